What follows belongs to an exercise in optimizing a design on an open flow for small area, a short achievable clock period and few clock cycles; a production flow would make more cautious choices.
Where RTL was checked, it was by simulation tests only, not by an equivalence proof against the original.
The runs stand in the order in which they began. Some may have run side by side, so a run need not build on the results above it, and the first need not be the original design.
Some runs may be left out. An edit can pass the tests and still lose a function that they never use.
Only the layout flow was run in runs 2 to 9, 12 to 14, 16, 17, 19 to 22, 28 and 29; the RTL was not checked for function there.

## design/flow/design.v

```verilog
module multipler_16x16 #(
    parameter integer BLOCK_LENGTH = 16
) (
    input  logic                        clk_i,           
    input  logic [BLOCK_LENGTH-1:0]     indata_a_i,      
    input  logic [BLOCK_LENGTH-1:0]     indata_b_i,      
    output logic [BLOCK_LENGTH*2-1:0]   outdata_r_o      
);
logic [BLOCK_LENGTH*2-1:0] result_buffer;
always_ff @(posedge clk_i) begin
    result_buffer <= indata_a_i * indata_b_i;
end
assign outdata_r_o = result_buffer;
endmodule
module multipler_top #(
    parameter integer DATA_LENGTH       = 64,
    parameter integer BLOCK_LENGTH      = 16,
    parameter integer LENGTH            = 16
) (
    input  logic                        clk_i,            
    input  logic                        rst_ni,           
    input  logic                        start_i,          
    output logic                        busy_o,           
    output logic                        finish_o,         
    input  logic [DATA_LENGTH-1:0]      indata_a_i,       
    input  logic [DATA_LENGTH-1:0]      indata_b_i,       
    output logic [DATA_LENGTH*2-1:0]    outdata_r_o       
);
localparam integer NUM_BLOCKS        = DATA_LENGTH / BLOCK_LENGTH;
localparam integer NUM_MULS          = NUM_BLOCKS * NUM_BLOCKS;
localparam logic [2:0] idle        = 3'd0;
localparam logic [2:0] init        = 3'd1;
localparam logic [2:0] compute_mul = 3'd2;
localparam logic [2:0] compute_acc = 3'd3;
localparam logic [2:0] compute_chk = 3'd4;
localparam logic [2:0] finish      = 3'd5;
logic [2:0] curr_state;
logic [2:0] next_state;
logic [LENGTH-1:0] a_counter;
logic [LENGTH-1:0] b_counter;
logic [LENGTH-1:0] r_counter;
logic [DATA_LENGTH-1:0] operand_a;
logic [DATA_LENGTH-1:0] operand_b;
logic [DATA_LENGTH*2-1:0] result;
logic [BLOCK_LENGTH-1:0] operand_a_block [NUM_BLOCKS-1:0];
logic [BLOCK_LENGTH-1:0] operand_b_block [NUM_BLOCKS-1:0];
generate
    for (genvar i=0; i<NUM_BLOCKS; i++) begin
        assign operand_a_block[i] = operand_a[BLOCK_LENGTH*i+:BLOCK_LENGTH];
        assign operand_b_block[i] = operand_b[BLOCK_LENGTH*i+:BLOCK_LENGTH];
    end
endgenerate
logic ctrl_update_operands;
logic ctrl_update_a_counter;
logic ctrl_update_b_counter;
logic ctrl_update_r_counter;
logic ctrl_update_result;
logic [BLOCK_LENGTH-1:0]    mul16_indata_a_i;   
logic [BLOCK_LENGTH-1:0]    mul16_indata_b_i;   
logic [BLOCK_LENGTH*2-1:0]  mul16_outdata_r_o;  
multipler_16x16 #(
    .BLOCK_LENGTH   (BLOCK_LENGTH)
) multipler_16x16_i (
    .clk_i          (clk_i),
    .indata_a_i     (mul16_indata_a_i),
    .indata_b_i     (mul16_indata_b_i),
    .outdata_r_o    (mul16_outdata_r_o)
);
always_comb begin
    mul16_indata_a_i = operand_a_block[a_counter];
    mul16_indata_b_i = operand_b_block[b_counter];
end
always_comb begin
    ctrl_update_operands = (curr_state == init);
    ctrl_update_a_counter = (curr_state == compute_chk);
    ctrl_update_b_counter = (curr_state == compute_chk);
    ctrl_update_r_counter = (curr_state == compute_chk);
    ctrl_update_result = (curr_state == compute_acc);
end
always_ff @(posedge clk_i) begin
    if (rst_ni == 0) begin
        curr_state <= idle;
    end 
    else begin
        curr_state <= next_state;
    end
end
always_comb begin
    next_state = curr_state;  
    case (curr_state)
        idle : begin
            if (start_i == 1) begin
                next_state = init;
            end
        end
        init : begin
            next_state = compute_mul;
        end
        compute_mul : begin
            next_state = compute_acc;
        end
        compute_acc : begin
            next_state = compute_chk;
        end
        compute_chk : begin
            if (r_counter == NUM_MULS-1) 
                next_state = finish;
            else 
                next_state = compute_mul;
        end
        finish : begin
            next_state = idle;
        end
        default : begin
            next_state = idle;
        end
    endcase
end
always_ff @(posedge clk_i) begin
    if (rst_ni == 0) begin
        operand_a <= 0;
    end 
    else if (ctrl_update_operands) begin
        operand_a <= indata_a_i;
    end
end
always_ff @(posedge clk_i) begin
    if (rst_ni == 0) begin
        operand_b <= 0;
    end 
    else if (ctrl_update_operands) begin
        operand_b <= indata_b_i;
    end
end
always_ff @(posedge clk_i) begin
    if (rst_ni == 0) begin
        a_counter <= 0;
    end 
    else if (ctrl_update_operands) begin
        a_counter <= 0;  
    end
    else if (ctrl_update_a_counter) begin
        a_counter <= (a_counter == NUM_BLOCKS-1) ? 0 : a_counter + 1;
    end
end
always_ff @(posedge clk_i) begin
    if (rst_ni == 0) begin
        b_counter <= 0;
    end 
    else if (ctrl_update_operands) begin
        b_counter <= 0;  
    end
    else if (ctrl_update_b_counter) begin
        b_counter <= (a_counter == NUM_BLOCKS-1) ? b_counter + 1 : b_counter;
    end
end
always_ff @(posedge clk_i) begin
    if (rst_ni == 0) begin
        r_counter <= 0;
    end 
    else if (ctrl_update_operands) begin
        r_counter <= 0;  
    end
    else if (ctrl_update_r_counter) begin
        r_counter <= r_counter + 1;
    end
end
always_ff @(posedge clk_i) begin
    if (rst_ni == 0) begin
        result <= 0;
    end 
    else if (ctrl_update_operands) begin
        result <= 0;  
    end
    else if (ctrl_update_result) begin
        result <= result + (mul16_outdata_r_o << (b_counter + a_counter)*BLOCK_LENGTH);
    end
end
assign busy_o = (curr_state != idle && curr_state != finish);
assign finish_o = (curr_state == finish);
assign outdata_r_o = result;
endmodule
```

## design/flow/constraint.sdc

```tcl
create_clock -name core_clock -period 10.0 [get_ports {clk_i}]
set_input_delay 2.0000 -clock core_clock [delete_from_list [all_inputs] [get_ports {clk_i}]]
set_output_delay 2.0000 -clock core_clock [all_outputs]
set_load 0.01 [all_outputs]
```

## design/flow/config.mk

```make
export PLATFORM = sky130hd
export DESIGN_NAME = multipler_top
export DESIGN_NICKNAME = multipler_top
export VERILOG_FILES = /design/flow/design.v
export SDC_FILE = /design/flow/constraint.sdc
export NUM_CORES = 4
export LEC_CHECK = 0
export CAP_MARGIN = 20
export CORE_MARGIN = 2
export CORE_UTILIZATION = 45
export SLEW_MARGIN = 20
```

## design/flow/run.sh

```bash
#!/bin/bash
# synth_recipe.tcl (not shown) runs the flow's synth.tcl, then flattens the netlist and writes it again
# the make line also repeats each setting of config.mk as NAME=value (left out here)
make -C /OpenROAD-flow-scripts/flow DESIGN_CONFIG=/design/flow/config.mk WORK_HOME=/design/flow/orfs CLKGATE_MAP_FILE= SYNTH_SCRIPT=/design/flow/synth_recipe.tcl finish
```

==> results of run 1 <==
## cell usage after synthesis (88+ instances only)
library cell and count:
nand2_1 656, nor2_1 379, dfxtp_1 339, inv_1 303, ha_1 256, a21oi_1 247
fa_1 196, clkbuf_1 186, o21ai_0 163, a21boi_0 143, a22oi_1 115, xnor2_1 109
nor2b_1 95, xor2_1 88
## cell type report
class,instances,area (um2),share of cell area [%]
clock buffer,60,1200,3.35
clock inverter,14,251,0.703
inverter,304,1140,3.19
multi-input combinational,3137,22400,62.6
sequential,339,6790,19.0
tap,882,1100,3.09
timing repair buffer,300,2900,8.11
## flip-flops by register name, indices dropped and copies added (netlist names)
register / count
r_counter: 16
result: 128
operand_b: 64
a_counter: 16
operand_a: 64
b_counter: 16
multipler_16x16_i.result_buffer: 32
curr_state: 3
## logic make-up after synthesis
| group | after synthesis | synth area share (%) |
|---|---|---|
| buffers and inverters | 514 | 6.40 |
| adders and majority gates | 452 | 22.9 |
| DFF | 339 | 21.8 |
| AOI/OAI and AO/OA | 971 | 20.5 |
| and+or+nand+nor | 1459 | 20.8 |
| xor gates and xnor gates | 197 | 5.55 |
| muxes | 58 | 1.94 |
## layout by cell type (no fill, tap or decap), types with 95 or more instances in the layout
cell and count:
xnor2_1 109, inv_1 303, clkdlybuf4s50_1 259, a21oi_1 247
a21boi_0 143, ha_1 256, nand2_1 654, a22oi_1 115
nor2_1 378, fa_1 196, dfxtp_1 339, nor2b_1 95
o21ai_0 161
## how the worst max path moves through the flow
| stage | start | endpoint | slack [ns] |
|---|---|---|---|
| global route | a_counter[0] | multipler_16x16_i.result_buffer[31] | 1.29 |
| CTS | a_counter[0] | multipler_16x16_i.result_buffer[31] | 1.81 |
| detailed placement | a_counter[0] | multipler_16x16_i.result_buffer[31] | 1.89 |
| global placement | a_counter[1] | multipler_16x16_i.result_buffer[31] | 2.03 |
| finish | a_counter[0] | multipler_16x16_i.result_buffer[31] | 1.78 |
| floorplan | a_counter[0] | multipler_16x16_i.result_buffer[31] | 2.32 |
## layer usage
layer | vias to the layer above | global-route usage, % | share of wire, %
met2 | 888 | 49.8 | 47
met5 | - | 0 | 0
met1 | 13631 | 38.6 | 43
li1 | 13875 | - | -
met3 | 174 | 4.60 | 6.2
met4 | 0 | 9.93 | 3.6
## worst max-delay path, delay by kind of cell, from the launching register on
kind                     cells  cell delay [ns]
AO/OA/AOI/OAI               10             2.14
multiplexers                 1             0.70
flip-flops                   1             0.45
adder cells (fa/ha/maj)      8             3.85
XOR/XNOR                     1             0.12
buffers and inverters        5             0.29
AND/OR/NAND/NOR              4             0.55
## metrics by stage
stage / hold slack (ns) / instances
2_1_floorplan: 0.440 / 3990
3_3_place_gp: 0.455 / 4962
3_5_place_dp: 0.461 / 4962
4_1_cts: 0.469 / 5036
5_1_grt: 0.485 / 5036
6_report: 0.467 / 5036
==> reports/summary.txt, run 1 <==
run status = complete, no violations
hold path startpoint = operand_b[3]
CTS tree = yes
CTS Sinks = 339
GPL Wtd Cong = 1.00
WP data required = 10.51 ns
FF-to-FF path depth = 29
gr ovfl total = 0
Reg2Reg Launch Point = a_counter[0]
Final Routed Wirelength = 106000 um
area delta synth->final = 15.0%
share of the yosys chip area belonging to registers = 21.8%
reg-to-reg critical path endpoint = multipler_16x16_i.result_buffer[31]
Post-DP HPWL = 84000 um
core area = 0.0685 mm2
Final Hold Vio Count = 0
H-tree levels = 2
final setup vio count = 0
PortBufs = 260
min-delay worst type = reg2reg
gr usage total = 29.6%
CP Class = reg2reg
NumNets Final = 4707
syn_nets = 4573
vias in the first global route = 27584
Synth Warn # = 4
Post-synth ARST share = 0%
DRT iter0 DRCs = 2362
biggest area consumer among synthesized cells = dfxtp_1
Ports = 261
Synth cell types = 79
utilization after layout = 52.2%
CP max stage delay = 0.70 ns
final period utilization = 82.2%
vias = 28568
Worst Hold Depth = 2
row count = 96
slowest CP cell = mux2i_1
CTS Hold Buffers Added = 0
die extent in y = 267 um
DP Area = 0.0343 mm2
Setup Buffers After CTS = 0
width of the die = 267 um
root buffer cell = clkbuf_16
Hold Path End = operand_b[3]
post-CTS sizing = 0
residual DRC count = 0
unrepaired setup endpoints after global routing = false
fmax = 0.122 GHz
Reg2Reg Setup Slack = 1.78 ns
Synth Flop Type = dfxtp_1
most used cell, CP = fa_1
max cap viols = 0
Slew @ Worst Pin = 1.22 ns
Inserted Clock Buffers = 42
fin area = 0.0358 mm2
Detailed Routing Iterations Pass 1 = 10
share of the synthesized area in the top cell type = 21.8%
antenna fix cells = 0
Slew headroom = 16.6%
critical path fanouts, max = 16
pin count of the biggest net entering global routing = 120
Worst-Skew Late Latency = 0.61 ns
routed length per instance = 21.0 um
Final Skew = 0.0355 ns
layout cells sized above 1 = 4.26%
Tmin final = 8.22 ns
Post-synth EDFFs = 0
first-pass GRT wire length = 163000 um
final worst slack = 1.78 ns
fill cell count = 6788
clock tree buffer depth = 3
register clock-pin slew on the reported worst setup and hold paths = 0.06 ns
Synth area leaders = dfxtp_1 (22%), fa_1 (13%), ha_1 (10%), nand2_1 (7.9%), nor2_1 (4.6%)
max-slew violations = 0
Post-Syn Area = 0.0311 mm2
Die ar. = 0.0712 mm2
dpl ws = 1.89 ns
initial antenna violation count = 0
Initial Util = 45.4%
Syn Area/Cell = 7.79 um2
number of synthesized register bits = 339
WP data arrival = 8.72 ns
DR vias/cell = 5.67
CP Launch Type = flip-flop
Cells after Synth = 3990
setup TNS = 0 ns
CP Capture Type = flip-flop
Antenna Nets Post-Route = 0
Testbench counts, summed over its fixed seeds: cycles 122,400.
Power of run 1 is not shown: the default activity estimate is doubtful for this run.
==> inputs of run 2 (changes only) <==
==> design/flow/design.v (replaced) <==
module multipler_16x16 #(
    parameter integer BLOCK_LENGTH = 16
) (
    input  logic                        clk_i,           
    input  logic [BLOCK_LENGTH-1:0]     indata_a_i,      
    input  logic [BLOCK_LENGTH-1:0]     indata_b_i,      
    output logic [BLOCK_LENGTH*2-1:0]   outdata_r_o      
);
logic [BLOCK_LENGTH*2-1:0] result_buffer;
always_ff @(posedge clk_i) begin
    result_buffer <= indata_a_i * indata_b_i;
end
assign outdata_r_o = result_buffer;
endmodule
module multipler_top #(
    parameter integer DATA_LENGTH       = 64,
    parameter integer BLOCK_LENGTH      = 16,
    parameter integer LENGTH            = 16
) (
    input  logic                        clk_i,
    input  logic                        rst_ni,
    input  logic                        start_i,
    output logic                        busy_o,
    output logic                        finish_o,
    input  logic [DATA_LENGTH-1:0]      indata_a_i,
    input  logic [DATA_LENGTH-1:0]      indata_b_i,
    output logic [DATA_LENGTH*2-1:0]    outdata_r_o
);
localparam integer K = 8;
localparam integer N = 8;
localparam integer W = 72;
logic st_run, st_cpa, st_fin;
logic [2:0] cnt_q;
wire  st_idle = ~(st_run | st_cpa | st_fin);
logic [63:0]  a_q;       
logic [63:0]  b_q;       
logic [63:0]  s_q;       
logic [63:0]  c_q;       
logic [K-1:0] ls_q;      
logic [K-1:0] lc_q;      
logic         cy_q;      
always_ff @(posedge clk_i) begin
    if (!rst_ni) begin
        st_run <= 1'b0;
        st_cpa <= 1'b0;
        st_fin <= 1'b0;
        cnt_q  <= '0;
    end else begin
        st_run <= (st_idle & start_i) | (st_run & ~(cnt_q == N-1));
        st_cpa <= st_run & (cnt_q == N-1);
        st_fin <= st_cpa;
        cnt_q  <= st_run ? cnt_q + 1'b1 : '0;
    end
end
wire [K-1:0] dig = b_q[K-1:0];
wire [63:0] pp [K-1:0];
generate
    for (genvar j = 0; j < K; j++) begin : g_pp
        assign pp[j] = a_q & {64{dig[j]}};
    end
endgenerate
wire [W-1:0] csa_s;
wire [W-1:0] csa_c;
wire hs1, hc2, fs3, fc4, fs5, fc6, fs7, fc8, fs9, fc10, fs11, fc12, fs13, fc14, fs15, fc16, fs17, fc18, fs19, fc20, fs21, fc22, fs23, fc24, fs25, fc26, fs27, fc28, fs29, fc30, fs31, fc32, fs33, fc34, fs35, fc36, fs37, fc38, fs39, fc40, fs41, fc42, fs43, fc44, fs45, fc46, fs47, fc48, fs49, fc50, fs51, fc52, fs53, fc54, fs55, fc56, fs57, fc58, fs59, fc60, fs61, fc62, fs63, fc64, fs65, fc66, fs67, fc68, fs69, fc70, fs71, fc72, fs73, fc74, fs75, fc76, fs77, fc78, fs79, fc80, fs81, fc82, fs83, fc84, fs85, fc86, fs87, fc88, fs89, fc90, fs91, fc92, fs93, fc94, fs95, fc96, fs97, fc98, fs99, fc100, fs101, fc102, fs103, fc104, fs105, fc106, fs107, fc108, fs109, fc110, fs111, fc112, fs113, fc114, hs115, hc116, fs117, fc118, hs119, hc120, fs121, fc122, fs123, fc124, hs125, hc126, fs127, fc128, fs129, fc130, fs131, fc132, fs133, fc134, fs135, fc136, fs137, fc138, fs139, fc140, fs141, fc142, fs143, fc144, fs145, fc146, fs147, fc148, fs149, fc150, fs151, fc152, fs153, fc154, fs155, fc156, fs157, fc158, fs159, fc160, fs161, fc162, fs163, fc164, fs165, fc166, fs167, fc168, fs169, fc170, fs171, fc172, fs173, fc174, fs175, fc176, fs177, fc178, fs179, fc180, fs181, fc182, fs183, fc184, fs185, fc186, fs187, fc188, fs189, fc190, fs191, fc192, fs193, fc194, fs195, fc196, fs197, fc198, fs199, fc200, fs201, fc202, fs203, fc204, fs205, fc206, fs207, fc208, fs209, fc210, fs211, fc212, fs213, fc214, fs215, fc216, fs217, fc218, fs219, fc220, fs221, fc222, fs223, fc224, fs225, fc226, fs227, fc228, fs229, fc230, fs231, fc232, fs233, fc234, fs235, fc236, fs237, fc238, fs239, fc240, fs241, fc242, fs243, fc244, fs245, fc246, fs247, fc248, fs249, fc250, fs251, fc252, fs253, fc254, fs255, fc256, fs257, fc258, fs259, fc260, fs261, fc262, fs263, fc264, fs265, fc266, fs267, fc268, fs269, fc270, fs271, fc272, fs273, fc274, fs275, fc276, fs277, fc278, fs279, fc280, fs281, fc282, fs283, fc284, fs285, fc286, fs287, fc288, fs289, fc290, fs291, fc292, fs293, fc294, fs295, fc296, fs297, fc298, fs299, fc300, fs301, fc302, fs303, fc304, fs305, fc306, fs307, fc308, fs309, fc310, fs311, fc312, fs313, fc314, fs315, fc316, fs317, fc318, fs319, fc320, fs321, fc322, fs323, fc324, fs325, fc326, fs327, fc328, fs329, fc330, fs331, fc332, fs333, fc334, fs335, fc336, fs337, fc338, fs339, fc340, fs341, fc342, fs343, fc344, fs345, fc346, fs347, fc348, fs349, fc350, fs351, fc352, fs353, fc354, fs355, fc356, fs357, fc358, fs359, fc360, fs361, fc362, fs363, fc364, fs365, fc366, fs367, fc368, fs369, fc370, fs371, fc372, fs373, fc374, fs375, fc376, fs377, fc378, fs379, fc380, fs381, fc382, fs383, fc384, fs385, fc386, fs387, fc388, fs389, fc390, fs391, fc392, fs393, fc394, fs395, fc396, fs397, fc398, fs399, fc400, fs401, fc402, fs403, fc404, fs405, fc406, fs407, fc408, fs409, fc410, fs411, fc412, fs413, fc414, fs415, fc416, fs417, fc418, fs419, fc420, fs421, fc422, fs423, fc424, fs425, fc426, fs427, fc428, fs429, fc430, fs431, fc432, fs433, fc434, fs435, fc436, fs437, fc438, fs439, fc440, fs441, fc442, fs443, fc444, fs445, fc446, fs447, fc448, fs449, fc450, fs451, fc452, fs453, fc454, fs455, fc456, fs457, fc458, fs459, fc460, fs461, fc462, fs463, fc464, fs465, fc466, fs467, fc468, fs469, fc470, fs471, fc472, hs473, hc474, fs475, fc476, hs477, hc478, hs479, hc480, hs481, hc482, fs483, fc484, hs485, hc486, fs487, fc488, fs489, fc490, fs491, fc492, fs493, fc494, fs495, fc496, fs497, fc498, fs499, fc500, fs501, fc502, fs503, fc504, fs505, fc506, fs507, fc508, fs509, fc510, fs511, fc512, fs513, fc514, fs515, fc516, fs517, fc518, fs519, fc520, fs521, fc522, fs523, fc524, fs525, fc526, fs527, fc528, fs529, fc530, fs531, fc532, fs533, fc534, fs535, fc536, fs537, fc538, fs539, fc540, fs541, fc542, fs543, fc544, fs545, fc546, fs547, fc548, fs549, fc550, fs551, fc552, fs553, fc554, fs555, fc556, fs557, fc558, fs559, fc560, fs561, fc562, fs563, fc564, fs565, fc566, fs567, fc568, fs569, fc570, fs571, fc572, fs573, fc574, fs575, fc576, fs577, fc578, fs579, fc580, fs581, fc582, fs583, fc584, fs585, fc586, fs587, fc588, fs589, fc590, fs591, fc592, fs593, fc594, fs595, fc596, fs597, fc598, fs599, fc600, fs601, fc602, fs603, fc604, fs605, fc606, fs607, fc608, fs609, fc610, fs611, fc612, fs613, fc614, fs615, fc616, fs617, fc618, fs619, fc620, fs621, fc622, fs623, fc624, fs625, fc626, fs627, fc628, fs629, fc630, fs631, fc632, fs633, fc634, fs635, fc636, fs637, fc638, fs639, fc640, fs641, fc642, fs643, fc644, fs645, fc646, fs647, fc648, fs649, fc650, fs651, fc652, fs653, fc654, fs655, fc656, fs657, fc658, fs659, fc660, fs661, fc662, fs663, fc664, fs665, fc666, fs667, fc668, fs669, fc670, fs671, fc672, fs673, fc674, fs675, fc676, fs677, fc678, fs679, fc680, fs681, fc682, fs683, fc684, fs685, fc686, fs687, fc688, fs689, fc690, fs691, fc692, fs693, fc694, fs695, fc696, fs697, fc698, fs699, fc700, fs701, fc702, fs703, fc704, fs705, fc706, fs707, fc708, fs709, fc710, fs711, fc712, fs713, fc714, fs715, fc716, fs717, fc718, fs719, fc720, fs721, fc722, fs723, fc724, fs725, fc726, fs727, fc728, fs729, fc730, fs731, fc732, fs733, fc734, fs735, fc736, fs737, fc738, fs739, fc740, hs741, hc742, hs743, hc744, hs745, hc746, fs747, fc748, fs749, fc750, fs751, fc752, fs753, fc754, fs755, fc756, fs757, fc758, fs759, fc760, fs761, fc762, fs763, fc764, fs765, fc766, fs767, fc768, fs769, fc770, fs771, fc772, fs773, fc774, fs775, fc776, fs777, fc778, fs779, fc780, fs781, fc782, fs783, fc784, fs785, fc786, fs787, fc788, fs789, fc790, fs791, fc792, fs793, fc794, fs795, fc796, fs797, fc798, fs799, fc800, fs801, fc802, fs803, fc804, fs805, fc806, fs807, fc808, fs809, fc810, fs811, fc812, fs813, fc814, fs815, fc816, fs817, fc818, fs819, fc820, fs821, fc822, fs823, fc824, fs825, fc826, fs827, fc828, fs829, fc830, fs831, fc832, fs833, fc834, fs835, fc836, fs837, fc838, fs839, fc840, fs841, fc842, fs843, fc844, fs845, fc846, fs847, fc848, fs849, fc850, fs851, fc852, fs853, fc854, fs855, fc856, fs857, fc858, fs859, fc860, fs861, fc862, fs863, fc864, fs865, fc866, fs867, fc868, fs869, fc870, fs871, fc872, fs873, fc874, fs875, fc876, fs877, fc878, fs879, fc880, hs881, hc882, hs883, hc884, fs885, fc886, fs887, fc888, fs889, fc890, fs891, fc892, fs893, fc894, fs895, fc896, fs897, fc898, fs899, fc900, fs901, fc902, fs903, fc904, fs905, fc906, fs907, fc908, fs909, fc910, fs911, fc912, fs913, fc914, fs915, fc916, fs917, fc918, fs919, fc920, fs921, fc922, fs923, fc924, fs925, fc926, fs927, fc928, fs929, fc930, fs931, fc932, fs933, fc934, fs935, fc936, fs937, fc938, fs939, fc940, fs941, fc942, fs943, fc944, fs945, fc946, fs947, fc948, fs949, fc950, fs951, fc952, fs953, fc954, fs955, fc956, fs957, fc958, fs959, fc960, fs961, fc962, fs963, fc964, fs965, fc966, fs967, fc968, fs969, fc970, fs971, fc972, fs973, fc974, fs975, fc976, fs977, fc978, fs979, fc980, fs981, fc982, fs983, fc984, fs985, fc986, fs987, fc988, fs989, fc990, fs991, fc992, fs993, fc994, fs995, fc996, fs997, fc998, fs999, fc1000, fs1001, fc1002, fs1003, fc1004, fs1005, fc1006, fs1007, fc1008, fs1009, fc1010, fs1011, fc1012, fs1013, fc1014, fs1015, fc1016, fs1017, fc1018, fs1019, fc1020, fs1021, fc1022, hs1023, hc1024;
assign hs1 = pp[0][7] ^ pp[1][6];
assign hc2 = pp[0][7] & pp[1][6];
assign fs3 = pp[0][8] ^ pp[1][7] ^ pp[2][6];
assign fc4 = (pp[0][8] & pp[1][7]) | (pp[0][8] & pp[2][6]) | (pp[1][7] & pp[2][6]);
assign fs5 = pp[0][9] ^ pp[1][8] ^ pp[2][7];
assign fc6 = (pp[0][9] & pp[1][8]) | (pp[0][9] & pp[2][7]) | (pp[1][8] & pp[2][7]);
assign fs7 = pp[0][10] ^ pp[1][9] ^ pp[2][8];
assign fc8 = (pp[0][10] & pp[1][9]) | (pp[0][10] & pp[2][8]) | (pp[1][9] & pp[2][8]);
assign fs9 = pp[0][11] ^ pp[1][10] ^ pp[2][9];
assign fc10 = (pp[0][11] & pp[1][10]) | (pp[0][11] & pp[2][9]) | (pp[1][10] & pp[2][9]);
assign fs11 = pp[0][12] ^ pp[1][11] ^ pp[2][10];
assign fc12 = (pp[0][12] & pp[1][11]) | (pp[0][12] & pp[2][10]) | (pp[1][11] & pp[2][10]);
assign fs13 = pp[0][13] ^ pp[1][12] ^ pp[2][11];
assign fc14 = (pp[0][13] & pp[1][12]) | (pp[0][13] & pp[2][11]) | (pp[1][12] & pp[2][11]);
assign fs15 = pp[0][14] ^ pp[1][13] ^ pp[2][12];
assign fc16 = (pp[0][14] & pp[1][13]) | (pp[0][14] & pp[2][12]) | (pp[1][13] & pp[2][12]);
assign fs17 = pp[0][15] ^ pp[1][14] ^ pp[2][13];
assign fc18 = (pp[0][15] & pp[1][14]) | (pp[0][15] & pp[2][13]) | (pp[1][14] & pp[2][13]);
assign fs19 = pp[0][16] ^ pp[1][15] ^ pp[2][14];
assign fc20 = (pp[0][16] & pp[1][15]) | (pp[0][16] & pp[2][14]) | (pp[1][15] & pp[2][14]);
assign fs21 = pp[0][17] ^ pp[1][16] ^ pp[2][15];
assign fc22 = (pp[0][17] & pp[1][16]) | (pp[0][17] & pp[2][15]) | (pp[1][16] & pp[2][15]);
assign fs23 = pp[0][18] ^ pp[1][17] ^ pp[2][16];
assign fc24 = (pp[0][18] & pp[1][17]) | (pp[0][18] & pp[2][16]) | (pp[1][17] & pp[2][16]);
assign fs25 = pp[0][19] ^ pp[1][18] ^ pp[2][17];
assign fc26 = (pp[0][19] & pp[1][18]) | (pp[0][19] & pp[2][17]) | (pp[1][18] & pp[2][17]);
assign fs27 = pp[0][20] ^ pp[1][19] ^ pp[2][18];
assign fc28 = (pp[0][20] & pp[1][19]) | (pp[0][20] & pp[2][18]) | (pp[1][19] & pp[2][18]);
assign fs29 = pp[0][21] ^ pp[1][20] ^ pp[2][19];
assign fc30 = (pp[0][21] & pp[1][20]) | (pp[0][21] & pp[2][19]) | (pp[1][20] & pp[2][19]);
assign fs31 = pp[0][22] ^ pp[1][21] ^ pp[2][20];
assign fc32 = (pp[0][22] & pp[1][21]) | (pp[0][22] & pp[2][20]) | (pp[1][21] & pp[2][20]);
assign fs33 = pp[0][23] ^ pp[1][22] ^ pp[2][21];
assign fc34 = (pp[0][23] & pp[1][22]) | (pp[0][23] & pp[2][21]) | (pp[1][22] & pp[2][21]);
assign fs35 = pp[0][24] ^ pp[1][23] ^ pp[2][22];
assign fc36 = (pp[0][24] & pp[1][23]) | (pp[0][24] & pp[2][22]) | (pp[1][23] & pp[2][22]);
assign fs37 = pp[0][25] ^ pp[1][24] ^ pp[2][23];
assign fc38 = (pp[0][25] & pp[1][24]) | (pp[0][25] & pp[2][23]) | (pp[1][24] & pp[2][23]);
assign fs39 = pp[0][26] ^ pp[1][25] ^ pp[2][24];
assign fc40 = (pp[0][26] & pp[1][25]) | (pp[0][26] & pp[2][24]) | (pp[1][25] & pp[2][24]);
assign fs41 = pp[0][27] ^ pp[1][26] ^ pp[2][25];
assign fc42 = (pp[0][27] & pp[1][26]) | (pp[0][27] & pp[2][25]) | (pp[1][26] & pp[2][25]);
assign fs43 = pp[0][28] ^ pp[1][27] ^ pp[2][26];
assign fc44 = (pp[0][28] & pp[1][27]) | (pp[0][28] & pp[2][26]) | (pp[1][27] & pp[2][26]);
assign fs45 = pp[0][29] ^ pp[1][28] ^ pp[2][27];
assign fc46 = (pp[0][29] & pp[1][28]) | (pp[0][29] & pp[2][27]) | (pp[1][28] & pp[2][27]);
assign fs47 = pp[0][30] ^ pp[1][29] ^ pp[2][28];
assign fc48 = (pp[0][30] & pp[1][29]) | (pp[0][30] & pp[2][28]) | (pp[1][29] & pp[2][28]);
assign fs49 = pp[0][31] ^ pp[1][30] ^ pp[2][29];
assign fc50 = (pp[0][31] & pp[1][30]) | (pp[0][31] & pp[2][29]) | (pp[1][30] & pp[2][29]);
assign fs51 = pp[0][32] ^ pp[1][31] ^ pp[2][30];
assign fc52 = (pp[0][32] & pp[1][31]) | (pp[0][32] & pp[2][30]) | (pp[1][31] & pp[2][30]);
assign fs53 = pp[0][33] ^ pp[1][32] ^ pp[2][31];
assign fc54 = (pp[0][33] & pp[1][32]) | (pp[0][33] & pp[2][31]) | (pp[1][32] & pp[2][31]);
assign fs55 = pp[0][34] ^ pp[1][33] ^ pp[2][32];
assign fc56 = (pp[0][34] & pp[1][33]) | (pp[0][34] & pp[2][32]) | (pp[1][33] & pp[2][32]);
assign fs57 = pp[0][35] ^ pp[1][34] ^ pp[2][33];
assign fc58 = (pp[0][35] & pp[1][34]) | (pp[0][35] & pp[2][33]) | (pp[1][34] & pp[2][33]);
assign fs59 = pp[0][36] ^ pp[1][35] ^ pp[2][34];
assign fc60 = (pp[0][36] & pp[1][35]) | (pp[0][36] & pp[2][34]) | (pp[1][35] & pp[2][34]);
assign fs61 = pp[0][37] ^ pp[1][36] ^ pp[2][35];
assign fc62 = (pp[0][37] & pp[1][36]) | (pp[0][37] & pp[2][35]) | (pp[1][36] & pp[2][35]);
assign fs63 = pp[0][38] ^ pp[1][37] ^ pp[2][36];
assign fc64 = (pp[0][38] & pp[1][37]) | (pp[0][38] & pp[2][36]) | (pp[1][37] & pp[2][36]);
assign fs65 = pp[0][39] ^ pp[1][38] ^ pp[2][37];
assign fc66 = (pp[0][39] & pp[1][38]) | (pp[0][39] & pp[2][37]) | (pp[1][38] & pp[2][37]);
assign fs67 = pp[0][40] ^ pp[1][39] ^ pp[2][38];
assign fc68 = (pp[0][40] & pp[1][39]) | (pp[0][40] & pp[2][38]) | (pp[1][39] & pp[2][38]);
assign fs69 = pp[0][41] ^ pp[1][40] ^ pp[2][39];
assign fc70 = (pp[0][41] & pp[1][40]) | (pp[0][41] & pp[2][39]) | (pp[1][40] & pp[2][39]);
assign fs71 = pp[0][42] ^ pp[1][41] ^ pp[2][40];
assign fc72 = (pp[0][42] & pp[1][41]) | (pp[0][42] & pp[2][40]) | (pp[1][41] & pp[2][40]);
assign fs73 = pp[0][43] ^ pp[1][42] ^ pp[2][41];
assign fc74 = (pp[0][43] & pp[1][42]) | (pp[0][43] & pp[2][41]) | (pp[1][42] & pp[2][41]);
assign fs75 = pp[0][44] ^ pp[1][43] ^ pp[2][42];
assign fc76 = (pp[0][44] & pp[1][43]) | (pp[0][44] & pp[2][42]) | (pp[1][43] & pp[2][42]);
assign fs77 = pp[0][45] ^ pp[1][44] ^ pp[2][43];
assign fc78 = (pp[0][45] & pp[1][44]) | (pp[0][45] & pp[2][43]) | (pp[1][44] & pp[2][43]);
assign fs79 = pp[0][46] ^ pp[1][45] ^ pp[2][44];
assign fc80 = (pp[0][46] & pp[1][45]) | (pp[0][46] & pp[2][44]) | (pp[1][45] & pp[2][44]);
assign fs81 = pp[0][47] ^ pp[1][46] ^ pp[2][45];
assign fc82 = (pp[0][47] & pp[1][46]) | (pp[0][47] & pp[2][45]) | (pp[1][46] & pp[2][45]);
assign fs83 = pp[0][48] ^ pp[1][47] ^ pp[2][46];
assign fc84 = (pp[0][48] & pp[1][47]) | (pp[0][48] & pp[2][46]) | (pp[1][47] & pp[2][46]);
assign fs85 = pp[0][49] ^ pp[1][48] ^ pp[2][47];
assign fc86 = (pp[0][49] & pp[1][48]) | (pp[0][49] & pp[2][47]) | (pp[1][48] & pp[2][47]);
assign fs87 = pp[0][50] ^ pp[1][49] ^ pp[2][48];
assign fc88 = (pp[0][50] & pp[1][49]) | (pp[0][50] & pp[2][48]) | (pp[1][49] & pp[2][48]);
assign fs89 = pp[0][51] ^ pp[1][50] ^ pp[2][49];
assign fc90 = (pp[0][51] & pp[1][50]) | (pp[0][51] & pp[2][49]) | (pp[1][50] & pp[2][49]);
assign fs91 = pp[0][52] ^ pp[1][51] ^ pp[2][50];
assign fc92 = (pp[0][52] & pp[1][51]) | (pp[0][52] & pp[2][50]) | (pp[1][51] & pp[2][50]);
assign fs93 = pp[0][53] ^ pp[1][52] ^ pp[2][51];
assign fc94 = (pp[0][53] & pp[1][52]) | (pp[0][53] & pp[2][51]) | (pp[1][52] & pp[2][51]);
assign fs95 = pp[0][54] ^ pp[1][53] ^ pp[2][52];
assign fc96 = (pp[0][54] & pp[1][53]) | (pp[0][54] & pp[2][52]) | (pp[1][53] & pp[2][52]);
assign fs97 = pp[0][55] ^ pp[1][54] ^ pp[2][53];
assign fc98 = (pp[0][55] & pp[1][54]) | (pp[0][55] & pp[2][53]) | (pp[1][54] & pp[2][53]);
assign fs99 = pp[0][56] ^ pp[1][55] ^ pp[2][54];
assign fc100 = (pp[0][56] & pp[1][55]) | (pp[0][56] & pp[2][54]) | (pp[1][55] & pp[2][54]);
assign fs101 = pp[0][57] ^ pp[1][56] ^ pp[2][55];
assign fc102 = (pp[0][57] & pp[1][56]) | (pp[0][57] & pp[2][55]) | (pp[1][56] & pp[2][55]);
assign fs103 = pp[0][58] ^ pp[1][57] ^ pp[2][56];
assign fc104 = (pp[0][58] & pp[1][57]) | (pp[0][58] & pp[2][56]) | (pp[1][57] & pp[2][56]);
assign fs105 = pp[0][59] ^ pp[1][58] ^ pp[2][57];
assign fc106 = (pp[0][59] & pp[1][58]) | (pp[0][59] & pp[2][57]) | (pp[1][58] & pp[2][57]);
assign fs107 = pp[0][60] ^ pp[1][59] ^ pp[2][58];
assign fc108 = (pp[0][60] & pp[1][59]) | (pp[0][60] & pp[2][58]) | (pp[1][59] & pp[2][58]);
assign fs109 = pp[0][61] ^ pp[1][60] ^ pp[2][59];
assign fc110 = (pp[0][61] & pp[1][60]) | (pp[0][61] & pp[2][59]) | (pp[1][60] & pp[2][59]);
assign fs111 = pp[0][62] ^ pp[1][61] ^ pp[2][60];
assign fc112 = (pp[0][62] & pp[1][61]) | (pp[0][62] & pp[2][60]) | (pp[1][61] & pp[2][60]);
assign fs113 = pp[0][63] ^ pp[1][62] ^ pp[2][61];
assign fc114 = (pp[0][63] & pp[1][62]) | (pp[0][63] & pp[2][61]) | (pp[1][62] & pp[2][61]);
assign hs115 = pp[0][4] ^ pp[1][3];
assign hc116 = pp[0][4] & pp[1][3];
assign fs117 = pp[0][5] ^ pp[1][4] ^ pp[2][3];
assign fc118 = (pp[0][5] & pp[1][4]) | (pp[0][5] & pp[2][3]) | (pp[1][4] & pp[2][3]);
assign hs119 = pp[3][2] ^ pp[4][1];
assign hc120 = pp[3][2] & pp[4][1];
assign fs121 = pp[0][6] ^ pp[1][5] ^ pp[2][4];
assign fc122 = (pp[0][6] & pp[1][5]) | (pp[0][6] & pp[2][4]) | (pp[1][5] & pp[2][4]);
assign fs123 = pp[3][3] ^ pp[4][2] ^ pp[5][1];
assign fc124 = (pp[3][3] & pp[4][2]) | (pp[3][3] & pp[5][1]) | (pp[4][2] & pp[5][1]);
assign hs125 = pp[6][0] ^ s_q[6];
assign hc126 = pp[6][0] & s_q[6];
assign fs127 = pp[2][5] ^ pp[3][4] ^ pp[4][3];
assign fc128 = (pp[2][5] & pp[3][4]) | (pp[2][5] & pp[4][3]) | (pp[3][4] & pp[4][3]);
assign fs129 = pp[5][2] ^ pp[6][1] ^ pp[7][0];
assign fc130 = (pp[5][2] & pp[6][1]) | (pp[5][2] & pp[7][0]) | (pp[6][1] & pp[7][0]);
assign fs131 = s_q[7] ^ c_q[7] ^ hs1;
assign fc132 = (s_q[7] & c_q[7]) | (s_q[7] & hs1) | (c_q[7] & hs1);
assign fs133 = pp[3][5] ^ pp[4][4] ^ pp[5][3];
assign fc134 = (pp[3][5] & pp[4][4]) | (pp[3][5] & pp[5][3]) | (pp[4][4] & pp[5][3]);
assign fs135 = pp[6][2] ^ pp[7][1] ^ s_q[8];
assign fc136 = (pp[6][2] & pp[7][1]) | (pp[6][2] & s_q[8]) | (pp[7][1] & s_q[8]);
assign fs137 = c_q[8] ^ fs3 ^ hc2;
assign fc138 = (c_q[8] & fs3) | (c_q[8] & hc2) | (fs3 & hc2);
assign fs139 = pp[3][6] ^ pp[4][5] ^ pp[5][4];
assign fc140 = (pp[3][6] & pp[4][5]) | (pp[3][6] & pp[5][4]) | (pp[4][5] & pp[5][4]);
assign fs141 = pp[6][3] ^ pp[7][2] ^ s_q[9];
assign fc142 = (pp[6][3] & pp[7][2]) | (pp[6][3] & s_q[9]) | (pp[7][2] & s_q[9]);
assign fs143 = c_q[9] ^ fs5 ^ fc4;
assign fc144 = (c_q[9] & fs5) | (c_q[9] & fc4) | (fs5 & fc4);
assign fs145 = pp[3][7] ^ pp[4][6] ^ pp[5][5];
assign fc146 = (pp[3][7] & pp[4][6]) | (pp[3][7] & pp[5][5]) | (pp[4][6] & pp[5][5]);
assign fs147 = pp[6][4] ^ pp[7][3] ^ s_q[10];
assign fc148 = (pp[6][4] & pp[7][3]) | (pp[6][4] & s_q[10]) | (pp[7][3] & s_q[10]);
assign fs149 = c_q[10] ^ fs7 ^ fc6;
assign fc150 = (c_q[10] & fs7) | (c_q[10] & fc6) | (fs7 & fc6);
assign fs151 = pp[3][8] ^ pp[4][7] ^ pp[5][6];
assign fc152 = (pp[3][8] & pp[4][7]) | (pp[3][8] & pp[5][6]) | (pp[4][7] & pp[5][6]);
assign fs153 = pp[6][5] ^ pp[7][4] ^ s_q[11];
assign fc154 = (pp[6][5] & pp[7][4]) | (pp[6][5] & s_q[11]) | (pp[7][4] & s_q[11]);
assign fs155 = c_q[11] ^ fs9 ^ fc8;
assign fc156 = (c_q[11] & fs9) | (c_q[11] & fc8) | (fs9 & fc8);
assign fs157 = pp[3][9] ^ pp[4][8] ^ pp[5][7];
assign fc158 = (pp[3][9] & pp[4][8]) | (pp[3][9] & pp[5][7]) | (pp[4][8] & pp[5][7]);
assign fs159 = pp[6][6] ^ pp[7][5] ^ s_q[12];
assign fc160 = (pp[6][6] & pp[7][5]) | (pp[6][6] & s_q[12]) | (pp[7][5] & s_q[12]);
assign fs161 = c_q[12] ^ fs11 ^ fc10;
assign fc162 = (c_q[12] & fs11) | (c_q[12] & fc10) | (fs11 & fc10);
assign fs163 = pp[3][10] ^ pp[4][9] ^ pp[5][8];
assign fc164 = (pp[3][10] & pp[4][9]) | (pp[3][10] & pp[5][8]) | (pp[4][9] & pp[5][8]);
assign fs165 = pp[6][7] ^ pp[7][6] ^ s_q[13];
assign fc166 = (pp[6][7] & pp[7][6]) | (pp[6][7] & s_q[13]) | (pp[7][6] & s_q[13]);
assign fs167 = c_q[13] ^ fs13 ^ fc12;
assign fc168 = (c_q[13] & fs13) | (c_q[13] & fc12) | (fs13 & fc12);
assign fs169 = pp[3][11] ^ pp[4][10] ^ pp[5][9];
assign fc170 = (pp[3][11] & pp[4][10]) | (pp[3][11] & pp[5][9]) | (pp[4][10] & pp[5][9]);
assign fs171 = pp[6][8] ^ pp[7][7] ^ s_q[14];
assign fc172 = (pp[6][8] & pp[7][7]) | (pp[6][8] & s_q[14]) | (pp[7][7] & s_q[14]);
assign fs173 = c_q[14] ^ fs15 ^ fc14;
assign fc174 = (c_q[14] & fs15) | (c_q[14] & fc14) | (fs15 & fc14);
assign fs175 = pp[3][12] ^ pp[4][11] ^ pp[5][10];
assign fc176 = (pp[3][12] & pp[4][11]) | (pp[3][12] & pp[5][10]) | (pp[4][11] & pp[5][10]);
assign fs177 = pp[6][9] ^ pp[7][8] ^ s_q[15];
assign fc178 = (pp[6][9] & pp[7][8]) | (pp[6][9] & s_q[15]) | (pp[7][8] & s_q[15]);
assign fs179 = c_q[15] ^ fs17 ^ fc16;
assign fc180 = (c_q[15] & fs17) | (c_q[15] & fc16) | (fs17 & fc16);
assign fs181 = pp[3][13] ^ pp[4][12] ^ pp[5][11];
assign fc182 = (pp[3][13] & pp[4][12]) | (pp[3][13] & pp[5][11]) | (pp[4][12] & pp[5][11]);
assign fs183 = pp[6][10] ^ pp[7][9] ^ s_q[16];
assign fc184 = (pp[6][10] & pp[7][9]) | (pp[6][10] & s_q[16]) | (pp[7][9] & s_q[16]);
assign fs185 = c_q[16] ^ fs19 ^ fc18;
assign fc186 = (c_q[16] & fs19) | (c_q[16] & fc18) | (fs19 & fc18);
assign fs187 = pp[3][14] ^ pp[4][13] ^ pp[5][12];
assign fc188 = (pp[3][14] & pp[4][13]) | (pp[3][14] & pp[5][12]) | (pp[4][13] & pp[5][12]);
assign fs189 = pp[6][11] ^ pp[7][10] ^ s_q[17];
assign fc190 = (pp[6][11] & pp[7][10]) | (pp[6][11] & s_q[17]) | (pp[7][10] & s_q[17]);
assign fs191 = c_q[17] ^ fs21 ^ fc20;
assign fc192 = (c_q[17] & fs21) | (c_q[17] & fc20) | (fs21 & fc20);
assign fs193 = pp[3][15] ^ pp[4][14] ^ pp[5][13];
assign fc194 = (pp[3][15] & pp[4][14]) | (pp[3][15] & pp[5][13]) | (pp[4][14] & pp[5][13]);
assign fs195 = pp[6][12] ^ pp[7][11] ^ s_q[18];
assign fc196 = (pp[6][12] & pp[7][11]) | (pp[6][12] & s_q[18]) | (pp[7][11] & s_q[18]);
assign fs197 = c_q[18] ^ fs23 ^ fc22;
assign fc198 = (c_q[18] & fs23) | (c_q[18] & fc22) | (fs23 & fc22);
assign fs199 = pp[3][16] ^ pp[4][15] ^ pp[5][14];
assign fc200 = (pp[3][16] & pp[4][15]) | (pp[3][16] & pp[5][14]) | (pp[4][15] & pp[5][14]);
assign fs201 = pp[6][13] ^ pp[7][12] ^ s_q[19];
assign fc202 = (pp[6][13] & pp[7][12]) | (pp[6][13] & s_q[19]) | (pp[7][12] & s_q[19]);
assign fs203 = c_q[19] ^ fs25 ^ fc24;
assign fc204 = (c_q[19] & fs25) | (c_q[19] & fc24) | (fs25 & fc24);
assign fs205 = pp[3][17] ^ pp[4][16] ^ pp[5][15];
assign fc206 = (pp[3][17] & pp[4][16]) | (pp[3][17] & pp[5][15]) | (pp[4][16] & pp[5][15]);
assign fs207 = pp[6][14] ^ pp[7][13] ^ s_q[20];
assign fc208 = (pp[6][14] & pp[7][13]) | (pp[6][14] & s_q[20]) | (pp[7][13] & s_q[20]);
assign fs209 = c_q[20] ^ fs27 ^ fc26;
assign fc210 = (c_q[20] & fs27) | (c_q[20] & fc26) | (fs27 & fc26);
assign fs211 = pp[3][18] ^ pp[4][17] ^ pp[5][16];
assign fc212 = (pp[3][18] & pp[4][17]) | (pp[3][18] & pp[5][16]) | (pp[4][17] & pp[5][16]);
assign fs213 = pp[6][15] ^ pp[7][14] ^ s_q[21];
assign fc214 = (pp[6][15] & pp[7][14]) | (pp[6][15] & s_q[21]) | (pp[7][14] & s_q[21]);
assign fs215 = c_q[21] ^ fs29 ^ fc28;
assign fc216 = (c_q[21] & fs29) | (c_q[21] & fc28) | (fs29 & fc28);
assign fs217 = pp[3][19] ^ pp[4][18] ^ pp[5][17];
assign fc218 = (pp[3][19] & pp[4][18]) | (pp[3][19] & pp[5][17]) | (pp[4][18] & pp[5][17]);
assign fs219 = pp[6][16] ^ pp[7][15] ^ s_q[22];
assign fc220 = (pp[6][16] & pp[7][15]) | (pp[6][16] & s_q[22]) | (pp[7][15] & s_q[22]);
assign fs221 = c_q[22] ^ fs31 ^ fc30;
assign fc222 = (c_q[22] & fs31) | (c_q[22] & fc30) | (fs31 & fc30);
assign fs223 = pp[3][20] ^ pp[4][19] ^ pp[5][18];
assign fc224 = (pp[3][20] & pp[4][19]) | (pp[3][20] & pp[5][18]) | (pp[4][19] & pp[5][18]);
assign fs225 = pp[6][17] ^ pp[7][16] ^ s_q[23];
assign fc226 = (pp[6][17] & pp[7][16]) | (pp[6][17] & s_q[23]) | (pp[7][16] & s_q[23]);
assign fs227 = c_q[23] ^ fs33 ^ fc32;
assign fc228 = (c_q[23] & fs33) | (c_q[23] & fc32) | (fs33 & fc32);
assign fs229 = pp[3][21] ^ pp[4][20] ^ pp[5][19];
assign fc230 = (pp[3][21] & pp[4][20]) | (pp[3][21] & pp[5][19]) | (pp[4][20] & pp[5][19]);
assign fs231 = pp[6][18] ^ pp[7][17] ^ s_q[24];
assign fc232 = (pp[6][18] & pp[7][17]) | (pp[6][18] & s_q[24]) | (pp[7][17] & s_q[24]);
assign fs233 = c_q[24] ^ fs35 ^ fc34;
assign fc234 = (c_q[24] & fs35) | (c_q[24] & fc34) | (fs35 & fc34);
assign fs235 = pp[3][22] ^ pp[4][21] ^ pp[5][20];
assign fc236 = (pp[3][22] & pp[4][21]) | (pp[3][22] & pp[5][20]) | (pp[4][21] & pp[5][20]);
assign fs237 = pp[6][19] ^ pp[7][18] ^ s_q[25];
assign fc238 = (pp[6][19] & pp[7][18]) | (pp[6][19] & s_q[25]) | (pp[7][18] & s_q[25]);
assign fs239 = c_q[25] ^ fs37 ^ fc36;
assign fc240 = (c_q[25] & fs37) | (c_q[25] & fc36) | (fs37 & fc36);
assign fs241 = pp[3][23] ^ pp[4][22] ^ pp[5][21];
assign fc242 = (pp[3][23] & pp[4][22]) | (pp[3][23] & pp[5][21]) | (pp[4][22] & pp[5][21]);
assign fs243 = pp[6][20] ^ pp[7][19] ^ s_q[26];
assign fc244 = (pp[6][20] & pp[7][19]) | (pp[6][20] & s_q[26]) | (pp[7][19] & s_q[26]);
assign fs245 = c_q[26] ^ fs39 ^ fc38;
assign fc246 = (c_q[26] & fs39) | (c_q[26] & fc38) | (fs39 & fc38);
assign fs247 = pp[3][24] ^ pp[4][23] ^ pp[5][22];
assign fc248 = (pp[3][24] & pp[4][23]) | (pp[3][24] & pp[5][22]) | (pp[4][23] & pp[5][22]);
assign fs249 = pp[6][21] ^ pp[7][20] ^ s_q[27];
assign fc250 = (pp[6][21] & pp[7][20]) | (pp[6][21] & s_q[27]) | (pp[7][20] & s_q[27]);
assign fs251 = c_q[27] ^ fs41 ^ fc40;
assign fc252 = (c_q[27] & fs41) | (c_q[27] & fc40) | (fs41 & fc40);
assign fs253 = pp[3][25] ^ pp[4][24] ^ pp[5][23];
assign fc254 = (pp[3][25] & pp[4][24]) | (pp[3][25] & pp[5][23]) | (pp[4][24] & pp[5][23]);
assign fs255 = pp[6][22] ^ pp[7][21] ^ s_q[28];
assign fc256 = (pp[6][22] & pp[7][21]) | (pp[6][22] & s_q[28]) | (pp[7][21] & s_q[28]);
assign fs257 = c_q[28] ^ fs43 ^ fc42;
assign fc258 = (c_q[28] & fs43) | (c_q[28] & fc42) | (fs43 & fc42);
assign fs259 = pp[3][26] ^ pp[4][25] ^ pp[5][24];
assign fc260 = (pp[3][26] & pp[4][25]) | (pp[3][26] & pp[5][24]) | (pp[4][25] & pp[5][24]);
assign fs261 = pp[6][23] ^ pp[7][22] ^ s_q[29];
assign fc262 = (pp[6][23] & pp[7][22]) | (pp[6][23] & s_q[29]) | (pp[7][22] & s_q[29]);
assign fs263 = c_q[29] ^ fs45 ^ fc44;
assign fc264 = (c_q[29] & fs45) | (c_q[29] & fc44) | (fs45 & fc44);
assign fs265 = pp[3][27] ^ pp[4][26] ^ pp[5][25];
assign fc266 = (pp[3][27] & pp[4][26]) | (pp[3][27] & pp[5][25]) | (pp[4][26] & pp[5][25]);
assign fs267 = pp[6][24] ^ pp[7][23] ^ s_q[30];
assign fc268 = (pp[6][24] & pp[7][23]) | (pp[6][24] & s_q[30]) | (pp[7][23] & s_q[30]);
assign fs269 = c_q[30] ^ fs47 ^ fc46;
assign fc270 = (c_q[30] & fs47) | (c_q[30] & fc46) | (fs47 & fc46);
assign fs271 = pp[3][28] ^ pp[4][27] ^ pp[5][26];
assign fc272 = (pp[3][28] & pp[4][27]) | (pp[3][28] & pp[5][26]) | (pp[4][27] & pp[5][26]);
assign fs273 = pp[6][25] ^ pp[7][24] ^ s_q[31];
assign fc274 = (pp[6][25] & pp[7][24]) | (pp[6][25] & s_q[31]) | (pp[7][24] & s_q[31]);
assign fs275 = c_q[31] ^ fs49 ^ fc48;
assign fc276 = (c_q[31] & fs49) | (c_q[31] & fc48) | (fs49 & fc48);
assign fs277 = pp[3][29] ^ pp[4][28] ^ pp[5][27];
assign fc278 = (pp[3][29] & pp[4][28]) | (pp[3][29] & pp[5][27]) | (pp[4][28] & pp[5][27]);
assign fs279 = pp[6][26] ^ pp[7][25] ^ s_q[32];
assign fc280 = (pp[6][26] & pp[7][25]) | (pp[6][26] & s_q[32]) | (pp[7][25] & s_q[32]);
assign fs281 = c_q[32] ^ fs51 ^ fc50;
assign fc282 = (c_q[32] & fs51) | (c_q[32] & fc50) | (fs51 & fc50);
assign fs283 = pp[3][30] ^ pp[4][29] ^ pp[5][28];
assign fc284 = (pp[3][30] & pp[4][29]) | (pp[3][30] & pp[5][28]) | (pp[4][29] & pp[5][28]);
assign fs285 = pp[6][27] ^ pp[7][26] ^ s_q[33];
assign fc286 = (pp[6][27] & pp[7][26]) | (pp[6][27] & s_q[33]) | (pp[7][26] & s_q[33]);
assign fs287 = c_q[33] ^ fs53 ^ fc52;
assign fc288 = (c_q[33] & fs53) | (c_q[33] & fc52) | (fs53 & fc52);
assign fs289 = pp[3][31] ^ pp[4][30] ^ pp[5][29];
assign fc290 = (pp[3][31] & pp[4][30]) | (pp[3][31] & pp[5][29]) | (pp[4][30] & pp[5][29]);
assign fs291 = pp[6][28] ^ pp[7][27] ^ s_q[34];
assign fc292 = (pp[6][28] & pp[7][27]) | (pp[6][28] & s_q[34]) | (pp[7][27] & s_q[34]);
assign fs293 = c_q[34] ^ fs55 ^ fc54;
assign fc294 = (c_q[34] & fs55) | (c_q[34] & fc54) | (fs55 & fc54);
assign fs295 = pp[3][32] ^ pp[4][31] ^ pp[5][30];
assign fc296 = (pp[3][32] & pp[4][31]) | (pp[3][32] & pp[5][30]) | (pp[4][31] & pp[5][30]);
assign fs297 = pp[6][29] ^ pp[7][28] ^ s_q[35];
assign fc298 = (pp[6][29] & pp[7][28]) | (pp[6][29] & s_q[35]) | (pp[7][28] & s_q[35]);
assign fs299 = c_q[35] ^ fs57 ^ fc56;
assign fc300 = (c_q[35] & fs57) | (c_q[35] & fc56) | (fs57 & fc56);
assign fs301 = pp[3][33] ^ pp[4][32] ^ pp[5][31];
assign fc302 = (pp[3][33] & pp[4][32]) | (pp[3][33] & pp[5][31]) | (pp[4][32] & pp[5][31]);
assign fs303 = pp[6][30] ^ pp[7][29] ^ s_q[36];
assign fc304 = (pp[6][30] & pp[7][29]) | (pp[6][30] & s_q[36]) | (pp[7][29] & s_q[36]);
assign fs305 = c_q[36] ^ fs59 ^ fc58;
assign fc306 = (c_q[36] & fs59) | (c_q[36] & fc58) | (fs59 & fc58);
assign fs307 = pp[3][34] ^ pp[4][33] ^ pp[5][32];
assign fc308 = (pp[3][34] & pp[4][33]) | (pp[3][34] & pp[5][32]) | (pp[4][33] & pp[5][32]);
assign fs309 = pp[6][31] ^ pp[7][30] ^ s_q[37];
assign fc310 = (pp[6][31] & pp[7][30]) | (pp[6][31] & s_q[37]) | (pp[7][30] & s_q[37]);
assign fs311 = c_q[37] ^ fs61 ^ fc60;
assign fc312 = (c_q[37] & fs61) | (c_q[37] & fc60) | (fs61 & fc60);
assign fs313 = pp[3][35] ^ pp[4][34] ^ pp[5][33];
assign fc314 = (pp[3][35] & pp[4][34]) | (pp[3][35] & pp[5][33]) | (pp[4][34] & pp[5][33]);
assign fs315 = pp[6][32] ^ pp[7][31] ^ s_q[38];
assign fc316 = (pp[6][32] & pp[7][31]) | (pp[6][32] & s_q[38]) | (pp[7][31] & s_q[38]);
assign fs317 = c_q[38] ^ fs63 ^ fc62;
assign fc318 = (c_q[38] & fs63) | (c_q[38] & fc62) | (fs63 & fc62);
assign fs319 = pp[3][36] ^ pp[4][35] ^ pp[5][34];
assign fc320 = (pp[3][36] & pp[4][35]) | (pp[3][36] & pp[5][34]) | (pp[4][35] & pp[5][34]);
assign fs321 = pp[6][33] ^ pp[7][32] ^ s_q[39];
assign fc322 = (pp[6][33] & pp[7][32]) | (pp[6][33] & s_q[39]) | (pp[7][32] & s_q[39]);
assign fs323 = c_q[39] ^ fs65 ^ fc64;
assign fc324 = (c_q[39] & fs65) | (c_q[39] & fc64) | (fs65 & fc64);
assign fs325 = pp[3][37] ^ pp[4][36] ^ pp[5][35];
assign fc326 = (pp[3][37] & pp[4][36]) | (pp[3][37] & pp[5][35]) | (pp[4][36] & pp[5][35]);
assign fs327 = pp[6][34] ^ pp[7][33] ^ s_q[40];
assign fc328 = (pp[6][34] & pp[7][33]) | (pp[6][34] & s_q[40]) | (pp[7][33] & s_q[40]);
assign fs329 = c_q[40] ^ fs67 ^ fc66;
assign fc330 = (c_q[40] & fs67) | (c_q[40] & fc66) | (fs67 & fc66);
assign fs331 = pp[3][38] ^ pp[4][37] ^ pp[5][36];
assign fc332 = (pp[3][38] & pp[4][37]) | (pp[3][38] & pp[5][36]) | (pp[4][37] & pp[5][36]);
assign fs333 = pp[6][35] ^ pp[7][34] ^ s_q[41];
assign fc334 = (pp[6][35] & pp[7][34]) | (pp[6][35] & s_q[41]) | (pp[7][34] & s_q[41]);
assign fs335 = c_q[41] ^ fs69 ^ fc68;
assign fc336 = (c_q[41] & fs69) | (c_q[41] & fc68) | (fs69 & fc68);
assign fs337 = pp[3][39] ^ pp[4][38] ^ pp[5][37];
assign fc338 = (pp[3][39] & pp[4][38]) | (pp[3][39] & pp[5][37]) | (pp[4][38] & pp[5][37]);
assign fs339 = pp[6][36] ^ pp[7][35] ^ s_q[42];
assign fc340 = (pp[6][36] & pp[7][35]) | (pp[6][36] & s_q[42]) | (pp[7][35] & s_q[42]);
assign fs341 = c_q[42] ^ fs71 ^ fc70;
assign fc342 = (c_q[42] & fs71) | (c_q[42] & fc70) | (fs71 & fc70);
assign fs343 = pp[3][40] ^ pp[4][39] ^ pp[5][38];
assign fc344 = (pp[3][40] & pp[4][39]) | (pp[3][40] & pp[5][38]) | (pp[4][39] & pp[5][38]);
assign fs345 = pp[6][37] ^ pp[7][36] ^ s_q[43];
assign fc346 = (pp[6][37] & pp[7][36]) | (pp[6][37] & s_q[43]) | (pp[7][36] & s_q[43]);
assign fs347 = c_q[43] ^ fs73 ^ fc72;
assign fc348 = (c_q[43] & fs73) | (c_q[43] & fc72) | (fs73 & fc72);
assign fs349 = pp[3][41] ^ pp[4][40] ^ pp[5][39];
assign fc350 = (pp[3][41] & pp[4][40]) | (pp[3][41] & pp[5][39]) | (pp[4][40] & pp[5][39]);
assign fs351 = pp[6][38] ^ pp[7][37] ^ s_q[44];
assign fc352 = (pp[6][38] & pp[7][37]) | (pp[6][38] & s_q[44]) | (pp[7][37] & s_q[44]);
assign fs353 = c_q[44] ^ fs75 ^ fc74;
assign fc354 = (c_q[44] & fs75) | (c_q[44] & fc74) | (fs75 & fc74);
assign fs355 = pp[3][42] ^ pp[4][41] ^ pp[5][40];
assign fc356 = (pp[3][42] & pp[4][41]) | (pp[3][42] & pp[5][40]) | (pp[4][41] & pp[5][40]);
assign fs357 = pp[6][39] ^ pp[7][38] ^ s_q[45];
assign fc358 = (pp[6][39] & pp[7][38]) | (pp[6][39] & s_q[45]) | (pp[7][38] & s_q[45]);
assign fs359 = c_q[45] ^ fs77 ^ fc76;
assign fc360 = (c_q[45] & fs77) | (c_q[45] & fc76) | (fs77 & fc76);
assign fs361 = pp[3][43] ^ pp[4][42] ^ pp[5][41];
assign fc362 = (pp[3][43] & pp[4][42]) | (pp[3][43] & pp[5][41]) | (pp[4][42] & pp[5][41]);
assign fs363 = pp[6][40] ^ pp[7][39] ^ s_q[46];
assign fc364 = (pp[6][40] & pp[7][39]) | (pp[6][40] & s_q[46]) | (pp[7][39] & s_q[46]);
assign fs365 = c_q[46] ^ fs79 ^ fc78;
assign fc366 = (c_q[46] & fs79) | (c_q[46] & fc78) | (fs79 & fc78);
assign fs367 = pp[3][44] ^ pp[4][43] ^ pp[5][42];
assign fc368 = (pp[3][44] & pp[4][43]) | (pp[3][44] & pp[5][42]) | (pp[4][43] & pp[5][42]);
assign fs369 = pp[6][41] ^ pp[7][40] ^ s_q[47];
assign fc370 = (pp[6][41] & pp[7][40]) | (pp[6][41] & s_q[47]) | (pp[7][40] & s_q[47]);
assign fs371 = c_q[47] ^ fs81 ^ fc80;
assign fc372 = (c_q[47] & fs81) | (c_q[47] & fc80) | (fs81 & fc80);
assign fs373 = pp[3][45] ^ pp[4][44] ^ pp[5][43];
assign fc374 = (pp[3][45] & pp[4][44]) | (pp[3][45] & pp[5][43]) | (pp[4][44] & pp[5][43]);
assign fs375 = pp[6][42] ^ pp[7][41] ^ s_q[48];
assign fc376 = (pp[6][42] & pp[7][41]) | (pp[6][42] & s_q[48]) | (pp[7][41] & s_q[48]);
assign fs377 = c_q[48] ^ fs83 ^ fc82;
assign fc378 = (c_q[48] & fs83) | (c_q[48] & fc82) | (fs83 & fc82);
assign fs379 = pp[3][46] ^ pp[4][45] ^ pp[5][44];
assign fc380 = (pp[3][46] & pp[4][45]) | (pp[3][46] & pp[5][44]) | (pp[4][45] & pp[5][44]);
assign fs381 = pp[6][43] ^ pp[7][42] ^ s_q[49];
assign fc382 = (pp[6][43] & pp[7][42]) | (pp[6][43] & s_q[49]) | (pp[7][42] & s_q[49]);
assign fs383 = c_q[49] ^ fs85 ^ fc84;
assign fc384 = (c_q[49] & fs85) | (c_q[49] & fc84) | (fs85 & fc84);
assign fs385 = pp[3][47] ^ pp[4][46] ^ pp[5][45];
assign fc386 = (pp[3][47] & pp[4][46]) | (pp[3][47] & pp[5][45]) | (pp[4][46] & pp[5][45]);
assign fs387 = pp[6][44] ^ pp[7][43] ^ s_q[50];
assign fc388 = (pp[6][44] & pp[7][43]) | (pp[6][44] & s_q[50]) | (pp[7][43] & s_q[50]);
assign fs389 = c_q[50] ^ fs87 ^ fc86;
assign fc390 = (c_q[50] & fs87) | (c_q[50] & fc86) | (fs87 & fc86);
assign fs391 = pp[3][48] ^ pp[4][47] ^ pp[5][46];
assign fc392 = (pp[3][48] & pp[4][47]) | (pp[3][48] & pp[5][46]) | (pp[4][47] & pp[5][46]);
assign fs393 = pp[6][45] ^ pp[7][44] ^ s_q[51];
assign fc394 = (pp[6][45] & pp[7][44]) | (pp[6][45] & s_q[51]) | (pp[7][44] & s_q[51]);
assign fs395 = c_q[51] ^ fs89 ^ fc88;
assign fc396 = (c_q[51] & fs89) | (c_q[51] & fc88) | (fs89 & fc88);
assign fs397 = pp[3][49] ^ pp[4][48] ^ pp[5][47];
assign fc398 = (pp[3][49] & pp[4][48]) | (pp[3][49] & pp[5][47]) | (pp[4][48] & pp[5][47]);
assign fs399 = pp[6][46] ^ pp[7][45] ^ s_q[52];
assign fc400 = (pp[6][46] & pp[7][45]) | (pp[6][46] & s_q[52]) | (pp[7][45] & s_q[52]);
assign fs401 = c_q[52] ^ fs91 ^ fc90;
assign fc402 = (c_q[52] & fs91) | (c_q[52] & fc90) | (fs91 & fc90);
assign fs403 = pp[3][50] ^ pp[4][49] ^ pp[5][48];
assign fc404 = (pp[3][50] & pp[4][49]) | (pp[3][50] & pp[5][48]) | (pp[4][49] & pp[5][48]);
assign fs405 = pp[6][47] ^ pp[7][46] ^ s_q[53];
assign fc406 = (pp[6][47] & pp[7][46]) | (pp[6][47] & s_q[53]) | (pp[7][46] & s_q[53]);
assign fs407 = c_q[53] ^ fs93 ^ fc92;
assign fc408 = (c_q[53] & fs93) | (c_q[53] & fc92) | (fs93 & fc92);
assign fs409 = pp[3][51] ^ pp[4][50] ^ pp[5][49];
assign fc410 = (pp[3][51] & pp[4][50]) | (pp[3][51] & pp[5][49]) | (pp[4][50] & pp[5][49]);
assign fs411 = pp[6][48] ^ pp[7][47] ^ s_q[54];
assign fc412 = (pp[6][48] & pp[7][47]) | (pp[6][48] & s_q[54]) | (pp[7][47] & s_q[54]);
assign fs413 = c_q[54] ^ fs95 ^ fc94;
assign fc414 = (c_q[54] & fs95) | (c_q[54] & fc94) | (fs95 & fc94);
assign fs415 = pp[3][52] ^ pp[4][51] ^ pp[5][50];
assign fc416 = (pp[3][52] & pp[4][51]) | (pp[3][52] & pp[5][50]) | (pp[4][51] & pp[5][50]);
assign fs417 = pp[6][49] ^ pp[7][48] ^ s_q[55];
assign fc418 = (pp[6][49] & pp[7][48]) | (pp[6][49] & s_q[55]) | (pp[7][48] & s_q[55]);
assign fs419 = c_q[55] ^ fs97 ^ fc96;
assign fc420 = (c_q[55] & fs97) | (c_q[55] & fc96) | (fs97 & fc96);
assign fs421 = pp[3][53] ^ pp[4][52] ^ pp[5][51];
assign fc422 = (pp[3][53] & pp[4][52]) | (pp[3][53] & pp[5][51]) | (pp[4][52] & pp[5][51]);
assign fs423 = pp[6][50] ^ pp[7][49] ^ s_q[56];
assign fc424 = (pp[6][50] & pp[7][49]) | (pp[6][50] & s_q[56]) | (pp[7][49] & s_q[56]);
assign fs425 = c_q[56] ^ fs99 ^ fc98;
assign fc426 = (c_q[56] & fs99) | (c_q[56] & fc98) | (fs99 & fc98);
assign fs427 = pp[3][54] ^ pp[4][53] ^ pp[5][52];
assign fc428 = (pp[3][54] & pp[4][53]) | (pp[3][54] & pp[5][52]) | (pp[4][53] & pp[5][52]);
assign fs429 = pp[6][51] ^ pp[7][50] ^ s_q[57];
assign fc430 = (pp[6][51] & pp[7][50]) | (pp[6][51] & s_q[57]) | (pp[7][50] & s_q[57]);
assign fs431 = c_q[57] ^ fs101 ^ fc100;
assign fc432 = (c_q[57] & fs101) | (c_q[57] & fc100) | (fs101 & fc100);
assign fs433 = pp[3][55] ^ pp[4][54] ^ pp[5][53];
assign fc434 = (pp[3][55] & pp[4][54]) | (pp[3][55] & pp[5][53]) | (pp[4][54] & pp[5][53]);
assign fs435 = pp[6][52] ^ pp[7][51] ^ s_q[58];
assign fc436 = (pp[6][52] & pp[7][51]) | (pp[6][52] & s_q[58]) | (pp[7][51] & s_q[58]);
assign fs437 = c_q[58] ^ fs103 ^ fc102;
assign fc438 = (c_q[58] & fs103) | (c_q[58] & fc102) | (fs103 & fc102);
assign fs439 = pp[3][56] ^ pp[4][55] ^ pp[5][54];
assign fc440 = (pp[3][56] & pp[4][55]) | (pp[3][56] & pp[5][54]) | (pp[4][55] & pp[5][54]);
assign fs441 = pp[6][53] ^ pp[7][52] ^ s_q[59];
assign fc442 = (pp[6][53] & pp[7][52]) | (pp[6][53] & s_q[59]) | (pp[7][52] & s_q[59]);
assign fs443 = c_q[59] ^ fs105 ^ fc104;
assign fc444 = (c_q[59] & fs105) | (c_q[59] & fc104) | (fs105 & fc104);
assign fs445 = pp[3][57] ^ pp[4][56] ^ pp[5][55];
assign fc446 = (pp[3][57] & pp[4][56]) | (pp[3][57] & pp[5][55]) | (pp[4][56] & pp[5][55]);
assign fs447 = pp[6][54] ^ pp[7][53] ^ s_q[60];
assign fc448 = (pp[6][54] & pp[7][53]) | (pp[6][54] & s_q[60]) | (pp[7][53] & s_q[60]);
assign fs449 = c_q[60] ^ fs107 ^ fc106;
assign fc450 = (c_q[60] & fs107) | (c_q[60] & fc106) | (fs107 & fc106);
assign fs451 = pp[3][58] ^ pp[4][57] ^ pp[5][56];
assign fc452 = (pp[3][58] & pp[4][57]) | (pp[3][58] & pp[5][56]) | (pp[4][57] & pp[5][56]);
assign fs453 = pp[6][55] ^ pp[7][54] ^ s_q[61];
assign fc454 = (pp[6][55] & pp[7][54]) | (pp[6][55] & s_q[61]) | (pp[7][54] & s_q[61]);
assign fs455 = c_q[61] ^ fs109 ^ fc108;
assign fc456 = (c_q[61] & fs109) | (c_q[61] & fc108) | (fs109 & fc108);
assign fs457 = pp[3][59] ^ pp[4][58] ^ pp[5][57];
assign fc458 = (pp[3][59] & pp[4][58]) | (pp[3][59] & pp[5][57]) | (pp[4][58] & pp[5][57]);
assign fs459 = pp[6][56] ^ pp[7][55] ^ s_q[62];
assign fc460 = (pp[6][56] & pp[7][55]) | (pp[6][56] & s_q[62]) | (pp[7][55] & s_q[62]);
assign fs461 = c_q[62] ^ fs111 ^ fc110;
assign fc462 = (c_q[62] & fs111) | (c_q[62] & fc110) | (fs111 & fc110);
assign fs463 = pp[3][60] ^ pp[4][59] ^ pp[5][58];
assign fc464 = (pp[3][60] & pp[4][59]) | (pp[3][60] & pp[5][58]) | (pp[4][59] & pp[5][58]);
assign fs465 = pp[6][57] ^ pp[7][56] ^ s_q[63];
assign fc466 = (pp[6][57] & pp[7][56]) | (pp[6][57] & s_q[63]) | (pp[7][56] & s_q[63]);
assign fs467 = c_q[63] ^ fs113 ^ fc112;
assign fc468 = (c_q[63] & fs113) | (c_q[63] & fc112) | (fs113 & fc112);
assign fs469 = pp[1][63] ^ pp[2][62] ^ pp[3][61];
assign fc470 = (pp[1][63] & pp[2][62]) | (pp[1][63] & pp[3][61]) | (pp[2][62] & pp[3][61]);
assign fs471 = pp[4][60] ^ pp[5][59] ^ pp[6][58];
assign fc472 = (pp[4][60] & pp[5][59]) | (pp[4][60] & pp[6][58]) | (pp[5][59] & pp[6][58]);
assign hs473 = pp[7][57] ^ fc114;
assign hc474 = pp[7][57] & fc114;
assign fs475 = pp[2][63] ^ pp[3][62] ^ pp[4][61];
assign fc476 = (pp[2][63] & pp[3][62]) | (pp[2][63] & pp[4][61]) | (pp[3][62] & pp[4][61]);
assign hs477 = pp[5][60] ^ pp[6][59];
assign hc478 = pp[5][60] & pp[6][59];
assign hs479 = pp[3][63] ^ pp[4][62];
assign hc480 = pp[3][63] & pp[4][62];
assign hs481 = pp[0][2] ^ pp[1][1];
assign hc482 = pp[0][2] & pp[1][1];
assign fs483 = pp[0][3] ^ pp[1][2] ^ pp[2][1];
assign fc484 = (pp[0][3] & pp[1][2]) | (pp[0][3] & pp[2][1]) | (pp[1][2] & pp[2][1]);
assign hs485 = pp[3][0] ^ s_q[3];
assign hc486 = pp[3][0] & s_q[3];
assign fs487 = pp[2][2] ^ pp[3][1] ^ pp[4][0];
assign fc488 = (pp[2][2] & pp[3][1]) | (pp[2][2] & pp[4][0]) | (pp[3][1] & pp[4][0]);
assign fs489 = s_q[4] ^ c_q[4] ^ hs115;
assign fc490 = (s_q[4] & c_q[4]) | (s_q[4] & hs115) | (c_q[4] & hs115);
assign fs491 = pp[5][0] ^ s_q[5] ^ c_q[5];
assign fc492 = (pp[5][0] & s_q[5]) | (pp[5][0] & c_q[5]) | (s_q[5] & c_q[5]);
assign fs493 = fs117 ^ hs119 ^ hc116;
assign fc494 = (fs117 & hs119) | (fs117 & hc116) | (hs119 & hc116);
assign fs495 = c_q[6] ^ fs121 ^ fs123;
assign fc496 = (c_q[6] & fs121) | (c_q[6] & fs123) | (fs121 & fs123);
assign fs497 = hs125 ^ fc118 ^ hc120;
assign fc498 = (hs125 & fc118) | (hs125 & hc120) | (fc118 & hc120);
assign fs499 = fs127 ^ fs129 ^ fs131;
assign fc500 = (fs127 & fs129) | (fs127 & fs131) | (fs129 & fs131);
assign fs501 = fc122 ^ fc124 ^ hc126;
assign fc502 = (fc122 & fc124) | (fc122 & hc126) | (fc124 & hc126);
assign fs503 = fs133 ^ fs135 ^ fs137;
assign fc504 = (fs133 & fs135) | (fs133 & fs137) | (fs135 & fs137);
assign fs505 = fc128 ^ fc130 ^ fc132;
assign fc506 = (fc128 & fc130) | (fc128 & fc132) | (fc130 & fc132);
assign fs507 = fs139 ^ fs141 ^ fs143;
assign fc508 = (fs139 & fs141) | (fs139 & fs143) | (fs141 & fs143);
assign fs509 = fc134 ^ fc136 ^ fc138;
assign fc510 = (fc134 & fc136) | (fc134 & fc138) | (fc136 & fc138);
assign fs511 = fs145 ^ fs147 ^ fs149;
assign fc512 = (fs145 & fs147) | (fs145 & fs149) | (fs147 & fs149);
assign fs513 = fc140 ^ fc142 ^ fc144;
assign fc514 = (fc140 & fc142) | (fc140 & fc144) | (fc142 & fc144);
assign fs515 = fs151 ^ fs153 ^ fs155;
assign fc516 = (fs151 & fs153) | (fs151 & fs155) | (fs153 & fs155);
assign fs517 = fc146 ^ fc148 ^ fc150;
assign fc518 = (fc146 & fc148) | (fc146 & fc150) | (fc148 & fc150);
assign fs519 = fs157 ^ fs159 ^ fs161;
assign fc520 = (fs157 & fs159) | (fs157 & fs161) | (fs159 & fs161);
assign fs521 = fc152 ^ fc154 ^ fc156;
assign fc522 = (fc152 & fc154) | (fc152 & fc156) | (fc154 & fc156);
assign fs523 = fs163 ^ fs165 ^ fs167;
assign fc524 = (fs163 & fs165) | (fs163 & fs167) | (fs165 & fs167);
assign fs525 = fc158 ^ fc160 ^ fc162;
assign fc526 = (fc158 & fc160) | (fc158 & fc162) | (fc160 & fc162);
assign fs527 = fs169 ^ fs171 ^ fs173;
assign fc528 = (fs169 & fs171) | (fs169 & fs173) | (fs171 & fs173);
assign fs529 = fc164 ^ fc166 ^ fc168;
assign fc530 = (fc164 & fc166) | (fc164 & fc168) | (fc166 & fc168);
assign fs531 = fs175 ^ fs177 ^ fs179;
assign fc532 = (fs175 & fs177) | (fs175 & fs179) | (fs177 & fs179);
assign fs533 = fc170 ^ fc172 ^ fc174;
assign fc534 = (fc170 & fc172) | (fc170 & fc174) | (fc172 & fc174);
assign fs535 = fs181 ^ fs183 ^ fs185;
assign fc536 = (fs181 & fs183) | (fs181 & fs185) | (fs183 & fs185);
assign fs537 = fc176 ^ fc178 ^ fc180;
assign fc538 = (fc176 & fc178) | (fc176 & fc180) | (fc178 & fc180);
assign fs539 = fs187 ^ fs189 ^ fs191;
assign fc540 = (fs187 & fs189) | (fs187 & fs191) | (fs189 & fs191);
assign fs541 = fc182 ^ fc184 ^ fc186;
assign fc542 = (fc182 & fc184) | (fc182 & fc186) | (fc184 & fc186);
assign fs543 = fs193 ^ fs195 ^ fs197;
assign fc544 = (fs193 & fs195) | (fs193 & fs197) | (fs195 & fs197);
assign fs545 = fc188 ^ fc190 ^ fc192;
assign fc546 = (fc188 & fc190) | (fc188 & fc192) | (fc190 & fc192);
assign fs547 = fs199 ^ fs201 ^ fs203;
assign fc548 = (fs199 & fs201) | (fs199 & fs203) | (fs201 & fs203);
assign fs549 = fc194 ^ fc196 ^ fc198;
assign fc550 = (fc194 & fc196) | (fc194 & fc198) | (fc196 & fc198);
assign fs551 = fs205 ^ fs207 ^ fs209;
assign fc552 = (fs205 & fs207) | (fs205 & fs209) | (fs207 & fs209);
assign fs553 = fc200 ^ fc202 ^ fc204;
assign fc554 = (fc200 & fc202) | (fc200 & fc204) | (fc202 & fc204);
assign fs555 = fs211 ^ fs213 ^ fs215;
assign fc556 = (fs211 & fs213) | (fs211 & fs215) | (fs213 & fs215);
assign fs557 = fc206 ^ fc208 ^ fc210;
assign fc558 = (fc206 & fc208) | (fc206 & fc210) | (fc208 & fc210);
assign fs559 = fs217 ^ fs219 ^ fs221;
assign fc560 = (fs217 & fs219) | (fs217 & fs221) | (fs219 & fs221);
assign fs561 = fc212 ^ fc214 ^ fc216;
assign fc562 = (fc212 & fc214) | (fc212 & fc216) | (fc214 & fc216);
assign fs563 = fs223 ^ fs225 ^ fs227;
assign fc564 = (fs223 & fs225) | (fs223 & fs227) | (fs225 & fs227);
assign fs565 = fc218 ^ fc220 ^ fc222;
assign fc566 = (fc218 & fc220) | (fc218 & fc222) | (fc220 & fc222);
assign fs567 = fs229 ^ fs231 ^ fs233;
assign fc568 = (fs229 & fs231) | (fs229 & fs233) | (fs231 & fs233);
assign fs569 = fc224 ^ fc226 ^ fc228;
assign fc570 = (fc224 & fc226) | (fc224 & fc228) | (fc226 & fc228);
assign fs571 = fs235 ^ fs237 ^ fs239;
assign fc572 = (fs235 & fs237) | (fs235 & fs239) | (fs237 & fs239);
assign fs573 = fc230 ^ fc232 ^ fc234;
assign fc574 = (fc230 & fc232) | (fc230 & fc234) | (fc232 & fc234);
assign fs575 = fs241 ^ fs243 ^ fs245;
assign fc576 = (fs241 & fs243) | (fs241 & fs245) | (fs243 & fs245);
assign fs577 = fc236 ^ fc238 ^ fc240;
assign fc578 = (fc236 & fc238) | (fc236 & fc240) | (fc238 & fc240);
assign fs579 = fs247 ^ fs249 ^ fs251;
assign fc580 = (fs247 & fs249) | (fs247 & fs251) | (fs249 & fs251);
assign fs581 = fc242 ^ fc244 ^ fc246;
assign fc582 = (fc242 & fc244) | (fc242 & fc246) | (fc244 & fc246);
assign fs583 = fs253 ^ fs255 ^ fs257;
assign fc584 = (fs253 & fs255) | (fs253 & fs257) | (fs255 & fs257);
assign fs585 = fc248 ^ fc250 ^ fc252;
assign fc586 = (fc248 & fc250) | (fc248 & fc252) | (fc250 & fc252);
assign fs587 = fs259 ^ fs261 ^ fs263;
assign fc588 = (fs259 & fs261) | (fs259 & fs263) | (fs261 & fs263);
assign fs589 = fc254 ^ fc256 ^ fc258;
assign fc590 = (fc254 & fc256) | (fc254 & fc258) | (fc256 & fc258);
assign fs591 = fs265 ^ fs267 ^ fs269;
assign fc592 = (fs265 & fs267) | (fs265 & fs269) | (fs267 & fs269);
assign fs593 = fc260 ^ fc262 ^ fc264;
assign fc594 = (fc260 & fc262) | (fc260 & fc264) | (fc262 & fc264);
assign fs595 = fs271 ^ fs273 ^ fs275;
assign fc596 = (fs271 & fs273) | (fs271 & fs275) | (fs273 & fs275);
assign fs597 = fc266 ^ fc268 ^ fc270;
assign fc598 = (fc266 & fc268) | (fc266 & fc270) | (fc268 & fc270);
assign fs599 = fs277 ^ fs279 ^ fs281;
assign fc600 = (fs277 & fs279) | (fs277 & fs281) | (fs279 & fs281);
assign fs601 = fc272 ^ fc274 ^ fc276;
assign fc602 = (fc272 & fc274) | (fc272 & fc276) | (fc274 & fc276);
assign fs603 = fs283 ^ fs285 ^ fs287;
assign fc604 = (fs283 & fs285) | (fs283 & fs287) | (fs285 & fs287);
assign fs605 = fc278 ^ fc280 ^ fc282;
assign fc606 = (fc278 & fc280) | (fc278 & fc282) | (fc280 & fc282);
assign fs607 = fs289 ^ fs291 ^ fs293;
assign fc608 = (fs289 & fs291) | (fs289 & fs293) | (fs291 & fs293);
assign fs609 = fc284 ^ fc286 ^ fc288;
assign fc610 = (fc284 & fc286) | (fc284 & fc288) | (fc286 & fc288);
assign fs611 = fs295 ^ fs297 ^ fs299;
assign fc612 = (fs295 & fs297) | (fs295 & fs299) | (fs297 & fs299);
assign fs613 = fc290 ^ fc292 ^ fc294;
assign fc614 = (fc290 & fc292) | (fc290 & fc294) | (fc292 & fc294);
assign fs615 = fs301 ^ fs303 ^ fs305;
assign fc616 = (fs301 & fs303) | (fs301 & fs305) | (fs303 & fs305);
assign fs617 = fc296 ^ fc298 ^ fc300;
assign fc618 = (fc296 & fc298) | (fc296 & fc300) | (fc298 & fc300);
assign fs619 = fs307 ^ fs309 ^ fs311;
assign fc620 = (fs307 & fs309) | (fs307 & fs311) | (fs309 & fs311);
assign fs621 = fc302 ^ fc304 ^ fc306;
assign fc622 = (fc302 & fc304) | (fc302 & fc306) | (fc304 & fc306);
assign fs623 = fs313 ^ fs315 ^ fs317;
assign fc624 = (fs313 & fs315) | (fs313 & fs317) | (fs315 & fs317);
assign fs625 = fc308 ^ fc310 ^ fc312;
assign fc626 = (fc308 & fc310) | (fc308 & fc312) | (fc310 & fc312);
assign fs627 = fs319 ^ fs321 ^ fs323;
assign fc628 = (fs319 & fs321) | (fs319 & fs323) | (fs321 & fs323);
assign fs629 = fc314 ^ fc316 ^ fc318;
assign fc630 = (fc314 & fc316) | (fc314 & fc318) | (fc316 & fc318);
assign fs631 = fs325 ^ fs327 ^ fs329;
assign fc632 = (fs325 & fs327) | (fs325 & fs329) | (fs327 & fs329);
assign fs633 = fc320 ^ fc322 ^ fc324;
assign fc634 = (fc320 & fc322) | (fc320 & fc324) | (fc322 & fc324);
assign fs635 = fs331 ^ fs333 ^ fs335;
assign fc636 = (fs331 & fs333) | (fs331 & fs335) | (fs333 & fs335);
assign fs637 = fc326 ^ fc328 ^ fc330;
assign fc638 = (fc326 & fc328) | (fc326 & fc330) | (fc328 & fc330);
assign fs639 = fs337 ^ fs339 ^ fs341;
assign fc640 = (fs337 & fs339) | (fs337 & fs341) | (fs339 & fs341);
assign fs641 = fc332 ^ fc334 ^ fc336;
assign fc642 = (fc332 & fc334) | (fc332 & fc336) | (fc334 & fc336);
assign fs643 = fs343 ^ fs345 ^ fs347;
assign fc644 = (fs343 & fs345) | (fs343 & fs347) | (fs345 & fs347);
assign fs645 = fc338 ^ fc340 ^ fc342;
assign fc646 = (fc338 & fc340) | (fc338 & fc342) | (fc340 & fc342);
assign fs647 = fs349 ^ fs351 ^ fs353;
assign fc648 = (fs349 & fs351) | (fs349 & fs353) | (fs351 & fs353);
assign fs649 = fc344 ^ fc346 ^ fc348;
assign fc650 = (fc344 & fc346) | (fc344 & fc348) | (fc346 & fc348);
assign fs651 = fs355 ^ fs357 ^ fs359;
assign fc652 = (fs355 & fs357) | (fs355 & fs359) | (fs357 & fs359);
assign fs653 = fc350 ^ fc352 ^ fc354;
assign fc654 = (fc350 & fc352) | (fc350 & fc354) | (fc352 & fc354);
assign fs655 = fs361 ^ fs363 ^ fs365;
assign fc656 = (fs361 & fs363) | (fs361 & fs365) | (fs363 & fs365);
assign fs657 = fc356 ^ fc358 ^ fc360;
assign fc658 = (fc356 & fc358) | (fc356 & fc360) | (fc358 & fc360);
assign fs659 = fs367 ^ fs369 ^ fs371;
assign fc660 = (fs367 & fs369) | (fs367 & fs371) | (fs369 & fs371);
assign fs661 = fc362 ^ fc364 ^ fc366;
assign fc662 = (fc362 & fc364) | (fc362 & fc366) | (fc364 & fc366);
assign fs663 = fs373 ^ fs375 ^ fs377;
assign fc664 = (fs373 & fs375) | (fs373 & fs377) | (fs375 & fs377);
assign fs665 = fc368 ^ fc370 ^ fc372;
assign fc666 = (fc368 & fc370) | (fc368 & fc372) | (fc370 & fc372);
assign fs667 = fs379 ^ fs381 ^ fs383;
assign fc668 = (fs379 & fs381) | (fs379 & fs383) | (fs381 & fs383);
assign fs669 = fc374 ^ fc376 ^ fc378;
assign fc670 = (fc374 & fc376) | (fc374 & fc378) | (fc376 & fc378);
assign fs671 = fs385 ^ fs387 ^ fs389;
assign fc672 = (fs385 & fs387) | (fs385 & fs389) | (fs387 & fs389);
assign fs673 = fc380 ^ fc382 ^ fc384;
assign fc674 = (fc380 & fc382) | (fc380 & fc384) | (fc382 & fc384);
assign fs675 = fs391 ^ fs393 ^ fs395;
assign fc676 = (fs391 & fs393) | (fs391 & fs395) | (fs393 & fs395);
assign fs677 = fc386 ^ fc388 ^ fc390;
assign fc678 = (fc386 & fc388) | (fc386 & fc390) | (fc388 & fc390);
assign fs679 = fs397 ^ fs399 ^ fs401;
assign fc680 = (fs397 & fs399) | (fs397 & fs401) | (fs399 & fs401);
assign fs681 = fc392 ^ fc394 ^ fc396;
assign fc682 = (fc392 & fc394) | (fc392 & fc396) | (fc394 & fc396);
assign fs683 = fs403 ^ fs405 ^ fs407;
assign fc684 = (fs403 & fs405) | (fs403 & fs407) | (fs405 & fs407);
assign fs685 = fc398 ^ fc400 ^ fc402;
assign fc686 = (fc398 & fc400) | (fc398 & fc402) | (fc400 & fc402);
assign fs687 = fs409 ^ fs411 ^ fs413;
assign fc688 = (fs409 & fs411) | (fs409 & fs413) | (fs411 & fs413);
assign fs689 = fc404 ^ fc406 ^ fc408;
assign fc690 = (fc404 & fc406) | (fc404 & fc408) | (fc406 & fc408);
assign fs691 = fs415 ^ fs417 ^ fs419;
assign fc692 = (fs415 & fs417) | (fs415 & fs419) | (fs417 & fs419);
assign fs693 = fc410 ^ fc412 ^ fc414;
assign fc694 = (fc410 & fc412) | (fc410 & fc414) | (fc412 & fc414);
assign fs695 = fs421 ^ fs423 ^ fs425;
assign fc696 = (fs421 & fs423) | (fs421 & fs425) | (fs423 & fs425);
assign fs697 = fc416 ^ fc418 ^ fc420;
assign fc698 = (fc416 & fc418) | (fc416 & fc420) | (fc418 & fc420);
assign fs699 = fs427 ^ fs429 ^ fs431;
assign fc700 = (fs427 & fs429) | (fs427 & fs431) | (fs429 & fs431);
assign fs701 = fc422 ^ fc424 ^ fc426;
assign fc702 = (fc422 & fc424) | (fc422 & fc426) | (fc424 & fc426);
assign fs703 = fs433 ^ fs435 ^ fs437;
assign fc704 = (fs433 & fs435) | (fs433 & fs437) | (fs435 & fs437);
assign fs705 = fc428 ^ fc430 ^ fc432;
assign fc706 = (fc428 & fc430) | (fc428 & fc432) | (fc430 & fc432);
assign fs707 = fs439 ^ fs441 ^ fs443;
assign fc708 = (fs439 & fs441) | (fs439 & fs443) | (fs441 & fs443);
assign fs709 = fc434 ^ fc436 ^ fc438;
assign fc710 = (fc434 & fc436) | (fc434 & fc438) | (fc436 & fc438);
assign fs711 = fs445 ^ fs447 ^ fs449;
assign fc712 = (fs445 & fs447) | (fs445 & fs449) | (fs447 & fs449);
assign fs713 = fc440 ^ fc442 ^ fc444;
assign fc714 = (fc440 & fc442) | (fc440 & fc444) | (fc442 & fc444);
assign fs715 = fs451 ^ fs453 ^ fs455;
assign fc716 = (fs451 & fs453) | (fs451 & fs455) | (fs453 & fs455);
assign fs717 = fc446 ^ fc448 ^ fc450;
assign fc718 = (fc446 & fc448) | (fc446 & fc450) | (fc448 & fc450);
assign fs719 = fs457 ^ fs459 ^ fs461;
assign fc720 = (fs457 & fs459) | (fs457 & fs461) | (fs459 & fs461);
assign fs721 = fc452 ^ fc454 ^ fc456;
assign fc722 = (fc452 & fc454) | (fc452 & fc456) | (fc454 & fc456);
assign fs723 = fs463 ^ fs465 ^ fs467;
assign fc724 = (fs463 & fs465) | (fs463 & fs467) | (fs465 & fs467);
assign fs725 = fc458 ^ fc460 ^ fc462;
assign fc726 = (fc458 & fc460) | (fc458 & fc462) | (fc460 & fc462);
assign fs727 = fs469 ^ fs471 ^ hs473;
assign fc728 = (fs469 & fs471) | (fs469 & hs473) | (fs471 & hs473);
assign fs729 = fc464 ^ fc466 ^ fc468;
assign fc730 = (fc464 & fc466) | (fc464 & fc468) | (fc466 & fc468);
assign fs731 = pp[7][58] ^ fs475 ^ hs477;
assign fc732 = (pp[7][58] & fs475) | (pp[7][58] & hs477) | (fs475 & hs477);
assign fs733 = fc470 ^ fc472 ^ hc474;
assign fc734 = (fc470 & fc472) | (fc470 & hc474) | (fc472 & hc474);
assign fs735 = pp[5][61] ^ pp[6][60] ^ pp[7][59];
assign fc736 = (pp[5][61] & pp[6][60]) | (pp[5][61] & pp[7][59]) | (pp[6][60] & pp[7][59]);
assign fs737 = hs479 ^ fc476 ^ hc478;
assign fc738 = (hs479 & fc476) | (hs479 & hc478) | (fc476 & hc478);
assign fs739 = pp[4][63] ^ pp[5][62] ^ pp[6][61];
assign fc740 = (pp[4][63] & pp[5][62]) | (pp[4][63] & pp[6][61]) | (pp[5][62] & pp[6][61]);
assign hs741 = pp[7][60] ^ hc480;
assign hc742 = pp[7][60] & hc480;
assign hs743 = pp[5][63] ^ pp[6][62];
assign hc744 = pp[5][63] & pp[6][62];
assign hs745 = pp[0][1] ^ pp[1][0];
assign hc746 = pp[0][1] & pp[1][0];
assign fs747 = pp[2][0] ^ s_q[2] ^ c_q[2];
assign fc748 = (pp[2][0] & s_q[2]) | (pp[2][0] & c_q[2]) | (s_q[2] & c_q[2]);
assign fs749 = c_q[3] ^ fs483 ^ hs485;
assign fc750 = (c_q[3] & fs483) | (c_q[3] & hs485) | (fs483 & hs485);
assign fs751 = fs487 ^ fs489 ^ fc484;
assign fc752 = (fs487 & fs489) | (fs487 & fc484) | (fs489 & fc484);
assign fs753 = fs491 ^ fs493 ^ fc488;
assign fc754 = (fs491 & fs493) | (fs491 & fc488) | (fs493 & fc488);
assign fs755 = fs495 ^ fs497 ^ fc492;
assign fc756 = (fs495 & fs497) | (fs495 & fc492) | (fs497 & fc492);
assign fs757 = fs499 ^ fs501 ^ fc496;
assign fc758 = (fs499 & fs501) | (fs499 & fc496) | (fs501 & fc496);
assign fs759 = fs503 ^ fs505 ^ fc500;
assign fc760 = (fs503 & fs505) | (fs503 & fc500) | (fs505 & fc500);
assign fs761 = fs507 ^ fs509 ^ fc504;
assign fc762 = (fs507 & fs509) | (fs507 & fc504) | (fs509 & fc504);
assign fs763 = fs511 ^ fs513 ^ fc508;
assign fc764 = (fs511 & fs513) | (fs511 & fc508) | (fs513 & fc508);
assign fs765 = fs515 ^ fs517 ^ fc512;
assign fc766 = (fs515 & fs517) | (fs515 & fc512) | (fs517 & fc512);
assign fs767 = fs519 ^ fs521 ^ fc516;
assign fc768 = (fs519 & fs521) | (fs519 & fc516) | (fs521 & fc516);
assign fs769 = fs523 ^ fs525 ^ fc520;
assign fc770 = (fs523 & fs525) | (fs523 & fc520) | (fs525 & fc520);
assign fs771 = fs527 ^ fs529 ^ fc524;
assign fc772 = (fs527 & fs529) | (fs527 & fc524) | (fs529 & fc524);
assign fs773 = fs531 ^ fs533 ^ fc528;
assign fc774 = (fs531 & fs533) | (fs531 & fc528) | (fs533 & fc528);
assign fs775 = fs535 ^ fs537 ^ fc532;
assign fc776 = (fs535 & fs537) | (fs535 & fc532) | (fs537 & fc532);
assign fs777 = fs539 ^ fs541 ^ fc536;
assign fc778 = (fs539 & fs541) | (fs539 & fc536) | (fs541 & fc536);
assign fs779 = fs543 ^ fs545 ^ fc540;
assign fc780 = (fs543 & fs545) | (fs543 & fc540) | (fs545 & fc540);
assign fs781 = fs547 ^ fs549 ^ fc544;
assign fc782 = (fs547 & fs549) | (fs547 & fc544) | (fs549 & fc544);
assign fs783 = fs551 ^ fs553 ^ fc548;
assign fc784 = (fs551 & fs553) | (fs551 & fc548) | (fs553 & fc548);
assign fs785 = fs555 ^ fs557 ^ fc552;
assign fc786 = (fs555 & fs557) | (fs555 & fc552) | (fs557 & fc552);
assign fs787 = fs559 ^ fs561 ^ fc556;
assign fc788 = (fs559 & fs561) | (fs559 & fc556) | (fs561 & fc556);
assign fs789 = fs563 ^ fs565 ^ fc560;
assign fc790 = (fs563 & fs565) | (fs563 & fc560) | (fs565 & fc560);
assign fs791 = fs567 ^ fs569 ^ fc564;
assign fc792 = (fs567 & fs569) | (fs567 & fc564) | (fs569 & fc564);
assign fs793 = fs571 ^ fs573 ^ fc568;
assign fc794 = (fs571 & fs573) | (fs571 & fc568) | (fs573 & fc568);
assign fs795 = fs575 ^ fs577 ^ fc572;
assign fc796 = (fs575 & fs577) | (fs575 & fc572) | (fs577 & fc572);
assign fs797 = fs579 ^ fs581 ^ fc576;
assign fc798 = (fs579 & fs581) | (fs579 & fc576) | (fs581 & fc576);
assign fs799 = fs583 ^ fs585 ^ fc580;
assign fc800 = (fs583 & fs585) | (fs583 & fc580) | (fs585 & fc580);
assign fs801 = fs587 ^ fs589 ^ fc584;
assign fc802 = (fs587 & fs589) | (fs587 & fc584) | (fs589 & fc584);
assign fs803 = fs591 ^ fs593 ^ fc588;
assign fc804 = (fs591 & fs593) | (fs591 & fc588) | (fs593 & fc588);
assign fs805 = fs595 ^ fs597 ^ fc592;
assign fc806 = (fs595 & fs597) | (fs595 & fc592) | (fs597 & fc592);
assign fs807 = fs599 ^ fs601 ^ fc596;
assign fc808 = (fs599 & fs601) | (fs599 & fc596) | (fs601 & fc596);
assign fs809 = fs603 ^ fs605 ^ fc600;
assign fc810 = (fs603 & fs605) | (fs603 & fc600) | (fs605 & fc600);
assign fs811 = fs607 ^ fs609 ^ fc604;
assign fc812 = (fs607 & fs609) | (fs607 & fc604) | (fs609 & fc604);
assign fs813 = fs611 ^ fs613 ^ fc608;
assign fc814 = (fs611 & fs613) | (fs611 & fc608) | (fs613 & fc608);
assign fs815 = fs615 ^ fs617 ^ fc612;
assign fc816 = (fs615 & fs617) | (fs615 & fc612) | (fs617 & fc612);
assign fs817 = fs619 ^ fs621 ^ fc616;
assign fc818 = (fs619 & fs621) | (fs619 & fc616) | (fs621 & fc616);
assign fs819 = fs623 ^ fs625 ^ fc620;
assign fc820 = (fs623 & fs625) | (fs623 & fc620) | (fs625 & fc620);
assign fs821 = fs627 ^ fs629 ^ fc624;
assign fc822 = (fs627 & fs629) | (fs627 & fc624) | (fs629 & fc624);
assign fs823 = fs631 ^ fs633 ^ fc628;
assign fc824 = (fs631 & fs633) | (fs631 & fc628) | (fs633 & fc628);
assign fs825 = fs635 ^ fs637 ^ fc632;
assign fc826 = (fs635 & fs637) | (fs635 & fc632) | (fs637 & fc632);
assign fs827 = fs639 ^ fs641 ^ fc636;
assign fc828 = (fs639 & fs641) | (fs639 & fc636) | (fs641 & fc636);
assign fs829 = fs643 ^ fs645 ^ fc640;
assign fc830 = (fs643 & fs645) | (fs643 & fc640) | (fs645 & fc640);
assign fs831 = fs647 ^ fs649 ^ fc644;
assign fc832 = (fs647 & fs649) | (fs647 & fc644) | (fs649 & fc644);
assign fs833 = fs651 ^ fs653 ^ fc648;
assign fc834 = (fs651 & fs653) | (fs651 & fc648) | (fs653 & fc648);
assign fs835 = fs655 ^ fs657 ^ fc652;
assign fc836 = (fs655 & fs657) | (fs655 & fc652) | (fs657 & fc652);
assign fs837 = fs659 ^ fs661 ^ fc656;
assign fc838 = (fs659 & fs661) | (fs659 & fc656) | (fs661 & fc656);
assign fs839 = fs663 ^ fs665 ^ fc660;
assign fc840 = (fs663 & fs665) | (fs663 & fc660) | (fs665 & fc660);
assign fs841 = fs667 ^ fs669 ^ fc664;
assign fc842 = (fs667 & fs669) | (fs667 & fc664) | (fs669 & fc664);
assign fs843 = fs671 ^ fs673 ^ fc668;
assign fc844 = (fs671 & fs673) | (fs671 & fc668) | (fs673 & fc668);
assign fs845 = fs675 ^ fs677 ^ fc672;
assign fc846 = (fs675 & fs677) | (fs675 & fc672) | (fs677 & fc672);
assign fs847 = fs679 ^ fs681 ^ fc676;
assign fc848 = (fs679 & fs681) | (fs679 & fc676) | (fs681 & fc676);
assign fs849 = fs683 ^ fs685 ^ fc680;
assign fc850 = (fs683 & fs685) | (fs683 & fc680) | (fs685 & fc680);
assign fs851 = fs687 ^ fs689 ^ fc684;
assign fc852 = (fs687 & fs689) | (fs687 & fc684) | (fs689 & fc684);
assign fs853 = fs691 ^ fs693 ^ fc688;
assign fc854 = (fs691 & fs693) | (fs691 & fc688) | (fs693 & fc688);
assign fs855 = fs695 ^ fs697 ^ fc692;
assign fc856 = (fs695 & fs697) | (fs695 & fc692) | (fs697 & fc692);
assign fs857 = fs699 ^ fs701 ^ fc696;
assign fc858 = (fs699 & fs701) | (fs699 & fc696) | (fs701 & fc696);
assign fs859 = fs703 ^ fs705 ^ fc700;
assign fc860 = (fs703 & fs705) | (fs703 & fc700) | (fs705 & fc700);
assign fs861 = fs707 ^ fs709 ^ fc704;
assign fc862 = (fs707 & fs709) | (fs707 & fc704) | (fs709 & fc704);
assign fs863 = fs711 ^ fs713 ^ fc708;
assign fc864 = (fs711 & fs713) | (fs711 & fc708) | (fs713 & fc708);
assign fs865 = fs715 ^ fs717 ^ fc712;
assign fc866 = (fs715 & fs717) | (fs715 & fc712) | (fs717 & fc712);
assign fs867 = fs719 ^ fs721 ^ fc716;
assign fc868 = (fs719 & fs721) | (fs719 & fc716) | (fs721 & fc716);
assign fs869 = fs723 ^ fs725 ^ fc720;
assign fc870 = (fs723 & fs725) | (fs723 & fc720) | (fs725 & fc720);
assign fs871 = fs727 ^ fs729 ^ fc724;
assign fc872 = (fs727 & fs729) | (fs727 & fc724) | (fs729 & fc724);
assign fs873 = fs731 ^ fs733 ^ fc728;
assign fc874 = (fs731 & fs733) | (fs731 & fc728) | (fs733 & fc728);
assign fs875 = fs735 ^ fs737 ^ fc732;
assign fc876 = (fs735 & fs737) | (fs735 & fc732) | (fs737 & fc732);
assign fs877 = fs739 ^ hs741 ^ fc736;
assign fc878 = (fs739 & hs741) | (fs739 & fc736) | (hs741 & fc736);
assign fs879 = pp[7][61] ^ hs743 ^ fc740;
assign fc880 = (pp[7][61] & hs743) | (pp[7][61] & fc740) | (hs743 & fc740);
assign hs881 = pp[6][63] ^ pp[7][62];
assign hc882 = pp[6][63] & pp[7][62];
assign hs883 = pp[0][0] ^ s_q[0];
assign hc884 = pp[0][0] & s_q[0];
assign fs885 = s_q[1] ^ c_q[1] ^ hs745;
assign fc886 = (s_q[1] & c_q[1]) | (s_q[1] & hs745) | (c_q[1] & hs745);
assign fs887 = hs481 ^ fs747 ^ hc746;
assign fc888 = (hs481 & fs747) | (hs481 & hc746) | (fs747 & hc746);
assign fs889 = hc482 ^ fs749 ^ fc748;
assign fc890 = (hc482 & fs749) | (hc482 & fc748) | (fs749 & fc748);
assign fs891 = hc486 ^ fs751 ^ fc750;
assign fc892 = (hc486 & fs751) | (hc486 & fc750) | (fs751 & fc750);
assign fs893 = fc490 ^ fs753 ^ fc752;
assign fc894 = (fc490 & fs753) | (fc490 & fc752) | (fs753 & fc752);
assign fs895 = fc494 ^ fs755 ^ fc754;
assign fc896 = (fc494 & fs755) | (fc494 & fc754) | (fs755 & fc754);
assign fs897 = fc498 ^ fs757 ^ fc756;
assign fc898 = (fc498 & fs757) | (fc498 & fc756) | (fs757 & fc756);
assign fs899 = fc502 ^ fs759 ^ fc758;
assign fc900 = (fc502 & fs759) | (fc502 & fc758) | (fs759 & fc758);
assign fs901 = fc506 ^ fs761 ^ fc760;
assign fc902 = (fc506 & fs761) | (fc506 & fc760) | (fs761 & fc760);
assign fs903 = fc510 ^ fs763 ^ fc762;
assign fc904 = (fc510 & fs763) | (fc510 & fc762) | (fs763 & fc762);
assign fs905 = fc514 ^ fs765 ^ fc764;
assign fc906 = (fc514 & fs765) | (fc514 & fc764) | (fs765 & fc764);
assign fs907 = fc518 ^ fs767 ^ fc766;
assign fc908 = (fc518 & fs767) | (fc518 & fc766) | (fs767 & fc766);
assign fs909 = fc522 ^ fs769 ^ fc768;
assign fc910 = (fc522 & fs769) | (fc522 & fc768) | (fs769 & fc768);
assign fs911 = fc526 ^ fs771 ^ fc770;
assign fc912 = (fc526 & fs771) | (fc526 & fc770) | (fs771 & fc770);
assign fs913 = fc530 ^ fs773 ^ fc772;
assign fc914 = (fc530 & fs773) | (fc530 & fc772) | (fs773 & fc772);
assign fs915 = fc534 ^ fs775 ^ fc774;
assign fc916 = (fc534 & fs775) | (fc534 & fc774) | (fs775 & fc774);
assign fs917 = fc538 ^ fs777 ^ fc776;
assign fc918 = (fc538 & fs777) | (fc538 & fc776) | (fs777 & fc776);
assign fs919 = fc542 ^ fs779 ^ fc778;
assign fc920 = (fc542 & fs779) | (fc542 & fc778) | (fs779 & fc778);
assign fs921 = fc546 ^ fs781 ^ fc780;
assign fc922 = (fc546 & fs781) | (fc546 & fc780) | (fs781 & fc780);
assign fs923 = fc550 ^ fs783 ^ fc782;
assign fc924 = (fc550 & fs783) | (fc550 & fc782) | (fs783 & fc782);
assign fs925 = fc554 ^ fs785 ^ fc784;
assign fc926 = (fc554 & fs785) | (fc554 & fc784) | (fs785 & fc784);
assign fs927 = fc558 ^ fs787 ^ fc786;
assign fc928 = (fc558 & fs787) | (fc558 & fc786) | (fs787 & fc786);
assign fs929 = fc562 ^ fs789 ^ fc788;
assign fc930 = (fc562 & fs789) | (fc562 & fc788) | (fs789 & fc788);
assign fs931 = fc566 ^ fs791 ^ fc790;
assign fc932 = (fc566 & fs791) | (fc566 & fc790) | (fs791 & fc790);
assign fs933 = fc570 ^ fs793 ^ fc792;
assign fc934 = (fc570 & fs793) | (fc570 & fc792) | (fs793 & fc792);
assign fs935 = fc574 ^ fs795 ^ fc794;
assign fc936 = (fc574 & fs795) | (fc574 & fc794) | (fs795 & fc794);
assign fs937 = fc578 ^ fs797 ^ fc796;
assign fc938 = (fc578 & fs797) | (fc578 & fc796) | (fs797 & fc796);
assign fs939 = fc582 ^ fs799 ^ fc798;
assign fc940 = (fc582 & fs799) | (fc582 & fc798) | (fs799 & fc798);
assign fs941 = fc586 ^ fs801 ^ fc800;
assign fc942 = (fc586 & fs801) | (fc586 & fc800) | (fs801 & fc800);
assign fs943 = fc590 ^ fs803 ^ fc802;
assign fc944 = (fc590 & fs803) | (fc590 & fc802) | (fs803 & fc802);
assign fs945 = fc594 ^ fs805 ^ fc804;
assign fc946 = (fc594 & fs805) | (fc594 & fc804) | (fs805 & fc804);
assign fs947 = fc598 ^ fs807 ^ fc806;
assign fc948 = (fc598 & fs807) | (fc598 & fc806) | (fs807 & fc806);
assign fs949 = fc602 ^ fs809 ^ fc808;
assign fc950 = (fc602 & fs809) | (fc602 & fc808) | (fs809 & fc808);
assign fs951 = fc606 ^ fs811 ^ fc810;
assign fc952 = (fc606 & fs811) | (fc606 & fc810) | (fs811 & fc810);
assign fs953 = fc610 ^ fs813 ^ fc812;
assign fc954 = (fc610 & fs813) | (fc610 & fc812) | (fs813 & fc812);
assign fs955 = fc614 ^ fs815 ^ fc814;
assign fc956 = (fc614 & fs815) | (fc614 & fc814) | (fs815 & fc814);
assign fs957 = fc618 ^ fs817 ^ fc816;
assign fc958 = (fc618 & fs817) | (fc618 & fc816) | (fs817 & fc816);
assign fs959 = fc622 ^ fs819 ^ fc818;
assign fc960 = (fc622 & fs819) | (fc622 & fc818) | (fs819 & fc818);
assign fs961 = fc626 ^ fs821 ^ fc820;
assign fc962 = (fc626 & fs821) | (fc626 & fc820) | (fs821 & fc820);
assign fs963 = fc630 ^ fs823 ^ fc822;
assign fc964 = (fc630 & fs823) | (fc630 & fc822) | (fs823 & fc822);
assign fs965 = fc634 ^ fs825 ^ fc824;
assign fc966 = (fc634 & fs825) | (fc634 & fc824) | (fs825 & fc824);
assign fs967 = fc638 ^ fs827 ^ fc826;
assign fc968 = (fc638 & fs827) | (fc638 & fc826) | (fs827 & fc826);
assign fs969 = fc642 ^ fs829 ^ fc828;
assign fc970 = (fc642 & fs829) | (fc642 & fc828) | (fs829 & fc828);
assign fs971 = fc646 ^ fs831 ^ fc830;
assign fc972 = (fc646 & fs831) | (fc646 & fc830) | (fs831 & fc830);
assign fs973 = fc650 ^ fs833 ^ fc832;
assign fc974 = (fc650 & fs833) | (fc650 & fc832) | (fs833 & fc832);
assign fs975 = fc654 ^ fs835 ^ fc834;
assign fc976 = (fc654 & fs835) | (fc654 & fc834) | (fs835 & fc834);
assign fs977 = fc658 ^ fs837 ^ fc836;
assign fc978 = (fc658 & fs837) | (fc658 & fc836) | (fs837 & fc836);
assign fs979 = fc662 ^ fs839 ^ fc838;
assign fc980 = (fc662 & fs839) | (fc662 & fc838) | (fs839 & fc838);
assign fs981 = fc666 ^ fs841 ^ fc840;
assign fc982 = (fc666 & fs841) | (fc666 & fc840) | (fs841 & fc840);
assign fs983 = fc670 ^ fs843 ^ fc842;
assign fc984 = (fc670 & fs843) | (fc670 & fc842) | (fs843 & fc842);
assign fs985 = fc674 ^ fs845 ^ fc844;
assign fc986 = (fc674 & fs845) | (fc674 & fc844) | (fs845 & fc844);
assign fs987 = fc678 ^ fs847 ^ fc846;
assign fc988 = (fc678 & fs847) | (fc678 & fc846) | (fs847 & fc846);
assign fs989 = fc682 ^ fs849 ^ fc848;
assign fc990 = (fc682 & fs849) | (fc682 & fc848) | (fs849 & fc848);
assign fs991 = fc686 ^ fs851 ^ fc850;
assign fc992 = (fc686 & fs851) | (fc686 & fc850) | (fs851 & fc850);
assign fs993 = fc690 ^ fs853 ^ fc852;
assign fc994 = (fc690 & fs853) | (fc690 & fc852) | (fs853 & fc852);
assign fs995 = fc694 ^ fs855 ^ fc854;
assign fc996 = (fc694 & fs855) | (fc694 & fc854) | (fs855 & fc854);
assign fs997 = fc698 ^ fs857 ^ fc856;
assign fc998 = (fc698 & fs857) | (fc698 & fc856) | (fs857 & fc856);
assign fs999 = fc702 ^ fs859 ^ fc858;
assign fc1000 = (fc702 & fs859) | (fc702 & fc858) | (fs859 & fc858);
assign fs1001 = fc706 ^ fs861 ^ fc860;
assign fc1002 = (fc706 & fs861) | (fc706 & fc860) | (fs861 & fc860);
assign fs1003 = fc710 ^ fs863 ^ fc862;
assign fc1004 = (fc710 & fs863) | (fc710 & fc862) | (fs863 & fc862);
assign fs1005 = fc714 ^ fs865 ^ fc864;
assign fc1006 = (fc714 & fs865) | (fc714 & fc864) | (fs865 & fc864);
assign fs1007 = fc718 ^ fs867 ^ fc866;
assign fc1008 = (fc718 & fs867) | (fc718 & fc866) | (fs867 & fc866);
assign fs1009 = fc722 ^ fs869 ^ fc868;
assign fc1010 = (fc722 & fs869) | (fc722 & fc868) | (fs869 & fc868);
assign fs1011 = fc726 ^ fs871 ^ fc870;
assign fc1012 = (fc726 & fs871) | (fc726 & fc870) | (fs871 & fc870);
assign fs1013 = fc730 ^ fs873 ^ fc872;
assign fc1014 = (fc730 & fs873) | (fc730 & fc872) | (fs873 & fc872);
assign fs1015 = fc734 ^ fs875 ^ fc874;
assign fc1016 = (fc734 & fs875) | (fc734 & fc874) | (fs875 & fc874);
assign fs1017 = fc738 ^ fs877 ^ fc876;
assign fc1018 = (fc738 & fs877) | (fc738 & fc876) | (fs877 & fc876);
assign fs1019 = hc742 ^ fs879 ^ fc878;
assign fc1020 = (hc742 & fs879) | (hc742 & fc878) | (fs879 & fc878);
assign fs1021 = hc744 ^ hs881 ^ fc880;
assign fc1022 = (hc744 & hs881) | (hc744 & fc880) | (hs881 & fc880);
assign hs1023 = pp[7][63] ^ hc882;
assign hc1024 = pp[7][63] & hc882;
assign csa_s[0] = c_q[0];
assign csa_s[1] = fs885;
assign csa_s[2] = fs887;
assign csa_s[3] = fs889;
assign csa_s[4] = fs891;
assign csa_s[5] = fs893;
assign csa_s[6] = fs895;
assign csa_s[7] = fs897;
assign csa_s[8] = fs899;
assign csa_s[9] = fs901;
assign csa_s[10] = fs903;
assign csa_s[11] = fs905;
assign csa_s[12] = fs907;
assign csa_s[13] = fs909;
assign csa_s[14] = fs911;
assign csa_s[15] = fs913;
assign csa_s[16] = fs915;
assign csa_s[17] = fs917;
assign csa_s[18] = fs919;
assign csa_s[19] = fs921;
assign csa_s[20] = fs923;
assign csa_s[21] = fs925;
assign csa_s[22] = fs927;
assign csa_s[23] = fs929;
assign csa_s[24] = fs931;
assign csa_s[25] = fs933;
assign csa_s[26] = fs935;
assign csa_s[27] = fs937;
assign csa_s[28] = fs939;
assign csa_s[29] = fs941;
assign csa_s[30] = fs943;
assign csa_s[31] = fs945;
assign csa_s[32] = fs947;
assign csa_s[33] = fs949;
assign csa_s[34] = fs951;
assign csa_s[35] = fs953;
assign csa_s[36] = fs955;
assign csa_s[37] = fs957;
assign csa_s[38] = fs959;
assign csa_s[39] = fs961;
assign csa_s[40] = fs963;
assign csa_s[41] = fs965;
assign csa_s[42] = fs967;
assign csa_s[43] = fs969;
assign csa_s[44] = fs971;
assign csa_s[45] = fs973;
assign csa_s[46] = fs975;
assign csa_s[47] = fs977;
assign csa_s[48] = fs979;
assign csa_s[49] = fs981;
assign csa_s[50] = fs983;
assign csa_s[51] = fs985;
assign csa_s[52] = fs987;
assign csa_s[53] = fs989;
assign csa_s[54] = fs991;
assign csa_s[55] = fs993;
assign csa_s[56] = fs995;
assign csa_s[57] = fs997;
assign csa_s[58] = fs999;
assign csa_s[59] = fs1001;
assign csa_s[60] = fs1003;
assign csa_s[61] = fs1005;
assign csa_s[62] = fs1007;
assign csa_s[63] = fs1009;
assign csa_s[64] = fs1011;
assign csa_s[65] = fs1013;
assign csa_s[66] = fs1015;
assign csa_s[67] = fs1017;
assign csa_s[68] = fs1019;
assign csa_s[69] = fs1021;
assign csa_s[70] = hs1023;
assign csa_s[71] = hc1024;
assign csa_c[0] = hs883;
assign csa_c[1] = hc884;
assign csa_c[2] = fc886;
assign csa_c[3] = fc888;
assign csa_c[4] = fc890;
assign csa_c[5] = fc892;
assign csa_c[6] = fc894;
assign csa_c[7] = fc896;
assign csa_c[8] = fc898;
assign csa_c[9] = fc900;
assign csa_c[10] = fc902;
assign csa_c[11] = fc904;
assign csa_c[12] = fc906;
assign csa_c[13] = fc908;
assign csa_c[14] = fc910;
assign csa_c[15] = fc912;
assign csa_c[16] = fc914;
assign csa_c[17] = fc916;
assign csa_c[18] = fc918;
assign csa_c[19] = fc920;
assign csa_c[20] = fc922;
assign csa_c[21] = fc924;
assign csa_c[22] = fc926;
assign csa_c[23] = fc928;
assign csa_c[24] = fc930;
assign csa_c[25] = fc932;
assign csa_c[26] = fc934;
assign csa_c[27] = fc936;
assign csa_c[28] = fc938;
assign csa_c[29] = fc940;
assign csa_c[30] = fc942;
assign csa_c[31] = fc944;
assign csa_c[32] = fc946;
assign csa_c[33] = fc948;
assign csa_c[34] = fc950;
assign csa_c[35] = fc952;
assign csa_c[36] = fc954;
assign csa_c[37] = fc956;
assign csa_c[38] = fc958;
assign csa_c[39] = fc960;
assign csa_c[40] = fc962;
assign csa_c[41] = fc964;
assign csa_c[42] = fc966;
assign csa_c[43] = fc968;
assign csa_c[44] = fc970;
assign csa_c[45] = fc972;
assign csa_c[46] = fc974;
assign csa_c[47] = fc976;
assign csa_c[48] = fc978;
assign csa_c[49] = fc980;
assign csa_c[50] = fc982;
assign csa_c[51] = fc984;
assign csa_c[52] = fc986;
assign csa_c[53] = fc988;
assign csa_c[54] = fc990;
assign csa_c[55] = fc992;
assign csa_c[56] = fc994;
assign csa_c[57] = fc996;
assign csa_c[58] = fc998;
assign csa_c[59] = fc1000;
assign csa_c[60] = fc1002;
assign csa_c[61] = fc1004;
assign csa_c[62] = fc1006;
assign csa_c[63] = fc1008;
assign csa_c[64] = fc1010;
assign csa_c[65] = fc1012;
assign csa_c[66] = fc1014;
assign csa_c[67] = fc1016;
assign csa_c[68] = fc1018;
assign csa_c[69] = fc1020;
assign csa_c[70] = fc1022;
assign csa_c[71] = 1'b0;
wire [K:0]  low_sum = {1'b0, ls_q} + {1'b0, lc_q} + {{K{1'b0}}, cy_q};
wire [63:0] hi_sum  = s_q + c_q + {63'd0, low_sum[K]};
always_ff @(posedge clk_i) begin
    a_q  <= st_idle ? indata_a_i : a_q;
    b_q  <= st_idle ? indata_b_i : {low_sum[K-1:0], b_q[63:K]};
    s_q  <= st_cpa ? hi_sum : (st_run ? csa_s[W-1:K] : 64'd0);
    c_q  <= st_run ? csa_c[W-1:K] : 64'd0;
    ls_q <= st_run ? csa_s[K-1:0] : {K{1'b0}};
    lc_q <= st_run ? csa_c[K-1:0] : {K{1'b0}};
    cy_q <= st_run & low_sum[K];
end
assign busy_o      = st_run | st_cpa;
assign finish_o    = st_fin;
assign outdata_r_o = {s_q, b_q};
endmodule
==> run 2 against run 1 <==
Compared with the run above:
- still clean
- clock skew is 0.0056 ns lower
- final area is 12% lower
- cell count is 26% lower
- first-iteration DRC count is 65% lower
- via count is 31% lower
- clock-buffer cell count is 9 lower
- flip-flop and latch count is 61 lower
- critical path type unchanged
==> reports/summary.txt, run 2 <==
CP delay by family, top = compound AO/OA/AOI/OAI gates
PortBufs = 260
Post-synth EDFFs = 64
Ports = 261
Setup Buffers After CTS = 0
Reg2Reg Setup Slack = 5.10 ns
commonest non-fill, non-tap cell in the layout = fa_1
vias = 19794
Post-Syn Area = 0.0270 mm2
Final Skew = 0.0299 ns
Synth Flop Type = dfxtp_1
WP data arrival = 5.38 ns
Reg2Reg Launch Point = ls_q[0]
pin count of the biggest net entering global routing = 88
Slew headroom = 28.4%
Synth Warn # = 1
share of the synthesized area in the top cell type = 37.1%
syn_nets = 3462
Detailed Routing Iterations Pass 1 = 5
CP Class = reg2reg
CTS Sinks = 278
biggest area consumer among synthesized cells = fa_1
Tmin final = 4.90 ns
WP data required = 10.47 ns
Hold Path End = cnt_q[0]
core area = 0.0591 mm2
DR vias/cell = 5.28
min-delay worst type = reg2reg
Die ar. = 0.0619 mm2
root buffer cell = clkbuf_16
CTS Hold Buffers Added = 0
area delta synth->final = 17.0%
gr usage total = 25.9%
Worst Hold Depth = 1
post-CTS sizing = 0
Syn Area/Cell = 9.83 um2
final setup vio count = 0
CP max stage delay = 0.52 ns
Cells after Synth = 2744
Antenna Nets Post-Route = 0
setup TNS = 0 ns
number of synthesized register bits = 278
register clock-pin slew on the reported worst setup and hold paths = 0.06 ns
unrepaired setup endpoints after global routing = false
CTS tree = yes
Post-DP HPWL = 58700 um
Synth cell types = 69
die extent in y = 249 um
run status = complete, no violations
Synth area leaders = fa_1 (37%), dfxtp_1 (16%), edfxtp_1 (7.1%), and2_1 (7.0%), inv_1 (6.7%)
GPL Wtd Cong = 0.902
commonest cells in the netlist = fa_1 (500), inv_1 (482), nand2_1 (408)
most frequent cells in the layout = fa_1 (500), inv_1 (481), nand2_1 (408), and2_1 (304), clkdlybuf4s50_1 (260)
final period utilization = 49.0%
first-pass GRT wire length = 125000 um
initial antenna violation count = 0
gr ovfl total = 0
vias in the first global route = 22146
worst path bufs/invs = 2
Initial Util = 45.6%
cell with the most instances after synthesis = fa_1
CP Launch Type = flip-flop
fmax = 0.204 GHz
routed length per instance = 20.8 um
share of the yosys chip area belonging to registers = 23.0%
Final Hold Vio Count = 0
antenna fix cells = 0
Inserted Clock Buffers = 38
row count = 89
clock tree buffer depth = 3
max-slew violations = 0
Final Routed Wirelength = 77900 um
residual DRC count = 0
CP Capture Type = flip-flop
layout cells sized above 1 = 5.65%
max cap viols = 0
hold path startpoint = cnt_q[0]
worst-path cell chain = inv_1, fa_1, inv_1, fa_1, nand2_1, nand2_1, a21oi_1, o21bai_1, a21oi_1, o21bai_1, a21oi_1, fa_1, fa_1, nand2b_2, a21oi_1, o41ai_4, a211oi_1, o21ai_1, a21o_1, a211oi_1, or3_1, a32o_1
H-tree levels = 2
biggest registers after layout = a_q (64), b_q (64), s_q (64)
Slew @ Worst Pin = 1.07 ns
slowest CP cell = o21ai_1
width of the die = 249 um
critical path fanouts, max = 4
FF-to-FF path depth = 22
DRT iter0 DRCs = 819
reg-to-reg critical path endpoint = s_q[58]
Post-synth ARST share = 0%
NumNets Final = 3664
Worst-Skew Late Latency = 0.59 ns
## run 2: changes by cell type in the layout (fill, tap and decap cells not counted), moves of 80 or more
cell	before	now
a21oi_1	247	92
a21boi_0	143	5
nand2_1	654	408
inv_1	303	481
nor2_1	378	43
dfxtp_1	339	205
fa_1	196	500
nor2b_1	95	11
xnor2_1	109	29
and2_1	35	304
ha_1	256	87
a22oi_1	115	0
## run 2: area by class of cell
class	instances	area, um2
Tap cell	773	967
Inverter	482	1810
Timing Repair Buffer	274	2720
Fill cell	5322	27600
Clock inverter	19	228
Multi-Input combinational cell	1872	18500
Sequential cell	278	6220
Clock buffer	51	1130
## run 2: cell families after synthesis
group | synth area share (%)
buf+inv | 8.56
fa+ha+maj | 41.1
flops | 23.0
simple gates | 15.7
xor+xnor | 1.72
mux | 2.45
compound gates | 7.45
## run 2: per-layer routing
| metal | track usage (%) | part of all wire [%] |
|---|---|---|
| met3 | 3.56 | 5.1 |
| met2 | 46.2 | 51 |
| met4 | 6.67 | 2.4 |
| met5 | 0 | 0 |
| met1 | 33.1 | 42 |
## run 2: through the flow
step	setup WS [ns]	hold WS [ns]	std cells	area, um2	utilization [%]
2_1_floorplan	5.62	0.396	2744	27000	-
3_3_place_gp	5.19	0.404	3678	30200	51.0
3_5_place_dp	5.13	0.411	3678	30200	51.0
4_1_cts	5.10	0.425	3748	31500	53.3
5_1_grt	4.77	0.452	3749	31600	53.4
6_report	5.10	0.427	3749	31600	53.4
## run 2: worst max-delay path by stage
stage | start | end | cells after the start | slack [ns]
2_1_floorplan | ls_q[0] | s_q[60] | 22 | 5.62
3_3_place_gp | ls_q[0] | s_q[60] | 22 | 5.19
3_5_place_dp | ls_q[0] | s_q[58] | 22 | 5.13
4_1_cts | ls_q[0] | s_q[58] | 22 | 5.10
5_1_grt | ls_q[0] | s_q[58] | 22 | 4.77
6_report | ls_q[0] | s_q[58] | 22 | 5.10
Power of run 2 is not shown: the default activity estimate is doubtful for this run.
==> inputs of run 3 (changes only) <==
--- a/design/flow/design.v
+++ b/design/flow/design.v
@@ -54,3 +54,3 @@
 end
-wire [K-1:0] dig = b_q[K-1:0];
+logic [K-1:0] dig;     
 wire [63:0] pp [K-1:0];
@@ -1233,3 +1233,1025 @@
 wire [K:0]  low_sum = {1'b0, ls_q} + {1'b0, lc_q} + {{K{1'b0}}, cy_q};
-wire [63:0] hi_sum  = s_q + c_q + {63'd0, low_sum[K]};
+wire [W-1:0] full_sum;
+wire [71:0] pa_p0, pa_g0;
+assign pa_p0 = {s_q, ls_q} ^ {c_q, lc_q};
+assign pa_g0 = {s_q, ls_q} & {c_q, lc_q};
+wire [71:0] pa_G_0, pa_P_0;
+assign pa_G_0 = {pa_g0[71:1], pa_g0[0] | (pa_p0[0] & cy_q)};
+assign pa_P_0 = pa_p0;
+wire [71:0] pa_G_1, pa_P_1;
+assign pa_G_1[0] = pa_G_0[0];
+assign pa_P_1[0] = pa_P_0[0];
+assign pa_G_1[1] = pa_G_0[1] | (pa_P_0[1] & pa_G_0[0]);
+assign pa_P_1[1] = pa_P_0[1] & pa_P_0[0];
+assign pa_G_1[2] = pa_G_0[2];
+assign pa_P_1[2] = pa_P_0[2];
+assign pa_G_1[3] = pa_G_0[3] | (pa_P_0[3] & pa_G_0[2]);
+assign pa_P_1[3] = pa_P_0[3] & pa_P_0[2];
+assign pa_G_1[4] = pa_G_0[4];
+assign pa_P_1[4] = pa_P_0[4];
+assign pa_G_1[5] = pa_G_0[5] | (pa_P_0[5] & pa_G_0[4]);
+assign pa_P_1[5] = pa_P_0[5] & pa_P_0[4];
+assign pa_G_1[6] = pa_G_0[6];
+assign pa_P_1[6] = pa_P_0[6];
+assign pa_G_1[7] = pa_G_0[7] | (pa_P_0[7] & pa_G_0[6]);
+assign pa_P_1[7] = pa_P_0[7] & pa_P_0[6];
+assign pa_G_1[8] = pa_G_0[8];
+assign pa_P_1[8] = pa_P_0[8];
+assign pa_G_1[9] = pa_G_0[9] | (pa_P_0[9] & pa_G_0[8]);
+assign pa_P_1[9] = pa_P_0[9] & pa_P_0[8];
+assign pa_G_1[10] = pa_G_0[10];
+assign pa_P_1[10] = pa_P_0[10];
+assign pa_G_1[11] = pa_G_0[11] | (pa_P_0[11] & pa_G_0[10]);
+assign pa_P_1[11] = pa_P_0[11] & pa_P_0[10];
+assign pa_G_1[12] = pa_G_0[12];
+assign pa_P_1[12] = pa_P_0[12];
+assign pa_G_1[13] = pa_G_0[13] | (pa_P_0[13] & pa_G_0[12]);
+assign pa_P_1[13] = pa_P_0[13] & pa_P_0[12];
+assign pa_G_1[14] = pa_G_0[14];
+assign pa_P_1[14] = pa_P_0[14];
+assign pa_G_1[15] = pa_G_0[15] | (pa_P_0[15] & pa_G_0[14]);
+assign pa_P_1[15] = pa_P_0[15] & pa_P_0[14];
+assign pa_G_1[16] = pa_G_0[16];
+assign pa_P_1[16] = pa_P_0[16];
+assign pa_G_1[17] = pa_G_0[17] | (pa_P_0[17] & pa_G_0[16]);
+assign pa_P_1[17] = pa_P_0[17] & pa_P_0[16];
+assign pa_G_1[18] = pa_G_0[18];
+assign pa_P_1[18] = pa_P_0[18];
+assign pa_G_1[19] = pa_G_0[19] | (pa_P_0[19] & pa_G_0[18]);
+assign pa_P_1[19] = pa_P_0[19] & pa_P_0[18];
+assign pa_G_1[20] = pa_G_0[20];
+assign pa_P_1[20] = pa_P_0[20];
+assign pa_G_1[21] = pa_G_0[21] | (pa_P_0[21] & pa_G_0[20]);
+assign pa_P_1[21] = pa_P_0[21] & pa_P_0[20];
+assign pa_G_1[22] = pa_G_0[22];
+assign pa_P_1[22] = pa_P_0[22];
+assign pa_G_1[23] = pa_G_0[23] | (pa_P_0[23] & pa_G_0[22]);
+assign pa_P_1[23] = pa_P_0[23] & pa_P_0[22];
+assign pa_G_1[24] = pa_G_0[24];
+assign pa_P_1[24] = pa_P_0[24];
+assign pa_G_1[25] = pa_G_0[25] | (pa_P_0[25] & pa_G_0[24]);
+assign pa_P_1[25] = pa_P_0[25] & pa_P_0[24];
+assign pa_G_1[26] = pa_G_0[26];
+assign pa_P_1[26] = pa_P_0[26];
+assign pa_G_1[27] = pa_G_0[27] | (pa_P_0[27] & pa_G_0[26]);
+assign pa_P_1[27] = pa_P_0[27] & pa_P_0[26];
+assign pa_G_1[28] = pa_G_0[28];
+assign pa_P_1[28] = pa_P_0[28];
+assign pa_G_1[29] = pa_G_0[29] | (pa_P_0[29] & pa_G_0[28]);
+assign pa_P_1[29] = pa_P_0[29] & pa_P_0[28];
+assign pa_G_1[30] = pa_G_0[30];
+assign pa_P_1[30] = pa_P_0[30];
+assign pa_G_1[31] = pa_G_0[31] | (pa_P_0[31] & pa_G_0[30]);
+assign pa_P_1[31] = pa_P_0[31] & pa_P_0[30];
+assign pa_G_1[32] = pa_G_0[32];
+assign pa_P_1[32] = pa_P_0[32];
+assign pa_G_1[33] = pa_G_0[33] | (pa_P_0[33] & pa_G_0[32]);
+assign pa_P_1[33] = pa_P_0[33] & pa_P_0[32];
+assign pa_G_1[34] = pa_G_0[34];
+assign pa_P_1[34] = pa_P_0[34];
+assign pa_G_1[35] = pa_G_0[35] | (pa_P_0[35] & pa_G_0[34]);
+assign pa_P_1[35] = pa_P_0[35] & pa_P_0[34];
+assign pa_G_1[36] = pa_G_0[36];
+assign pa_P_1[36] = pa_P_0[36];
+assign pa_G_1[37] = pa_G_0[37] | (pa_P_0[37] & pa_G_0[36]);
+assign pa_P_1[37] = pa_P_0[37] & pa_P_0[36];
+assign pa_G_1[38] = pa_G_0[38];
+assign pa_P_1[38] = pa_P_0[38];
+assign pa_G_1[39] = pa_G_0[39] | (pa_P_0[39] & pa_G_0[38]);
+assign pa_P_1[39] = pa_P_0[39] & pa_P_0[38];
+assign pa_G_1[40] = pa_G_0[40];
+assign pa_P_1[40] = pa_P_0[40];
+assign pa_G_1[41] = pa_G_0[41] | (pa_P_0[41] & pa_G_0[40]);
+assign pa_P_1[41] = pa_P_0[41] & pa_P_0[40];
+assign pa_G_1[42] = pa_G_0[42];
+assign pa_P_1[42] = pa_P_0[42];
+assign pa_G_1[43] = pa_G_0[43] | (pa_P_0[43] & pa_G_0[42]);
+assign pa_P_1[43] = pa_P_0[43] & pa_P_0[42];
+assign pa_G_1[44] = pa_G_0[44];
+assign pa_P_1[44] = pa_P_0[44];
+assign pa_G_1[45] = pa_G_0[45] | (pa_P_0[45] & pa_G_0[44]);
+assign pa_P_1[45] = pa_P_0[45] & pa_P_0[44];
+assign pa_G_1[46] = pa_G_0[46];
+assign pa_P_1[46] = pa_P_0[46];
+assign pa_G_1[47] = pa_G_0[47] | (pa_P_0[47] & pa_G_0[46]);
+assign pa_P_1[47] = pa_P_0[47] & pa_P_0[46];
+assign pa_G_1[48] = pa_G_0[48];
+assign pa_P_1[48] = pa_P_0[48];
+assign pa_G_1[49] = pa_G_0[49] | (pa_P_0[49] & pa_G_0[48]);
+assign pa_P_1[49] = pa_P_0[49] & pa_P_0[48];
+assign pa_G_1[50] = pa_G_0[50];
+assign pa_P_1[50] = pa_P_0[50];
+assign pa_G_1[51] = pa_G_0[51] | (pa_P_0[51] & pa_G_0[50]);
+assign pa_P_1[51] = pa_P_0[51] & pa_P_0[50];
+assign pa_G_1[52] = pa_G_0[52];
+assign pa_P_1[52] = pa_P_0[52];
+assign pa_G_1[53] = pa_G_0[53] | (pa_P_0[53] & pa_G_0[52]);
+assign pa_P_1[53] = pa_P_0[53] & pa_P_0[52];
+assign pa_G_1[54] = pa_G_0[54];
+assign pa_P_1[54] = pa_P_0[54];
+assign pa_G_1[55] = pa_G_0[55] | (pa_P_0[55] & pa_G_0[54]);
+assign pa_P_1[55] = pa_P_0[55] & pa_P_0[54];
+assign pa_G_1[56] = pa_G_0[56];
+assign pa_P_1[56] = pa_P_0[56];
+assign pa_G_1[57] = pa_G_0[57] | (pa_P_0[57] & pa_G_0[56]);
+assign pa_P_1[57] = pa_P_0[57] & pa_P_0[56];
+assign pa_G_1[58] = pa_G_0[58];
+assign pa_P_1[58] = pa_P_0[58];
+assign pa_G_1[59] = pa_G_0[59] | (pa_P_0[59] & pa_G_0[58]);
+assign pa_P_1[59] = pa_P_0[59] & pa_P_0[58];
+assign pa_G_1[60] = pa_G_0[60];
+assign pa_P_1[60] = pa_P_0[60];
+assign pa_G_1[61] = pa_G_0[61] | (pa_P_0[61] & pa_G_0[60]);
+assign pa_P_1[61] = pa_P_0[61] & pa_P_0[60];
+assign pa_G_1[62] = pa_G_0[62];
+assign pa_P_1[62] = pa_P_0[62];
+assign pa_G_1[63] = pa_G_0[63] | (pa_P_0[63] & pa_G_0[62]);
+assign pa_P_1[63] = pa_P_0[63] & pa_P_0[62];
+assign pa_G_1[64] = pa_G_0[64];
+assign pa_P_1[64] = pa_P_0[64];
+assign pa_G_1[65] = pa_G_0[65] | (pa_P_0[65] & pa_G_0[64]);
+assign pa_P_1[65] = pa_P_0[65] & pa_P_0[64];
+assign pa_G_1[66] = pa_G_0[66];
+assign pa_P_1[66] = pa_P_0[66];
+assign pa_G_1[67] = pa_G_0[67] | (pa_P_0[67] & pa_G_0[66]);
+assign pa_P_1[67] = pa_P_0[67] & pa_P_0[66];
+assign pa_G_1[68] = pa_G_0[68];
+assign pa_P_1[68] = pa_P_0[68];
+assign pa_G_1[69] = pa_G_0[69] | (pa_P_0[69] & pa_G_0[68]);
+assign pa_P_1[69] = pa_P_0[69] & pa_P_0[68];
+assign pa_G_1[70] = pa_G_0[70];
+assign pa_P_1[70] = pa_P_0[70];
+assign pa_G_1[71] = pa_G_0[71] | (pa_P_0[71] & pa_G_0[70]);
+assign pa_P_1[71] = pa_P_0[71] & pa_P_0[70];
+wire [71:0] pa_G_2, pa_P_2;
+assign pa_G_2[0] = pa_G_1[0];
+assign pa_P_2[0] = pa_P_1[0];
+assign pa_G_2[1] = pa_G_1[1];
+assign pa_P_2[1] = pa_P_1[1];
+assign pa_G_2[2] = pa_G_1[2] | (pa_P_1[2] & pa_G_1[1]);
+assign pa_P_2[2] = pa_P_1[2] & pa_P_1[1];
+assign pa_G_2[3] = pa_G_1[3] | (pa_P_1[3] & pa_G_1[1]);
+assign pa_P_2[3] = pa_P_1[3] & pa_P_1[1];
+assign pa_G_2[4] = pa_G_1[4];
+assign pa_P_2[4] = pa_P_1[4];
+assign pa_G_2[5] = pa_G_1[5];
+assign pa_P_2[5] = pa_P_1[5];
+assign pa_G_2[6] = pa_G_1[6] | (pa_P_1[6] & pa_G_1[5]);
+assign pa_P_2[6] = pa_P_1[6] & pa_P_1[5];
+assign pa_G_2[7] = pa_G_1[7] | (pa_P_1[7] & pa_G_1[5]);
+assign pa_P_2[7] = pa_P_1[7] & pa_P_1[5];
+assign pa_G_2[8] = pa_G_1[8];
+assign pa_P_2[8] = pa_P_1[8];
+assign pa_G_2[9] = pa_G_1[9];
+assign pa_P_2[9] = pa_P_1[9];
+assign pa_G_2[10] = pa_G_1[10] | (pa_P_1[10] & pa_G_1[9]);
+assign pa_P_2[10] = pa_P_1[10] & pa_P_1[9];
+assign pa_G_2[11] = pa_G_1[11] | (pa_P_1[11] & pa_G_1[9]);
+assign pa_P_2[11] = pa_P_1[11] & pa_P_1[9];
+assign pa_G_2[12] = pa_G_1[12];
+assign pa_P_2[12] = pa_P_1[12];
+assign pa_G_2[13] = pa_G_1[13];
+assign pa_P_2[13] = pa_P_1[13];
+assign pa_G_2[14] = pa_G_1[14] | (pa_P_1[14] & pa_G_1[13]);
+assign pa_P_2[14] = pa_P_1[14] & pa_P_1[13];
+assign pa_G_2[15] = pa_G_1[15] | (pa_P_1[15] & pa_G_1[13]);
+assign pa_P_2[15] = pa_P_1[15] & pa_P_1[13];
+assign pa_G_2[16] = pa_G_1[16];
+assign pa_P_2[16] = pa_P_1[16];
+assign pa_G_2[17] = pa_G_1[17];
+assign pa_P_2[17] = pa_P_1[17];
+assign pa_G_2[18] = pa_G_1[18] | (pa_P_1[18] & pa_G_1[17]);
+assign pa_P_2[18] = pa_P_1[18] & pa_P_1[17];
+assign pa_G_2[19] = pa_G_1[19] | (pa_P_1[19] & pa_G_1[17]);
+assign pa_P_2[19] = pa_P_1[19] & pa_P_1[17];
+assign pa_G_2[20] = pa_G_1[20];
+assign pa_P_2[20] = pa_P_1[20];
+assign pa_G_2[21] = pa_G_1[21];
+assign pa_P_2[21] = pa_P_1[21];
+assign pa_G_2[22] = pa_G_1[22] | (pa_P_1[22] & pa_G_1[21]);
+assign pa_P_2[22] = pa_P_1[22] & pa_P_1[21];
+assign pa_G_2[23] = pa_G_1[23] | (pa_P_1[23] & pa_G_1[21]);
+assign pa_P_2[23] = pa_P_1[23] & pa_P_1[21];
+assign pa_G_2[24] = pa_G_1[24];
+assign pa_P_2[24] = pa_P_1[24];
+assign pa_G_2[25] = pa_G_1[25];
+assign pa_P_2[25] = pa_P_1[25];
+assign pa_G_2[26] = pa_G_1[26] | (pa_P_1[26] & pa_G_1[25]);
+assign pa_P_2[26] = pa_P_1[26] & pa_P_1[25];
+assign pa_G_2[27] = pa_G_1[27] | (pa_P_1[27] & pa_G_1[25]);
+assign pa_P_2[27] = pa_P_1[27] & pa_P_1[25];
+assign pa_G_2[28] = pa_G_1[28];
+assign pa_P_2[28] = pa_P_1[28];
+assign pa_G_2[29] = pa_G_1[29];
+assign pa_P_2[29] = pa_P_1[29];
+assign pa_G_2[30] = pa_G_1[30] | (pa_P_1[30] & pa_G_1[29]);
+assign pa_P_2[30] = pa_P_1[30] & pa_P_1[29];
+assign pa_G_2[31] = pa_G_1[31] | (pa_P_1[31] & pa_G_1[29]);
+assign pa_P_2[31] = pa_P_1[31] & pa_P_1[29];
+assign pa_G_2[32] = pa_G_1[32];
+assign pa_P_2[32] = pa_P_1[32];
+assign pa_G_2[33] = pa_G_1[33];
+assign pa_P_2[33] = pa_P_1[33];
+assign pa_G_2[34] = pa_G_1[34] | (pa_P_1[34] & pa_G_1[33]);
+assign pa_P_2[34] = pa_P_1[34] & pa_P_1[33];
+assign pa_G_2[35] = pa_G_1[35] | (pa_P_1[35] & pa_G_1[33]);
+assign pa_P_2[35] = pa_P_1[35] & pa_P_1[33];
+assign pa_G_2[36] = pa_G_1[36];
+assign pa_P_2[36] = pa_P_1[36];
+assign pa_G_2[37] = pa_G_1[37];
+assign pa_P_2[37] = pa_P_1[37];
+assign pa_G_2[38] = pa_G_1[38] | (pa_P_1[38] & pa_G_1[37]);
+assign pa_P_2[38] = pa_P_1[38] & pa_P_1[37];
+assign pa_G_2[39] = pa_G_1[39] | (pa_P_1[39] & pa_G_1[37]);
+assign pa_P_2[39] = pa_P_1[39] & pa_P_1[37];
+assign pa_G_2[40] = pa_G_1[40];
+assign pa_P_2[40] = pa_P_1[40];
+assign pa_G_2[41] = pa_G_1[41];
+assign pa_P_2[41] = pa_P_1[41];
+assign pa_G_2[42] = pa_G_1[42] | (pa_P_1[42] & pa_G_1[41]);
+assign pa_P_2[42] = pa_P_1[42] & pa_P_1[41];
+assign pa_G_2[43] = pa_G_1[43] | (pa_P_1[43] & pa_G_1[41]);
+assign pa_P_2[43] = pa_P_1[43] & pa_P_1[41];
+assign pa_G_2[44] = pa_G_1[44];
+assign pa_P_2[44] = pa_P_1[44];
+assign pa_G_2[45] = pa_G_1[45];
+assign pa_P_2[45] = pa_P_1[45];
+assign pa_G_2[46] = pa_G_1[46] | (pa_P_1[46] & pa_G_1[45]);
+assign pa_P_2[46] = pa_P_1[46] & pa_P_1[45];
+assign pa_G_2[47] = pa_G_1[47] | (pa_P_1[47] & pa_G_1[45]);
+assign pa_P_2[47] = pa_P_1[47] & pa_P_1[45];
+assign pa_G_2[48] = pa_G_1[48];
+assign pa_P_2[48] = pa_P_1[48];
+assign pa_G_2[49] = pa_G_1[49];
+assign pa_P_2[49] = pa_P_1[49];
+assign pa_G_2[50] = pa_G_1[50] | (pa_P_1[50] & pa_G_1[49]);
+assign pa_P_2[50] = pa_P_1[50] & pa_P_1[49];
+assign pa_G_2[51] = pa_G_1[51] | (pa_P_1[51] & pa_G_1[49]);
+assign pa_P_2[51] = pa_P_1[51] & pa_P_1[49];
+assign pa_G_2[52] = pa_G_1[52];
+assign pa_P_2[52] = pa_P_1[52];
+assign pa_G_2[53] = pa_G_1[53];
+assign pa_P_2[53] = pa_P_1[53];
+assign pa_G_2[54] = pa_G_1[54] | (pa_P_1[54] & pa_G_1[53]);
+assign pa_P_2[54] = pa_P_1[54] & pa_P_1[53];
+assign pa_G_2[55] = pa_G_1[55] | (pa_P_1[55] & pa_G_1[53]);
+assign pa_P_2[55] = pa_P_1[55] & pa_P_1[53];
+assign pa_G_2[56] = pa_G_1[56];
+assign pa_P_2[56] = pa_P_1[56];
+assign pa_G_2[57] = pa_G_1[57];
+assign pa_P_2[57] = pa_P_1[57];
+assign pa_G_2[58] = pa_G_1[58] | (pa_P_1[58] & pa_G_1[57]);
+assign pa_P_2[58] = pa_P_1[58] & pa_P_1[57];
+assign pa_G_2[59] = pa_G_1[59] | (pa_P_1[59] & pa_G_1[57]);
+assign pa_P_2[59] = pa_P_1[59] & pa_P_1[57];
+assign pa_G_2[60] = pa_G_1[60];
+assign pa_P_2[60] = pa_P_1[60];
+assign pa_G_2[61] = pa_G_1[61];
+assign pa_P_2[61] = pa_P_1[61];
+assign pa_G_2[62] = pa_G_1[62] | (pa_P_1[62] & pa_G_1[61]);
+assign pa_P_2[62] = pa_P_1[62] & pa_P_1[61];
+assign pa_G_2[63] = pa_G_1[63] | (pa_P_1[63] & pa_G_1[61]);
+assign pa_P_2[63] = pa_P_1[63] & pa_P_1[61];
+assign pa_G_2[64] = pa_G_1[64];
+assign pa_P_2[64] = pa_P_1[64];
+assign pa_G_2[65] = pa_G_1[65];
+assign pa_P_2[65] = pa_P_1[65];
+assign pa_G_2[66] = pa_G_1[66] | (pa_P_1[66] & pa_G_1[65]);
+assign pa_P_2[66] = pa_P_1[66] & pa_P_1[65];
+assign pa_G_2[67] = pa_G_1[67] | (pa_P_1[67] & pa_G_1[65]);
+assign pa_P_2[67] = pa_P_1[67] & pa_P_1[65];
+assign pa_G_2[68] = pa_G_1[68];
+assign pa_P_2[68] = pa_P_1[68];
+assign pa_G_2[69] = pa_G_1[69];
+assign pa_P_2[69] = pa_P_1[69];
+assign pa_G_2[70] = pa_G_1[70] | (pa_P_1[70] & pa_G_1[69]);
+assign pa_P_2[70] = pa_P_1[70] & pa_P_1[69];
+assign pa_G_2[71] = pa_G_1[71] | (pa_P_1[71] & pa_G_1[69]);
+assign pa_P_2[71] = pa_P_1[71] & pa_P_1[69];
+wire [71:0] pa_G_3, pa_P_3;
+assign pa_G_3[0] = pa_G_2[0];
+assign pa_P_3[0] = pa_P_2[0];
+assign pa_G_3[1] = pa_G_2[1];
+assign pa_P_3[1] = pa_P_2[1];
+assign pa_G_3[2] = pa_G_2[2];
+assign pa_P_3[2] = pa_P_2[2];
+assign pa_G_3[3] = pa_G_2[3];
+assign pa_P_3[3] = pa_P_2[3];
+assign pa_G_3[4] = pa_G_2[4] | (pa_P_2[4] & pa_G_2[3]);
+assign pa_P_3[4] = pa_P_2[4] & pa_P_2[3];
+assign pa_G_3[5] = pa_G_2[5] | (pa_P_2[5] & pa_G_2[3]);
+assign pa_P_3[5] = pa_P_2[5] & pa_P_2[3];
+assign pa_G_3[6] = pa_G_2[6] | (pa_P_2[6] & pa_G_2[3]);
+assign pa_P_3[6] = pa_P_2[6] & pa_P_2[3];
+assign pa_G_3[7] = pa_G_2[7] | (pa_P_2[7] & pa_G_2[3]);
+assign pa_P_3[7] = pa_P_2[7] & pa_P_2[3];
+assign pa_G_3[8] = pa_G_2[8];
+assign pa_P_3[8] = pa_P_2[8];
+assign pa_G_3[9] = pa_G_2[9];
+assign pa_P_3[9] = pa_P_2[9];
+assign pa_G_3[10] = pa_G_2[10];
+assign pa_P_3[10] = pa_P_2[10];
+assign pa_G_3[11] = pa_G_2[11];
+assign pa_P_3[11] = pa_P_2[11];
+assign pa_G_3[12] = pa_G_2[12] | (pa_P_2[12] & pa_G_2[11]);
+assign pa_P_3[12] = pa_P_2[12] & pa_P_2[11];
+assign pa_G_3[13] = pa_G_2[13] | (pa_P_2[13] & pa_G_2[11]);
+assign pa_P_3[13] = pa_P_2[13] & pa_P_2[11];
+assign pa_G_3[14] = pa_G_2[14] | (pa_P_2[14] & pa_G_2[11]);
+assign pa_P_3[14] = pa_P_2[14] & pa_P_2[11];
+assign pa_G_3[15] = pa_G_2[15] | (pa_P_2[15] & pa_G_2[11]);
+assign pa_P_3[15] = pa_P_2[15] & pa_P_2[11];
+assign pa_G_3[16] = pa_G_2[16];
+assign pa_P_3[16] = pa_P_2[16];
+assign pa_G_3[17] = pa_G_2[17];
+assign pa_P_3[17] = pa_P_2[17];
+assign pa_G_3[18] = pa_G_2[18];
+assign pa_P_3[18] = pa_P_2[18];
+assign pa_G_3[19] = pa_G_2[19];
+assign pa_P_3[19] = pa_P_2[19];
+assign pa_G_3[20] = pa_G_2[20] | (pa_P_2[20] & pa_G_2[19]);
+assign pa_P_3[20] = pa_P_2[20] & pa_P_2[19];
+assign pa_G_3[21] = pa_G_2[21] | (pa_P_2[21] & pa_G_2[19]);
+assign pa_P_3[21] = pa_P_2[21] & pa_P_2[19];
+assign pa_G_3[22] = pa_G_2[22] | (pa_P_2[22] & pa_G_2[19]);
+assign pa_P_3[22] = pa_P_2[22] & pa_P_2[19];
+assign pa_G_3[23] = pa_G_2[23] | (pa_P_2[23] & pa_G_2[19]);
+assign pa_P_3[23] = pa_P_2[23] & pa_P_2[19];
+assign pa_G_3[24] = pa_G_2[24];
+assign pa_P_3[24] = pa_P_2[24];
+assign pa_G_3[25] = pa_G_2[25];
+assign pa_P_3[25] = pa_P_2[25];
+assign pa_G_3[26] = pa_G_2[26];
+assign pa_P_3[26] = pa_P_2[26];
+assign pa_G_3[27] = pa_G_2[27];
+assign pa_P_3[27] = pa_P_2[27];
+assign pa_G_3[28] = pa_G_2[28] | (pa_P_2[28] & pa_G_2[27]);
+assign pa_P_3[28] = pa_P_2[28] & pa_P_2[27];
+assign pa_G_3[29] = pa_G_2[29] | (pa_P_2[29] & pa_G_2[27]);
+assign pa_P_3[29] = pa_P_2[29] & pa_P_2[27];
+assign pa_G_3[30] = pa_G_2[30] | (pa_P_2[30] & pa_G_2[27]);
+assign pa_P_3[30] = pa_P_2[30] & pa_P_2[27];
+assign pa_G_3[31] = pa_G_2[31] | (pa_P_2[31] & pa_G_2[27]);
+assign pa_P_3[31] = pa_P_2[31] & pa_P_2[27];
+assign pa_G_3[32] = pa_G_2[32];
+assign pa_P_3[32] = pa_P_2[32];
+assign pa_G_3[33] = pa_G_2[33];
+assign pa_P_3[33] = pa_P_2[33];
+assign pa_G_3[34] = pa_G_2[34];
+assign pa_P_3[34] = pa_P_2[34];
+assign pa_G_3[35] = pa_G_2[35];
+assign pa_P_3[35] = pa_P_2[35];
+assign pa_G_3[36] = pa_G_2[36] | (pa_P_2[36] & pa_G_2[35]);
+assign pa_P_3[36] = pa_P_2[36] & pa_P_2[35];
+assign pa_G_3[37] = pa_G_2[37] | (pa_P_2[37] & pa_G_2[35]);
+assign pa_P_3[37] = pa_P_2[37] & pa_P_2[35];
+assign pa_G_3[38] = pa_G_2[38] | (pa_P_2[38] & pa_G_2[35]);
+assign pa_P_3[38] = pa_P_2[38] & pa_P_2[35];
+assign pa_G_3[39] = pa_G_2[39] | (pa_P_2[39] & pa_G_2[35]);
+assign pa_P_3[39] = pa_P_2[39] & pa_P_2[35];
+assign pa_G_3[40] = pa_G_2[40];
+assign pa_P_3[40] = pa_P_2[40];
+assign pa_G_3[41] = pa_G_2[41];
+assign pa_P_3[41] = pa_P_2[41];
+assign pa_G_3[42] = pa_G_2[42];
+assign pa_P_3[42] = pa_P_2[42];
+assign pa_G_3[43] = pa_G_2[43];
+assign pa_P_3[43] = pa_P_2[43];
+assign pa_G_3[44] = pa_G_2[44] | (pa_P_2[44] & pa_G_2[43]);
+assign pa_P_3[44] = pa_P_2[44] & pa_P_2[43];
+assign pa_G_3[45] = pa_G_2[45] | (pa_P_2[45] & pa_G_2[43]);
+assign pa_P_3[45] = pa_P_2[45] & pa_P_2[43];
+assign pa_G_3[46] = pa_G_2[46] | (pa_P_2[46] & pa_G_2[43]);
+assign pa_P_3[46] = pa_P_2[46] & pa_P_2[43];
+assign pa_G_3[47] = pa_G_2[47] | (pa_P_2[47] & pa_G_2[43]);
+assign pa_P_3[47] = pa_P_2[47] & pa_P_2[43];
+assign pa_G_3[48] = pa_G_2[48];
+assign pa_P_3[48] = pa_P_2[48];
+assign pa_G_3[49] = pa_G_2[49];
+assign pa_P_3[49] = pa_P_2[49];
+assign pa_G_3[50] = pa_G_2[50];
+assign pa_P_3[50] = pa_P_2[50];
+assign pa_G_3[51] = pa_G_2[51];
+assign pa_P_3[51] = pa_P_2[51];
+assign pa_G_3[52] = pa_G_2[52] | (pa_P_2[52] & pa_G_2[51]);
+assign pa_P_3[52] = pa_P_2[52] & pa_P_2[51];
+assign pa_G_3[53] = pa_G_2[53] | (pa_P_2[53] & pa_G_2[51]);
+assign pa_P_3[53] = pa_P_2[53] & pa_P_2[51];
+assign pa_G_3[54] = pa_G_2[54] | (pa_P_2[54] & pa_G_2[51]);
+assign pa_P_3[54] = pa_P_2[54] & pa_P_2[51];
+assign pa_G_3[55] = pa_G_2[55] | (pa_P_2[55] & pa_G_2[51]);
+assign pa_P_3[55] = pa_P_2[55] & pa_P_2[51];
+assign pa_G_3[56] = pa_G_2[56];
+assign pa_P_3[56] = pa_P_2[56];
+assign pa_G_3[57] = pa_G_2[57];
+assign pa_P_3[57] = pa_P_2[57];
+assign pa_G_3[58] = pa_G_2[58];
+assign pa_P_3[58] = pa_P_2[58];
+assign pa_G_3[59] = pa_G_2[59];
+assign pa_P_3[59] = pa_P_2[59];
+assign pa_G_3[60] = pa_G_2[60] | (pa_P_2[60] & pa_G_2[59]);
+assign pa_P_3[60] = pa_P_2[60] & pa_P_2[59];
+assign pa_G_3[61] = pa_G_2[61] | (pa_P_2[61] & pa_G_2[59]);
+assign pa_P_3[61] = pa_P_2[61] & pa_P_2[59];
+assign pa_G_3[62] = pa_G_2[62] | (pa_P_2[62] & pa_G_2[59]);
+assign pa_P_3[62] = pa_P_2[62] & pa_P_2[59];
+assign pa_G_3[63] = pa_G_2[63] | (pa_P_2[63] & pa_G_2[59]);
+assign pa_P_3[63] = pa_P_2[63] & pa_P_2[59];
+assign pa_G_3[64] = pa_G_2[64];
+assign pa_P_3[64] = pa_P_2[64];
+assign pa_G_3[65] = pa_G_2[65];
+assign pa_P_3[65] = pa_P_2[65];
+assign pa_G_3[66] = pa_G_2[66];
+assign pa_P_3[66] = pa_P_2[66];
+assign pa_G_3[67] = pa_G_2[67];
+assign pa_P_3[67] = pa_P_2[67];
+assign pa_G_3[68] = pa_G_2[68] | (pa_P_2[68] & pa_G_2[67]);
+assign pa_P_3[68] = pa_P_2[68] & pa_P_2[67];
+assign pa_G_3[69] = pa_G_2[69] | (pa_P_2[69] & pa_G_2[67]);
+assign pa_P_3[69] = pa_P_2[69] & pa_P_2[67];
+assign pa_G_3[70] = pa_G_2[70] | (pa_P_2[70] & pa_G_2[67]);
+assign pa_P_3[70] = pa_P_2[70] & pa_P_2[67];
+assign pa_G_3[71] = pa_G_2[71] | (pa_P_2[71] & pa_G_2[67]);
+assign pa_P_3[71] = pa_P_2[71] & pa_P_2[67];
+wire [71:0] pa_G_4, pa_P_4;
+assign pa_G_4[0] = pa_G_3[0];
+assign pa_P_4[0] = pa_P_3[0];
+assign pa_G_4[1] = pa_G_3[1];
+assign pa_P_4[1] = pa_P_3[1];
+assign pa_G_4[2] = pa_G_3[2];
+assign pa_P_4[2] = pa_P_3[2];
+assign pa_G_4[3] = pa_G_3[3];
+assign pa_P_4[3] = pa_P_3[3];
+assign pa_G_4[4] = pa_G_3[4];
+assign pa_P_4[4] = pa_P_3[4];
+assign pa_G_4[5] = pa_G_3[5];
+assign pa_P_4[5] = pa_P_3[5];
+assign pa_G_4[6] = pa_G_3[6];
+assign pa_P_4[6] = pa_P_3[6];
+assign pa_G_4[7] = pa_G_3[7];
+assign pa_P_4[7] = pa_P_3[7];
+assign pa_G_4[8] = pa_G_3[8] | (pa_P_3[8] & pa_G_3[7]);
+assign pa_P_4[8] = pa_P_3[8] & pa_P_3[7];
+assign pa_G_4[9] = pa_G_3[9] | (pa_P_3[9] & pa_G_3[7]);
+assign pa_P_4[9] = pa_P_3[9] & pa_P_3[7];
+assign pa_G_4[10] = pa_G_3[10] | (pa_P_3[10] & pa_G_3[7]);
+assign pa_P_4[10] = pa_P_3[10] & pa_P_3[7];
+assign pa_G_4[11] = pa_G_3[11] | (pa_P_3[11] & pa_G_3[7]);
+assign pa_P_4[11] = pa_P_3[11] & pa_P_3[7];
+assign pa_G_4[12] = pa_G_3[12] | (pa_P_3[12] & pa_G_3[7]);
+assign pa_P_4[12] = pa_P_3[12] & pa_P_3[7];
+assign pa_G_4[13] = pa_G_3[13] | (pa_P_3[13] & pa_G_3[7]);
+assign pa_P_4[13] = pa_P_3[13] & pa_P_3[7];
+assign pa_G_4[14] = pa_G_3[14] | (pa_P_3[14] & pa_G_3[7]);
+assign pa_P_4[14] = pa_P_3[14] & pa_P_3[7];
+assign pa_G_4[15] = pa_G_3[15] | (pa_P_3[15] & pa_G_3[7]);
+assign pa_P_4[15] = pa_P_3[15] & pa_P_3[7];
+assign pa_G_4[16] = pa_G_3[16];
+assign pa_P_4[16] = pa_P_3[16];
+assign pa_G_4[17] = pa_G_3[17];
+assign pa_P_4[17] = pa_P_3[17];
+assign pa_G_4[18] = pa_G_3[18];
+assign pa_P_4[18] = pa_P_3[18];
+assign pa_G_4[19] = pa_G_3[19];
+assign pa_P_4[19] = pa_P_3[19];
+assign pa_G_4[20] = pa_G_3[20];
+assign pa_P_4[20] = pa_P_3[20];
+assign pa_G_4[21] = pa_G_3[21];
+assign pa_P_4[21] = pa_P_3[21];
+assign pa_G_4[22] = pa_G_3[22];
+assign pa_P_4[22] = pa_P_3[22];
+assign pa_G_4[23] = pa_G_3[23];
+assign pa_P_4[23] = pa_P_3[23];
+assign pa_G_4[24] = pa_G_3[24] | (pa_P_3[24] & pa_G_3[23]);
+assign pa_P_4[24] = pa_P_3[24] & pa_P_3[23];
+assign pa_G_4[25] = pa_G_3[25] | (pa_P_3[25] & pa_G_3[23]);
+assign pa_P_4[25] = pa_P_3[25] & pa_P_3[23];
+assign pa_G_4[26] = pa_G_3[26] | (pa_P_3[26] & pa_G_3[23]);
+assign pa_P_4[26] = pa_P_3[26] & pa_P_3[23];
+assign pa_G_4[27] = pa_G_3[27] | (pa_P_3[27] & pa_G_3[23]);
+assign pa_P_4[27] = pa_P_3[27] & pa_P_3[23];
+assign pa_G_4[28] = pa_G_3[28] | (pa_P_3[28] & pa_G_3[23]);
+assign pa_P_4[28] = pa_P_3[28] & pa_P_3[23];
+assign pa_G_4[29] = pa_G_3[29] | (pa_P_3[29] & pa_G_3[23]);
+assign pa_P_4[29] = pa_P_3[29] & pa_P_3[23];
+assign pa_G_4[30] = pa_G_3[30] | (pa_P_3[30] & pa_G_3[23]);
+assign pa_P_4[30] = pa_P_3[30] & pa_P_3[23];
+assign pa_G_4[31] = pa_G_3[31] | (pa_P_3[31] & pa_G_3[23]);
+assign pa_P_4[31] = pa_P_3[31] & pa_P_3[23];
+assign pa_G_4[32] = pa_G_3[32];
+assign pa_P_4[32] = pa_P_3[32];
+assign pa_G_4[33] = pa_G_3[33];
+assign pa_P_4[33] = pa_P_3[33];
+assign pa_G_4[34] = pa_G_3[34];
+assign pa_P_4[34] = pa_P_3[34];
+assign pa_G_4[35] = pa_G_3[35];
+assign pa_P_4[35] = pa_P_3[35];
+assign pa_G_4[36] = pa_G_3[36];
+assign pa_P_4[36] = pa_P_3[36];
+assign pa_G_4[37] = pa_G_3[37];
+assign pa_P_4[37] = pa_P_3[37];
+assign pa_G_4[38] = pa_G_3[38];
+assign pa_P_4[38] = pa_P_3[38];
+assign pa_G_4[39] = pa_G_3[39];
+assign pa_P_4[39] = pa_P_3[39];
+assign pa_G_4[40] = pa_G_3[40] | (pa_P_3[40] & pa_G_3[39]);
+assign pa_P_4[40] = pa_P_3[40] & pa_P_3[39];
+assign pa_G_4[41] = pa_G_3[41] | (pa_P_3[41] & pa_G_3[39]);
+assign pa_P_4[41] = pa_P_3[41] & pa_P_3[39];
+assign pa_G_4[42] = pa_G_3[42] | (pa_P_3[42] & pa_G_3[39]);
+assign pa_P_4[42] = pa_P_3[42] & pa_P_3[39];
+assign pa_G_4[43] = pa_G_3[43] | (pa_P_3[43] & pa_G_3[39]);
+assign pa_P_4[43] = pa_P_3[43] & pa_P_3[39];
+assign pa_G_4[44] = pa_G_3[44] | (pa_P_3[44] & pa_G_3[39]);
+assign pa_P_4[44] = pa_P_3[44] & pa_P_3[39];
+assign pa_G_4[45] = pa_G_3[45] | (pa_P_3[45] & pa_G_3[39]);
+assign pa_P_4[45] = pa_P_3[45] & pa_P_3[39];
+assign pa_G_4[46] = pa_G_3[46] | (pa_P_3[46] & pa_G_3[39]);
+assign pa_P_4[46] = pa_P_3[46] & pa_P_3[39];
+assign pa_G_4[47] = pa_G_3[47] | (pa_P_3[47] & pa_G_3[39]);
+assign pa_P_4[47] = pa_P_3[47] & pa_P_3[39];
+assign pa_G_4[48] = pa_G_3[48];
+assign pa_P_4[48] = pa_P_3[48];
+assign pa_G_4[49] = pa_G_3[49];
+assign pa_P_4[49] = pa_P_3[49];
+assign pa_G_4[50] = pa_G_3[50];
+assign pa_P_4[50] = pa_P_3[50];
+assign pa_G_4[51] = pa_G_3[51];
+assign pa_P_4[51] = pa_P_3[51];
+assign pa_G_4[52] = pa_G_3[52];
+assign pa_P_4[52] = pa_P_3[52];
+assign pa_G_4[53] = pa_G_3[53];
+assign pa_P_4[53] = pa_P_3[53];
+assign pa_G_4[54] = pa_G_3[54];
+assign pa_P_4[54] = pa_P_3[54];
+assign pa_G_4[55] = pa_G_3[55];
+assign pa_P_4[55] = pa_P_3[55];
+assign pa_G_4[56] = pa_G_3[56] | (pa_P_3[56] & pa_G_3[55]);
+assign pa_P_4[56] = pa_P_3[56] & pa_P_3[55];
+assign pa_G_4[57] = pa_G_3[57] | (pa_P_3[57] & pa_G_3[55]);
+assign pa_P_4[57] = pa_P_3[57] & pa_P_3[55];
+assign pa_G_4[58] = pa_G_3[58] | (pa_P_3[58] & pa_G_3[55]);
+assign pa_P_4[58] = pa_P_3[58] & pa_P_3[55];
+assign pa_G_4[59] = pa_G_3[59] | (pa_P_3[59] & pa_G_3[55]);
+assign pa_P_4[59] = pa_P_3[59] & pa_P_3[55];
+assign pa_G_4[60] = pa_G_3[60] | (pa_P_3[60] & pa_G_3[55]);
+assign pa_P_4[60] = pa_P_3[60] & pa_P_3[55];
+assign pa_G_4[61] = pa_G_3[61] | (pa_P_3[61] & pa_G_3[55]);
+assign pa_P_4[61] = pa_P_3[61] & pa_P_3[55];
+assign pa_G_4[62] = pa_G_3[62] | (pa_P_3[62] & pa_G_3[55]);
+assign pa_P_4[62] = pa_P_3[62] & pa_P_3[55];
+assign pa_G_4[63] = pa_G_3[63] | (pa_P_3[63] & pa_G_3[55]);
+assign pa_P_4[63] = pa_P_3[63] & pa_P_3[55];
+assign pa_G_4[64] = pa_G_3[64];
+assign pa_P_4[64] = pa_P_3[64];
+assign pa_G_4[65] = pa_G_3[65];
+assign pa_P_4[65] = pa_P_3[65];
+assign pa_G_4[66] = pa_G_3[66];
+assign pa_P_4[66] = pa_P_3[66];
+assign pa_G_4[67] = pa_G_3[67];
+assign pa_P_4[67] = pa_P_3[67];
+assign pa_G_4[68] = pa_G_3[68];
+assign pa_P_4[68] = pa_P_3[68];
+assign pa_G_4[69] = pa_G_3[69];
+assign pa_P_4[69] = pa_P_3[69];
+assign pa_G_4[70] = pa_G_3[70];
+assign pa_P_4[70] = pa_P_3[70];
+assign pa_G_4[71] = pa_G_3[71];
+assign pa_P_4[71] = pa_P_3[71];
+wire [71:0] pa_G_5, pa_P_5;
+assign pa_G_5[0] = pa_G_4[0];
+assign pa_P_5[0] = pa_P_4[0];
+assign pa_G_5[1] = pa_G_4[1];
+assign pa_P_5[1] = pa_P_4[1];
+assign pa_G_5[2] = pa_G_4[2];
+assign pa_P_5[2] = pa_P_4[2];
+assign pa_G_5[3] = pa_G_4[3];
+assign pa_P_5[3] = pa_P_4[3];
+assign pa_G_5[4] = pa_G_4[4];
+assign pa_P_5[4] = pa_P_4[4];
+assign pa_G_5[5] = pa_G_4[5];
+assign pa_P_5[5] = pa_P_4[5];
+assign pa_G_5[6] = pa_G_4[6];
+assign pa_P_5[6] = pa_P_4[6];
+assign pa_G_5[7] = pa_G_4[7];
+assign pa_P_5[7] = pa_P_4[7];
+assign pa_G_5[8] = pa_G_4[8];
+assign pa_P_5[8] = pa_P_4[8];
+assign pa_G_5[9] = pa_G_4[9];
+assign pa_P_5[9] = pa_P_4[9];
+assign pa_G_5[10] = pa_G_4[10];
+assign pa_P_5[10] = pa_P_4[10];
+assign pa_G_5[11] = pa_G_4[11];
+assign pa_P_5[11] = pa_P_4[11];
+assign pa_G_5[12] = pa_G_4[12];
+assign pa_P_5[12] = pa_P_4[12];
+assign pa_G_5[13] = pa_G_4[13];
+assign pa_P_5[13] = pa_P_4[13];
+assign pa_G_5[14] = pa_G_4[14];
+assign pa_P_5[14] = pa_P_4[14];
+assign pa_G_5[15] = pa_G_4[15];
+assign pa_P_5[15] = pa_P_4[15];
+assign pa_G_5[16] = pa_G_4[16] | (pa_P_4[16] & pa_G_4[15]);
+assign pa_P_5[16] = pa_P_4[16] & pa_P_4[15];
+assign pa_G_5[17] = pa_G_4[17] | (pa_P_4[17] & pa_G_4[15]);
+assign pa_P_5[17] = pa_P_4[17] & pa_P_4[15];
+assign pa_G_5[18] = pa_G_4[18] | (pa_P_4[18] & pa_G_4[15]);
+assign pa_P_5[18] = pa_P_4[18] & pa_P_4[15];
+assign pa_G_5[19] = pa_G_4[19] | (pa_P_4[19] & pa_G_4[15]);
+assign pa_P_5[19] = pa_P_4[19] & pa_P_4[15];
+assign pa_G_5[20] = pa_G_4[20] | (pa_P_4[20] & pa_G_4[15]);
+assign pa_P_5[20] = pa_P_4[20] & pa_P_4[15];
+assign pa_G_5[21] = pa_G_4[21] | (pa_P_4[21] & pa_G_4[15]);
+assign pa_P_5[21] = pa_P_4[21] & pa_P_4[15];
+assign pa_G_5[22] = pa_G_4[22] | (pa_P_4[22] & pa_G_4[15]);
+assign pa_P_5[22] = pa_P_4[22] & pa_P_4[15];
+assign pa_G_5[23] = pa_G_4[23] | (pa_P_4[23] & pa_G_4[15]);
+assign pa_P_5[23] = pa_P_4[23] & pa_P_4[15];
+assign pa_G_5[24] = pa_G_4[24] | (pa_P_4[24] & pa_G_4[15]);
+assign pa_P_5[24] = pa_P_4[24] & pa_P_4[15];
+assign pa_G_5[25] = pa_G_4[25] | (pa_P_4[25] & pa_G_4[15]);
+assign pa_P_5[25] = pa_P_4[25] & pa_P_4[15];
+assign pa_G_5[26] = pa_G_4[26] | (pa_P_4[26] & pa_G_4[15]);
+assign pa_P_5[26] = pa_P_4[26] & pa_P_4[15];
+assign pa_G_5[27] = pa_G_4[27] | (pa_P_4[27] & pa_G_4[15]);
+assign pa_P_5[27] = pa_P_4[27] & pa_P_4[15];
+assign pa_G_5[28] = pa_G_4[28] | (pa_P_4[28] & pa_G_4[15]);
+assign pa_P_5[28] = pa_P_4[28] & pa_P_4[15];
+assign pa_G_5[29] = pa_G_4[29] | (pa_P_4[29] & pa_G_4[15]);
+assign pa_P_5[29] = pa_P_4[29] & pa_P_4[15];
+assign pa_G_5[30] = pa_G_4[30] | (pa_P_4[30] & pa_G_4[15]);
+assign pa_P_5[30] = pa_P_4[30] & pa_P_4[15];
+assign pa_G_5[31] = pa_G_4[31] | (pa_P_4[31] & pa_G_4[15]);
+assign pa_P_5[31] = pa_P_4[31] & pa_P_4[15];
+assign pa_G_5[32] = pa_G_4[32];
+assign pa_P_5[32] = pa_P_4[32];
+assign pa_G_5[33] = pa_G_4[33];
+assign pa_P_5[33] = pa_P_4[33];
+assign pa_G_5[34] = pa_G_4[34];
+assign pa_P_5[34] = pa_P_4[34];
+assign pa_G_5[35] = pa_G_4[35];
+assign pa_P_5[35] = pa_P_4[35];
+assign pa_G_5[36] = pa_G_4[36];
+assign pa_P_5[36] = pa_P_4[36];
+assign pa_G_5[37] = pa_G_4[37];
+assign pa_P_5[37] = pa_P_4[37];
+assign pa_G_5[38] = pa_G_4[38];
+assign pa_P_5[38] = pa_P_4[38];
+assign pa_G_5[39] = pa_G_4[39];
+assign pa_P_5[39] = pa_P_4[39];
+assign pa_G_5[40] = pa_G_4[40];
+assign pa_P_5[40] = pa_P_4[40];
+assign pa_G_5[41] = pa_G_4[41];
+assign pa_P_5[41] = pa_P_4[41];
+assign pa_G_5[42] = pa_G_4[42];
+assign pa_P_5[42] = pa_P_4[42];
+assign pa_G_5[43] = pa_G_4[43];
+assign pa_P_5[43] = pa_P_4[43];
+assign pa_G_5[44] = pa_G_4[44];
+assign pa_P_5[44] = pa_P_4[44];
+assign pa_G_5[45] = pa_G_4[45];
+assign pa_P_5[45] = pa_P_4[45];
+assign pa_G_5[46] = pa_G_4[46];
+assign pa_P_5[46] = pa_P_4[46];
+assign pa_G_5[47] = pa_G_4[47];
+assign pa_P_5[47] = pa_P_4[47];
+assign pa_G_5[48] = pa_G_4[48] | (pa_P_4[48] & pa_G_4[47]);
+assign pa_P_5[48] = pa_P_4[48] & pa_P_4[47];
+assign pa_G_5[49] = pa_G_4[49] | (pa_P_4[49] & pa_G_4[47]);
+assign pa_P_5[49] = pa_P_4[49] & pa_P_4[47];
+assign pa_G_5[50] = pa_G_4[50] | (pa_P_4[50] & pa_G_4[47]);
+assign pa_P_5[50] = pa_P_4[50] & pa_P_4[47];
+assign pa_G_5[51] = pa_G_4[51] | (pa_P_4[51] & pa_G_4[47]);
+assign pa_P_5[51] = pa_P_4[51] & pa_P_4[47];
+assign pa_G_5[52] = pa_G_4[52] | (pa_P_4[52] & pa_G_4[47]);
+assign pa_P_5[52] = pa_P_4[52] & pa_P_4[47];
+assign pa_G_5[53] = pa_G_4[53] | (pa_P_4[53] & pa_G_4[47]);
+assign pa_P_5[53] = pa_P_4[53] & pa_P_4[47];
+assign pa_G_5[54] = pa_G_4[54] | (pa_P_4[54] & pa_G_4[47]);
+assign pa_P_5[54] = pa_P_4[54] & pa_P_4[47];
+assign pa_G_5[55] = pa_G_4[55] | (pa_P_4[55] & pa_G_4[47]);
+assign pa_P_5[55] = pa_P_4[55] & pa_P_4[47];
+assign pa_G_5[56] = pa_G_4[56] | (pa_P_4[56] & pa_G_4[47]);
+assign pa_P_5[56] = pa_P_4[56] & pa_P_4[47];
+assign pa_G_5[57] = pa_G_4[57] | (pa_P_4[57] & pa_G_4[47]);
+assign pa_P_5[57] = pa_P_4[57] & pa_P_4[47];
+assign pa_G_5[58] = pa_G_4[58] | (pa_P_4[58] & pa_G_4[47]);
+assign pa_P_5[58] = pa_P_4[58] & pa_P_4[47];
+assign pa_G_5[59] = pa_G_4[59] | (pa_P_4[59] & pa_G_4[47]);
+assign pa_P_5[59] = pa_P_4[59] & pa_P_4[47];
+assign pa_G_5[60] = pa_G_4[60] | (pa_P_4[60] & pa_G_4[47]);
+assign pa_P_5[60] = pa_P_4[60] & pa_P_4[47];
+assign pa_G_5[61] = pa_G_4[61] | (pa_P_4[61] & pa_G_4[47]);
+assign pa_P_5[61] = pa_P_4[61] & pa_P_4[47];
+assign pa_G_5[62] = pa_G_4[62] | (pa_P_4[62] & pa_G_4[47]);
+assign pa_P_5[62] = pa_P_4[62] & pa_P_4[47];
+assign pa_G_5[63] = pa_G_4[63] | (pa_P_4[63] & pa_G_4[47]);
+assign pa_P_5[63] = pa_P_4[63] & pa_P_4[47];
+assign pa_G_5[64] = pa_G_4[64];
+assign pa_P_5[64] = pa_P_4[64];
+assign pa_G_5[65] = pa_G_4[65];
+assign pa_P_5[65] = pa_P_4[65];
+assign pa_G_5[66] = pa_G_4[66];
+assign pa_P_5[66] = pa_P_4[66];
+assign pa_G_5[67] = pa_G_4[67];
+assign pa_P_5[67] = pa_P_4[67];
+assign pa_G_5[68] = pa_G_4[68];
+assign pa_P_5[68] = pa_P_4[68];
+assign pa_G_5[69] = pa_G_4[69];
+assign pa_P_5[69] = pa_P_4[69];
+assign pa_G_5[70] = pa_G_4[70];
+assign pa_P_5[70] = pa_P_4[70];
+assign pa_G_5[71] = pa_G_4[71];
+assign pa_P_5[71] = pa_P_4[71];
+wire [71:0] pa_G_6, pa_P_6;
+assign pa_G_6[0] = pa_G_5[0];
+assign pa_P_6[0] = pa_P_5[0];
+assign pa_G_6[1] = pa_G_5[1];
+assign pa_P_6[1] = pa_P_5[1];
+assign pa_G_6[2] = pa_G_5[2];
+assign pa_P_6[2] = pa_P_5[2];
+assign pa_G_6[3] = pa_G_5[3];
+assign pa_P_6[3] = pa_P_5[3];
+assign pa_G_6[4] = pa_G_5[4];
+assign pa_P_6[4] = pa_P_5[4];
+assign pa_G_6[5] = pa_G_5[5];
+assign pa_P_6[5] = pa_P_5[5];
+assign pa_G_6[6] = pa_G_5[6];
+assign pa_P_6[6] = pa_P_5[6];
+assign pa_G_6[7] = pa_G_5[7];
+assign pa_P_6[7] = pa_P_5[7];
+assign pa_G_6[8] = pa_G_5[8];
+assign pa_P_6[8] = pa_P_5[8];
+assign pa_G_6[9] = pa_G_5[9];
+assign pa_P_6[9] = pa_P_5[9];
+assign pa_G_6[10] = pa_G_5[10];
+assign pa_P_6[10] = pa_P_5[10];
+assign pa_G_6[11] = pa_G_5[11];
+assign pa_P_6[11] = pa_P_5[11];
+assign pa_G_6[12] = pa_G_5[12];
+assign pa_P_6[12] = pa_P_5[12];
+assign pa_G_6[13] = pa_G_5[13];
+assign pa_P_6[13] = pa_P_5[13];
+assign pa_G_6[14] = pa_G_5[14];
+assign pa_P_6[14] = pa_P_5[14];
+assign pa_G_6[15] = pa_G_5[15];
+assign pa_P_6[15] = pa_P_5[15];
+assign pa_G_6[16] = pa_G_5[16];
+assign pa_P_6[16] = pa_P_5[16];
+assign pa_G_6[17] = pa_G_5[17];
+assign pa_P_6[17] = pa_P_5[17];
+assign pa_G_6[18] = pa_G_5[18];
+assign pa_P_6[18] = pa_P_5[18];
+assign pa_G_6[19] = pa_G_5[19];
+assign pa_P_6[19] = pa_P_5[19];
+assign pa_G_6[20] = pa_G_5[20];
+assign pa_P_6[20] = pa_P_5[20];
+assign pa_G_6[21] = pa_G_5[21];
+assign pa_P_6[21] = pa_P_5[21];
+assign pa_G_6[22] = pa_G_5[22];
+assign pa_P_6[22] = pa_P_5[22];
+assign pa_G_6[23] = pa_G_5[23];
+assign pa_P_6[23] = pa_P_5[23];
+assign pa_G_6[24] = pa_G_5[24];
+assign pa_P_6[24] = pa_P_5[24];
+assign pa_G_6[25] = pa_G_5[25];
+assign pa_P_6[25] = pa_P_5[25];
+assign pa_G_6[26] = pa_G_5[26];
+assign pa_P_6[26] = pa_P_5[26];
+assign pa_G_6[27] = pa_G_5[27];
+assign pa_P_6[27] = pa_P_5[27];
+assign pa_G_6[28] = pa_G_5[28];
+assign pa_P_6[28] = pa_P_5[28];
+assign pa_G_6[29] = pa_G_5[29];
+assign pa_P_6[29] = pa_P_5[29];
+assign pa_G_6[30] = pa_G_5[30];
+assign pa_P_6[30] = pa_P_5[30];
+assign pa_G_6[31] = pa_G_5[31];
+assign pa_P_6[31] = pa_P_5[31];
+assign pa_G_6[32] = pa_G_5[32] | (pa_P_5[32] & pa_G_5[31]);
+assign pa_P_6[32] = pa_P_5[32] & pa_P_5[31];
+assign pa_G_6[33] = pa_G_5[33] | (pa_P_5[33] & pa_G_5[31]);
+assign pa_P_6[33] = pa_P_5[33] & pa_P_5[31];
+assign pa_G_6[34] = pa_G_5[34] | (pa_P_5[34] & pa_G_5[31]);
+assign pa_P_6[34] = pa_P_5[34] & pa_P_5[31];
+assign pa_G_6[35] = pa_G_5[35] | (pa_P_5[35] & pa_G_5[31]);
+assign pa_P_6[35] = pa_P_5[35] & pa_P_5[31];
+assign pa_G_6[36] = pa_G_5[36] | (pa_P_5[36] & pa_G_5[31]);
+assign pa_P_6[36] = pa_P_5[36] & pa_P_5[31];
+assign pa_G_6[37] = pa_G_5[37] | (pa_P_5[37] & pa_G_5[31]);
+assign pa_P_6[37] = pa_P_5[37] & pa_P_5[31];
+assign pa_G_6[38] = pa_G_5[38] | (pa_P_5[38] & pa_G_5[31]);
+assign pa_P_6[38] = pa_P_5[38] & pa_P_5[31];
+assign pa_G_6[39] = pa_G_5[39] | (pa_P_5[39] & pa_G_5[31]);
+assign pa_P_6[39] = pa_P_5[39] & pa_P_5[31];
+assign pa_G_6[40] = pa_G_5[40] | (pa_P_5[40] & pa_G_5[31]);
+assign pa_P_6[40] = pa_P_5[40] & pa_P_5[31];
+assign pa_G_6[41] = pa_G_5[41] | (pa_P_5[41] & pa_G_5[31]);
+assign pa_P_6[41] = pa_P_5[41] & pa_P_5[31];
+assign pa_G_6[42] = pa_G_5[42] | (pa_P_5[42] & pa_G_5[31]);
+assign pa_P_6[42] = pa_P_5[42] & pa_P_5[31];
+assign pa_G_6[43] = pa_G_5[43] | (pa_P_5[43] & pa_G_5[31]);
+assign pa_P_6[43] = pa_P_5[43] & pa_P_5[31];
+assign pa_G_6[44] = pa_G_5[44] | (pa_P_5[44] & pa_G_5[31]);
+assign pa_P_6[44] = pa_P_5[44] & pa_P_5[31];
+assign pa_G_6[45] = pa_G_5[45] | (pa_P_5[45] & pa_G_5[31]);
+assign pa_P_6[45] = pa_P_5[45] & pa_P_5[31];
+assign pa_G_6[46] = pa_G_5[46] | (pa_P_5[46] & pa_G_5[31]);
+assign pa_P_6[46] = pa_P_5[46] & pa_P_5[31];
+assign pa_G_6[47] = pa_G_5[47] | (pa_P_5[47] & pa_G_5[31]);
+assign pa_P_6[47] = pa_P_5[47] & pa_P_5[31];
+assign pa_G_6[48] = pa_G_5[48] | (pa_P_5[48] & pa_G_5[31]);
+assign pa_P_6[48] = pa_P_5[48] & pa_P_5[31];
+assign pa_G_6[49] = pa_G_5[49] | (pa_P_5[49] & pa_G_5[31]);
+assign pa_P_6[49] = pa_P_5[49] & pa_P_5[31];
+assign pa_G_6[50] = pa_G_5[50] | (pa_P_5[50] & pa_G_5[31]);
+assign pa_P_6[50] = pa_P_5[50] & pa_P_5[31];
+assign pa_G_6[51] = pa_G_5[51] | (pa_P_5[51] & pa_G_5[31]);
+assign pa_P_6[51] = pa_P_5[51] & pa_P_5[31];
+assign pa_G_6[52] = pa_G_5[52] | (pa_P_5[52] & pa_G_5[31]);
+assign pa_P_6[52] = pa_P_5[52] & pa_P_5[31];
+assign pa_G_6[53] = pa_G_5[53] | (pa_P_5[53] & pa_G_5[31]);
+assign pa_P_6[53] = pa_P_5[53] & pa_P_5[31];
+assign pa_G_6[54] = pa_G_5[54] | (pa_P_5[54] & pa_G_5[31]);
+assign pa_P_6[54] = pa_P_5[54] & pa_P_5[31];
+assign pa_G_6[55] = pa_G_5[55] | (pa_P_5[55] & pa_G_5[31]);
+assign pa_P_6[55] = pa_P_5[55] & pa_P_5[31];
+assign pa_G_6[56] = pa_G_5[56] | (pa_P_5[56] & pa_G_5[31]);
+assign pa_P_6[56] = pa_P_5[56] & pa_P_5[31];
+assign pa_G_6[57] = pa_G_5[57] | (pa_P_5[57] & pa_G_5[31]);
+assign pa_P_6[57] = pa_P_5[57] & pa_P_5[31];
+assign pa_G_6[58] = pa_G_5[58] | (pa_P_5[58] & pa_G_5[31]);
+assign pa_P_6[58] = pa_P_5[58] & pa_P_5[31];
+assign pa_G_6[59] = pa_G_5[59] | (pa_P_5[59] & pa_G_5[31]);
+assign pa_P_6[59] = pa_P_5[59] & pa_P_5[31];
+assign pa_G_6[60] = pa_G_5[60] | (pa_P_5[60] & pa_G_5[31]);
+assign pa_P_6[60] = pa_P_5[60] & pa_P_5[31];
+assign pa_G_6[61] = pa_G_5[61] | (pa_P_5[61] & pa_G_5[31]);
+assign pa_P_6[61] = pa_P_5[61] & pa_P_5[31];
+assign pa_G_6[62] = pa_G_5[62] | (pa_P_5[62] & pa_G_5[31]);
+assign pa_P_6[62] = pa_P_5[62] & pa_P_5[31];
+assign pa_G_6[63] = pa_G_5[63] | (pa_P_5[63] & pa_G_5[31]);
+assign pa_P_6[63] = pa_P_5[63] & pa_P_5[31];
+assign pa_G_6[64] = pa_G_5[64];
+assign pa_P_6[64] = pa_P_5[64];
+assign pa_G_6[65] = pa_G_5[65];
+assign pa_P_6[65] = pa_P_5[65];
+assign pa_G_6[66] = pa_G_5[66];
+assign pa_P_6[66] = pa_P_5[66];
+assign pa_G_6[67] = pa_G_5[67];
+assign pa_P_6[67] = pa_P_5[67];
+assign pa_G_6[68] = pa_G_5[68];
+assign pa_P_6[68] = pa_P_5[68];
+assign pa_G_6[69] = pa_G_5[69];
+assign pa_P_6[69] = pa_P_5[69];
+assign pa_G_6[70] = pa_G_5[70];
+assign pa_P_6[70] = pa_P_5[70];
+assign pa_G_6[71] = pa_G_5[71];
+assign pa_P_6[71] = pa_P_5[71];
+wire [71:0] pa_G_7, pa_P_7;
+assign pa_G_7[0] = pa_G_6[0];
+assign pa_P_7[0] = pa_P_6[0];
+assign pa_G_7[1] = pa_G_6[1];
+assign pa_P_7[1] = pa_P_6[1];
+assign pa_G_7[2] = pa_G_6[2];
+assign pa_P_7[2] = pa_P_6[2];
+assign pa_G_7[3] = pa_G_6[3];
+assign pa_P_7[3] = pa_P_6[3];
+assign pa_G_7[4] = pa_G_6[4];
+assign pa_P_7[4] = pa_P_6[4];
+assign pa_G_7[5] = pa_G_6[5];
+assign pa_P_7[5] = pa_P_6[5];
+assign pa_G_7[6] = pa_G_6[6];
+assign pa_P_7[6] = pa_P_6[6];
+assign pa_G_7[7] = pa_G_6[7];
+assign pa_P_7[7] = pa_P_6[7];
+assign pa_G_7[8] = pa_G_6[8];
+assign pa_P_7[8] = pa_P_6[8];
+assign pa_G_7[9] = pa_G_6[9];
+assign pa_P_7[9] = pa_P_6[9];
+assign pa_G_7[10] = pa_G_6[10];
+assign pa_P_7[10] = pa_P_6[10];
+assign pa_G_7[11] = pa_G_6[11];
+assign pa_P_7[11] = pa_P_6[11];
+assign pa_G_7[12] = pa_G_6[12];
+assign pa_P_7[12] = pa_P_6[12];
+assign pa_G_7[13] = pa_G_6[13];
+assign pa_P_7[13] = pa_P_6[13];
+assign pa_G_7[14] = pa_G_6[14];
+assign pa_P_7[14] = pa_P_6[14];
+assign pa_G_7[15] = pa_G_6[15];
+assign pa_P_7[15] = pa_P_6[15];
+assign pa_G_7[16] = pa_G_6[16];
+assign pa_P_7[16] = pa_P_6[16];
+assign pa_G_7[17] = pa_G_6[17];
+assign pa_P_7[17] = pa_P_6[17];
+assign pa_G_7[18] = pa_G_6[18];
+assign pa_P_7[18] = pa_P_6[18];
+assign pa_G_7[19] = pa_G_6[19];
+assign pa_P_7[19] = pa_P_6[19];
+assign pa_G_7[20] = pa_G_6[20];
+assign pa_P_7[20] = pa_P_6[20];
+assign pa_G_7[21] = pa_G_6[21];
+assign pa_P_7[21] = pa_P_6[21];
+assign pa_G_7[22] = pa_G_6[22];
+assign pa_P_7[22] = pa_P_6[22];
+assign pa_G_7[23] = pa_G_6[23];
+assign pa_P_7[23] = pa_P_6[23];
+assign pa_G_7[24] = pa_G_6[24];
+assign pa_P_7[24] = pa_P_6[24];
+assign pa_G_7[25] = pa_G_6[25];
+assign pa_P_7[25] = pa_P_6[25];
+assign pa_G_7[26] = pa_G_6[26];
+assign pa_P_7[26] = pa_P_6[26];
+assign pa_G_7[27] = pa_G_6[27];
+assign pa_P_7[27] = pa_P_6[27];
+assign pa_G_7[28] = pa_G_6[28];
+assign pa_P_7[28] = pa_P_6[28];
+assign pa_G_7[29] = pa_G_6[29];
+assign pa_P_7[29] = pa_P_6[29];
+assign pa_G_7[30] = pa_G_6[30];
+assign pa_P_7[30] = pa_P_6[30];
+assign pa_G_7[31] = pa_G_6[31];
+assign pa_P_7[31] = pa_P_6[31];
+assign pa_G_7[32] = pa_G_6[32];
+assign pa_P_7[32] = pa_P_6[32];
+assign pa_G_7[33] = pa_G_6[33];
+assign pa_P_7[33] = pa_P_6[33];
+assign pa_G_7[34] = pa_G_6[34];
+assign pa_P_7[34] = pa_P_6[34];
+assign pa_G_7[35] = pa_G_6[35];
+assign pa_P_7[35] = pa_P_6[35];
+assign pa_G_7[36] = pa_G_6[36];
+assign pa_P_7[36] = pa_P_6[36];
+assign pa_G_7[37] = pa_G_6[37];
+assign pa_P_7[37] = pa_P_6[37];
+assign pa_G_7[38] = pa_G_6[38];
+assign pa_P_7[38] = pa_P_6[38];
+assign pa_G_7[39] = pa_G_6[39];
+assign pa_P_7[39] = pa_P_6[39];
+assign pa_G_7[40] = pa_G_6[40];
+assign pa_P_7[40] = pa_P_6[40];
+assign pa_G_7[41] = pa_G_6[41];
+assign pa_P_7[41] = pa_P_6[41];
+assign pa_G_7[42] = pa_G_6[42];
+assign pa_P_7[42] = pa_P_6[42];
+assign pa_G_7[43] = pa_G_6[43];
+assign pa_P_7[43] = pa_P_6[43];
+assign pa_G_7[44] = pa_G_6[44];
+assign pa_P_7[44] = pa_P_6[44];
+assign pa_G_7[45] = pa_G_6[45];
+assign pa_P_7[45] = pa_P_6[45];
+assign pa_G_7[46] = pa_G_6[46];
+assign pa_P_7[46] = pa_P_6[46];
+assign pa_G_7[47] = pa_G_6[47];
+assign pa_P_7[47] = pa_P_6[47];
+assign pa_G_7[48] = pa_G_6[48];
+assign pa_P_7[48] = pa_P_6[48];
+assign pa_G_7[49] = pa_G_6[49];
+assign pa_P_7[49] = pa_P_6[49];
+assign pa_G_7[50] = pa_G_6[50];
+assign pa_P_7[50] = pa_P_6[50];
+assign pa_G_7[51] = pa_G_6[51];
+assign pa_P_7[51] = pa_P_6[51];
+assign pa_G_7[52] = pa_G_6[52];
+assign pa_P_7[52] = pa_P_6[52];
+assign pa_G_7[53] = pa_G_6[53];
+assign pa_P_7[53] = pa_P_6[53];
+assign pa_G_7[54] = pa_G_6[54];
+assign pa_P_7[54] = pa_P_6[54];
+assign pa_G_7[55] = pa_G_6[55];
+assign pa_P_7[55] = pa_P_6[55];
+assign pa_G_7[56] = pa_G_6[56];
+assign pa_P_7[56] = pa_P_6[56];
+assign pa_G_7[57] = pa_G_6[57];
+assign pa_P_7[57] = pa_P_6[57];
+assign pa_G_7[58] = pa_G_6[58];
+assign pa_P_7[58] = pa_P_6[58];
+assign pa_G_7[59] = pa_G_6[59];
+assign pa_P_7[59] = pa_P_6[59];
+assign pa_G_7[60] = pa_G_6[60];
+assign pa_P_7[60] = pa_P_6[60];
+assign pa_G_7[61] = pa_G_6[61];
+assign pa_P_7[61] = pa_P_6[61];
+assign pa_G_7[62] = pa_G_6[62];
+assign pa_P_7[62] = pa_P_6[62];
+assign pa_G_7[63] = pa_G_6[63];
+assign pa_P_7[63] = pa_P_6[63];
+assign pa_G_7[64] = pa_G_6[64] | (pa_P_6[64] & pa_G_6[63]);
+assign pa_P_7[64] = pa_P_6[64] & pa_P_6[63];
+assign pa_G_7[65] = pa_G_6[65] | (pa_P_6[65] & pa_G_6[63]);
+assign pa_P_7[65] = pa_P_6[65] & pa_P_6[63];
+assign pa_G_7[66] = pa_G_6[66] | (pa_P_6[66] & pa_G_6[63]);
+assign pa_P_7[66] = pa_P_6[66] & pa_P_6[63];
+assign pa_G_7[67] = pa_G_6[67] | (pa_P_6[67] & pa_G_6[63]);
+assign pa_P_7[67] = pa_P_6[67] & pa_P_6[63];
+assign pa_G_7[68] = pa_G_6[68] | (pa_P_6[68] & pa_G_6[63]);
+assign pa_P_7[68] = pa_P_6[68] & pa_P_6[63];
+assign pa_G_7[69] = pa_G_6[69] | (pa_P_6[69] & pa_G_6[63]);
+assign pa_P_7[69] = pa_P_6[69] & pa_P_6[63];
+assign pa_G_7[70] = pa_G_6[70] | (pa_P_6[70] & pa_G_6[63]);
+assign pa_P_7[70] = pa_P_6[70] & pa_P_6[63];
+assign pa_G_7[71] = pa_G_6[71] | (pa_P_6[71] & pa_G_6[63]);
+assign pa_P_7[71] = pa_P_6[71] & pa_P_6[63];
+assign full_sum = pa_p0 ^ {pa_G_7[70:0], cy_q};
 always_ff @(posedge clk_i) begin
@@ -1237,3 +2259,4 @@
     b_q  <= st_idle ? indata_b_i : {low_sum[K-1:0], b_q[63:K]};
-    s_q  <= st_cpa ? hi_sum : (st_run ? csa_s[W-1:K] : 64'd0);
+    dig  <= st_idle ? indata_b_i[K-1:0] : b_q[2*K-1:K];
+    s_q  <= st_cpa ? full_sum[W-1:K] : (st_run ? csa_s[W-1:K] : 64'd0);
     c_q  <= st_run ? csa_c[W-1:K] : 64'd0;
--- a/design/flow/config.mk
+++ b/design/flow/config.mk
@@ -10,2 +10,3 @@
 export CORE_UTILIZATION = 45
+export SETUP_SLACK_MARGIN = 5
 export SLEW_MARGIN = 20
==> run 3 against run 2 <==
Compared with the run above:
- non-clock buffer count is 1 higher
- critical path type is now reg2out
- still clean on timing, DRC and antenna
- worst setup slack better by 0.48 ns
- via count is 9.2% lower
- die area is 5.0% lower
- utilization is 0.29 points higher
- final area is 4.1% lower
- first-iteration DRC count is 28% higher
- clock skew is 0.012 ns lower
- clock-buffer cell count is 4 lower
- synthesized area is 5.1% lower
- routed wire length is 7.5% lower
==> reports/summary.txt, run 3 <==
run status = complete, no violations
Synth Warn # = 1
largest family of logic cells by synthesized area = adder cells
syn_nets = 3212
layout cells sized above 1 = 5.71%
total placed cells including tap cells = 3435
worst-path cell chain = buf_4, clkdlybuf4s50_1
CTS Hold Buffers Added = 0
Post-DP HPWL = 53000 um
Tmin final = 4.42 ns
Synth cell types = 59
cell with the most instances after synthesis = fa_1
DR vias/cell = 5.13
CP Launch Type = flip-flop
Initial Util = 45.4%
biggest area consumer among synthesized cells = fa_1
Post-Synth XOR/XNOR Area = 1.91%
Post-Synth Adder-Cell Area = 43.5%
Post-synth EDFFs = 64
Synth area leaders = fa_1 (39%), dfxtp_1 (17%), edfxtp_1 (7.5%), and2_1 (7.5%), inv_1 (6.9%)
hold path startpoint = cnt_q[0]
clock tree buffer depth = 3
utilization after layout = 53.7%
max-slew violations = 0
share of the synthesized area in the top cell type = 39.2%
routed length per instance = 20.6 um
reg-to-reg critical path endpoint = s_q[46]
Final Hold Vio Count = 0
area delta synth->final = 18.1%
CP Capture Type = output port
die extent in y = 243 um
Post-Syn Area = 0.0256 mm2
Slew @ Worst Pin = 1.13 ns
min-delay worst type = reg2reg
WP data arrival = 2.42 ns
Post-synth ARST share = 0%
root buffer cell = clkbuf_16
number of synthesized register bits = 278
vias = 17974
Cells after Synth = 2491
Slew headroom = 24.8%
CP Class = reg2out
commonest cells in the netlist = fa_1 (502), inv_1 (473), nand2_1 (373)
WP data required = 8.00 ns
gr ovfl total = 0
Synth Flop Type = dfxtp_1
width of the die = 243 um
CTS tree = yes
PortBufs = 260
max cap viols = 0
post-CTS sizing = 0
row count = 87
Reg2Reg Setup Slack = 5.79 ns
pin count of the biggest net entering global routing = 66
setup TNS = 0 ns
Final Skew = 0.0180 ns
Final Routed Wirelength = 72100 um
post-synthesis compound-gate area fraction = 5.00%
Crit path depth = 2
fin area = 0.0303 mm2
initial antenna violation count = 2
share of the yosys chip area belonging to registers = 24.2%
Ports = 261
Setup Buffers After CTS = 0
DRT iter0 DRCs = 1046
DP Area = 0.0290 mm2
non-filler cells, final = 3507
critical path fanouts, max = 65
Inserted Clock Buffers = 38
Reg2Reg Launch Point = dig[1]
area occupied by multi-input gates = 0.0173 mm2
Worst-Skew Late Latency = 0.58 ns
Syn Area/Cell = 10.3 um2
most frequent cells in the layout = fa_1 (502), inv_1 (473), nand2_1 (373), and2_1 (307), clkdlybuf4s50_1 (260)
multiplexer share of the synthesized area = 2.54%
vias in the first global route = 20029
Detailed Routing Iterations Pass 1 = 5
fill cell count = 5155
fmax = 0.226 GHz
Antenna Nets Post-Route = 0
residual DRC count = 0
biggest registers after layout = a_q (64), s_q (64), c_q (63)
simple-gate portion of the synthesized area = 14.6%
core area = 0.0564 mm2
CP max stage delay = 0.82 ns
slowest CP cell = buf_4
register clock-pin slew on the reported worst setup and hold paths = 0.05 ns
unrepaired setup endpoints after global routing = false
gr usage total = 25.3%
first-pass GRT wire length = 115000 um
GPL Wtd Cong = 0.864
Hold Path End = cnt_q[0]
final period utilization = 44.2%
H-tree levels = 2
NumNets Final = 3440
register area = 0.00622 mm2
final setup vio count = 0
CTS Sinks = 278
Worst Hold Depth = 1
Die ar. = 0.0589 mm2
worst path bufs/invs = 2
commonest non-fill, non-tap cell in the layout = fa_1
CP delay by family, top = buffers and inverters
FF-to-FF path depth = 10
run 3: cell families after synthesis:
kind of cell / count (synthesis)
AO/OA/AOI/OAI: 200
XOR/XNOR: 56
adder cells (fa/ha/maj): 590
buffers and inverters: 560
flip-flops: 278
multiplexers: 58
AND/OR/NAND/NOR: 749
run 3: how the worst max path moves through the flow:
stage,start,end,slack (ns)
6_report,dig[3],outdata_r_o[3],5.58
2_1_floorplan,dig[1],s_q[30],6.28
4_1_cts,dig[3],outdata_r_o[3],5.57
5_1_grt,dig[4],outdata_r_o[4],5.50
3_5_place_dp,dig[1],s_q[46],5.82
3_3_place_gp,dig[1],s_q[25],5.88
run 3: cell type report:
type	count	share of cell area, %
multi-input cells	1653	57.3
clock buffers	47	3.35
clock inverters	23	0.860
flip-flops and latches	278	20.5
diodes	2	0.0165
well taps	756	3.13
repair buffers	275	8.97
inverters	473	5.87
run 3: per-stage QoR:
step | setup slack (ns) | hold WS, ns
floorplan | 6.28 | 0.396
global placement | 5.88 | 0.404
detailed placement | 5.82 | 0.424
CTS | 5.57 | 0.431
global route | 5.50 | 0.443
finish | 5.58 | 0.423
run 3: routing by layer:
| metal | wire (um) | GRT usage [%] | up-vias | share of wire, % |
|---|---|---|---|---|
| met1 | 30700 | 33.6 | 9301 | 43 |
| met2 | 35700 | 43.3 | 575 | 50 |
| li1 | - | - | 8000 | - |
| met5 | 0 | 0 | - | 0 |
| met4 | 1450 | 6.10 | 0 | 2.0 |
| met3 | 4220 | 4.20 | 98 | 5.9 |
Power of run 3 is not shown: the default activity estimate is doubtful for this run.
## Run 4: large edit since run 3, in outline
design/flow/design.v: 2270 -> 1694 lines; modules unchanged: 1
  multipler_top: edited, 2256 -> 1680 lines, shown in part
==> module multipler_top, changes in run 4, first 14 of 1936 lines <==
@@ -14,7 +14,7 @@
 );
-localparam integer K = 8;
-localparam integer N = 8;
-localparam integer W = 72;
+localparam integer K = 4;
+localparam integer N = 16;
+localparam integer W = 68;
 logic st_run, st_cpa, st_fin;
-logic [2:0] cnt_q;
+logic [3:0] cnt_q;
 wire  st_idle = ~(st_run | st_cpa | st_fin);
@@ -49,1180 +49,660 @@
 wire [W-1:0] csa_c;
==> run 4 against run 3 <==
Compared with the run above:
- flip-flop and latch count shrank 7
- via count fell by 30%
- clock-buffer cell count grew 5
- first-iteration DRC count shrank 49%
- register-to-register slack gained 0.39 ns
==> reports/summary.txt, run 4 <==
run status = complete, no violations
worst path bufs/invs = 2
final setup vio count = 0
biggest area consumer among synthesized cells = fa_1
dpl ws = 6.22 ns
launch point of the worst path = b_q[0]
Post-synth ARST share = 0%
Reg2Reg Setup Slack = 6.18 ns
non-filler cells, final = 2571
Slew headroom = 34.9%
Synth cell types = 50
CP max stage delay = 0.67 ns
DRT iter0 DRCs = 538
clock tree buffer depth = 3
register clock-pin slew on the reported worst setup and hold paths = 0.06 ns
CTS Sinks = 271
Worst-Skew Late Latency = 0.54 ns
Post-Syn Area = 0.0187 mm2
hold path startpoint = cnt_q[0]
max cap viols = 0
Synth area leaders = fa_1 (27%), dfxtp_1 (22%), and2_1 (11%), edfxtp_1 (10%), inv_1 (6.6%)
fmax = 0.244 GHz
slowest CP cell = clkdlybuf4s50_1
Slew @ Worst Pin = 0.977 ns
layout cells sized above 1 = 6.72%
pin count of the biggest net entering global routing = 78
H-tree levels = 2
reg-to-reg critical path endpoint = s_q[60]
critical path fanouts, max = 65
Tmin final = 4.10 ns
gr usage total = 21.9%
Worst Hold Depth = 1
CTS Hold Buffers Added = 0
Post-DP HPWL = 34000 um
routed length per instance = 17.7 um
min-delay worst type = reg2reg
Initial Util = 45.7%
number of synthesized register bits = 271
antenna fix cells = 0
Final Routed Wirelength = 45500 um
syn_nets = 2227
vias = 12543
CP Capture Type = output port
area delta synth->final = 23.0%
unrepaired setup endpoints after global routing = false
worst-path cell chain = buf_4, clkdlybuf4s50_1
DR vias/cell = 4.88
WP data required = 8.00 ns
final period utilization = 41.0%
root buffer cell = clkbuf_16
Hold Path End = cnt_q[0]
share of the synthesized area in the top cell type = 27.4%
row count = 74
cell with the most instances after synthesis = and2_1
CP delay by family, top = buffers and inverters
die extent in y = 208 um
setup TNS = 0 ns
Cells after Synth = 1766
fill cell count = 3637
residual DRC count = 0
WP data arrival = 2.10 ns
width of the die = 208 um
commonest non-fill, non-tap cell in the layout = and2_1
Antenna Nets Post-Route = 0
Reg2Reg Launch Point = ls_q[0]
Detailed Routing Iterations Pass 1 = 4
CP Class = reg2out
Post-synth EDFFs = 64
commonest cells in the netlist = and2_1 (327), inv_1 (326), fa_1 (255)
most frequent cells in the layout = and2_1 (327), inv_1 (326), clkdlybuf4s50_1 (260), fa_1 (255), dfxtp_1 (202)
vias in the first global route = 13577
Synth Warn # = 1
Syn Area/Cell = 10.6 um2
initial antenna violation count = 0
total placed cells including tap cells = 2511
utilization after layout = 56.2%
Final Skew = 0.0177 ns
Inserted Clock Buffers = 35
FF-to-FF path depth = 15
final worst slack = 5.90 ns
share of the yosys chip area belonging to registers = 32.5%
NumNets Final = 2477
first-pass GRT wire length = 74800 um
Setup Buffers After CTS = 0
CP Launch Type = flip-flop
gr ovfl total = 0
Synth Flop Type = dfxtp_1
biggest registers after layout = a_q (64), b_q (64), s_q (64)
CTS tree = yes
Final Hold Vio Count = 0
core area = 0.0408 mm2
PortBufs = 260
post-CTS sizing = 0
Die ar. = 0.0431 mm2
Ports = 261
GPL Wtd Cong = 0.844
max-slew violations = 0
==> run 4: layer usage <==
layer | vias up | part of all wire (%) | global-route usage, %
met4 | 0 | 2.8 | 6.26
met3 | 67 | 5.2 | 4.49
met2 | 269 | 47 | 35.7
met5 | - | 0 | 0
met1 | 6230 | 45 | 29.6
li1 | 5977 | - | -
==> run 4: cells by family after synthesis <==
family	Yosys count	synth area share [%]
flops	271	32.5
simple gates	476	14.6
fa+ha+maj	330	32.4
compound gates	190	6.49
mux	62	3.74
buf+inv	384	7.73
xor+xnor	53	2.49
==> run 4: how the worst max path moves through the flow <==
stage / to / slack [ns] / cells past startpoint
floorplan: b_q[0] / 6.08 / 6
global placement: s_q[60] / 6.37 / 15
global route: outdata_r_o[1] / 5.80 / 2
detailed placement: s_q[60] / 6.22 / 15
CTS: outdata_r_o[1] / 5.85 / 2
finish: outdata_r_o[0] / 5.90 / 2
==> run 4: area by class of cell <==
cell class	instances	area [um2]	area share (%)
inverter	327	1230	5.35
multi-input combinational	1111	11200	48.6
sequential	271	6070	26.5
clock inverter	8	87.6	0.382
clock buffer	52	1050	4.59
tap	532	666	2.90
timing repair buffer	270	2680	11.7
==> run 4: per-stage QoR <==
step | instance area, um2 | hold WS [ns]
after floorplan | 18700 | 0.418
final | 22900 | 0.461
after global placement | 21800 | 0.431
after global routing | 22900 | 0.477
after CTS | 22900 | 0.461
after detailed placement | 21800 | 0.447
Power of run 4 is not shown: the default activity estimate is doubtful for this run.
--- run 5: outline of the changes from run 4 ---
design/flow/design.v: 1694 -> 2270 lines; modules unchanged: 1
  multipler_top: edited, 1680 -> 2256 lines, shown in part
==> module multipler_top, changes in run 5, first 14 of 1941 lines <==
@@ -14,7 +14,7 @@
 );
-localparam integer K = 4;
-localparam integer N = 16;
-localparam integer W = 68;
+localparam integer K = 8;
+localparam integer N = 8;
+localparam integer W = 72;
 logic st_run, st_cpa, st_fin;
-logic [3:0] cnt_q;
+logic [2:0] cnt_q;
 wire  st_idle = ~(st_run | st_cpa | st_fin);
@@ -49,660 +49,1180 @@
 wire [W-1:0] csa_c;
removed: design/flow/run.sh
==> design/flow/flow/run.sh (new file) <==
#!/bin/bash
set -euo pipefail
MARGIN=$(cat flow/margin.txt)
{
  echo "include $(pwd)/config.mk"
  echo "export SETUP_SLACK_MARGIN = $MARGIN"
} > margin_config.mk
sed "s#DESIGN_CONFIG=[^ ]*#DESIGN_CONFIG=$(pwd)/margin_config.mk#" standard.sh > standard_margin.sh
bash standard_margin.sh > standard.log 2>&1
==> design/flow/flow/margin.txt (new file) <==
6.5
==> design/flow/standard.sh (new file) <==
#!/bin/bash
# synth_recipe.tcl (not shown) runs the flow's synth.tcl, then flattens the netlist and writes it again
# the make line also repeats each setting of config.mk as NAME=value (left out here)
make -C /OpenROAD-flow-scripts/flow DESIGN_CONFIG=/design/flow/config.mk WORK_HOME=/design/flow/orfs CLKGATE_MAP_FILE= SYNTH_SCRIPT=/design/flow/synth_recipe.tcl "${@:-finish}"
--- a/design/flow/config.mk
+++ b/design/flow/config.mk
@@ -10,3 +10,2 @@
 export CORE_UTILIZATION = 45
-export SETUP_SLACK_MARGIN = 5
 export SLEW_MARGIN = 20
==> run 5 against run 4 <==
Compared with the run above:
- still clean on timing, DRC and antenna
- worst setup slack better by 0.21 ns
- clock-buffer cell count up 3
- utilization down 1.2 points
- register-to-register slack worse by 0.07 ns
- cell count up 38%
- clock skew down 0.0014 ns
- flip-flop and latch count up 15
- final area up 36%
==> reports/summary.txt, run 5 <==
max-slew violations = 0
total placed cells including tap cells = 3454
PortBufs = 260
pin count of the biggest net entering global routing = 133
initial antenna violation count = 1
DR vias/cell = 5.20
antenna fix cells = 0
Post-synth EDFFs = 72
final period utilization = 38.9%
Synth Warn # = 1
biggest registers after layout = a_q (64), b_q (64), s_q (64)
fmax = 0.257 GHz
register area = 0.00652 mm2
die extent in y = 244 um
width of the die = 244 um
Detailed Routing Iterations Pass 1 = 5
Slew @ Worst Pin = 1.07 ns
commonest cells in the netlist = fa_1 (502), inv_1 (474), nand2_1 (363)
vias = 18421
share of the synthesized area in the top cell type = 38.8%
first-pass GRT wire length = 117000 um
Post-synth ARST share = 0%
GPL Wtd Cong = 0.859
Final Skew = 0.0163 ns
Worst Hold Depth = 1
Ports = 261
share of the yosys chip area belonging to registers = 24.9%
run status = complete, no violations
number of synthesized register bits = 286
WP data required = 10.44 ns
CP Launch Type = flip-flop
biggest area consumer among synthesized cells = fa_1
most frequent cells in the layout = inv_1 (466), fa_1 (433), nand2_1 (362), and2_1 (289), dfxtp_1 (167)
CP Capture Type = flip-flop
gr usage total = 25.7%
critical path fanouts, max = 16
non-filler cells, final = 3540
Tmin final = 3.89 ns
Final Routed Wirelength = 73800 um
Post-DP HPWL = 52600 um
residual DRC count = 0
gr ovfl total = 0
FF-to-FF path depth = 12
Cells after Synth = 2513
Synth cell types = 47
clock tree buffer depth = 3
CTS Sinks = 286
Antenna Nets Post-Route = 0
routed length per instance = 20.8 um
min-delay worst type = reg2reg
fill cell count = 5114
Synth area leaders = fa_1 (39%), dfxtp_1 (17%), edfxtp_1 (8.4%), and2_1 (7.4%), inv_1 (6.9%)
commonest non-fill, non-tap cell in the layout = inv_1
Inserted Clock Buffers = 39
CTS Hold Buffers Added = 0
core area = 0.0566 mm2
unrepaired setup endpoints after global routing = true
NumNets Final = 3474
Worst-Skew Late Latency = 0.57 ns
Final Hold Vio Count = 0
cell with the most instances after synthesis = fa_1
vias in the first global route = 20789
root buffer cell = clkbuf_16
H-tree levels = 2
row count = 87
DRT iter0 DRCs = 1128
max cap viols = 0
dpl ws = 5.63 ns
final setup vio count = 0
Die ar. = 0.0594 mm2
WP data arrival = 4.33 ns
layout cells sized above 1 = 11.2%
Slew headroom = 28.4%
area occupied by multi-input gates = 0.0177 mm2
CTS tree = yes
Synth Flop Type = dfxtp_1
final worst slack = 6.11 ns
syn_nets = 3234
area delta synth->final = 20.3%
Post-Syn Area = 0.0259 mm2
CP Class = reg2reg
setup TNS = 0 ns
Initial Util = 45.7%
Syn Area/Cell = 10.3 um2
register clock-pin slew on the reported worst setup and hold paths = 0.06 ns
-- run 5: cell count changes in the layout (fill, tap and decap cells not counted), moves of 10 or more --
cell             delta
nand2_1           +284
fa_1              +178
inv_1             +140
clkdlybuf4s50_1   -104
dlygate4sd2_1      +91
fa_2               +69
and2_1             -38
dfxtp_1            -35
dfxtp_2            +35
and2_4             +16
dlymetal6s2s_1     +12
o21ai_0            +12
ha_1               +10
-- run 5: cells by family (layout without fill, tap and decap cells) --
family | count (synthesis) | count (layout) | synth area share, %
adders and majority gates | 590 | 590 | 43.1
buffers and inverters | 562 | 833 | 8.15
and+or+nand+nor | 750 | 750 | 14.3
AOI/OAI and AO/OA | 214 | 214 | 5.17
xor gates and xnor gates | 54 | 54 | 1.83
DFF | 286 | 286 | 24.9
muxes | 57 | 57 | 2.48
-- run 5: critical path, stage by stage (launching register included) --
cell,delay (ns)
edfxtp_1,0.41
buf_4,0.20
buf_16,0.18
and2_1,0.17
fa_1,0.51
fa_2,0.54
inv_1,0.06
fa_2,0.57
fa_1,0.41
inv_1,0.09
fa_1,0.44
nand2_1,0.07
o21ai_0,0.09
-- run 5: layer usage --
metal | vias to the layer above | global-route usage (%) | wire length, um
met2 | 717 | 43.1 | 35300
met3 | 132 | 4.51 | 5640
met1 | 9468 | 34.4 | 31000
met5 | - | 0 | 0
li1 | 8104 | - | -
met4 | 0 | 6.99 | 1880
-- run 5: metrics by stage --
stage,utilization (%),area [um2],hold WS [ns]
floorplan,-,26200,0.396
global placement,51.9,29400,0.406
detailed placement,51.9,29400,0.416
CTS,54.4,30800,0.424
global route,55.0,31100,0.439
finish,55.0,31100,0.417
-- run 5: path summary, 6_finish.rpt --
path | from | endpoint | slack, ns
worst min register to register | cnt_q[0] | cnt_q[0] | 0.42
worst max register to register | dig[2] | s_q[10] | 6.11
worst min-delay path | cnt_q[0] | cnt_q[0] | 0.42
worst max-delay path | dig[2] | s_q[10] | 6.11
-- run 5: cell type report --
cell class | count | area share [%]
Clock buffer | 55 | 3.73
Clock inverter | 17 | 0.539
Timing Repair Buffer | 287 | 9.20
Tap cell | 756 | 3.04
Sequential cell | 286 | 21.0
Inverter | 474 | 5.72
Multi-Input combinational cell | 1665 | 56.8
-- run 5: what timing repair did --
action,in CTS,in global routing
cloned,0,2
setup endpoints to repair,219,136
endpoints found under the hold margin,0,0
pin swaps,5,22
resized for setup,160,72
buffers inserted,3,9
Power of run 5 is not shown: the default activity estimate is doubtful for this run.
==> inputs of run 6 (changes only) <==
==> design/flow/run.sh (new file) <==
#!/bin/bash
# synth_recipe.tcl (not shown) runs the flow's synth.tcl, then flattens the netlist and writes it again
# the make line also repeats each setting of config.mk as NAME=value (left out here)
make -C /OpenROAD-flow-scripts/flow DESIGN_CONFIG=/design/flow/config.mk WORK_HOME=/design/flow/orfs CLKGATE_MAP_FILE= SYNTH_SCRIPT=/design/flow/synth_recipe.tcl finish
--- a/design/flow/config.mk
+++ b/design/flow/config.mk
@@ -10,2 +10,3 @@
 export CORE_UTILIZATION = 45
+export SETUP_SLACK_MARGIN = 5
 export SLEW_MARGIN = 20
removed: design/flow/flow/run.sh
removed: design/flow/flow/margin.txt
removed: design/flow/standard.sh
==> run 6 against run 5 <==
Compared with the run above:
- critical path depth is 1 higher
- synthesized area did not move
- routed wire length fell by 2.4%
- clock-buffer cell count fell by 1
- register-to-register slack lost 0.57 ns
- utilization decreased by 1.1 points
- flip-flop and latch count did not move
- cell count down 0.51%
- global-route usage shrank 0.59 points
- non-clock buffer count shrank 13
- worst setup slack got worse by 0.57 ns
- first-iteration DRC count fell by 12%
- critical path type unchanged
==> reports/summary.txt, run 6 <==
run status = complete, no violations
root buffer cell = clkbuf_16
vias in the first global route = 20303
final setup vio count = 0
gr usage total = 25.1%
WHS = 0.421 ns
DRT iter0 DRCs = 990
worst-path cell chain = inv_1, fa_1, inv_1, fa_1, a211oi_1, o21bai_1, o211ai_1, a31oi_1, a21oi_1, o41ai_2, a41oi_1, or4_1, nand3_1
row count = 87
CP Class = reg2reg
WP data required = 10.51 ns
vias = 18038
Inserted Clock Buffers = 37
FF-to-FF path depth = 13
number of synthesized register bits = 286
Slew headroom = 28.3%
core area = 0.0566 mm2
max-slew violations = 0
biggest registers after layout = a_q (64), b_q (64), s_q (64)
CTS Hold Buffers Added = 0
WP data arrival = 4.97 ns
GPL Wtd Cong = 0.866
Die ar. = 0.0594 mm2
unrepaired setup endpoints after global routing = false
residual DRC count = 0
Setup Buffers After CTS = 0
Synth cell types = 47
DR vias/cell = 5.12
die extent in y = 244 um
Antenna Nets Post-Route = 0
pin count of the biggest net entering global routing = 76
Reg2Reg Setup Slack = 5.54 ns
gr ovfl total = 0
CTS Sinks = 286
Synth Flop Type = dfxtp_1
Reg2Reg Launch Point = ls_q[0]
Cells after Synth = 2513
H-tree levels = 2
fmax = 0.224 GHz
commonest cells in the netlist = fa_1 (502), inv_1 (474), nand2_1 (363)
Tmin final = 4.46 ns
Synth Warn # = 1
Final Hold Vio Count = 0
syn_nets = 3234
setup TNS = 0 ns
initial antenna violation count = 1
Post-DP HPWL = 53000 um
PortBufs = 260
CP Capture Point = s_q[60]
Post-synth EDFFs = 72
critical path fanouts, max = 5
width of the die = 244 um
post-CTS sizing = 0
cell with the most instances after synthesis = fa_1
routed length per instance = 20.5 um
Post-synth ARST share = 0%
most frequent cells in the layout = fa_1 (502), inv_1 (474), nand2_1 (363), and2_1 (305), clkdlybuf4s50_1 (260)
Detailed Routing Iterations Pass 1 = 5
area delta synth->final = 17.9%
final period utilization = 44.6%
CP max stage delay = 0.86 ns
Final Skew = 0.0244 ns
register clock-pin slew on the reported worst setup and hold paths = 0.06 ns
NumNets Final = 3459
Synth area leaders = fa_1 (39%), dfxtp_1 (17%), edfxtp_1 (8.4%), and2_1 (7.4%), inv_1 (6.9%)
min-delay worst type = reg2reg
max cap viols = 0
Final Routed Wirelength = 72000 um
Syn Area/Cell = 10.3 um2
layout cells sized above 1 = 4.92%
biggest area consumer among synthesized cells = fa_1
clock tree buffer depth = 3
CTS tree = yes
share of the synthesized area in the top cell type = 38.8%
Ports = 261
slowest CP cell = o41ai_2
Worst-Skew Late Latency = 0.57 ns
launch point of the worst path = ls_q[0]
Post-Syn Area = 0.0259 mm2
commonest non-fill, non-tap cell in the layout = fa_1
first-pass GRT wire length = 115000 um
Slew @ Worst Pin = 1.08 ns
reg-to-reg critical path endpoint = s_q[60]
Initial Util = 45.7%
CP Capture Type = flip-flop
share of the yosys chip area belonging to registers = 24.9%
fill cell count = 5076
CP Launch Type = flip-flop
## run 6: cell counts after synthesis
No cell type changed its count.
## run 6: worst min-delay path by stage
stage | depth (start not counted) | startpoint | to
after floorplan | 1 | cnt_q[0] | cnt_q[0]
after global placement | 1 | cnt_q[0] | cnt_q[0]
after detailed placement | 1 | cnt_q[0] | cnt_q[0]
after CTS | 1 | cnt_q[0] | cnt_q[0]
after global routing | 1 | cnt_q[0] | cnt_q[0]
final | 1 | cnt_q[0] | cnt_q[0]
## run 6: cell families after synthesis
family | count (synthesis) | share of synthesized area [%]
fa+ha+maj | 590 | 43.1
xor+xnor | 54 | 1.83
buf+inv | 562 | 8.15
compound gates | 214 | 5.17
simple gates | 750 | 14.3
flops | 286 | 24.9
mux | 57 | 2.48
## run 6: critical path, delay by kind of cell (launching register included)
family	cells	cell delay (ns)
buf+inv	2	0.15
fa+ha+maj	2	0.66
simple gates	2	0.60
compound gates	7	2.66
flops	1	0.31
## run 6: area by class of cell
class / instances / area [um2] / share of cell area, %
Antenna cell: 1 / 2.50 / 0.00821
Clock buffer: 54 / 1090 / 3.59
Clock inverter: 12 / 188 / 0.616
Inverter: 474 / 1780 / 5.84
Multi-Input combinational cell: 1665 / 17300 / 56.8
Sequential cell: 286 / 6450 / 21.1
Tap cell: 756 / 946 / 3.10
Timing Repair Buffer: 274 / 2710 / 8.88
## run 6: metrics by stage
step	utilization (%)	cells	setup slack (ns)	cell area [um2]
after floorplan	-	2513	6.26	25900
after global placement	51.6	3455	5.67	29200
after detailed placement	51.6	3455	5.56	29200
after CTS	53.9	3521	5.53	30500
after global routing	53.9	3522	5.26	30500
final	53.9	3522	5.54	30500
## run 6: per-layer routing
metal  track usage, %  wire [um]  share of wire (%)
met5                0          0                  0
met4             6.60       1710                2.4
met3             4.35       4210                5.8
met2             42.5      35100                 49
met1             33.5      31000                 43
Power of run 6 is not shown: the default activity estimate is doubtful for this run.
==> run 7: too many edits to list; what changed since run 6 <==
design/flow/design.v: 2270 -> 2154 lines; modules unchanged: 1
  multipler_top: edited, 2256 -> 2140 lines, shown in part
==> module multipler_top, changes in run 7, first 46 of 2452 lines <==
@@ -14,5 +14,8 @@
 );
-localparam integer K = 8;
-localparam integer N = 8;
-localparam integer W = 72;
+localparam integer K  = 12;
+localparam integer R  = 6;
+localparam integer N  = 6;
+localparam integer NK = 72;
+localparam integer M  = 67;
+localparam integer W  = 79;
 logic st_run, st_cpa, st_fin;
@@ -20,9 +23,13 @@
 wire  st_idle = ~(st_run | st_cpa | st_fin);
-logic [63:0]  a_q;       
-logic [63:0]  b_q;       
-logic [63:0]  s_q;       
-logic [63:0]  c_q;       
-logic [K-1:0] ls_q;      
-logic [K-1:0] lc_q;      
-logic         cy_q;      
+wire  first   = (cnt_q == '0);
+logic [63:0]   a_q;       
+logic [NK-1:0] b_q;       
+logic [M-1:0]  s_q;       
+logic [M-1:0]  c_q;       
+logic [K-1:0]  ls_q;      
+logic [K-1:0]  lc_q;      
+logic          cy_q;      
+logic [R-1:0]  one_q;     
+logic [R-1:0]  two_q;     
+logic [R-1:0]  neg_q;     
 always_ff @(posedge clk_i) begin
@@ -40,1189 +47,1120 @@
 end
-logic [K-1:0] dig;     
-wire [63:0] pp [K-1:0];
-generate
-    for (genvar j = 0; j < K; j++) begin : g_pp
-        assign pp[j] = a_q & {64{dig[j]}};
-    end
-endgenerate
+wire [R-1:0] one_in, two_in, neg_in, one_nx, two_nx, neg_nx;
+assign one_in[0] = (indata_b_i[0] ^ 1'b0); assign two_in[0] = ((indata_b_i[1] & ~indata_b_i[0] & ~1'b0) | (~indata_b_i[1] & indata_b_i[0] & 1'b0)); assign neg_in[0] = indata_b_i[1];
+assign one_nx[0] = (b_q[12] ^ b_q[11]); assign two_nx[0] = ((b_q[13] & ~b_q[12] & ~b_q[11]) | (~b_q[13] & b_q[12] & b_q[11])); assign neg_nx[0] = b_q[13];
+assign one_in[1] = (indata_b_i[2] ^ indata_b_i[1]); assign two_in[1] = ((indata_b_i[3] & ~indata_b_i[2] & ~indata_b_i[1]) | (~indata_b_i[3] & indata_b_i[2] & indata_b_i[1])); assign neg_in[1] = indata_b_i[3];
==> run 7 against run 6 <==
Compared with the run above:
- synthesized area up 13%
- critical endpoint is now s_q[3]
- global-route usage up 2.9 points
- register-to-register slack worse by 0.42 ns
- still clean on timing, DRC and antenna
- flip-flop and latch count rose by 28
- highest routed layer is now met5
- worst setup slack worse by 0.42 ns
==> reports/summary.txt, run 7 <==
run status = complete, no violations
max reg flops = 72
final period utilization = 48.8%
setup TNS = 0 ns
Final Skew = 0.0306 ns
launch point of the worst path = neg_q[2]
fill cell count = 5782
number of synthesized register bits = 314
non-filler cells, final = 3946
core area = 0.0643 mm2
Final Routed Wirelength = 93600 um
CTS tree = yes
GPL Wtd Cong = 0.914
most frequent cells in the layout = inv_1 (395), fa_1 (388), a22oi_1 (381), clkdlybuf4s50_1 (260), nand2_1 (255)
die extent in y = 259 um
Post-synth EDFFs = 82
Ports = 261
Worst Hold Depth = 2
critical path fanouts, max = 40
row count = 93
CTS Hold Buffers Added = 0
Post-Syn Area = 0.0292 mm2
biggest area consumer among synthesized cells = fa_1
DRT iter0 DRCs = 2138
min-delay worst type = reg2reg
worst-path cell chain = inv_2, buf_4, xnor2_1, fa_1, fa_1, fa_1, fa_1, o32a_1, nand2_1, a211o_1
vias in the first global route = 23790
gr usage total = 28.0%
CP Capture Point = s_q[3]
CTS Sinks = 314
CP Class = reg2reg
FF-to-FF path depth = 10
slowest CP cell = edfxtp_1
commonest cells in the netlist = inv_1 (396), fa_1 (388), a22oi_1 (381)
Inserted Clock Buffers = 41
final setup vio count = 0
CP Capture Type = flip-flop
max-slew violations = 0
max cap viols = 0
Post-DP HPWL = 63900 um
Reg2Reg Launch Point = neg_q[2]
post-CTS sizing = 1
Worst-Skew Late Latency = 0.61 ns
Initial Util = 45.4%
Biggest register = b_q
syn_nets = 3631
fmax = 0.205 GHz
initial antenna violation count = 3
NumNets Final = 3672
commonest non-fill, non-tap cell in the layout = inv_1
Die ar. = 0.0670 mm2
pin count of the biggest net entering global routing = 82
reg-to-reg critical path endpoint = s_q[3]
Slew headroom = 19.2%
H-tree levels = 2
Reg2Reg Setup Slack = 5.12 ns
WHS = 0.442 ns
root buffer cell = clkbuf_16
register clock-pin slew on the reported worst setup and hold paths = 0.07 ns
area delta synth->final = 13.9%
width of the die = 259 um
Synth Warn # = 1
cell with the most instances after synthesis = inv_1
share of the synthesized area in the top cell type = 26.6%
Setup Buffers After CTS = 0
CP max stage delay = 0.74 ns
Tmin final = 4.88 ns
routed length per instance = 23.7 um
Syn Area/Cell = 9.70 um2
layout cells sized above 1 = 3.66%
share of the yosys chip area belonging to registers = 24.3%
clock tree buffer depth = 3
vias = 22258
first-pass GRT wire length = 144000 um
residual DRC count = 0
Antenna Nets Post-Route = 0
DR vias/cell = 5.64
WP data arrival = 5.39 ns
Final Hold Vio Count = 0
Detailed Routing Iterations Pass 1 = 8
Cells after Synth = 3016
Post-synth ARST share = 0%
Synth cell types = 63
biggest registers after layout = b_q (72), s_q (65)
CP Launch Type = flip-flop
Slew @ Worst Pin = 1.21 ns
unrepaired setup endpoints after global routing = false
most used cell, CP = fa_1
gr ovfl total = 0
WP data required = 10.51 ns
Synth Flop Type = dfxtp_1
Synth area leaders = fa_1 (27%), dfxtp_1 (16%), a22oi_1 (9.8%), edfxtp_1 (8.4%), xor2_1 (7.3%)
PortBufs = 260
total placed cells including tap cells = 3869
==> run 7: cell count changes after synthesis, moves of 18 or more <==
| cell | before | now |
|---|---|---|
| a22oi_1 | 1 | 381 |
| inv_1 | 474 | 396 |
| mux2_2 | 57 | 0 |
| xnor2_1 | 34 | 195 |
| xor2_1 | 20 | 245 |
| and2_1 | 305 | 75 |
| clkbuf_1 | 87 | 181 |
| nor2_1 | 22 | 63 |
| fa_1 | 502 | 388 |
| buf_1 | 1 | 52 |
| buf_4 | 0 | 56 |
| nand2_1 | 363 | 256 |
| o21ai_0 | 79 | 58 |
| dfxtp_1 | 214 | 232 |
==> run 7: worst min path at each step <==
stage	slack (ns)	endpoint	start
CTS	0.44	b_q[12]	b_q[24]
global route	0.47	b_q[13]	b_q[25]
floorplan	0.43	cnt_q[0]	cnt_q[0]
finish	0.44	b_q[12]	b_q[24]
detailed placement	0.43	b_q[12]	b_q[24]
global placement	0.43	b_q[13]	b_q[25]
==> run 7: cell type report <==
cell class,instances,area (um2),share of cell area (%)
Sequential cell,314,7110,21.3
Inverter,400,1510,4.52
Clock buffer,47,1080,3.24
Antenna cell,1,2.50,0.00751
Multi-Input combinational cell,2013,19400,58.1
Tap cell,855,1070,3.21
Timing Repair Buffer,287,2810,8.43
Clock inverter,29,388,1.16
==> run 7: cell families after synthesis <==
group	after synthesis	synth area share (%)
AO/OA/AOI/OAI	589	14.3
XOR/XNOR	440	13.2
adder cells (fa/ha/maj)	484	30.7
buffers and inverters	689	9.56
flip-flops	314	24.3
multiplexers	4	0.137
AND/OR/NAND/NOR	496	7.87
==> run 7: per-stage QoR <==
stage	instance area, um2	util, %	setup WS (ns)
floorplan	29200	-	6.07
global placement	31800	49.5	5.25
detailed placement	31800	49.5	5.19
CTS	33300	51.8	5.10
global route	33300	51.8	5.01
finish	33300	51.8	5.12
==> run 7: per-layer routing <==
| metal | share of wire [%] | track usage (%) |
|---|---|---|
| met1 | 41 | 37.4 |
| met2 | 46 | 44.6 |
| met3 | 9.4 | 6.34 |
| met4 | 3.5 | 10.5 |
| met5 | 0.044 | 0 |
==> run 7: critical path: cells and delay by family, from the launching register on <==
family,cells,cell delay [ns]
AO/OA/AOI/OAI,2,0.36
XOR/XNOR,1,0.22
adder cells (fa/ha/maj),4,2.08
buffers and inverters,2,1.22
flip-flops,1,0.74
AND/OR/NAND/NOR,1,0.05
Power of run 7 is not shown: the default activity estimate is doubtful for this run.
==> inputs of run 8 (changes only) <==
==> design/flow/flow/run.sh (new file) <==
#!/bin/bash
set -euo pipefail
MARGIN=$(cat flow/margin.txt)
{
  echo "include $(pwd)/config.mk"
  echo "export SETUP_SLACK_MARGIN = $MARGIN"
} > margin_config.mk
sed "s#DESIGN_CONFIG=[^ ]*#DESIGN_CONFIG=$(pwd)/margin_config.mk#" standard.sh > standard_margin.sh
bash standard_margin.sh > standard.log 2>&1
==> design/flow/flow/margin.txt (new file) <==
6.5
==> design/flow/standard.sh (new file) <==
#!/bin/bash
# synth_recipe.tcl (not shown) runs the flow's synth.tcl, then flattens the netlist and writes it again
# the make line also repeats each setting of config.mk as NAME=value (left out here)
make -C /OpenROAD-flow-scripts/flow DESIGN_CONFIG=/design/flow/config.mk WORK_HOME=/design/flow/orfs CLKGATE_MAP_FILE= SYNTH_SCRIPT=/design/flow/synth_recipe.tcl "${@:-finish}"
--- a/design/flow/config.mk
+++ b/design/flow/config.mk
@@ -10,3 +10,2 @@
 export CORE_UTILIZATION = 45
-export SETUP_SLACK_MARGIN = 5
 export SLEW_MARGIN = 20
removed: design/flow/run.sh
==> run 8 against run 7 <==
Compared with the run above:
- clock-buffer cell count grew 11
- synthesized cell count is the same
- final area grew 17%
- non-clock buffer count grew 263
- worst hold slack gained 0.0011 ns
- critical endpoint is now s_q[0]
- highest routed layer unchanged
==> reports/summary.txt, run 8 <==
Post-Syn Area = 0.0292 mm2
cell with the most instances after synthesis = inv_1
core area = 0.0643 mm2
Synth cell types = 63
critical path fanouts, max = 8
area occupied by multi-input gates = 0.0211 mm2
GPL Wtd Cong = 0.880
Post-DP HPWL = 64200 um
Biggest register = b_q
share of the yosys chip area belonging to registers = 24.3%
worst path bufs/invs = 4
run status = complete, no violations
root buffer cell = clkbuf_16
Slew @ Worst Pin = 0.947 ns
biggest area consumer among synthesized cells = fa_1
DRT iter0 DRCs = 2617
Final Routed Wirelength = 115000 um
Cells after Synth = 3016
Synth Flop Type = dfxtp_1
Worst-Skew Late Latency = 0.61 ns
area delta synth->final = 33.4%
max cap viols = 0
max reg flops = 72
first-pass GRT wire length = 169000 um
CP max stage delay = 0.61 ns
CP Capture Type = flip-flop
routed length per instance = 27.3 um
CP Launch Type = flip-flop
NumNets Final = 3936
Post-synth EDFFs = 82
Final Hold Vio Count = 0
residual DRC count = 0
width of the die = 259 um
CTS Sinks = 314
max-slew violations = 0
gr usage total = 34.1%
unrepaired setup endpoints after global routing = true
most used cell, CP = fa_2
most frequent cells in the layout = inv_1 (359), fa_1 (285), nand2_1 (254), xor2_1 (231), dfxtp_1 (205)
final setup vio count = 0
register clock-pin slew on the reported worst setup and hold paths = 0.07 ns
commonest cells in the netlist = inv_1 (396), fa_1 (388), a22oi_1 (381)
share of the synthesized area in the top cell type = 26.6%
gr ovfl total = 0
Detailed Routing Iterations Pass 1 = 9
CTS tree = yes
Tmin final = 3.87 ns
PortBufs = 260
WP data arrival = 4.32 ns
register area = 0.00714 mm2
min-delay worst type = reg2reg
worst-path cell chain = buf_4, buf_6, buf_12, buf_16, a22oi_2, xor2_1, fa_1, fa_2, fa_2, fa_2, o22ai_1
Syn Area/Cell = 9.70 um2
biggest registers after layout = b_q (72), s_q (65)
WP data required = 10.45 ns
commonest non-fill, non-tap cell in the layout = inv_1
DR vias/cell = 5.94
syn_nets = 3631
row count = 93
CP Class = reg2reg
fill cell count = 5191
Synth Warn # = 1
Antenna Nets Post-Route = 0
Die ar. = 0.0670 mm2
initial antenna violation count = 8
fmax = 0.259 GHz
Final Skew = 0.0264 ns
CP delay by family, top = adder cells
pin count of the biggest net entering global routing = 89
Synth area leaders = fa_1 (27%), dfxtp_1 (16%), a22oi_1 (9.8%), edfxtp_1 (8.4%), xor2_1 (7.3%)
Initial Util = 45.4%
clock tree buffer depth = 3
die extent in y = 259 um
Post-synth ARST share = 0%
Inserted Clock Buffers = 42
vias = 25031
final period utilization = 38.7%
number of synthesized register bits = 314
setup TNS = 0 ns
Slew headroom = 36.9%
Ports = 261
H-tree levels = 2
vias in the first global route = 26131
slowest CP cell = fa_2
layout cells sized above 1 = 24.3%
[run 8: cell counts after synthesis]
No cell type changed its count.
[run 8: cell type report]
type,count,area share [%]
diodes,6,0.0385
clock buffers,58,3.06
clock inverters,18,0.510
inverters,400,3.94
multi-input cells,2013,54.0
flip-flops and latches,314,18.3
well taps,855,2.74
repair buffers,550,17.4
[run 8: cells by family (layout without fill, tap and decap cells)]
group / Yosys count / in the layout / share of synthesized area (%)
buffers and inverters: 689 / 1026 / 9.56
AOI/OAI and AO/OA: 589 / 589 / 14.3
and+or+nand+nor: 496 / 496 / 7.87
adders and majority gates: 484 / 484 / 30.7
xor gates and xnor gates: 440 / 440 / 13.2
DFF: 314 / 314 / 24.3
muxes: 4 / 4 / 0.137
other: 0 / 6 / 0
[run 8: path summary, 6_finish.rpt]
kind | start | end | slack (ns) | cells past startpoint
min reg2reg | b_q[25] | b_q[13] | 0.44 | 2
max | one_q[3] | s_q[0] | 6.13 | 11
min | b_q[25] | b_q[13] | 0.44 | 2
max reg2reg | one_q[3] | s_q[0] | 6.13 | 11
[run 8: what timing repair did]
action | CTS | global route
resized for setup | 601 | 151
pin swaps | 334 | 178
hold buffers | 0 | 0
buffers inserted | 163 | 45
gates cloned | 50 | 2
endpoints found under the setup margin | 292 | 173
[run 8: stage by stage]
| step | hold WS, ns | worst slack (ns) | utilization [%] | instances | cell area [um2] |
|---|---|---|---|---|---|
| global route | 0.460 | 6.07 | 60.6 | 4209 | 39000 |
| floorplan | 0.433 | 6.39 | - | 3016 | 29300 |
| detailed placement | 0.436 | 5.34 | 49.5 | 3872 | 31900 |
| global placement | 0.435 | 5.40 | 49.5 | 3872 | 31900 |
| CTS | 0.445 | 6.16 | 59.1 | 4161 | 38100 |
| finish | 0.443 | 6.13 | 60.6 | 4214 | 39000 |
[run 8: per-layer routing]
layer	vias to the layer above	track usage, %	wire length (um)
li1	10373	-	-
met1	12372	43.3	42600
met2	1725	51.3	49400
met3	551	10.5	14600
met4	10	20.0	8410
met5	-	0	68
[run 8: tightest hold or removal path, cell delays in order, from the launching register on]
cell	delay, ns
dfxtp_1	0.30
nand2_1	0.06
nand2_1	0.04
Power of run 8 is not shown: the default activity estimate is doubtful for this run.
==> inputs of run 9 (changes only) <==
--- a/design/flow/design.v
+++ b/design/flow/design.v
@@ -89,2 +89,4 @@
 assign cb[5] = (cnt_q <= 3'd4);
+wire [M-1:0] s_g = s_q & {M{~first}};
+wire [M-1:0] c_g = c_q & {M{~first}};
 wire [W-1:0] csa_s;
@@ -108,4 +110,4 @@
 assign fc16 = (pp3[4] & pp4[2]) | (pp3[4] & pp5[0]) | (pp4[2] & pp5[0]);
-assign hs17 = neg_q[5] ^ s_q[10];
-assign hc18 = neg_q[5] & s_q[10];
+assign hs17 = neg_q[5] ^ s_g[10];
+assign hc18 = neg_q[5] & s_g[10];
 assign fs19 = pp0[11] ^ pp1[9] ^ pp2[7];
@@ -114,4 +116,4 @@
 assign fc22 = (pp3[5] & pp4[3]) | (pp3[5] & pp5[1]) | (pp4[3] & pp5[1]);
-assign hs23 = s_q[11] ^ c_q[11];
-assign hc24 = s_q[11] & c_q[11];
+assign hs23 = s_g[11] ^ c_g[11];
+assign hc24 = s_g[11] & c_g[11];
 assign fs25 = pp0[12] ^ pp1[10] ^ pp2[8];
@@ -120,4 +122,4 @@
 assign fc28 = (pp3[6] & pp4[4]) | (pp3[6] & pp5[2]) | (pp4[4] & pp5[2]);
-assign hs29 = s_q[12] ^ c_q[12];
-assign hc30 = s_q[12] & c_q[12];
+assign hs29 = s_g[12] ^ c_g[12];
+assign hc30 = s_g[12] & c_g[12];
 assign fs31 = pp0[13] ^ pp1[11] ^ pp2[9];
@@ -126,4 +128,4 @@
 assign fc34 = (pp3[7] & pp4[5]) | (pp3[7] & pp5[3]) | (pp4[5] & pp5[3]);
-assign hs35 = s_q[13] ^ c_q[13];
-assign hc36 = s_q[13] & c_q[13];
+assign hs35 = s_g[13] ^ c_g[13];
+assign hc36 = s_g[13] & c_g[13];
 assign fs37 = pp0[14] ^ pp1[12] ^ pp2[10];
@@ -132,4 +134,4 @@
 assign fc40 = (pp3[8] & pp4[6]) | (pp3[8] & pp5[4]) | (pp4[6] & pp5[4]);
-assign hs41 = s_q[14] ^ c_q[14];
-assign hc42 = s_q[14] & c_q[14];
+assign hs41 = s_g[14] ^ c_g[14];
+assign hc42 = s_g[14] & c_g[14];
 assign fs43 = pp0[15] ^ pp1[13] ^ pp2[11];
@@ -138,4 +140,4 @@
 assign fc46 = (pp3[9] & pp4[7]) | (pp3[9] & pp5[5]) | (pp4[7] & pp5[5]);
-assign hs47 = s_q[15] ^ c_q[15];
-assign hc48 = s_q[15] & c_q[15];
+assign hs47 = s_g[15] ^ c_g[15];
+assign hc48 = s_g[15] & c_g[15];
 assign fs49 = pp0[16] ^ pp1[14] ^ pp2[12];
@@ -144,4 +146,4 @@
 assign fc52 = (pp3[10] & pp4[8]) | (pp3[10] & pp5[6]) | (pp4[8] & pp5[6]);
-assign hs53 = s_q[16] ^ c_q[16];
-assign hc54 = s_q[16] & c_q[16];
+assign hs53 = s_g[16] ^ c_g[16];
+assign hc54 = s_g[16] & c_g[16];
 assign fs55 = pp0[17] ^ pp1[15] ^ pp2[13];
@@ -150,4 +152,4 @@
 assign fc58 = (pp3[11] & pp4[9]) | (pp3[11] & pp5[7]) | (pp4[9] & pp5[7]);
-assign hs59 = s_q[17] ^ c_q[17];
-assign hc60 = s_q[17] & c_q[17];
+assign hs59 = s_g[17] ^ c_g[17];
+assign hc60 = s_g[17] & c_g[17];
 assign fs61 = pp0[18] ^ pp1[16] ^ pp2[14];
@@ -156,4 +158,4 @@
 assign fc64 = (pp3[12] & pp4[10]) | (pp3[12] & pp5[8]) | (pp4[10] & pp5[8]);
-assign hs65 = s_q[18] ^ c_q[18];
-assign hc66 = s_q[18] & c_q[18];
+assign hs65 = s_g[18] ^ c_g[18];
+assign hc66 = s_g[18] & c_g[18];
 assign fs67 = pp0[19] ^ pp1[17] ^ pp2[15];
@@ -162,4 +164,4 @@
 assign fc70 = (pp3[13] & pp4[11]) | (pp3[13] & pp5[9]) | (pp4[11] & pp5[9]);
-assign hs71 = s_q[19] ^ c_q[19];
-assign hc72 = s_q[19] & c_q[19];
+assign hs71 = s_g[19] ^ c_g[19];
+assign hc72 = s_g[19] & c_g[19];
 assign fs73 = pp0[20] ^ pp1[18] ^ pp2[16];
@@ -168,4 +170,4 @@
 assign fc76 = (pp3[14] & pp4[12]) | (pp3[14] & pp5[10]) | (pp4[12] & pp5[10]);
-assign hs77 = s_q[20] ^ c_q[20];
-assign hc78 = s_q[20] & c_q[20];
+assign hs77 = s_g[20] ^ c_g[20];
+assign hc78 = s_g[20] & c_g[20];
 assign fs79 = pp0[21] ^ pp1[19] ^ pp2[17];
@@ -174,4 +176,4 @@
 assign fc82 = (pp3[15] & pp4[13]) | (pp3[15] & pp5[11]) | (pp4[13] & pp5[11]);
-assign hs83 = s_q[21] ^ c_q[21];
-assign hc84 = s_q[21] & c_q[21];
+assign hs83 = s_g[21] ^ c_g[21];
+assign hc84 = s_g[21] & c_g[21];
 assign fs85 = pp0[22] ^ pp1[20] ^ pp2[18];
@@ -180,4 +182,4 @@
 assign fc88 = (pp3[16] & pp4[14]) | (pp3[16] & pp5[12]) | (pp4[14] & pp5[12]);
-assign hs89 = s_q[22] ^ c_q[22];
-assign hc90 = s_q[22] & c_q[22];
+assign hs89 = s_g[22] ^ c_g[22];
+assign hc90 = s_g[22] & c_g[22];
 assign fs91 = pp0[23] ^ pp1[21] ^ pp2[19];
@@ -186,4 +188,4 @@
 assign fc94 = (pp3[17] & pp4[15]) | (pp3[17] & pp5[13]) | (pp4[15] & pp5[13]);
-assign hs95 = s_q[23] ^ c_q[23];
-assign hc96 = s_q[23] & c_q[23];
+assign hs95 = s_g[23] ^ c_g[23];
+assign hc96 = s_g[23] & c_g[23];
 assign fs97 = pp0[24] ^ pp1[22] ^ pp2[20];
@@ -192,4 +194,4 @@
 assign fc100 = (pp3[18] & pp4[16]) | (pp3[18] & pp5[14]) | (pp4[16] & pp5[14]);
-assign hs101 = s_q[24] ^ c_q[24];
-assign hc102 = s_q[24] & c_q[24];
+assign hs101 = s_g[24] ^ c_g[24];
+assign hc102 = s_g[24] & c_g[24];
 assign fs103 = pp0[25] ^ pp1[23] ^ pp2[21];
@@ -198,4 +200,4 @@
 assign fc106 = (pp3[19] & pp4[17]) | (pp3[19] & pp5[15]) | (pp4[17] & pp5[15]);
-assign hs107 = s_q[25] ^ c_q[25];
-assign hc108 = s_q[25] & c_q[25];
+assign hs107 = s_g[25] ^ c_g[25];
+assign hc108 = s_g[25] & c_g[25];
 assign fs109 = pp0[26] ^ pp1[24] ^ pp2[22];
@@ -204,4 +206,4 @@
 assign fc112 = (pp3[20] & pp4[18]) | (pp3[20] & pp5[16]) | (pp4[18] & pp5[16]);
-assign hs113 = s_q[26] ^ c_q[26];
-assign hc114 = s_q[26] & c_q[26];
+assign hs113 = s_g[26] ^ c_g[26];
+assign hc114 = s_g[26] & c_g[26];
 assign fs115 = pp0[27] ^ pp1[25] ^ pp2[23];
@@ -210,4 +212,4 @@
 assign fc118 = (pp3[21] & pp4[19]) | (pp3[21] & pp5[17]) | (pp4[19] & pp5[17]);
-assign hs119 = s_q[27] ^ c_q[27];
-assign hc120 = s_q[27] & c_q[27];
+assign hs119 = s_g[27] ^ c_g[27];
+assign hc120 = s_g[27] & c_g[27];
 assign fs121 = pp0[28] ^ pp1[26] ^ pp2[24];
@@ -216,4 +218,4 @@
 assign fc124 = (pp3[22] & pp4[20]) | (pp3[22] & pp5[18]) | (pp4[20] & pp5[18]);
-assign hs125 = s_q[28] ^ c_q[28];
-assign hc126 = s_q[28] & c_q[28];
+assign hs125 = s_g[28] ^ c_g[28];
+assign hc126 = s_g[28] & c_g[28];
 assign fs127 = pp0[29] ^ pp1[27] ^ pp2[25];
@@ -222,4 +224,4 @@
 assign fc130 = (pp3[23] & pp4[21]) | (pp3[23] & pp5[19]) | (pp4[21] & pp5[19]);
-assign hs131 = s_q[29] ^ c_q[29];
-assign hc132 = s_q[29] & c_q[29];
+assign hs131 = s_g[29] ^ c_g[29];
+assign hc132 = s_g[29] & c_g[29];
 assign fs133 = pp0[30] ^ pp1[28] ^ pp2[26];
@@ -228,4 +230,4 @@
 assign fc136 = (pp3[24] & pp4[22]) | (pp3[24] & pp5[20]) | (pp4[22] & pp5[20]);
-assign hs137 = s_q[30] ^ c_q[30];
-assign hc138 = s_q[30] & c_q[30];
+assign hs137 = s_g[30] ^ c_g[30];
+assign hc138 = s_g[30] & c_g[30];
 assign fs139 = pp0[31] ^ pp1[29] ^ pp2[27];
@@ -234,4 +236,4 @@
 assign fc142 = (pp3[25] & pp4[23]) | (pp3[25] & pp5[21]) | (pp4[23] & pp5[21]);
-assign hs143 = s_q[31] ^ c_q[31];
-assign hc144 = s_q[31] & c_q[31];
+assign hs143 = s_g[31] ^ c_g[31];
+assign hc144 = s_g[31] & c_g[31];
 assign fs145 = pp0[32] ^ pp1[30] ^ pp2[28];
@@ -240,4 +242,4 @@
 assign fc148 = (pp3[26] & pp4[24]) | (pp3[26] & pp5[22]) | (pp4[24] & pp5[22]);
-assign hs149 = s_q[32] ^ c_q[32];
-assign hc150 = s_q[32] & c_q[32];
+assign hs149 = s_g[32] ^ c_g[32];
+assign hc150 = s_g[32] & c_g[32];
 assign fs151 = pp0[33] ^ pp1[31] ^ pp2[29];
@@ -246,4 +248,4 @@
 assign fc154 = (pp3[27] & pp4[25]) | (pp3[27] & pp5[23]) | (pp4[25] & pp5[23]);
-assign hs155 = s_q[33] ^ c_q[33];
-assign hc156 = s_q[33] & c_q[33];
+assign hs155 = s_g[33] ^ c_g[33];
+assign hc156 = s_g[33] & c_g[33];
 assign fs157 = pp0[34] ^ pp1[32] ^ pp2[30];
@@ -252,4 +254,4 @@
 assign fc160 = (pp3[28] & pp4[26]) | (pp3[28] & pp5[24]) | (pp4[26] & pp5[24]);
-assign hs161 = s_q[34] ^ c_q[34];
-assign hc162 = s_q[34] & c_q[34];
+assign hs161 = s_g[34] ^ c_g[34];
+assign hc162 = s_g[34] & c_g[34];
 assign fs163 = pp0[35] ^ pp1[33] ^ pp2[31];
@@ -258,4 +260,4 @@
 assign fc166 = (pp3[29] & pp4[27]) | (pp3[29] & pp5[25]) | (pp4[27] & pp5[25]);
-assign hs167 = s_q[35] ^ c_q[35];
-assign hc168 = s_q[35] & c_q[35];
+assign hs167 = s_g[35] ^ c_g[35];
+assign hc168 = s_g[35] & c_g[35];
 assign fs169 = pp0[36] ^ pp1[34] ^ pp2[32];
@@ -264,4 +266,4 @@
 assign fc172 = (pp3[30] & pp4[28]) | (pp3[30] & pp5[26]) | (pp4[28] & pp5[26]);
-assign hs173 = s_q[36] ^ c_q[36];
-assign hc174 = s_q[36] & c_q[36];
+assign hs173 = s_g[36] ^ c_g[36];
+assign hc174 = s_g[36] & c_g[36];
 assign fs175 = pp0[37] ^ pp1[35] ^ pp2[33];
@@ -270,4 +272,4 @@
 assign fc178 = (pp3[31] & pp4[29]) | (pp3[31] & pp5[27]) | (pp4[29] & pp5[27]);
-assign hs179 = s_q[37] ^ c_q[37];
-assign hc180 = s_q[37] & c_q[37];
+assign hs179 = s_g[37] ^ c_g[37];
+assign hc180 = s_g[37] & c_g[37];
 assign fs181 = pp0[38] ^ pp1[36] ^ pp2[34];
@@ -276,4 +278,4 @@
 assign fc184 = (pp3[32] & pp4[30]) | (pp3[32] & pp5[28]) | (pp4[30] & pp5[28]);
-assign hs185 = s_q[38] ^ c_q[38];
-assign hc186 = s_q[38] & c_q[38];
+assign hs185 = s_g[38] ^ c_g[38];
+assign hc186 = s_g[38] & c_g[38];
 assign fs187 = pp0[39] ^ pp1[37] ^ pp2[35];
@@ -282,4 +284,4 @@
 assign fc190 = (pp3[33] & pp4[31]) | (pp3[33] & pp5[29]) | (pp4[31] & pp5[29]);
-assign hs191 = s_q[39] ^ c_q[39];
-assign hc192 = s_q[39] & c_q[39];
+assign hs191 = s_g[39] ^ c_g[39];
+assign hc192 = s_g[39] & c_g[39];
 assign fs193 = pp0[40] ^ pp1[38] ^ pp2[36];
@@ -288,4 +290,4 @@
 assign fc196 = (pp3[34] & pp4[32]) | (pp3[34] & pp5[30]) | (pp4[32] & pp5[30]);
-assign hs197 = s_q[40] ^ c_q[40];
-assign hc198 = s_q[40] & c_q[40];
+assign hs197 = s_g[40] ^ c_g[40];
+assign hc198 = s_g[40] & c_g[40];
 assign fs199 = pp0[41] ^ pp1[39] ^ pp2[37];
@@ -294,4 +296,4 @@
 assign fc202 = (pp3[35] & pp4[33]) | (pp3[35] & pp5[31]) | (pp4[33] & pp5[31]);
-assign hs203 = s_q[41] ^ c_q[41];
-assign hc204 = s_q[41] & c_q[41];
+assign hs203 = s_g[41] ^ c_g[41];
+assign hc204 = s_g[41] & c_g[41];
 assign fs205 = pp0[42] ^ pp1[40] ^ pp2[38];
@@ -300,4 +302,4 @@
 assign fc208 = (pp3[36] & pp4[34]) | (pp3[36] & pp5[32]) | (pp4[34] & pp5[32]);
-assign hs209 = s_q[42] ^ c_q[42];
-assign hc210 = s_q[42] & c_q[42];
+assign hs209 = s_g[42] ^ c_g[42];
+assign hc210 = s_g[42] & c_g[42];
 assign fs211 = pp0[43] ^ pp1[41] ^ pp2[39];
@@ -306,4 +308,4 @@
 assign fc214 = (pp3[37] & pp4[35]) | (pp3[37] & pp5[33]) | (pp4[35] & pp5[33]);
-assign hs215 = s_q[43] ^ c_q[43];
-assign hc216 = s_q[43] & c_q[43];
+assign hs215 = s_g[43] ^ c_g[43];
+assign hc216 = s_g[43] & c_g[43];
 assign fs217 = pp0[44] ^ pp1[42] ^ pp2[40];
@@ -312,4 +314,4 @@
 assign fc220 = (pp3[38] & pp4[36]) | (pp3[38] & pp5[34]) | (pp4[36] & pp5[34]);
-assign hs221 = s_q[44] ^ c_q[44];
-assign hc222 = s_q[44] & c_q[44];
+assign hs221 = s_g[44] ^ c_g[44];
+assign hc222 = s_g[44] & c_g[44];
 assign fs223 = pp0[45] ^ pp1[43] ^ pp2[41];
@@ -318,4 +320,4 @@
 assign fc226 = (pp3[39] & pp4[37]) | (pp3[39] & pp5[35]) | (pp4[37] & pp5[35]);
-assign hs227 = s_q[45] ^ c_q[45];
-assign hc228 = s_q[45] & c_q[45];
+assign hs227 = s_g[45] ^ c_g[45];
+assign hc228 = s_g[45] & c_g[45];
 assign fs229 = pp0[46] ^ pp1[44] ^ pp2[42];
@@ -324,4 +326,4 @@
 assign fc232 = (pp3[40] & pp4[38]) | (pp3[40] & pp5[36]) | (pp4[38] & pp5[36]);
-assign hs233 = s_q[46] ^ c_q[46];
-assign hc234 = s_q[46] & c_q[46];
+assign hs233 = s_g[46] ^ c_g[46];
+assign hc234 = s_g[46] & c_g[46];
 assign fs235 = pp0[47] ^ pp1[45] ^ pp2[43];
@@ -330,4 +332,4 @@
 assign fc238 = (pp3[41] & pp4[39]) | (pp3[41] & pp5[37]) | (pp4[39] & pp5[37]);
-assign hs239 = s_q[47] ^ c_q[47];
-assign hc240 = s_q[47] & c_q[47];
+assign hs239 = s_g[47] ^ c_g[47];
+assign hc240 = s_g[47] & c_g[47];
 assign fs241 = pp0[48] ^ pp1[46] ^ pp2[44];
@@ -336,4 +338,4 @@
 assign fc244 = (pp3[42] & pp4[40]) | (pp3[42] & pp5[38]) | (pp4[40] & pp5[38]);
-assign hs245 = s_q[48] ^ c_q[48];
-assign hc246 = s_q[48] & c_q[48];
+assign hs245 = s_g[48] ^ c_g[48];
+assign hc246 = s_g[48] & c_g[48];
 assign fs247 = pp0[49] ^ pp1[47] ^ pp2[45];
@@ -342,4 +344,4 @@
 assign fc250 = (pp3[43] & pp4[41]) | (pp3[43] & pp5[39]) | (pp4[41] & pp5[39]);
-assign hs251 = s_q[49] ^ c_q[49];
-assign hc252 = s_q[49] & c_q[49];
+assign hs251 = s_g[49] ^ c_g[49];
+assign hc252 = s_g[49] & c_g[49];
 assign fs253 = pp0[50] ^ pp1[48] ^ pp2[46];
@@ -348,4 +350,4 @@
 assign fc256 = (pp3[44] & pp4[42]) | (pp3[44] & pp5[40]) | (pp4[42] & pp5[40]);
-assign hs257 = s_q[50] ^ c_q[50];
-assign hc258 = s_q[50] & c_q[50];
+assign hs257 = s_g[50] ^ c_g[50];
+assign hc258 = s_g[50] & c_g[50];
 assign fs259 = pp0[51] ^ pp1[49] ^ pp2[47];
@@ -354,4 +356,4 @@
 assign fc262 = (pp3[45] & pp4[43]) | (pp3[45] & pp5[41]) | (pp4[43] & pp5[41]);
-assign hs263 = s_q[51] ^ c_q[51];
-assign hc264 = s_q[51] & c_q[51];
+assign hs263 = s_g[51] ^ c_g[51];
+assign hc264 = s_g[51] & c_g[51];
 assign fs265 = pp0[52] ^ pp1[50] ^ pp2[48];
@@ -360,4 +362,4 @@
 assign fc268 = (pp3[46] & pp4[44]) | (pp3[46] & pp5[42]) | (pp4[44] & pp5[42]);
-assign hs269 = s_q[52] ^ c_q[52];
-assign hc270 = s_q[52] & c_q[52];
+assign hs269 = s_g[52] ^ c_g[52];
+assign hc270 = s_g[52] & c_g[52];
 assign fs271 = pp0[53] ^ pp1[51] ^ pp2[49];
@@ -366,4 +368,4 @@
 assign fc274 = (pp3[47] & pp4[45]) | (pp3[47] & pp5[43]) | (pp4[45] & pp5[43]);
-assign hs275 = s_q[53] ^ c_q[53];
-assign hc276 = s_q[53] & c_q[53];
+assign hs275 = s_g[53] ^ c_g[53];
+assign hc276 = s_g[53] & c_g[53];
 assign fs277 = pp0[54] ^ pp1[52] ^ pp2[50];
@@ -372,4 +374,4 @@
 assign fc280 = (pp3[48] & pp4[46]) | (pp3[48] & pp5[44]) | (pp4[46] & pp5[44]);
-assign hs281 = s_q[54] ^ c_q[54];
-assign hc282 = s_q[54] & c_q[54];
+assign hs281 = s_g[54] ^ c_g[54];
+assign hc282 = s_g[54] & c_g[54];
 assign fs283 = pp0[55] ^ pp1[53] ^ pp2[51];
@@ -378,4 +380,4 @@
 assign fc286 = (pp3[49] & pp4[47]) | (pp3[49] & pp5[45]) | (pp4[47] & pp5[45]);
-assign hs287 = s_q[55] ^ c_q[55];
-assign hc288 = s_q[55] & c_q[55];
+assign hs287 = s_g[55] ^ c_g[55];
+assign hc288 = s_g[55] & c_g[55];
 assign fs289 = pp0[56] ^ pp1[54] ^ pp2[52];
@@ -384,4 +386,4 @@
 assign fc292 = (pp3[50] & pp4[48]) | (pp3[50] & pp5[46]) | (pp4[48] & pp5[46]);
-assign hs293 = s_q[56] ^ c_q[56];
-assign hc294 = s_q[56] & c_q[56];
+assign hs293 = s_g[56] ^ c_g[56];
+assign hc294 = s_g[56] & c_g[56];
 assign fs295 = pp0[57] ^ pp1[55] ^ pp2[53];
@@ -390,4 +392,4 @@
 assign fc298 = (pp3[51] & pp4[49]) | (pp3[51] & pp5[47]) | (pp4[49] & pp5[47]);
-assign hs299 = s_q[57] ^ c_q[57];
-assign hc300 = s_q[57] & c_q[57];
+assign hs299 = s_g[57] ^ c_g[57];
+assign hc300 = s_g[57] & c_g[57];
 assign fs301 = pp0[58] ^ pp1[56] ^ pp2[54];
@@ -396,4 +398,4 @@
 assign fc304 = (pp3[52] & pp4[50]) | (pp3[52] & pp5[48]) | (pp4[50] & pp5[48]);
-assign hs305 = s_q[58] ^ c_q[58];
-assign hc306 = s_q[58] & c_q[58];
+assign hs305 = s_g[58] ^ c_g[58];
+assign hc306 = s_g[58] & c_g[58];
 assign fs307 = pp0[59] ^ pp1[57] ^ pp2[55];
@@ -402,4 +404,4 @@
 assign fc310 = (pp3[53] & pp4[51]) | (pp3[53] & pp5[49]) | (pp4[51] & pp5[49]);
-assign hs311 = s_q[59] ^ c_q[59];
-assign hc312 = s_q[59] & c_q[59];
+assign hs311 = s_g[59] ^ c_g[59];
+assign hc312 = s_g[59] & c_g[59];
 assign fs313 = pp0[60] ^ pp1[58] ^ pp2[56];
@@ -408,4 +410,4 @@
 assign fc316 = (pp3[54] & pp4[52]) | (pp3[54] & pp5[50]) | (pp4[52] & pp5[50]);
-assign hs317 = s_q[60] ^ c_q[60];
-assign hc318 = s_q[60] & c_q[60];
+assign hs317 = s_g[60] ^ c_g[60];
+assign hc318 = s_g[60] & c_g[60];
 assign fs319 = pp0[61] ^ pp1[59] ^ pp2[57];
@@ -414,4 +416,4 @@
 assign fc322 = (pp3[55] & pp4[53]) | (pp3[55] & pp5[51]) | (pp4[53] & pp5[51]);
-assign hs323 = s_q[61] ^ c_q[61];
-assign hc324 = s_q[61] & c_q[61];
+assign hs323 = s_g[61] ^ c_g[61];
+assign hc324 = s_g[61] & c_g[61];
 assign fs325 = pp0[62] ^ pp1[60] ^ pp2[58];
@@ -420,4 +422,4 @@
 assign fc328 = (pp3[56] & pp4[54]) | (pp3[56] & pp5[52]) | (pp4[54] & pp5[52]);
-assign hs329 = s_q[62] ^ c_q[62];
-assign hc330 = s_q[62] & c_q[62];
+assign hs329 = s_g[62] ^ c_g[62];
+assign hc330 = s_g[62] & c_g[62];
 assign fs331 = pp0[63] ^ pp1[61] ^ pp2[59];
@@ -426,4 +428,4 @@
 assign fc334 = (pp3[57] & pp4[55]) | (pp3[57] & pp5[53]) | (pp4[55] & pp5[53]);
-assign hs335 = s_q[63] ^ c_q[63];
-assign hc336 = s_q[63] & c_q[63];
+assign hs335 = s_g[63] ^ c_g[63];
+assign hc336 = s_g[63] & c_g[63];
 assign fs337 = pp0[64] ^ pp1[62] ^ pp2[60];
@@ -432,4 +434,4 @@
 assign fc340 = (pp3[58] & pp4[56]) | (pp3[58] & pp5[54]) | (pp4[56] & pp5[54]);
-assign hs341 = s_q[64] ^ c_q[64];
-assign hc342 = s_q[64] & c_q[64];
+assign hs341 = s_g[64] ^ c_g[64];
+assign hc342 = s_g[64] & c_g[64];
 assign fs343 = pp0[65] ^ pp1[63] ^ pp2[61];
@@ -438,4 +440,4 @@
 assign fc346 = (pp3[59] & pp4[57]) | (pp3[59] & pp5[55]) | (pp4[57] & pp5[55]);
-assign fs347 = first ^ s_q[65] ^ c_q[65];
-assign fc348 = (first & s_q[65]) | (first & c_q[65]) | (s_q[65] & c_q[65]);
+assign fs347 = first ^ s_g[65] ^ c_g[65];
+assign fc348 = (first & s_g[65]) | (first & c_g[65]) | (s_g[65] & c_g[65]);
 assign fs349 = cb[0] ^ pp1[64] ^ pp2[62];
@@ -444,4 +446,4 @@
 assign fc352 = (pp3[60] & pp4[58]) | (pp3[60] & pp5[56]) | (pp4[58] & pp5[56]);
-assign hs353 = s_q[66] ^ c_q[66];
-assign hc354 = s_q[66] & c_q[66];
+assign hs353 = s_g[66] ^ c_g[66];
+assign hc354 = s_g[66] & c_g[66];
 assign fs355 = pp1[65] ^ pp2[63] ^ pp3[61];
@@ -454,26 +456,26 @@
 assign fc362 = (pp0[4] & pp1[2]) | (pp0[4] & pp2[0]) | (pp1[2] & pp2[0]);
-assign hs363 = neg_q[2] ^ s_q[4];
-assign hc364 = neg_q[2] & s_q[4];
+assign hs363 = neg_q[2] ^ s_g[4];
+assign hc364 = neg_q[2] & s_g[4];
 assign fs365 = pp0[5] ^ pp1[3] ^ pp2[1];
 assign fc366 = (pp0[5] & pp1[3]) | (pp0[5] & pp2[1]) | (pp1[3] & pp2[1]);
-assign hs367 = s_q[5] ^ c_q[5];
-assign hc368 = s_q[5] & c_q[5];
+assign hs367 = s_g[5] ^ c_g[5];
+assign hc368 = s_g[5] & c_g[5];
 assign fs369 = pp2[2] ^ pp3[0] ^ neg_q[3];
 assign fc370 = (pp2[2] & pp3[0]) | (pp2[2] & neg_q[3]) | (pp3[0] & neg_q[3]);
-assign fs371 = s_q[6] ^ c_q[6] ^ hs1;
-assign fc372 = (s_q[6] & c_q[6]) | (s_q[6] & hs1) | (c_q[6] & hs1);
-assign fs373 = pp2[3] ^ pp3[1] ^ s_q[7];
-assign fc374 = (pp2[3] & pp3[1]) | (pp2[3] & s_q[7]) | (pp3[1] & s_q[7]);
-assign fs375 = c_q[7] ^ hs3 ^ hc2;
-assign fc376 = (c_q[7] & hs3) | (c_q[7] & hc2) | (hs3 & hc2);
-assign fs377 = neg_q[4] ^ s_q[8] ^ c_q[8];
-assign fc378 = (neg_q[4] & s_q[8]) | (neg_q[4] & c_q[8]) | (s_q[8] & c_q[8]);
+assign fs371 = s_g[6] ^ c_g[6] ^ hs1;
+assign fc372 = (s_g[6] & c_g[6]) | (s_g[6] & hs1) | (c_g[6] & hs1);
+assign fs373 = pp2[3] ^ pp3[1] ^ s_g[7];
+assign fc374 = (pp2[3] & pp3[1]) | (pp2[3] & s_g[7]) | (pp3[1] & s_g[7]);
+assign fs375 = c_g[7] ^ hs3 ^ hc2;
+assign fc376 = (c_g[7] & hs3) | (c_g[7] & hc2) | (hs3 & hc2);
+assign fs377 = neg_q[4] ^ s_g[8] ^ c_g[8];
+assign fc378 = (neg_q[4] & s_g[8]) | (neg_q[4] & c_g[8]) | (s_g[8] & c_g[8]);
 assign fs379 = fs5 ^ hs7 ^ hc4;
 assign fc380 = (fs5 & hs7) | (fs5 & hc4) | (hs7 & hc4);
-assign fs381 = s_q[9] ^ c_q[9] ^ fs9;
-assign fc382 = (s_q[9] & c_q[9]) | (s_q[9] & fs9) | (c_q[9] & fs9);
+assign fs381 = s_g[9] ^ c_g[9] ^ fs9;
+assign fc382 = (s_g[9] & c_g[9]) | (s_g[9] & fs9) | (c_g[9] & fs9);
 assign fs383 = hs11 ^ fc6 ^ hc8;
 assign fc384 = (hs11 & fc6) | (hs11 & hc8) | (fc6 & hc8);
-assign fs385 = c_q[10] ^ fs13 ^ fs15;
-assign fc386 = (c_q[10] & fs13) | (c_q[10] & fs15) | (fs13 & fs15);
+assign fs385 = c_g[10] ^ fs13 ^ fs15;
+assign fc386 = (c_g[10] & fs13) | (c_g[10] & fs15) | (fs13 & fs15);
 assign fs387 = hs17 ^ fc10 ^ hc12;
@@ -718,10 +720,10 @@
 assign hc626 = pp0[0] & neg_q[0];
-assign hs627 = pp0[1] ^ s_q[1];
-assign hc628 = pp0[1] & s_q[1];
-assign fs629 = neg_q[1] ^ s_q[2] ^ c_q[2];
-assign fc630 = (neg_q[1] & s_q[2]) | (neg_q[1] & c_q[2]) | (s_q[2] & c_q[2]);
-assign fs631 = s_q[3] ^ c_q[3] ^ hs359;
-assign fc632 = (s_q[3] & c_q[3]) | (s_q[3] & hs359) | (c_q[3] & hs359);
-assign fs633 = c_q[4] ^ fs361 ^ hs363;
-assign fc634 = (c_q[4] & fs361) | (c_q[4] & hs363) | (fs361 & hs363);
+assign hs627 = pp0[1] ^ s_g[1];
+assign hc628 = pp0[1] & s_g[1];
+assign fs629 = neg_q[1] ^ s_g[2] ^ c_g[2];
+assign fc630 = (neg_q[1] & s_g[2]) | (neg_q[1] & c_g[2]) | (s_g[2] & c_g[2]);
+assign fs631 = s_g[3] ^ c_g[3] ^ hs359;
+assign fc632 = (s_g[3] & c_g[3]) | (s_g[3] & hs359) | (c_g[3] & hs359);
+assign fs633 = c_g[4] ^ fs361 ^ hs363;
+assign fc634 = (c_g[4] & fs361) | (c_g[4] & hs363) | (fs361 & hs363);
 assign fs635 = fs365 ^ hs367 ^ fc362;
@@ -862,6 +864,6 @@
 assign hc770 = cb[3] & pp4[64];
-assign hs771 = s_q[0] ^ c_q[0];
-assign hc772 = s_q[0] & c_q[0];
-assign fs773 = c_q[1] ^ hs627 ^ hc626;
-assign fc774 = (c_q[1] & hs627) | (c_q[1] & hc626) | (hs627 & hc626);
+assign hs771 = s_g[0] ^ c_g[0];
+assign hc772 = s_g[0] & c_g[0];
+assign fs773 = c_g[1] ^ hs627 ^ hc626;
+assign fc774 = (c_g[1] & hs627) | (c_g[1] & hc626) | (hs627 & hc626);
 assign fs775 = hs357 ^ fs629 ^ hc628;
@@ -2141,10 +2143,10 @@
     b_q   <= st_idle ? {{(NK-64){1'b0}}, indata_b_i} : {low_sum[K-1:0], b_q[NK-1:K]};
-    one_q <= st_idle ? one_in : (st_run ? one_nx : one_q);
-    two_q <= st_idle ? two_in : (st_run ? two_nx : two_q);
-    neg_q <= st_idle ? neg_in : (st_run ? neg_nx : neg_q);
-    s_q   <= st_cpa ? {{(M-56){1'b0}}, full_sum[67:K]} : (st_run ? csa_s[W-1:K] : {M{1'b0}});
-    c_q   <= st_run ? csa_c[W-1:K] : {M{1'b0}};
-    ls_q  <= st_run ? csa_s[K-1:0] : {K{1'b0}};
-    lc_q  <= st_run ? csa_c[K-1:0] : {K{1'b0}};
-    cy_q  <= st_run & low_sum[K];
+    one_q <= st_idle ? one_in : one_nx;
+    two_q <= st_idle ? two_in : two_nx;
+    neg_q <= st_idle ? neg_in : neg_nx;
+    s_q   <= st_cpa ? {{(M-56){1'b0}}, full_sum[67:K]} : csa_s[W-1:K];
+    c_q   <= csa_c[W-1:K];
+    ls_q  <= csa_s[K-1:0];
+    lc_q  <= csa_c[K-1:0];
+    cy_q  <= st_run & ~first & low_sum[K];
 end
==> run 9 against run 8 <==
Compared with the run above:
- register-to-register slack worse by 0.05 ns
- final area grew 0.98%
- worst setup slack got worse by 0.051 ns
- non-clock buffer count is 4 higher
- worst hold slack got worse by 0.0029 ns
- routed wire length up 3.9%
- cell count up 2.0%
- critical path type unchanged
- largest cell class unchanged
==> reports/summary.txt, run 9 <==
cell with the most instances after synthesis = inv_1
initial antenna violation count = 7
Final Hold Vio Count = 0
Tmin final = 3.92 ns
Hold Path End = b_q[19]
clock tree buffer depth = 3
CP Capture Type = flip-flop
Synth Warn # = 1
Worst-Skew Late Latency = 0.62 ns
hold path startpoint = b_q[31]
fmax = 0.255 GHz
CTS Hold Buffers Added = 0
number of synthesized register bits = 308
Synth Flop Type = dfxtp_1
width of the die = 262 um
max cap viols = 0
Slew headroom = 43.4%
share of the yosys chip area belonging to registers = 22.7%
Reg2Reg Launch Point = outdata_r_o[98]
Biggest register = b_q
H-tree levels = 2
gr usage total = 32.2%
syn_nets = 3745
Final Routed Wirelength = 120000 um
commonest cells in the netlist = inv_1 (415), fa_1 (388), a22oi_1 (382)
final setup vio count = 0
row count = 94
CTS Sinks = 308
reg-to-reg critical path endpoint = outdata_r_o[124]
vias in the first global route = 26294
biggest registers after layout = b_q (69), a_q (64), c_q (64)
DR vias/cell = 5.97
Syn Area/Cell = 9.73 um2
pin count of the biggest net entering global routing = 81
core area = 0.0659 mm2
final period utilization = 39.2%
register clock-pin slew on the reported worst setup and hold paths = 0.07 ns
Die ar. = 0.0687 mm2
Inserted Clock Buffers = 39
max-slew violations = 0
FF-to-FF path depth = 13
layout cells sized above 1 = 20.9%
most frequent cells in the layout = inv_1 (390), fa_1 (349), a22oi_1 (255), xor2_1 (255), nand2_1 (249)
area delta synth->final = 31.4%
critical path fanouts, max = 3
CTS tree = yes
Final Skew = 0.0553 ns
Initial Util = 45.5%
first-pass GRT wire length = 165000 um
Ports = 261
residual DRC count = 0
Slew @ Worst Pin = 0.850 ns
Antenna Nets Post-Route = 0
Post-synth EDFFs = 64
WP data required = 10.50 ns
Post-synth ARST share = 0%
biggest area consumer among synthesized cells = fa_1
max reg flops = 69
run status = complete, no violations
vias = 25644
die extent in y = 262 um
WP data arrival = 4.42 ns
GPL Wtd Cong = 0.900
PortBufs = 260
Detailed Routing Iterations Pass 1 = 13
min-delay worst type = reg2reg
commonest non-fill, non-tap cell in the layout = inv_1
Synth area leaders = fa_1 (26%), dfxtp_1 (16%), a22oi_1 (9.6%), xor2_1 (7.9%), edfxtp_1 (6.4%)
Post-Syn Area = 0.0300 mm2
setup TNS = 0 ns
DRT iter0 DRCs = 3388
NumNets Final = 4061
CP Launch Type = flip-flop
Post-DP HPWL = 66400 um
gr ovfl total = 0
Cells after Synth = 3084
unrepaired setup endpoints after global routing = true
Reg2Reg Setup Slack = 6.08 ns
Worst Hold Depth = 2
Synth cell types = 66
root buffer cell = clkbuf_16
share of the synthesized area in the top cell type = 25.9%
CP Class = reg2reg
routed length per instance = 27.8 um
## run 9: worst max path at each step
stage	slack, ns	startpoint	to	depth (start not counted)
finish	6.08	outdata_r_o[98]	outdata_r_o[124]	13
global route	5.96	ls_q[0]	outdata_r_o[124]	16
CTS	5.99	ls_q[0]	outdata_r_o[124]	16
detailed placement	5.34	neg_q[2]	outdata_r_o[127]	10
global placement	5.41	neg_q[2]	outdata_r_o[127]	10
floorplan	6.39	b_q[9]	outdata_r_o[105]	10
## run 9: timing repair
action / in CTS / in global routing
setup buffers: 133 / 84
setup endpoints to repair: 248 / 70
endpoints found under the hold margin: 0 / 0
pin swaps: 98 / 241
gates resized for setup: 341 / 252
gates cloned: 35 / 27
## run 9: final cells by class
class,count,area (um2)
well taps,864,1080
flip-flops and latches,308,6920
inverters,419,1600
clock buffers,49,1060
fillers,5447,26500
multi-input cells,2077,21600
clock inverters,22,190
diodes,3,7.51
repair buffers,554,6880
repair inverters,1,16.3
## run 9: critical path: stages (launching register included)
cell      delay (ns)
dfxtp_1         0.35
ha_1            0.35
and3_1          0.23
a221o_1         0.30
a31oi_1         0.32
o21a_1          0.18
o21ai_0         0.28
a21oi_1         0.42
a21o_1          0.22
a311oi_4        0.13
a21oi_2         0.20
o21bai_1        0.10
fa_2            0.46
mux2_4          0.27
## run 9: cell families after synthesis
family | count (synthesis) | synth area share, %
AOI/OAI and AO/OA | 533 | 12.9
buffers and inverters | 706 | 9.59
DFF | 308 | 22.7
xor gates and xnor gates | 451 | 13.2
adders and majority gates | 530 | 31.8
muxes | 44 | 1.64
and+or+nand+nor | 512 | 8.17
## run 9: through the flow
step | util [%] | std cells | hold slack, ns | instance area, um2 | setup WS (ns)
finish | 59.8 | 4297 | 0.440 | 39400 | 6.08
floorplan | - | 3084 | 0.433 | 30100 | 6.39
global placement | 49.5 | 3944 | 0.437 | 32600 | 5.41
detailed placement | 49.5 | 3944 | 0.435 | 32600 | 5.34
CTS | 56.2 | 4183 | 0.445 | 37000 | 5.99
global route | 59.8 | 4296 | 0.456 | 39400 | 5.96
## run 9: layer usage
metal,track usage [%],wire length [um],up-vias
met4,17.2,8160,5
met5,0,121,-
met1,41.0,43600,12686
li1,-,-,10569
met2,50.0,51900,1810
met3,8.70,15700,574
Power of run 9 is not shown: the default activity estimate is doubtful for this run.
## Run 10: large edit since run 9, in outline
design/flow/design.v: 2156 -> 1743 lines; modules unchanged: 1
  multipler_top: edited, 2142 -> 1729 lines, shown in part
==> module multipler_top, changes in run 10, first 25 of 1834 lines <==
@@ -14,10 +14,10 @@
 );
-localparam integer K  = 12;
-localparam integer R  = 6;
-localparam integer N  = 6;
-localparam integer NK = 72;
+localparam integer K  = 6;
+localparam integer R  = 3;
+localparam integer N  = 11;
+localparam integer NK = 66;
 localparam integer M  = 67;
-localparam integer W  = 79;
+localparam integer W  = 73;
 logic st_run, st_cpa, st_fin;
-logic [2:0] cnt_q;
+logic [3:0] cnt_q;
 wire  st_idle = ~(st_run | st_cpa | st_fin);
@@ -49,13 +49,7 @@
 assign one_in[0] = (indata_b_i[0] ^ 1'b0); assign two_in[0] = ((indata_b_i[1] & ~indata_b_i[0] & ~1'b0) | (~indata_b_i[1] & indata_b_i[0] & 1'b0)); assign neg_in[0] = indata_b_i[1];
-assign one_nx[0] = (b_q[12] ^ b_q[11]); assign two_nx[0] = ((b_q[13] & ~b_q[12] & ~b_q[11]) | (~b_q[13] & b_q[12] & b_q[11])); assign neg_nx[0] = b_q[13];
+assign one_nx[0] = (b_q[6] ^ b_q[5]); assign two_nx[0] = ((b_q[7] & ~b_q[6] & ~b_q[5]) | (~b_q[7] & b_q[6] & b_q[5])); assign neg_nx[0] = b_q[7];
 assign one_in[1] = (indata_b_i[2] ^ indata_b_i[1]); assign two_in[1] = ((indata_b_i[3] & ~indata_b_i[2] & ~indata_b_i[1]) | (~indata_b_i[3] & indata_b_i[2] & indata_b_i[1])); assign neg_in[1] = indata_b_i[3];
-assign one_nx[1] = (b_q[14] ^ b_q[13]); assign two_nx[1] = ((b_q[15] & ~b_q[14] & ~b_q[13]) | (~b_q[15] & b_q[14] & b_q[13])); assign neg_nx[1] = b_q[15];
+assign one_nx[1] = (b_q[8] ^ b_q[7]); assign two_nx[1] = ((b_q[9] & ~b_q[8] & ~b_q[7]) | (~b_q[9] & b_q[8] & b_q[7])); assign neg_nx[1] = b_q[9];
 assign one_in[2] = (indata_b_i[4] ^ indata_b_i[3]); assign two_in[2] = ((indata_b_i[5] & ~indata_b_i[4] & ~indata_b_i[3]) | (~indata_b_i[5] & indata_b_i[4] & indata_b_i[3])); assign neg_in[2] = indata_b_i[5];
==> run 10 against run 9 <==
Compared with the run above:
- first-iteration DRC count fell by 68%
- register-to-register slack improved by 0.49 ns
- clock-buffer cell count rose by 7
- die area fell by 29%
- worst setup slack improved by 0.45 ns
- sequential share of layout area rose by 7.5 points
- global-route usage fell by 8.5 points
==> reports/summary.txt, run 10 <==
Final Skew = 0.0130 ns
CP max stage delay = 0.56 ns
total placed cells including tap cells = 2867
Post-synth ARST share = 0%
slowest CP cell = clkdlybuf4s50_1
biggest area consumer among synthesized cells = dfxtp_1
Post-synth EDFFs = 64
final period utilization = 34.7%
Slew headroom = 35.6%
Final Routed Wirelength = 58500 um
most frequent cells in the layout = nand2_1 (246), inv_1 (218), fa_1 (200), a22oi_1 (192), dfxtp_1 (189)
unrepaired setup endpoints after global routing = false
Initial Util = 45.7%
commonest non-fill, non-tap cell in the layout = nand2_1
Detailed Routing Iterations Pass 1 = 16
DP Area = 0.0240 mm2
gr ovfl total = 0
residual DRC count = 0
WP data arrival = 1.47 ns
CTS tree = yes
Ports = 261
routed length per instance = 19.8 um
launch point of the worst path = b_q[32]
non-filler cells, final = 2948
core area = 0.0467 mm2
Reg2Reg Launch Point = outdata_r_o[79]
first-pass GRT wire length = 92400 um
H-tree levels = 2
CP delay by family, top = buffers and inverters
Final Hold Vio Count = 0
share of the synthesized area in the top cell type = 20.8%
Synth cell types = 71
Die ar. = 0.0491 mm2
Syn Area/Cell = 9.90 um2
number of synthesized register bits = 285
cell with the most instances after synthesis = nand2_1
initial antenna violation count = 3
register area = 0.00639 mm2
Post-Syn Area = 0.0213 mm2
CTS Hold Buffers Added = 0
Antenna Nets Post-Route = 0
register clock-pin slew on the reported worst setup and hold paths = 0.06 ns
Cells after Synth = 2152
setup TNS = 0 ns
Tmin final = 3.47 ns
WP data required = 8.00 ns
vias in the first global route = 16501
FF-to-FF path depth = 10
Worst-Skew Late Latency = 0.56 ns
NumNets Final = 2784
GPL Wtd Cong = 0.827
utilization after layout = 54.7%
Inserted Clock Buffers = 37
Synth Flop Type = dfxtp_1
fill cell count = 4202
M1 GR Usage = 31.7%
row count = 79
max cap viols = 0
width of the die = 222 um
CP Launch Type = flip-flop
reg-to-reg critical path endpoint = outdata_r_o[124]
met3 GRT Util = 5.51%
clock tree buffer depth = 3
fmax = 0.288 GHz
run status = complete, no violations
max-slew violations = 0
worst-path cell chain = clkdlybuf4s50_1
root buffer cell = clkbuf_16
Synth area leaders = dfxtp_1 (21%), fa_1 (19%), edfxtp_1 (9.0%), ha_1 (8.2%), a22oi_1 (6.8%)
gr usage total = 23.7%
layout cells sized above 1 = 7.90%
CTS Sinks = 285
Crit path depth = 1
Slew @ Worst Pin = 0.957 ns
CP Class = reg2out
CP Capture Point = outdata_r_o[32]
commonest cells in the netlist = nand2_1 (247), dfxtp_1 (221), inv_1 (219)
GR peak layer = met2
syn_nets = 2622
PortBufs = 260
fin area = 0.0255 mm2
biggest registers after layout = a_q (64), b_q (64), c_q (64)
worst path bufs/invs = 1
DRT iter0 DRCs = 1071
pin count of the biggest net entering global routing = 95
area delta synth->final = 19.7%
Reg2Reg Setup Slack = 6.57 ns
DR vias/cell = 5.37
share of the yosys chip area belonging to registers = 29.8%
grt met2 use = 38.5%
CP Capture Type = output port
area occupied by multi-input gates = 0.0134 mm2
antenna fix cells = 0
min-delay worst type = reg2reg
vias = 15831
critical path fanouts, max = 2
die extent in y = 222 um
Post-DP HPWL = 41800 um
final setup vio count = 0
Synth Warn # = 1
run 10: changes by cell type in the layout (fill, tap and decap cells not counted), moves of 24 or more:
cell             before  now
clkdlybuf4s50_1     140  165
dlygate4sd2_1       114   78
inv_1               390  218
fa_2                 39    0
buf_16               41    2
buf_4               127   16
fa_1                349  200
a22oi_1             255  192
inv_2                25    1
a22oi_2             127    0
xor2_1              255  142
buf_12               70    1
xnor2_1             166   98
run 10: repair_timing:
action | in CTS | in global routing
endpoints found under the setup margin | 249 | 87
gates cloned | 0 | 1
pin swaps | 3 | 7
buffers inserted | 8 | 6
hold endpoints to repair | 0 | 0
resized for setup | 120 | 34
run 10: stage by stage:
| stage | setup slack (ns) | hold slack (ns) |
|---|---|---|
| after floorplan | 6.54 | 0.445 |
| after global placement | 5.46 | 0.429 |
| after detailed placement | 5.67 | 0.433 |
| after CTS | 6.50 | 0.433 |
| after global routing | 6.48 | 0.445 |
| final | 6.53 | 0.434 |
run 10: metal layers:
metal / vias to the layer above / share of wire, %
li1: 7423 / -
met1: 7739 / 43
met2: 561 / 46
met3: 102 / 7.8
met4: 6 / 2.5
met5: - / 0.065
run 10: cells by family after synthesis:
family / Yosys count / share of synthesized area, %
and+or+nand+nor: 501 / 11.2
buffers and inverters: 387 / 7.91
AOI/OAI and AO/OA: 368 / 12.6
adders and majority gates: 339 / 26.9
DFF: 285 / 29.8
xor gates and xnor gates: 240 / 9.86
muxes: 32 / 1.70
run 10: layout make-up:
| class | instances | share of cell area [%] |
|---|---|---|
| Clock buffer | 56 | 4.31 |
| Clock inverter | 10 | 0.505 |
| Inverter | 221 | 3.32 |
| Multi-Input combinational cell | 1480 | 52.6 |
| Sequential cell | 285 | 25.1 |
| Tap cell | 607 | 2.98 |
| Timing Repair Buffer | 289 | 11.3 |
run 10: how the worst min path moves through the flow:
stage | slack (ns) | startpoint | depth (start not counted) | endpoint
after floorplan | 0.44 | cnt_q[0] | 1 | cnt_q[0]
after global placement | 0.43 | b_q[22] | 2 | b_q[16]
after detailed placement | 0.43 | b_q[15] | 2 | b_q[9]
after CTS | 0.43 | b_q[15] | 2 | b_q[9]
after global routing | 0.45 | b_q[15] | 2 | b_q[9]
final | 0.43 | b_q[15] | 2 | b_q[9]
Testbench counts for the RTL of run 10, summed over its fixed seeds: cycles 33,600.
Power of run 10 is not shown: the default activity estimate is doubtful for this run.
==> inputs of run 11 (changes only) <==
--- a/design/flow/design.v
+++ b/design/flow/design.v
@@ -758,4 +758,4 @@
 assign csa_c[72] = 1'b0;
+wire [K:0]  low_sum = {1'b0, ls_q} + {1'b0, lc_q} + {{K{1'b0}}, cy_q};
 wire [67:0] full_sum;
-wire low_cy;
 wire [67:0] pa_p0, pa_g0;
@@ -1726,6 +1726,5 @@
 assign full_sum = pa_p0 ^ {pa_G_7[66:0], cy_q};
-assign low_cy = pa_G_7[5];
 always_ff @(posedge clk_i) begin
     a_q   <= st_idle ? indata_a_i : a_q;
-    b_q   <= st_idle ? {{(NK-64){1'b0}}, indata_b_i} : {full_sum[K-1:0], b_q[NK-1:K]};
+    b_q   <= st_idle ? {{(NK-64){1'b0}}, indata_b_i} : {low_sum[K-1:0], b_q[NK-1:K]};
     one_q <= st_idle ? one_in : one_nx;
@@ -1737,3 +1736,3 @@
     lc_q  <= csa_c[K-1:0];
-    cy_q  <= st_run & ~first & low_cy;
+    cy_q  <= st_run & ~first & low_sum[K];
 end
==> run 11 against run 10 <==
Compared with the run above:
- worst setup slack worse by 0.15 ns
- critical endpoint is now outdata_r_o[124]
- clock skew up 0.011 ns
- clock-buffer cell count down 9
- maximum frequency down 4.1%
- utilization about the same
- cell count down 1.3%
- still clean on timing, DRC and antenna
- synthesized cell count down 2.3%
- synthesized area down 1.2%
- critical path depth up 16
- global-route usage up 0.37 points
==> reports/summary.txt, run 11 <==
unrepaired setup endpoints after global routing = true
first-pass GRT wire length = 90000 um
min-delay worst type = reg2reg
Syn Area/Cell = 10.0 um2
worst path bufs/invs = 3
initial antenna violation count = 6
launch point of the worst path = ls_q[0]
max-slew violations = 0
Slew headroom = 38.0%
biggest registers after layout = a_q (64), b_q (64), c_q (64)
number of synthesized register bits = 285
Inserted Clock Buffers = 35
Final Routed Wirelength = 57500 um
Synth cell types = 61
Reg2Reg Launch Point = ls_q[0]
Post-synth EDFFs = 64
CP Class = reg2reg
critical path fanouts, max = 3
root buffer cell = clkbuf_16
CP max stage delay = 0.43 ns
Final Hold Vio Count = 0
gr usage total = 24.1%
reg-to-reg critical path endpoint = outdata_r_o[124]
PortBufs = 260
FF-to-FF path depth = 17
fill cell count = 4098
Synth Warn # = 1
fmax = 0.276 GHz
Post-DP HPWL = 41200 um
clock tree buffer depth = 3
WP data arrival = 4.07 ns
hold path startpoint = b_q[20]
Worst-Skew Late Latency = 0.56 ns
Post-synth ARST share = 0%
Tmin final = 3.62 ns
DR vias/cell = 5.25
CP Capture Type = flip-flop
area delta synth->final = 20.4%
setup TNS = 0 ns
die extent in y = 220 um
CP Launch Type = flip-flop
Slew @ Worst Pin = 0.930 ns
CP delay by family, top = compound AO/OA/AOI/OAI gates
max cap viols = 0
slowest CP cell = fa_2
Initial Util = 45.4%
row count = 79
cell with the most instances after synthesis = inv_1
routed length per instance = 19.7 um
most frequent cells in the layout = inv_1 (219), nand2_1 (219), fa_1 (195), dfxtp_1 (193), a22oi_1 (190)
worst-path cell chain = inv_2, fa_2, inv_2, fa_2, a21oi_2, o22ai_2, a21oi_2, o21ai_4, a21oi_4, o31a_4, clkinv_4, a21oi_4, o21a_1, o21bai_1, a21o_1, fa_2, mux2_2
final period utilization = 36.2%
Ports = 261
gr ovfl total = 0
vias = 15293
Final Skew = 0.0235 ns
NumNets Final = 2743
register clock-pin slew on the reported worst setup and hold paths = 0.06 ns
width of the die = 220 um
Antenna Nets Post-Route = 0
syn_nets = 2571
core area = 0.0464 mm2
Post-Syn Area = 0.0211 mm2
CTS Sinks = 285
vias in the first global route = 15992
residual DRC count = 0
CTS tree = yes
Synth Flop Type = dfxtp_1
Hold Path End = b_q[14]
pin count of the biggest net entering global routing = 76
GPL Wtd Cong = 0.853
run status = complete, no violations
commonest cells in the netlist = inv_1 (223), dfxtp_1 (221), nand2_1 (220)
WP data required = 10.45 ns
Synth area leaders = dfxtp_1 (21%), fa_1 (19%), edfxtp_1 (9.1%), ha_1 (8.3%), a22oi_1 (6.8%)
share of the yosys chip area belonging to registers = 30.1%
Worst Hold Depth = 2
Reg2Reg Setup Slack = 6.38 ns
share of the synthesized area in the top cell type = 21.0%
H-tree levels = 2
layout cells sized above 1 = 9.04%
final setup vio count = 0
biggest area consumer among synthesized cells = dfxtp_1
DRT iter0 DRCs = 1006
most used cell, CP = fa_2
Detailed Routing Iterations Pass 1 = 5
Die ar. = 0.0485 mm2
Cells after Synth = 2102
==> run 11: cell types whose count changed after synthesis, moves of 4 or more <==
| cell | delta |
|---|---|
| and3_1 | -8 |
| inv_1 | +4 |
| mux2_2 | +15 |
| nand2_1 | -27 |
| nand4_1 | +4 |
| nor3_1 | -7 |
| o21ai_1 | -4 |
| xnor2_1 | +10 |
==> run 11: per-stage QoR <==
step           instances  hold WS [ns]  worst slack [ns]  utilization (%)  cell area [um2]
4_1_cts             2899         0.439              6.38             54.3            25200
3_3_place_gp        2819         0.430              6.04             51.1            23700
3_5_place_dp        2819         0.432              5.95             51.1            23700
5_1_grt             2911         0.464              6.28             54.7            25400
2_1_floorplan       2102         0.445              6.56                -            21100
6_report            2911         0.436              6.38             54.7            25400
==> run 11: layout make-up <==
class                   count  area, um2  share of cell area, %
clock inverters            16        267                   1.05
well taps                 607        759                   2.99
inverters                 227        861                   3.39
flip-flops and latches    285       6390                   25.2
clock buffers              47        981                   3.87
multi-input cells        1427      13200                   51.9
repair buffers            298       2920                   11.5
diodes                      4       10.0                 0.0395
==> run 11: cells by family after synthesis <==
family | share of synthesized area [%]
mux | 2.35
buf+inv | 8.08
simple gates | 10.1
flops | 30.1
fa+ha+maj | 27.1
compound gates | 11.6
xor+xnor | 10.5
==> run 11: what timing repair did <==
item,CTS,global route
pin swaps,14,11
endpoints found under the setup margin,140,67
setup buffers,17,7
endpoints found under the hold margin,0,0
gates cloned,0,1
hold buffers,0,0
resized for setup,121,45
==> run 11: tightest hold or removal path, stage by stage (launching register included) <==
cell     delay [ns]
dfxtp_1        0.30
nand2_1        0.05
nand2_1        0.04
==> run 11: worst max-delay path by stage <==
stage	end	slack, ns	cells after the start
after detailed placement	outdata_r_o[124]	5.95	17
after CTS	outdata_r_o[124]	6.38	17
after global routing	outdata_r_o[124]	6.28	17
after floorplan	outdata_r_o[124]	6.56	17
final	outdata_r_o[124]	6.38	17
after global placement	outdata_r_o[124]	6.04	17
==> run 11: routing by layer <==
layer / share of wire, % / global-route usage (%) / up-vias
met3: 5.7 / 4.07 / 88
met5: 0 / 0 / -
met2: 46 / 37.7 / 419
met4: 2.9 / 8.23 / 0
met1: 45 / 33.7 / 7583
li1: - / - / 7203
Testbench counts for the RTL of run 11, summed over its fixed seeds: cycles 33,600.
Power of run 11 is not shown: the default activity estimate is doubtful for this run.
## Run 12: large edit since run 11, in outline
design/flow/design.v: 1742 -> 1743 lines; modules unchanged: 1
  multipler_top: edited, 1728 -> 1729 lines, not shown
removed: design/flow/flow/margin.txt
==> design/flow/flow/run.sh (replaced) <==
#!/bin/bash
set -euo pipefail
{
  echo "include $(pwd)/config.mk"
  cat flow/extra.mk
} > extra_config.mk
sed "s#DESIGN_CONFIG=[^ ]*#DESIGN_CONFIG=$(pwd)/extra_config.mk#" standard.sh > standard_extra.sh
bash standard_extra.sh > standard.log 2>&1
==> design/flow/flow/extra.mk (new file) <==
export SETUP_SLACK_MARGIN = 6.5
export BUFFER_PORTS_ARGS = -buffer_cell sky130_fd_sc_hd__buf_1
==> run 12 against run 11 <==
Compared with the run above:
- non-clock buffer count fell by 19
- register-to-register slack gained 0.13 ns
- utilization shrank 3.7 points
- sequential share of layout area grew 0.26 points
- worst setup slack better by 0.13 ns
- first-iteration DRC count rose by 80%
- worst hold slack improved by 0.0053 ns
- cell count is 9.0% higher
- synthesized cell count rose by 12%
- global-route usage is 0.057 points lower
- critical path type unchanged
==> reports/summary.txt, run 12 <==
H-tree levels = 2
Final Hold Vio Count = 0
Post-DP HPWL = 46400 um
PortBufs = 260
run status = complete, no violations
Final Skew = 0.0349 ns
Final Routed Wirelength = 61800 um
area delta synth->final = 11.5%
min-delay worst type = reg2reg
max cap viols = 0
setup TNS = 0 ns
Tmin final = 3.49 ns
WP data required = 10.46 ns
CP Launch Type = flip-flop
gr ovfl total = 0
final period utilization = 34.9%
row count = 81
Detailed Routing Iterations Pass 1 = 6
most frequent cells in the layout = nand2_1 (269), buf_1 (260), inv_1 (212), dfxtp_1 (212), fa_1 (194)
fill cell count = 4619
Slew headroom = 30.2%
biggest area consumer among synthesized cells = dfxtp_1
Synth Flop Type = dfxtp_1
DR vias/cell = 5.50
Syn Area/Cell = 9.54 um2
share of the synthesized area in the top cell type = 19.7%
vias in the first global route = 17533
Die ar. = 0.0516 mm2
WP data arrival = 3.95 ns
layout cells sized above 1 = 7.22%
commonest non-fill, non-tap cell in the layout = nand2_1
Post-synth ARST share = 0%
cell with the most instances after synthesis = nand2_1
commonest cells in the netlist = nand2_1 (270), dfxtp_1 (221), inv_1 (212)
CTS tree = yes
syn_nets = 2817
WHS = 0.441 ns
core area = 0.0491 mm2
Post-Syn Area = 0.0224 mm2
max-slew violations = 0
Slew @ Worst Pin = 1.05 ns
Post-synth EDFFs = 64
Cells after Synth = 2352
unrepaired setup endpoints after global routing = true
Inserted Clock Buffers = 38
initial antenna violation count = 1
die extent in y = 227 um
final setup vio count = 0
fmax = 0.287 GHz
pin count of the biggest net entering global routing = 85
CP Capture Type = flip-flop
residual DRC count = 0
clock tree buffer depth = 3
number of synthesized register bits = 285
CP Class = reg2reg
routed length per instance = 19.5 um
critical path fanouts, max = 4
gr usage total = 24.0%
Worst-Skew Late Latency = 0.57 ns
Antenna Nets Post-Route = 0
DRT iter0 DRCs = 1806
share of the yosys chip area belonging to registers = 28.3%
Synth cell types = 69
first-pass GRT wire length = 97500 um
vias = 17431
Synth area leaders = dfxtp_1 (20%), fa_1 (17%), edfxtp_1 (8.6%), ha_1 (7.8%), a22oi_1 (6.4%)
GPL Wtd Cong = 0.908
Ports = 261
biggest registers after layout = a_q (64), b_q (64), c_q (64)
root buffer cell = clkbuf_16
Synth Warn # = 1
Initial Util = 45.7%
NumNets Final = 2942
utilization after layout = 51.0%
CTS Sinks = 285
register clock-pin slew on the reported worst setup and hold paths = 0.06 ns
width of the die = 227 um
==> run 12: changes by cell type in the layout (fill, tap and decap cells not counted), sizes merged, moves of 15 or more <==
cell,change
o21ai,+23
a21o,+21
dlymetal6s2s,-19
buf,+241
nand4,+15
dlygate4sd2,-76
clkdlybuf4s50,-164
a21oi,+47
nor2,+18
nand2,+50
==> run 12: cell type report <==
class	instances	area, um2	area share, %
diodes	1	2.50	0.0100
clock buffers	55	1140	4.55
clock inverters	15	221	0.886
inverters	215	811	3.24
multi-input cells	1658	14400	57.8
flip-flops and latches	285	6370	25.5
well taps	664	831	3.32
repair buffers	279	1190	4.76
==> run 12: path summary, 6_finish.rpt <==
path | start | endpoint | slack [ns] | cells past startpoint
setup / recovery | ls_q[3] | outdata_r_o[123] | 6.51 | 13
hold / removal | b_q[31] | b_q[25] | 0.44 | 2
hold reg to reg | b_q[31] | b_q[25] | 0.44 | 2
setup reg to reg | ls_q[3] | outdata_r_o[123] | 6.51 | 13
==> run 12: stage by stage <==
step,setup slack (ns),cell area [um2],std cells
after CTS,6.42,24800,3166
after global placement,6.32,23400,3095
after global routing,6.41,25000,3172
after floorplan,6.53,22400,2352
after detailed placement,6.27,23400,3095
final,6.51,25000,3172
==> run 12: logic make-up (layout without fill, tap and decap cells) <==
| kind of cell | Yosys count | after routing | share of synthesized area, % |
|---|---|---|---|
| buffers and inverters | 409 | 564 | 7.94 |
| and+or+nand+nor | 549 | 549 | 11.6 |
| xor gates and xnor gates | 266 | 266 | 10.4 |
| other | 0 | 1 | 0 |
| muxes | 52 | 52 | 2.61 |
| DFF | 285 | 285 | 28.3 |
| adders and majority gates | 334 | 334 | 25.1 |
| AOI/OAI and AO/OA | 457 | 457 | 14.1 |
==> run 12: worst max-delay path: stages (launching register included) <==
cell	delay (ns)
dfxtp_1	0.30
ha_1	0.35
o211ai_1	0.14
o211ai_1	0.40
a21o_1	0.24
o211ai_1	0.11
buf_4	0.18
a2111oi_4	0.45
o211ai_2	0.19
a2111oi_4	0.42
buf_4	0.18
o21ai_2	0.05
a21o_1	0.15
a31o_1	0.20
==> run 12: timing repair <==
| action | in CTS | in global routing |
|---|---|---|
| gates cloned | 0 | 1 |
| pin swaps | 1 | 8 |
| hold endpoints to repair | 0 | 0 |
| setup buffers | 1 | 4 |
| hold buffers | 0 | 0 |
| resized for setup | 15 | 24 |
| endpoints found under the setup margin | 61 | 53 |
==> run 12: per-layer routing <==
metal / part of all wire (%) / track usage (%) / wire length [um]
met3: 5.8 / 3.68 / 3560
met2: 46 / 38.2 / 28500
met1: 46 / 33.9 / 28300
met5: 0 / 0 / 0
met4: 2.3 / 6.96 / 1420
Power of run 12 is not shown: the default activity estimate is doubtful for this run.
==> run 13: too many edits to list; what changed since run 12 <==
design/flow/design.v: 1743 -> 1747 lines; modules unchanged: 1
  multipler_top: edited, 1729 -> 1733 lines, not shown
==> run 13 against run 12 <==
Compared with the run above:
- still clean on timing, DRC and antenna
- flip-flop and latch count grew 4
- clock-buffer cell count down 7
- register-to-register slack worse by 0.19 ns
- maximum frequency fell by 5.1%
- worst hold slack worse by 0.0069 ns
- clock skew decreased by 0.0051 ns
- utilization is 0.51 points higher
- synthesized area decreased by 3.5%
- die area is 3.5% lower
- first-iteration DRC count shrank 37%
- routed wire length decreased by 10%
==> reports/summary.txt, run 13 <==
run status = complete, no violations
Final Routed Wirelength = 55400 um
CTS Hold Buffers Added = 0
Synth Warn # = 1
die extent in y = 223 um
root buffer cell = clkbuf_16
WHS = 0.434 ns
core area = 0.0476 mm2
pin count of the biggest net entering global routing = 130
fmax = 0.272 GHz
Biggest register = b_q
biggest area consumer among synthesized cells = dfxtp_1
PortBufs = 260
Synth Flop Type = dfxtp_1
DR vias/cell = 5.18
Worst-Skew Late Latency = 0.57 ns
biggest registers after layout = b_q (66), a_q (64), c_q (64)
Syn Area/Cell = 9.76 um2
width of the die = 223 um
final setup vio count = 0
post-synthesis compound-gate area fraction = 11.4%
number of synthesized register bits = 289
Synth cell types = 61
vias = 15719
GPL Wtd Cong = 0.864
most frequent cells in the layout = inv_1 (329), buf_1 (260), nand2_1 (218), dfxtp_1 (214), fa_1 (198)
unrepaired setup endpoints after global routing = true
Die ar. = 0.0499 mm2
setup TNS = 0 ns
residual DRC count = 0
WP data arrival = 4.13 ns
clock tree buffer depth = 3
Final Skew = 0.0298 ns
critical path fanouts, max = 2
Detailed Routing Iterations Pass 1 = 5
Tmin final = 3.67 ns
Inserted Clock Buffers = 35
Slew @ Worst Pin = 1.02 ns
gr usage total = 22.4%
Cells after Synth = 2217
Reg2Reg Setup Slack = 6.33 ns
CP Class = reg2reg
layout cells sized above 1 = 8.63%
Antenna Nets Post-Route = 0
commonest non-fill, non-tap cell in the layout = inv_1
antenna fix cells = 0
area delta synth->final = 13.4%
multiplexer share of the synthesized area = 2.44%
cell with the most instances after synthesis = inv_1
Post-Synth XOR/XNOR Area = 10.2%
wire length on met2 = 25500 um
Post-Synth Adder-Cell Area = 26.5%
Synth area leaders = dfxtp_1 (21%), fa_1 (19%), edfxtp_1 (8.9%), ha_1 (8.0%), a22oi_1 (6.6%)
Post-synth ARST share = 0%
min-delay worst type = reg2reg
NumNets Final = 2864
Post-synth EDFFs = 64
CP Launch Type = flip-flop
Post-Syn Area = 0.0216 mm2
largest family of logic cells by synthesized area = adder cells
Detail Route met3 WL = 3340 um
row count = 80
vias in the first global route = 16237
met1 WL = 24500 um
CTS tree = yes
fin area = 0.0245 mm2
DRT iter0 DRCs = 1137
register clock-pin slew on the reported worst setup and hold paths = 0.06 ns
CTS Sinks = 289
max layer used = met4
Initial Util = 45.4%
first-pass GRT wire length = 88400 um
Final Hold Vio Count = 0
max-slew violations = 0
Slew headroom = 31.4%
max reg flops = 66
initial antenna violation count = 0
gr ovfl total = 0
syn_nets = 2687
share of the yosys chip area belonging to registers = 29.7%
final period utilization = 36.7%
max cap viols = 0
WP data required = 10.45 ns
DP Area = 0.0227 mm2
routed length per instance = 18.2 um
Post-DP HPWL = 40200 um
simple-gate portion of the synthesized area = 9.93%
H-tree levels = 2
share of the synthesized area in the top cell type = 20.8%
commonest cells in the netlist = inv_1 (335), dfxtp_1 (225), nand2_1 (220)
CP Capture Type = flip-flop
Ports = 261
## run 13: cell types whose count changed in the layout (fill, tap and decap cells not counted), sizes merged, moves of 8 or more
cell | before | now
o21ai | 51 | 22
nand4 | 24 | 7
a21oi | 97 | 46
xor2 | 154 | 92
nor2 | 63 | 48
nand2 | 271 | 220
a21o | 39 | 22
clkbuf | 56 | 48
buf | 278 | 304
inv | 217 | 335
xnor2 | 112 | 160
## run 13: area by class of cell
class	instances	area, um2
Clock inverter	16	228
Inverter	336	1290
Clock buffer	48	996
Sequential cell	289	6440
Timing Repair Buffer	304	1390
Fill cell	4405	23100
Multi-Input combinational cell	1428	13400
Tap cell	615	769
## run 13: critical path, cell delays in order (launching register included)
cell and delay [ns]:
dfxtp_2 0.32, inv_2 0.04, fa_2 0.38, inv_2 0.06
fa_2 0.21, a211oi_2 0.08, o211a_1 0.25, or3_4 0.41
a2111oi_4 0.44, o211ai_2 0.18, a21oi_4 0.20, a41oi_2 0.12
nor2_1 0.15, fa_1 0.44, mux2_4 0.28
## run 13: kinds of logic after synthesis
| kind of cell | after synthesis |
|---|---|
| AND/OR/NAND/NOR | 450 |
| adder cells (fa/ha/maj) | 339 |
| flip-flops | 289 |
| multiplexers | 47 |
| XOR/XNOR | 252 |
| buffers and inverters | 500 |
| AO/OA/AOI/OAI | 340 |
## run 13: worst paths after layout
path / startpoint / to / cells past startpoint
setup / recovery: cy_q / outdata_r_o[124] / 14
hold / removal: b_q[52] / b_q[46] / 2
setup reg to reg: cy_q / outdata_r_o[124] / 14
hold reg to reg: b_q[52] / b_q[46] / 2
## run 13: through the flow
step	setup slack [ns]	std cells	utilization (%)
final	6.33	3036	51.5
after CTS	6.18	3026	50.8
after global routing	6.23	3036	51.5
after global placement	5.97	2943	47.6
after floorplan	6.51	2217	-
after detailed placement	5.90	2943	47.6
## run 13: routing by layer
layer,vias to the layer above,global-route usage [%]
li1,7466,-
met1,7658,29.5
met2,479,35.6
met3,116,5.27
met4,0,9.20
met5,-,0
## run 13: what timing repair did
action	in CTS	in global routing
resized for setup	43	55
setup buffers	19	10
pin swaps	34	28
setup endpoints to repair	74	53
Power of run 13 is not shown: the default activity estimate is doubtful for this run.
==> inputs of run 14 (changes only) <==
==> design/flow/flow/extra.mk (replaced) <==
export SETUP_SLACK_MARGIN = 7
export BUFFER_PORTS_ARGS = -buffer_cell sky130_fd_sc_hd__buf_1
==> run 14 against run 13 <==
Compared with the run above:
- via count grew 5.9%
- die area did not move
- maximum frequency shrank 1.3%
- worst hold slack better by 0.014 ns
- flip-flop and latch count is the same
- highest routed layer unchanged
==> reports/summary.txt, run 14 <==
antenna fix cells = 0
Final Hold Vio Count = 0
Synth area leaders = dfxtp_1 (21%), fa_1 (19%), edfxtp_1 (8.9%), ha_1 (8.0%), a22oi_1 (6.6%)
WP data required = 10.45 ns
Ports = 261
Worst Hold Depth = 2
fin area = 0.0269 mm2
Worst-Skew Late Latency = 0.57 ns
fmax = 0.269 GHz
gr ovfl total = 0
GPL Wtd Cong = 0.867
unrepaired setup endpoints after global routing = true
max-slew violations = 0
max reg flops = 66
CP Class = reg2reg
Reg2Reg Launch Point = cy_q
Die ar. = 0.0499 mm2
row count = 80
core area = 0.0476 mm2
run status = complete, no violations
layout cells sized above 1 = 23.4%
die extent in y = 223 um
NumNets Final = 2942
width of the die = 223 um
Tmin final = 3.72 ns
Post-DP HPWL = 41300 um
wire length on met2 = 30800 um
share of the synthesized area in the top cell type = 20.8%
routed length per instance = 20.7 um
CTS Sinks = 289
Synth cell types = 61
Detailed Routing Iterations Pass 1 = 5
Final Routed Wirelength = 64600 um
Syn Area/Cell = 9.76 um2
max cap viols = 0
area delta synth->final = 24.3%
gr usage total = 24.2%
Slew @ Worst Pin = 1.07 ns
vias = 16646
number of synthesized register bits = 289
Synth Flop Type = dfxtp_1
biggest area consumer among synthesized cells = dfxtp_1
utilization after layout = 56.5%
DP Area = 0.0227 mm2
fill cell count = 4153
Post-Syn Area = 0.0216 mm2
Biggest register = b_q
Post-synth EDFFs = 64
biggest registers after layout = b_q (66), a_q (64), c_q (64)
Reg2Reg Setup Slack = 6.28 ns
critical path fanouts, max = 2
CTS tree = yes
PortBufs = 260
DRT iter0 DRCs = 1153
residual DRC count = 0
most frequent cells in the layout = inv_1 (327), nand2_1 (216), fa_1 (197), a22oi_1 (162), xnor2_1 (154)
cell with the most instances after synthesis = inv_1
final period utilization = 37.2%
pin count of the biggest net entering global routing = 77
CP Capture Type = flip-flop
Hold Path End = b_q[10]
syn_nets = 2687
reg-to-reg critical path endpoint = outdata_r_o[124]
final setup vio count = 0
Inserted Clock Buffers = 37
commonest cells in the netlist = inv_1 (335), dfxtp_1 (225), nand2_1 (220)
hold path startpoint = b_q[16]
H-tree levels = 2
DR vias/cell = 5.34
setup TNS = 0 ns
WP data arrival = 4.17 ns
commonest non-fill, non-tap cell in the layout = inv_1
WHS = 0.449 ns
register clock-pin slew on the reported worst setup and hold paths = 0.06 ns
Detail Route met3 WL = 4790 um
max layer used = met4
min-delay worst type = reg2reg
Final Skew = 0.0291 ns
CP Launch Type = flip-flop
clock tree buffer depth = 3
share of the yosys chip area belonging to registers = 29.7%
root buffer cell = clkbuf_16
first-pass GRT wire length = 94100 um
Post-synth ARST share = 0%
FF-to-FF path depth = 15
Synth Warn # = 1
Slew headroom = 28.0%
Cells after Synth = 2217
Antenna Nets Post-Route = 0
met1 WL = 27200 um
Initial Util = 45.4%
vias in the first global route = 16988
initial antenna violation count = 1
==> run 14: cells by family (layout without fill, tap and decap cells) <==
| group | after synthesis | after routing | synth area share [%] |
|---|---|---|---|
| fa+ha+maj | 339 | 339 | 26.5 |
| mux | 47 | 47 | 2.44 |
| simple gates | 450 | 453 | 9.93 |
| compound gates | 340 | 340 | 11.4 |
| xor+xnor | 252 | 252 | 10.2 |
| flops | 289 | 289 | 29.7 |
| buf+inv | 500 | 781 | 9.75 |
==> run 14: routing by layer <==
metal,vias to the layer above,global-route usage [%]
met4,0,6.49
met1,8253,31.7
met2,635,40.8
li1,7646,-
met5,-,0
met3,112,4.78
==> run 14: critical path: stages, from the launching register on <==
cell and delay (ns):
dfxtp_2 0.32, inv_2 0.04, fa_2 0.37, inv_2 0.06, fa_2 0.20, a211oi_2 0.07
o211a_1 0.26, or3_4 0.44, a2111oi_4 0.31, buf_4 0.20, o211ai_4 0.13, a21oi_4 0.19
a41oi_2 0.16, nor2_2 0.15, fa_1 0.43, mux2_4 0.27
==> run 14: cell type report <==
cell class / count / area, um2 / share of cell area (%)
multi-input combinational: 1431 / 13600 / 50.5
inverter: 336 / 1300 / 4.83
timing repair buffer: 374 / 3290 / 12.2
sequential: 289 / 6690 / 24.9
tap: 615 / 769 / 2.86
timing repair inverter: 3 / 28.8 / 0.107
clock inverter: 15 / 165 / 0.614
clock buffer: 53 / 1090 / 4.04
==> run 14: repair_timing <==
action                     in CTS  in global routing
resized for setup             462                106
pin swaps                      25                 40
hold buffers                    0                  0
setup endpoints to repair     321                194
buffers inserted               52                 26
gates cloned                    9                 18
==> run 14: how the worst max path moves through the flow <==
stage	startpoint	end
after floorplan	cy_q	outdata_r_o[124]
after global placement	pos_q[0]	outdata_r_o[103]
after detailed placement	pos_q[0]	outdata_r_o[103]
after CTS	cy_q	outdata_r_o[124]
after global routing	cy_q	outdata_r_o[124]
final	cy_q	outdata_r_o[124]
==> run 14: through the flow <==
step	instances	setup slack, ns
finish	3116	6.28
global route	3116	6.16
CTS	3072	6.25
detailed placement	2943	5.84
global placement	2943	5.85
floorplan	2217	6.56
Power of run 14 is not shown: the default activity estimate is doubtful for this run.
==> inputs of run 15 (changes only) <==
==> design/flow/design.v: back to that of run 10 <==
==> run 15 against run 14 <==
Compared with the run above:
- critical endpoint is now busy_o
- sequential share of layout area down 1.0 points
- final area rose by 3.5%
- clock skew is 0.0087 ns lower
- cell count is 1.6% lower
- via count grew 4.9%
- worst setup slack improved by 0.34 ns
- largest cell class unchanged
- critical path depth shrank 12
- clock-buffer cell count down 4
- still clean
- global-route usage increased by 0.71 points
==> reports/summary.txt, run 15 <==
run status = complete, no violations
CP Capture Point = busy_o
hold path startpoint = b_q[27]
final setup vio count = 0
max-slew violations = 0
initial antenna violation count = 2
WP data required = 8.00 ns
antenna fix cells = 0
Die ar. = 0.0491 mm2
cell with the most instances after synthesis = nand2_1
width of the die = 222 um
Post-Syn Area = 0.0213 mm2
Crit path depth = 3
CP Class = reg2out
critical path fanouts, max = 2
biggest registers after layout = a_q (64), b_q (64), c_q (64)
Final Hold Vio Count = 0
slowest CP cell = dfxtp_4
share of the synthesized area in the top cell type = 20.8%
CTS tree = yes
row count = 79
min-delay worst type = reg2reg
residual DRC count = 0
Tmin final = 3.38 ns
Final Skew = 0.0205 ns
first-pass GRT wire length = 95900 um
NumNets Final = 2904
fmax = 0.296 GHz
most frequent cells in the layout = nand2_1 (245), inv_1 (212), fa_1 (187), buf_6 (155), a22oi_1 (153)
biggest area consumer among synthesized cells = dfxtp_1
Synth cell types = 71
Post-DP HPWL = 40100 um
Reg2Reg Setup Slack = 6.70 ns
Cells after Synth = 2152
H-tree levels = 2
number of synthesized register bits = 285
Slew @ Worst Pin = 1.12 ns
CTS Sinks = 285
die extent in y = 222 um
Synth area leaders = dfxtp_1 (21%), fa_1 (19%), edfxtp_1 (9.0%), ha_1 (8.2%), a22oi_1 (6.8%)
Worst-Skew Late Latency = 0.57 ns
Slew headroom = 25.2%
gr ovfl total = 0
Syn Area/Cell = 9.90 um2
Detailed Routing Iterations Pass 1 = 19
Antenna Nets Post-Route = 0
setup TNS = 0 ns
FF-to-FF path depth = 10
reg-to-reg critical path endpoint = outdata_r_o[124]
Final Routed Wirelength = 76100 um
area delta synth->final = 30.7%
GPL Wtd Cong = 0.871
layout cells sized above 1 = 27.6%
vias in the first global route = 16991
routed length per instance = 24.8 um
Ports = 261
root buffer cell = clkbuf_16
CP Launch Type = flip-flop
CP Capture Type = output port
worst-path cell chain = buf_16, or2_4, buf_6
CTS Hold Buffers Added = 0
DRT iter0 DRCs = 1776
commonest cells in the netlist = nand2_1 (247), dfxtp_1 (221), inv_1 (219)
worst path bufs/invs = 2
unrepaired setup endpoints after global routing = true
Synth Warn # = 1
final period utilization = 33.8%
Post-synth ARST share = 0%
pin count of the biggest net entering global routing = 78
WP data arrival = 1.38 ns
core area = 0.0467 mm2
Reg2Reg Launch Point = outdata_r_o[109]
PortBufs = 260
register clock-pin slew on the reported worst setup and hold paths = 0.06 ns
Post-synth EDFFs = 64
Inserted Clock Buffers = 36
syn_nets = 2622
max cap viols = 0
Synth Flop Type = dfxtp_1
launch point of the worst path = st_cpa
clock tree buffer depth = 3
share of the yosys chip area belonging to registers = 29.8%
CP max stage delay = 0.36 ns
gr usage total = 24.9%
vias = 17456
DR vias/cell = 5.69
commonest non-fill, non-tap cell in the layout = nand2_1
Initial Util = 45.7%
CP delay by family, top = flip-flops
-- run 15: what timing repair did --
| item | CTS | global route |
|---|---|---|
| resized for setup | 535 | 184 |
| setup buffers | 57 | 34 |
| pin swaps | 44 | 109 |
| setup endpoints to repair | 331 | 230 |
| cloned | 7 | 39 |
-- run 15: layout make-up --
class,instances,area (um2)
clock inverter,15,203
tap,607,759
clock buffer,49,1000
fill,3820,18800
sequential,285,6640
inverter,221,840
multi-input combinational,1481,14300
timing repair buffer,409,4100
-- run 15: through the flow --
step | util [%] | std cells | hold WS (ns) | setup WS, ns | instance area [um2]
after floorplan | - | 2152 | 0.445 | 6.93 | 21400
after global placement | 48.0 | 2866 | 0.428 | 6.12 | 22400
after detailed placement | 48.0 | 2866 | 0.429 | 6.10 | 22400
after CTS | 55.7 | 2994 | 0.426 | 6.59 | 26000
after global routing | 59.7 | 3067 | 0.449 | 6.59 | 27800
final | 59.7 | 3067 | 0.444 | 6.62 | 27800
-- run 15: how the worst min path moves through the flow --
| stage | endpoint | slack, ns | cells after the start |
|---|---|---|---|
| 2_1_floorplan | cnt_q[0] | 0.44 | 1 |
| 3_3_place_gp | b_q[7] | 0.43 | 2 |
| 3_5_place_dp | b_q[7] | 0.43 | 2 |
| 4_1_cts | b_q[12] | 0.43 | 2 |
| 5_1_grt | b_q[21] | 0.45 | 2 |
| 6_report | b_q[21] | 0.44 | 2 |
-- run 15: logic make-up (layout without fill, tap and decap cells) --
group,after synthesis,in the layout,synth area share [%]
compound gates,368,368,12.6
xor+xnor,240,240,9.86
fa+ha+maj,339,339,26.9
buf+inv,387,694,7.91
flops,285,285,29.8
mux,32,32,1.70
simple gates,501,502,11.2
-- run 15: worst register-to-register path, stage by stage (launching register included) --
cell,delay [ns]
dfxtp_4,0.37
ha_1,0.37
a21oi_2,0.23
o21bai_1,0.11
a2111oi_2,0.48
o21bai_2,0.17
a221oi_4,0.35
nand2_2,0.13
a211o_2,0.33
fa_2,0.41
mux2_2,0.27
-- run 15: layer usage --
layer  track usage [%]  vias to the layer above  routed length [um]
met5                 0                        -                  16
met4              9.98                        2                4380
met3              5.38                      271                8180
met2              39.7                      976               34300
met1              32.9                     8530               29200
li1                  -                     7677                   -
Testbench counts for the RTL of run 15, summed over its fixed seeds: cycles 33,600.
Power of run 15 is not shown: the default activity estimate is doubtful for this run.
## Run 16: large edit since run 15, in outline
design/flow/design.v: 1743 -> 2023 lines; modules unchanged: 1
  multipler_top: edited, 1729 -> 2009 lines, shown in part
==> module multipler_top, changes in run 16, first 36 of 1716 lines <==
@@ -14,10 +14,11 @@
 );
-localparam integer K  = 6;
-localparam integer R  = 3;
-localparam integer N  = 11;
-localparam integer NK = 66;
+localparam integer K  = 10;
+localparam integer R  = 5;
+localparam integer N  = 7;
+localparam integer NK = 70;
 localparam integer M  = 67;
-localparam integer W  = 73;
+localparam integer W  = 77;
 logic st_run, st_cpa, st_fin;
-logic [3:0] cnt_q;
+logic busy_q;
+logic [2:0] cnt_q;
 wire  st_idle = ~(st_run | st_cpa | st_fin);
@@ -33,3 +34,3 @@
 logic [R-1:0]  two_q;     
-logic [R-1:0]  neg_q;     
+logic [R-1:0]  pos_q;     
 always_ff @(posedge clk_i) begin
@@ -39,4 +40,6 @@
         st_fin <= 1'b0;
+        busy_q <= 1'b0;
         cnt_q  <= '0;
     end else begin
+        busy_q <= (st_idle & start_i) | st_run;
         st_run <= (st_idle & start_i) | (st_run & ~(cnt_q == N-1));
@@ -49,16 +52,25 @@
 assign one_in[0] = (indata_b_i[0] ^ 1'b0); assign two_in[0] = ((indata_b_i[1] & ~indata_b_i[0] & ~1'b0) | (~indata_b_i[1] & indata_b_i[0] & 1'b0)); assign neg_in[0] = indata_b_i[1];
-assign one_nx[0] = (b_q[6] ^ b_q[5]); assign two_nx[0] = ((b_q[7] & ~b_q[6] & ~b_q[5]) | (~b_q[7] & b_q[6] & b_q[5])); assign neg_nx[0] = b_q[7];
+assign one_nx[0] = (b_q[10] ^ b_q[9]); assign two_nx[0] = ((b_q[11] & ~b_q[10] & ~b_q[9]) | (~b_q[11] & b_q[10] & b_q[9])); assign neg_nx[0] = b_q[11];
 assign one_in[1] = (indata_b_i[2] ^ indata_b_i[1]); assign two_in[1] = ((indata_b_i[3] & ~indata_b_i[2] & ~indata_b_i[1]) | (~indata_b_i[3] & indata_b_i[2] & indata_b_i[1])); assign neg_in[1] = indata_b_i[3];
-assign one_nx[1] = (b_q[8] ^ b_q[7]); assign two_nx[1] = ((b_q[9] & ~b_q[8] & ~b_q[7]) | (~b_q[9] & b_q[8] & b_q[7])); assign neg_nx[1] = b_q[9];
==> design/flow/flow/extra.mk (replaced) <==
export SETUP_SLACK_MARGIN = 6.5
export BUFFER_PORTS_ARGS = -buffer_cell sky130_fd_sc_hd__buf_1
==> run 16 against run 15 <==
Compared with the run above:
- first-iteration DRC count up 44%
- register-to-register slack worse by 0.46 ns
- synthesized area up 25%
- maximum frequency down 10%
- sequential share of layout area down 3.3 points
- utilization down 3.2 points
- clock skew up 0.016 ns
- worst setup slack worse by 0.38 ns
- die area up 25%
- clock-buffer cell count unchanged
==> reports/summary.txt, run 16 <==
run status = complete, no violations
H-tree levels = 2
share of the synthesized area in the top cell type = 24.6%
CP Launch Type = flip-flop
commonest non-fill, non-tap cell in the layout = nand2_1
Inserted Clock Buffers = 39
area occupied by multi-input gates = 0.0188 mm2
Post-synth EDFFs = 64
CP Capture Type = flip-flop
Post-synth ARST share = 0%
initial antenna violation count = 2
gr ovfl total = 0
setup TNS = 0 ns
Detailed Routing Iterations Pass 1 = 6
biggest registers after layout = b_q (70), a_q (64), c_q (64)
max-slew violations = 0
unrepaired setup endpoints after global routing = true
register clock-pin slew on the reported worst setup and hold paths = 0.06 ns
CP Class = reg2reg
GPL Wtd Cong = 1.01
Post-Synth XOR/XNOR Area = 12.6%
Slew @ Worst Pin = 0.955 ns
residual DRC count = 0
DRT iter0 DRCs = 2561
Synth area leaders = fa_1 (25%), dfxtp_1 (18%), a22oi_1 (8.9%), xnor2_1 (7.5%), edfxtp_1 (7.2%)
core area = 0.0588 mm2
non-filler cells, final = 3792
fill cell count = 4990
DR vias/cell = 5.89
Synth Flop Type = dfxtp_1
final worst slack = 6.24 ns
Post-Syn Area = 0.0266 mm2
Final Routed Wirelength = 101000 um
width of the die = 247 um
Initial Util = 45.3%
root buffer cell = clkbuf_16
gr usage total = 30.3%
final period utilization = 37.6%
Antenna Nets Post-Route = 0
clock tree buffer depth = 3
WP data arrival = 4.23 ns
min-delay worst type = reg2reg
largest family of logic cells by synthesized area = adder cells
Syn Area/Cell = 9.84 um2
Slew headroom = 36.3%
Tmin final = 3.76 ns
Synth Warn # = 1
Biggest register = b_q
Synth cell types = 64
critical path fanouts, max = 8
pin count of the biggest net entering global routing = 88
PortBufs = 260
layout cells sized above 1 = 21.4%
dpl ws = 5.48 ns
area delta synth->final = 24.6%
register area = 0.00683 mm2
biggest area consumer among synthesized cells = fa_1
max reg flops = 70
multiplexer share of the synthesized area = 1.73%
CTS tree = yes
simple-gate portion of the synthesized area = 7.40%
share of the yosys chip area belonging to registers = 25.4%
Final Skew = 0.0368 ns
Ports = 261
Worst-Skew Late Latency = 0.61 ns
CTS Sinks = 306
fmax = 0.266 GHz
number of synthesized register bits = 306
total placed cells including tap cells = 3492
vias = 22352
cell with the most instances after synthesis = nand2_1
Die ar. = 0.0612 mm2
Final Hold Vio Count = 0
row count = 89
syn_nets = 3307
most frequent cells in the layout = nand2_1 (349), fa_1 (274), buf_1 (260), inv_1 (251), dfxtp_1 (225)
Cells after Synth = 2707
Post-DP HPWL = 59900 um
routed length per instance = 26.7 um
commonest cells in the netlist = nand2_1 (350), fa_1 (327), a22oi_1 (317)
NumNets Final = 3586
max cap viols = 0
vias in the first global route = 21883
Post-Synth Adder-Cell Area = 31.2%
final setup vio count = 0
post-synthesis compound-gate area fraction = 12.9%
first-pass GRT wire length = 137000 um
WP data required = 10.48 ns
die extent in y = 247 um
[run 16: changes by cell type after synthesis, sizes merged, moves of 10 or more]
| cell | before | now |
|---|---|---|
| clkbuf | 61 | 154 |
| a22oi | 192 | 317 |
| dfxtp | 221 | 242 |
| fa | 200 | 327 |
| xor2 | 142 | 155 |
| xnor2 | 98 | 228 |
| inv | 221 | 289 |
| and2 | 131 | 17 |
| buf | 105 | 115 |
| nand2 | 248 | 350 |
| mux2 | 30 | 40 |
[run 16: through the flow]
| stage | utilization, % | hold slack (ns) | instance area (um2) |
|---|---|---|---|
| 6_report | 56.4 | 0.440 | 33200 |
| 5_1_grt | 56.4 | 0.465 | 33200 |
| 4_1_cts | 52.4 | 0.441 | 30800 |
| 3_5_place_dp | 46.9 | 0.432 | 27600 |
| 3_3_place_gp | 46.9 | 0.434 | 27600 |
| 2_1_floorplan | - | 0.444 | 26700 |
[run 16: final cells by class]
type / count / share of cell area (%)
timing repair buffer: 502 / 12.3
timing repair inverter: 3 / 0.0792
clock inverter: 23 / 0.845
inverter: 290 / 3.41
clock buffer: 49 / 3.24
antenna: 2 / 0.0151
sequential: 306 / 20.6
multi-input combinational: 1844 / 56.7
tap: 773 / 2.91
[run 16: worst max-delay path, cell delays in order, from the launching register on]
cell	delay, ns
dfxtp_4	0.36
buf_12	0.15
clkbuf_16	0.20
a22oi_2	0.22
xor2_2	0.24
fa_1	0.47
inv_1	0.10
fa_2	0.50
fa_1	0.52
inv_1	0.05
fa_1	0.51
mux2_2	0.29
[run 16: logic make-up after synthesis]
family,count (synthesis)
buf+inv,559
compound gates,478
simple gates,471
fa+ha+maj,469
xor+xnor,383
flops,306
mux,41
[run 16: per-layer routing]
metal / vias up / global-route usage (%) / wire [um]
met5: - / 0 / 0
met3: 446 / 6.28 / 11200
met2: 1524 / 48.1 / 44800
met1: 10987 / 39.9 / 38300
li1: 9395 / - / -
met4: 0 / 13.5 / 6950
[run 16: path summary, 6_finish.rpt]
check	start	endpoint	slack, ns	cells after the start
worst max-delay path	two_q[1]	outdata_r_o[120]	6.24	11
worst min-delay path	b_q[46]	b_q[36]	0.44	2
worst max register to register	two_q[1]	outdata_r_o[120]	6.24	11
worst min register to register	b_q[46]	b_q[36]	0.44	2
[run 16: what timing repair did]
action | CTS | global route
pin swaps | 24 | 224
resized for setup | 135 | 255
buffers inserted | 78 | 100
cloned | 25 | 23
hold buffers | 0 | 0
setup endpoints to repair | 128 | 58
Power of run 16 is not shown: the default activity estimate is doubtful for this run.
--- run 17: outline of the changes from run 16 ---
design/flow/design.v: 2023 -> 2161 lines; modules unchanged: 1
  multipler_top: edited, 2009 -> 2147 lines, shown in part
==> module multipler_top, changes in run 17, first 23 of 2071 lines <==
@@ -14,8 +14,8 @@
 );
-localparam integer K  = 10;
-localparam integer R  = 5;
-localparam integer N  = 7;
-localparam integer NK = 70;
+localparam integer K  = 12;
+localparam integer R  = 6;
+localparam integer N  = 6;
+localparam integer NK = 72;
 localparam integer M  = 67;
-localparam integer W  = 77;
+localparam integer W  = 79;
 logic st_run, st_cpa, st_fin;
@@ -52,11 +52,13 @@
 assign one_in[0] = (indata_b_i[0] ^ 1'b0); assign two_in[0] = ((indata_b_i[1] & ~indata_b_i[0] & ~1'b0) | (~indata_b_i[1] & indata_b_i[0] & 1'b0)); assign neg_in[0] = indata_b_i[1];
-assign one_nx[0] = (b_q[10] ^ b_q[9]); assign two_nx[0] = ((b_q[11] & ~b_q[10] & ~b_q[9]) | (~b_q[11] & b_q[10] & b_q[9])); assign neg_nx[0] = b_q[11];
+assign one_nx[0] = (b_q[12] ^ b_q[11]); assign two_nx[0] = ((b_q[13] & ~b_q[12] & ~b_q[11]) | (~b_q[13] & b_q[12] & b_q[11])); assign neg_nx[0] = b_q[13];
 assign one_in[1] = (indata_b_i[2] ^ indata_b_i[1]); assign two_in[1] = ((indata_b_i[3] & ~indata_b_i[2] & ~indata_b_i[1]) | (~indata_b_i[3] & indata_b_i[2] & indata_b_i[1])); assign neg_in[1] = indata_b_i[3];
-assign one_nx[1] = (b_q[12] ^ b_q[11]); assign two_nx[1] = ((b_q[13] & ~b_q[12] & ~b_q[11]) | (~b_q[13] & b_q[12] & b_q[11])); assign neg_nx[1] = b_q[13];
+assign one_nx[1] = (b_q[14] ^ b_q[13]); assign two_nx[1] = ((b_q[15] & ~b_q[14] & ~b_q[13]) | (~b_q[15] & b_q[14] & b_q[13])); assign neg_nx[1] = b_q[15];
 assign one_in[2] = (indata_b_i[4] ^ indata_b_i[3]); assign two_in[2] = ((indata_b_i[5] & ~indata_b_i[4] & ~indata_b_i[3]) | (~indata_b_i[5] & indata_b_i[4] & indata_b_i[3])); assign neg_in[2] = indata_b_i[5];
-assign one_nx[2] = (b_q[14] ^ b_q[13]); assign two_nx[2] = ((b_q[15] & ~b_q[14] & ~b_q[13]) | (~b_q[15] & b_q[14] & b_q[13])); assign neg_nx[2] = b_q[15];
==> run 17 against run 16 <==
Compared with the run above:
- still clean
- synthesized cell count rose by 16%
- maximum frequency fell by 1.9%
- worst hold slack improved by 0.0019 ns
- clock-buffer cell count rose by 3
==> reports/summary.txt, run 17 <==
Synth cell types = 79
Tmin final = 3.83 ns
CTS tree = yes
min-delay worst type = reg2reg
root buffer cell = clkbuf_16
Post-Synth XOR/XNOR Area = 12.6%
Initial Util = 45.3%
DRT iter0 DRCs = 2676
initial antenna violation count = 7
unrepaired setup endpoints after global routing = true
Post-synth ARST share = 0%
number of synthesized register bits = 315
Syn Area/Cell = 9.70 um2
CP Launch Type = flip-flop
multiplexer share of the synthesized area = 1.20%
final setup vio count = 0
commonest non-fill, non-tap cell in the layout = inv_1
Biggest register = b_q
die extent in y = 264 um
fmax = 0.261 GHz
register clock-pin slew on the reported worst setup and hold paths = 0.06 ns
row count = 95
run status = complete, no violations
critical path fanouts, max = 16
CP Class = reg2reg
max cap viols = 0
width of the die = 264 um
vias in the first global route = 25450
residual DRC count = 0
Synth area leaders = fa_1 (26%), dfxtp_1 (17%), xnor2_1 (10%), a22oi_1 (9.4%), edfxtp_1 (6.3%)
Post-Synth Adder-Cell Area = 31.6%
Synth Flop Type = dfxtp_1
pin count of the biggest net entering global routing = 104
NumNets Final = 4070
share of the synthesized area in the top cell type = 25.8%
Slew headroom = 26.0%
layout cells sized above 1 = 19.9%
biggest registers after layout = b_q (72), a_q (64), c_q (64)
GPL Wtd Cong = 0.935
Detailed Routing Iterations Pass 1 = 6
max reg flops = 72
most frequent cells in the layout = inv_1 (391), fa_1 (336), xnor2_1 (310), buf_1 (260), a22oi_1 (257)
gr usage total = 30.2%
area delta synth->final = 23.2%
Inserted Clock Buffers = 41
WP data required = 10.46 ns
Final Skew = 0.0352 ns
gr ovfl total = 0
post-synthesis compound-gate area fraction = 13.6%
Post-Syn Area = 0.0304 mm2
simple-gate portion of the synthesized area = 8.59%
Cells after Synth = 3131
Final Routed Wirelength = 112000 um
Antenna Nets Post-Route = 0
Synth Warn # = 1
PortBufs = 260
H-tree levels = 2
Post-synth EDFFs = 64
CTS Sinks = 315
largest family of logic cells by synthesized area = adder cells
Final Hold Vio Count = 0
fill cell count = 5766
Ports = 261
core area = 0.0670 mm2
final period utilization = 38.3%
DR vias/cell = 5.82
biggest area consumer among synthesized cells = fa_1
setup TNS = 0 ns
Post-DP HPWL = 67300 um
cell with the most instances after synthesis = inv_1
CP Capture Type = flip-flop
Die ar. = 0.0696 mm2
Slew @ Worst Pin = 1.10 ns
syn_nets = 3794
WP data arrival = 4.29 ns
vias = 25119
max-slew violations = 0
clock tree buffer depth = 3
routed length per instance = 25.9 um
commonest cells in the netlist = inv_1 (421), fa_1 (391), a22oi_1 (382)
share of the yosys chip area belonging to registers = 22.9%
Worst-Skew Late Latency = 0.60 ns
first-pass GRT wire length = 159000 um
[run 17: cell types whose count changed after synthesis, sizes merged, moves of 66 or more]
| cell | delta |
|---|---|
| a22oi | +66 |
| and2 | +106 |
| inv | +136 |
| nand2 | -93 |
| xnor2 | +118 |
[run 17: area by class of cell]
class / instances / area, um2 / share of cell area (%)
antenna: 5 / 12.5 / 0.0334
clock buffer: 52 / 1190 / 3.18
clock inverter: 23 / 244 / 0.652
inverter: 426 / 1630 / 4.37
multi-input combinational: 2104 / 21800 / 58.2
sequential: 315 / 7020 / 18.8
tap: 873 / 1090 / 2.92
timing repair buffer: 517 / 4420 / 11.8
timing repair inverter: 2 / 17.5 / 0.0468
[run 17: metrics by stage]
step                cell area [um2]  std cells  utilization (%)  hold slack (ns)  setup WS [ns]
floorplan                     30500       3131                -            0.433           6.32
global route                  37400       4315             55.8            0.459           6.10
global placement              31400       3998             46.8            0.428           5.51
CTS                           35400       4221             52.8            0.442           6.25
finish                        37400       4317             55.8            0.441           6.17
detailed placement            31400       3998             46.8            0.434           5.46
[run 17: critical path, cell delays in order, from the launching register on]
cell	delay, ns
dfxtp_4	0.43
buf_12	0.21
a22oi_2	0.11
xor2_1	0.17
fa_1	0.55
inv_1	0.05
fa_1	0.45
fa_1	0.49
inv_1	0.06
fa_1	0.53
a211o_1	0.28
or3b_1	0.36
[run 17: cells by family (layout without fill, tap and decap cells)]
family	after synthesis	count (layout)
buf+inv	716	1020
compound gates	560	560
simple gates	538	542
fa+ha+maj	532	532
xor+xnor	437	437
flops	315	315
mux	33	33
other cells	0	5
[run 17: metal layers]
metal  part of all wire, %  wire length, um  vias up  track usage, %
met5                 0.020               22        -               0
met4                   7.0             7830        4            16.1
met3                    10            11400      475            6.32
met2                    45            50700     1472            48.6
met1                    37            41800    12461            38.4
li1                      -                -    10707               -
[run 17: final timing paths]
kind | startpoint | end | slack, ns | cells after the start
worst max-delay path | one_q[3] | outdata_r_o[99] | 6.17 | 11
worst min-delay path | b_q[53] | b_q[41] | 0.44 | 2
worst max register to register | one_q[3] | outdata_r_o[99] | 6.17 | 11
worst min register to register | b_q[53] | b_q[41] | 0.44 | 2
[run 17: timing repair]
item / 4_1_cts / 5_1_grt
gates resized for setup: 162 / 267
pin swaps: 48 / 150
gates cloned: 28 / 13
setup endpoints to repair: 125 / 59
buffers inserted: 120 / 78
hold buffers: 0 / 0
Power of run 17 is not shown: the default activity estimate is doubtful for this run.
==> inputs of run 18 (changes only) <==
==> design/flow/design.v: back to that of run 10 <==
==> run 18 against run 17 <==
Compared with the run above:
- synthesized area decreased by 30%
- routed wire length is 50% lower
- first-iteration DRC count shrank 56%
- via count is 38% lower
- worst hold slack lost 0.0037 ns
- final area is 36% lower
- utilization is 4.7 points lower
- non-clock buffer count is 233 lower
- clock-buffer cell count decreased by 5
- flip-flop and latch count fell by 30
- register-to-register slack improved by 0.44 ns
- synthesized cell count decreased by 31%
- largest cell class unchanged
- highest routed layer is now met4
==> reports/summary.txt, run 18 <==
gr ovfl total = 0
Synth cell types = 71
share of the yosys chip area belonging to registers = 29.8%
gr usage total = 22.4%
commonest non-fill, non-tap cell in the layout = buf_1
FF-to-FF path depth = 10
Final Hold Vio Count = 0
area delta synth->final = 12.0%
first-pass GRT wire length = 88400 um
number of synthesized register bits = 285
final setup vio count = 0
DR vias/cell = 5.31
fmax = 0.290 GHz
run status = complete, no violations
launch point of the worst path = st_cpa
Reg2Reg Launch Point = outdata_r_o[109]
DRT iter0 DRCs = 1176
initial antenna violation count = 2
Synth Flop Type = dfxtp_1
biggest registers after layout = a_q (64), b_q (64), c_q (64)
NumNets Final = 2778
core area = 0.0467 mm2
Inserted Clock Buffers = 36
pin count of the biggest net entering global routing = 108
total placed cells including tap cells = 2867
CP Class = reg2out
non-filler cells, final = 2945
cell with the most instances after synthesis = nand2_1
min-delay worst type = reg2reg
CTS tree = yes
critical path fanouts, max = 13
clock tree buffer depth = 3
share of the synthesized area in the top cell type = 20.8%
DP Area = 0.0223 mm2
Worst Hold Depth = 2
utilization after layout = 51.2%
Final Routed Wirelength = 55400 um
residual DRC count = 0
Post-synth ARST share = 0%
root buffer cell = clkbuf_16
Slew @ Worst Pin = 0.998 ns
CP Capture Type = output port
vias = 15630
WP data arrival = 1.45 ns
routed length per instance = 18.8 um
register clock-pin slew on the reported worst setup and hold paths = 0.06 ns
Tmin final = 3.45 ns
reg-to-reg critical path endpoint = outdata_r_o[124]
Synth area leaders = dfxtp_1 (21%), fa_1 (19%), edfxtp_1 (9.0%), ha_1 (8.2%), a22oi_1 (6.8%)
Reg2Reg Setup Slack = 6.61 ns
CTS Sinks = 285
row count = 79
setup TNS = 0 ns
Syn Area/Cell = 9.90 um2
Synth Warn # = 1
CP Capture Point = busy_o
Ports = 261
most frequent cells in the layout = buf_1 (260), nand2_1 (246), inv_1 (218), dfxtp_1 (212), fa_1 (200)
commonest cells in the netlist = nand2_1 (247), dfxtp_1 (221), inv_1 (219)
Final Skew = 0.0208 ns
width of the die = 222 um
max cap viols = 0
Antenna Nets Post-Route = 0
fin area = 0.0239 mm2
Post-DP HPWL = 40000 um
WP data required = 8.00 ns
H-tree levels = 2
die extent in y = 222 um
CP Launch Type = flip-flop
Initial Util = 45.7%
layout cells sized above 1 = 6.93%
PortBufs = 260
CTS Hold Buffers Added = 0
Slew headroom = 33.5%
final period utilization = 34.5%
max-slew violations = 0
GPL Wtd Cong = 0.860
vias in the first global route = 16248
Post-Syn Area = 0.0213 mm2
Worst-Skew Late Latency = 0.57 ns
Post-synth EDFFs = 64
syn_nets = 2622
Cells after Synth = 2152
biggest area consumer among synthesized cells = dfxtp_1
unrepaired setup endpoints after global routing = true
Detailed Routing Iterations Pass 1 = 18
Die ar. = 0.0491 mm2
## run 18: final cells by class
class                      count  area (um2)
fill                        4344       22800
timing repair buffer         284        1260
tap                          607         759
inverter                     221         833
clock buffer                  47        1020
sequential                   285        6360
clock inverter                19         274
multi-input combinational   1480       13300
antenna                        2        5.00
## run 18: timing repair
item / in CTS / in global routing
gates cloned: 0 / 1
pin swaps: 2 / 3
resized for setup: 12 / 15
endpoints found under the setup margin: 63 / 36
buffers inserted: 6 / 3
## run 18: cells by family (layout without fill, tap and decap cells)
logic type                 Yosys count  count (layout)  synth area share (%)
AOI/OAI and AO/OA                  368             368                  12.6
adders and majority gates          339             339                  26.9
and+or+nand+nor                    501             501                  11.2
other                                0               2                     0
buffers and inverters              387             571                  7.91
xor gates and xnor gates           240             240                  9.86
muxes                               32              32                  1.70
DFF                                285             285                  29.8
## run 18: worst min-delay path by stage
stage	startpoint	end
finish	b_q[15]	b_q[9]
global route	b_q[15]	b_q[9]
CTS	b_q[15]	b_q[9]
detailed placement	b_q[15]	b_q[9]
global placement	b_q[15]	b_q[9]
floorplan	cnt_q[0]	cnt_q[0]
## run 18: worst max-delay path: stages, from the launching register on
cell     delay [ns]
dfxtp_2        0.42
or2_2          0.33
buf_1          0.13
## run 18: metrics by stage
stage               worst slack (ns)  hold slack (ns)
global route                    6.46            0.457
floorplan                       6.54            0.445
detailed placement              6.16            0.432
global placement                6.27            0.429
CTS                             6.51            0.440
finish                          6.55            0.438
## run 18: layer usage
metal	global-route usage, %	wire, um	share of wire [%]
met1	30.2	24300	44
met2	36.2	25300	46
met3	4.94	4340	7.8
met4	6.54	1450	2.6
met5	0	0	0
Testbench counts for the RTL of run 18, summed over its fixed seeds: cycles 33,600.
Power of run 18 is not shown: the default activity estimate is doubtful for this run.
==> inputs of run 19 (changes only) <==
--- a/design/flow/design.v
+++ b/design/flow/design.v
@@ -35,2 +35,3 @@
 logic st_run, st_cpa, st_fin;
+logic busy_q;
 logic [3:0] cnt_q;
@@ -47,3 +48,3 @@
 logic [R-1:0]  two_q;     
-logic [R-1:0]  neg_q;     
+logic [R-1:0]  pos_q;     
 always_ff @(posedge clk_i) begin
@@ -53,4 +54,6 @@
         st_fin <= 1'b0;
+        busy_q <= 1'b0;
         cnt_q  <= '0;
     end else begin
+        busy_q <= (st_idle & start_i) | st_run;
         st_run <= (st_idle & start_i) | (st_run & ~(cnt_q == N-1));
@@ -68,7 +71,8 @@
 assign one_nx[2] = (b_q[10] ^ b_q[9]); assign two_nx[2] = ((b_q[11] & ~b_q[10] & ~b_q[9]) | (~b_q[11] & b_q[10] & b_q[9])); assign neg_nx[2] = b_q[11];
+wire [R-1:0] neg = ~pos_q;
 wire [64:0] a_x1 = {1'b0, a_q};
 wire [64:0] a_x2 = {a_q, 1'b0};
-wire [65:0] pp0 = {~neg_q[0], ((a_x1 & {65{one_q[0]}}) | (a_x2 & {65{two_q[0]}})) ^ {65{neg_q[0]}}};
-wire [65:0] pp1 = {~neg_q[1], ((a_x1 & {65{one_q[1]}}) | (a_x2 & {65{two_q[1]}})) ^ {65{neg_q[1]}}};
-wire [65:0] pp2 = {~neg_q[2], ((a_x1 & {65{one_q[2]}}) | (a_x2 & {65{two_q[2]}})) ^ {65{neg_q[2]}}};
+wire [65:0] pp0 = {pos_q[0], ~(((a_x1 & {65{one_q[0]}}) | (a_x2 & {65{two_q[0]}})) ^ {65{pos_q[0]}})};
+wire [65:0] pp1 = {pos_q[1], ~(((a_x1 & {65{one_q[1]}}) | (a_x2 & {65{two_q[1]}})) ^ {65{pos_q[1]}})};
+wire [65:0] pp2 = {pos_q[2], ~(((a_x1 & {65{one_q[2]}}) | (a_x2 & {65{two_q[2]}})) ^ {65{pos_q[2]}})};
 wire [R-1:0] cb;
@@ -78,5 +82,7 @@
 wire [M-1:0] s_g = s_q & {M{~first}};
-wire [M-1:0] c_g = c_q & {M{~first}};
+wire [M-1:0] c_g = {c_q[M-2:0], 1'b0} & {M{~first}};
 wire [W-1:0] csa_s;
 wire [W-1:0] csa_c;
+wire [W-1:0] csa_p = csa_s ^ csa_c;
+wire [W-1:0] csa_h = csa_s & csa_c;
 wire hs1, hc2, hs3, hc4, fs5, fc6, hs7, hc8, fs9, fc10, hs11, hc12, fs13, fc14, hs15, hc16, fs17, fc18, hs19, hc20, fs21, fc22, hs23, hc24, fs25, fc26, hs27, hc28, fs29, fc30, hs31, hc32, fs33, fc34, hs35, hc36, fs37, fc38, hs39, hc40, fs41, fc42, hs43, hc44, fs45, fc46, hs47, hc48, fs49, fc50, hs51, hc52, fs53, fc54, hs55, hc56, fs57, fc58, hs59, hc60, fs61, fc62, hs63, hc64, fs65, fc66, hs67, hc68, fs69, fc70, hs71, hc72, fs73, fc74, hs75, hc76, fs77, fc78, hs79, hc80, fs81, fc82, hs83, hc84, fs85, fc86, hs87, hc88, fs89, fc90, hs91, hc92, fs93, fc94, hs95, hc96, fs97, fc98, hs99, hc100, fs101, fc102, hs103, hc104, fs105, fc106, hs107, hc108, fs109, fc110, hs111, hc112, fs113, fc114, hs115, hc116, fs117, fc118, hs119, hc120, fs121, fc122, hs123, hc124, fs125, fc126, hs127, hc128, fs129, fc130, hs131, hc132, fs133, fc134, hs135, hc136, fs137, fc138, hs139, hc140, fs141, fc142, hs143, hc144, fs145, fc146, hs147, hc148, fs149, fc150, hs151, hc152, fs153, fc154, hs155, hc156, fs157, fc158, hs159, hc160, fs161, fc162, hs163, hc164, fs165, fc166, hs167, hc168, fs169, fc170, hs171, hc172, fs173, fc174, hs175, hc176, fs177, fc178, hs179, hc180, fs181, fc182, hs183, hc184, fs185, fc186, hs187, hc188, fs189, fc190, hs191, hc192, fs193, fc194, hs195, hc196, fs197, fc198, hs199, hc200, fs201, fc202, hs203, hc204, fs205, fc206, hs207, hc208, fs209, fc210, hs211, hc212, fs213, fc214, hs215, hc216, fs217, fc218, hs219, hc220, fs221, fc222, hs223, hc224, fs225, fc226, hs227, hc228, fs229, fc230, hs231, hc232, fs233, fc234, hs235, hc236, fs237, fc238, hs239, hc240, fs241, fc242, hs243, hc244, fs245, fc246, hs247, hc248, fs249, fc250, fs251, fc252, fs253, fc254, hs255, hc256, hs257, hc258, hs259, hc260, fs261, fc262, fs263, fc264, fs265, fc266, fs267, fc268, fs269, fc270, fs271, fc272, fs273, fc274, fs275, fc276, fs277, fc278, fs279, fc280, fs281, fc282, fs283, fc284, fs285, fc286, fs287, fc288, fs289, fc290, fs291, fc292, fs293, fc294, fs295, fc296, fs297, fc298, fs299, fc300, fs301, fc302, fs303, fc304, fs305, fc306, fs307, fc308, fs309, fc310, fs311, fc312, fs313, fc314, fs315, fc316, fs317, fc318, fs319, fc320, fs321, fc322, fs323, fc324, fs325, fc326, fs327, fc328, fs329, fc330, fs331, fc332, fs333, fc334, fs335, fc336, fs337, fc338, fs339, fc340, fs341, fc342, fs343, fc344, fs345, fc346, fs347, fc348, fs349, fc350, fs351, fc352, fs353, fc354, fs355, fc356, fs357, fc358, fs359, fc360, fs361, fc362, fs363, fc364, fs365, fc366, fs367, fc368, fs369, fc370, fs371, fc372, fs373, fc374, fs375, fc376, fs377, fc378, fs379, fc380, fs381, fc382, fs383, fc384, fs385, fc386, fs387, fc388, fs389, fc390, fs391, fc392, hs393, hc394, fs395, fc396, fs397, fc398, fs399, fc400, fs401, fc402, fs403, fc404, fs405, fc406, fs407, fc408, fs409, fc410, fs411, fc412, fs413, fc414, fs415, fc416, fs417, fc418, fs419, fc420, fs421, fc422, fs423, fc424, fs425, fc426, fs427, fc428, fs429, fc430, fs431, fc432, fs433, fc434, fs435, fc436, fs437, fc438, fs439, fc440, fs441, fc442, fs443, fc444, fs445, fc446, fs447, fc448, fs449, fc450, fs451, fc452, fs453, fc454, fs455, fc456, fs457, fc458, fs459, fc460, fs461, fc462, fs463, fc464, fs465, fc466, fs467, fc468, fs469, fc470, fs471, fc472, fs473, fc474, fs475, fc476, fs477, fc478, fs479, fc480, fs481, fc482, fs483, fc484, fs485, fc486, fs487, fc488, fs489, fc490, fs491, fc492, fs493, fc494, fs495, fc496, fs497, fc498, fs499, fc500, fs501, fc502, fs503, fc504, fs505, fc506, fs507, fc508, fs509, fc510, fs511, fc512, fs513, fc514, fs515, fc516, fs517, fc518, fs519, fc520, fs521, fc522, fs523, fc524, fs525, fc526, fs527, fc528, fs529, fc530;
@@ -88,4 +94,4 @@
 assign fc6 = (pp0[4] & pp1[2]) | (pp0[4] & pp2[0]) | (pp1[2] & pp2[0]);
-assign hs7 = neg_q[2] ^ s_g[4];
-assign hc8 = neg_q[2] & s_g[4];
+assign hs7 = neg[2] ^ s_g[4];
+assign hc8 = neg[2] & s_g[4];
 assign fs9 = pp0[5] ^ pp1[3] ^ pp2[1];
@@ -338,8 +344,8 @@
 assign hc256 = s_g[66] & c_g[66];
-assign hs257 = pp0[0] ^ neg_q[0];
-assign hc258 = pp0[0] & neg_q[0];
+assign hs257 = pp0[0] ^ neg[0];
+assign hc258 = pp0[0] & neg[0];
 assign hs259 = pp0[1] ^ s_g[1];
 assign hc260 = pp0[1] & s_g[1];
-assign fs261 = neg_q[1] ^ s_g[2] ^ c_g[2];
-assign fc262 = (neg_q[1] & s_g[2]) | (neg_q[1] & c_g[2]) | (s_g[2] & c_g[2]);
+assign fs261 = neg[1] ^ s_g[2] ^ c_g[2];
+assign fc262 = (neg[1] & s_g[2]) | (neg[1] & c_g[2]) | (s_g[2] & c_g[2]);
 assign fs263 = s_g[3] ^ c_g[3] ^ hs3;
@@ -761,4 +767,4 @@
 wire [67:0] pa_p0, pa_g0;
-assign pa_p0 = {s_q[61:0], ls_q} ^ {c_q[61:0], lc_q};
-assign pa_g0 = {s_q[61:0], ls_q} & {c_q[61:0], lc_q};
+assign pa_p0 = {s_q[61:0], ls_q};
+assign pa_g0 = {c_q[61:0], lc_q};
 wire [67:0] pa_G_0, pa_P_0;
@@ -1732,10 +1738,10 @@
     two_q <= st_idle ? two_in : two_nx;
-    neg_q <= st_idle ? neg_in : neg_nx;
-    s_q   <= st_cpa ? {{(M-62){1'b0}}, full_sum[67:K]} : csa_s[W-1:K];
-    c_q   <= csa_c[W-1:K];
-    ls_q  <= csa_s[K-1:0];
-    lc_q  <= csa_c[K-1:0];
+    pos_q <= st_idle ? ~neg_in : ~neg_nx;
+    s_q   <= st_cpa ? {{(M-62){1'b0}}, full_sum[67:K]} : csa_p[W-1:K];
+    c_q   <= csa_h[W-1:K];
+    ls_q  <= csa_p[K-1:0];
+    lc_q  <= csa_h[K-1:0];
     cy_q  <= st_run & ~first & low_cy;
 end
-assign busy_o      = st_run | st_cpa;
+assign busy_o      = busy_q;
 assign finish_o    = st_fin;
==> run 19 against run 18 <==
Compared with the run above:
- register-to-register slack hardly changed
- largest cell class unchanged
- synthesized cell count is 9.5% lower
- synthesized area is 1.2% lower
- clock-buffer cell count is 4 lower
- clock skew is 0.0047 ns lower
- cell count is 5.6% lower
- worst setup slack better by 0.053 ns
- utilization is 0.92 points higher
- flip-flop and latch count is 3 higher
- sequential share of layout area hardly changed
- critical path type is now reg2reg
==> reports/summary.txt, run 19 <==
PortBufs = 260
Ports = 261
cell with the most instances after synthesis = dfxtp_1
Biggest register = b_q
clock tree buffer depth = 3
commonest non-fill, non-tap cell in the layout = buf_1
vias in the first global route = 15051
WP data required = 10.45 ns
non-filler cells, final = 2779
Die ar. = 0.0485 mm2
most frequent cells in the layout = buf_1 (260), xnor2_1 (219), dfxtp_1 (212), fa_1 (193), a22oi_1 (191)
number of synthesized register bits = 288
biggest area consumer among synthesized cells = dfxtp_1
area delta synth->final = 14.7%
H-tree levels = 2
run status = complete, no violations
DR vias/cell = 5.34
worst path bufs/invs = 3
Synth Flop Type = dfxtp_1
max cap viols = 0
max-slew violations = 0
NumNets Final = 2618
final setup vio count = 0
WP data arrival = 3.84 ns
gr usage total = 21.9%
slowest CP cell = fa_1
Synth area leaders = dfxtp_1 (21%), fa_1 (18%), edfxtp_1 (9.1%), xnor2_1 (9.1%), ha_1 (8.9%)
Post-synth ARST share = 0%
Tmin final = 3.39 ns
die extent in y = 220 um
fmax = 0.295 GHz
worst-path cell chain = inv_1, ha_1, nand2_4, buf_12, buf_16, and2_1, ha_1, fa_1, fa_1, ha_1, a22o_1, a211o_1
root buffer cell = clkbuf_16
CTS Sinks = 288
pin count of the biggest net entering global routing = 88
Post-synth EDFFs = 64
gr ovfl total = 0
first-pass GRT wire length = 83300 um
Post-Syn Area = 0.0211 mm2
antenna fix cells = 0
layout cells sized above 1 = 12.5%
biggest registers after layout = b_q (66), a_q (64), c_q (64)
Cells after Synth = 1948
Final Skew = 0.0161 ns
max reg flops = 66
CP Launch Type = flip-flop
DRT iter0 DRCs = 1112
width of the die = 220 um
critical path fanouts, max = 26
vias = 14834
GPL Wtd Cong = 0.832
residual DRC count = 0
Syn Area/Cell = 10.8 um2
min-delay worst type = reg2reg
Synth cell types = 77
setup TNS = 0 ns
row count = 79
CTS tree = yes
core area = 0.0464 mm2
share of the yosys chip area belonging to registers = 30.4%
initial antenna violation count = 0
unrepaired setup endpoints after global routing = true
total placed cells including tap cells = 2675
Worst-Skew Late Latency = 0.56 ns
Inserted Clock Buffers = 36
Initial Util = 45.4%
register clock-pin slew on the reported worst setup and hold paths = 0.06 ns
CP max stage delay = 0.54 ns
syn_nets = 2422
Final Hold Vio Count = 0
fill cell count = 4145
Slew headroom = 32.9%
CP Class = reg2reg
share of the synthesized area in the top cell type = 21.3%
Post-DP HPWL = 37500 um
Final Routed Wirelength = 54600 um
Antenna Nets Post-Route = 0
CP Capture Type = flip-flop
Synth Warn # = 1
Detailed Routing Iterations Pass 1 = 5
Slew @ Worst Pin = 1.01 ns
routed length per instance = 19.7 um
commonest cells in the netlist = dfxtp_1 (224), xnor2_1 (219), fa_1 (193)
most used cell, CP = ha_1
final period utilization = 33.9%
CP delay by family, top = adder cells
## run 19: cell types whose count changed in the layout (fill, tap and decap cells not counted), moves of 7 or more
| cell | previous run | this run |
|---|---|---|
| nand2_1 | 246 | 57 |
| xnor2_1 | 98 | 219 |
| xor2_1 | 142 | 24 |
| mux2_2 | 29 | 104 |
| inv_1 | 218 | 157 |
| and2_1 | 131 | 113 |
| buf_4 | 15 | 33 |
| ha_1 | 139 | 149 |
| nor2_1 | 45 | 53 |
| o21ai_0 | 20 | 28 |
| buf_12 | 2 | 9 |
| fa_1 | 200 | 193 |
| o21ai_1 | 8 | 1 |
## run 19: worst paths after layout
check        cells after the start     start  slack [ns]                to
max reg2reg                     12  cnt_q[0]        6.61  outdata_r_o[114]
min reg2reg                      1  cnt_q[0]        0.46          cnt_q[0]
max                             12  cnt_q[0]        6.61  outdata_r_o[114]
min                              1  cnt_q[0]        0.46          cnt_q[0]
## run 19: kinds of logic after synthesis
logic type,Yosys count,synth area share (%)
and+or+nand+nor,305,7.85
buffers and inverters,317,6.76
adders and majority gates,343,27.3
xor gates and xnor gates,243,10.1
DFF,288,30.4
muxes,105,5.61
AOI/OAI and AO/OA,347,12.0
## run 19: final cells by class
type                    instances  area, um2  share of cell area [%]
multi-input cells            1343      13300                    55.1
flip-flops and latches        288       6430                    26.6
repair buffers                315       1750                    7.26
clock buffers                  43        977                    4.05
well taps                     607        759                    3.15
inverters                     160        606                    2.51
clock inverters                23        303                    1.25
## run 19: per-layer routing
metal	vias to the layer above	share of wire [%]	global-route usage, %
li1	6988	-	-
met1	7333	45	30.4
met2	449	47	35.0
met3	64	6.1	3.89
met4	0	2.1	6.22
met5	-	0	0
## run 19: stage by stage
stage | cell area [um2] | worst slack (ns) | utilization, % | hold WS (ns)
final | 24100 | 6.61 | 52.1 | 0.457
after global routing | 24100 | 6.45 | 52.1 | 0.481
after CTS | 23800 | 6.50 | 51.3 | 0.458
after detailed placement | 22100 | 5.82 | 47.7 | 0.467
after global placement | 22100 | 5.90 | 47.7 | 0.460
after floorplan | 21100 | 6.50 | - | 0.445
## run 19: what timing repair did
action / CTS / global route
resized for setup: 36 / 20
pin swaps: 4 / 7
setup buffers: 10 / 20
endpoints found under the setup margin: 76 / 23
cloned: 3 / 5
hold buffers: 0 / 0
Power of run 19 is not shown: the default activity estimate is doubtful for this run.
==> inputs of run 20 (changes only) <==
--- a/design/flow/config.mk
+++ b/design/flow/config.mk
@@ -9,3 +9,4 @@
 export CORE_MARGIN = 2
-export CORE_UTILIZATION = 45
+export CORE_UTILIZATION = 55
+export PLACE_DENSITY = 0.65
 export SLEW_MARGIN = 20
==> run 20 against run 19 <==
Compared with the run above:
- worst hold slack gained 0.022 ns
- clock-buffer cell count grew 3
- cell count shrank 3.6%
- final area shrank 1.4%
- first-iteration DRC count grew 4.9%
- critical path depth shrank 2
- sequential share of layout area grew 0.36 points
- highest routed layer unchanged
- critical path type unchanged
- global-route usage grew 4.2 points
- utilization grew 11 points
- clock skew grew 0.0068 ns
- worst setup slack lost 0.025 ns
- routed wire length shrank 3.4%
==> reports/summary.txt, run 20 <==
run status = complete, no violations
number of synthesized register bits = 288
critical path fanouts, max = 16
grt met2 use = 41.2%
Biggest register = b_q
max cap viols = 0
Worst-Skew Late Latency = 0.56 ns
Reg2Reg Setup Slack = 6.58 ns
pin count of the biggest net entering global routing = 118
CP Class = reg2reg
Final Skew = 0.0229 ns
Synth Warn # = 1
commonest cells in the netlist = dfxtp_1 (224), xnor2_1 (219), fa_1 (193)
Inserted Clock Buffers = 35
Post-synth EDFFs = 64
row count = 71
share of the synthesized area in the top cell type = 21.3%
Tmin final = 3.42 ns
gr ovfl total = 0
WP data arrival = 3.86 ns
syn_nets = 2422
Post-synth ARST share = 0%
layout cells sized above 1 = 11.9%
biggest area consumer among synthesized cells = dfxtp_1
Antenna Nets Post-Route = 0
Slew @ Worst Pin = 0.933 ns
gr usage total = 26.1%
M1 GR Usage = 36.7%
CP Capture Type = flip-flop
Ports = 261
CTS Sinks = 288
initial antenna violation count = 0
CTS tree = yes
max reg flops = 66
Final Hold Vio Count = 0
GR peak layer = met2
residual DRC count = 0
PortBufs = 260
Post-Syn Area = 0.0211 mm2
register clock-pin slew on the reported worst setup and hold paths = 0.06 ns
Initial Util = 55.9%
NumNets Final = 2616
max-slew violations = 0
Synth Flop Type = dfxtp_1
setup TNS = 0 ns
Worst Hold Depth = 1
Synth cell types = 77
die extent in y = 200 um
Synth area leaders = dfxtp_1 (21%), fa_1 (18%), edfxtp_1 (9.1%), xnor2_1 (9.1%), ha_1 (8.9%)
fill cell count = 3137
first-pass GRT wire length = 81000 um
width of the die = 200 um
vias = 15037
core area = 0.0377 mm2
biggest registers after layout = b_q (66), a_q (64), c_q (64)
antenna fix cells = 0
Slew headroom = 37.8%
fmax = 0.293 GHz
clock tree buffer depth = 3
DRT iter0 DRCs = 1166
min-delay worst type = reg2reg
root buffer cell = clkbuf_16
Detailed Routing Iterations Pass 1 = 6
GPL Wtd Cong = 0.850
commonest non-fill, non-tap cell in the layout = buf_1
Die ar. = 0.0399 mm2
Cells after Synth = 1948
routed length per instance = 19.7 um
area delta synth->final = 13.1%
Syn Area/Cell = 10.8 um2
H-tree levels = 2
DR vias/cell = 5.61
cell with the most instances after synthesis = dfxtp_1
final period utilization = 34.2%
most frequent cells in the layout = buf_1 (260), xnor2_1 (219), dfxtp_1 (214), fa_1 (193), a22oi_1 (191)
unrepaired setup endpoints after global routing = false
Post-DP HPWL = 36500 um
FF-to-FF path depth = 10
Final Routed Wirelength = 52800 um
CP Launch Type = flip-flop
vias in the first global route = 15066
final setup vio count = 0
met3 GRT Util = 4.29%
share of the yosys chip area belonging to registers = 30.4%
WP data required = 10.44 ns
CTS Hold Buffers Added = 0
[run 20: cell types whose count changed in the layout (fill, tap and decap cells not counted), moves of 3 or more]
| cell | before | now |
|---|---|---|
| clkbuf_8 | 5 | 1 |
| bufbuf_16 | 3 | 0 |
| clkbuf_1 | 2 | 8 |
| clkinv_4 | 4 | 0 |
[run 20: final cells by class]
type,count,area (um2),area share (%)
Sequential cell,288,6430,27.0
Timing Repair inverter,1,7.51,0.0315
Clock buffer,46,970,4.07
Inverter,160,604,2.54
Tap cell,511,639,2.69
Multi-Input combinational cell,1343,13300,55.9
Clock inverter,17,228,0.956
Timing Repair Buffer,313,1620,6.82
[run 20: what timing repair did]
item,in CTS,in global routing
setup buffers,10,25
cloned,0,5
resized for setup,26,25
pin swaps,2,8
setup endpoints to repair,68,28
[run 20: layer usage]
layer	routed length, um	share of wire, %
met2	24400	46
met3	3410	6.5
met4	1270	2.4
met5	0	0
met1	23800	45
[run 20: critical path, stage by stage (launching register included)]
cell	delay [ns]
dfxtp_2	0.47
buf_12	0.21
a22oi_1	0.12
xnor2_1	0.17
fa_1	0.56
inv_1	0.05
fa_1	0.46
fa_1	0.50
ha_1	0.29
a22o_1	0.23
a211o_1	0.25
[run 20: logic make-up after synthesis]
group | after synthesis | share of synthesized area [%]
muxes | 105 | 5.61
adders and majority gates | 343 | 27.3
DFF | 288 | 30.4
and+or+nand+nor | 305 | 7.85
xor gates and xnor gates | 243 | 10.1
AOI/OAI and AO/OA | 347 | 12.0
buffers and inverters | 317 | 6.76
[run 20: final timing paths]
check,end,startpoint
max reg2reg,outdata_r_o[114],one_q[2]
max,outdata_r_o[114],one_q[2]
min reg2reg,b_q[35],b_q[41]
min,b_q[35],b_q[41]
[run 20: per-stage QoR]
| stage | std cells | utilization (%) | hold WS [ns] | setup slack, ns | area [um2] |
|---|---|---|---|---|---|
| 3_5_place_dp | 2576 | 58.3 | 0.469 | 5.99 | 22000 |
| 2_1_floorplan | 1948 | - | 0.445 | 6.50 | 21100 |
| 3_3_place_gp | 2576 | 58.3 | 0.461 | 6.04 | 22000 |
| 4_1_cts | 2649 | 62.1 | 0.480 | 6.46 | 23400 |
| 6_report | 2679 | 63.2 | 0.479 | 6.58 | 23800 |
| 5_1_grt | 2679 | 63.2 | 0.493 | 6.46 | 23800 |
Power of run 20 is not shown: the default activity estimate is doubtful for this run.
==> inputs of run 21 (changes only) <==
--- a/design/flow/design.v
+++ b/design/flow/design.v
@@ -37,4 +37,4 @@
 logic [3:0] cnt_q;
-wire  st_idle = ~(st_run | st_cpa | st_fin);
-wire  first   = (cnt_q == '0);
+logic st_idle;   
+logic first;     
 logic [63:0]   a_q;       
@@ -55,4 +55,8 @@
         busy_q <= 1'b0;
+        first  <= 1'b1;
+        st_idle <= 1'b1;
         cnt_q  <= '0;
     end else begin
+        st_idle <= ~((st_idle & start_i) | st_run | st_cpa);
+        first  <= ~st_run;
         busy_q <= (st_idle & start_i) | st_run;
--- a/design/flow/config.mk
+++ b/design/flow/config.mk
@@ -9,4 +9,3 @@
 export CORE_MARGIN = 2
-export CORE_UTILIZATION = 55
-export PLACE_DENSITY = 0.65
+export CORE_UTILIZATION = 45
 export SLEW_MARGIN = 20
==> run 21 against run 20 <==
Compared with the run above:
- clock skew is 0.0073 ns lower
- cell count rose by 1.3%
- via count decreased by 1.4%
- largest cell class unchanged
- first-iteration DRC count grew 4.5%
- worst setup slack got worse by 0.18 ns
- clock-buffer cell count is 2 higher
- non-clock buffer count fell by 5
- highest routed layer is now met5
- still clean
==> reports/summary.txt, run 21 <==
Final Skew = 0.0156 ns
Slew @ Worst Pin = 0.931 ns
worst-path cell chain = ha_2, or2_4, ha_4, a211oi_4, o211ai_4, a41oi_4, a21oi_4, o211ai_1, buf_4, a21oi_4, a41oi_2, nand2b_1, a21oi_2, o21bai_2, ha_2, nor2_2, xnor2_1, mux2_4
Initial Util = 45.8%
residual DRC count = 0
critical path fanouts, max = 3
share of the synthesized area in the top cell type = 21.7%
root buffer cell = clkbuf_16
register clock-pin slew on the reported worst setup and hold paths = 0.06 ns
CTS Hold Buffers Added = 0
area delta synth->final = 14.8%
Synth Flop Type = dfxtp_1
Slew headroom = 38.0%
Post-synth EDFFs = 64
CTS tree = yes
CP Capture Type = flip-flop
Post-Syn Area = 0.0209 mm2
CP Class = reg2reg
Final Hold Vio Count = 0
Antenna Nets Post-Route = 0
unrepaired setup endpoints after global routing = true
core area = 0.0456 mm2
WP data arrival = 4.05 ns
Synth cell types = 55
CP Launch Type = flip-flop
gr usage total = 22.3%
biggest registers after layout = b_q (66), a_q (64), c_q (64)
vias in the first global route = 15222
Syn Area/Cell = 11.0 um2
gr ovfl total = 0
max-slew violations = 0
routed length per instance = 20.5 um
share of the yosys chip area belonging to registers = 30.9%
Post-DP HPWL = 37200 um
number of synthesized register bits = 290
Final Routed Wirelength = 55700 um
Tmin final = 3.60 ns
PortBufs = 260
utilization after layout = 52.6%
slowest CP cell = a41oi_4
first-pass GRT wire length = 83500 um
Die ar. = 0.0481 mm2
Worst-Skew Late Latency = 0.56 ns
Synth area leaders = dfxtp_1 (22%), fa_1 (19%), xnor2_1 (9.7%), edfxtp_1 (9.2%), ha_1 (9.0%)
DRT iter0 DRCs = 1219
layout cells sized above 1 = 12.4%
max reg flops = 66
Inserted Clock Buffers = 35
NumNets Final = 2561
min-delay worst type = reg2reg
biggest area consumer among synthesized cells = dfxtp_1
FF-to-FF path depth = 18
width of the die = 219 um
cell with the most instances after synthesis = xnor2_1
die extent in y = 219 um
Worst Hold Depth = 1
final setup vio count = 0
CP max stage delay = 0.32 ns
Synth Warn # = 1
final period utilization = 36.0%
pin count of the biggest net entering global routing = 80
DR vias/cell = 5.46
Detailed Routing Iterations Pass 1 = 5
WP data required = 10.44 ns
antenna fix cells = 0
max cap viols = 0
Ports = 261
fmax = 0.278 GHz
setup TNS = 0 ns
CTS Sinks = 290
commonest non-fill, non-tap cell in the layout = buf_1
Cells after Synth = 1899
Biggest register = b_q
commonest cells in the netlist = xnor2_1 (231), dfxtp_1 (226), fa_1 (193)
most frequent cells in the layout = buf_1 (260), xnor2_1 (231), dfxtp_1 (213), fa_1 (193), a22oi_1 (188)
syn_nets = 2373
Post-synth ARST share = 0%
vias = 14819
GPL Wtd Cong = 0.846
clock tree buffer depth = 3
row count = 78
initial antenna violation count = 1
H-tree levels = 2
run status = complete, no violations
-- run 21: changes by cell type after synthesis, sizes merged, moves of 9 or more --
| cell | previous run | this run |
|---|---|---|
| xnor2 | 219 | 231 |
| a21oi | 41 | 51 |
| clkbuf | 52 | 69 |
| buf | 105 | 88 |
| nor2b | 7 | 121 |
| and2 | 114 | 5 |
| o21ai | 29 | 20 |
| nand2 | 59 | 30 |
| o31ai | 9 | 0 |
-- run 21: through the flow --
step	worst slack (ns)	cell area, um2	instances	hold WS, ns
floorplan	6.51	20900	1899	0.445
detailed placement	5.85	21900	2612	0.468
global route	6.22	24000	2714	0.501
CTS	6.40	23400	2688	0.489
global placement	5.83	21900	2612	0.464
finish	6.40	24000	2714	0.488
-- run 21: layout make-up --
type,count,area [um2]
Clock buffer,48,1020
Clock inverter,16,193
Fill cell,4090,21600
Inverter,166,623
Multi-Input combinational cell,1286,13100
Sequential cell,290,6490
Tap cell,600,751
Timing Repair Buffer,308,1760
-- run 21: per-layer routing --
layer | part of all wire, % | global-route usage [%]
met1 | 42 | 29.7
met2 | 48 | 37.0
met3 | 7.9 | 4.68
met4 | 2.0 | 5.25
met5 | 0.027 | 0
-- run 21: what timing repair did --
item / 4_1_cts / 5_1_grt
pin swaps: 12 / 23
gates cloned: 1 / 12
buffers inserted: 11 / 14
endpoints found under the setup margin: 72 / 24
resized for setup: 29 / 34
-- run 21: critical path, delay by kind of cell, from the launching register on --
family / cells / cell delay, ns
adders and majority gates: 3 / 0.53
DFF: 1 / 0.30
buffers and inverters: 1 / 0.18
xor gates and xnor gates: 1 / 0.10
and+or+nand+nor: 3 / 0.48
AOI/OAI and AO/OA: 9 / 1.63
muxes: 1 / 0.27
-- run 21: cells by family (layout without fill, tap and decap cells) --
family                     after synthesis  after routing  synth area share [%]
and+or+nand+nor                        246            246                  6.48
AOI/OAI and AO/OA                      323            323                  11.2
xor gates and xnor gates               257            257                  10.8
muxes                                  117            117                  6.27
DFF                                    290            290                  30.9
adders and majority gates              343            343                  27.5
buffers and inverters                  323            538                  6.92
-- run 21: path summary, 6_finish.rpt --
kind	from	end	slack [ns]
setup reg to reg	ls_q[0]	outdata_r_o[125]	6.40
hold reg to reg	b_q[42]	b_q[36]	0.49
hold / removal	b_q[42]	b_q[36]	0.49
setup / recovery	ls_q[0]	outdata_r_o[125]	6.40
Power of run 21 is not shown: the default activity estimate is doubtful for this run.
==> inputs of run 22 (changes only) <==
==> design/flow/flow/extra.mk (replaced) <==
export SETUP_SLACK_MARGIN = 6.0
export BUFFER_PORTS_ARGS = -buffer_cell sky130_fd_sc_hd__buf_1
==> run 22 against run 21 <==
Compared with the run above:
- register-to-register slack got worse by 0.31 ns
- cell count decreased by 1.3%
- synthesized cell count stayed put
- die area unchanged
- critical path type unchanged
- utilization is 1.7 points lower
==> reports/summary.txt, run 22 <==
share of the yosys chip area belonging to registers = 30.9%
gr usage total = 21.6%
CP Launch Type = flip-flop
FF-to-FF path depth = 18
DR vias/cell = 5.30
max-slew violations = 0
unrepaired setup endpoints after global routing = true
NumNets Final = 2528
Synth area leaders = dfxtp_1 (22%), fa_1 (19%), xnor2_1 (9.7%), edfxtp_1 (9.2%), ha_1 (9.0%)
area delta synth->final = 11.1%
most frequent cells in the layout = buf_1 (260), xnor2_1 (231), dfxtp_1 (214), fa_1 (193), a22oi_1 (189)
WP data required = 10.46 ns
Final Skew = 0.0218 ns
width of the die = 219 um
CP Class = reg2reg
cell with the most instances after synthesis = xnor2_1
clock tree buffer depth = 3
syn_nets = 2373
fmax = 0.255 GHz
Worst Hold Depth = 1
number of synthesized register bits = 290
Post-Syn Area = 0.0209 mm2
register clock-pin slew on the reported worst setup and hold paths = 0.06 ns
commonest cells in the netlist = xnor2_1 (231), dfxtp_1 (226), fa_1 (193)
Post-DP HPWL = 37200 um
Post-synth ARST share = 0%
Synth cell types = 55
Slew headroom = 30.4%
Inserted Clock Buffers = 35
Final Routed Wirelength = 50700 um
final setup vio count = 0
H-tree levels = 2
Antenna Nets Post-Route = 0
CTS tree = yes
CP max stage delay = 0.34 ns
setup TNS = 0 ns
Worst-Skew Late Latency = 0.57 ns
max reg flops = 66
vias = 14195
slowest CP cell = a41oi_4
Synth Warn # = 1
CTS Hold Buffers Added = 0
pin count of the biggest net entering global routing = 83
initial antenna violation count = 1
Initial Util = 45.8%
critical path fanouts, max = 6
register area = 0.00648 mm2
commonest non-fill, non-tap cell in the layout = buf_1
Biggest register = b_q
most used cell, CP = ha_1
layout cells sized above 1 = 10.0%
residual DRC count = 0
Detailed Routing Iterations Pass 1 = 5
area occupied by multi-input gates = 0.0130 mm2
first-pass GRT wire length = 81100 um
gr ovfl total = 0
max cap viols = 0
Cells after Synth = 1899
root buffer cell = clkbuf_16
core area = 0.0456 mm2
row count = 78
biggest registers after layout = b_q (66), a_q (64), c_q (64)
vias in the first global route = 14820
share of the synthesized area in the top cell type = 21.7%
GPL Wtd Cong = 0.817
antenna fix cells = 0
Die ar. = 0.0481 mm2
Final Hold Vio Count = 0
WP data arrival = 4.38 ns
run status = complete, no violations
fill cell count = 4147
Synth Flop Type = dfxtp_1
min-delay worst type = reg2reg
DRT iter0 DRCs = 966
Tmin final = 3.92 ns
Syn Area/Cell = 11.0 um2
CTS Sinks = 290
CP Capture Type = flip-flop
die extent in y = 219 um
Post-synth EDFFs = 64
worst-path cell chain = ha_1, or2_2, ha_1, a211oi_2, o211ai_2, a41oi_4, a21oi_4, o211ai_1, buf_4, a21oi_2, a41oi_2, nand2b_1, a21oi_2, o21bai_1, ha_1, nor2_2, xnor2_1, mux2_2
PortBufs = 260
Ports = 261
biggest area consumer among synthesized cells = dfxtp_1
final period utilization = 39.2%
routed length per instance = 18.9 um
Slew @ Worst Pin = 1.04 ns
## run 22: cell count changes in the layout (fill, tap and decap cells not counted), moves of 4 or more
cell,before,now
dfxtp_4,12,7
buf_12,10,0
clkbuf_16,48,36
clkbuf_8,7,3
clkbuf_1,4,9
buf_4,21,11
a21oi_1,37,42
dfxtp_2,1,5
## run 22: layout make-up
type | instances | area share [%]
clock buffers | 48 | 4.21
multi-input cells | 1286 | 56.1
repair buffers | 275 | 4.97
well taps | 600 | 3.24
clock inverters | 15 | 0.836
flip-flops and latches | 290 | 27.9
inverters | 166 | 2.69
## run 22: what timing repair did
item | 4_1_cts | 5_1_grt
gates resized for setup | 1 | 4
setup buffers | 3 | 2
setup endpoints to repair | 3 | 2
pin swaps | 2 | 5
## run 22: worst paths after layout
| path | from | slack (ns) | to |
|---|---|---|---|
| setup / recovery | cy_q | 6.08 | outdata_r_o[125] |
| hold / removal | b_q[49] | 0.48 | b_q[43] |
| hold reg to reg | b_q[49] | 0.48 | b_q[43] |
| setup reg to reg | cy_q | 6.08 | outdata_r_o[125] |
## run 22: cells by family after synthesis
group,synth area share (%)
buf+inv,6.92
mux,6.27
xor+xnor,10.8
compound gates,11.2
flops,30.9
fa+ha+maj,27.5
simple gates,6.48
## run 22: metrics by stage
stage               instances  area (um2)  utilization [%]  hold WS [ns]  setup WS (ns)
floorplan                1899       20900                -         0.445           6.39
global placement         2610       21900             48.0         0.465           5.62
global route             2680       23200             50.9         0.504           5.90
CTS                      2676       23100             50.7         0.483           6.03
detailed placement       2610       21900             48.0         0.469           5.58
finish                   2680       23200             50.9         0.482           6.08
## run 22: metal layers
metal,track usage (%),wire length [um],vias to the layer above
met5,0,13,-
met4,6.19,1050,2
met3,4.34,3250,63
met2,35.8,24500,425
met1,28.6,21900,7013
li1,-,-,6692
## run 22: critical path: cells and delay by family (launching register included)
| kind | cells | cell delay (ns) |
|---|---|---|
| fa+ha+maj | 3 | 0.61 |
| flops | 1 | 0.30 |
| simple gates | 3 | 0.52 |
| buf+inv | 1 | 0.18 |
| xor+xnor | 1 | 0.08 |
| mux | 1 | 0.27 |
| compound gates | 9 | 1.81 |
Power of run 22 is not shown: the default activity estimate is doubtful for this run.
## Run 23: large edit since run 22, in outline
design/flow/design.v: 1753 -> 1890 lines; modules unchanged: 1
  multipler_top: edited, 1739 -> 1876 lines, not shown
==> design/flow/flow/extra.mk (replaced) <==
export SETUP_SLACK_MARGIN = 6.5
export BUFFER_PORTS_ARGS = -buffer_cell sky130_fd_sc_hd__buf_1
==> run 23 against run 22 <==
Compared with the run above:
- first-iteration DRC count down 6.4%
- maximum frequency up 15%
- global-route usage up 0.75 points
- clock-buffer cell count up 2
- final area up 3.1%
- flip-flop and latch count unchanged
- highest routed layer unchanged
- clock skew up 0.0052 ns
- cell count up 1.8%
- via count up 2.8%
- still clean on timing, DRC and antenna
- utilization up 0.59 points
- worst setup slack better by 0.52 ns
==> reports/summary.txt, run 23 <==
run status = complete, no violations
CTS Sinks = 290
width of the die = 221 um
CP max stage delay = 0.55 ns
gr usage total = 22.3%
Cells after Synth = 1923
commonest cells in the netlist = xnor2_1 (229), dfxtp_1 (226), fa_1 (193)
WP data required = 10.46 ns
DRT iter0 DRCs = 904
Antenna Nets Post-Route = 0
layout cells sized above 1 = 11.4%
routed length per instance = 19.9 um
fmax = 0.294 GHz
simple-gate portion of the synthesized area = 7.29%
Post-Synth XOR/XNOR Area = 9.74%
Die ar. = 0.0487 mm2
worst-path cell chain = clkbuf_8, a22oi_1, xnor2_1, fa_1, inv_1, fa_1, fa_1, ha_1, mux2_2
most frequent cells in the layout = buf_1 (260), xnor2_1 (229), dfxtp_1 (214), fa_1 (193), a22oi_1 (189)
pin count of the biggest net entering global routing = 86
slowest CP cell = fa_1
PortBufs = 260
final period utilization = 34.0%
Post-Syn Area = 0.0211 mm2
die extent in y = 221 um
register area = 0.00648 mm2
H-tree levels = 2
Post-synth EDFFs = 64
gr ovfl total = 0
Synth Flop Type = dfxtp_1
biggest registers after layout = b_q (66), a_q (64), c_q (64)
unrepaired setup endpoints after global routing = true
largest family of logic cells by synthesized area = adder cells
CTS tree = yes
final setup vio count = 0
max reg flops = 66
Slew headroom = 35.0%
Post-DP HPWL = 38600 um
Detailed Routing Iterations Pass 1 = 5
antenna fix cells = 0
residual DRC count = 0
min-delay worst type = reg2reg
M1 GR Usage = 29.6%
number of synthesized register bits = 290
Biggest register = b_q
WHS = 0.484 ns
biggest area consumer among synthesized cells = dfxtp_1
critical path fanouts, max = 64
clock tree buffer depth = 3
Post-Synth Adder-Cell Area = 28.8%
fill cell count = 4254
syn_nets = 2424
cell with the most instances after synthesis = xnor2_1
share of the yosys chip area belonging to registers = 30.5%
GR peak layer = met2
CP delay by family, top = adder cells
met3 GRT Util = 4.56%
core area = 0.0465 mm2
register clock-pin slew on the reported worst setup and hold paths = 0.06 ns
Worst-Skew Late Latency = 0.58 ns
multiplexer share of the synthesized area = 6.55%
Initial Util = 45.5%
row count = 79
vias in the first global route = 15308
Final Hold Vio Count = 0
Final Skew = 0.0270 ns
max-slew violations = 0
Synth area leaders = dfxtp_1 (21%), fa_1 (18%), ha_1 (10%), xnor2_1 (9.5%), edfxtp_1 (9.1%)
NumNets Final = 2593
Ports = 261
grt met2 use = 36.8%
initial antenna violation count = 2
Slew @ Worst Pin = 0.975 ns
CP Class = reg2reg
setup TNS = 0 ns
GPL Wtd Cong = 0.863
Synth Warn # = 1
commonest non-fill, non-tap cell in the layout = buf_1
area delta synth->final = 13.1%
CP Launch Type = flip-flop
Syn Area/Cell = 11.0 um2
area occupied by multi-input gates = 0.0134 mm2
root buffer cell = clkbuf_16
DR vias/cell = 5.35
most used cell, CP = fa_1
Inserted Clock Buffers = 37
Tmin final = 3.40 ns
share of the synthesized area in the top cell type = 21.4%
Post-synth ARST share = 0%
worst path bufs/invs = 2
Final Routed Wirelength = 54400 um
Synth cell types = 55
CP Capture Type = flip-flop
vias = 14588
WP data arrival = 3.85 ns
post-synthesis compound-gate area fraction = 10.6%
max cap viols = 0
first-pass GRT wire length = 84600 um
-- run 23: cell types whose count changed after synthesis, moves of 9 or more --
cell / previous run / this run
o21bai_1: 11 / 1
nor2_1: 47 / 69
a21oi_1: 43 / 25
mux2_2: 110 / 122
xor2_1: 26 / 6
clkbuf_1: 69 / 60
nand2_1: 30 / 50
inv_1: 164 / 150
ha_1: 150 / 177
-- run 23: final cells by class --
class	count	share of cell area, %
Clock buffer	50	4.29
Clock inverter	18	1.26
Inverter	152	2.40
Multi-Input combinational cell	1326	56.1
Sequential cell	290	27.1
Tap cell	607	3.18
Timing Repair Buffer	285	5.70
-- run 23: worst paths after layout --
path	start	endpoint	slack (ns)	depth (start not counted)
worst max-delay path	two_q[0]	outdata_r_o[122]	6.60	9
worst min-delay path	b_q[49]	b_q[43]	0.48	1
worst max register to register	two_q[0]	outdata_r_o[122]	6.60	9
worst min register to register	b_q[49]	b_q[43]	0.48	1
-- run 23: layer usage --
| layer | part of all wire, % | wire length [um] |
|---|---|---|
| met5 | 0.050 | 27 |
| met4 | 2.7 | 1480 |
| met3 | 6.6 | 3590 |
| met2 | 46 | 25200 |
| met1 | 44 | 24000 |
-- run 23: cell families (layout without fill, tap and decap cells) --
group	after synthesis	after routing
AO/OA/AOI/OAI	306	306
XOR/XNOR	235	235
adder cells (fa/ha/maj)	370	370
buffers and inverters	307	505
flip-flops	290	290
multiplexers	123	123
AND/OR/NAND/NOR	292	292
-- run 23: what timing repair did --
item / in CTS / in global routing
hold buffers: 0 / 0
setup buffers: 7 / 10
gates resized for setup: 21 / 17
setup endpoints to repair: 89 / 62
pin swaps: 7 / 10
gates cloned: 0 / 0
-- run 23: metrics by stage --
step / cell area (um2) / setup WS, ns / utilization [%] / std cells
2_1_floorplan: 21100 / 6.61 / - / 1923
3_3_place_gp: 22100 / 6.02 / 47.7 / 2643
3_5_place_dp: 22100 / 5.99 / 47.7 / 2643
4_1_cts: 23700 / 6.50 / 51.0 / 2718
5_1_grt: 23900 / 6.47 / 51.5 / 2728
6_report: 23900 / 6.60 / 51.5 / 2728
Testbench counts for the RTL of run 23, summed over its fixed seeds: cycles 33,600.
Power of run 23 is not shown: the default activity estimate is doubtful for this run.
==> inputs of run 24 (changes only) <==
--- a/design/flow/config.mk
+++ b/design/flow/config.mk
@@ -10,2 +10,4 @@
 export CORE_UTILIZATION = 45
+export CTS_CLUSTER_DIAMETER = 80
+export CTS_CLUSTER_SIZE = 24
 export SLEW_MARGIN = 20
==> run 24 against run 23 <==
Compared with the run above:
- highest routed layer unchanged
- worst hold slack worse by 0.020 ns
- global-route usage fell by 0.17 points
- still clean on timing, DRC and antenna
- synthesized cell count unchanged
- worst setup slack got worse by 0.050 ns
- cell count down 0.77%
- routed wire length is 0.87% lower
- synthesized area stayed put
- clock skew up 0.018 ns
- via count fell by 0.73%
==> reports/summary.txt, run 24 <==
Detailed Routing Iterations Pass 1 = 7
Post-synth EDFFs = 64
Synth cell types = 55
Initial Util = 45.5%
min-delay worst type = reg2reg
Hold Path End = b_q[34]
antenna fix cells = 0
Slew @ Worst Pin = 0.969 ns
number of synthesized register bits = 290
final period utilization = 34.5%
Tmin final = 3.45 ns
Worst Hold Depth = 1
die extent in y = 221 um
gr usage total = 22.2%
CTS tree = yes
WP data required = 10.49 ns
area occupied by multi-input gates = 0.0134 mm2
root buffer cell = clkbuf_16
core area = 0.0465 mm2
H-tree levels = 1
hold path startpoint = b_q[40]
layout cells sized above 1 = 10.9%
GPL Wtd Cong = 0.863
gr ovfl total = 0
max-slew violations = 0
register clock-pin slew on the reported worst setup and hold paths = 0.09 ns
area delta synth->final = 11.2%
CTS Sinks = 290
syn_nets = 2424
initial antenna violation count = 2
vias in the first global route = 15164
register area = 0.00648 mm2
final worst slack = 6.55 ns
reg-to-reg critical path endpoint = outdata_r_o[109]
vias = 14481
CP max stage delay = 0.40 ns
WP data arrival = 3.94 ns
FF-to-FF path depth = 15
NumNets Final = 2584
setup TNS = 0 ns
Reg2Reg Launch Point = cy_q
Slew headroom = 35.4%
final setup vio count = 0
Synth Warn # = 1
biggest registers after layout = b_q (66), a_q (64), c_q (64)
dpl ws = 5.99 ns
width of the die = 221 um
Syn Area/Cell = 11.0 um2
row count = 79
commonest non-fill, non-tap cell in the layout = buf_1
Post-Syn Area = 0.0211 mm2
Final Routed Wirelength = 53900 um
Post-DP HPWL = 38600 um
Synth Flop Type = dfxtp_1
PortBufs = 260
worst-path cell chain = ha_2, or2_4, ha_4, a21o_1, nand4_1, a21bo_4, o21ai_4, a21o_1, a221o_1, a2bb2oi_4, a221o_1, ha_2, nor2_2, xnor2_1, mux2_4
share of the yosys chip area belonging to registers = 30.5%
Reg2Reg Setup Slack = 6.55 ns
CP delay by family, top = compound AO/OA/AOI/OAI gates
worst path bufs/invs = 0
CP Capture Type = flip-flop
CTS Hold Buffers Added = 0
Final Hold Vio Count = 0
share of the synthesized area in the top cell type = 21.4%
CP Class = reg2reg
Worst-Skew Late Latency = 0.60 ns
Ports = 261
fill cell count = 4286
Antenna Nets Post-Route = 0
residual DRC count = 0
Post-synth ARST share = 0%
biggest area consumer among synthesized cells = dfxtp_1
max reg flops = 66
CP Launch Type = flip-flop
Synth area leaders = dfxtp_1 (21%), fa_1 (18%), ha_1 (10%), xnor2_1 (9.5%), edfxtp_1 (9.1%)
fmax = 0.290 GHz
run status = complete, no violations
commonest cells in the netlist = xnor2_1 (229), dfxtp_1 (226), fa_1 (193)
unrepaired setup endpoints after global routing = true
Final Skew = 0.0450 ns
Inserted Clock Buffers = 23
DR vias/cell = 5.35
Cells after Synth = 1923
critical path fanouts, max = 4
routed length per instance = 19.9 um
Die ar. = 0.0487 mm2
DRT iter0 DRCs = 927
first-pass GRT wire length = 84300 um
Biggest register = b_q
max cap viols = 0
cell with the most instances after synthesis = xnor2_1
most frequent cells in the layout = buf_1 (260), xnor2_1 (229), dfxtp_1 (213), fa_1 (193), a22oi_1 (189)
pin count of the biggest net entering global routing = 86
slowest CP cell = a221o_1
clock tree buffer depth = 3
run 24: cell counts after synthesis:
No cell type changed its count.
run 24: worst register-to-register path, stage by stage (launching register included):
cell	delay, ns
dfxtp_2	0.32
ha_2	0.16
or2_4	0.23
ha_4	0.16
a21o_1	0.16
nand4_1	0.11
a21bo_4	0.22
o21ai_4	0.12
a21o_1	0.23
a221o_1	0.40
a2bb2oi_4	0.22
a221o_1	0.35
ha_2	0.19
nor2_2	0.12
xnor2_1	0.08
mux2_4	0.26
run 24: per-layer routing:
layer	share of wire, %	GRT usage (%)
met1	44	29.8
met2	47	36.2
met3	6.3	4.41
met4	2.9	6.56
met5	0.050	0
run 24: worst max-delay path by stage:
| stage | to | startpoint | slack, ns | cells after the start |
|---|---|---|---|---|
| floorplan | outdata_r_o[107] | pos_q[2] | 6.61 | 9 |
| global placement | outdata_r_o[125] | pos_q[1] | 6.02 | 8 |
| detailed placement | outdata_r_o[125] | pos_q[1] | 5.99 | 8 |
| CTS | outdata_r_o[109] | cy_q | 6.49 | 15 |
| global route | outdata_r_o[125] | cy_q | 6.45 | 15 |
| finish | outdata_r_o[109] | cy_q | 6.55 | 15 |
run 24: cell type report:
type | instances | area share (%)
multi-input cells | 1326 | 57.1
flip-flops and latches | 290 | 27.6
repair buffers | 290 | 6.08
well taps | 607 | 3.23
clock buffers | 28 | 2.80
inverters | 152 | 2.44
clock inverters | 14 | 0.740
run 24: timing repair:
action	4_1_cts	5_1_grt
endpoints found under the setup margin	96	62
setup buffers	9	13
gates resized for setup	20	26
pin swaps	6	13
run 24: stage by stage:
step / util [%] / instance area [um2] / instances / hold slack, ns
after floorplan: - / 21100 / 1923 / 0.445
after global placement: 47.7 / 22100 / 2643 / 0.461
after CTS: 50.0 / 23200 / 2694 / 0.470
after detailed placement: 47.7 / 22100 / 2643 / 0.470
after global routing: 50.6 / 23500 / 2707 / 0.482
final: 50.6 / 23500 / 2707 / 0.464
run 24: cell families (layout without fill, tap and decap cells):
group                      after synthesis  in the layout  synth area share [%]
AOI/OAI and AO/OA                      306            306                  10.6
xor gates and xnor gates               235            235                  9.74
adders and majority gates              370            370                  28.8
buffers and inverters                  307            484                  6.55
DFF                                    290            290                  30.5
muxes                                  123            123                  6.55
and+or+nand+nor                        292            292                  7.29
Power of run 24 is not shown: the default activity estimate is doubtful for this run.
==> inputs of run 25 (changes only) <==
--- a/design/flow/config.mk
+++ b/design/flow/config.mk
@@ -10,4 +10,5 @@
 export CORE_UTILIZATION = 45
-export CTS_CLUSTER_DIAMETER = 80
-export CTS_CLUSTER_SIZE = 24
+export CTS_BUF_LIST = sky130_fd_sc_hd__clkbuf_8
+export CTS_CLUSTER_DIAMETER = 60
+export CTS_CLUSTER_SIZE = 20
 export SLEW_MARGIN = 20
==> run 25 against run 24 <==
Compared with the run above:
- worst setup slack lost 0.0070 ns
- critical path depth stayed put
- final area shrank 0.39%
- sequential share of layout area is 0.11 points higher
- clock skew grew 0.032 ns
- die area unchanged
- flip-flop and latch count stayed put
- synthesized area unchanged
- register-to-register slack about the same
- clock-buffer cell count up 3
- worst hold slack improved by 0.020 ns
- routed wire length up 0.50%
- critical endpoint is now outdata_r_o[125]
==> reports/summary.txt, run 25 <==
Syn Area/Cell = 11.0 um2
width of the die = 221 um
max reg flops = 66
biggest area consumer among synthesized cells = dfxtp_1
core area = 0.0465 mm2
vias = 14575
gr ovfl total = 0
Final Routed Wirelength = 54100 um
Final Skew = 0.0765 ns
Cells after Synth = 1923
Worst Hold Depth = 1
Post-synth EDFFs = 64
Slew @ Worst Pin = 0.969 ns
WP data required = 10.58 ns
syn_nets = 2424
die extent in y = 221 um
first-pass GRT wire length = 84300 um
reg-to-reg critical path endpoint = outdata_r_o[125]
area delta synth->final = 10.7%
WP data arrival = 4.03 ns
share of the synthesized area in the top cell type = 21.4%
utilization after layout = 50.4%
layout cells sized above 1 = 11.2%
grt met2 use = 36.8%
Post-Syn Area = 0.0211 mm2
pin count of the biggest net entering global routing = 86
commonest non-fill, non-tap cell in the layout = buf_1
Biggest register = b_q
run status = complete, no violations
Post-DP HPWL = 38600 um
final setup vio count = 0
share of the yosys chip area belonging to registers = 30.5%
fmax = 0.290 GHz
GR peak layer = met2
min-delay worst type = reg2reg
unrepaired setup endpoints after global routing = true
hold path startpoint = b_q[42]
CTS tree = yes
Reg2Reg Launch Point = cy_q
CTS Sinks = 290
Post-synth ARST share = 0%
max-slew violations = 0
commonest cells in the netlist = xnor2_1 (229), dfxtp_1 (226), fa_1 (193)
DRT iter0 DRCs = 860
Antenna Nets Post-Route = 0
Worst-Skew Late Latency = 0.69 ns
NumNets Final = 2584
final period utilization = 34.5%
CP Launch Type = flip-flop
clock tree buffer depth = 3
DP Area = 0.0221 mm2
Reg2Reg Setup Slack = 6.55 ns
Die ar. = 0.0487 mm2
Ports = 261
Tmin final = 3.45 ns
DR vias/cell = 5.37
GPL Wtd Cong = 0.863
Detailed Routing Iterations Pass 1 = 5
biggest registers after layout = b_q (66), a_q (64), c_q (64)
Final Hold Vio Count = 0
CP Class = reg2reg
gr usage total = 22.2%
row count = 79
setup TNS = 0 ns
number of synthesized register bits = 290
non-filler cells, final = 2714
root buffer cell = clkbuf_8
Synth Flop Type = dfxtp_1
most frequent cells in the layout = buf_1 (260), xnor2_1 (229), dfxtp_1 (212), fa_1 (193), a22oi_1 (189)
Synth Warn # = 1
Inserted Clock Buffers = 30
initial antenna violation count = 3
register clock-pin slew on the reported worst setup and hold paths = 0.12 ns
M1 GR Usage = 29.5%
antenna fix cells = 0
FF-to-FF path depth = 15
met3 GRT Util = 4.41%
CTS Hold Buffers Added = 0
max cap viols = 0
Initial Util = 45.5%
H-tree levels = 1
Hold Path End = b_q[36]
residual DRC count = 0
vias in the first global route = 15207
Slew headroom = 35.4%
fin area = 0.0234 mm2
CP Capture Type = flip-flop
critical path fanouts, max = 5
routed length per instance = 20.0 um
PortBufs = 260
cell with the most instances after synthesis = xnor2_1
Synth cell types = 55
Synth area leaders = dfxtp_1 (21%), fa_1 (18%), ha_1 (10%), xnor2_1 (9.5%), edfxtp_1 (9.1%)
total placed cells including tap cells = 2643
[run 25: cell types whose count changed in the layout (fill, tap and decap cells not counted), sizes merged]
cell,delta
clkbuf,+4
bufinv,+5
buf,-8
clkinvlp,+2
inv,+4
[run 25: through the flow]
step	setup slack (ns)	hold slack, ns
floorplan	6.61	0.445
global placement	6.02	0.461
detailed placement	5.99	0.470
CTS	6.49	0.481
global route	6.45	0.509
finish	6.55	0.485
[run 25: routing by layer]
metal,up-vias,part of all wire (%)
li1,6804,-
met1,7234,44
met2,445,46
met3,88,6.4
met4,4,2.8
met5,-,0.050
[run 25: worst max-delay path, stage by stage, from the launching register on]
cell,delay [ns]
dfxtp_2,0.33
ha_1,0.18
or2_4,0.24
ha_4,0.16
a21o_1,0.16
nand4_1,0.11
a21bo_4,0.22
a2bb2oi_4,0.20
o21ai_4,0.14
a31oi_4,0.35
a41oi_4,0.19
a221o_1,0.40
ha_2,0.19
nor2_4,0.10
xnor2_1,0.08
mux2_4,0.26
[run 25: worst max-delay path by stage]
stage          startpoint          endpoint  slack (ns)  depth (start not counted)
2_1_floorplan    pos_q[2]  outdata_r_o[107]        6.61                          9
3_3_place_gp     pos_q[1]  outdata_r_o[125]        6.02                          8
3_5_place_dp     pos_q[1]  outdata_r_o[125]        5.99                          8
4_1_cts              cy_q  outdata_r_o[125]        6.49                         15
5_1_grt              cy_q  outdata_r_o[125]        6.45                         15
6_report             cy_q  outdata_r_o[125]        6.55                         15
[run 25: what timing repair did]
item,CTS,global route
pin swaps,9,11
gates cloned,0,1
resized for setup,26,20
setup buffers,10,4
endpoints found under the setup margin,120,56
[run 25: area by class of cell]
cell class / instances / area (um2)
clock inverter: 25 / 359
sequential: 290 / 6480
timing repair buffer: 283 / 1380
tap: 607 / 759
clock buffer: 31 / 427
fill: 4313 / 23100
inverter: 152 / 574
multi-input combinational: 1326 / 13400
[run 25: cells by family after synthesis]
kind of cell,share of synthesized area [%]
AO/OA/AOI/OAI,10.6
XOR/XNOR,9.74
adder cells (fa/ha/maj),28.8
buffers and inverters,6.55
flip-flops,30.5
multiplexers,6.55
AND/OR/NAND/NOR,7.29
Power of run 25 is not shown: the default activity estimate is doubtful for this run.
==> inputs of run 26 (changes only) <==
--- a/design/flow/config.mk
+++ b/design/flow/config.mk
@@ -10,5 +10,4 @@
 export CORE_UTILIZATION = 45
-export CTS_BUF_LIST = sky130_fd_sc_hd__clkbuf_8
-export CTS_CLUSTER_DIAMETER = 60
-export CTS_CLUSTER_SIZE = 20
+export CTS_CLUSTER_DIAMETER = 100
+export CTS_CLUSTER_SIZE = 30
 export SLEW_MARGIN = 20
==> run 26 against run 25 <==
Compared with the run above:
- synthesized area unchanged
- clock skew down 0.046 ns
- routed wire length decreased by 0.66%
- cell count decreased by 0.81%
- die area unchanged
- sequential share of layout area up 0.29 points
- register-to-register slack improved by 0.06 ns
- global-route usage shrank 0.069 points
- flip-flop and latch count stayed put
- critical path type unchanged
==> reports/summary.txt, run 26 <==
Final Hold Vio Count = 0
Post-synth ARST share = 0%
CTS Hold Buffers Added = 0
Cells after Synth = 1923
CTS tree = yes
worst path bufs/invs = 0
max cap viols = 0
width of the die = 221 um
pin count of the biggest net entering global routing = 86
Post-Synth Adder-Cell Area = 28.8%
Initial Util = 45.5%
largest family of logic cells by synthesized area = adder cells
Worst-Skew Late Latency = 0.56 ns
CP Class = reg2reg
H-tree levels = 1
Final Routed Wirelength = 53800 um
CP Capture Type = flip-flop
final setup vio count = 0
post-synthesis compound-gate area fraction = 10.6%
WP data arrival = 3.86 ns
most used cell, CP = ha_2
commonest non-fill, non-tap cell in the layout = buf_1
Ports = 261
final period utilization = 33.9%
CP Launch Type = flip-flop
fmax = 0.295 GHz
share of the yosys chip area belonging to registers = 30.5%
syn_nets = 2424
DR vias/cell = 5.35
Reg2Reg Setup Slack = 6.61 ns
DRT iter0 DRCs = 928
gr ovfl total = 0
root buffer cell = clkbuf_16
Slew headroom = 35.7%
slowest CP cell = a221o_1
most frequent cells in the layout = buf_1 (260), xnor2_1 (229), dfxtp_1 (213), fa_1 (193), a22oi_1 (189)
register area = 0.00648 mm2
Tmin final = 3.39 ns
Biggest register = b_q
area occupied by multi-input gates = 0.0134 mm2
Post-Syn Area = 0.0211 mm2
gr usage total = 22.1%
first-pass GRT wire length = 84100 um
Post-Synth XOR/XNOR Area = 9.74%
unrepaired setup endpoints after global routing = true
Slew @ Worst Pin = 0.965 ns
Post-synth EDFFs = 64
CTS Sinks = 290
Synth cell types = 55
worst-path cell chain = ha_2, or2_4, ha_4, a21o_1, nand4_1, a21bo_4, a2bb2oi_4, o21ai_4, a31oi_4, a41oi_4, a221o_1, ha_2, nor2_2, xnor2_1, mux2_2
run status = complete, no violations
Antenna Nets Post-Route = 0
clock tree buffer depth = 3
min-delay worst type = reg2reg
biggest area consumer among synthesized cells = dfxtp_1
antenna fix cells = 0
max reg flops = 66
fill cell count = 4343
DP Area = 0.0221 mm2
Detailed Routing Iterations Pass 1 = 6
fin area = 0.0232 mm2
GPL Wtd Cong = 0.863
setup TNS = 0 ns
register clock-pin slew on the reported worst setup and hold paths = 0.12 ns
share of the synthesized area in the top cell type = 21.4%
cell with the most instances after synthesis = xnor2_1
residual DRC count = 0
Synth Flop Type = dfxtp_1
area delta synth->final = 9.57%
multiplexer share of the synthesized area = 6.55%
NumNets Final = 2576
core area = 0.0465 mm2
biggest registers after layout = b_q (66), a_q (64), c_q (64)
Final Skew = 0.0306 ns
simple-gate portion of the synthesized area = 7.29%
Die ar. = 0.0487 mm2
layout cells sized above 1 = 10.3%
commonest cells in the netlist = xnor2_1 (229), dfxtp_1 (226), fa_1 (193)
max-slew violations = 0
PortBufs = 260
die extent in y = 221 um
CP max stage delay = 0.40 ns
number of synthesized register bits = 290
critical path fanouts, max = 5
WP data required = 10.46 ns
Synth Warn # = 1
CP delay by family, top = compound AO/OA/AOI/OAI gates
vias in the first global route = 15112
vias = 14408
initial antenna violation count = 3
row count = 79
Inserted Clock Buffers = 16
routed length per instance = 20.0 um
Post-DP HPWL = 38600 um
Syn Area/Cell = 11.0 um2
Synth area leaders = dfxtp_1 (21%), fa_1 (18%), ha_1 (10%), xnor2_1 (9.5%), edfxtp_1 (9.1%)
run 26: cell count changes in the layout (fill, tap and decap cells not counted), sizes merged:
cell      previous run  this run
clkbuf              32        19
inv                164       155
buf                282       288
bufinv               5         0
clkinvlp             4         1
clkinv               4         6
run 26: cell families (layout without fill, tap and decap cells):
kind of cell,Yosys count,count (layout)
compound gates,306,306
flops,290,290
simple gates,292,292
fa+ha+maj,370,370
mux,123,123
buf+inv,307,469
xor+xnor,235,235
run 26: metal layers:
layer | GRT usage [%] | vias to the layer above | wire length, um
met5 | 0 | - | 31
met4 | 6.27 | 4 | 1460
met3 | 4.30 | 73 | 3250
met2 | 36.3 | 424 | 25200
met1 | 29.6 | 7141 | 23900
li1 | - | 6766 | -
run 26: repair_timing:
item	in CTS	in global routing
pin swaps	7	9
setup buffers	10	11
resized for setup	23	19
setup endpoints to repair	94	56
run 26: layout make-up:
| type | instances | area share (%) |
|---|---|---|
| sequential | 290 | 28.0 |
| timing repair buffer | 289 | 5.99 |
| tap | 607 | 3.28 |
| multi-input combinational | 1326 | 57.9 |
| inverter | 152 | 2.48 |
| clock inverter | 10 | 0.573 |
| clock buffer | 18 | 1.76 |
run 26: worst paths after layout:
| kind | startpoint | to | cells after the start |
|---|---|---|---|
| worst min-delay path | b_q[20] | b_q[14] | 1 |
| worst min register to register | b_q[20] | b_q[14] | 1 |
| worst max-delay path | cy_q | outdata_r_o[125] | 15 |
| worst max register to register | cy_q | outdata_r_o[125] | 15 |
run 26: per-stage QoR:
step	instances	utilization, %	hold WS, ns	worst slack (ns)
2_1_floorplan	1923	-	0.445	6.61
3_3_place_gp	2643	47.7	0.461	6.02
3_5_place_dp	2643	47.7	0.470	5.99
4_1_cts	2681	49.4	0.483	6.49
5_1_grt	2692	49.9	0.509	6.46
6_report	2692	49.9	0.484	6.61
run 26: worst reg2reg max path, delay by kind of cell (launching register included):
family / cells / cell delay, ns
AOI/OAI and AO/OA: 7 / 1.69
adders and majority gates: 3 / 0.50
and+or+nand+nor: 3 / 0.45
DFF: 1 / 0.33
muxes: 1 / 0.26
xor gates and xnor gates: 1 / 0.07
Power of run 26 is not shown: the default activity estimate is doubtful for this run.
==> inputs of run 27 (changes only) <==
--- a/design/flow/config.mk
+++ b/design/flow/config.mk
@@ -9,5 +9,6 @@
 export CORE_MARGIN = 2
-export CORE_UTILIZATION = 45
+export CORE_UTILIZATION = 55
 export CTS_CLUSTER_DIAMETER = 100
 export CTS_CLUSTER_SIZE = 30
+export PLACE_DENSITY = 0.65
 export SLEW_MARGIN = 20
==> run 27 against run 26 <==
Compared with the run above:
- clock skew shrank 0.0040 ns
- register-to-register slack got worse by 0.09 ns
- global-route usage increased by 4.6 points
- die area is 18% lower
- maximum frequency shrank 2.5%
- utilization increased by 12 points
==> reports/summary.txt, run 27 <==
gr ovfl total = 0
pin count of the biggest net entering global routing = 86
unrepaired setup endpoints after global routing = true
PortBufs = 260
WHS = 0.491 ns
Ports = 261
commonest cells in the netlist = xnor2_1 (229), dfxtp_1 (226), fa_1 (193)
Post-synth ARST share = 0%
GPL Wtd Cong = 0.887
Inserted Clock Buffers = 16
routed length per instance = 20.2 um
FF-to-FF path depth = 24
DRT iter0 DRCs = 909
Synth area leaders = dfxtp_1 (21%), fa_1 (18%), ha_1 (10%), xnor2_1 (9.5%), edfxtp_1 (9.1%)
CP max stage delay = 0.33 ns
share of the yosys chip area belonging to registers = 30.5%
Hold Path End = b_q[35]
Die ar. = 0.0400 mm2
Slew headroom = 29.1%
clock tree buffer depth = 3
setup TNS = 0 ns
H-tree levels = 1
syn_nets = 2424
root buffer cell = clkbuf_16
Synth Warn # = 1
min-delay worst type = reg2reg
Reg2Reg Launch Point = ls_q[0]
WP data arrival = 3.91 ns
final setup vio count = 0
gr usage total = 26.7%
vias in the first global route = 15128
max cap viols = 0
row count = 71
biggest registers after layout = b_q (66), a_q (64), c_q (64)
CP Launch Type = flip-flop
reg-to-reg critical path endpoint = outdata_r_o[75]
CP Class = reg2reg
first-pass GRT wire length = 83000 um
most used cell, CP = buf_4
hold path startpoint = b_q[41]
Reg2Reg Setup Slack = 6.52 ns
wire length on met2 = 25400 um
Biggest register = b_q
slowest CP cell = dfxtp_2
area delta synth->final = 9.67%
Worst-Skew Late Latency = 0.55 ns
die extent in y = 200 um
Final Skew = 0.0267 ns
NumNets Final = 2585
Post-synth EDFFs = 64
cell with the most instances after synthesis = xnor2_1
width of the die = 200 um
utilization after layout = 61.4%
Post-Syn Area = 0.0211 mm2
fill cell count = 3163
Slew @ Worst Pin = 1.06 ns
WP data required = 10.43 ns
max reg flops = 66
Synth Flop Type = dfxtp_1
critical path fanouts, max = 2
share of the synthesized area in the top cell type = 21.4%
max-slew violations = 0
Final Routed Wirelength = 52700 um
Syn Area/Cell = 11.0 um2
core area = 0.0378 mm2
Worst Hold Depth = 1
layout cells sized above 1 = 10.9%
non-filler cells, final = 2606
total placed cells including tap cells = 2547
met1 WL = 23000 um
number of synthesized register bits = 290
fmax = 0.287 GHz
biggest area consumer among synthesized cells = dfxtp_1
commonest non-fill, non-tap cell in the layout = buf_1
CTS tree = yes
Post-DP HPWL = 37100 um
CTS Hold Buffers Added = 0
initial antenna violation count = 4
Detail Route met3 WL = 3160 um
CP Capture Type = flip-flop
Initial Util = 56.0%
most frequent cells in the layout = buf_1 (260), xnor2_1 (228), dfxtp_1 (212), fa_1 (193), a22oi_1 (189)
Synth cell types = 55
Cells after Synth = 1923
Tmin final = 3.48 ns
DR vias/cell = 5.58
Final Hold Vio Count = 0
final period utilization = 34.8%
Antenna Nets Post-Route = 0
run status = complete, no violations
worst-path cell chain = ha_2, or2_4, ha_4, a21o_1, nand4_1, buf_4, buf_4, buf_4, buf_4, buf_6, buf_6, buf_6, buf_6, buf_4, buf_4, buf_4, buf_6, buf_6, nand2_4, a31o_4, ha_4, nor2_4, xnor2_2, mux2_4
vias = 14547
Detailed Routing Iterations Pass 1 = 5
register clock-pin slew on the reported worst setup and hold paths = 0.11 ns
CTS Sinks = 290
residual DRC count = 0
max layer used = met5
run 27: cell counts after synthesis:
No cell type changed its count.
run 27: worst max path at each step:
stage / slack, ns / depth (start not counted) / start / endpoint
after floorplan: 6.61 / 9 / pos_q[2] / outdata_r_o[107]
after global placement: 6.05 / 7 / pos_q[1] / outdata_r_o[125]
after detailed placement: 5.98 / 7 / pos_q[1] / outdata_r_o[125]
after CTS: 6.49 / 15 / cy_q / outdata_r_o[109]
after global routing: 6.43 / 24 / cy_q / outdata_r_o[75]
final: 6.52 / 24 / ls_q[0] / outdata_r_o[75]
run 27: cells by family after synthesis:
kind of cell / Yosys count / share of synthesized area [%]
fa+ha+maj: 370 / 28.8
buf+inv: 307 / 6.55
compound gates: 306 / 10.6
simple gates: 292 / 7.29
flops: 290 / 30.5
xor+xnor: 235 / 9.74
mux: 123 / 6.55
run 27: critical path, delay by kind of cell, from the launching register on:
kind | cells | cell delay (ns)
compound gates | 2 | 0.31
xor+xnor | 1 | 0.13
fa+ha+maj | 3 | 0.42
buf+inv | 13 | 1.50
flops | 1 | 0.33
mux | 1 | 0.26
simple gates | 4 | 0.41
run 27: cell type report:
type	count	area (um2)	area share, %
clock inverter	8	85.1	0.367
timing repair buffer	298	1480	6.37
sequential	290	6480	28.0
multi-input combinational	1326	13500	58.2
inverter	152	571	2.46
antenna	1	2.50	0.0108
tap	511	639	2.76
clock buffer	20	437	1.88
run 27: per-stage QoR:
step                      setup WS [ns]  area, um2
after floorplan                    6.61      21100
after global placement             6.05      22000
after detailed placement           5.98      22000
after CTS                          6.49      22900
after global routing               6.43      23200
final                              6.52      23200
run 27: routing by layer:
metal	track usage (%)	up-vias
met1	35.8	7282
li1	-	6781
met5	0	-
met3	4.52	56
met2	45.3	426
met4	5.90	2
run 27: what timing repair did:
action | 4_1_cts | 5_1_grt
endpoints found under the hold margin | 0 | 0
pin swaps | 7 | 16
gates resized for setup | 23 | 36
setup endpoints to repair | 115 | 62
buffers inserted | 23 | 7
Power of run 27 is not shown: the default activity estimate is doubtful for this run.
==> run 28: too many edits to list; what changed since run 27 <==
design/flow/design.v: 1890 -> 2712 lines; modules unchanged: 1
  multipler_top: edited, 1876 -> 2698 lines, not shown
--- a/design/flow/config.mk
+++ b/design/flow/config.mk
@@ -9,6 +9,5 @@
 export CORE_MARGIN = 2
-export CORE_UTILIZATION = 55
+export CORE_UTILIZATION = 45
 export CTS_CLUSTER_DIAMETER = 100
 export CTS_CLUSTER_SIZE = 30
-export PLACE_DENSITY = 0.65
 export SLEW_MARGIN = 20
==> run 28 against run 27 <==
Compared with the run above:
- still clean
- register-to-register slack got worse by 0.09 ns
- routed wire length grew 0.14%
- utilization fell by 11 points
- global-route usage is 5.6 points lower
- via count rose by 1.5%
- worst hold slack got worse by 0.041 ns
- sequential share of layout area shrank 0.79 points
- maximum frequency decreased by 2.6%
- critical path depth decreased by 8
- synthesized area is 2.1% higher
- clock skew grew 0.010 ns
- worst setup slack got worse by 0.094 ns
- critical path type unchanged
- critical endpoint is now outdata_r_o[119]
- highest routed layer is now met4
==> reports/summary.txt, run 28 <==
biggest area consumer among synthesized cells = dfxtp_1
width of the die = 223 um
hold path startpoint = b_q[16]
fmax = 0.280 GHz
Final Routed Wirelength = 52800 um
Antenna Nets Post-Route = 0
Hold Path End = b_q[10]
Worst Hold Depth = 1
Post-Syn Area = 0.0216 mm2
max reg flops = 66
NumNets Final = 2721
Post-synth EDFFs = 64
CP Class = reg2reg
Initial Util = 45.4%
Slew headroom = 28.6%
routed length per instance = 18.6 um
Ports = 261
Inserted Clock Buffers = 16
vias in the first global route = 15410
gr ovfl total = 0
CTS Sinks = 290
unrepaired setup endpoints after global routing = true
die extent in y = 223 um
layout cells sized above 1 = 10.8%
Synth Flop Type = dfxtp_1
Post-synth ARST share = 0%
Post-Synth XOR/XNOR Area = 9.54%
largest family of logic cells by synthesized area = adder cells
Final Hold Vio Count = 0
max cap viols = 0
min-delay worst type = reg2reg
most frequent cells in the layout = inv_1 (325), buf_1 (260), xnor2_1 (229), dfxtp_1 (213), fa_1 (193)
first-pass GRT wire length = 83600 um
GPL Wtd Cong = 0.831
WP data required = 10.43 ns
Detailed Routing Iterations Pass 1 = 5
row count = 80
DRT iter0 DRCs = 1136
max-slew violations = 0
setup TNS = 0 ns
register clock-pin slew on the reported worst setup and hold paths = 0.12 ns
Synth area leaders = dfxtp_1 (21%), fa_1 (18%), ha_1 (10%), xnor2_1 (9.3%), edfxtp_1 (8.9%)
clock tree buffer depth = 3
syn_nets = 2566
critical path fanouts, max = 4
H-tree levels = 1
final period utilization = 35.7%
fill cell count = 4360
share of the synthesized area in the top cell type = 21.0%
residual DRC count = 0
PortBufs = 260
Tmin final = 3.57 ns
Die ar. = 0.0497 mm2
DR vias/cell = 5.19
Biggest register = b_q
biggest registers after layout = b_q (66), a_q (64), c_q (64)
WP data arrival = 4.00 ns
share of the yosys chip area belonging to registers = 29.9%
WHS = 0.450 ns
core area = 0.0475 mm2
cell with the most instances after synthesis = inv_1
Cells after Synth = 2065
Synth Warn # = 1
initial antenna violation count = 0
area delta synth->final = 10.4%
run status = complete, no violations
final setup vio count = 0
commonest non-fill, non-tap cell in the layout = inv_1
root buffer cell = clkbuf_16
Reg2Reg Setup Slack = 6.43 ns
Worst-Skew Late Latency = 0.55 ns
CTS tree = yes
gr usage total = 21.1%
Final Skew = 0.0370 ns
Post-DP HPWL = 37900 um
non-filler cells, final = 2845
number of synthesized register bits = 290
Synth cell types = 51
vias = 14760
multiplexer share of the synthesized area = 6.41%
pin count of the biggest net entering global routing = 77
Reg2Reg Launch Point = cy_q
Slew @ Worst Pin = 1.07 ns
CP Capture Type = flip-flop
CP Launch Type = flip-flop
commonest cells in the netlist = inv_1 (329), xnor2_1 (229), dfxtp_1 (226)
post-synthesis compound-gate area fraction = 9.90%
Syn Area/Cell = 10.5 um2
Post-Synth Adder-Cell Area = 28.2%
FF-to-FF path depth = 16
reg-to-reg critical path endpoint = outdata_r_o[119]
total placed cells including tap cells = 2797
simple-gate portion of the synthesized area = 6.58%
antenna fix cells = 0
[run 28: area by class of cell]
cell class | instances | area [um2] | area share [%]
multi-input combinational | 1289 | 13400 | 56.1
sequential | 290 | 6470 | 27.2
timing repair buffer | 292 | 1450 | 6.10
inverter | 331 | 1250 | 5.24
tap | 615 | 769 | 3.23
clock buffer | 20 | 415 | 1.74
clock inverter | 8 | 111 | 0.468
[run 28: logic make-up (layout without fill, tap and decap cells)]
| logic type | after synthesis | count (layout) |
|---|---|---|
| AOI/OAI and AO/OA | 298 | 298 |
| DFF | 290 | 290 |
| buffers and inverters | 486 | 651 |
| muxes | 123 | 123 |
| and+or+nand+nor | 263 | 263 |
| xor gates and xnor gates | 235 | 235 |
| adders and majority gates | 370 | 370 |
[run 28: metal layers]
| layer | global-route usage [%] | up-vias | part of all wire, % |
|---|---|---|---|
| li1 | - | 6978 | - |
| met5 | 0 | - | 0 |
| met3 | 3.56 | 65 | 5.6 |
| met1 | 28.3 | 7304 | 44 |
| met4 | 6.17 | 0 | 2.4 |
| met2 | 34.9 | 413 | 48 |
[run 28: worst max path at each step]
stage,start,end,slack (ns)
finish,cy_q,outdata_r_o[119],6.43
global route,cy_q,outdata_r_o[119],6.31
CTS,cy_q,outdata_r_o[119],6.32
detailed placement,ls_q[0],outdata_r_o[119],6.07
global placement,one_q[2],outdata_r_o[117],5.90
floorplan,pos_q[1],outdata_r_o[107],6.48
[run 28: repair_timing]
| item | 4_1_cts | 5_1_grt |
|---|---|---|
| pin swaps | 14 | 29 |
| setup buffers | 10 | 9 |
| cloned | 1 | 0 |
| setup endpoints to repair | 123 | 62 |
| resized for setup | 37 | 69 |
| hold buffers | 0 | 0 |
[run 28: worst max-delay path, cell delays in order (launching register included)]
cell     delay [ns]
dfxtp_2        0.36
ha_4           0.12
or2_4          0.11
ha_4           0.12
a21o_1         0.13
nand4_1        0.15
a311o_1        0.40
a21o_1         0.29
o41ai_4        0.23
buf_6          0.18
and2_4         0.22
a31oi_4        0.16
o31ai_4        0.37
ha_4           0.18
nor2_2         0.03
xnor2_1        0.12
mux2_4         0.25
[run 28: stage by stage]
step	util [%]	area (um2)	setup slack [ns]
2_1_floorplan	-	21600	6.48
3_3_place_gp	47.6	22600	5.90
3_5_place_dp	47.6	22600	6.07
4_1_cts	49.3	23500	6.32
5_1_grt	50.1	23800	6.31
6_report	50.1	23800	6.43
Power of run 28 is not shown: the default activity estimate is doubtful for this run.
==> inputs of run 29 (changes only) <==
==> design/flow/design.v: back to that of run 21 <==
==> run 29 against run 28 <==
Compared with the run above:
- global-route usage rose by 0.64 points
- flip-flop and latch count unchanged
- first-iteration DRC count is 0.97% higher
- via count decreased by 2.1%
- utilization rose by 0.76 points
- routed wire length rose by 1.6%
- synthesized cell count is 8.0% lower
- cell count down 6.1%
- clock-buffer cell count did not move
==> reports/summary.txt, run 29 <==
CP max stage delay = 0.33 ns
final period utilization = 35.6%
Initial Util = 45.8%
area delta synth->final = 11.0%
DRT iter0 DRCs = 1147
Synth Flop Type = dfxtp_1
final setup vio count = 0
max reg flops = 66
slowest CP cell = dfxtp_2
Worst-Skew Late Latency = 0.55 ns
clock tree buffer depth = 3
NumNets Final = 2536
CP Class = reg2reg
Tmin final = 3.56 ns
fill cell count = 4156
vias = 14455
register clock-pin slew on the reported worst setup and hold paths = 0.12 ns
Slew @ Worst Pin = 0.945 ns
min-delay worst type = reg2reg
width of the die = 219 um
max cap viols = 0
syn_nets = 2373
Final Skew = 0.0384 ns
most frequent cells in the layout = buf_1 (260), xnor2_1 (231), dfxtp_1 (213), fa_1 (193), a22oi_1 (189)
WP data required = 10.45 ns
commonest non-fill, non-tap cell in the layout = buf_1
non-filler cells, final = 2672
Die ar. = 0.0481 mm2
Syn Area/Cell = 11.0 um2
CP delay by family, top = compound AO/OA/AOI/OAI gates
biggest registers after layout = b_q (66), a_q (64), c_q (64)
routed length per instance = 20.1 um
PortBufs = 260
gr ovfl total = 0
CTS tree = yes
gr usage total = 21.7%
total placed cells including tap cells = 2612
max-slew violations = 0
Final Hold Vio Count = 0
Detailed Routing Iterations Pass 1 = 5
CTS Hold Buffers Added = 0
pin count of the biggest net entering global routing = 80
Biggest register = b_q
WP data arrival = 4.02 ns
worst-path cell chain = ha_2, or2_4, ha_4, a211oi_4, o211ai_4, a41oi_4, a21oi_4, o211ai_1, buf_4, a21oi_4, a41oi_2, nand2b_1, a21oi_2, o21bai_2, ha_2, nor2_2, xnor2_1, mux2_2
core area = 0.0456 mm2
initial antenna violation count = 1
biggest area consumer among synthesized cells = dfxtp_1
commonest cells in the netlist = xnor2_1 (231), dfxtp_1 (226), fa_1 (193)
run status = complete, no violations
CP Launch Type = flip-flop
layout cells sized above 1 = 10.8%
CP Capture Type = flip-flop
Post-synth EDFFs = 64
Post-synth ARST share = 0%
Synth cell types = 55
Inserted Clock Buffers = 16
vias in the first global route = 14976
antenna fix cells = 0
Cells after Synth = 1899
critical path fanouts, max = 3
Post-DP HPWL = 37200 um
Slew headroom = 37.0%
row count = 78
die extent in y = 219 um
area occupied by multi-input gates = 0.0131 mm2
Synth Warn # = 1
CTS Sinks = 290
unrepaired setup endpoints after global routing = true
register area = 0.00648 mm2
root buffer cell = clkbuf_16
share of the yosys chip area belonging to registers = 30.9%
Post-Syn Area = 0.0209 mm2
Synth area leaders = dfxtp_1 (22%), fa_1 (19%), xnor2_1 (9.7%), edfxtp_1 (9.2%), ha_1 (9.0%)
fmax = 0.281 GHz
DR vias/cell = 5.41
setup TNS = 0 ns
share of the synthesized area in the top cell type = 21.7%
residual DRC count = 0
cell with the most instances after synthesis = xnor2_1
worst path bufs/invs = 1
Ports = 261
H-tree levels = 1
GPL Wtd Cong = 0.846
Antenna Nets Post-Route = 0
first-pass GRT wire length = 82100 um
number of synthesized register bits = 290
Final Routed Wirelength = 53700 um
## run 29: changes by cell type in the layout (fill, tap and decap cells not counted), moves of 7 or more
cell / before / now
ha_4: 9 / 1
nor2b_1: 128 / 121
ha_1: 163 / 147
mux2_2: 119 / 110
inv_1: 325 / 164
nor2_2: 9 / 1
buf_4: 9 / 19
a21oi_2: 0 / 10
xor2_1: 6 / 26
clkbuf_16: 16 / 26
## run 29: worst register-to-register path: stages, from the launching register on
cell	delay, ns
dfxtp_2	0.33
ha_2	0.16
or2_4	0.23
ha_4	0.17
a211oi_4	0.25
o211ai_4	0.13
a41oi_4	0.31
a21oi_4	0.14
o211ai_1	0.21
buf_4	0.17
a21oi_4	0.08
a41oi_2	0.20
nand2b_1	0.13
a21oi_2	0.19
o21bai_2	0.10
ha_2	0.19
nor2_2	0.12
xnor2_1	0.09
mux2_2	0.27
## run 29: cell type report
class                           instances  area share [%]
Sequential cell                       290            27.9
Multi-Input combinational cell       1286            56.5
Clock buffer                           20            1.98
Clock inverter                          8           0.540
Timing Repair Buffer                  302            7.10
Tap cell                              600            3.24
Inverter                              166            2.69
## run 29: stage by stage
stage / instance area, um2 / setup WS [ns] / util, % / hold slack [ns]
2_1_floorplan: 20900 / 6.51 / - / 0.445
3_3_place_gp: 21900 / 5.83 / 48.0 / 0.464
3_5_place_dp: 21900 / 5.85 / 48.0 / 0.468
4_1_cts: 22800 / 6.42 / 50.0 / 0.501
5_1_grt: 23200 / 6.27 / 50.9 / 0.515
6_report: 23200 / 6.44 / 50.9 / 0.500
## run 29: kinds of logic (layout without fill, tap and decap cells)
family                     count (synthesis)  after routing  share of synthesized area, %
DFF                                      290            290                          30.9
adders and majority gates                343            343                          27.5
muxes                                    117            117                          6.27
xor gates and xnor gates                 257            257                          10.8
buffers and inverters                    323            496                          6.92
and+or+nand+nor                          246            246                          6.48
AOI/OAI and AO/OA                        323            323                          11.2
## run 29: repair_timing
action	in CTS	in global routing
setup endpoints to repair	72	35
buffers inserted	12	11
pin swaps	12	11
endpoints found under the hold margin	0	0
resized for setup	30	20
gates cloned	1	8
## run 29: path summary, 6_finish.rpt
check          start               end  slack [ns]  depth (start not counted)
max reg2reg     cy_q  outdata_r_o[125]        6.44                         18
max             cy_q  outdata_r_o[125]        6.44                         18
min          b_q[27]           b_q[21]        0.50                          1
min reg2reg  b_q[27]           b_q[21]        0.50                          1
## run 29: layer usage
layer  part of all wire, %  global-route usage, %
met5                 0.024                      0
met4                   1.7                   4.19
met3                   6.8                   3.78
met2                    48                   36.9
met1                    43                   29.1
Power of run 29 is not shown: the default activity estimate is doubtful for this run.
==> inputs of run 30 (changes only) <==
==> design/flow/design.v: back to that of run 23 <==
==> design/flow/flow/extra.mk (replaced) <==
export SETUP_SLACK_MARGIN = 6.25
export BUFFER_PORTS_ARGS = -buffer_cell sky130_fd_sc_hd__buf_1
==> run 30 against run 29 <==
Compared with the run above:
- still clean on timing, DRC and antenna
- critical path depth down 9
- synthesized area up 1.2%
- maximum frequency shrank 1.5%
- worst hold slack worse by 0.014 ns
- worst setup slack got worse by 0.053 ns
- final area decreased by 1.4%
- cell count is 0.11% higher
- global-route usage shrank 0.24 points
- synthesized cell count increased by 1.3%
- first-iteration DRC count decreased by 24%
- largest cell class unchanged
==> reports/summary.txt, run 30 <==
run status = complete, no violations
vias = 14265
fill cell count = 4365
Cells after Synth = 1923
Tmin final = 3.62 ns
share of the yosys chip area belonging to registers = 30.5%
fmax = 0.277 GHz
multiplexer share of the synthesized area = 6.55%
Antenna Nets Post-Route = 0
core area = 0.0465 mm2
max reg flops = 66
die extent in y = 221 um
first-pass GRT wire length = 82100 um
simple-gate portion of the synthesized area = 7.29%
CP delay by family, top = adder cells
gr ovfl total = 0
Reg2Reg Setup Slack = 6.38 ns
vias in the first global route = 14966
CTS Hold Buffers Added = 0
DR vias/cell = 5.33
unrepaired setup endpoints after global routing = false
GPL Wtd Cong = 0.863
layout cells sized above 1 = 9.24%
Synth cell types = 55
register clock-pin slew on the reported worst setup and hold paths = 0.11 ns
Reg2Reg Launch Point = two_q[0]
commonest cells in the netlist = xnor2_1 (229), dfxtp_1 (226), fa_1 (193)
max-slew violations = 0
utilization after layout = 49.2%
launch point of the worst path = two_q[0]
most used cell, CP = fa_1
routed length per instance = 19.4 um
commonest non-fill, non-tap cell in the layout = buf_1
slowest CP cell = fa_1
WP data required = 10.44 ns
share of the synthesized area in the top cell type = 21.4%
CP max stage delay = 0.55 ns
Synth area leaders = dfxtp_1 (21%), fa_1 (18%), ha_1 (10%), xnor2_1 (9.5%), edfxtp_1 (9.1%)
Synth Flop Type = dfxtp_1
WP data arrival = 4.06 ns
Slew @ Worst Pin = 0.963 ns
Inserted Clock Buffers = 16
final setup vio count = 0
Final Skew = 0.0288 ns
cell with the most instances after synthesis = xnor2_1
final period utilization = 36.2%
root buffer cell = clkbuf_16
largest family of logic cells by synthesized area = adder cells
number of synthesized register bits = 290
PortBufs = 260
Post-Synth Adder-Cell Area = 28.8%
Final Routed Wirelength = 51800 um
CTS Sinks = 290
H-tree levels = 1
Final Hold Vio Count = 0
worst path bufs/invs = 2
clock tree buffer depth = 3
Initial Util = 45.5%
pin count of the biggest net entering global routing = 86
Crit path depth = 9
DRT iter0 DRCs = 872
Biggest register = b_q
critical path fanouts, max = 64
Post-DP HPWL = 38600 um
Synth Warn # = 1
residual DRC count = 0
min-delay worst type = reg2reg
CTS tree = yes
biggest registers after layout = b_q (66), a_q (64), c_q (64)
CP Capture Point = outdata_r_o[115]
max cap viols = 0
width of the die = 221 um
Syn Area/Cell = 11.0 um2
CP Launch Type = flip-flop
Ports = 261
gr usage total = 21.5%
worst-path cell chain = buf_4, a22oi_1, xnor2_1, fa_1, inv_1, fa_1, fa_1, ha_1, mux2_2
Post-synth ARST share = 0%
row count = 79
antenna fix cells = 0
Post-Synth XOR/XNOR Area = 9.74%
initial antenna violation count = 2
CP Capture Type = flip-flop
CP Class = reg2reg
syn_nets = 2424
setup TNS = 0 ns
NumNets Final = 2559
post-synthesis compound-gate area fraction = 10.6%
most frequent cells in the layout = buf_1 (260), xnor2_1 (229), dfxtp_1 (214), fa_1 (193), a22oi_1 (189)
Post-Syn Area = 0.0211 mm2
biggest area consumer among synthesized cells = dfxtp_1
area delta synth->final = 8.09%
Worst-Skew Late Latency = 0.55 ns
Slew headroom = 35.8%
reg-to-reg critical path endpoint = outdata_r_o[115]
Detailed Routing Iterations Pass 1 = 6
Die ar. = 0.0487 mm2
FF-to-FF path depth = 9
Post-synth EDFFs = 64
[run 30: cell types whose count changed in the layout (fill, tap and decap cells not counted), sizes merged, moves of 10 or more]
cell    before  now
a21oi       51   30
clkbuf      28   18
mux2       110  122
xor2        26    6
nand2       30   50
ha         150  177
nor2        47   69
inv        169  155
buf        293  272
o21bai      11    1
[run 30: metrics by stage]
step / hold WS, ns / worst slack [ns] / cells / instance area, um2
floorplan: 0.445 / 6.61 / 1923 / 21100
CTS: 0.483 / 6.26 / 2673 / 22800
global route: 0.509 / 6.24 / 2675 / 22800
global placement: 0.461 / 6.02 / 2643 / 22100
finish: 0.485 / 6.38 / 2675 / 22800
detailed placement: 0.470 / 5.99 / 2643 / 22100
[run 30: kinds of logic (layout without fill, tap and decap cells)]
| family | after synthesis | in the layout |
|---|---|---|
| flops | 290 | 290 |
| mux | 123 | 123 |
| compound gates | 306 | 306 |
| xor+xnor | 235 | 235 |
| fa+ha+maj | 370 | 370 |
| buf+inv | 307 | 452 |
| simple gates | 292 | 292 |
[run 30: area by class of cell]
cell class	count	area [um2]	area share, %
Clock buffer	18	408	1.79
Clock inverter	10	133	0.581
Inverter	152	574	2.51
Multi-Input combinational cell	1326	13400	58.5
Sequential cell	290	6480	28.4
Tap cell	607	759	3.32
Timing Repair Buffer	272	1140	4.97
[run 30: worst min-delay path by stage]
stage / from / endpoint / slack [ns] / cells past startpoint
after floorplan: cnt_q[0] / cnt_q[0] / 0.44 / 1
after global placement: cnt_q[0] / cnt_q[0] / 0.46 / 1
after detailed placement: b_q[49] / b_q[43] / 0.47 / 1
after CTS: b_q[20] / b_q[14] / 0.48 / 1
after global routing: b_q[42] / b_q[36] / 0.51 / 1
final: b_q[20] / b_q[14] / 0.49 / 1
[run 30: what timing repair did]
action	in CTS	in global routing
endpoints found under the setup margin	64	50
buffers inserted	2	2
cloned	0	0
resized for setup	5	13
pin swaps	0	5
[run 30: layer usage]
layer	up-vias	GRT usage, %	part of all wire [%]
li1	6734	-	-
met4	4	6.20	2.8
met2	399	35.2	46
met3	68	3.74	5.9
met1	7060	29.1	45
met5	-	0	0.060
Testbench counts for the RTL of run 30, summed over its fixed seeds: cycles 33,600.
Power of run 30 is not shown: the default activity estimate is doubtful for this run.
==> inputs of run 31 (changes only) <==
==> design/flow/flow/extra.mk (replaced) <==
export SETUP_SLACK_MARGIN = 6.75
export BUFFER_PORTS_ARGS = -buffer_cell sky130_fd_sc_hd__buf_1
==> run 31 against run 30 <==
Compared with the run above:
- still clean
- final area up 11%
- via count up 6.4%
- clock-buffer cell count up 3
- clock skew up 0.0034 ns
- synthesized cell count unchanged
- critical path depth up 6
- flip-flop and latch count unchanged
- synthesized area unchanged
- cell count up 2.8%
- worst setup slack better by 0.28 ns
- non-clock buffer count up 70
- routed wire length up 19%
- critical endpoint is now outdata_r_o[109]
==> reports/summary.txt, run 31 <==
register clock-pin slew on the reported worst setup and hold paths = 0.11 ns
CP Class = reg2reg
Post-synth ARST share = 0%
NumNets Final = 2631
WP data required = 10.46 ns
clock tree buffer depth = 3
max-slew violations = 0
CP max stage delay = 0.40 ns
Synth Warn # = 1
CTS Sinks = 290
Inserted Clock Buffers = 18
WP data arrival = 3.80 ns
CTS tree = yes
root buffer cell = clkbuf_16
layout cells sized above 1 = 23.5%
CP Capture Type = flip-flop
row count = 79
DRT iter0 DRCs = 1151
critical path fanouts, max = 3
vias in the first global route = 15316
Synth Flop Type = dfxtp_1
share of the synthesized area in the top cell type = 21.4%
setup TNS = 0 ns
first-pass GRT wire length = 86400 um
Post-Syn Area = 0.0211 mm2
GPL Wtd Cong = 0.822
DR vias/cell = 5.52
worst-path cell chain = ha_2, or2_4, ha_4, a21o_1, nand4_1, a21bo_4, o21ai_4, a21o_1, a221o_1, a2bb2oi_4, a221o_1, ha_4, nor2_2, xnor2_1, mux2_2
share of the yosys chip area belonging to registers = 30.5%
Tmin final = 3.34 ns
width of the die = 221 um
Worst-Skew Late Latency = 0.56 ns
pin count of the biggest net entering global routing = 78
routed length per instance = 22.4 um
run status = complete, no violations
Post-DP HPWL = 37400 um
min-delay worst type = reg2reg
fmax = 0.300 GHz
unrepaired setup endpoints after global routing = true
Final Routed Wirelength = 61600 um
final period utilization = 33.4%
gr usage total = 22.8%
Antenna Nets Post-Route = 0
CP Launch Type = flip-flop
area delta synth->final = 20.4%
Syn Area/Cell = 11.0 um2
PortBufs = 260
Final Skew = 0.0322 ns
initial antenna violation count = 2
core area = 0.0465 mm2
Synth cell types = 55
fill cell count = 3986
gr ovfl total = 0
Synth area leaders = dfxtp_1 (21%), fa_1 (18%), ha_1 (10%), xnor2_1 (9.5%), edfxtp_1 (9.1%)
Detailed Routing Iterations Pass 1 = 5
H-tree levels = 1
most frequent cells in the layout = buf_1 (260), xnor2_1 (191), dfxtp_1 (181), fa_1 (167), ha_1 (160)
commonest cells in the netlist = xnor2_1 (229), dfxtp_1 (226), fa_1 (193)
biggest registers after layout = b_q (66), a_q (64), c_q (64)
cell with the most instances after synthesis = xnor2_1
Cells after Synth = 1923
number of synthesized register bits = 290
Initial Util = 45.5%
slowest CP cell = a221o_1
Biggest register = b_q
max cap viols = 0
final setup vio count = 0
residual DRC count = 0
syn_nets = 2424
max reg flops = 66
Final Hold Vio Count = 0
biggest area consumer among synthesized cells = dfxtp_1
commonest non-fill, non-tap cell in the layout = buf_1
Ports = 261
Slew @ Worst Pin = 1.03 ns
Die ar. = 0.0487 mm2
vias = 15178
Slew headroom = 31.5%
die extent in y = 221 um
Post-synth EDFFs = 64
## run 31: cell counts after synthesis
No cell type changed its count.
## run 31: final cells by class
class | instances | area, um2 | share of cell area [%]
Timing Repair Buffer | 342 | 2390 | 9.38
Clock buffer | 21 | 483 | 1.90
Antenna cell | 2 | 5.00 | 0.0197
Multi-Input combinational cell | 1326 | 14500 | 57.1
Clock inverter | 11 | 184 | 0.723
Inverter | 152 | 572 | 2.25
Tap cell | 607 | 759 | 2.99
Sequential cell | 290 | 6530 | 25.7
## run 31: worst paths after layout
path,slack [ns],end,cells after the start,from
worst max-delay path,6.66,outdata_r_o[109],15,cy_q
worst min-delay path,0.48,b_q[30],1,b_q[36]
worst max register to register,6.66,outdata_r_o[109],15,cy_q
worst min register to register,0.48,b_q[30],1,b_q[36]
## run 31: per-layer routing
layer | GRT usage (%) | wire length, um
met4 | 5.91 | 2040
met3 | 4.29 | 5180
met5 | 0 | 0
met1 | 31.6 | 25800
met2 | 36.7 | 28500
## run 31: worst max-delay path: cells and delay by family (launching register included)
kind / cells / cell delay [ns]
and+or+nand+nor: 3 / 0.43
muxes: 1 / 0.26
AOI/OAI and AO/OA: 7 / 1.65
xor gates and xnor gates: 1 / 0.07
adders and majority gates: 3 / 0.50
DFF: 1 / 0.33
## run 31: kinds of logic (layout without fill, tap and decap cells)
kind of cell / after synthesis / after routing / share of synthesized area, %
adder cells (fa/ha/maj): 370 / 370 / 28.8
buffers and inverters: 307 / 526 / 6.55
AO/OA/AOI/OAI: 306 / 306 / 10.6
AND/OR/NAND/NOR: 292 / 292 / 7.29
flip-flops: 290 / 290 / 30.5
XOR/XNOR: 235 / 235 / 9.74
multiplexers: 123 / 123 / 6.55
other: 0 / 2 / 0
## run 31: what timing repair did
action,in CTS,in global routing
hold buffers,0,0
pin swaps,23,187
gates resized for setup,67,236
cloned,6,26
buffers inserted,18,23
setup endpoints to repair,145,82
## run 31: stage by stage
step | worst slack [ns] | hold WS (ns) | cell area [um2] | util [%] | std cells
3_5_place_dp | 5.94 | 0.468 | 22200 | 47.7 | 2644
5_1_grt | 6.54 | 0.508 | 25400 | 54.8 | 2750
4_1_cts | 6.62 | 0.493 | 23500 | 50.6 | 2700
3_3_place_gp | 5.94 | 0.462 | 22200 | 47.7 | 2644
6_report | 6.66 | 0.484 | 25400 | 54.8 | 2751
2_1_floorplan | 6.75 | 0.445 | 21200 | - | 1923
Power of run 31 is not shown: the default activity estimate is doubtful for this run.

## afterwards: timing with drivers on the ports
The flow's constraints put no driver on any port. The routed layouts listed below were extracted and timed again, unchanged, in two steps. Step 1 sets driving cells, clkbuf_16 on the clock port and buf_2 on the other inputs (assumed; they add their load-dependent delay and slew). Step 2 times the ports against the registers' clock, not the clock port: input delays grow and output delays shrink by t, the midpoint of the rising clock arrivals with the driver on. Slacks: ideal / step 1 / step 2; pairs: ideal / step 1.
run	t, ns	setup WS [ns]	worst setup path after step 2	slew at the worst register clock pin (ns)
run 1	0.651	1.782 / 1.782 / 1.782	register to register	0.06 / 0.06
run 2	0.633	5.096 / 5.096 / 5.096	register to register	0.07 / 0.07
run 3	0.629	5.576 / 5.516 / 5.790	register to register	0.07 / 0.07
run 4	0.593	5.902 / 5.843 / 6.181	register to register	0.06 / 0.06
run 5	0.627	6.113 / 6.113 / 6.113	register to register	0.06 / 0.06
run 6	0.627	5.539 / 5.539 / 5.539	register to register	0.06 / 0.06
run 7	0.661	5.117 / 5.117 / 5.117	register to register	0.07 / 0.07
run 8	0.664	6.134 / 6.134 / 6.134	register to register	0.07 / 0.07
run 9	0.651	6.083 / 6.083 / 6.083	register to register	0.07 / 0.07
run 10	0.615	6.532 / 6.475 / 6.574	register to register	0.06 / 0.06
run 11	0.609	6.383 / 6.383 / 6.383	register to register	0.06 / 0.06
run 12	0.614	6.513 / 6.512 / 6.513	register to register	0.06 / 0.06
run 13	0.618	6.327 / 6.327 / 6.327	register to register	0.06 / 0.06
run 14	0.615	6.277 / 6.277 / 6.277	register to register	0.06 / 0.06
run 15	0.623	6.621 / 6.560 / 6.697	register to register	0.06 / 0.06
run 16	0.647	6.243 / 6.243 / 6.243	register to register	0.07 / 0.07
run 17	0.645	6.168 / 6.168 / 6.168	register to register	0.07 / 0.07
run 18	0.619	6.553 / 6.496 / 6.608	register to register	0.06 / 0.06
run 19	0.609	6.606 / 6.606 / 6.606	register to register	0.07 / 0.07
run 20	0.601	6.581 / 6.581 / 6.581	register to register	0.06 / 0.06
run 21	0.606	6.397 / 6.397 / 6.397	register to register	0.06 / 0.06
run 22	0.617	6.082 / 6.082 / 6.082	register to register	0.06 / 0.06
run 23	0.615	6.604 / 6.604 / 6.604	register to register	0.07 / 0.07
run 24	0.629	6.554 / 6.554 / 6.554	register to register	0.10 / 0.10
run 25	0.709	6.547 / 6.539 / 6.547	register to register	0.12 / 0.12
run 26	0.599	6.605 / 6.605 / 6.605	register to register	0.12 / 0.12
run 27	0.589	6.519 / 6.519 / 6.519	register to register	0.11 / 0.11
run 28	0.590	6.426 / 6.426 / 6.426	register to register	0.12 / 0.12
run 29	0.585	6.437 / 6.437 / 6.437	register to register	0.12 / 0.12
run 30	0.595	6.384 / 6.384 / 6.384	register to register	0.12 / 0.12
run 31	0.603	6.663 / 6.663 / 6.663	register to register	0.12 / 0.12
After both steps every run listed still meets setup and hold.
